Source: an optimization exercise on an open RTL-to-GDS flow (aim: small area). Production flows keep margins and buffers that such runs may drop.
At most, simulation tests tie the RTL to the original design; equivalence was not proved.
The runs stand in the order in which they began. Some may have run side by side, so a run need not build on the results above it, and the first need not be the original design.
Not every run is shown, and edits may drop behaviour that the tests do not exercise.
The RTL of runs 1 to 19, 21, 23 to 25, 27 to 29, 31, 43 to 47, 49, 51, 52, 63, 64, 67, 71, 72 and 75 was laid out without a check of its function.
The flow treats the clock pin as an ideal source, which a real chip does not have.
No activity file was given, so power comes from the tool's default toggle rates.

**flow/run.sh**
```bash
#!/bin/bash
# synth_recipe.tcl (not shown) runs the flow's synth.tcl, then flattens the netlist and writes it again
# the make line also repeats each setting of config.mk as NAME=value (left out here)
make -C /OpenROAD-flow-scripts/flow DESIGN_CONFIG=/design/flow/config.mk WORK_HOME=/design/flow/orfs CLKGATE_MAP_FILE= SYNTH_SCRIPT=/design/flow/synth_recipe.tcl finish
```
**flow/config.mk**
```make
export PLATFORM = sky130hd
export DESIGN_NAME = xor_encrypt
export DESIGN_NICKNAME = xor_encrypt
export VERILOG_FILES = /design/flow/design.v
export SDC_FILE = /design/flow/constraint.sdc
export NUM_CORES = 4
export LEC_CHECK = 0
export CAP_MARGIN = 20
export CORE_MARGIN = 2
export CORE_UTILIZATION = 40
export SLEW_MARGIN = 20
export SYNTH_HIERARCHICAL = 1
export SYNTH_MINIMUM_KEEP_SIZE = 0
```
**flow/constraint.sdc**
```tcl
create_clock -name core_clock -period 4.0 [get_ports {clk}]
set_input_delay 0.8000 -clock core_clock [delete_from_list [all_inputs] [get_ports {clk}]]
set_output_delay 0.8000 -clock core_clock [all_outputs]
set_load 0.01 [all_outputs]
```
**flow/design.v**
```verilog
module xor_gate(
    input logic [7:0] A,
    input logic [7:0] B,
    output logic [7:0] Y
);
    assign Y = A^B;
endmodule
`timescale 1ns/1ps
module xor_encrypt(
        input logic clk,
        input logic valid_in,
        input logic [7:0] key,
        input logic [255:0] code,
        output logic [255:0] code_out,
        output logic valid_out
);
logic [255:0] d;    
logic [255:0] r;    
logic [7:0] p0;
logic [7:0] p1;
logic [7:0] bs2_3;
logic [7:0] p2;
logic [7:0] p3;
logic [7:0] p4;
logic [7:0] bs5_6;
logic [7:0] p5;
logic [7:0] p6;
logic [7:0] p7;
logic [7:0] bs8_9;
logic [7:0] p8;
logic [7:0] p9;
logic [7:0] p10;
logic [7:0] bs11_12;
logic [7:0] p11;
logic [7:0] p12;
logic [7:0] p13;
logic [7:0] bs14_15;
logic [7:0] p14;
logic [7:0] p15;
logic [7:0] p16;
logic [7:0] bs17_18;
logic [7:0] bs19_20;
logic [7:0] bs21_22;
logic [7:0] bs23_24;
logic [7:0] bs25_26;
logic [7:0] bs27_28;
logic [7:0] bs29_30;
logic [7:0] q17;
logic [7:0] q18;
logic [7:0] q19;
logic [7:0] q20;
logic [7:0] q21;
logic [7:0] q22;
logic [7:0] q23;
logic [7:0] q24;
logic [7:0] q25;
logic [7:0] q26;
logic [7:0] q27;
logic [7:0] q28;
logic [7:0] q29;
logic [7:0] q30;
logic [7:0] q31;
xor_gate u_p0 (.A(key), .B(code[7:0]), .Y(p0));
xor_gate u_p1 (.A(p0), .B(code[15:8]), .Y(p1));
xor_gate u_bs2_3 (.A(code[23:16]), .B(code[31:24]), .Y(bs2_3));
xor_gate u_p2 (.A(p1), .B(code[23:16]), .Y(p2));
xor_gate u_p3 (.A(p1), .B(bs2_3), .Y(p3));
xor_gate u_p4 (.A(p3), .B(code[39:32]), .Y(p4));
xor_gate u_bs5_6 (.A(code[47:40]), .B(code[55:48]), .Y(bs5_6));
xor_gate u_p5 (.A(p4), .B(code[47:40]), .Y(p5));
xor_gate u_p6 (.A(p4), .B(bs5_6), .Y(p6));
xor_gate u_p7 (.A(p6), .B(code[63:56]), .Y(p7));
xor_gate u_bs8_9 (.A(code[71:64]), .B(code[79:72]), .Y(bs8_9));
xor_gate u_p8 (.A(p7), .B(code[71:64]), .Y(p8));
xor_gate u_p9 (.A(p7), .B(bs8_9), .Y(p9));
xor_gate u_p10 (.A(p9), .B(code[87:80]), .Y(p10));
xor_gate u_bs11_12 (.A(code[95:88]), .B(code[103:96]), .Y(bs11_12));
xor_gate u_p11 (.A(p10), .B(code[95:88]), .Y(p11));
xor_gate u_p12 (.A(p10), .B(bs11_12), .Y(p12));
xor_gate u_p13 (.A(p12), .B(code[111:104]), .Y(p13));
xor_gate u_bs14_15 (.A(code[119:112]), .B(code[127:120]), .Y(bs14_15));
xor_gate u_p14 (.A(p13), .B(code[119:112]), .Y(p14));
xor_gate u_p15 (.A(p13), .B(bs14_15), .Y(p15));
xor_gate u_p16 (.A(p15), .B(code[135:128]), .Y(p16));
xor_gate u_bs17_18 (.A(code[143:136]), .B(code[151:144]), .Y(bs17_18));
xor_gate u_bs19_20 (.A(code[159:152]), .B(code[167:160]), .Y(bs19_20));
xor_gate u_bs21_22 (.A(code[175:168]), .B(code[183:176]), .Y(bs21_22));
xor_gate u_bs23_24 (.A(code[191:184]), .B(code[199:192]), .Y(bs23_24));
xor_gate u_bs25_26 (.A(code[207:200]), .B(code[215:208]), .Y(bs25_26));
xor_gate u_bs27_28 (.A(code[223:216]), .B(code[231:224]), .Y(bs27_28));
xor_gate u_bs29_30 (.A(code[239:232]), .B(code[247:240]), .Y(bs29_30));
xor_gate u_q17 (.A(r[135:128]), .B(r[143:136]), .Y(q17));
xor_gate u_q18 (.A(r[135:128]), .B(r[151:144]), .Y(q18));
xor_gate u_q19 (.A(q18), .B(r[159:152]), .Y(q19));
xor_gate u_q20 (.A(q18), .B(r[167:160]), .Y(q20));
xor_gate u_q21 (.A(q20), .B(r[175:168]), .Y(q21));
xor_gate u_q22 (.A(q20), .B(r[183:176]), .Y(q22));
xor_gate u_q23 (.A(q22), .B(r[191:184]), .Y(q23));
xor_gate u_q24 (.A(q22), .B(r[199:192]), .Y(q24));
xor_gate u_q25 (.A(q24), .B(r[207:200]), .Y(q25));
xor_gate u_q26 (.A(q24), .B(r[215:208]), .Y(q26));
xor_gate u_q27 (.A(q26), .B(r[223:216]), .Y(q27));
xor_gate u_q28 (.A(q26), .B(r[231:224]), .Y(q28));
xor_gate u_q29 (.A(q28), .B(r[239:232]), .Y(q29));
xor_gate u_q30 (.A(q28), .B(r[247:240]), .Y(q30));
xor_gate u_q31 (.A(q30), .B(r[255:248]), .Y(q31));
assign d[7:0] = p0;
assign d[15:8] = p1;
assign d[23:16] = p2;
assign d[31:24] = p3;
assign d[39:32] = p4;
assign d[47:40] = p5;
assign d[55:48] = p6;
assign d[63:56] = p7;
assign d[71:64] = p8;
assign d[79:72] = p9;
assign d[87:80] = p10;
assign d[95:88] = p11;
assign d[103:96] = p12;
assign d[111:104] = p13;
assign d[119:112] = p14;
assign d[127:120] = p15;
assign d[135:128] = p16;
assign d[143:136] = code[143:136];
assign d[151:144] = bs17_18;
assign d[159:152] = code[159:152];
assign d[167:160] = bs19_20;
assign d[175:168] = code[175:168];
assign d[183:176] = bs21_22;
assign d[191:184] = code[191:184];
assign d[199:192] = bs23_24;
assign d[207:200] = code[207:200];
assign d[215:208] = bs25_26;
assign d[223:216] = code[223:216];
assign d[231:224] = bs27_28;
assign d[239:232] = code[239:232];
assign d[247:240] = bs29_30;
assign d[255:248] = code[255:248];
always_ff @(posedge clk) begin
    valid_out <= valid_in;
end
always_ff @(posedge clk) begin
    if (valid_in) r <= d;
end
assign code_out[7:0] = r[7:0];
assign code_out[15:8] = r[15:8];
assign code_out[23:16] = r[23:16];
assign code_out[31:24] = r[31:24];
assign code_out[39:32] = r[39:32];
assign code_out[47:40] = r[47:40];
assign code_out[55:48] = r[55:48];
assign code_out[63:56] = r[63:56];
assign code_out[71:64] = r[71:64];
assign code_out[79:72] = r[79:72];
assign code_out[87:80] = r[87:80];
assign code_out[95:88] = r[95:88];
assign code_out[103:96] = r[103:96];
assign code_out[111:104] = r[111:104];
assign code_out[119:112] = r[119:112];
assign code_out[127:120] = r[127:120];
assign code_out[135:128] = r[135:128];
assign code_out[143:136] = q17;
assign code_out[151:144] = q18;
assign code_out[159:152] = q19;
assign code_out[167:160] = q20;
assign code_out[175:168] = q21;
assign code_out[183:176] = q22;
assign code_out[191:184] = q23;
assign code_out[199:192] = q24;
assign code_out[207:200] = q25;
assign code_out[215:208] = q26;
assign code_out[223:216] = q27;
assign code_out[231:224] = q28;
assign code_out[239:232] = q29;
assign code_out[247:240] = q30;
assign code_out[255:248] = q31;
endmodule
```
==> run notes, run 1 <==
DIE AREA between 30,000 and 40,000 um^2; Net Count, Synth ~1,000; Pwr per Cell Area approximately 770 nW/um^2; Syn Area/Cell between 15 and 20 um^2; H-tree depth 1; Synthesis Warnings 7; # IOs 523; WL per Instance 19.3 um; Slew Viols, Final 0; Startpoint Class input pin; RSZ-0062 raised after global routing yes; Synth Cell Area approximately 12,000 um^2; 1st-iter DRT viols between 300 and 400; Final setup viols 0; register area share after synthesis 0.653; total CTS buffers 29; DR vias/cell 4.23; Synth Register Bits ~260; grt total ovfl 0; buffers added on ports ~520; # DRC 0; Cells after Synth around 750; CP required 4.28 ns; Max Clock Freq approximately 0.26 GHz; CTS Root Cell clkbuf_16; vias in the first global route approximately 7,600; Netlist cell types 4; Die Span Y about 180 um; largest net degree at the start of global routing 82; Initial Util 0.409; worst-path maximum fanout 3; area of the core 28,900 um^2; Hold Startpoint valid_in; DP Wirelength around 26,000 um; CTS tree done; outcome complete, no violations; Final ANT Viol Nets 0; vias post-DR approximately 7,400; Syn-to-layout area delta 62.8%; Worst-Margin Slew a little under 0.6 ns; die width 176 um; CP Class in -> reg; Max IR drop VDD roughly 0.35 mV; post-route cell area ~19,000 um^2; layout cell share with drive strength beyond 1 0.201; Sink Count 257; Synth top area share 0.651; Placed Area approximately 17,000 um^2; Worst setup startpoint key[4]; Slew HR 0.605; setup TNS 0 ns; Layout Nets 1,600; row count 62; final worst path period need around 3.9 ns; first-pass GRT wire length approximately 47,000 um; clock-pin slew on the worst setup and hold paths ~0.06 ns; max-cap viol count 0; Initial DRT Pass Iterations 4; clock buffer depth 3; total wire length between 30,000 and 40,000 um; synth top area cells edfxtp_1 (65%), xor2_1 (26%), buf_4 (8.6%), dfxtp_1 (0.17%); LEAKAGE ~0.0076 uW; GPL Wtd Cong 0.834; Crit path arrival time 4.16 ns; initial antenna violation count 3; Tcrit/Tclk final 0.969; worst hold path type in -> reg; total global-route track usage 0.209; final hold violations 0; Critical Path End Type register; post-synth top area cell edfxtp_1
[final timing paths]
kind	depth (start not counted)	slack [ns]	to
min	1	0.63	valid_out
max	15	0.12	r[132]
[critical path, cell delays in order]
cell and delay, ns:
clkdlybuf4s50_1 0.47, xor2_1 0.21, xor2_1 0.24, xor2_1 0.27, xor2_1 0.20, buf_4 0.15, xor2_1 0.20, xor2_1 0.30
xor2_1 0.25, xor2_1 0.19, buf_4 0.16, xor2_2 0.20, xor2_2 0.25, xor2_2 0.18, xor2_1 0.08
[kinds of logic (layout without fill, tap and decap cells)]
logic type             count (synthesis)  in the layout  share of synthesized area
other                                  0              3                          0
XOR/XNOR                             352            352                      0.261
flip-flops                           257            257                      0.653
buffers and inverters                136            747                     0.0864
[layout by cell type, fill, tap and decap left out, types with 7 or more instances in the layout]
| cell type | count |
|---|---|
| xor2_2 | 53 |
| clkinv_1 | 7 |
| clkdlybuf4s50_1 | 492 |
| clkinv_2 | 9 |
| dlygate4sd2_1 | 13 |
| dlymetal6s2s_1 | 14 |
| edfxtp_1 | 256 |
| buf_4 | 170 |
| xor2_1 | 293 |
| clkbuf_16 | 29 |
[sequential cells by signal (all words and copies together) (netlist names)]
name and flops:
r 256, valid_out 1
[Yosys cell counts]
library cell	n
xor2_1	352
buf_4	136
dfxtp_1	1
edfxtp_1	256
[report_power, final]
part	internal, uW	switching [uW]	total (uW)	leakage (uW)
clock	1450	1040	2490	0.000439
sequential	3770	217	3990	0.00251
combinational	4780	3530	8310	0.00462
[modules after synthesis, one instance, submodules excluded]
module       cell area [um^2]  times used  flops+latches  cells
xor_encrypt              8730           1            257    393
xor_gate                 70.1          44              0      8
[layout make-up]
| type | count | area [um^2] |
|---|---|---|
| well taps | 384 | 480 |
| fillers | 2176 | 9630 |
| diodes | 3 | 7.51 |
| repair buffers | 694 | 6560 |
| clock inverters | 18 | 131 |
| multi-input cells | 352 | 3590 |
| flip-flops and latches | 257 | 7710 |
| clock buffers | 35 | 748 |
[metal layers]
layer | part of all wire | GRT usage
met4 | 0.026 | 0.0627
met2 | 0.55 | 0.403
met3 | 0.098 | 0.0755
met1 | 0.33 | 0.209
met5 | 0 | 0
[stage by stage]
stage          power [uW]  setup WS, ns  hold WS [ns]   util  cells
2_1_floorplan        7200        0.0678         0.828      -    745
3_3_place_gp        11300        -0.538          1.21  0.599   1591
3_5_place_dp        11300        -0.623          1.21  0.599   1591
4_1_cts             14600      0.000309         0.639  0.651   1709
5_1_grt             15500        -0.135         0.640  0.666   1741
6_report            14800         0.123         0.626  0.666   1743
[repair_timing]
action | CTS | global route
hold buffers | 0 | 0
setup endpoints to repair | 30 | 41
pin swaps | 47 | 78
resized for setup | 33 | 40
gates cloned | 0 | 0
setup buffers | 65 | 31
==> run 2, diff against run 1 <==
--- a/flow/design.v
+++ b/flow/design.v
@@ -41,2 +41,4 @@
 logic [7:0] bs17_18;
+logic [7:0] p17;
+logic [7:0] p18;
 logic [7:0] bs19_20;
@@ -47,4 +49,2 @@
 logic [7:0] bs29_30;
-logic [7:0] q17;
-logic [7:0] q18;
 logic [7:0] q19;
@@ -85,2 +85,4 @@
 xor_gate u_bs17_18 (.A(code[143:136]), .B(code[151:144]), .Y(bs17_18));
+xor_gate u_p17 (.A(p16), .B(code[143:136]), .Y(p17));
+xor_gate u_p18 (.A(p16), .B(bs17_18), .Y(p18));
 xor_gate u_bs19_20 (.A(code[159:152]), .B(code[167:160]), .Y(bs19_20));
@@ -91,6 +93,4 @@
 xor_gate u_bs29_30 (.A(code[239:232]), .B(code[247:240]), .Y(bs29_30));
-xor_gate u_q17 (.A(r[135:128]), .B(r[143:136]), .Y(q17));
-xor_gate u_q18 (.A(r[135:128]), .B(r[151:144]), .Y(q18));
-xor_gate u_q19 (.A(q18), .B(r[159:152]), .Y(q19));
-xor_gate u_q20 (.A(q18), .B(r[167:160]), .Y(q20));
+xor_gate u_q19 (.A(r[151:144]), .B(r[159:152]), .Y(q19));
+xor_gate u_q20 (.A(r[151:144]), .B(r[167:160]), .Y(q20));
 xor_gate u_q21 (.A(q20), .B(r[175:168]), .Y(q21));
@@ -123,4 +123,4 @@
 assign d[135:128] = p16;
-assign d[143:136] = code[143:136];
-assign d[151:144] = bs17_18;
+assign d[143:136] = p17;
+assign d[151:144] = p18;
 assign d[159:152] = code[159:152];
@@ -161,4 +161,4 @@
 assign code_out[135:128] = r[135:128];
-assign code_out[143:136] = q17;
-assign code_out[151:144] = q18;
+assign code_out[143:136] = r[143:136];
+assign code_out[151:144] = r[151:144];
 assign code_out[159:152] = q19;
==> run notes, run 2 <==
first-pass GRT wire length 45,800 um (-3.2%); Cells after Synth 761 (+2.1%); H-tree depth 1 (unchanged); GPL Wtd Cong 0.805 (-3.5%); Startpoint Class register; ys async rst share 0 (unchanged); post-synthesis xor/xnor area fraction 0.258 (-0.00263); top post-synthesis cells by count xor2_1 (352), edfxtp_1 (256), buf_4 (152); Syn-to-layout area delta 63.0%; outcome complete, no violations; kind of cell adding the most delay to the critical path XOR/XNOR gates; worst hold endpoint r[1]; largest net degree at the start of global routing 81 (-1.2%); total wire length 33,100 um (-1.6%); Layout Nets 1,611 (+0.69%); Synthesis Warnings 7 (unchanged); row count 63 (+1.6%); max-cap viol count 0 (unchanged); CP Depth 9 (-6); die width 177 um (+0.49%); CP Class reg -> out; final hold violations 0 (unchanged); total global-route track usage 0.200 (-0.00909); total CTS buffers 28 (-3.4%); Netlist cell types 4 (unchanged); ys flop type edfxtp_1; vias post-DR 7,427 (+0.81%); CP most frequent cell xor2_2; Reg with most FFs r; Synth Area in Adders 0 (unchanged); Net Count, Synth 1,027 (+1.6%); Critical Path Slowest Stage Cell clkdlybuf4s50_1; DIE AREA 31,200 um^2 (+0.99%); DP Wirelength 25,700 um (-3.0%); hold_buf cts 0 (unchanged); max reg flops 256 (unchanged); Initial DRT Pass Iterations 4 (unchanged); CP required 3.20 ns (-1.08 ns); Synth Cell Area 11,900 um^2 (+1.0%); Slew Viols, Final 0 (unchanged); WL per Instance 18.8 um (-2.6%); Final ANT Viol Nets 0 (unchanged); most frequent cells in the layout clkdlybuf4s50_1 (482), xor2_1 (276), edfxtp_1 (256); Tcrit/Tclk final 0.976 (+0.00733); Post-CTS Setup Bufs 68 (+4.6%); top-count cell post-synth xor2_1; compound-gate portion of the synthesized area 0 (unchanged); 1st-iter DRT viols 292 (-17%); Hold Crit Depth 2 (+1)
-- run 2: layout make-up --
class	instances	area, um^2
Fill cell	2200	10000
Sequential cell	257	7710
Clock inverter	10	68.8
Timing Repair Buffer	706	6650
Tap cell	390	488
Clock buffer	42	825
Multi-Input combinational cell	352	3700
Antenna cell	4	10.0
-- run 2: power breakdown --
part | internal, uW | switching, uW
combinational | 4630 | 3350
sequential | 3890 | 232
clock | 1480 | 1020
-- run 2: per-stage QoR --
stage               instances  setup TNS (ns)  worst slack, ns
floorplan                 761          -0.219          -0.0137
global placement         1594          -18.32           -0.792
detailed placement       1594          -23.02           -0.956
CTS                      1714               0          0.00329
global route             1760          -0.531          -0.0638
finish                   1761               0           0.0940
-- run 2: layer usage --
metal  part of all wire  vias up  wire [um]  global-route usage
met4              0.021        4        702              0.0530
met5            0.00072        -         24                   0
li1                   -     3531          -                   -
met1               0.31     3536      10100               0.184
met3               0.11       39       3660              0.0874
met2               0.56      317      18600               0.394
-- run 2: kinds of logic (layout without fill, tap and decap cells) --
| family | Yosys count | count (layout) |
|---|---|---|
| buf+inv | 152 | 758 |
| xor+xnor | 352 | 352 |
| flops | 257 | 257 |
| other cells | 0 | 4 |
-- run 2: Yosys stat by module (local to each module, per instance) --
module       area (um^2)  times used  flops+latches
xor_encrypt         8850           1            257
xor_gate            70.1          44              0
==> run 3, diff against run 2 <==
==> flow/flow/run.sh (new file) <==
#!/bin/bash
# Own layout flow: the standard flow (standard synthesis unchanged), with the port
# buffers that global placement inserts on every input and output made the smallest
# buffer, sky130_fd_sc_hd__buf_1, instead of the default pick. Everything else is as in
# the standard flow. make's full output goes to flow_make.log in this folder; ORFS
# writes each step's log under orfs/logs/.
set -euo pipefail
export BUFFER_PORTS_ARGS="-buffer_cell sky130_fd_sc_hd__buf_1"
bash standard.sh finish > flow_make.log 2>&1
test -f out/final.def
==> flow/standard.sh (new file) <==
#!/bin/bash
# synth_recipe.tcl (not shown) runs the flow's synth.tcl, then flattens the netlist and writes it again
# the make line also repeats each setting of config.mk as NAME=value (left out here)
make -C /OpenROAD-flow-scripts/flow DESIGN_CONFIG=/design/flow/config.mk WORK_HOME=/design/flow/orfs CLKGATE_MAP_FILE= SYNTH_SCRIPT=/design/flow/synth_recipe.tcl "${@:-finish}"
removed: flow/run.sh
==> run notes, run 3 <==
Slew HR 0.537; hold_buf cts 0 (unchanged); main combinational cell family by area after synthesis XOR/XNOR gates; ys async rst share 0 (unchanged); Gate power share 0.413 (-0.134); top-count cell post-synth xor2_1; switch share 0.367 (+0.0516); total CTS buffers 30 (+7.1%); Slew Viols, Final 0 (unchanged); Initial DRT Pass Iterations 4 (unchanged); Synth Area in Adders 0 (unchanged); row count 63 (unchanged); max reg flops 256 (unchanged); final hold violations 0 (unchanged); largest registers r x256, valid_out x1; DIE AREA 31,200 um^2 (unchanged); Main power group combinational logic; Flop pwr share 0.352 (+0.070); outcome complete, no violations; Netlist cell types 4 (unchanged); GPL Wtd Cong 0.803 (-0.21%); Filler cells 2,654 (+21%); most frequent cells in the layout buf_1 (521), xor2_1 (283), edfxtp_1 (256); Reg with most FFs r; ys flop type edfxtp_1; Syn-to-layout area delta 29.0%; 1st-iter DRT viols 305 (+4.5%); setup TNS 0 ns (unchanged); post-synthesis simple-gate area fraction 0; CTS Root Cell clkbuf_16; post-synthesis xor/xnor area fraction 0.258 (unchanged); clk pwr 2770 uW (+11%); Net Switching 4320 uW (-6.0%); Tcrit/Tclk final 0.941 (-0.0357); post-synth top area cell edfxtp_1; Layout Nets 1,503 (-6.7%); Final ANT Viol Nets 0 (unchanged); largest net degree at the start of global routing 89 (+9.9%); top post-synthesis cells by count xor2_1 (352), edfxtp_1 (256), buf_4 (152); Power Internal 7470 uW (-25%); compound-gate portion of the synthesized area 0 (unchanged); Startpoint Class register; total global-route track usage 0.171 (-0.0298); Cells after Synth 761 (unchanged); total wire length 28,600 um (-14%); worst hold path type in -> reg; vias in the first global route roughly 7,100; Synth Cell Area 11,900 um^2 (unchanged); post-placement cell count 1,574 (-1.3%); die width 177 um (unchanged); Non-Filler Instances 1,652 (-6.2%); LEAKAGE approximately 0.0056 uW; final worst slack 0.237 ns (+0.143 ns); Synth top area share 0.644; leading cell type in the layout, fill and taps excluded buf_1; WL per Instance 17.3 um (-7.9%); CP Class reg -> out; Net Count, Synth 1,027 (unchanged); buffers added on ports roughly 520; Synthesis Warnings 7 (unchanged); H-tree depth 1 (unchanged); first-pass GRT wire length 39,900 um (-13%); vias post-DR 7,013 (-5.6%); CP required 3.20 ns (about the same); DP Wirelength 22,400 um (-13%); clock share of power 0.235 (+0.064); sequential power 4150 uW (about the same); Comb. pwr 4870 uW (-39%); Worst Setup Slack post-DPL -0.728 ns (+0.227 ns); Hold Startpoint code[251]; max-cap viol count 0 (unchanged)
==> run 3: what timing repair did <==
item	CTS	global route
hold endpoints to repair	0	0
buffers inserted	6	15
endpoints found under the setup margin	14	28
pin swaps	10	40
gates cloned	0	0
gates resized for setup	18	46
==> run 3: cells by family after synthesis <==
| family | count (synthesis) |
|---|---|
| xor gates and xnor gates | 352 |
| buffers and inverters | 152 |
| DFF | 257 |
==> run 3: final timing paths <==
kind | slack (ns) | cells after the start | endpoint
setup / recovery | 0.24 | 9 | code_out[254]
hold / removal | 0.43 | 1 | r[251]
==> run 3: per-layer routing <==
metal  part of all wire  GRT usage  up-vias
met4              0.031     0.0623        4
met5            0.00084          0        -
li1                   -          -     3309
met3               0.10     0.0644       57
met2               0.53      0.319      330
met1               0.33      0.171     3313
==> run 3: area by class of cell <==
type / instances / area [um^2] / share of cell area
flip-flops and latches: 257 / 7710 / 0.501
multi-input cells: 352 / 3630 / 0.236
repair buffers: 596 / 2540 / 0.165
clock buffers: 42 / 867 / 0.0563
well taps: 390 / 488 / 0.0317
clock inverters: 14 / 149 / 0.00967
diodes: 1 / 2.50 / 0.000163
==> run 3: critical path: stages (launching register included) <==
cell and delay, ns:
edfxtp_1 0.45, xor2_2 0.27, xor2_2 0.26, xor2_2 0.21, xor2_1 0.24, xor2_1 0.17
buf_4 0.16, xor2_1 0.22, xor2_1 0.26, buf_1 0.18
==> run 4, diff against run 3 <==
--- a/flow/design.v
+++ b/flow/design.v
@@ -41,4 +41,2 @@
 logic [7:0] bs17_18;
-logic [7:0] p17;
-logic [7:0] p18;
 logic [7:0] bs19_20;
@@ -49,2 +47,4 @@
 logic [7:0] bs29_30;
+logic [7:0] q17;
+logic [7:0] q18;
 logic [7:0] q19;
@@ -85,4 +85,2 @@
 xor_gate u_bs17_18 (.A(code[143:136]), .B(code[151:144]), .Y(bs17_18));
-xor_gate u_p17 (.A(p16), .B(code[143:136]), .Y(p17));
-xor_gate u_p18 (.A(p16), .B(bs17_18), .Y(p18));
 xor_gate u_bs19_20 (.A(code[159:152]), .B(code[167:160]), .Y(bs19_20));
@@ -93,4 +91,6 @@
 xor_gate u_bs29_30 (.A(code[239:232]), .B(code[247:240]), .Y(bs29_30));
-xor_gate u_q19 (.A(r[151:144]), .B(r[159:152]), .Y(q19));
-xor_gate u_q20 (.A(r[151:144]), .B(r[167:160]), .Y(q20));
+xor_gate u_q17 (.A(r[135:128]), .B(r[143:136]), .Y(q17));
+xor_gate u_q18 (.A(r[135:128]), .B(r[151:144]), .Y(q18));
+xor_gate u_q19 (.A(q18), .B(r[159:152]), .Y(q19));
+xor_gate u_q20 (.A(q18), .B(r[167:160]), .Y(q20));
 xor_gate u_q21 (.A(q20), .B(r[175:168]), .Y(q21));
@@ -123,4 +123,4 @@
 assign d[135:128] = p16;
-assign d[143:136] = p17;
-assign d[151:144] = p18;
+assign d[143:136] = code[143:136];
+assign d[151:144] = bs17_18;
 assign d[159:152] = code[159:152];
@@ -161,4 +161,4 @@
 assign code_out[135:128] = r[135:128];
-assign code_out[143:136] = r[143:136];
-assign code_out[151:144] = r[151:144];
+assign code_out[143:136] = q17;
+assign code_out[151:144] = q18;
 assign code_out[159:152] = q19;
==> run notes, run 4 <==
top-count cell post-synth xor2_1; CP Class reg -> out; largest net degree at the start of global routing 50 (-44%); Flop pwr share 0.331 (-0.021); Tcrit/Tclk final 0.972 (+0.0310); vias in the first global route 7,158 (+1.5%); clock share of power 0.223 (-0.012); final worst slack 0.113 ns (-0.124 ns); LEAKAGE 0.00566 uW (+1.0%); DP Wirelength 22,700 um (+1.2%); Worst Setup Slack post-DPL -0.209 ns (+0.520 ns); max-cap viol count 0 (unchanged); max reg flops 256 (unchanged); setup TNS 0 ns (unchanged); Main power group combinational logic; total wire length 28,900 um (+1.0%); clock buffer depth 3; GPL Wtd Cong 0.822 (+2.3%); Post-Route M1 WL 10,100 um (+5.6%); Comb. pwr 5410 uW (+11%); ys flop type edfxtp_1; H-tree depth 1 (unchanged); CTS Root Cell clkbuf_16; Syn-to-layout area delta 30.2%; crit-path cells xor2_2 > xor2_2 > xor2_2 > xor2_2 > xor2_2 > xor2_2 > xor2_2 > xor2_1 > buf_1; Startpoint Class register; post-synth top area cell edfxtp_1; WL per Instance 17.4 um (+0.23%); metal2 WL 15,600 um (+2.2%); buffers added on ports 522 (unchanged); outcome complete, no violations; post-placement cell count 1,569 (-0.32%); 1st-iter DRT viols 318 (+4.3%); switch share 0.372 (+0.00501); CP required 3.20 ns (about the same); die width 176 um (-0.49%); met3 GRT Util 0.0595 (-0.00491); vias post-DR 7,071 (+0.83%); Synth Cell Area 11,800 um^2 (-1.0%); Cells after Synth 745 (-2.1%); M2 GR Usage 0.331 (+0.0119); Synthesis Warnings 7 (unchanged); final hold violations 0 (unchanged); total CTS buffers 30 (unchanged); first-pass GRT wire length 40,600 um (+1.6%); Synth top area share 0.651 (+0.00655); Slew HR 0.451 (-0.0862); clk pwr 2700 uW (-3%); largest registers r x256, valid_out x1; total global-route track usage 0.174 (+0.00370); top post-synthesis cells by count xor2_1 (352), edfxtp_1 (256), buf_4 (136); Reg with most FFs r; Net Switching 4510 uW (+4.3%); Slew Viols, Final 0 (unchanged); Non-Filler Instances 1,665 (+0.79%); Max Used Layer met4; Critical Path Slowest Stage Cell edfxtp_1; Layout Nets 1,525 (+1.5%); hold_buf cts 0 (unchanged); critical path's largest stage delay 0.50 ns (+0.05 ns); Filler cells 2,555 (-3.7%); worst hold path type in -> reg; Net Count, Synth 1,011 (-1.6%); gr busiest metal met2; Power Internal 7620 uW (+2.1%); worst-path maximum fanout 3; Gate power share 0.446 (+0.033); row count 62 (-1.6%); sequential power 4010 uW (-3%); leading cell type in the layout, fill and taps excluded buf_1; CP most frequent cell xor2_2
[run 4: changes by cell type after synthesis, sizes merged]
cell | previous run | this run
buf | 152 | 136
[run 4: timing repair]
| item | 4_1_cts | 5_1_grt |
|---|---|---|
| resized for setup | 18 | 9 |
| setup endpoints to repair | 18 | 12 |
| pin swaps | 15 | 30 |
| buffers inserted | 15 | 27 |
| cloned | 0 | 0 |
[run 4: Yosys stat by module, one instance, submodules excluded]
| module | copies in the design | area [um^2] | cells | flip-flops and latches |
|---|---|---|---|---|
| xor_encrypt | 1 | 8730 | 393 | 257 |
| xor_gate | 44 | 70.1 | 8 | 0 |
[run 4: logic make-up after synthesis]
group     count (synthesis)  synth area share
xor+xnor                352             0.261
flops                   257             0.653
buf+inv                 136            0.0864
[run 4: cell type report]
type / count / area [um^2] / share of cell area
Timing Repair Buffer: 618 / 2750 / 0.179
Antenna cell: 1 / 2.50 / 0.000163
Clock inverter: 18 / 180 / 0.0117
Clock buffer: 35 / 791 / 0.0514
Sequential cell: 257 / 7710 / 0.501
Tap cell: 384 / 480 / 0.0312
Multi-Input combinational cell: 352 / 3470 / 0.226
[run 4: worst max-delay path: cells and delay by family, from the launching register on]
kind	cells	cell delay, ns
XOR/XNOR	8	1.89
buffers and inverters	1	0.16
flip-flops	1	0.50
[run 4: worst paths after layout]
path	slack [ns]	start	end	depth (start not counted)
setup / recovery	0.11	r[133]	code_out[253]	9
hold / removal	0.43	code[255]	r[255]	1
==> run 5, diff against run 4 <==
--- a/flow/design.v
+++ b/flow/design.v
@@ -31,5 +31,6 @@
 logic [7:0] p9;
+logic [7:0] bs10_11;
 logic [7:0] p10;
-logic [7:0] bs11_12;
 logic [7:0] p11;
+logic [7:0] bs12_13;
 logic [7:0] p12;
@@ -39,13 +40,14 @@
 logic [7:0] p15;
+logic [7:0] bs16_17;
 logic [7:0] p16;
-logic [7:0] bs17_18;
-logic [7:0] bs19_20;
-logic [7:0] bs21_22;
-logic [7:0] bs23_24;
-logic [7:0] bs25_26;
-logic [7:0] bs27_28;
-logic [7:0] bs29_30;
-logic [7:0] q17;
-logic [7:0] q18;
-logic [7:0] q19;
+logic [7:0] p17;
+logic [7:0] bs18_19;
+logic [7:0] p18;
+logic [7:0] p19;
+logic [7:0] bs20_21;
+logic [7:0] bs22_23;
+logic [7:0] bs24_25;
+logic [7:0] bs26_27;
+logic [7:0] bs28_29;
+logic [7:0] bs30_31;
 logic [7:0] q20;
@@ -75,7 +77,8 @@
 xor_gate u_p9 (.A(p7), .B(bs8_9), .Y(p9));
+xor_gate u_bs10_11 (.A(code[87:80]), .B(code[95:88]), .Y(bs10_11));
 xor_gate u_p10 (.A(p9), .B(code[87:80]), .Y(p10));
-xor_gate u_bs11_12 (.A(code[95:88]), .B(code[103:96]), .Y(bs11_12));
-xor_gate u_p11 (.A(p10), .B(code[95:88]), .Y(p11));
-xor_gate u_p12 (.A(p10), .B(bs11_12), .Y(p12));
-xor_gate u_p13 (.A(p12), .B(code[111:104]), .Y(p13));
+xor_gate u_p11 (.A(p9), .B(bs10_11), .Y(p11));
+xor_gate u_bs12_13 (.A(code[103:96]), .B(code[111:104]), .Y(bs12_13));
+xor_gate u_p12 (.A(p11), .B(code[103:96]), .Y(p12));
+xor_gate u_p13 (.A(p11), .B(bs12_13), .Y(p13));
 xor_gate u_bs14_15 (.A(code[119:112]), .B(code[127:120]), .Y(bs14_15));
@@ -83,25 +86,26 @@
 xor_gate u_p15 (.A(p13), .B(bs14_15), .Y(p15));
+xor_gate u_bs16_17 (.A(code[135:128]), .B(code[143:136]), .Y(bs16_17));
 xor_gate u_p16 (.A(p15), .B(code[135:128]), .Y(p16));
-xor_gate u_bs17_18 (.A(code[143:136]), .B(code[151:144]), .Y(bs17_18));
-xor_gate u_bs19_20 (.A(code[159:152]), .B(code[167:160]), .Y(bs19_20));
-xor_gate u_bs21_22 (.A(code[175:168]), .B(code[183:176]), .Y(bs21_22));
-xor_gate u_bs23_24 (.A(code[191:184]), .B(code[199:192]), .Y(bs23_24));
-xor_gate u_bs25_26 (.A(code[207:200]), .B(code[215:208]), .Y(bs25_26));
-xor_gate u_bs27_28 (.A(code[223:216]), .B(code[231:224]), .Y(bs27_28));
-xor_gate u_bs29_30 (.A(code[239:232]), .B(code[247:240]), .Y(bs29_30));
-xor_gate u_q17 (.A(r[135:128]), .B(r[143:136]), .Y(q17));
-xor_gate u_q18 (.A(r[135:128]), .B(r[151:144]), .Y(q18));
-xor_gate u_q19 (.A(q18), .B(r[159:152]), .Y(q19));
-xor_gate u_q20 (.A(q18), .B(r[167:160]), .Y(q20));
-xor_gate u_q21 (.A(q20), .B(r[175:168]), .Y(q21));
-xor_gate u_q22 (.A(q20), .B(r[183:176]), .Y(q22));
-xor_gate u_q23 (.A(q22), .B(r[191:184]), .Y(q23));
-xor_gate u_q24 (.A(q22), .B(r[199:192]), .Y(q24));
-xor_gate u_q25 (.A(q24), .B(r[207:200]), .Y(q25));
-xor_gate u_q26 (.A(q24), .B(r[215:208]), .Y(q26));
-xor_gate u_q27 (.A(q26), .B(r[223:216]), .Y(q27));
-xor_gate u_q28 (.A(q26), .B(r[231:224]), .Y(q28));
-xor_gate u_q29 (.A(q28), .B(r[239:232]), .Y(q29));
-xor_gate u_q30 (.A(q28), .B(r[247:240]), .Y(q30));
-xor_gate u_q31 (.A(q30), .B(r[255:248]), .Y(q31));
+xor_gate u_p17 (.A(p15), .B(bs16_17), .Y(p17));
+xor_gate u_bs18_19 (.A(code[151:144]), .B(code[159:152]), .Y(bs18_19));
+xor_gate u_p18 (.A(p17), .B(code[151:144]), .Y(p18));
+xor_gate u_p19 (.A(p17), .B(bs18_19), .Y(p19));
+xor_gate u_bs20_21 (.A(code[167:160]), .B(code[175:168]), .Y(bs20_21));
+xor_gate u_bs22_23 (.A(code[183:176]), .B(code[191:184]), .Y(bs22_23));
+xor_gate u_bs24_25 (.A(code[199:192]), .B(code[207:200]), .Y(bs24_25));
+xor_gate u_bs26_27 (.A(code[215:208]), .B(code[223:216]), .Y(bs26_27));
+xor_gate u_bs28_29 (.A(code[231:224]), .B(code[239:232]), .Y(bs28_29));
+xor_gate u_bs30_31 (.A(code[247:240]), .B(code[255:248]), .Y(bs30_31));
+xor_gate u_q20 (.A(r[159:152]), .B(r[167:160]), .Y(q20));
+xor_gate u_q21 (.A(r[159:152]), .B(r[175:168]), .Y(q21));
+xor_gate u_q22 (.A(q21), .B(r[183:176]), .Y(q22));
+xor_gate u_q23 (.A(q21), .B(r[191:184]), .Y(q23));
+xor_gate u_q24 (.A(q23), .B(r[199:192]), .Y(q24));
+xor_gate u_q25 (.A(q23), .B(r[207:200]), .Y(q25));
+xor_gate u_q26 (.A(q25), .B(r[215:208]), .Y(q26));
+xor_gate u_q27 (.A(q25), .B(r[223:216]), .Y(q27));
+xor_gate u_q28 (.A(q27), .B(r[231:224]), .Y(q28));
+xor_gate u_q29 (.A(q27), .B(r[239:232]), .Y(q29));
+xor_gate u_q30 (.A(q29), .B(r[247:240]), .Y(q30));
+xor_gate u_q31 (.A(q29), .B(r[255:248]), .Y(q31));
 assign d[7:0] = p0;
@@ -123,17 +127,17 @@
 assign d[135:128] = p16;
-assign d[143:136] = code[143:136];
-assign d[151:144] = bs17_18;
-assign d[159:152] = code[159:152];
-assign d[167:160] = bs19_20;
-assign d[175:168] = code[175:168];
-assign d[183:176] = bs21_22;
-assign d[191:184] = code[191:184];
-assign d[199:192] = bs23_24;
-assign d[207:200] = code[207:200];
-assign d[215:208] = bs25_26;
-assign d[223:216] = code[223:216];
-assign d[231:224] = bs27_28;
-assign d[239:232] = code[239:232];
-assign d[247:240] = bs29_30;
-assign d[255:248] = code[255:248];
+assign d[143:136] = p17;
+assign d[151:144] = p18;
+assign d[159:152] = p19;
+assign d[167:160] = code[167:160];
+assign d[175:168] = bs20_21;
+assign d[183:176] = code[183:176];
+assign d[191:184] = bs22_23;
+assign d[199:192] = code[199:192];
+assign d[207:200] = bs24_25;
+assign d[215:208] = code[215:208];
+assign d[223:216] = bs26_27;
+assign d[231:224] = code[231:224];
+assign d[239:232] = bs28_29;
+assign d[247:240] = code[247:240];
+assign d[255:248] = bs30_31;
 always_ff @(posedge clk) begin
@@ -161,5 +165,5 @@
 assign code_out[135:128] = r[135:128];
-assign code_out[143:136] = q17;
-assign code_out[151:144] = q18;
-assign code_out[159:152] = q19;
+assign code_out[143:136] = r[143:136];
+assign code_out[151:144] = r[151:144];
+assign code_out[159:152] = r[159:152];
 assign code_out[167:160] = q20;
==> run notes, run 5 <==
outcome complete, no violations; max-cap viol count 0 (unchanged); M2 GR Usage 0.306 (-0.0250); Synthesis Warnings 7 (unchanged); top post-synthesis cells by count xor2_1 (368), edfxtp_1 (256), buf_4 (160); post-placement cell count 1,592 (+1.5%); worst-path maximum fanout 3 (unchanged); Cells after Synth 785 (+5.4%); GPL Wtd Cong 0.812 (-1.2%); vias post-DR 6,972 (-1.4%); largest net degree at the start of global routing 67 (+34%); total CTS buffers 29 (-3.3%); Synth Cell Area 12,100 um^2 (+2.7%); final worst path period need 3.76 ns; first-pass GRT wire length 39,000 um (-4.0%); Power Internal 6960 uW (-8.7%); Synth top area share 0.634 (-0.0172); Worst Setup Slack post-DPL -0.407 ns (-0.199 ns); worst hold path type in -> reg; clk pwr 2400 uW (-11%); CTS Root Cell clkbuf_16; Gate power share 0.400 (-0.046); Tcrit/Tclk final 0.941 (-0.0307); Net Count, Synth 1,051 (+4.0%); Hold Crit Depth 1 (unchanged); Layout Nets 1,499 (-1.7%); final worst slack 0.236 ns (+0.123 ns); leading cell type in the layout, fill and taps excluded buf_1; Flop pwr share 0.383 (+0.052); LEAKAGE 0.00543 uW (-4.1%); WHS roughly 0.5 ns; Slew Viols, Final 0 (unchanged); Startpoint Class register; total global-route track usage 0.163 (-0.0115); Main power group combinational logic; Netlist cell types 4; ys flop type edfxtp_1; Comb. pwr 4400 uW (-19%); Non-Filler Instances 1,642 (-1.4%); clock share of power 0.218 (-0.005); Max Used Layer met5; switch share 0.369 (-0.00307); WL per Instance 17.0 um (-2.4%); clock buffer depth 3 (unchanged); CP Class reg -> out; metal2 WL 14,700 um (-5.8%); DP Wirelength 22,300 um (-1.8%); CP required 3.20 ns (about the same); post-synth top area cell edfxtp_1; initial antenna violation count 3; setup TNS 0 ns (unchanged); buffers added on ports 522 (unchanged); Slew HR 0.527 (+0.0763); 1st-iter DRT viols 249 (-22%); largest registers r x256, valid_out x1; row count 63 (+1.6%); die width 178 um (+1.3%); max reg flops 256 (unchanged); total wire length 27,800 um (-3.8%); vias in the first global route 7,011 (-2.1%); # IOs 523; Reg with most FFs r; Worst-Margin Slew between 0.7 and 0.8 ns; ys async rst share 0; final hold violations 0 (unchanged); Net Switching 4060 uW (-9.9%); H-tree depth 1 (unchanged); sequential power 4220 uW (+5.2%); top-count cell post-synth xor2_1; Syn-to-layout area delta 22.2%; gr busiest metal met2
==> run 5: cell count changes after synthesis <==
cell / before / now
xor2_1: 352 / 368
buf_4: 136 / 160
==> run 5: path summary, 6_finish.rpt <==
path / start / endpoint / slack [ns]
max: r[156] / code_out[252] / 0.24
min: code[164] / r[164] / 0.49
==> run 5: critical path, stage by stage (launching register included) <==
cell	delay [ns]
edfxtp_1	0.48
xor2_2	0.31
xor2_2	0.27
xor2_1	0.40
xor2_2	0.29
xor2_1	0.33
xor2_1	0.19
buf_1	0.17
==> run 5: kinds of logic (layout without fill, tap and decap cells) <==
logic type	after synthesis	after routing	synth area share
xor+xnor	368	368	0.266
other cells	0	1	0
buf+inv	160	626	0.0990
flops	257	257	0.635
==> run 5: layout make-up <==
cell class / count / area (um^2)
diodes: 1 / 2.50
well taps: 390 / 488
multi-input cells: 368 / 3380
fillers: 2706 / 14900
clock inverters: 15 / 103
clock buffers: 34 / 744
flip-flops and latches: 257 / 7710
repair buffers: 577 / 2400
==> run 5: what timing repair did <==
action | 4_1_cts | 5_1_grt
gates resized for setup | 4 | 17
setup endpoints to repair | 4 | 17
setup buffers | 0 | 0
hold buffers | 0 | 0
pin swaps | 0 | 0
==> run 5: Yosys stat by module (local to each module, per instance) <==
module / flip-flops and latches / cell area, um^2 / cells / times used
xor_encrypt: 257 / 8910 / 417 / 1
xor_gate: 0 / 70.1 / 8 / 46
==> run 6, diff against run 5 <==
--- a/flow/design.v
+++ b/flow/design.v
@@ -19,9 +19,10 @@
 logic [7:0] p0;
+logic [7:0] bs1_2;
 logic [7:0] p1;
-logic [7:0] bs2_3;
 logic [7:0] p2;
 logic [7:0] p3;
+logic [7:0] bs4_5;
 logic [7:0] p4;
-logic [7:0] bs5_6;
 logic [7:0] p5;
+logic [7:0] bs6_7;
 logic [7:0] p6;
@@ -43,11 +44,10 @@
 logic [7:0] p17;
-logic [7:0] bs18_19;
 logic [7:0] p18;
-logic [7:0] p19;
-logic [7:0] bs20_21;
-logic [7:0] bs22_23;
-logic [7:0] bs24_25;
-logic [7:0] bs26_27;
-logic [7:0] bs28_29;
-logic [7:0] bs30_31;
+logic [7:0] bs19_20;
+logic [7:0] bs21_22;
+logic [7:0] bs23_24;
+logic [7:0] bs25_26;
+logic [7:0] bs27_28;
+logic [7:0] bs29_30;
+logic [7:0] q19;
 logic [7:0] q20;
@@ -65,11 +65,12 @@
 xor_gate u_p0 (.A(key), .B(code[7:0]), .Y(p0));
+xor_gate u_bs1_2 (.A(code[15:8]), .B(code[23:16]), .Y(bs1_2));
 xor_gate u_p1 (.A(p0), .B(code[15:8]), .Y(p1));
-xor_gate u_bs2_3 (.A(code[23:16]), .B(code[31:24]), .Y(bs2_3));
-xor_gate u_p2 (.A(p1), .B(code[23:16]), .Y(p2));
-xor_gate u_p3 (.A(p1), .B(bs2_3), .Y(p3));
+xor_gate u_p2 (.A(p0), .B(bs1_2), .Y(p2));
+xor_gate u_p3 (.A(p2), .B(code[31:24]), .Y(p3));
+xor_gate u_bs4_5 (.A(code[39:32]), .B(code[47:40]), .Y(bs4_5));
 xor_gate u_p4 (.A(p3), .B(code[39:32]), .Y(p4));
-xor_gate u_bs5_6 (.A(code[47:40]), .B(code[55:48]), .Y(bs5_6));
-xor_gate u_p5 (.A(p4), .B(code[47:40]), .Y(p5));
-xor_gate u_p6 (.A(p4), .B(bs5_6), .Y(p6));
-xor_gate u_p7 (.A(p6), .B(code[63:56]), .Y(p7));
+xor_gate u_p5 (.A(p3), .B(bs4_5), .Y(p5));
+xor_gate u_bs6_7 (.A(code[55:48]), .B(code[63:56]), .Y(bs6_7));
+xor_gate u_p6 (.A(p5), .B(code[55:48]), .Y(p6));
+xor_gate u_p7 (.A(p5), .B(bs6_7), .Y(p7));
 xor_gate u_bs8_9 (.A(code[71:64]), .B(code[79:72]), .Y(bs8_9));
@@ -89,23 +90,22 @@
 xor_gate u_p17 (.A(p15), .B(bs16_17), .Y(p17));
-xor_gate u_bs18_19 (.A(code[151:144]), .B(code[159:152]), .Y(bs18_19));
 xor_gate u_p18 (.A(p17), .B(code[151:144]), .Y(p18));
-xor_gate u_p19 (.A(p17), .B(bs18_19), .Y(p19));
-xor_gate u_bs20_21 (.A(code[167:160]), .B(code[175:168]), .Y(bs20_21));
-xor_gate u_bs22_23 (.A(code[183:176]), .B(code[191:184]), .Y(bs22_23));
-xor_gate u_bs24_25 (.A(code[199:192]), .B(code[207:200]), .Y(bs24_25));
-xor_gate u_bs26_27 (.A(code[215:208]), .B(code[223:216]), .Y(bs26_27));
-xor_gate u_bs28_29 (.A(code[231:224]), .B(code[239:232]), .Y(bs28_29));
-xor_gate u_bs30_31 (.A(code[247:240]), .B(code[255:248]), .Y(bs30_31));
-xor_gate u_q20 (.A(r[159:152]), .B(r[167:160]), .Y(q20));
-xor_gate u_q21 (.A(r[159:152]), .B(r[175:168]), .Y(q21));
-xor_gate u_q22 (.A(q21), .B(r[183:176]), .Y(q22));
-xor_gate u_q23 (.A(q21), .B(r[191:184]), .Y(q23));
-xor_gate u_q24 (.A(q23), .B(r[199:192]), .Y(q24));
-xor_gate u_q25 (.A(q23), .B(r[207:200]), .Y(q25));
-xor_gate u_q26 (.A(q25), .B(r[215:208]), .Y(q26));
-xor_gate u_q27 (.A(q25), .B(r[223:216]), .Y(q27));
-xor_gate u_q28 (.A(q27), .B(r[231:224]), .Y(q28));
-xor_gate u_q29 (.A(q27), .B(r[239:232]), .Y(q29));
-xor_gate u_q30 (.A(q29), .B(r[247:240]), .Y(q30));
-xor_gate u_q31 (.A(q29), .B(r[255:248]), .Y(q31));
+xor_gate u_bs19_20 (.A(code[159:152]), .B(code[167:160]), .Y(bs19_20));
+xor_gate u_bs21_22 (.A(code[175:168]), .B(code[183:176]), .Y(bs21_22));
+xor_gate u_bs23_24 (.A(code[191:184]), .B(code[199:192]), .Y(bs23_24));
+xor_gate u_bs25_26 (.A(code[207:200]), .B(code[215:208]), .Y(bs25_26));
+xor_gate u_bs27_28 (.A(code[223:216]), .B(code[231:224]), .Y(bs27_28));
+xor_gate u_bs29_30 (.A(code[239:232]), .B(code[247:240]), .Y(bs29_30));
+xor_gate u_q19 (.A(r[151:144]), .B(r[159:152]), .Y(q19));
+xor_gate u_q20 (.A(r[151:144]), .B(r[167:160]), .Y(q20));
+xor_gate u_q21 (.A(q20), .B(r[175:168]), .Y(q21));
+xor_gate u_q22 (.A(q20), .B(r[183:176]), .Y(q22));
+xor_gate u_q23 (.A(q22), .B(r[191:184]), .Y(q23));
+xor_gate u_q24 (.A(q22), .B(r[199:192]), .Y(q24));
+xor_gate u_q25 (.A(q24), .B(r[207:200]), .Y(q25));
+xor_gate u_q26 (.A(q24), .B(r[215:208]), .Y(q26));
+xor_gate u_q27 (.A(q26), .B(r[223:216]), .Y(q27));
+xor_gate u_q28 (.A(q26), .B(r[231:224]), .Y(q28));
+xor_gate u_q29 (.A(q28), .B(r[239:232]), .Y(q29));
+xor_gate u_q30 (.A(q28), .B(r[247:240]), .Y(q30));
+xor_gate u_q31 (.A(q30), .B(r[255:248]), .Y(q31));
 assign d[7:0] = p0;
@@ -129,15 +129,15 @@
 assign d[151:144] = p18;
-assign d[159:152] = p19;
-assign d[167:160] = code[167:160];
-assign d[175:168] = bs20_21;
-assign d[183:176] = code[183:176];
-assign d[191:184] = bs22_23;
-assign d[199:192] = code[199:192];
-assign d[207:200] = bs24_25;
-assign d[215:208] = code[215:208];
-assign d[223:216] = bs26_27;
-assign d[231:224] = code[231:224];
-assign d[239:232] = bs28_29;
-assign d[247:240] = code[247:240];
-assign d[255:248] = bs30_31;
+assign d[159:152] = code[159:152];
+assign d[167:160] = bs19_20;
+assign d[175:168] = code[175:168];
+assign d[183:176] = bs21_22;
+assign d[191:184] = code[191:184];
+assign d[199:192] = bs23_24;
+assign d[207:200] = code[207:200];
+assign d[215:208] = bs25_26;
+assign d[223:216] = code[223:216];
+assign d[231:224] = bs27_28;
+assign d[239:232] = code[239:232];
+assign d[247:240] = bs29_30;
+assign d[255:248] = code[255:248];
 always_ff @(posedge clk) begin
@@ -167,3 +167,3 @@
 assign code_out[151:144] = r[151:144];
-assign code_out[159:152] = r[159:152];
+assign code_out[159:152] = q19;
 assign code_out[167:160] = q20;
==> run notes, run 6 <==
Synth Cell Area 12,100 um^2 (-0.50%); WL per Instance 17.5 um (+3.0%); critical path's largest stage delay 0.52 ns (+0.04 ns); total wire length 28,900 um (+3.8%); die width 178 um (-0.24%); M2 GR Usage 0.314 (+0.00759); WHS 0.419 ns (-0.0715 ns); top-count cell post-synth xor2_1; Cells after Synth 777 (-1.0%); vias in the first global route 6,933 (-1.1%); ys async rst share 0 (unchanged); clock share of power 0.223 (+0.005); DP Wirelength 23,000 um (+3.4%); CP Depth 8 (+1); 1st-iter DRT viols 295 (+18%); Comb. pwr 4710 uW (+7.0%); gr busiest metal met2; sequential power 4170 uW (-1%); final hold violations 0 (unchanged); Synth top area share 0.637 (+0.00315); Setup crit end code_out[252]; worst hold endpoint r[252]; clock buffer depth 3 (unchanged); Hold Startpoint code[252]; CP required 3.20 ns (about the same); Worst-Margin Slew 0.792 ns (+0.0825 ns); switch share 0.375 (+0.00658); Critical Path Slowest Stage Cell edfxtp_1; outcome complete, no violations; total global-route track usage 0.169 (+0.00643); Power Internal 7140 uW (+2.7%); Crit path arrival time between 3 and 4 ns; post-synth top area cell edfxtp_1; Max IR drop VDD around 0.39 mV; Gate power share 0.412 (+0.012); Hold Crit Depth 1 (unchanged); initial antenna violation count 0 (-3); row count 63 (unchanged); clk pwr 2550 uW (+6%); leading cell type in the layout, fill and taps excluded buf_1; GPL Wtd Cong 0.809 (-0.38%); LEAKAGE 0.00550 uW (+1.3%); Syn-to-layout area delta 25.1%; Net Switching 4290 uW (+5.6%); worst hold path type in -> reg; Worst setup startpoint r[148]; # DRC 0; Slew HR 0.472 (-0.0550); Buf/Inv on CP 1 (unchanged); Main power group combinational logic; top post-synthesis cells by count xor2_1 (368), edfxtp_1 (256), buf_4 (152); clock-pin slew on the worst setup and hold paths about 0.06 ns; first-pass GRT wire length 39,600 um (+1.6%); crit-path cells xor2_4 > xor2_2 > xor2_2 > xor2_2 > xor2_2 > xor2_1 > xor2_1 > buf_1; final worst slack 0.175 ns (-0.0612 ns); Synthesis Warnings 7 (unchanged); Layout Nets 1,506 (+0.47%); Netlist cell types 4 (unchanged); kind of cell adding the most delay to the critical path XOR/XNOR gates; Slew Viols, Final 0 (unchanged); max-cap viol count 0 (unchanged); Tcrit/Tclk final 0.956 (+0.0153); Net Count, Synth 1,043 (-0.76%); Reg with most FFs r; largest net degree at the start of global routing 57 (-15%); buffers added on ports 522 (unchanged); ys flop type edfxtp_1; CP Class reg -> out; vias post-DR 6,954 (-0.26%); max reg flops 256 (unchanged); total CTS buffers 29 (unchanged)
## run 6: changes by cell type after synthesis
cell / before / now
buf_4: 160 / 152
## run 6: layer usage
metal,share of wire,up-vias
li1,-,3360
met1,0.35,3238
met2,0.53,306
met3,0.094,50
met4,0.031,0
met5,0,-
## run 6: through the flow
stage                     setup TNS, ns  std cells  utilization  total power (uW)  cell area [um^2]
final                                 0       1654        0.508             11400             15100
after global routing            -0.0174       1653        0.508             12100             15100
after CTS                             0       1647        0.502             11400             14900
after detailed placement        -0.0666       1589        0.465              8710             13800
after global placement                0       1589        0.465              8660             13800
after floorplan                       0        777            -              7190             12100
## run 6: kinds of logic (layout without fill, tap and decap cells)
kind of cell | Yosys count | count (layout) | synth area share
other cells | 0 | 1 | 0
flops | 257 | 257 | 0.638
xor+xnor | 368 | 368 | 0.267
buf+inv | 152 | 638 | 0.0945
## run 6: what timing repair did
action                                  in CTS  in global routing
buffers inserted                             4                  6
resized for setup                           21                 17
hold buffers                                 0                  0
pin swaps                                    4                  5
endpoints found under the setup margin      13                  9
## run 6: modules after synthesis, one instance, submodules excluded
module	flip-flops and latches	times used	cells
xor_encrypt	257	1	409
xor_gate	0	46	8
## run 6: cell type report
cell class                 count  area, um^2
clock buffer                  32         737
sequential                   257        7710
timing repair buffer         584        2480
clock inverter                22         178
tap                          390         488
fill                        2684       14600
antenna                        1        2.50
multi-input combinational    368        3510
==> run 7, diff against run 6 <==
==> flow/design.v: back to that of run 5 <==
--- a/flow/config.mk
+++ b/flow/config.mk
@@ -9,3 +9,4 @@
 export CORE_MARGIN = 2
-export CORE_UTILIZATION = 40
+export CORE_UTILIZATION = 60
+export GPL_TIMING_DRIVEN = 0
 export SLEW_MARGIN = 20
==> run notes, run 7 <==
Syn Area/Cell between 15 and 20 um^2; synth top area cells edfxtp_1 (63%), xor2_1 (27%), buf_4 (9.9%), dfxtp_1 (0.17%); Initial Util 0.605; row count 52 (-17%); outcome did not finish; Synth Register Bits roughly 260; Synth Cell Area 12,100 um^2 (+0.50%); Synthesis Warnings 7 (unchanged); Post-synth EDFFs between 200 and 300; Die Span Y between 100 and 150 um; Cells after Synth 785 (+1.0%); ys async rst share 0 (unchanged); ys flop type edfxtp_1; top post-synthesis cells by count xor2_1 (368), edfxtp_1 (256), buf_4 (160); top-count cell post-synth xor2_1; Net Count, Synth 1,051 (+0.77%); die width 146 um (-18%); Log Error [ERROR PPL-0024] Number of IO pins (523) exceeds maximum number of available positions (522). Increase the die perimeter from 584.78um to 711.28um.; Halt Stage I/O pin placement (3_2_place_iop); Synth top area share 0.634 (-0.00315); Netlist cell types 4 (unchanged); post-synth top area cell edfxtp_1; register area share after synthesis 0.635
## run 7: cells by family after synthesis
kind of cell,share of synthesized area
buffers and inverters,0.0990
xor gates and xnor gates,0.266
DFF,0.635
## run 7: modules after synthesis, one instance, submodules excluded
| module | copies in the design | flops+latches | cells inside |
|---|---|---|---|
| xor_encrypt | 1 | 257 | 417 |
| xor_gate | 46 | 0 | 8 |
==> run 8, diff against run 7 <==
--- a/flow/config.mk
+++ b/flow/config.mk
@@ -9,3 +9,3 @@
 export CORE_MARGIN = 2
-export CORE_UTILIZATION = 60
+export CORE_UTILIZATION = 40
 export GPL_TIMING_DRIVEN = 0
==> run notes, run 8 <==
DIE AREA 31,700 um^2; post-route cell area 16,300 um^2; setup TNS 0 ns; top-count cell post-synth xor2_1; crit-path cells xor2_1 > xor2_1 > xor2_2 > xor2_1 > xor2_1 > xor2_1 > buf_1; Synth Cell Area 12,100 um^2 (unchanged); row count 63 (+21%); Crit path arrival time between 3 and 4 ns; Syn Area/Cell 15.5 um^2 (unchanged); area of the core a little under 30,000 um^2; Register Area between 7000 and 8000 um^2; ys flop type edfxtp_1; vias in the first global route between 7,000 and 8,000; final hold violations 0; max reg flops about 260; Synth Register Bits 257 (unchanged); post-synth top area cell edfxtp_1; clock-pin slew on the worst setup and hold paths roughly 0.06 ns; Final setup viols 0; Multi-input gate area roughly 3800 um^2; Filler cells between 2,000 and 3,000; CTS tree done; Layout Nets between 1,500 and 2,000; Synthesis Warnings 7 (unchanged); Critical Path End Type output pin; first-pass GRT wire length roughly 40,000 um; CP required about 3.2 ns; # IOs 523; Max Clock Freq about 0.26 GHz; kind of cell adding the most delay to the critical path XOR/XNOR gates; Post-synth EDFFs 256 (unchanged); ys async rst share 0 (unchanged); grt total ovfl 0; layout cell share with drive strength beyond 1 0.207; Sink Count 257; Initial DRT Pass Iterations 4; Final ANT Viol Nets 0; leading cell type in the layout, fill and taps excluded buf_1; outcome complete, no violations; DR vias/cell between 4 and 5; Worst setup startpoint r[153]; top post-synthesis cells by count xor2_1 (368), edfxtp_1 (256), buf_4 (160); Die Span Y 178 um (+22%); final worst path period need roughly 3.8 ns; Slew Viols, Final 0; Final Power roughly 12,000 uW; Cells after Synth 785 (unchanged); largest registers r x256, valid_out x1; Netlist cell types 4 (unchanged); Placed Area 14,800 um^2; synth top area cells edfxtp_1 (63%), xor2_1 (27%), buf_4 (9.9%), dfxtp_1 (0.17%); Startpoint Class register; vias post-DR between 7,000 and 8,000; LEAKAGE about 0.0061 uW; Layout Utilization 0.548; total wire length 29,100 um; Slew HR 0.491; Initial Util 0.408 (-0.197); DP Wirelength 23,400 um; H-tree depth 1; 1st-iter DRT viols approximately 250; Pwr per Cell Area between 700 and 800 nW/um^2; total CTS buffers 29; die width 178 um (+22%); largest net degree at the start of global routing 35; Net Count, Synth 1,051 (unchanged); GPL Wtd Cong slightly above 0.8; Worst Setup Slack post-DPL -0.974 ns; Synth top area share 0.634 (unchanged); register area share after synthesis 0.635 (unchanged); # DRC 0
run 8: metal layers:
metal | GRT usage | part of all wire | up-vias
li1 | - | - | 3565
met1 | 0.166 | 0.33 | 3449
met2 | 0.323 | 0.54 | 337
met3 | 0.0586 | 0.10 | 51
met4 | 0.0632 | 0.030 | 2
met5 | 0 | 0.00045 | -
run 8: logic make-up after synthesis:
family,Yosys count,share of synthesized area
XOR/XNOR,368,0.266
buffers and inverters,160,0.0990
flip-flops,257,0.635
run 8: cell type report:
cell class / count / area share
repair buffers: 536 / 0.136
plain buffers: 160 / 0.0738
clock inverters: 18 / 0.00846
well taps: 390 / 0.0300
flip-flops and latches: 257 / 0.474
clock buffers: 36 / 0.0462
diodes: 4 / 0.000615
multi-input cells: 368 / 0.232
run 8: repair_timing:
item                       CTS  global route
setup endpoints to repair   24            39
pin swaps                    3             1
gates resized for setup     26            46
buffers inserted             4             1
run 8: modules after synthesis, one instance, submodules excluded:
module,copies in the design,flops+latches,cell area (um^2)
xor_encrypt,1,257,8910
xor_gate,46,0,70.1
run 8: power breakdown:
part	total, uW	leakage [uW]	switching, uW	internal [uW]
sequential	4190	0.00251	236	3950
clock	2500	0.000429	1050	1450
combinational	5080	0.00318	3010	2070
run 8: path summary, 6_finish.rpt:
path | endpoint | slack (ns) | cells after the start
setup / recovery | code_out[241] | 0.18 | 7
hold / removal | r[167] | 0.47 | 1
==> run 9, diff against run 8 <==
--- a/flow/config.mk
+++ b/flow/config.mk
@@ -10,3 +10,3 @@
 export CORE_UTILIZATION = 40
-export GPL_TIMING_DRIVEN = 0
+export CTS_BUF_LIST = sky130_fd_sc_hd__clkbuf_4
 export SLEW_MARGIN = 20
==> run notes, run 9 <==
outcome complete, no violations; max reg flops 256 (unchanged); row count 63 (unchanged); Final Power 11,200 uW (-4.8%); Max Clock Freq 0.262 GHz (+0.32%); Layout Utilization 0.506 (-0.0419); DIE AREA 31,700 um^2 (unchanged); 1st-iter DRT viols 243 (-1.6%); GPL Wtd Cong 0.812 (+0.91%); gr busiest metal met2; Initial DRT Pass Iterations 4 (unchanged); total wire length 28,200 um (-3.1%); Net Count, Synth 1,051 (unchanged); H-tree depth 3 (+2); Synth top area share 0.634 (unchanged); Die Span Y 178 um (unchanged); Setup crit end code_out[252]; GR Util met1 0.152 (-0.0141); Worst setup startpoint r[156]; Pwr per Cell Area 745 nW/um^2 (+3.1%); Multi-input gate area 3440 um^2 (-8.8%); Final ANT Viol Nets 0 (unchanged); post-synth top area cell edfxtp_1; Layout Nets 1,543 (-4.6%); top post-synthesis cells by count xor2_1 (368), edfxtp_1 (256), buf_4 (160); Synth Register Bits 257 (unchanged); leading cell type in the layout, fill and taps excluded buf_1; Placed Area 13,800 um^2 (-6.6%); Post-CTS Setup Bufs 0 (-4); register area share after synthesis 0.635 (unchanged); Netlist cell types 4 (unchanged); DR vias/cell 4.21 (+0.67%); worst hold endpoint r[244]; Slew HR 0.526 (+0.0348); setup TNS 0 ns (unchanged); area of the core 29,700 um^2 (unchanged); worst-path maximum fanout 3; first-pass GRT wire length 39,500 um (-2.1%); total CTS buffers 73 (+150%); Cells after Synth 785 (unchanged); DP Wirelength 22,300 um (-5.0%); # IOs 523 (unchanged); Post-synth EDFFs 256 (unchanged); # DRC 0 (unchanged); Critical Path End Type output pin; vias post-DR 7,260 (-1.9%); Sink Count 257 (unchanged); CTS tree done; largest registers r x256, valid_out x1; CP required 3.20 ns (about the same); clock-pin slew on the worst setup and hold paths 0.06 ns (about the same); final worst path period need 3.81 ns (-0.0121 ns); synth top area cells edfxtp_1 (63%), xor2_1 (27%), buf_4 (9.9%), dfxtp_1 (0.17%); Syn-to-layout area delta 23.9%; Syn Area/Cell 15.5 um^2 (unchanged); die width 178 um (unchanged); met3 GRT Util 0.0878 (+0.0292); Slew Viols, Final 0 (unchanged); Startpoint Class register; Final setup viols 0 (unchanged); Synth Cell Area 12,100 um^2 (unchanged); Synthesis Warnings 7 (unchanged); Crit path arrival time 3.01 ns (about the same); LEAKAGE 0.00560 uW (-8.5%); Filler cells 2,731 (+3.0%); Worst Setup Slack post-DPL -0.407 ns (+0.567 ns); ys flop type edfxtp_1; Register Area 7710 um^2 (unchanged); layout cell share with drive strength beyond 1 0.151 (-0.0555); grt total ovfl 0 (unchanged); ys async rst share 0 (unchanged)
[run 9: repair_timing]
| item | 4_1_cts | 5_1_grt |
|---|---|---|
| resized for setup | 11 | 17 |
| hold buffers | 0 | 0 |
| pin swaps | 0 | 0 |
| gates cloned | 0 | 0 |
| endpoints found under the setup margin | 12 | 17 |
[run 9: kinds of logic after synthesis]
logic type / after synthesis / share of synthesized area
buffers and inverters: 160 / 0.0990
XOR/XNOR: 368 / 0.266
flip-flops: 257 / 0.635
[run 9: modules after synthesis, one instance, submodules excluded]
module,times used,cell area (um^2),flops+latches
xor_encrypt,1,8910,257
xor_gate,46,70.1,0
[run 9: layout make-up]
type,instances,area share
sequential,257,0.513
tap,390,0.0325
clock inverter,17,0.00991
multi-input combinational,368,0.229
timing repair buffer,577,0.160
clock buffer,112,0.0559
antenna,2,0.000333
[run 9: layer usage]
metal	wire length, um	part of all wire
met5	13	0.00046
met1	8990	0.32
met4	980	0.035
met2	14700	0.52
met3	3570	0.13
[run 9: worst max-delay path, stage by stage (launching register included)]
cell,delay (ns)
edfxtp_1,0.48
xor2_2,0.31
xor2_2,0.31
xor2_2,0.30
xor2_2,0.28
xor2_1,0.33
xor2_1,0.19
buf_1,0.17
[run 9: power breakdown]
| group | switching (uW) | leakage, uW | internal (uW) |
|---|---|---|---|
| clock | 1080 | 0.000583 | 1460 |
| combinational | 2790 | 0.00250 | 1640 |
| sequential | 275 | 0.00251 | 3960 |
==> run 10, diff against run 9 <==
--- a/flow/config.mk
+++ b/flow/config.mk
@@ -10,3 +10,4 @@
 export CORE_UTILIZATION = 40
-export CTS_BUF_LIST = sky130_fd_sc_hd__clkbuf_4
+export CTS_BUF_LIST = sky130_fd_sc_hd__clkbuf_8
+export CTS_CLUSTER_SIZE = 20
 export SLEW_MARGIN = 20
==> run notes, run 10 <==
post-synth top area cell edfxtp_1; Netlist cell types 4 (unchanged); Layout Nets 1,516 (-1.7%); kind of cell adding the most delay to the critical path XOR/XNOR gates; Tcrit/Tclk final 0.948; Die Span Y 178 um (unchanged); final worst path period need 3.79 ns (-0.0177 ns); Antenna Cells 2 (unchanged); crit-path cells buf_1 > xor2_1 > xor2_1 > xor2_1 > xor2_1 > xor2_1 > xor2_1 > xor2_1 > xor2_1 > xor2_1 > xor2_2 > xor2_2 > xor2_1; buffer share of cell area 0.163 (+0.00279); register share of the cell area 0.522 (+0.00895); die width 178 um (unchanged); area of the core 29,700 um^2 (unchanged); clk_buf instances 49 (-56%); leading cell type in the layout, fill and taps excluded buf_1; CP required 4.28 ns (+1.08 ns); Synth top area share 0.634 (unchanged); Buf/Inv on CP 1 (unchanged); Cells after Synth 785 (unchanged); Multi-input gate area 3370 um^2 (-1.9%); worst hold endpoint r[164]; vias post-DR 7,020 (-3.3%); DIE AREA 31,700 um^2 (unchanged); outcome complete, no violations; Syn Area/Cell 15.5 um^2 (unchanged); Synthesis Warnings 7 (unchanged); Layout clock area frac 0.0539 (-0.0120); DR vias/cell 4.21 (-0.12%); comb_multi_in 368 (unchanged); Slew Viols, Final 0 (unchanged); Synth Register Bits 257 (unchanged); top cell category flip-flops and latches; Slew HR 0.518 (-0.00743); Non-clk bufs 577 (unchanged); Critical Path End Type register; Sink Count 257 (unchanged); # DRC 0 (unchanged); H-tree depth 2 (-1); metal2 WL 14,900 um (+1.4%); grt total ovfl 0 (unchanged); first-pass GRT wire length 39,200 um (-0.61%); clock-pin slew on the worst setup and hold paths 0.06 ns (about the same); max reg flops 256 (unchanged); Final ANT Viol Nets 0 (unchanged); layout cell share with drive strength beyond 1 0.0995 (-0.0515); Max Used Layer met5; met3 GRT Util 0.0714 (-0.0164); total wire length 28,000 um (-0.59%); Filler cells 2,732 (+0.037%); largest registers r x256, valid_out x1; total CTS buffers 46 (-37%); routed wl met3 3150 um (-12%); Register Area 7710 um^2 (unchanged); LEAKAGE 0.00546 uW (-2.5%); Syn-to-layout area delta 21.8%; Synth Cell Area 12,100 um^2 (unchanged); Tap Cells 390 (unchanged); Net Count, Synth 1,051 (unchanged); register area share after synthesis 0.635 (unchanged); Initial DRT Pass Iterations 4 (unchanged); CP most frequent cell xor2_1; GR Util met1 0.160 (+0.00850); DP Wirelength 22,300 um (unchanged); row count 63 (unchanged); Critical Path Slowest Stage Cell xor2_1; # IOs 523 (unchanged); Post-Route M1 WL 9280 um (+3.2%); synth top area cells edfxtp_1 (63%), xor2_1 (27%), buf_4 (9.9%), dfxtp_1 (0.17%); Pwr per Cell Area 732 nW/um^2 (-1.8%); Placed Area 13,800 um^2 (unchanged); Post-synth EDFFs 256 (unchanged)
==> run 10: logic make-up after synthesis <==
family	synth area share
xor gates and xnor gates	0.266
buffers and inverters	0.0990
DFF	0.635
==> run 10: power by group <==
group | internal [uW] | total, uW | switching, uW
logic | 1620 | 4400 | 2780
clock network | 1170 | 2190 | 1020
registers | 3960 | 4220 | 260
==> run 10: metrics by stage <==
stage | hold WS (ns) | setup TNS [ns] | setup WS [ns] | utilization
floorplan | 0.828 | 0 | 0.0246 | -
global placement | 1.02 | -1.67 | -0.265 | 0.465
detailed placement | 1.03 | -4.43 | -0.407 | 0.465
CTS | 0.438 | 0 | 0.0525 | 0.493
global route | 0.448 | -0.00183 | -0.00183 | 0.497
finish | 0.485 | 0 | 0.206 | 0.497
==> run 10: how the worst max path moves through the flow <==
stage	start	to	slack, ns	depth (start not counted)
after floorplan	code[0]	r[144]	0.02	12
after global placement	code[1]	r[145]	-0.26	13
after detailed placement	code[1]	r[153]	-0.41	13
after CTS	r[157]	code_out[253]	0.05	7
after global routing	r[157]	code_out[245]	-0.002	7
final	code[1]	r[153]	0.21	13
==> run 10: per-module statistics from Yosys, one instance, submodules excluded <==
module	flops+latches	cell area [um^2]	copies in the design	cells inside
xor_gate	0	70.1	46	8
xor_encrypt	257	8910	1	417
==> run 10: timing repair <==
item / CTS / global route
setup endpoints to repair: 4 / 18
gates resized for setup: 4 / 16
hold buffers: 0 / 0
setup buffers: 0 / 0
==> run 11, diff against run 10 <==
--- a/flow/config.mk
+++ b/flow/config.mk
@@ -10,4 +10,3 @@
 export CORE_UTILIZATION = 40
-export CTS_BUF_LIST = sky130_fd_sc_hd__clkbuf_8
-export CTS_CLUSTER_SIZE = 20
+export PLACE_DENSITY = 0.8
 export SLEW_MARGIN = 20
==> run notes, run 11 <==
crit-path cells xor2_2 > xor2_2 > xor2_1 > xor2_1 > xor2_2 > xor2_1 > buf_1; Setup crit end code_out[247]; Resize count post-CTS 1 (-3); area of the core 29,700 um^2 (unchanged); Slew HR 0.500 (-0.0178); Placed Area 13,800 um^2 (-0.34%); LEAKAGE 0.00547 uW (about the same); Initial DRT Pass Iterations 5 (+1); Synth Cell Area 12,100 um^2 (unchanged); Layout Nets 1,490 (-1.7%); setup TNS 0 ns (unchanged); H-tree depth 1 (-1); Synthesis Warnings 7 (unchanged); Post-Route M1 WL 10,300 um (+11%); Die Span Y 178 um (unchanged); DR vias/cell 4.38 (+4.1%); Sink Count 257 (unchanged); CP Depth 7 (-6); leading cell type in the layout, fill and taps excluded buf_1; Initial Util 0.408; post-synth top area cell edfxtp_1; total wire length 28,600 um (+1.9%); total CTS buffers 27 (-41%); Pwr per Cell Area 762 nW/um^2 (+4.1%); Max Used Layer met4; # IOs 523 (unchanged); synth top area cells edfxtp_1 (63%), xor2_1 (27%), buf_4 (9.9%), dfxtp_1 (0.17%); Netlist cell types 4 (unchanged); Slew Viols, Final 0 (unchanged); register area share after synthesis 0.635 (unchanged); metal2 WL 15,000 um (+0.67%); largest registers r x256, valid_out x1; Tcrit/Tclk final 0.955 (+0.00709); first-pass GRT wire length 40,500 um (+3.3%); routed wl met3 2510 um (-20%); die width 178 um (unchanged); Cells after Synth 785 (unchanged); outcome complete, no violations; Critical Path End Type output pin; Net Count, Synth 1,051 (unchanged); Worst setup startpoint r[159]; kind of cell adding the most delay to the critical path XOR/XNOR gates; vias post-DR 7,162 (+2.0%); row count 63 (unchanged); Synth Register Bits 257 (unchanged); DIE AREA 31,700 um^2 (unchanged); WHS 0.485 ns (+0.000721 ns); Post-synth EDFFs 256 (unchanged); DP Wirelength 22,800 um (+2.5%); Final ANT Viol Nets 0 (unchanged); Antenna Cells 0 (-2); Buf/Inv on CP 1 (unchanged); layout cell share with drive strength beyond 1 0.0964 (-0.00314); final worst slack 0.178 ns (-0.0283 ns); grt total ovfl 0 (unchanged); Critical Path Slowest Stage Cell edfxtp_1; final worst path period need 3.82 ns (+0.0283 ns); max reg flops 256 (unchanged); hold_buf cts 0 (unchanged); Syn-to-layout area delta 23.1%; Synth top area share 0.634 (unchanged); total global-route track usage 0.169; Syn Area/Cell 15.5 um^2 (unchanged); clock-pin slew on the worst setup and hold paths 0.06 ns (about the same); CP required 3.20 ns (-1.08 ns); Worst Setup Slack post-DPL -0.537 ns (-0.129 ns); CTS Root Cell clkbuf_16; Post-CTS Setup Bufs 0 (unchanged); WL per Instance around 17 um; Layout Utilization 0.503 (+0.00564); # DRC 0 (unchanged)
## run 11: cell counts after synthesis
Identical to the previous run, type by type.
## run 11: cell type report
type / count / area [um^2]
Fill cell: 2565 / 14800
Tap cell: 390 / 488
Timing Repair Buffer: 570 / 2360
Multi-Input combinational cell: 368 / 3420
Clock inverter: 17 / 245
Clock buffer: 33 / 718
Sequential cell: 257 / 7710
## run 11: kinds of logic after synthesis
logic type,count (synthesis),share of synthesized area
xor gates and xnor gates,368,0.266
DFF,257,0.635
buffers and inverters,160,0.0990
## run 11: how the worst min path moves through the flow
stage,end,depth (start not counted),slack (ns),from
floorplan,valid_out,0,0.83,valid_in
global placement,r[227],1,1.02,code[227]
detailed placement,r[228],1,1.03,code[228]
CTS,r[228],1,0.45,code[228]
global route,r[215],1,0.46,code[215]
finish,r[228],1,0.49,code[228]
## run 11: metal layers
metal,track usage,vias to the layer above
met5,0,-
met4,0.0557,0
met3,0.0450,57
met2,0.309,348
met1,0.189,3415
li1,-,3342
## run 11: where the power goes
part | leakage [uW] | total [uW] | switching, uW | internal, uW
Sequential | 0.00251 | 4230 | 271 | 3960
Combinational | 0.00247 | 4460 | 2840 | 1620
Clock | 0.000479 | 2690 | 1030 | 1670
Total | 0.00547 | 11400 | 4130 | 7240
## run 11: Yosys stat by module, one instance, submodules excluded
module	cell area (um^2)	copies in the design	flip-flops and latches	cells inside
xor_encrypt	8910	1	257	417
xor_gate	70.1	46	0	8
==> run 12, diff against run 11 <==
--- a/flow/config.mk
+++ b/flow/config.mk
@@ -10,3 +10,3 @@
 export CORE_UTILIZATION = 40
-export PLACE_DENSITY = 0.8
+export PLACE_DENSITY = 0.4
 export SLEW_MARGIN = 20
==> run notes, run 12 <==
Synth Register Bits 257 (unchanged); max reg flops 256 (unchanged); Max Used Layer met5; CP required 3.20 ns (about the same); Slew Viols, Final 0 (unchanged); Net Count, Synth 1,051 (unchanged); FFs & Latches 257 (unchanged); Initial DRT Pass Iterations 4 (-1); switch share 0.369 (+0.00558); Syn Area/Cell 15.5 um^2 (unchanged); Synth top area share 0.634 (unchanged); Layout clock area frac 0.0602 (-0.00425); total wire length 30,600 um (+7.1%); kind of cell adding the most delay to the critical path XOR/XNOR gates; Main power group combinational logic; sequential power 4190 uW (-0.9%); Critical Path End Type output pin; Post-CTS Setup Bufs 0 (unchanged); die width 178 um (unchanged); Sink Count 257 (unchanged); Final ANT Viol Nets 0 (unchanged); vias post-DR 7,088 (-1.0%); Multi-input gate area 3320 um^2 (-2.9%); Gate power share 0.403 (+0.011); Comb. pwr 4550 uW (+2%); synth top area cells edfxtp_1 (63%), xor2_1 (27%), buf_4 (9.9%), dfxtp_1 (0.17%); grt total ovfl 0 (unchanged); WHS 0.476 ns (-0.00892 ns); metal2 WL 16,200 um (+8.1%); register share of the cell area 0.518 (+0.00160); gr busiest metal met2; Initial Util 0.408 (unchanged); clk_buf instances 37 (+12%); Cells after Synth 785 (unchanged); main combinational cell family by area after synthesis XOR/XNOR gates; largest registers r x256, valid_out x1; Buf/Inv on CP 1 (unchanged); Netlist cell types 4 (unchanged); register area share after synthesis 0.635 (unchanged); Placed Area 13,900 um^2 (+0.82%); layout cell share with drive strength beyond 1 0.0905 (-0.00584); total global-route track usage 0.184 (+0.0150); Critical Path Slowest Stage Cell edfxtp_1; Die Span Y 178 um (unchanged); Non-clk bufs 584 (+2.5%); Power Internal 7110 uW (-1.8%); clock share of power 0.225 (-0.012); Post-synth EDFFs 256 (unchanged); post-synth top area cell edfxtp_1; Antenna Cells 5 (+5); outcome complete, no violations; Worst setup startpoint r[159]; final worst path period need 3.79 ns (-0.0273 ns); Layout Nets 1,507 (+1.1%); # DRC 0 (unchanged); GR Util met1 0.170 (-0.0198); CP Depth 7 (unchanged); DP Wirelength 24,900 um (+9.3%); Filler cells 2,767 (+7.9%); total CTS buffers 30 (+11%); M2 GR Usage 0.338 (+0.0292); Flop pwr share 0.372 (about the same); WL per Instance 18.5 um (+5.8%); H-tree depth 1 (unchanged); Register Area 7710 um^2 (unchanged); Synth Area in Adders 0 (unchanged); mux share of post-synthesis cell area 0 (unchanged); top cell category flip-flops and latches; Slew HR 0.616 (+0.115); post-synthesis xor/xnor area fraction 0.266 (unchanged); Synthesis Warnings 7 (unchanged)
## run 12: cells by family (layout without fill, tap and decap cells)
group	count (synthesis)	after routing
buffers and inverters	160	634
other	0	5
DFF	257	257
xor gates and xnor gates	368	368
## run 12: how the worst min path moves through the flow
stage                   start         to  slack (ns)  cells after the start
floorplan            valid_in  valid_out        0.83                      0
finish              code[244]     r[244]        0.48                      1
global route        code[240]     r[240]        0.44                      1
CTS                 code[244]     r[244]        0.44                      1
global placement    code[198]     r[198]        1.03                      1
detailed placement  code[244]     r[244]        1.03                      1
## run 12: per-module statistics from Yosys (local to each module, per instance)
module | cell area (um^2) | times used | flops+latches | cells
xor_encrypt | 8910 | 1 | 257 | 417
xor_gate | 70.1 | 46 | 0 | 8
## run 12: metrics by stage
| step | setup WS (ns) | utilization | cells | setup TNS (ns) |
|---|---|---|---|---|
| 6_report | 0.205 | 0.501 | 1654 | 0 |
| 5_1_grt | -0.00772 | 0.501 | 1653 | -0.00772 |
| 4_1_cts | 0.00490 | 0.498 | 1649 | 0 |
| 3_5_place_dp | -0.355 | 0.467 | 1599 | -1.53 |
| 3_3_place_gp | -0.202 | 0.467 | 1599 | -0.439 |
| 2_1_floorplan | 0.0246 | - | 785 | 0 |
## run 12: timing repair
item / 4_1_cts / 5_1_grt
endpoints found under the setup margin: 1 / 15
hold endpoints to repair: 0 / 0
gates resized for setup: 1 / 12
==> run 13, diff against run 12 <==
--- a/flow/config.mk
+++ b/flow/config.mk
@@ -10,3 +10,5 @@
 export CORE_UTILIZATION = 40
-export PLACE_DENSITY = 0.4
+export CTS_BUF_LIST = sky130_fd_sc_hd__clkbuf_16
+export CTS_CLUSTER_DIAMETER = 100
+export CTS_CLUSTER_SIZE = 24
 export SLEW_MARGIN = 20
==> run notes, run 13 <==
total wire length 27,500 um (-10%); final worst slack 0.221 ns (+0.0157 ns); register area share after synthesis 0.635 (unchanged); synth top area cells edfxtp_1 (63%), xor2_1 (27%), buf_4 (9.9%), dfxtp_1 (0.17%); grt total ovfl 0 (unchanged); clock share of power 0.150 (-0.075); # DRC 0 (unchanged); Layout Utilization 0.483 (-0.0179); worst-path maximum fanout 3; Tcrit/Tclk final 0.945; outcome complete, no violations; leading cell type in the layout, fill and taps excluded buf_1; Initial DRT Pass Iterations 4 (unchanged); kind of cell adding the most delay to the critical path XOR/XNOR gates; Worst-Margin Slew ~0.71 ns; die width 178 um (unchanged); Reg with most FFs r; WHS 0.530 ns (+0.0540 ns); clock-pin slew on the worst setup and hold paths around 0.10 ns; Slew HR 0.527 (-0.0885); Critical Path End Type register; CTS Root Cell clkbuf_16; largest registers r x256, valid_out x1; Power Internal 6250 uW (-12%); Critical Path Slowest Stage Cell xor2_1; Synth Register Bits 257 (unchanged); Post-synth EDFFs 256 (unchanged); Buf/Inv on CP 1 (unchanged); layout cell share with drive strength beyond 1 0.0736 (-0.0170); Net Count, Synth 1,051 (unchanged); Layout Nets 1,484 (-1.5%); Flop pwr share 0.416 (+0.044); final worst path period need 3.78 ns (-0.0157 ns); Post-CTS Setup Bufs 0 (unchanged); ys flop type edfxtp_1; post-placement cell count 1,592 (-0.44%); Netlist cell types 4 (unchanged); H-tree depth 1 (unchanged); Final setup viols 0; Slew Viols, Final 0 (unchanged); sequential power 4200 uW (about the same); Main power group combinational logic; Synth top area share 0.634 (unchanged); Final ANT Viol Nets 0 (unchanged); switch share 0.382 (+0.0135); Worst setup startpoint code[1]; Worst Setup Slack post-DPL -0.407 ns (-0.0526 ns); CP required 4.23 ns (+1.03 ns); DP Wirelength 22,300 um (-11%); Filler cells 2,746 (-0.76%); vias post-DR 6,806 (-4.0%); setup TNS 0 ns (unchanged); total CTS buffers 14 (-53%); WL per Instance 17.0 um (-8.1%); Cells after Synth 785 (unchanged); Syn Area/Cell 15.5 um^2 (unchanged); Die Span Y 178 um (unchanged); Crit path arrival time 4.01 ns; Gate power share 0.434 (+0.031); Placed Area 13,800 um^2 (-0.47%); post-synth top area cell edfxtp_1; Sink Count 257 (unchanged); clk pwr ~1500 uW; total global-route track usage 0.160 (-0.0236); Comb. pwr 4390 uW (-4%); first-pass GRT wire length 38,200 um; max reg flops 256 (unchanged); Synthesis Warnings 7 (unchanged); Initial Util 0.408 (unchanged); Hold Startpoint code[226]; Non-Filler Instances 1,614 (-2.4%)
-- run 13: worst paths after layout --
kind     end  slack, ns  depth (start not counted)
max   r[153]       0.22                         13
min   r[226]       0.53                          1
-- run 13: cells by family (layout without fill, tap and decap cells) --
family / Yosys count / after routing / synth area share
xor+xnor: 368 / 368 / 0.266
flops: 257 / 257 / 0.635
buf+inv: 160 / 598 / 0.0990
other cells: 0 / 1 / 0
-- run 13: routing by layer --
metal / wire length (um) / vias up / share of wire / track usage
met3: 2980 / 35 / 0.11 / 0.0614
met5: 13 / - / 0.00047 / 0
met1: 9250 / 3149 / 0.34 / 0.161
li1: - / 3321 / - / -
met2: 14600 / 299 / 0.53 / 0.305
met4: 563 / 2 / 0.021 / 0.0434
-- run 13: final cells by class --
cell class / instances / area [um^2] / share of cell area
sequential: 257 / 7710 / 0.537
multi-input combinational: 368 / 3360 / 0.234
timing repair buffer: 577 / 2400 / 0.167
tap: 390 / 488 / 0.0340
clock buffer: 15 / 375 / 0.0261
clock inverter: 6 / 27.5 / 0.00192
antenna: 1 / 2.50 / 0.000174
-- run 13: timing repair --
action                                  4_1_cts  5_1_grt
gates resized for setup                       2       16
hold buffers                                  0        0
endpoints found under the setup margin        4       17
-- run 13: per-module statistics from Yosys (local to each module, per instance) --
module,cells inside,copies in the design
xor_encrypt,417,1
xor_gate,8,46
==> run 14, diff against run 13 <==
--- a/flow/flow/run.sh
+++ b/flow/flow/run.sh
@@ -8,2 +8,3 @@
 export BUFFER_PORTS_ARGS="-buffer_cell sky130_fd_sc_hd__buf_1"
+export GLOBAL_PLACEMENT_ARGS="-keep_resize_below_overflow 0"
 bash standard.sh finish > flow_make.log 2>&1
--- a/flow/config.mk
+++ b/flow/config.mk
@@ -10,5 +10,2 @@
 export CORE_UTILIZATION = 40
-export CTS_BUF_LIST = sky130_fd_sc_hd__clkbuf_16
-export CTS_CLUSTER_DIAMETER = 100
-export CTS_CLUSTER_SIZE = 24
 export SLEW_MARGIN = 20
==> run notes, run 14 <==
outcome complete, no violations; Synth Register Bits 257 (unchanged); synth top area cells edfxtp_1 (63%), xor2_1 (27%), buf_4 (9.9%), dfxtp_1 (0.17%); Worst Setup Slack post-DPL -0.762 ns (-0.355 ns); routed wl met3 3190 um (+7.3%); Buf/Inv on CP 1 (unchanged); Layout Nets 1,453 (-2.1%); mux share of post-synthesis cell area 0 (unchanged); Final setup viols 0 (unchanged); main combinational cell family by area after synthesis XOR/XNOR gates; Worst-Margin Slew 0.674 ns (-0.0348 ns); GR Util met1 0.158 (-0.00337); metal2 WL 15,000 um (+2.6%); Non-Filler Instances 1,597 (-1.1%); setup TNS 0 ns (unchanged); Max Used Layer met5; Hold Startpoint code[242]; compound-gate portion of the synthesized area 0 (unchanged); Crit path arrival time 4.09 ns (+0.08 ns); Synthesis Warnings 7 (unchanged); Critical Path Slowest Stage Cell xor2_1; Initial Util 0.408 (unchanged); die width 178 um (unchanged); met3 GRT Util 0.0648 (+0.00341); post-synthesis xor/xnor area fraction 0.266 (unchanged); vias post-DR 6,789 (-0.25%); Final ANT Viol Nets 0 (unchanged); register area share after synthesis 0.635 (unchanged); hold_buf cts 0 (unchanged); Reg with most FFs r; Netlist cell types 4 (unchanged); leading cell type in the layout, fill and taps excluded buf_1; grt total ovfl 0 (unchanged); CP required 4.27 ns (+0.04 ns); Slew Viols, Final 0 (unchanged); Synth Area in Adders 0 (unchanged); worst-path maximum fanout 3 (unchanged); total global-route track usage 0.162 (+0.00194); Synth top area share 0.634 (unchanged); CP Depth 13 (unchanged); WHS 0.489 ns (-0.0416 ns); Filler cells 2,642 (-3.8%); Post-Route M1 WL 9000 um (-2.7%); Multi-input gate area 3720 um^2 (+11%); post-synthesis simple-gate area fraction 0 (unchanged); # DRC 0 (unchanged); worst hold endpoint r[242]; LEAKAGE ~0.0053 uW; Cells after Synth 785 (unchanged); post-placement cell count 1,545 (-3.0%); total wire length 27,800 um (+1.4%); final worst path period need 3.82 ns (+0.0389 ns); Register Area 7710 um^2 (unchanged); clock buffer depth 3; Initial DRT Pass Iterations 4 (unchanged); CTS Root Cell clkbuf_16; Placed Area 13,600 um^2 (-1.9%); Slew HR 0.551 (+0.0232); max reg flops 256 (unchanged); kind of cell adding the most delay to the critical path XOR/XNOR gates; Hold Crit Depth 1 (unchanged); Layout Utilization 0.501 (+0.0183); final worst slack 0.182 ns (-0.0389 ns); # IOs 523; Sink Count 257 (unchanged); WL per Instance 17.4 um (+2.5%); total CTS buffers 29 (+15); clock-pin slew on the worst setup and hold paths 0.06 ns (-0.04 ns); H-tree depth 1 (unchanged); M2 GR Usage 0.310 (+0.00517); Net Count, Synth 1,051 (unchanged)
==> run 14: area by class of cell <==
| type | count | share of cell area |
|---|---|---|
| diodes | 2 | 0.000336 |
| clock buffers | 37 | 0.0507 |
| clock inverters | 12 | 0.00546 |
| multi-input cells | 368 | 0.250 |
| flip-flops and latches | 257 | 0.517 |
| well taps | 390 | 0.0327 |
| repair buffers | 531 | 0.144 |
==> run 14: worst max path at each step <==
stage                        start         to  slack [ns]
after detailed placement   code[6]     r[158]       -0.76
after global placement    valid_in  valid_out       -7.71
after global routing       code[6]     r[150]       -0.04
final                      code[1]     r[145]        0.18
after CTS                   key[5]     r[149]       0.007
after floorplan            code[0]     r[144]        0.02
==> run 14: cells by family (layout without fill, tap and decap cells) <==
logic type / after synthesis / in the layout
buffers and inverters: 160 / 580
other: 0 / 2
xor gates and xnor gates: 368 / 368
DFF: 257 / 257
==> run 14: repair_timing <==
item,in CTS,in global routing
setup endpoints to repair,17,37
setup buffers,0,1
cloned,0,0
resized for setup,18,48
pin swaps,0,1
==> run 14: where the power goes <==
group | leakage, uW | total (uW) | switching [uW] | internal (uW)
clock network | 0.000402 | 2390 | 1010 | 1380
logic | 0.00237 | 4220 | 2810 | 1400
registers | 0.00251 | 4220 | 269 | 3950
total | 0.00528 | 10800 | 4090 | 6740
==> run 14: modules after synthesis, one instance, submodules excluded <==
module       cells  times used  area, um^2
xor_encrypt    417           1        8910
xor_gate         8          46        70.1
==> run 15, diff against run 14 <==
--- a/flow/flow/run.sh
+++ b/flow/flow/run.sh
@@ -8,3 +8,3 @@
 export BUFFER_PORTS_ARGS="-buffer_cell sky130_fd_sc_hd__buf_1"
-export GLOBAL_PLACEMENT_ARGS="-keep_resize_below_overflow 0"
+export GLOBAL_PLACEMENT_ARGS="-virtual_cts"
 bash standard.sh finish > flow_make.log 2>&1
==> run notes, run 15 <==
outcome complete, no violations; grt total ovfl 0 (unchanged); Cells after Synth 785 (unchanged); post-synthesis xor/xnor area fraction 0.266 (unchanged); max reg flops 256 (unchanged); Layout Utilization 0.499 (-0.00278); Antenna Cells 0 (-2); critical path's largest stage delay approximately 0.46 ns; main combinational cell family by area after synthesis XOR/XNOR gates; setup TNS 0 ns (unchanged); # IOs 523 (unchanged); Sink Count 257 (unchanged); compound-gate portion of the synthesized area 0 (unchanged); synth top area cells edfxtp_1 (63%), xor2_1 (27%), buf_4 (9.9%), dfxtp_1 (0.17%); CP required 3.20 ns (-1.07 ns); kind of cell adding the most delay to the critical path XOR/XNOR gates; Critical Path Slowest Stage Cell edfxtp_1; # DRC 0 (unchanged); Final setup viols 0 (unchanged); clock buffer depth 3 (unchanged); Netlist cell types 4 (unchanged); Die Span Y about 180 um; mux share of post-synthesis cell area 0 (unchanged); Reg with most FFs r; Initial DRT Pass Iterations 4 (unchanged); final worst slack 0.138 ns (-0.0441 ns); worst hold path type in -> reg; total global-route track usage 0.163 (+0.000467); total CTS buffers 29 (unchanged); LEAKAGE 0.00544 uW (+3.0%); Tcrit/Tclk final 0.965; Initial Util 0.408 (unchanged); hold_buf cts 0 (unchanged); Worst-Margin Slew 0.730 ns (+0.0557 ns); clock-pin slew on the worst setup and hold paths 0.06 ns (about the same); top-count cell post-synth xor2_1; CP Depth 7 (-6); Layout Nets 1,498 (+3.1%); Worst setup startpoint r[153]; total wire length 27,900 um (about the same); CTS Root Cell clkbuf_16; Non-Filler Instances 1,643 (+2.9%); Synth Cell Area 12,100 um^2; Slew Viols, Final 0 (unchanged); Worst Setup Slack post-DPL -0.345 ns (+0.417 ns); Max Clock Freq 0.259 GHz; Slew HR 0.513 (-0.0371); WHS 0.486 ns (-0.00230 ns); leading cell type in the layout, fill and taps excluded buf_1; Buf/Inv on CP 1 (unchanged); Syn-to-layout area delta 22.2%; Placed Area 13,800 um^2 (+2.0%); Setup crit end code_out[241]; Synth Area in Adders 0 (unchanged); Crit path arrival time 3.06 ns (-1.03 ns); post-synthesis simple-gate area fraction 0 (unchanged); register area share after synthesis 0.635 (unchanged); die width 178 um (unchanged); vias post-DR 6,969 (+2.7%); final worst path period need 3.86 ns (+0.0441 ns); first-pass GRT wire length 38,800 um; H-tree depth 1 (unchanged); Synthesis Warnings 7 (unchanged); Final ANT Viol Nets 0 (unchanged); Synth top area share 0.634 (unchanged); worst-path maximum fanout 3 (unchanged); Synth Register Bits 257 (unchanged); WL per Instance 17.0 um (-2.8%); Net Count, Synth 1,051 (unchanged); post-placement cell count 1,589 (+2.8%); final hold violations 0
run 15: cell counts after synthesis:
Identical to the previous run, type by type.
run 15: modules after synthesis, one instance, submodules excluded:
| module | cells inside | cell area [um^2] |
|---|---|---|
| xor_encrypt | 417 | 8910 |
| xor_gate | 8 | 70.1 |
run 15: worst min-delay path by stage:
| stage | end | depth (start not counted) | startpoint |
|---|---|---|---|
| after floorplan | valid_out | 0 | valid_in |
| after global placement | r[208] | 1 | code[208] |
| after detailed placement | r[178] | 1 | code[178] |
| after CTS | r[160] | 1 | code[160] |
| after global routing | r[244] | 1 | code[244] |
| final | r[160] | 1 | code[160] |
run 15: kinds of logic after synthesis:
| kind of cell | Yosys count |
|---|---|
| xor gates and xnor gates | 368 |
| DFF | 257 |
| buffers and inverters | 160 |
run 15: layout make-up:
type | count | area [um^2]
clock inverter | 16 | 125
multi-input combinational | 368 | 3320
clock buffer | 36 | 752
tap | 390 | 488
timing repair buffer | 576 | 2430
sequential | 257 | 7710
fill | 2706 | 14900
run 15: repair_timing:
action                     4_1_cts  5_1_grt
gates resized for setup          1       11
setup endpoints to repair        2       16
setup buffers                    0        2
run 15: power by group:
group	total (uW)	internal (uW)	switching, uW
Clock	2480	1450	1030
Combinational	4440	1640	2790
Sequential	4200	3950	246
Total	11100	7050	4070
run 15: routing by layer:
layer,GRT usage,wire (um)
met5,0,13
met4,0.0546,732
met3,0.0663,3130
met2,0.302,14600
met1,0.163,9380
==> run 16, diff against run 15 <==
--- a/flow/design.v
+++ b/flow/design.v
@@ -19,5 +19,6 @@
 logic [7:0] p0;
+logic [7:0] bs1_2;
 logic [7:0] p1;
-logic [7:0] bs2_3;
 logic [7:0] p2;
+logic [7:0] bs3_4;
 logic [7:0] p3;
@@ -27,19 +28,19 @@
 logic [7:0] p6;
+logic [7:0] bs7_8;
 logic [7:0] p7;
-logic [7:0] bs8_9;
 logic [7:0] p8;
+logic [7:0] bs9_10;
 logic [7:0] p9;
-logic [7:0] bs10_11;
 logic [7:0] p10;
+logic [7:0] bs11_12;
 logic [7:0] p11;
-logic [7:0] bs12_13;
 logic [7:0] p12;
+logic [7:0] bs13_14;
 logic [7:0] p13;
-logic [7:0] bs14_15;
 logic [7:0] p14;
+logic [7:0] bs15_16;
 logic [7:0] p15;
-logic [7:0] bs16_17;
 logic [7:0] p16;
+logic [7:0] bs17_18;
 logic [7:0] p17;
-logic [7:0] bs18_19;
 logic [7:0] p18;
@@ -65,7 +66,8 @@
 xor_gate u_p0 (.A(key), .B(code[7:0]), .Y(p0));
+xor_gate u_bs1_2 (.A(code[15:8]), .B(code[23:16]), .Y(bs1_2));
 xor_gate u_p1 (.A(p0), .B(code[15:8]), .Y(p1));
-xor_gate u_bs2_3 (.A(code[23:16]), .B(code[31:24]), .Y(bs2_3));
-xor_gate u_p2 (.A(p1), .B(code[23:16]), .Y(p2));
-xor_gate u_p3 (.A(p1), .B(bs2_3), .Y(p3));
-xor_gate u_p4 (.A(p3), .B(code[39:32]), .Y(p4));
+xor_gate u_p2 (.A(p0), .B(bs1_2), .Y(p2));
+xor_gate u_bs3_4 (.A(code[31:24]), .B(code[39:32]), .Y(bs3_4));
+xor_gate u_p3 (.A(p2), .B(code[31:24]), .Y(p3));
+xor_gate u_p4 (.A(p2), .B(bs3_4), .Y(p4));
 xor_gate u_bs5_6 (.A(code[47:40]), .B(code[55:48]), .Y(bs5_6));
@@ -73,21 +75,21 @@
 xor_gate u_p6 (.A(p4), .B(bs5_6), .Y(p6));
+xor_gate u_bs7_8 (.A(code[63:56]), .B(code[71:64]), .Y(bs7_8));
 xor_gate u_p7 (.A(p6), .B(code[63:56]), .Y(p7));
-xor_gate u_bs8_9 (.A(code[71:64]), .B(code[79:72]), .Y(bs8_9));
-xor_gate u_p8 (.A(p7), .B(code[71:64]), .Y(p8));
-xor_gate u_p9 (.A(p7), .B(bs8_9), .Y(p9));
-xor_gate u_bs10_11 (.A(code[87:80]), .B(code[95:88]), .Y(bs10_11));
-xor_gate u_p10 (.A(p9), .B(code[87:80]), .Y(p10));
-xor_gate u_p11 (.A(p9), .B(bs10_11), .Y(p11));
-xor_gate u_bs12_13 (.A(code[103:96]), .B(code[111:104]), .Y(bs12_13));
-xor_gate u_p12 (.A(p11), .B(code[103:96]), .Y(p12));
-xor_gate u_p13 (.A(p11), .B(bs12_13), .Y(p13));
-xor_gate u_bs14_15 (.A(code[119:112]), .B(code[127:120]), .Y(bs14_15));
-xor_gate u_p14 (.A(p13), .B(code[119:112]), .Y(p14));
-xor_gate u_p15 (.A(p13), .B(bs14_15), .Y(p15));
-xor_gate u_bs16_17 (.A(code[135:128]), .B(code[143:136]), .Y(bs16_17));
-xor_gate u_p16 (.A(p15), .B(code[135:128]), .Y(p16));
-xor_gate u_p17 (.A(p15), .B(bs16_17), .Y(p17));
-xor_gate u_bs18_19 (.A(code[151:144]), .B(code[159:152]), .Y(bs18_19));
-xor_gate u_p18 (.A(p17), .B(code[151:144]), .Y(p18));
-xor_gate u_p19 (.A(p17), .B(bs18_19), .Y(p19));
+xor_gate u_p8 (.A(p6), .B(bs7_8), .Y(p8));
+xor_gate u_bs9_10 (.A(code[79:72]), .B(code[87:80]), .Y(bs9_10));
+xor_gate u_p9 (.A(p8), .B(code[79:72]), .Y(p9));
+xor_gate u_p10 (.A(p8), .B(bs9_10), .Y(p10));
+xor_gate u_bs11_12 (.A(code[95:88]), .B(code[103:96]), .Y(bs11_12));
+xor_gate u_p11 (.A(p10), .B(code[95:88]), .Y(p11));
+xor_gate u_p12 (.A(p10), .B(bs11_12), .Y(p12));
+xor_gate u_bs13_14 (.A(code[111:104]), .B(code[119:112]), .Y(bs13_14));
+xor_gate u_p13 (.A(p12), .B(code[111:104]), .Y(p13));
+xor_gate u_p14 (.A(p12), .B(bs13_14), .Y(p14));
+xor_gate u_bs15_16 (.A(code[127:120]), .B(code[135:128]), .Y(bs15_16));
+xor_gate u_p15 (.A(p14), .B(code[127:120]), .Y(p15));
+xor_gate u_p16 (.A(p14), .B(bs15_16), .Y(p16));
+xor_gate u_bs17_18 (.A(code[143:136]), .B(code[151:144]), .Y(bs17_18));
+xor_gate u_p17 (.A(p16), .B(code[143:136]), .Y(p17));
+xor_gate u_p18 (.A(p16), .B(bs17_18), .Y(p18));
+xor_gate u_p19 (.A(p18), .B(code[159:152]), .Y(p19));
 xor_gate u_bs20_21 (.A(code[167:160]), .B(code[175:168]), .Y(bs20_21));
--- a/flow/flow/run.sh
+++ b/flow/flow/run.sh
@@ -8,3 +8,2 @@
 export BUFFER_PORTS_ARGS="-buffer_cell sky130_fd_sc_hd__buf_1"
-export GLOBAL_PLACEMENT_ARGS="-virtual_cts"
 bash standard.sh finish > flow_make.log 2>&1
--- a/flow/config.mk
+++ b/flow/config.mk
@@ -10,2 +10,5 @@
 export CORE_UTILIZATION = 40
+export CTS_BUF_LIST = sky130_fd_sc_hd__clkbuf_16
+export CTS_CLUSTER_DIAMETER = 100
+export CTS_CLUSTER_SIZE = 24
 export SLEW_MARGIN = 20
==> run notes, run 16 <==
outcome complete, no violations; Final setup viols 0 (unchanged); ys async rst share 0; Initial DRT Pass Iterations 4 (unchanged); WHS 0.533 ns (+0.0468 ns); synth top area cells edfxtp_1 (63%), xor2_1 (27%), buf_4 (9.8%), dfxtp_1 (0.16%); Net Count, Synth 1,059 (+0.76%); Synthesis Warnings 7 (unchanged); kind of cell adding the most delay to the critical path XOR/XNOR gates; H-tree depth 1 (unchanged); grt total ovfl 0 (unchanged); Synth top area share 0.630 (-0.00364); Sink Count 257 (unchanged); first-pass GRT wire length 40,200 um (+3.6%); worst-path maximum fanout 3 (unchanged); Placed Area 13,900 um^2 (+0.76%); critical path's largest stage delay 0.47 ns (about the same); Netlist cell types 4 (unchanged); post-placement cell count 1,605 (+1.0%); # IOs 523 (unchanged); Layout Utilization 0.482 (-0.0165); Worst Setup Slack post-DPL -0.311 ns (+0.0339 ns); total wire length 28,900 um (+3.6%); Max IR drop VDD about 0.37 mV; Slew Viols, Final 0 (unchanged); Reg with most FFs r; Post-CTS Setup Bufs 0 (unchanged); Die Span Y 179 um (+0.28%); WL per Instance 17.7 um (+4.7%); CP required 3.20 ns (about the same); Slew HR 0.452 (-0.0613); Register Area 7710 um^2 (unchanged); Worst-Margin Slew 0.822 ns (+0.0920 ns); Non-Filler Instances 1,627 (-0.97%); DP Wirelength ~23,000 um; layout cell share with drive strength beyond 1 0.0704; Tcrit/Tclk final 0.947 (-0.0188); vias post-DR 6,974 (+0.072%); worst hold path type in -> reg; final hold violations 0 (unchanged); Worst setup startpoint r[153]; setup TNS 0 ns (unchanged); Net Switching 3930 uW (-3.3%); final worst slack 0.213 ns (+0.0751 ns); Critical Path Slowest Stage Cell edfxtp_1; die width 179 um (+0.28%); Synth Register Bits 257 (unchanged); register area share after synthesis 0.632 (-0.00365); final worst path period need 3.79 ns (-0.0751 ns); Flop pwr share 0.413 (+0.035); Gate power share 0.436 (+0.037); switch share 0.387 (+0.0206); Synth Cell Area 12,200 um^2 (+0.58%); clock-pin slew on the worst setup and hold paths 0.10 ns (+0.04 ns); total global-route track usage 0.168 (+0.00575); area of the core 29,900 um^2; Filler cells 2,811 (+3.9%); CTS Root Cell clkbuf_16; top-count cell post-synth xor2_1; Final ANT Viol Nets 0 (unchanged); Cells after Synth 793 (+1.0%); Layout Nets 1,497 (-0.067%); leading cell type in the layout, fill and taps excluded buf_1; Buf/Inv on CP 1 (unchanged); # DRC 0 (unchanged); Crit path arrival time 2.99 ns (-0.07 ns); Initial Util 0.408 (about the same); Multi-input gate area 3370 um^2 (+1.5%); Hold Startpoint code[226]; total CTS buffers 14 (-52%); Syn-to-layout area delta 18.1%
-- run 16: cell count changes after synthesis, sizes merged --
cell  change
xor2      +8
-- run 16: layout make-up --
type	count	area share
antenna	1	0.000174
clock buffer	15	0.0261
clock inverter	6	0.00182
multi-input combinational	376	0.234
sequential	257	0.535
tap	390	0.0339
timing repair buffer	582	0.169
-- run 16: final timing paths --
path / end / depth (start not counted)
min: r[226] / 1
max: code_out[241] / 7
-- run 16: cells by family after synthesis --
logic type / count (synthesis) / synth area share
XOR/XNOR: 376 / 0.270
flip-flops: 257 / 0.632
buffers and inverters: 160 / 0.0984
-- run 16: what timing repair did --
action,4_1_cts,5_1_grt
resized for setup,0,10
setup endpoints to repair,0,12
hold endpoints to repair,0,0
hold buffers,0,0
-- run 16: power by group through the flow --
stage | clock network, uW | logic, uW | registers [uW]
global route | 1680 | 4920 | 4270
finish | 1530 | 4440 | 4200
floorplan | 0 | 3110 | 4170
detailed placement | 0 | 4480 | 4260
global placement | 0 | 4440 | 4240
CTS | 1590 | 4490 | 4200
-- run 16: layer usage --
layer | GRT usage | up-vias | wire (um)
li1 | - | 3361 | -
met3 | 0.0447 | 27 | 2170
met2 | 0.312 | 255 | 15500
met4 | 0.0379 | 0 | 418
met5 | 0 | - | 0
met1 | 0.193 | 3331 | 10700
-- run 16: modules after synthesis (local to each module, per instance) --
module,flops+latches,times used
xor_encrypt,257,1
xor_gate,0,47
==> run 17, diff against run 16 <==
==> flow/design.v: back to that of run 5 <==
--- a/flow/flow/run.sh
+++ b/flow/flow/run.sh
@@ -8,2 +8,3 @@
 export BUFFER_PORTS_ARGS="-buffer_cell sky130_fd_sc_hd__buf_1"
+export RECOVER_POWER=100
 bash standard.sh finish > flow_make.log 2>&1
==> run notes, run 17 <==
buffers added on ports ~520; layout cell share with drive strength beyond 1 0.0597 (-0.0107); Tcrit/Tclk final 0.940 (-0.00656); die width 178 um (-0.28%); Initial DRT Pass Iterations 5 (+1); worst hold path type in -> reg; total CTS buffers 14 (unchanged); H-tree depth 1 (unchanged); CTS tree done; # DRC 0 (unchanged); Buf/Inv on CP 1 (unchanged); kind of cell adding the most delay to the critical path XOR/XNOR gates; Synth Register Bits 257 (unchanged); clock buffer depth 3; final worst slack 0.239 ns (+0.0262 ns); DP Wirelength 22,300 um (-5.0%); Netlist cell types 4 (unchanged); register area share after synthesis 0.635 (+0.00365); area of the core 29,700 um^2 (-0.53%); Die Span Y 178 um (-0.28%); clock-pin slew on the worst setup and hold paths 0.10 ns (about the same); Worst Setup Slack post-DPL -0.407 ns (-0.0961 ns); Worst-Margin Slew 2.68 ns (+1.86 ns); Placed Area 13,800 um^2 (-0.77%); Critical Path Slowest Stage Cell edfxtp_1; Slew Viols, Final 46 (+46); Initial Util 0.408 (about the same); Cells after Synth 785 (-1.0%); Crit path arrival time 2.96 ns (-0.03 ns); RSZ-0062 raised after global routing no; Syn Area/Cell 15.5 um^2; final hold violations 0 (unchanged); hold_buf cts 0 (unchanged); max-cap viol count 1; # IOs 523 (unchanged); Pwr per Cell Area between 700 and 800 nW/um^2; Layout Utilization 0.480 (-0.00182); total wire length 27,400 um (-5.1%); Net Count, Synth 1,051 (-0.76%); Critical Path End Type output pin; ys async rst share 0 (unchanged); CP required 3.20 ns (about the same); grt total ovfl 0 (unchanged); Layout Nets 1,484 (-0.87%); Synthesis Warnings 7 (unchanged); Resize count post-CTS 2 (+2); Synth Cell Area 12,100 um^2 (-0.57%); Reg with most FFs r; total global-route track usage 0.160 (-0.00815); leading cell type in the layout, fill and taps excluded buf_1; outcome failed layout checks; first-pass GRT wire length 38,200 um (-4.9%); Syn-to-layout area delta 17.7%; top-count cell post-synth xor2_1; Post-CTS Setup Bufs 0 (unchanged); critical path's largest stage delay 0.50 ns (+0.03 ns); Sink Count 257 (unchanged); Slew HR -0.787 (-1.24); synth top area cells edfxtp_1 (63%), xor2_1 (27%), buf_4 (9.9%), dfxtp_1 (0.17%); Final setup viols 0 (unchanged); setup TNS 0 ns (unchanged); final worst path period need 3.76 ns (-0.0262 ns); Synth top area share 0.634 (+0.00364); WL per Instance 17.0 um (-4.3%); Final ANT Viol Nets 0 (unchanged); vias post-DR 6,809 (-2.4%); SO Viols max-capacitance violations, max-slew violations; Max IR drop VDD 0.336 mV (-8.3%); worst-path maximum fanout 3 (unchanged); CTS Root Cell clkbuf_16; Final Power around 10,000 uW
-- run 17: cell types whose count changed after synthesis --
cell    change
xor2_1      -8
-- run 17: path summary, 6_finish.rpt --
kind                   from       endpoint  depth (start not counted)
setup / recovery     r[156]  code_out[252]                          7
hold / removal    code[226]         r[226]                          1
-- run 17: logic make-up (layout without fill, tap and decap cells) --
family	count (synthesis)	in the layout	synth area share
DFF	257	257	0.635
other	0	1	0
buffers and inverters	160	598	0.0990
xor gates and xnor gates	368	368	0.266
-- run 17: layout make-up --
class                      instances  area (um^2)
tap                              390          488
multi-input combinational        368         3360
clock inverter                     6         27.5
clock buffer                      15          375
antenna                            1         2.50
sequential                       257         7710
fill                            2764        15400
timing repair buffer             577         2320
-- run 17: power breakdown --
group          switching (uW)  internal [uW]
combinational            2770           1570
clock                     834            684
sequential                257           3950
total                    3860           6200
-- run 17: layer usage --
metal,global-route usage,routed length (um),part of all wire
met1,0.161,9180,0.34
met2,0.305,14600,0.53
met3,0.0614,2990,0.11
met4,0.0434,571,0.021
met5,0,13,0.00047
-- run 17: per-stage QoR --
step | hold slack, ns | cells
finish | 0.529 | 1614
global route | 0.506 | 1613
CTS | 0.505 | 1613
detailed placement | 1.03 | 1592
global placement | 1.02 | 1592
floorplan | 0.828 | 785
-- run 17: per-module statistics from Yosys (local to each module, per instance) --
module | copies in the design | cells
xor_gate | 46 | 8
xor_encrypt | 1 | 417
==> run 18, diff against run 17 <==
--- a/flow/design.v
+++ b/flow/design.v
@@ -19,5 +19,6 @@
 logic [7:0] p0;
+logic [7:0] bs1_2;
 logic [7:0] p1;
-logic [7:0] bs2_3;
 logic [7:0] p2;
+logic [7:0] bs3_4;
 logic [7:0] p3;
@@ -27,22 +28,24 @@
 logic [7:0] p6;
+logic [7:0] bs7_8;
 logic [7:0] p7;
-logic [7:0] bs8_9;
 logic [7:0] p8;
+logic [7:0] bs9_10;
 logic [7:0] p9;
-logic [7:0] bs10_11;
 logic [7:0] p10;
+logic [7:0] bs11_12;
 logic [7:0] p11;
-logic [7:0] bs12_13;
 logic [7:0] p12;
+logic [7:0] bs13_14;
 logic [7:0] p13;
-logic [7:0] bs14_15;
 logic [7:0] p14;
+logic [7:0] bs15_16;
 logic [7:0] p15;
-logic [7:0] bs16_17;
 logic [7:0] p16;
+logic [7:0] bs17_18;
 logic [7:0] p17;
-logic [7:0] bs18_19;
 logic [7:0] p18;
+logic [7:0] bs19_20;
 logic [7:0] p19;
-logic [7:0] bs20_21;
+logic [7:0] p20;
+logic [7:0] p21;
 logic [7:0] bs22_23;
@@ -52,4 +55,2 @@
 logic [7:0] bs30_31;
-logic [7:0] q20;
-logic [7:0] q21;
 logic [7:0] q22;
@@ -65,7 +66,8 @@
 xor_gate u_p0 (.A(key), .B(code[7:0]), .Y(p0));
+xor_gate u_bs1_2 (.A(code[15:8]), .B(code[23:16]), .Y(bs1_2));
 xor_gate u_p1 (.A(p0), .B(code[15:8]), .Y(p1));
-xor_gate u_bs2_3 (.A(code[23:16]), .B(code[31:24]), .Y(bs2_3));
-xor_gate u_p2 (.A(p1), .B(code[23:16]), .Y(p2));
-xor_gate u_p3 (.A(p1), .B(bs2_3), .Y(p3));
-xor_gate u_p4 (.A(p3), .B(code[39:32]), .Y(p4));
+xor_gate u_p2 (.A(p0), .B(bs1_2), .Y(p2));
+xor_gate u_bs3_4 (.A(code[31:24]), .B(code[39:32]), .Y(bs3_4));
+xor_gate u_p3 (.A(p2), .B(code[31:24]), .Y(p3));
+xor_gate u_p4 (.A(p2), .B(bs3_4), .Y(p4));
 xor_gate u_bs5_6 (.A(code[47:40]), .B(code[55:48]), .Y(bs5_6));
@@ -73,22 +75,24 @@
 xor_gate u_p6 (.A(p4), .B(bs5_6), .Y(p6));
+xor_gate u_bs7_8 (.A(code[63:56]), .B(code[71:64]), .Y(bs7_8));
 xor_gate u_p7 (.A(p6), .B(code[63:56]), .Y(p7));
-xor_gate u_bs8_9 (.A(code[71:64]), .B(code[79:72]), .Y(bs8_9));
-xor_gate u_p8 (.A(p7), .B(code[71:64]), .Y(p8));
-xor_gate u_p9 (.A(p7), .B(bs8_9), .Y(p9));
-xor_gate u_bs10_11 (.A(code[87:80]), .B(code[95:88]), .Y(bs10_11));
-xor_gate u_p10 (.A(p9), .B(code[87:80]), .Y(p10));
-xor_gate u_p11 (.A(p9), .B(bs10_11), .Y(p11));
-xor_gate u_bs12_13 (.A(code[103:96]), .B(code[111:104]), .Y(bs12_13));
-xor_gate u_p12 (.A(p11), .B(code[103:96]), .Y(p12));
-xor_gate u_p13 (.A(p11), .B(bs12_13), .Y(p13));
-xor_gate u_bs14_15 (.A(code[119:112]), .B(code[127:120]), .Y(bs14_15));
-xor_gate u_p14 (.A(p13), .B(code[119:112]), .Y(p14));
-xor_gate u_p15 (.A(p13), .B(bs14_15), .Y(p15));
-xor_gate u_bs16_17 (.A(code[135:128]), .B(code[143:136]), .Y(bs16_17));
-xor_gate u_p16 (.A(p15), .B(code[135:128]), .Y(p16));
-xor_gate u_p17 (.A(p15), .B(bs16_17), .Y(p17));
-xor_gate u_bs18_19 (.A(code[151:144]), .B(code[159:152]), .Y(bs18_19));
-xor_gate u_p18 (.A(p17), .B(code[151:144]), .Y(p18));
-xor_gate u_p19 (.A(p17), .B(bs18_19), .Y(p19));
-xor_gate u_bs20_21 (.A(code[167:160]), .B(code[175:168]), .Y(bs20_21));
+xor_gate u_p8 (.A(p6), .B(bs7_8), .Y(p8));
+xor_gate u_bs9_10 (.A(code[79:72]), .B(code[87:80]), .Y(bs9_10));
+xor_gate u_p9 (.A(p8), .B(code[79:72]), .Y(p9));
+xor_gate u_p10 (.A(p8), .B(bs9_10), .Y(p10));
+xor_gate u_bs11_12 (.A(code[95:88]), .B(code[103:96]), .Y(bs11_12));
+xor_gate u_p11 (.A(p10), .B(code[95:88]), .Y(p11));
+xor_gate u_p12 (.A(p10), .B(bs11_12), .Y(p12));
+xor_gate u_bs13_14 (.A(code[111:104]), .B(code[119:112]), .Y(bs13_14));
+xor_gate u_p13 (.A(p12), .B(code[111:104]), .Y(p13));
+xor_gate u_p14 (.A(p12), .B(bs13_14), .Y(p14));
+xor_gate u_bs15_16 (.A(code[127:120]), .B(code[135:128]), .Y(bs15_16));
+xor_gate u_p15 (.A(p14), .B(code[127:120]), .Y(p15));
+xor_gate u_p16 (.A(p14), .B(bs15_16), .Y(p16));
+xor_gate u_bs17_18 (.A(code[143:136]), .B(code[151:144]), .Y(bs17_18));
+xor_gate u_p17 (.A(p16), .B(code[143:136]), .Y(p17));
+xor_gate u_p18 (.A(p16), .B(bs17_18), .Y(p18));
+xor_gate u_bs19_20 (.A(code[159:152]), .B(code[167:160]), .Y(bs19_20));
+xor_gate u_p19 (.A(p18), .B(code[159:152]), .Y(p19));
+xor_gate u_p20 (.A(p18), .B(bs19_20), .Y(p20));
+xor_gate u_p21 (.A(p20), .B(code[175:168]), .Y(p21));
 xor_gate u_bs22_23 (.A(code[183:176]), .B(code[191:184]), .Y(bs22_23));
@@ -98,6 +102,4 @@
 xor_gate u_bs30_31 (.A(code[247:240]), .B(code[255:248]), .Y(bs30_31));
-xor_gate u_q20 (.A(r[159:152]), .B(r[167:160]), .Y(q20));
-xor_gate u_q21 (.A(r[159:152]), .B(r[175:168]), .Y(q21));
-xor_gate u_q22 (.A(q21), .B(r[183:176]), .Y(q22));
-xor_gate u_q23 (.A(q21), .B(r[191:184]), .Y(q23));
+xor_gate u_q22 (.A(r[175:168]), .B(r[183:176]), .Y(q22));
+xor_gate u_q23 (.A(r[175:168]), .B(r[191:184]), .Y(q23));
 xor_gate u_q24 (.A(q23), .B(r[199:192]), .Y(q24));
@@ -130,4 +132,4 @@
 assign d[159:152] = p19;
-assign d[167:160] = code[167:160];
-assign d[175:168] = bs20_21;
+assign d[167:160] = p20;
+assign d[175:168] = p21;
 assign d[183:176] = code[183:176];
@@ -168,4 +170,4 @@
 assign code_out[159:152] = r[159:152];
-assign code_out[167:160] = q20;
-assign code_out[175:168] = q21;
+assign code_out[167:160] = r[167:160];
+assign code_out[175:168] = r[175:168];
 assign code_out[183:176] = q22;
--- a/flow/flow/run.sh
+++ b/flow/flow/run.sh
@@ -8,3 +8,2 @@
 export BUFFER_PORTS_ARGS="-buffer_cell sky130_fd_sc_hd__buf_1"
-export RECOVER_POWER=100
 bash standard.sh finish > flow_make.log 2>&1
==> run notes, run 18 <==
clock buffer depth 3 (unchanged); Cells after Synth 809 (+3.1%); worst hold path type in -> reg; # IOs 523 (unchanged); Post-Route M1 WL 10,100 um (+9.7%); switch share 0.368 (-0.0162); synth top area cells edfxtp_1 (62%), xor2_1 (27%), buf_4 (11%), dfxtp_1 (0.16%); gr busiest metal met2; Die Span Y 180 um (+0.76%); Synth top area share 0.624 (-0.00978); Gate power share 0.427 (-0.004); grt total ovfl 0 (unchanged); compound-gate portion of the synthesized area 0 (unchanged); Power Internal 6520 uW (+5.2%); DP Wirelength 22,600 um (+1.5%); Worst-Margin Slew 0.638 ns (-2.04 ns); main combinational cell family by area after synthesis XOR/XNOR gates; met3 GRT Util 0.0519 (-0.00952); metal2 WL 14,800 um (+0.87%); CTS Root Cell clkbuf_16; final worst path period need 3.75 ns (-0.0109 ns); # DRC 0 (unchanged); Post-CTS Setup Bufs 0 (unchanged); Sink Count 257 (unchanged); total global-route track usage 0.165 (+0.00531); Synthesis Warnings 7 (unchanged); Syn Area/Cell 15.2 um^2 (-1.4%); clock share of power 0.154 (+0.003); register area share after synthesis 0.626 (-0.00981); final hold violations 0 (unchanged); Layout Nets 1,514 (+2.0%); Initial DRT Pass Iterations 4 (-1); Main power group combinational logic; Reg with most FFs r; Net Count, Synth 1,075 (+2.3%); Max IR drop VDD 0.339 mV (+0.73%); CTS tree done; Synth Register Bits 257 (unchanged); clk pwr 1590 uW (+5%); kind of cell adding the most delay to the critical path XOR/XNOR gates; area of the core 30,400 um^2 (+2.4%); total wire length 28,000 um (+2.1%); H-tree depth 1 (unchanged); Tcrit/Tclk final 0.937 (-0.00272); Resize count post-CTS 0 (-2); Syn-to-layout area delta 19.5%; first-pass GRT wire length 41,100 um (+7.6%); Initial Util 0.405 (-0.00330); Pwr per Cell Area 701 nW/um^2 (-0.56%); RSZ-0062 raised after global routing no; worst-path maximum fanout 3 (unchanged); Critical Path End Type register; Slew Viols, Final 0 (-100%); leading cell type in the layout, fill and taps excluded buf_1; outcome complete, no violations; Slew HR 0.575 (+1.36); Final Power 10,300 uW (+2.5%); Synth Cell Area 12,300 um^2 (+1.6%); ys async rst share 0 (unchanged); WL per Instance 16.9 um (-0.27%); Filler cells 2,840 (+2.7%); buffers added on ports 522 (unchanged); M2 GR Usage 0.305 (about the same); Final ANT Viol Nets 0 (unchanged); die width 180 um (+0.76%); max-cap viol count 0 (-1); Buf/Inv on CP 1 (unchanged); Netlist cell types 4 (unchanged); Crit path arrival time 3.98 ns (+1.02 ns); Critical Path Slowest Stage Cell xor2_1; total CTS buffers 14 (unchanged)
==> run 18: cell types whose count changed after synthesis <==
cell / delta
buf_4: +16
xor2_1: +8
==> run 18: Yosys stat by module, one instance, submodules excluded <==
module       flip-flops and latches  cell area [um^2]
xor_gate                          0              70.1
xor_encrypt                     257              9030
==> run 18: worst paths after layout <==
check                    end  slack (ns)      start  cells after the start
worst min-delay path  r[193]        0.53  code[193]                      1
worst max-delay path  r[175]        0.25    code[7]                     13
==> run 18: area by class of cell <==
type	count	area, um^2	share of cell area
Sequential cell	257	7710	0.524
Multi-Input combinational cell	376	3520	0.239
Timing Repair Buffer	599	2570	0.174
Tap cell	396	495	0.0337
Clock buffer	15	375	0.0255
Clock inverter	6	48.8	0.00332
Antenna cell	3	7.51	0.000510
==> run 18: metrics by stage <==
step | utilization | setup slack [ns] | instance area [um^2] | setup TNS (ns) | instances
after detailed placement | 0.468 | -0.397 | 14200 | -2.81 | 1628
after floorplan | - | -0.0639 | 12500 | -0.0639 | 809
after CTS | 0.482 | 0.115 | 14700 | 0 | 1649
after global routing | 0.484 | 0.0362 | 14700 | 0 | 1652
after global placement | 0.468 | -0.298 | 14200 | -1.63 | 1628
final | 0.484 | 0.250 | 14700 | 0 | 1652
==> run 18: logic make-up (layout without fill, tap and decap cells) <==
kind of cell | count (synthesis) | count (layout)
other cells | 0 | 3
buf+inv | 176 | 620
flops | 257 | 257
xor+xnor | 376 | 376
==> run 19, diff against run 18 <==
--- a/flow/design.v
+++ b/flow/design.v
@@ -47,10 +47,10 @@
 logic [7:0] bs19_20;
-logic [7:0] p19;
-logic [7:0] p20;
-logic [7:0] p21;
-logic [7:0] bs22_23;
-logic [7:0] bs24_25;
-logic [7:0] bs26_27;
-logic [7:0] bs28_29;
-logic [7:0] bs30_31;
+logic [7:0] bs21_22;
+logic [7:0] bs23_24;
+logic [7:0] bs25_26;
+logic [7:0] bs27_28;
+logic [7:0] bs29_30;
+logic [7:0] q19;
+logic [7:0] q20;
+logic [7:0] q21;
 logic [7:0] q22;
@@ -94,20 +94,20 @@
 xor_gate u_bs19_20 (.A(code[159:152]), .B(code[167:160]), .Y(bs19_20));
-xor_gate u_p19 (.A(p18), .B(code[159:152]), .Y(p19));
-xor_gate u_p20 (.A(p18), .B(bs19_20), .Y(p20));
-xor_gate u_p21 (.A(p20), .B(code[175:168]), .Y(p21));
-xor_gate u_bs22_23 (.A(code[183:176]), .B(code[191:184]), .Y(bs22_23));
-xor_gate u_bs24_25 (.A(code[199:192]), .B(code[207:200]), .Y(bs24_25));
-xor_gate u_bs26_27 (.A(code[215:208]), .B(code[223:216]), .Y(bs26_27));
-xor_gate u_bs28_29 (.A(code[231:224]), .B(code[239:232]), .Y(bs28_29));
-xor_gate u_bs30_31 (.A(code[247:240]), .B(code[255:248]), .Y(bs30_31));
-xor_gate u_q22 (.A(r[175:168]), .B(r[183:176]), .Y(q22));
-xor_gate u_q23 (.A(r[175:168]), .B(r[191:184]), .Y(q23));
-xor_gate u_q24 (.A(q23), .B(r[199:192]), .Y(q24));
-xor_gate u_q25 (.A(q23), .B(r[207:200]), .Y(q25));
-xor_gate u_q26 (.A(q25), .B(r[215:208]), .Y(q26));
-xor_gate u_q27 (.A(q25), .B(r[223:216]), .Y(q27));
-xor_gate u_q28 (.A(q27), .B(r[231:224]), .Y(q28));
-xor_gate u_q29 (.A(q27), .B(r[239:232]), .Y(q29));
-xor_gate u_q30 (.A(q29), .B(r[247:240]), .Y(q30));
-xor_gate u_q31 (.A(q29), .B(r[255:248]), .Y(q31));
+xor_gate u_bs21_22 (.A(code[175:168]), .B(code[183:176]), .Y(bs21_22));
+xor_gate u_bs23_24 (.A(code[191:184]), .B(code[199:192]), .Y(bs23_24));
+xor_gate u_bs25_26 (.A(code[207:200]), .B(code[215:208]), .Y(bs25_26));
+xor_gate u_bs27_28 (.A(code[223:216]), .B(code[231:224]), .Y(bs27_28));
+xor_gate u_bs29_30 (.A(code[239:232]), .B(code[247:240]), .Y(bs29_30));
+xor_gate u_q19 (.A(r[151:144]), .B(r[159:152]), .Y(q19));
+xor_gate u_q20 (.A(r[151:144]), .B(r[167:160]), .Y(q20));
+xor_gate u_q21 (.A(q20), .B(r[175:168]), .Y(q21));
+xor_gate u_q22 (.A(q20), .B(r[183:176]), .Y(q22));
+xor_gate u_q23 (.A(q22), .B(r[191:184]), .Y(q23));
+xor_gate u_q24 (.A(q22), .B(r[199:192]), .Y(q24));
+xor_gate u_q25 (.A(q24), .B(r[207:200]), .Y(q25));
+xor_gate u_q26 (.A(q24), .B(r[215:208]), .Y(q26));
+xor_gate u_q27 (.A(q26), .B(r[223:216]), .Y(q27));
+xor_gate u_q28 (.A(q26), .B(r[231:224]), .Y(q28));
+xor_gate u_q29 (.A(q28), .B(r[239:232]), .Y(q29));
+xor_gate u_q30 (.A(q28), .B(r[247:240]), .Y(q30));
+xor_gate u_q31 (.A(q30), .B(r[255:248]), .Y(q31));
 assign d[7:0] = p0;
@@ -131,15 +131,15 @@
 assign d[151:144] = p18;
-assign d[159:152] = p19;
-assign d[167:160] = p20;
-assign d[175:168] = p21;
-assign d[183:176] = code[183:176];
-assign d[191:184] = bs22_23;
-assign d[199:192] = code[199:192];
-assign d[207:200] = bs24_25;
-assign d[215:208] = code[215:208];
-assign d[223:216] = bs26_27;
-assign d[231:224] = code[231:224];
-assign d[239:232] = bs28_29;
-assign d[247:240] = code[247:240];
-assign d[255:248] = bs30_31;
+assign d[159:152] = code[159:152];
+assign d[167:160] = bs19_20;
+assign d[175:168] = code[175:168];
+assign d[183:176] = bs21_22;
+assign d[191:184] = code[191:184];
+assign d[199:192] = bs23_24;
+assign d[207:200] = code[207:200];
+assign d[215:208] = bs25_26;
+assign d[223:216] = code[223:216];
+assign d[231:224] = bs27_28;
+assign d[239:232] = code[239:232];
+assign d[247:240] = bs29_30;
+assign d[255:248] = code[255:248];
 always_ff @(posedge clk) begin
@@ -169,5 +169,5 @@
 assign code_out[151:144] = r[151:144];
-assign code_out[159:152] = r[159:152];
-assign code_out[167:160] = r[167:160];
-assign code_out[175:168] = r[175:168];
+assign code_out[159:152] = q19;
+assign code_out[167:160] = q20;
+assign code_out[175:168] = q21;
 assign code_out[183:176] = q22;
==> run notes, run 19 <==
Layout Utilization 0.486 (+0.00209); outcome complete, no violations; # IOs 523 (unchanged); Resize count post-CTS 14 (+14); ys async rst share 0 (unchanged); Slew HR 0.466 (-0.109); Syn Area/Cell 15.5 um^2 (+1.6%); Cells after Synth 785 (-3.0%); Pwr per Cell Area 702 nW/um^2 (+0.22%); max reg flops between 200 and 300; final worst slack 0.235 ns (-0.0155 ns); CP Class reg -> out; Layout Nets 1,481 (-2.2%); RSZ-0062 raised after global routing no; post-placement cell count 1,588 (-2.5%); # DRC 0 (unchanged); H-tree depth 1 (unchanged); Slew Viols, Final 0 (unchanged); leading cell type in the layout, fill and taps excluded buf_1; setup TNS 0 ns (unchanged); buffers added on ports 522 (unchanged); Final Power 10,200 uW (-1.4%); Hold Crit Depth 1 (unchanged); Non-Filler Instances 1,612 (-2.4%); Initial DRT Pass Iterations 4 (unchanged); 1st-iter DRT viols 315; DP Wirelength 22,800 um (+0.90%); Post-CTS Setup Bufs 0 (unchanged); Crit path arrival time 2.97 ns (-1.01 ns); first-pass GRT wire length 39,100 um (-5.0%); Setup crit end code_out[255]; Synth top area share 0.633 (+0.00926); post-route cell area 14,500 um^2 (-1.7%); Final ANT Viol Nets 0 (unchanged); Sink Count 257 (unchanged); final hold violations 0 (unchanged); worst hold endpoint r[255]; final worst path period need 3.77 ns (+0.0155 ns); Die Span Y 178 um (-0.72%); Net Count, Synth 1,051 (-2.2%); Worst Setup Slack post-DPL -0.0152 ns (+0.382 ns); total CTS buffers 14 (unchanged); Worst setup startpoint r[151]; die width 178 um (-0.72%); Syn-to-layout area delta 19.2%; Max IR drop VDD 0.345 mV (+1.8%); CTS tree done; worst hold path type in -> reg; Synth Cell Area 12,100 um^2 (-1.5%); area of the core 29,800 um^2 (-2.1%); Critical Path End Type output pin; CTS Root Cell clkbuf_16; register area share after synthesis 0.635 (+0.00928); Synthesis Warnings 7 (unchanged); worst-path maximum fanout 3 (unchanged); max-cap viol count 0 (unchanged); Netlist cell types 4 (unchanged); grt total ovfl 0 (unchanged); Synth Register Bits 257 (unchanged); Initial Util 0.407 (+0.00256); Tcrit/Tclk final 0.941 (+0.00388); synth top area cells edfxtp_1 (63%), xor2_1 (27%), buf_4 (9.4%), dfxtp_1 (0.16%); clock buffer depth 3 (unchanged); total global-route track usage 0.164 (-0.00168); hold_buf cts 0; total wire length 28,000 um (+0.20%); Worst-Margin Slew 0.801 ns (+0.163 ns); Reg with most FFs r; Hold Startpoint code[255]; Placed Area 13,800 um^2 (-3.1%); WL per Instance 17.4 um (+2.7%)
-- run 19: cell types whose count changed in the layout (fill, tap and decap cells not counted), sizes merged --
cell      previous run  this run
bufinv               1         0
inv                  4         5
buf                598       565
clkinvlp             0         1
diode                3         1
-- run 19: per-layer routing --
layer	global-route usage	wire length, um
met5	0	0
met4	0.0329	367
met3	0.0458	2480
met2	0.308	15000
met1	0.184	10200
-- run 19: power by group --
group	total (uW)	internal [uW]	leakage, uW	switching (uW)
Clock	1520	683	0.000213	834
Sequential	4150	3890	0.00251	269
Combinational	4500	1630	0.00250	2870
-- run 19: critical path, stage by stage, from the launching register on --
cell and delay, ns:
edfxtp_1 0.48, xor2_2 0.27, xor2_2 0.31, xor2_2 0.29, xor2_2 0.27, xor2_1 0.27, xor2_1 0.26, xor2_1 0.17
buf_1 0.16
-- run 19: per-module statistics from Yosys (local to each module, per instance) --
module | area, um^2 | cells inside
xor_gate | 70.1 | 8
xor_encrypt | 8850 | 409
-- run 19: cell families (layout without fill, tap and decap cells) --
kind of cell              after synthesis  after routing  synth area share
xor gates and xnor gates              376            376             0.271
DFF                                   257            257             0.635
buffers and inverters                 152            588            0.0940
other                                   0              1                 0
-- run 19: cell type report --
type                       count  area, um^2
tap                          390         488
multi-input combinational    376        3540
clock inverter                 7        30.0
timing repair buffer         566        2330
clock buffer                  15         375
antenna                        1        2.50
sequential                   257        7710
fill                        2727       15300
==> run 20, diff against run 19 <==
--- a/flow/design.v
+++ b/flow/design.v
@@ -50,4 +50,5 @@
 logic [7:0] bs25_26;
-logic [7:0] bs27_28;
-logic [7:0] bs29_30;
+logic [7:0] bs25_27;
+logic [7:0] bs28_29;
+logic [7:0] bs30_31;
 logic [7:0] q19;
@@ -97,4 +98,5 @@
 xor_gate u_bs25_26 (.A(code[207:200]), .B(code[215:208]), .Y(bs25_26));
-xor_gate u_bs27_28 (.A(code[223:216]), .B(code[231:224]), .Y(bs27_28));
-xor_gate u_bs29_30 (.A(code[239:232]), .B(code[247:240]), .Y(bs29_30));
+xor_gate u_bs25_27 (.A(bs25_26), .B(code[223:216]), .Y(bs25_27));
+xor_gate u_bs28_29 (.A(code[231:224]), .B(code[239:232]), .Y(bs28_29));
+xor_gate u_bs30_31 (.A(code[247:240]), .B(code[255:248]), .Y(bs30_31));
 xor_gate u_q19 (.A(r[151:144]), .B(r[159:152]), .Y(q19));
@@ -107,7 +109,7 @@
 xor_gate u_q26 (.A(q24), .B(r[215:208]), .Y(q26));
-xor_gate u_q27 (.A(q26), .B(r[223:216]), .Y(q27));
-xor_gate u_q28 (.A(q26), .B(r[231:224]), .Y(q28));
-xor_gate u_q29 (.A(q28), .B(r[239:232]), .Y(q29));
-xor_gate u_q30 (.A(q28), .B(r[247:240]), .Y(q30));
-xor_gate u_q31 (.A(q30), .B(r[255:248]), .Y(q31));
+xor_gate u_q27 (.A(q24), .B(r[223:216]), .Y(q27));
+xor_gate u_q28 (.A(q27), .B(r[231:224]), .Y(q28));
+xor_gate u_q29 (.A(q27), .B(r[239:232]), .Y(q29));
+xor_gate u_q30 (.A(q29), .B(r[247:240]), .Y(q30));
+xor_gate u_q31 (.A(q29), .B(r[255:248]), .Y(q31));
 assign d[7:0] = p0;
@@ -139,7 +141,7 @@
 assign d[215:208] = bs25_26;
-assign d[223:216] = code[223:216];
-assign d[231:224] = bs27_28;
-assign d[239:232] = code[239:232];
-assign d[247:240] = bs29_30;
-assign d[255:248] = code[255:248];
+assign d[223:216] = bs25_27;
+assign d[231:224] = code[231:224];
+assign d[239:232] = bs28_29;
+assign d[247:240] = code[247:240];
+assign d[255:248] = bs30_31;
 always_ff @(posedge clk) begin
--- a/flow/flow/run.sh
+++ b/flow/flow/run.sh
@@ -8,2 +8,3 @@
 export BUFFER_PORTS_ARGS="-buffer_cell sky130_fd_sc_hd__buf_1"
+export PRE_GLOBAL_PLACE_TCL="$PWD/flow/pre_gpl.tcl"
 bash standard.sh finish > flow_make.log 2>&1
==> flow/flow/pre_gpl.tcl (new file) <==
remove_buffers
--- a/flow/config.mk
+++ b/flow/config.mk
@@ -13,2 +13,3 @@
 export CTS_CLUSTER_SIZE = 24
+export GPL_TIMING_DRIVEN = 0
 export SLEW_MARGIN = 20
==> run notes, run 20 <==
Non-Filler Instances 1,585 (-1.7%); total CTS buffers 14 (unchanged); CTS Root Cell clkbuf_16; H-tree depth 1 (unchanged); Filler cells 2,745 (+0.66%); WL per Instance 17.6 um (+1.2%); Worst-Margin Slew 0.471 ns (-0.330 ns); Register Area 7710 um^2 (unchanged); clk_buf instances 15 (unchanged); total wire length 27,900 um (-0.46%); CP Class reg -> out; Critical Path Slowest Stage Cell edfxtp_1; total global-route track usage 0.163 (-0.00101); Die Span Y 179 um (+0.28%); Cells after Synth 793 (+1.0%); GR Util met1 0.176 (-0.00858); Post-Route M1 WL 9850 um (-3.2%); M2 GR Usage 0.308 (-0.000385); Pwr per Cell Area 687 nW/um^2 (-2.3%); Reg with most FFs r; hold_buf cts 0 (unchanged); post-placement cell count 1,562 (-1.6%); grt total ovfl 0 (unchanged); first-pass GRT wire length 38,900 um (-0.51%); worst-path maximum fanout 4 (+1); gr busiest metal met2; CP most frequent cell xor2_1; met3 GRT Util 0.0464 (+0.000615); register share of the cell area 0.536 (+0.00394); final hold violations 0 (unchanged); max-cap viol count 0 (unchanged); Synth Cell Area 12,200 um^2 (+0.58%); Flop pwr share 0.417 (+0.008); register area share after synthesis 0.631 (-0.00364); Syn Area/Cell 15.4 um^2 (-0.44%); # DRC 0 (unchanged); Critical Path End Type output pin; Max IR drop VDD 0.355 mV (+2.8%); buffer share of cell area 0.150 (-0.0110); Initial Util 0.409 (+0.00127); Multi-input gate area 3610 um^2 (+2.0%); leading cell type in the layout, fill and taps excluded buf_1; outcome complete, no violations; area of the core 29,900 um^2 (+0.26%); Power Internal 5940 uW (-4.1%); max reg flops 256 (unchanged); die width 179 um (+0.28%); clock buffer depth 3 (unchanged); Crit path arrival time 2.98 ns (about the same); Netlist cell types 4 (unchanged); Synthesis Warnings 7 (unchanged); final worst path period need 3.78 ns (+0.0181 ns); metal2 WL 15,100 um (+0.31%); Syn-to-layout area delta 17.7%; 1st-iter DRT viols 310 (-1.6%); top cell category flip-flops and latches; Slew HR 0.685 (+0.219); Layout Nets 1,454 (-1.8%); Tap Cells 390 (unchanged); invs w/o clock 0 (unchanged); switch share 0.398 (+0.00686); FFs & Latches 257 (unchanged); Final Power 9860 uW (-3.0%); routed wl met3 2260 um (-8.6%); Post-CTS Setup Bufs 0 (unchanged); crit-path cells xor2_1 > xor2_2 > xor2_2 > xor2_1 > xor2_1 > xor2_1 > buf_1; Tcrit/Tclk final 0.946 (+0.00453); post-route cell area 14,400 um^2 (-0.73%); DP Wirelength 22,900 um (+0.26%); CTS tree done; Layout clock area frac 0.0283 (+0.000294)
run 20: changes by cell type after synthesis, sizes merged:
| cell | before | now |
|---|---|---|
| xor2 | 376 | 384 |
run 20: through the flow:
stage / setup TNS [ns] / utilization / setup slack (ns) / hold WS, ns
6_report: 0 / 0.481 / 0.217 / 0.529
5_1_grt: -0.00834 / 0.481 / -0.00828 / 0.508
4_1_cts: 0 / 0.474 / 0.00130 / 0.498
3_5_place_dp: -9.08 / 0.459 / -0.648 / 1.03
3_3_place_gp: -1905.08 / 0.452 / -7.79 / 1.02
2_1_floorplan: 0 / - / 0.370 / 0.828
run 20: power groups by stage:
stage	registers [uW]	logic, uW	clock network [uW]
after global placement	4210	4120	0
after detailed placement	4180	4170	0
after global routing	4180	4690	1670
after floorplan	4110	3090	0
after CTS	4120	4200	1590
final	4110	4230	1520
run 20: timing repair:
action | 4_1_cts | 5_1_grt
pin swaps | 0 | 0
endpoints found under the setup margin | 6 | 35
resized for setup | 4 | 29
run 20: kinds of logic (layout without fill, tap and decap cells):
group	count (synthesis)	in the layout	synth area share
buffers and inverters	152	554	0.0934
DFF	257	257	0.631
xor gates and xnor gates	384	384	0.275
run 20: Yosys stat by module, one instance, submodules excluded:
module       times used  cells inside
xor_encrypt           1           409
xor_gate             48             8
run 20: path summary, 6_finish.rpt:
check,from,endpoint,slack [ns],depth (start not counted)
worst max-delay path,r[146],code_out[242],0.22,7
worst min-delay path,code[225],r[225],0.53,1
==> run 21, diff against run 20 <==
==> flow/design.v: back to that of run 5 <==
==> run notes, run 21 <==
outcome complete, no violations; worst-path maximum fanout 3 (-1); vias post-DR between 6,000 and 7,000; Non-Filler Instances 1,578 (-0.44%); Worst setup startpoint code[5]; max-cap viol count 0 (unchanged); grt total ovfl 0 (unchanged); Pwr per Cell Area 685 nW/um^2 (-0.18%); Reg with most FFs r; 1st-iter DRT viols 285 (-8.1%); Critical Path Slowest Stage Cell xor2_1; final worst slack 0.215 ns (-0.00163 ns); CP Depth 14 (+7); total CTS buffers 14 (unchanged); routed wl met3 2880 um (+27%); Synthesis Warnings 7 (unchanged); Cells after Synth 785 (-1.0%); Filler cells 2,704 (-1.5%); register share of the cell area 0.527 (-0.00941); hold_buf cts 0 (unchanged); buffer share of cell area 0.154 (+0.00353); top cell category flip-flops and latches; Final Power 10,000 uW (+1.6%); Critical Path End Type register; Crit path arrival time 4.03 ns (+1.05 ns); metal2 WL 14,500 um (-3.7%); clock buffer depth 3 (unchanged); DP Wirelength 21,900 um (-4.0%); Layout Nets 1,449 (-0.34%); WL per Instance 17.0 um (-3.6%); Final setup viols 0; max reg flops 256 (unchanged); first-pass GRT wire length 38,000 um (-2.4%); WHS 0.531 ns (+0.00274 ns); Multi-input gate area 3780 um^2 (+4.7%); final hold violations 0 (unchanged); Initial Util 0.408 (-0.000526); Tap Cells 390 (unchanged); total wire length 26,800 um (-4.1%); Setup crit end r[157]; Tcrit/Tclk final 0.946 (about the same); critical path's largest stage delay 0.31 ns; H-tree depth 1 (unchanged); Syn Area/Cell 15.5 um^2 (+0.36%); crit-path cells buf_1 > xor2_2 > xor2_2 > xor2_1 > xor2_1 > xor2_1 > xor2_2 > xor2_2 > xor2_2 > xor2_2 > xor2_2 > xor2_2 > buf_4 > xor2_1; register area share after synthesis 0.635 (+0.00417); Layout Utilization 0.492 (+0.0112); Syn-to-layout area delta 20.6%; die width 178 um (-0.32%); invs w/o clock 0 (unchanged); Synth Cell Area 12,100 um^2 (-0.66%); Die Span Y 178 um (-0.32%); Layout clock area frac 0.0273 (-0.00101); clk_buf instances 15 (unchanged); Max IR drop VDD 0.337 mV (-5.1%); CTS tree done; CP Class in -> reg; post-placement cell count 1,546 (-1.0%); area of the core 29,700 um^2 (-0.53%); Worst-Margin Slew 0.581 ns (+0.110 ns); leading cell type in the layout, fill and taps excluded buf_1; CTS Root Cell clkbuf_16; Startpoint Class input pin; total global-route track usage 0.159 (-0.00345); Slew HR 0.613 (-0.0722); final worst path period need 3.79 ns (+0.00163 ns); FFs & Latches 257 (unchanged); Netlist cell types 4 (unchanged); # DRC 0 (unchanged); Post-Route M1 WL 8750 um (-11%); CP most frequent cell xor2_2
run 21: cell types whose count changed in the layout (fill, tap and decap cells not counted), sizes merged:
cell,before,now
buf,531,542
clkinv,2,0
diode,0,1
inv,6,5
xor2,384,368
run 21: per-stage QoR:
step | area [um^2] | setup TNS (ns)
after floorplan | 12100 | 0
after global placement | 13400 | -1902.23
after detailed placement | 13600 | -24.97
after CTS | 14300 | -0.0750
after global routing | 14600 | -0.0535
final | 14600 | 0
run 21: power by group:
group,leakage (uW),internal (uW),total [uW],switching [uW]
clock network,0.000211,683,1510,825
logic,0.00244,1480,4340,2850
registers,0.00251,3940,4180,238
total,0.00516,6110,10000,3910
run 21: cell families after synthesis:
family | Yosys count | synth area share
buf+inv | 160 | 0.0990
xor+xnor | 368 | 0.266
flops | 257 | 0.635
run 21: routing by layer:
metal | up-vias | global-route usage
li1 | 3203 | -
met1 | 3192 | 0.162
met2 | 321 | 0.304
met3 | 33 | 0.0556
met4 | 2 | 0.0464
met5 | - | 0
run 21: how the worst min path moves through the flow:
stage / startpoint / to / cells after the start
global route: code[192] / r[192] / 1
global placement: code[244] / r[244] / 1
finish: code[244] / r[244] / 1
detailed placement: code[192] / r[192] / 1
floorplan: valid_in / valid_out / 0
CTS: code[164] / r[164] / 1
run 21: repair_timing:
action                     4_1_cts  5_1_grt
setup endpoints to repair       26       36
pin swaps                        3        6
gates resized for setup         32       42
setup buffers                    4        7
--- run 22: outline of the changes from run 21 ---
flow/design.v: 181 -> 195 lines; modules unchanged: 1
  xor_encrypt: edited, 173 -> 187 lines, shown in part
==> module xor_encrypt, changes in run 22, first 81 of 218 lines <==
@@ -11,12 +11,15 @@
 logic [7:0] p0;
+logic [7:0] bs1_2;
+logic [7:0] bs1_3;
 logic [7:0] p1;
-logic [7:0] bs2_3;
 logic [7:0] p2;
 logic [7:0] p3;
+logic [7:0] bs4_5;
+logic [7:0] bs4_6;
 logic [7:0] p4;
-logic [7:0] bs5_6;
 logic [7:0] p5;
 logic [7:0] p6;
+logic [7:0] bs7_8;
+logic [7:0] bs7_9;
 logic [7:0] p7;
-logic [7:0] bs8_9;
 logic [7:0] p8;
@@ -24,8 +27,9 @@
 logic [7:0] bs10_11;
+logic [7:0] bs10_12;
 logic [7:0] p10;
 logic [7:0] p11;
-logic [7:0] bs12_13;
 logic [7:0] p12;
+logic [7:0] bs13_14;
+logic [7:0] bs13_15;
 logic [7:0] p13;
-logic [7:0] bs14_15;
 logic [7:0] p14;
@@ -33,71 +37,81 @@
 logic [7:0] bs16_17;
+logic [7:0] bs16_18;
 logic [7:0] p16;
 logic [7:0] p17;
-logic [7:0] bs18_19;
 logic [7:0] p18;
+logic [7:0] bs19_20;
+logic [7:0] bs19_21;
 logic [7:0] p19;
-logic [7:0] bs20_21;
+logic [7:0] p20;
+logic [7:0] p21;
 logic [7:0] bs22_23;
-logic [7:0] bs24_25;
-logic [7:0] bs26_27;
+logic [7:0] bs22_24;
+logic [7:0] p22;
+logic [7:0] p23;
+logic [7:0] p24;
+logic [7:0] bs25_26;
+logic [7:0] bs25_27;
+logic [7:0] p25;
+logic [7:0] p26;
+logic [7:0] p27;
 logic [7:0] bs28_29;
-logic [7:0] bs30_31;
-logic [7:0] q20;
-logic [7:0] q21;
-logic [7:0] q22;
-logic [7:0] q23;
-logic [7:0] q24;
-logic [7:0] q25;
-logic [7:0] q26;
-logic [7:0] q27;
-logic [7:0] q28;
-logic [7:0] q29;
-logic [7:0] q30;
-logic [7:0] q31;
+logic [7:0] bs28_30;
+logic [7:0] bs28_31;
+logic [7:0] p28;
+logic [7:0] p29;
+logic [7:0] p30;
+logic [7:0] p31;
 xor_gate u_p0 (.A(key), .B(code[7:0]), .Y(p0));
+xor_gate u_bs1_2 (.A(code[15:8]), .B(code[23:16]), .Y(bs1_2));
+xor_gate u_bs1_3 (.A(bs1_2), .B(code[31:24]), .Y(bs1_3));
 xor_gate u_p1 (.A(p0), .B(code[15:8]), .Y(p1));
-xor_gate u_bs2_3 (.A(code[23:16]), .B(code[31:24]), .Y(bs2_3));
removed: flow/flow/pre_gpl.tcl
--- a/flow/flow/run.sh
+++ b/flow/flow/run.sh
@@ -8,3 +8,2 @@
 export BUFFER_PORTS_ARGS="-buffer_cell sky130_fd_sc_hd__buf_1"
-export PRE_GLOBAL_PLACE_TCL="$PWD/flow/pre_gpl.tcl"
 bash standard.sh finish > flow_make.log 2>&1
--- a/flow/config.mk
+++ b/flow/config.mk
@@ -13,3 +13,2 @@
 export CTS_CLUSTER_SIZE = 24
-export GPL_TIMING_DRIVEN = 0
 export SLEW_MARGIN = 20
==> run notes, run 22 <==
outcome complete, no violations; post-route cell area 15,700 um^2 (+7.5%); Slew HR 0.488 (-0.124); Main power group combinational logic; Comb. pwr 5450 uW (+26%); CP Class in -> reg; Crit path arrival time 3.72 ns (-0.31 ns); first-pass GRT wire length 44,400 um (+17%); Cells after Synth 681 (-13%); 1st-iter DRT viols 358 (+26%); routed wl met3 2580 um (-10%); Flop pwr share 0.422 (+0.005); total global-route track usage 0.198 (+0.0382); invs w/o clock 0 (unchanged); Worst-Margin Slew 0.767 ns (+0.187 ns); vias post-DR 7,161 (+6.1%); clk pwr 1520 uW (about the same); Synth Area in Adders 0 (unchanged); Multi-input gate area 4520 um^2 (+20%); Final setup viols 0 (unchanged); Layout clock area frac 0.0252 (-0.00214); Tap Cells 378 (-3.1%); clock buffer depth 3 (unchanged); switch share 0.362 (-0.0283); Layout Utilization 0.563 (+0.0706); clk_buf instances 15 (unchanged); Resize count post-CTS 0 (-100%); gr busiest metal met2; Post-CTS Setup Bufs 0 (-4); WL per Instance 18.1 um (+6.9%); Startpoint Class input pin; leading cell type in the layout, fill and taps excluded buf_1; Critical Path End Type register; register share of the cell area 0.490 (-0.0367); grt total ovfl 0 (unchanged); sequential power 5100 uW (+22%); total CTS buffers 14 (unchanged); post-synthesis simple-gate area fraction 0 (unchanged); Syn-to-layout area delta 37.6%; Post-Route M1 WL 10,700 um (+22%); Non-Filler Instances 1,685 (+6.8%); max reg flops 256 (unchanged); register area share after synthesis 0.675 (+0.0395); mux share of post-synthesis cell area 0 (unchanged); Net Switching 4370 uW (+12%); CTS tree done; Power Internal 7700 uW (+26%); setup TNS 0 ns (unchanged); die width 173 um (-2.9%); Gate power share 0.452 (+0.019); Syn Area/Cell 16.8 um^2 (+8.5%); Synth Cell Area 11,400 um^2 (-5.9%); final hold violations 0 (unchanged); final worst path period need 3.50 ns (-0.284 ns); clock-pin slew on the worst setup and hold paths roughly 0.090 ns; Netlist cell types 3 (-1); post-synthesis xor/xnor area fraction 0.325 (+0.0595); max-cap viol count 0 (unchanged); M2 GR Usage 0.369 (+0.0647); Filler cells 2,423 (-10%); GR Util met1 0.207 (+0.0454); Tcrit/Tclk final 0.875 (-0.0709); Max IR drop VDD 0.363 mV (+7.6%); area of the core 27,900 um^2 (-6.0%); top cell category flip-flops and latches; CTS Root Cell clkbuf_16; Die Span Y 173 um (-2.9%); # DRC 0 (unchanged); met3 GRT Util 0.0660 (+0.0103); buffer share of cell area 0.166 (+0.0124); Layout Nets 1,566 (+8.1%)
==> run 22: cell count changes in the layout (fill, tap and decap cells not counted), moves of 3 or more <==
cell / previous run / this run
buf_16: 3 / 0
buf_4: 11 / 78
xor2_1: 295 / 328
buf_12: 6 / 3
xor2_2: 72 / 88
xor2_4: 1 / 8
diode_2: 1 / 4
==> run 22: critical path, stage by stage <==
cell    delay [ns]
buf_1         0.20
xor2_4        0.23
xor2_2        0.18
xor2_2        0.23
xor2_2        0.24
xor2_2        0.22
xor2_2        0.23
xor2_2        0.22
xor2_2        0.22
xor2_2        0.27
xor2_2        0.23
xor2_2        0.32
xor2_1        0.12
==> run 22: final timing paths <==
path	startpoint	end	slack, ns	cells past startpoint
worst max-delay path	code[15]	r[239]	0.50	13
worst min-delay path	code[225]	r[225]	0.65	2
==> run 22: stage by stage <==
| stage | hold slack, ns | total power, uW | worst slack (ns) |
|---|---|---|---|
| after floorplan | 0.828 | 8260 | -0.132 |
| after global placement | 1.15 | 10600 | 0.0571 |
| after detailed placement | 1.15 | 10700 | -0.0318 |
| after CTS | 0.630 | 12200 | 0.482 |
| after global routing | 0.647 | 12800 | 0.257 |
| final | 0.654 | 12100 | 0.499 |
==> run 22: Yosys stat by module, one instance, submodules excluded <==
module,cell area (um^2),flops+latches
xor_gate,70.1,0
xor_encrypt,7710,257
==> run 23, diff against run 22 <==
--- a/flow/design.v
+++ b/flow/design.v
@@ -65,6 +65,5 @@
 logic [7:0] bs28_29;
-logic [7:0] bs28_30;
-logic [7:0] bs28_31;
 logic [7:0] p28;
 logic [7:0] p29;
+logic [7:0] bs30_31;
 logic [7:0] p30;
@@ -118,8 +117,7 @@
 xor_gate u_bs28_29 (.A(code[231:224]), .B(code[239:232]), .Y(bs28_29));
-xor_gate u_bs28_30 (.A(bs28_29), .B(code[247:240]), .Y(bs28_30));
-xor_gate u_bs28_31 (.A(bs28_30), .B(code[255:248]), .Y(bs28_31));
 xor_gate u_p28 (.A(p27), .B(code[231:224]), .Y(p28));
 xor_gate u_p29 (.A(p27), .B(bs28_29), .Y(p29));
-xor_gate u_p30 (.A(p27), .B(bs28_30), .Y(p30));
-xor_gate u_p31 (.A(p27), .B(bs28_31), .Y(p31));
+xor_gate u_bs30_31 (.A(code[247:240]), .B(code[255:248]), .Y(bs30_31));
+xor_gate u_p30 (.A(p29), .B(code[247:240]), .Y(p30));
+xor_gate u_p31 (.A(p29), .B(bs30_31), .Y(p31));
 assign d[7:0] = p0;
==> run notes, run 23 <==
outcome complete, no violations; buffers added on ports about 520; CP most frequent cell xor2_2; met3 GRT Util 0.0607 (-0.00531); Flop pwr share 0.414 (-0.008); final hold violations 0 (unchanged); Initial Util 0.407; ys async rst share 0; Netlist cell types 3 (unchanged); total global-route track usage 0.192 (-0.00562); die width 172 um (-0.30%); vias post-DR 7,260 (+1.4%); WL per Instance 17.9 um (-1.2%); area of the core 27,900 um^2 (-0.27%); Syn-to-layout area delta 40.1%; first-pass GRT wire length 42,100 um (-5.2%); final worst slack 0.298 ns (-0.200 ns); Final setup viols 0 (unchanged); synth top area cells edfxtp_1 (68%), xor2_1 (32%), dfxtp_1 (0.18%); CTS Root Cell clkbuf_16; Die Span Y 172 um (-0.30%); Layout Nets 1,582 (+1.0%); max-cap viol count 0 (unchanged); CTS tree done; # DRC 0 (unchanged); Synth Cell Area 11,400 um^2 (-0.61%); Gate power share 0.459 (+0.007); gr busiest metal met2; Tcrit/Tclk final 0.925 (+0.0501); total CTS buffers 14 (unchanged); Buf/Inv on CP 1 (unchanged); Worst-Margin Slew 0.837 ns (+0.0696 ns); WHS 0.673 ns (+0.0182 ns); Crit path arrival time 3.92 ns (+0.20 ns); Critical Path End Type register; max reg flops 256 (unchanged); critical path's largest stage delay 0.31 ns (about the same); Post-CTS Setup Bufs 0 (unchanged); Synth Area in Adders 0 (unchanged); Resize count post-CTS 0 (unchanged); grt total ovfl 0 (unchanged); Worst Setup Slack post-DPL -0.256 ns (-0.224 ns); kind of cell adding the most delay to the critical path XOR/XNOR gates; Critical Path Slowest Stage Cell xor2_1; hold_buf cts 0; Hold Startpoint code[206]; Post-Route M1 WL 10,600 um (about the same); 1st-iter DRT viols 379 (+5.9%); crit-path cells buf_1 > xor2_4 > xor2_2 > xor2_2 > xor2_2 > xor2_2 > xor2_2 > xor2_2 > xor2_2 > xor2_2 > xor2_2 > xor2_2 > xor2_1 > xor2_1; DP Wirelength about 25,000 um; compound-gate portion of the synthesized area 0; Syn Area/Cell 16.9 um^2 (+0.57%); clock-pin slew on the worst setup and hold paths 0.10 ns (about the same); M2 GR Usage 0.355 (-0.0137); mux share of post-synthesis cell area 0 (unchanged); final worst path period need 3.70 ns (+0.200 ns); post-synthesis xor/xnor area fraction 0.321 (-0.00417); post-synthesis simple-gate area fraction 0 (unchanged); register area share after synthesis 0.679 (+0.00417); Net Switching 4410 uW (+0.98%); Startpoint Class input pin; Cells after Synth 673 (-1.2%); worst hold endpoint r[206]; Max IR drop VDD 0.326 mV (-10%); LEAKAGE between 0.005 and 0.006 uW; leading cell type in the layout, fill and taps excluded buf_1; routed wl met3 2740 um (+6.0%); Sink Count 257; DIE AREA 29,700 um^2; CP Class in -> reg; switch share 0.360 (-0.00254)
-- run 23: worst max path at each step --
stage                         from      to  cells after the start
after floorplan           code[16]  r[240]                     13
after global placement    code[15]  r[247]                     14
after detailed placement  code[15]  r[247]                     14
after CTS                 code[15]  r[247]                     14
after global routing      code[23]  r[255]                     14
final                     code[15]  r[247]                     14
-- run 23: logic make-up after synthesis --
family      after synthesis
XOR/XNOR                416
flip-flops              257
-- run 23: through the flow --
step	power, uW	util	area (um^2)	setup TNS (ns)
2_1_floorplan	8280	-	12200	-5.21
3_3_place_gp	10700	0.556	15500	-0.566
4_1_cts	12400	0.571	15900	0
6_report	12300	0.571	15900	0
3_5_place_dp	10800	0.556	15500	-2.02
5_1_grt	13100	0.571	15900	0
-- run 23: layout make-up --
class	instances	area (um^2)
multi-input combinational	416	4480
clock inverter	2	35.0
tap	378	473
fill	2378	12000
sequential	257	7710
timing repair buffer	627	2830
antenna	1	2.50
clock buffer	15	375
-- run 23: power groups by stage --
| stage | clock (uW) | sequential (uW) | combinational [uW] |
|---|---|---|---|
| finish | 1570 | 5080 | 5630 |
| global route | 1700 | 5200 | 6170 |
| CTS | 1630 | 5090 | 5710 |
| detailed placement | 0 | 5150 | 5700 |
| global placement | 0 | 5130 | 5610 |
| floorplan | 0 | 5750 | 2530 |
-- run 23: modules after synthesis (local to each module, per instance) --
module / flip-flops and latches / area, um^2
xor_encrypt: 257 / 7710
xor_gate: 0 / 70.1
==> run 24, diff against run 23 <==
==> flow/design.v (replaced) <==
module xor_gate(
    input logic [7:0] A,
    input logic [7:0] B,
    output logic [7:0] Y
);
    assign Y = A^B;
endmodule
`timescale 1ns/1ps
module xor_encrypt(
        input logic clk,
        input logic valid_in,
        input logic [7:0] key,
        input logic [255:0] code,
        output logic [255:0] code_out,
        output logic valid_out
);
logic [255:0] d;    
logic [255:0] r;    
logic [7:0] p0;
logic [7:0] bs1_2;
logic [7:0] p1;
logic [7:0] p2;
logic [7:0] bs3_4;
logic [7:0] p3;
logic [7:0] p4;
logic [7:0] bs5_6;
logic [7:0] p5;
logic [7:0] p6;
logic [7:0] bs7_8;
logic [7:0] p7;
logic [7:0] p8;
logic [7:0] bs9_10;
logic [7:0] p9;
logic [7:0] p10;
logic [7:0] bs11_12;
logic [7:0] p11;
logic [7:0] p12;
logic [7:0] bs13_14;
logic [7:0] p13;
logic [7:0] p14;
logic [7:0] bs15_16;
logic [7:0] p15;
logic [7:0] p16;
logic [7:0] bs17_18;
logic [7:0] bs17_19;
logic [7:0] p17;
logic [7:0] p18;
logic [7:0] p19;
logic [7:0] bs20_21;
logic [7:0] p20;
logic [7:0] p21;
logic [7:0] bs22_23;
logic [7:0] bs24_25;
logic [7:0] bs26_27;
logic [7:0] bs28_29;
logic [7:0] bs30_31;
logic [7:0] q22;
logic [7:0] q23;
logic [7:0] q24;
logic [7:0] q25;
logic [7:0] q26;
logic [7:0] q27;
logic [7:0] q28;
logic [7:0] q29;
logic [7:0] q30;
logic [7:0] q31;
xor_gate u_p0 (.A(key), .B(code[7:0]), .Y(p0));
xor_gate u_bs1_2 (.A(code[15:8]), .B(code[23:16]), .Y(bs1_2));
xor_gate u_p1 (.A(p0), .B(code[15:8]), .Y(p1));
xor_gate u_p2 (.A(p0), .B(bs1_2), .Y(p2));
xor_gate u_bs3_4 (.A(code[31:24]), .B(code[39:32]), .Y(bs3_4));
xor_gate u_p3 (.A(p2), .B(code[31:24]), .Y(p3));
xor_gate u_p4 (.A(p2), .B(bs3_4), .Y(p4));
xor_gate u_bs5_6 (.A(code[47:40]), .B(code[55:48]), .Y(bs5_6));
xor_gate u_p5 (.A(p4), .B(code[47:40]), .Y(p5));
xor_gate u_p6 (.A(p4), .B(bs5_6), .Y(p6));
xor_gate u_bs7_8 (.A(code[63:56]), .B(code[71:64]), .Y(bs7_8));
xor_gate u_p7 (.A(p6), .B(code[63:56]), .Y(p7));
xor_gate u_p8 (.A(p6), .B(bs7_8), .Y(p8));
xor_gate u_bs9_10 (.A(code[79:72]), .B(code[87:80]), .Y(bs9_10));
xor_gate u_p9 (.A(p8), .B(code[79:72]), .Y(p9));
xor_gate u_p10 (.A(p8), .B(bs9_10), .Y(p10));
xor_gate u_bs11_12 (.A(code[95:88]), .B(code[103:96]), .Y(bs11_12));
xor_gate u_p11 (.A(p10), .B(code[95:88]), .Y(p11));
xor_gate u_p12 (.A(p10), .B(bs11_12), .Y(p12));
xor_gate u_bs13_14 (.A(code[111:104]), .B(code[119:112]), .Y(bs13_14));
xor_gate u_p13 (.A(p12), .B(code[111:104]), .Y(p13));
xor_gate u_p14 (.A(p12), .B(bs13_14), .Y(p14));
xor_gate u_bs15_16 (.A(code[127:120]), .B(code[135:128]), .Y(bs15_16));
xor_gate u_p15 (.A(p14), .B(code[127:120]), .Y(p15));
xor_gate u_p16 (.A(p14), .B(bs15_16), .Y(p16));
xor_gate u_bs17_18 (.A(code[143:136]), .B(code[151:144]), .Y(bs17_18));
xor_gate u_bs17_19 (.A(bs17_18), .B(code[159:152]), .Y(bs17_19));
xor_gate u_p17 (.A(p16), .B(code[143:136]), .Y(p17));
xor_gate u_p18 (.A(p16), .B(bs17_18), .Y(p18));
xor_gate u_p19 (.A(p16), .B(bs17_19), .Y(p19));
xor_gate u_bs20_21 (.A(code[167:160]), .B(code[175:168]), .Y(bs20_21));
xor_gate u_p20 (.A(p19), .B(code[167:160]), .Y(p20));
xor_gate u_p21 (.A(p19), .B(bs20_21), .Y(p21));
xor_gate u_bs22_23 (.A(code[183:176]), .B(code[191:184]), .Y(bs22_23));
xor_gate u_bs24_25 (.A(code[199:192]), .B(code[207:200]), .Y(bs24_25));
xor_gate u_bs26_27 (.A(code[215:208]), .B(code[223:216]), .Y(bs26_27));
xor_gate u_bs28_29 (.A(code[231:224]), .B(code[239:232]), .Y(bs28_29));
xor_gate u_bs30_31 (.A(code[247:240]), .B(code[255:248]), .Y(bs30_31));
xor_gate u_q22 (.A(r[175:168]), .B(r[183:176]), .Y(q22));
xor_gate u_q23 (.A(r[175:168]), .B(r[191:184]), .Y(q23));
xor_gate u_q24 (.A(q23), .B(r[199:192]), .Y(q24));
xor_gate u_q25 (.A(q23), .B(r[207:200]), .Y(q25));
xor_gate u_q26 (.A(q25), .B(r[215:208]), .Y(q26));
xor_gate u_q27 (.A(q25), .B(r[223:216]), .Y(q27));
xor_gate u_q28 (.A(q27), .B(r[231:224]), .Y(q28));
xor_gate u_q29 (.A(q27), .B(r[239:232]), .Y(q29));
xor_gate u_q30 (.A(q29), .B(r[247:240]), .Y(q30));
xor_gate u_q31 (.A(q29), .B(r[255:248]), .Y(q31));
assign d[7:0] = p0;
assign d[15:8] = p1;
assign d[23:16] = p2;
assign d[31:24] = p3;
assign d[39:32] = p4;
assign d[47:40] = p5;
assign d[55:48] = p6;
assign d[63:56] = p7;
assign d[71:64] = p8;
assign d[79:72] = p9;
assign d[87:80] = p10;
assign d[95:88] = p11;
assign d[103:96] = p12;
assign d[111:104] = p13;
assign d[119:112] = p14;
assign d[127:120] = p15;
assign d[135:128] = p16;
assign d[143:136] = p17;
assign d[151:144] = p18;
assign d[159:152] = p19;
assign d[167:160] = p20;
assign d[175:168] = p21;
assign d[183:176] = code[183:176];
assign d[191:184] = bs22_23;
assign d[199:192] = code[199:192];
assign d[207:200] = bs24_25;
assign d[215:208] = code[215:208];
assign d[223:216] = bs26_27;
assign d[231:224] = code[231:224];
assign d[239:232] = bs28_29;
assign d[247:240] = code[247:240];
assign d[255:248] = bs30_31;
always_ff @(posedge clk) begin
    valid_out <= valid_in;
end
always_ff @(posedge clk) begin
    if (valid_in) r <= d;
end
assign code_out[7:0] = r[7:0];
assign code_out[15:8] = r[15:8];
assign code_out[23:16] = r[23:16];
assign code_out[31:24] = r[31:24];
assign code_out[39:32] = r[39:32];
assign code_out[47:40] = r[47:40];
assign code_out[55:48] = r[55:48];
assign code_out[63:56] = r[63:56];
assign code_out[71:64] = r[71:64];
assign code_out[79:72] = r[79:72];
assign code_out[87:80] = r[87:80];
assign code_out[95:88] = r[95:88];
assign code_out[103:96] = r[103:96];
assign code_out[111:104] = r[111:104];
assign code_out[119:112] = r[119:112];
assign code_out[127:120] = r[127:120];
assign code_out[135:128] = r[135:128];
assign code_out[143:136] = r[143:136];
assign code_out[151:144] = r[151:144];
assign code_out[159:152] = r[159:152];
assign code_out[167:160] = r[167:160];
assign code_out[175:168] = r[175:168];
assign code_out[183:176] = q22;
assign code_out[191:184] = q23;
assign code_out[199:192] = q24;
assign code_out[207:200] = q25;
assign code_out[215:208] = q26;
assign code_out[223:216] = q27;
assign code_out[231:224] = q28;
assign code_out[239:232] = q29;
assign code_out[247:240] = q30;
assign code_out[255:248] = q31;
endmodule
--- a/flow/flow/run.sh
+++ b/flow/flow/run.sh
@@ -8,2 +8,3 @@
 export BUFFER_PORTS_ARGS="-buffer_cell sky130_fd_sc_hd__buf_1"
+export PRE_GLOBAL_PLACE_TCL="$PWD/flow/pre_gpl.tcl"
 bash standard.sh finish > flow_make.log 2>&1
==> flow/flow/pre_gpl.tcl (new file) <==
remove_buffers
--- a/flow/config.mk
+++ b/flow/config.mk
@@ -13,2 +13,3 @@
 export CTS_CLUSTER_SIZE = 24
+export GPL_TIMING_DRIVEN = 0
 export SLEW_MARGIN = 20
==> run notes, run 24 <==
outcome complete, no violations; Crit path arrival time 4.00 ns (+0.08 ns); met3 GRT Util 0.0418 (-0.0188); max-cap viol count 0 (unchanged); # IOs approximately 520; first-pass GRT wire length 41,200 um (-2.1%); post-synthesis xor/xnor area fraction 0.271 (-0.0496); ys flop type edfxtp_1; max reg flops 256 (unchanged); M2 GR Usage 0.299 (-0.0561); Tcrit/Tclk final 0.943 (+0.0175); Syn-to-layout area delta 17.9%; register area share after synthesis 0.622 (-0.0570); CTS tree done; Syn Area/Cell 15.2 um^2 (-10%); Critical Path End Type register; Comb. pwr 4190 uW (-26%); die width 180 um (+4.4%); post-synthesis simple-gate area fraction 0 (unchanged); clk pwr 1510 uW (-4%); metal2 WL about 15,000 um; DP Wirelength 22,800 um (-9.0%); final worst path period need 3.77 ns (+0.0700 ns); post-route cell area 14,600 um^2 (-8.1%); final worst slack 0.228 ns (-0.0700 ns); LEAKAGE 0.00515 uW (-11%); total global-route track usage 0.166 (-0.0258); Startpoint Class input pin; vias post-DR 6,828 (-6.0%); setup TNS 0 ns (unchanged); CP Class in -> reg; Post-synth EDFFs roughly 260; worst hold endpoint r[212]; CTS Root Cell clkbuf_16; Net Switching 3890 uW (-12%); clock-pin slew on the worst setup and hold paths 0.10 ns (about the same); Synth Cell Area 12,400 um^2 (+9.2%); WHS 0.539 ns (-0.134 ns); grt total ovfl 0 (unchanged); leading cell type in the layout, fill and taps excluded buf_1; # DRC 0 (unchanged); Post-Route M1 WL 10,700 um (+0.52%); Post-CTS Setup Bufs 0 (unchanged); gr busiest metal met2; ys async rst share 0 (unchanged); buffers added on ports 522 (unchanged); Max IR drop VDD 0.313 mV (-4.1%); Gate power share 0.419 (-0.040); mux share of post-synthesis cell area 0 (unchanged); final hold violations 0 (unchanged); synth top area cells edfxtp_1 (62%), xor2_1 (27%), buf_4 (11%), dfxtp_1 (0.16%); total CTS buffers 14 (unchanged); Die Span Y 180 um (+4.4%); DIE AREA 32,400 um^2 (+9.0%); Layout Utilization 0.479 (-0.0919); switch share 0.388 (+0.0286); Synth Area in Adders 0 (unchanged); Netlist cell types 4 (+1); compound-gate portion of the synthesized area 0 (unchanged); Pwr per Cell Area slightly below 700 nW/um^2; WL per Instance 17.7 um (-1.5%); Placed Area 13,700 um^2 (-12%); Final Power 10,000 uW (-18%); routed wl met3 2010 um (-27%); Final setup viols 0 (unchanged); Cells after Synth 817 (+21%); area of the core 30,500 um^2 (+9.5%); Sink Count 257 (unchanged); Worst Setup Slack post-DPL -1.23 ns (-0.975 ns); 1st-iter DRT viols 307 (-19%); sequential power 4310 uW (-15%)
run 24: layout make-up:
| cell class | instances | area [um^2] |
|---|---|---|
| diodes | 1 | 2.50 |
| multi-input cells | 384 | 3880 |
| clock inverters | 6 | 26.3 |
| flip-flops and latches | 257 | 7710 |
| fillers | 2811 | 15900 |
| well taps | 396 | 495 |
| repair buffers | 530 | 2120 |
| clock buffers | 15 | 375 |
run 24: worst max-delay path, cell delays in order:
cell and delay, ns:
buf_1 0.09, xor2_1 0.32, xor2_1 0.36, xor2_2 0.27, xor2_2 0.25, xor2_2 0.29
xor2_2 0.32, xor2_2 0.29, xor2_2 0.29, xor2_2 0.28, xor2_1 0.32, xor2_1 0.10
run 24: timing repair:
item | 4_1_cts | 5_1_grt
setup endpoints to repair | 30 | 24
gates resized for setup | 36 | 31
cloned | 0 | 0
hold endpoints to repair | 0 | 0
hold buffers | 0 | 0
run 24: worst max path at each step:
stage / startpoint / to / slack (ns) / depth (start not counted)
after floorplan: code[0] / r[160] / 0.02 / 11
after global placement: valid_in / valid_out / -7.73 / 1
after detailed placement: key[6] / r[166] / -1.23 / 12
after CTS: key[4] / r[164] / 0.004 / 12
after global routing: key[4] / r[172] / -0.03 / 12
final: key[2] / r[170] / 0.23 / 12
run 24: kinds of logic (layout without fill, tap and decap cells):
logic type / Yosys count / count (layout)
DFF: 257 / 257
buffers and inverters: 176 / 551
xor gates and xnor gates: 384 / 384
other: 0 / 1
==> run 25, diff against run 24 <==
--- a/flow/design.v
+++ b/flow/design.v
@@ -44,3 +44,2 @@
 logic [7:0] bs17_18;
-logic [7:0] bs17_19;
 logic [7:0] p17;
@@ -49,4 +48,2 @@
 logic [7:0] bs20_21;
-logic [7:0] p20;
-logic [7:0] p21;
 logic [7:0] bs22_23;
@@ -56,2 +53,4 @@
 logic [7:0] bs30_31;
+logic [7:0] q20;
+logic [7:0] q21;
 logic [7:0] q22;
@@ -92,9 +91,6 @@
 xor_gate u_bs17_18 (.A(code[143:136]), .B(code[151:144]), .Y(bs17_18));
-xor_gate u_bs17_19 (.A(bs17_18), .B(code[159:152]), .Y(bs17_19));
 xor_gate u_p17 (.A(p16), .B(code[143:136]), .Y(p17));
 xor_gate u_p18 (.A(p16), .B(bs17_18), .Y(p18));
-xor_gate u_p19 (.A(p16), .B(bs17_19), .Y(p19));
+xor_gate u_p19 (.A(p18), .B(code[159:152]), .Y(p19));
 xor_gate u_bs20_21 (.A(code[167:160]), .B(code[175:168]), .Y(bs20_21));
-xor_gate u_p20 (.A(p19), .B(code[167:160]), .Y(p20));
-xor_gate u_p21 (.A(p19), .B(bs20_21), .Y(p21));
 xor_gate u_bs22_23 (.A(code[183:176]), .B(code[191:184]), .Y(bs22_23));
@@ -104,4 +100,6 @@
 xor_gate u_bs30_31 (.A(code[247:240]), .B(code[255:248]), .Y(bs30_31));
-xor_gate u_q22 (.A(r[175:168]), .B(r[183:176]), .Y(q22));
-xor_gate u_q23 (.A(r[175:168]), .B(r[191:184]), .Y(q23));
+xor_gate u_q20 (.A(r[159:152]), .B(r[167:160]), .Y(q20));
+xor_gate u_q21 (.A(r[159:152]), .B(r[175:168]), .Y(q21));
+xor_gate u_q22 (.A(q21), .B(r[183:176]), .Y(q22));
+xor_gate u_q23 (.A(q21), .B(r[191:184]), .Y(q23));
 xor_gate u_q24 (.A(q23), .B(r[199:192]), .Y(q24));
@@ -134,4 +132,4 @@
 assign d[159:152] = p19;
-assign d[167:160] = p20;
-assign d[175:168] = p21;
+assign d[167:160] = code[167:160];
+assign d[175:168] = bs20_21;
 assign d[183:176] = code[183:176];
@@ -172,4 +170,4 @@
 assign code_out[159:152] = r[159:152];
-assign code_out[167:160] = r[167:160];
-assign code_out[175:168] = r[175:168];
+assign code_out[167:160] = q20;
+assign code_out[175:168] = q21;
 assign code_out[183:176] = q22;
==> run notes, run 25 <==
Tcrit/Tclk final 0.964 (+0.0214); synth top area cells edfxtp_1 (63%), xor2_1 (27%), buf_4 (9.8%), dfxtp_1 (0.16%); Die Span Y 179 um (-0.75%); ys flop type edfxtp_1; outcome complete, no violations; final worst slack 0.143 ns (-0.0856 ns); DP Wirelength 22,900 um (+0.38%); WL per Instance 17.8 um (+1.0%); area of the core 29,900 um^2 (-2.1%); max-cap viol count 0 (unchanged); total CTS buffers 14 (unchanged); Max Clock Freq ~0.26 GHz; buffers added on ports 522 (unchanged); Final setup viols 0 (unchanged); mux share of post-synthesis cell area 0 (unchanged); Synth Cell Area 12,200 um^2 (-1.5%); LEAKAGE 0.00510 uW (-0.90%); compound-gate portion of the synthesized area 0 (unchanged); Filler cells 2,749 (-2.2%); Max IR drop VDD 0.357 mV (+14%); post-synth top area cell edfxtp_1; hold_buf cts 0 (unchanged); Syn Area/Cell 15.4 um^2 (+1.4%); clock-pin slew on the worst setup and hold paths 0.10 ns (about the same); Post-Route M1 WL 9970 um (-6.8%); CTS Root Cell clkbuf_16; # DRC 0 (unchanged); Critical Path End Type register; 1st-iter DRT viols 306 (-0.33%); vias post-DR 6,780 (-0.70%); M2 GR Usage 0.299 (about the same); Initial DRT Pass Iterations 4; post-synthesis xor/xnor area fraction 0.270 (-0.00151); Worst Setup Slack post-DPL -0.751 ns (+0.480 ns); gr busiest metal met2; metal2 WL 15,100 um (+2.8%); leading cell type in the layout, fill and taps excluded buf_1; crit-path cells buf_1 > xor2_1 > xor2_2 > xor2_2 > xor2_2 > xor2_1 > xor2_1 > xor2_1 > xor2_1 > xor2_1 > xor2_1 > xor2_1; kind of cell adding the most delay to the critical path XOR/XNOR gates; Netlist cell types 4 (unchanged); DIE AREA 31,900 um^2 (-1.5%); Synth Area in Adders 0 (unchanged); Crit path arrival time 4.09 ns (+0.09 ns); Post-synth EDFFs 256 (unchanged); final worst path period need 3.86 ns (+0.0856 ns); Layout Utilization 0.482 (+0.00343); layout cell share with drive strength beyond 1 0.0633; DR vias/cell ~4.3; Startpoint Class input pin; Placed Area 13,600 um^2 (-0.51%); final hold violations 0 (unchanged); setup TNS 0 ns (unchanged); post-synthesis simple-gate area fraction 0 (unchanged); CTS tree done; Sink Count 257 (unchanged); first-pass GRT wire length 38,500 um (-6.6%); post-route cell area 14,400 um^2 (-1.4%); CP most frequent cell xor2_1; ys async rst share 0 (unchanged); CP Class in -> reg; Syn-to-layout area delta 18.1%; worst hold path type in -> reg; die width 179 um (-0.75%); total global-route track usage 0.161 (-0.00482); Pwr per Cell Area 686 nW/um^2 (about the same); # IOs 523 (unchanged); routed wl met3 2490 um (+24%); WHS 0.529 ns (-0.00966 ns); register area share after synthesis 0.632 (+0.00969); max reg flops 256 (unchanged); Critical Path Slowest Stage Cell xor2_1
[run 25: final timing paths]
check | start | end | slack, ns | cells past startpoint
max | code[8] | r[152] | 0.14 | 12
min | code[213] | r[213] | 0.53 | 1
[run 25: timing repair]
action / CTS / global route
pin swaps: 0 / 0
gates cloned: 0 / 0
setup buffers: 0 / 0
endpoints found under the setup margin: 7 / 27
gates resized for setup: 11 / 40
[run 25: per-module statistics from Yosys (local to each module, per instance)]
module | copies in the design | cells inside | flops+latches | area, um^2
xor_gate | 47 | 8 | 0 | 70.1
xor_encrypt | 1 | 417 | 257 | 8910
[run 25: power breakdown]
group          switching, uW  internal [uW]  leakage (uW)  total [uW]
Clock                    845            684      0.000216        1530
Sequential               241           3940       0.00251        4180
Combinational           2820           1350       0.00237        4170
[run 25: kinds of logic after synthesis]
group / count (synthesis)
xor gates and xnor gates: 376
buffers and inverters: 160
DFF: 257
[run 25: final cells by class]
type | instances | area, um^2 | area share
clock buffer | 15 | 375 | 0.0260
timing repair buffer | 530 | 2130 | 0.148
antenna | 2 | 5.00 | 0.000347
clock inverter | 6 | 27.5 | 0.00191
tap | 390 | 488 | 0.0339
multi-input combinational | 376 | 3680 | 0.255
sequential | 257 | 7710 | 0.535
==> run 26, diff against run 25 <==
==> flow/design.v: back to that of run 20 <==
--- a/flow/flow/run.sh
+++ b/flow/flow/run.sh
@@ -8,3 +8,2 @@
 export BUFFER_PORTS_ARGS="-buffer_cell sky130_fd_sc_hd__buf_1"
-export PRE_GLOBAL_PLACE_TCL="$PWD/flow/pre_gpl.tcl"
 bash standard.sh finish > flow_make.log 2>&1
--- a/flow/config.mk
+++ b/flow/config.mk
@@ -13,3 +13,2 @@
 export CTS_CLUSTER_SIZE = 24
-export GPL_TIMING_DRIVEN = 0
 export SLEW_MARGIN = 20
removed: flow/flow/pre_gpl.tcl
==> run notes, run 26 <==
Critical Path End Type output pin; row count 63; area of the core 29,900 um^2 (unchanged); Post-synth EDFFs 256 (unchanged); layout cell share with drive strength beyond 1 0.0517 (-0.0116); Worst Setup Slack post-DPL -0.112 ns (+0.639 ns); post-synth top area cell edfxtp_1; total wire length between 20,000 and 30,000 um; final hold violations 0 (unchanged); Synth Cell Area 12,200 um^2 (about the same); leading cell type in the layout, fill and taps excluded buf_1; Antenna Cells 0 (-2); total global-route track usage 0.164 (+0.00284); Startpoint Class register; Netlist cell types 4 (unchanged); CTS tree done; Sink Count 257 (unchanged); LEAKAGE 0.00519 uW (+1.7%); Final setup viols 0 (unchanged); Worst-Margin Slew approximately 0.8 ns; Max IR drop VDD 0.303 mV (-15%); CTS Root Cell clkbuf_16; register area share after synthesis 0.631 (about the same); die width 179 um (about the same); top post-synthesis cells by count xor2_1 (384), edfxtp_1 (256), buf_4 (152); DP Wirelength 23,100 um (+0.66%); final worst slack 0.201 ns (+0.0582 ns); Crit path arrival time 3.00 ns (-1.09 ns); DR vias/cell 4.32 (+0.34%); Placed Area 13,800 um^2 (+1.5%); Pwr per Cell Area 696 nW/um^2 (+1.5%); WHS 0.532 ns (+0.00250 ns); WL per Instance 17.7 um (-0.77%); Syn Area/Cell 15.4 um^2 (about the same); synth top area cells edfxtp_1 (63%), xor2_1 (28%), buf_4 (9.3%), dfxtp_1 (0.16%); crit-path cells xor2_1 > xor2_2 > xor2_2 > xor2_1 > xor2_1 > xor2_1 > buf_1; total CTS buffers 14 (unchanged); final worst path period need 3.80 ns (-0.0582 ns); largest net degree at the start of global routing between 60 and 70; post-route cell area 14,300 um^2 (-0.63%); 1st-iter DRT viols 260 (-15%); ys flop type edfxtp_1; Die Span Y 179 um (about the same); Critical Path Slowest Stage Cell edfxtp_1; initial antenna violation count 0; ys async rst share 0 (unchanged); max reg flops 256 (unchanged); # DRC 0 (unchanged); Initial DRT Pass Iterations 4 (unchanged); CP Class reg -> out; CP most frequent cell xor2_1; Tcrit/Tclk final 0.950 (-0.0146); Max Clock Freq 0.263 GHz (+1.5%); Post-CTS Setup Bufs 0 (unchanged); most frequent cells in the layout buf_1 (521), xor2_1 (372), edfxtp_1 (256); clock-pin slew on the worst setup and hold paths 0.10 ns (about the same); largest registers r x256, valid_out x1; first-pass GRT wire length 39,100 um (+1.7%); Layout Utilization 0.479 (-0.00306); setup TNS 0 ns (unchanged); outcome complete, no violations; max-cap viol count 0 (unchanged); buffers added on ports 522 (unchanged); Syn-to-layout area delta 17.3%; clock buffer depth 3; post-placement cell count ~1,600; # IOs 523 (unchanged); H-tree depth 1; worst hold path type in -> reg; DIE AREA 31,900 um^2 (about the same); vias post-DR 6,941 (+2.4%)
run 26: layout make-up:
type	instances	area, um^2
repair buffers	556	2270
well taps	390	488
fillers	2745	15600
clock inverters	6	27.5
clock buffers	15	375
multi-input cells	384	3450
flip-flops and latches	257	7710
run 26: worst max-delay path, delay by kind of cell, from the launching register on:
kind / cells / cell delay, ns
buffers and inverters: 1 / 0.17
XOR/XNOR: 6 / 1.86
flip-flops: 1 / 0.48
run 26: repair_timing:
item	4_1_cts	5_1_grt
hold buffers	0	0
endpoints found under the setup margin	0	17
gates resized for setup	0	12
run 26: worst paths after layout:
kind | startpoint | to | slack [ns] | cells after the start
worst max-delay path | r[146] | code_out[242] | 0.20 | 7
worst min-delay path | code[156] | r[156] | 0.53 | 1
run 26: cells by family after synthesis:
family,synth area share
xor+xnor,0.275
flops,0.631
buf+inv,0.0934
run 26: where the power goes:
group,leakage [uW],switching [uW],internal (uW)
Sequential,0.00251,248,3890
Clock,0.000216,834,683
Combinational,0.00246,2820,1500
run 26: per-layer routing:
| metal | global-route usage | wire length, um | share of wire | vias up |
|---|---|---|---|---|
| li1 | - | - | - | 3328 |
| met1 | 0.183 | 10300 | 0.36 | 3289 |
| met2 | 0.303 | 14900 | 0.52 | 286 |
| met3 | 0.0456 | 2500 | 0.088 | 38 |
| met4 | 0.0505 | 768 | 0.027 | 0 |
| met5 | 0 | 0 | 0 | - |
==> run 27, diff against run 26 <==
==> flow/design.v (replaced) <==
module xor_gate(
    input logic [7:0] A,
    input logic [7:0] B,
    output logic [7:0] Y
);
    assign Y = A^B;
endmodule
`timescale 1ns/1ps
module xor_encrypt(
        input logic clk,
        input logic valid_in,
        input logic [7:0] key,
        input logic [255:0] code,
        output logic [255:0] code_out,
        output logic valid_out
);
logic [255:0] d;    
logic [255:0] r;    
logic [7:0] p0;
logic [7:0] bs1_2;
logic [7:0] bs1_3;
logic [7:0] p1;
logic [7:0] p2;
logic [7:0] p3;
logic [7:0] bs4_5;
logic [7:0] bs4_6;
logic [7:0] p4;
logic [7:0] p5;
logic [7:0] p6;
logic [7:0] bs7_8;
logic [7:0] p7;
logic [7:0] p8;
logic [7:0] bs9_10;
logic [7:0] bs9_11;
logic [7:0] p9;
logic [7:0] p10;
logic [7:0] p11;
logic [7:0] bs12_13;
logic [7:0] p12;
logic [7:0] p13;
logic [7:0] bs14_15;
logic [7:0] bs14_16;
logic [7:0] p14;
logic [7:0] p15;
logic [7:0] p16;
logic [7:0] bs17_18;
logic [7:0] p17;
logic [7:0] p18;
logic [7:0] bs19_20;
logic [7:0] bs19_21;
logic [7:0] p19;
logic [7:0] p20;
logic [7:0] p21;
logic [7:0] bs22_23;
logic [7:0] p22;
logic [7:0] p23;
logic [7:0] bs24_25;
logic [7:0] bs24_26;
logic [7:0] p24;
logic [7:0] p25;
logic [7:0] p26;
logic [7:0] bs27_28;
logic [7:0] p27;
logic [7:0] p28;
logic [7:0] bs29_30;
logic [7:0] bs29_31;
logic [7:0] p29;
logic [7:0] p30;
logic [7:0] p31;
xor_gate u_p0 (.A(key), .B(code[7:0]), .Y(p0));
xor_gate u_bs1_2 (.A(code[15:8]), .B(code[23:16]), .Y(bs1_2));
xor_gate u_bs1_3 (.A(bs1_2), .B(code[31:24]), .Y(bs1_3));
xor_gate u_p1 (.A(p0), .B(code[15:8]), .Y(p1));
xor_gate u_p2 (.A(p0), .B(bs1_2), .Y(p2));
xor_gate u_p3 (.A(p0), .B(bs1_3), .Y(p3));
xor_gate u_bs4_5 (.A(code[39:32]), .B(code[47:40]), .Y(bs4_5));
xor_gate u_bs4_6 (.A(bs4_5), .B(code[55:48]), .Y(bs4_6));
xor_gate u_p4 (.A(p3), .B(code[39:32]), .Y(p4));
xor_gate u_p5 (.A(p3), .B(bs4_5), .Y(p5));
xor_gate u_p6 (.A(p3), .B(bs4_6), .Y(p6));
xor_gate u_bs7_8 (.A(code[63:56]), .B(code[71:64]), .Y(bs7_8));
xor_gate u_p7 (.A(p6), .B(code[63:56]), .Y(p7));
xor_gate u_p8 (.A(p6), .B(bs7_8), .Y(p8));
xor_gate u_bs9_10 (.A(code[79:72]), .B(code[87:80]), .Y(bs9_10));
xor_gate u_bs9_11 (.A(bs9_10), .B(code[95:88]), .Y(bs9_11));
xor_gate u_p9 (.A(p8), .B(code[79:72]), .Y(p9));
xor_gate u_p10 (.A(p8), .B(bs9_10), .Y(p10));
xor_gate u_p11 (.A(p8), .B(bs9_11), .Y(p11));
xor_gate u_bs12_13 (.A(code[103:96]), .B(code[111:104]), .Y(bs12_13));
xor_gate u_p12 (.A(p11), .B(code[103:96]), .Y(p12));
xor_gate u_p13 (.A(p11), .B(bs12_13), .Y(p13));
xor_gate u_bs14_15 (.A(code[119:112]), .B(code[127:120]), .Y(bs14_15));
xor_gate u_bs14_16 (.A(bs14_15), .B(code[135:128]), .Y(bs14_16));
xor_gate u_p14 (.A(p13), .B(code[119:112]), .Y(p14));
xor_gate u_p15 (.A(p13), .B(bs14_15), .Y(p15));
xor_gate u_p16 (.A(p13), .B(bs14_16), .Y(p16));
xor_gate u_bs17_18 (.A(code[143:136]), .B(code[151:144]), .Y(bs17_18));
xor_gate u_p17 (.A(p16), .B(code[143:136]), .Y(p17));
xor_gate u_p18 (.A(p16), .B(bs17_18), .Y(p18));
xor_gate u_bs19_20 (.A(code[159:152]), .B(code[167:160]), .Y(bs19_20));
xor_gate u_bs19_21 (.A(bs19_20), .B(code[175:168]), .Y(bs19_21));
xor_gate u_p19 (.A(p18), .B(code[159:152]), .Y(p19));
xor_gate u_p20 (.A(p18), .B(bs19_20), .Y(p20));
xor_gate u_p21 (.A(p18), .B(bs19_21), .Y(p21));
xor_gate u_bs22_23 (.A(code[183:176]), .B(code[191:184]), .Y(bs22_23));
xor_gate u_p22 (.A(p21), .B(code[183:176]), .Y(p22));
xor_gate u_p23 (.A(p21), .B(bs22_23), .Y(p23));
xor_gate u_bs24_25 (.A(code[199:192]), .B(code[207:200]), .Y(bs24_25));
xor_gate u_bs24_26 (.A(bs24_25), .B(code[215:208]), .Y(bs24_26));
xor_gate u_p24 (.A(p23), .B(code[199:192]), .Y(p24));
xor_gate u_p25 (.A(p23), .B(bs24_25), .Y(p25));
xor_gate u_p26 (.A(p23), .B(bs24_26), .Y(p26));
xor_gate u_bs27_28 (.A(code[223:216]), .B(code[231:224]), .Y(bs27_28));
xor_gate u_p27 (.A(p26), .B(code[223:216]), .Y(p27));
xor_gate u_p28 (.A(p26), .B(bs27_28), .Y(p28));
xor_gate u_bs29_30 (.A(code[239:232]), .B(code[247:240]), .Y(bs29_30));
xor_gate u_bs29_31 (.A(bs29_30), .B(code[255:248]), .Y(bs29_31));
xor_gate u_p29 (.A(p28), .B(code[239:232]), .Y(p29));
xor_gate u_p30 (.A(p28), .B(bs29_30), .Y(p30));
xor_gate u_p31 (.A(p28), .B(bs29_31), .Y(p31));
assign d[7:0] = p0;
assign d[15:8] = p1;
assign d[23:16] = p2;
assign d[31:24] = p3;
assign d[39:32] = p4;
assign d[47:40] = p5;
assign d[55:48] = p6;
assign d[63:56] = p7;
assign d[71:64] = p8;
assign d[79:72] = p9;
assign d[87:80] = p10;
assign d[95:88] = p11;
assign d[103:96] = p12;
assign d[111:104] = p13;
assign d[119:112] = p14;
assign d[127:120] = p15;
assign d[135:128] = p16;
assign d[143:136] = p17;
assign d[151:144] = p18;
assign d[159:152] = p19;
assign d[167:160] = p20;
assign d[175:168] = p21;
assign d[183:176] = p22;
assign d[191:184] = p23;
assign d[199:192] = p24;
assign d[207:200] = p25;
assign d[215:208] = p26;
assign d[223:216] = p27;
assign d[231:224] = p28;
assign d[239:232] = p29;
assign d[247:240] = p30;
assign d[255:248] = p31;
always_ff @(posedge clk) begin
    valid_out <= valid_in;
end
always_ff @(posedge clk) begin
    if (valid_in) r <= d;
end
assign code_out[7:0] = r[7:0];
assign code_out[15:8] = r[15:8];
assign code_out[23:16] = r[23:16];
assign code_out[31:24] = r[31:24];
assign code_out[39:32] = r[39:32];
assign code_out[47:40] = r[47:40];
assign code_out[55:48] = r[55:48];
assign code_out[63:56] = r[63:56];
assign code_out[71:64] = r[71:64];
assign code_out[79:72] = r[79:72];
assign code_out[87:80] = r[87:80];
assign code_out[95:88] = r[95:88];
assign code_out[103:96] = r[103:96];
assign code_out[111:104] = r[111:104];
assign code_out[119:112] = r[119:112];
assign code_out[127:120] = r[127:120];
assign code_out[135:128] = r[135:128];
assign code_out[143:136] = r[143:136];
assign code_out[151:144] = r[151:144];
assign code_out[159:152] = r[159:152];
assign code_out[167:160] = r[167:160];
assign code_out[175:168] = r[175:168];
assign code_out[183:176] = r[183:176];
assign code_out[191:184] = r[191:184];
assign code_out[199:192] = r[199:192];
assign code_out[207:200] = r[207:200];
assign code_out[215:208] = r[215:208];
assign code_out[223:216] = r[223:216];
assign code_out[231:224] = r[231:224];
assign code_out[239:232] = r[239:232];
assign code_out[247:240] = r[247:240];
assign code_out[255:248] = r[255:248];
endmodule
--- a/flow/flow/run.sh
+++ b/flow/flow/run.sh
@@ -8,2 +8,3 @@
 export BUFFER_PORTS_ARGS="-buffer_cell sky130_fd_sc_hd__buf_1"
+export PRE_GLOBAL_PLACE_TCL="$PWD/flow/pre_gpl.tcl"
 bash standard.sh finish > flow_make.log 2>&1
==> flow/flow/pre_gpl.tcl (new file) <==
remove_buffers
--- a/flow/config.mk
+++ b/flow/config.mk
@@ -13,2 +13,3 @@
 export CTS_CLUSTER_SIZE = 24
+export GPL_TIMING_DRIVEN = 0
 export SLEW_MARGIN = 20
==> run notes, run 27 <==
outcome complete, no violations; Post-Route M1 WL 11,000 um (+6.8%); largest registers r x256, valid_out x1; # IOs 523 (unchanged); Layout Utilization 0.578 (+0.0989); worst hold endpoint r[10]; ys async rst share 0 (unchanged); CTS tree done; post-route cell area 16,100 um^2 (+12%); max-cap viol count 0 (unchanged); total global-route track usage 0.189 (+0.0246); Post-synth EDFFs 256 (unchanged); metal2 WL 15,800 um (+6.1%); Die Span Y 172 um (-3.8%); leading cell type in the layout, fill and taps excluded buf_1; Syn Area/Cell 17.0 um^2 (+10%); synth top area cells edfxtp_1 (68%), xor2_1 (32%), dfxtp_1 (0.18%); Worst-Margin Slew 0.497 ns (-0.318 ns); routed wl met3 2540 um (+1.4%); Placed Area 14,600 um^2 (+5.6%); Pwr per Cell Area 792 nW/um^2 (+14%); Main power group combinational logic; Filler cells 2,411 (-12%); Critical Path End Type register; largest net degree at the start of global routing 35 (-44%); Syn-to-layout area delta 42.4%; Tcrit/Tclk final 0.968 (+0.0183); M2 GR Usage 0.336 (+0.0330); vias post-DR 7,302 (+5.2%); Max Used Layer met5; Crit path arrival time 4.10 ns (+1.10 ns); register area share after synthesis 0.683 (+0.0521); layout cell share with drive strength beyond 1 0.191 (+0.139); post-synth top area cell edfxtp_1; setup TNS 0 ns (unchanged); Sink Count 257 (unchanged); H-tree depth 1 (unchanged); Post-CTS Setup Bufs 69 (+69); buffers added on ports 522 (unchanged); DR vias/cell 4.31 (-0.26%); die width 172 um (-3.8%); clk pwr 1530 uW (about the same); final worst path period need 3.87 ns (+0.0733 ns); Final setup viols 0 (unchanged); Initial DRT Pass Iterations 4 (unchanged); DP Wirelength 24,300 um (+5.4%); Net Switching 4590 uW (+18%); Gate power share 0.479 (+0.046); switch share 0.361 (-0.0304); LEAKAGE 0.00587 uW (+13%); Hold Crit Depth 2 (+1); 1st-iter DRT viols 329 (+27%); post-placement cell count 1,574 (-0.82%); Flop pwr share 0.401 (-0.014); Synth Cell Area 11,300 um^2 (-7.6%); Resize count post-CTS 21 (+21); Max IR drop VDD 0.365 mV (+20%); top post-synthesis cells by count xor2_1 (408), edfxtp_1 (256), dfxtp_1 (1); clock-pin slew on the worst setup and hold paths 0.10 ns (about the same); row count 61 (-3.2%); initial antenna violation count 3 (+3); area of the core 27,800 um^2 (-7.0%); Startpoint Class input pin; GR Util met1 0.208 (+0.0256); total wire length 30,600 um (+7.5%); Netlist cell types 3 (-1); max reg flops 256 (unchanged); Power Internal 8130 uW (+34%); CP most frequent cell xor2_2; # DRC 0 (unchanged); clock buffer depth 3 (unchanged)
-- run 27: cell types whose count changed after synthesis --
| cell | delta |
|---|---|
| buf_4 | -152 |
| xor2_1 | +24 |
-- run 27: Yosys stat by module, one instance, submodules excluded --
module | flip-flops and latches | cells | copies in the design | area, um^2
xor_encrypt | 257 | 257 | 1 | 7710
xor_gate | 0 | 8 | 51 | 70.1
-- run 27: critical path: cells and delay by family --
family,cells,cell delay (ns)
xor+xnor,14,3.19
buf+inv,1,0.12
-- run 27: area by class of cell --
| cell class | instances | area [um^2] | area share |
|---|---|---|---|
| Timing Repair Buffer | 630 | 2930 | 0.182 |
| Clock buffer | 15 | 375 | 0.0234 |
| Antenna cell | 3 | 7.51 | 0.000467 |
| Tap cell | 378 | 473 | 0.0294 |
| Sequential cell | 257 | 7710 | 0.480 |
| Multi-Input combinational cell | 408 | 4550 | 0.283 |
| Clock inverter | 5 | 23.8 | 0.00148 |
-- run 27: how the worst max path moves through the flow --
stage / start / endpoint / slack (ns) / cells past startpoint
after detailed placement: code[11] / r[243] / -1.35 / 15
after global routing: code[18] / r[242] / -0.08 / 15
after CTS: code[12] / r[252] / 0.001 / 16
final: code[18] / r[242] / 0.13 / 15
after floorplan: code[16] / r[232] / -0.51 / 14
after global placement: valid_in / valid_out / -7.90 / 1
-- run 27: logic make-up after synthesis --
logic type	Yosys count	share of synthesized area
XOR/XNOR	408	0.317
flip-flops	257	0.683
==> run 28, diff against run 27 <==
==> flow/design.v: back to that of run 23 <==
==> run notes, run 28 <==
outcome complete, no violations; 1st-iter DRT viols 308 (-6.4%); GR Util met1 0.199 (-0.00970); Max IR drop VDD 0.366 mV (+0.49%); Flop pwr share 0.410 (+0.009); compound-gate portion of the synthesized area 0 (unchanged); Worst-Margin Slew 0.596 ns (+0.0990 ns); Max Used Layer met4; Gate power share 0.467 (-0.012); Hold Crit Depth 2 (unchanged); clock-pin slew on the worst setup and hold paths 0.09 ns (about the same); Initial DRT Pass Iterations 4 (unchanged); Sink Count 257 (unchanged); die width 172 um (+0.30%); Power Internal 7840 uW (-3.7%); Syn Area/Cell 16.9 um^2 (-0.57%); Synth Cell Area 11,400 um^2 (+0.62%); register area share after synthesis 0.679 (-0.00422); Critical Path End Type register; largest registers r x256, valid_out x1; WL per Instance around 18 um; Setup crit end r[249]; ys async rst share 0 (unchanged); leading cell type in the layout, fill and taps excluded buf_1; LEAKAGE 0.00573 uW (-2.4%); # DRC 0 (unchanged); Buf/Inv on CP 1 (unchanged); setup TNS 0 ns (unchanged); Net Switching 4520 uW (-1.5%); initial antenna violation count 1 (-2); post-synthesis xor/xnor area fraction 0.321 (+0.00422); row count 61 (unchanged); Pwr per Cell Area 778 nW/um^2 (-1.8%); # IOs 523 (unchanged); Worst setup startpoint code[9]; Synth Area in Adders 0 (unchanged); total global-route track usage 0.190 (+0.00145); Placed Area 14,800 um^2 (+1.5%); buffers added on ports 522 (unchanged); CP Depth 14 (-1); routed wl met3 2750 um (+8.5%); Tcrit/Tclk final 0.954 (-0.0142); area of the core 27,900 um^2 (+0.28%); Main power group combinational logic; Syn-to-layout area delta 40.0%; clk pwr 1520 uW (about the same); synth top area cells edfxtp_1 (68%), xor2_1 (32%), dfxtp_1 (0.18%); Post-Route M1 WL 10,100 um (-8.3%); post-placement cell count 1,582 (+0.51%); main combinational cell family by area after synthesis XOR/XNOR gates; Netlist cell types 3 (unchanged); Final setup viols 0 (unchanged); M2 GR Usage 0.353 (+0.0169); max reg flops 256 (unchanged); post-synth top area cell edfxtp_1; final worst path period need 3.82 ns (-0.0568 ns); total wire length 30,200 um (-1.3%); gr busiest metal met2; max-cap viol count 0 (unchanged); DP Wirelength 24,300 um (-0.12%); post-route cell area 15,900 um^2 (-1.1%); H-tree depth 1 (unchanged); Crit path arrival time 4.06 ns (-0.04 ns); layout cell share with drive strength beyond 1 0.159 (-0.0318); Startpoint Class input pin; Layout Utilization 0.571 (-0.00769); CTS tree done; Die Span Y 172 um (+0.30%); largest net degree at the start of global routing 35 (unchanged); DR vias/cell 4.30 (-0.20%); mux share of post-synthesis cell area 0 (unchanged)
run 28: cell types whose count changed in the layout (fill, tap and decap cells not counted):
| cell | change |
|---|---|
| buf_1 | +11 |
| buf_2 | -3 |
| buf_4 | -28 |
| buf_6 | -2 |
| clkbuf_2 | -6 |
| clkinv_4 | -1 |
| clkinvlp_4 | +1 |
| diode_2 | -1 |
| xor2_1 | +14 |
| xor2_2 | -10 |
| xor2_4 | +4 |
run 28: cell type report:
cell class	count	area (um^2)
repair buffers	602	2700
clock inverters	5	22.5
clock buffers	15	375
multi-input cells	416	4620
fillers	2342	12000
diodes	2	5.00
well taps	378	473
flip-flops and latches	257	7710
run 28: cells by family (layout without fill, tap and decap cells):
kind of cell | Yosys count | after routing
xor gates and xnor gates | 416 | 416
DFF | 257 | 257
buffers and inverters | 0 | 622
other | 0 | 2
run 28: worst min-delay path by stage:
stage | from | to | slack [ns]
after floorplan | valid_in | valid_out | 0.83
after global placement | code[178] | r[178] | 1.16
after detailed placement | code[134] | r[134] | 1.17
after CTS | code[85] | r[85] | 0.64
after global routing | code[33] | r[33] | 0.66
final | code[109] | r[109] | 0.67
run 28: what timing repair did:
| action | CTS | global route |
|---|---|---|
| gates resized for setup | 12 | 6 |
| endpoints found under the hold margin | 0 | 0 |
| buffers inserted | 36 | 35 |
| pin swaps | 43 | 15 |
| endpoints found under the setup margin | 38 | 21 |
==> run 29, diff against run 28 <==
==> flow/design.v: back to that of run 5 <==
==> flow/flow/pre_gpl.tcl (replaced) <==
set_clock_latency 0.48 [all_clocks]
--- a/flow/config.mk
+++ b/flow/config.mk
@@ -13,3 +13,2 @@
 export CTS_CLUSTER_SIZE = 24
-export GPL_TIMING_DRIVEN = 0
 export SLEW_MARGIN = 20
==> run notes, run 29 <==
multi-input combinational area share 0.232 (-0.0589); invs w/o clock 0 (unchanged); register share of the cell area 0.537 (+0.0519); GR Util met1 0.163 (-0.0359); max reg flops 256 (unchanged); Max IR drop VDD 0.377 mV (+2.9%); Gate power share 0.434 (-0.033); Syn-to-layout area delta 18.3%; Tap Cells 390 (+3.2%); total wire length 27,300 um (-9.5%); comb_multi_in 368 (-12%); Flop pwr share 0.416 (+0.006); DR vias/cell 4.18 (-2.7%); Max Used Layer met4; top cell category flip-flops and latches; # DRC 0 (unchanged); clk pwr 1520 uW (about the same); row count 63 (+3.3%); Syn Area/Cell 15.5 um^2 (-8.4%); Pwr per Cell Area 703 nW/um^2 (-9.6%); # IOs 523 (unchanged); register area share after synthesis 0.635 (-0.0437); area of the core 29,700 um^2 (+6.7%); setup TNS 0 ns (unchanged); CTS tree done; M2 GR Usage 0.300 (-0.0525); clock-pin slew on the worst setup and hold paths 0.09 ns (about the same); Crit path arrival time 3.01 ns (-1.05 ns); initial antenna violation count 2 (+1); Tcrit/Tclk final 0.953 (about the same); Synth Cell Area 12,100 um^2 (+6.9%); buffers added on ports 522 (unchanged); die width 178 um (+3.3%); Post-CTS Setup Bufs 0 (-100%); Post-Route M1 WL 9270 um (-8.2%); gr busiest metal met2; Worst setup startpoint r[156]; WL per Instance 16.9 um (-6.3%); Filler cells 2,731 (+17%); ys flop type edfxtp_1; Register Area 7710 um^2 (unchanged); max-cap viol count 0 (unchanged); layout cell share with drive strength beyond 1 0.0710 (-0.0881); post-synth top area cell edfxtp_1; synth top area cells edfxtp_1 (63%), xor2_1 (27%), buf_4 (9.9%), dfxtp_1 (0.17%); DP Wirelength 22,200 um (-8.5%); largest registers r x256, valid_out x1; Sink Count 257 (unchanged); total global-route track usage 0.159 (-0.0309); Antenna Cells 2 (unchanged); ys async rst share 0 (unchanged); routed wl met3 2890 um (+5.1%); Non-clk bufs 579 (-3.8%); CP Depth 7 (-7); clk_buf instances 15 (unchanged); Layout clock area frac 0.0281 (+0.00311); Power Internal 6250 uW (-20%); Netlist cell types 4 (+1); 1st-iter DRT viols 279 (-9.4%); Multi-input gate area 3320 um^2 (-28%); LEAKAGE 0.00523 uW (-8.7%); buffer share of cell area 0.169 (-0.000415); Final setup viols 0 (unchanged); FFs & Latches 257 (unchanged); Startpoint Class register; Initial DRT Pass Iterations 4 (unchanged); Setup crit end code_out[252]; H-tree depth 1 (unchanged); final worst path period need 3.81 ns (-0.00201 ns); Main power group combinational logic; outcome complete, no violations
## run 29: worst min path at each step
stage / start / to / slack [ns] / cells after the start
after detailed placement: code[160] / r[160] / 1.03 / 1
final: code[164] / r[164] / 0.53 / 1
after floorplan: valid_in / valid_out / 0.83 / 0
after global placement: code[208] / r[208] / 1.02 / 1
after CTS: code[160] / r[160] / 0.50 / 1
after global routing: code[244] / r[244] / 0.51 / 1
## run 29: timing repair
item / CTS / global route
gates resized for setup: 1 / 12
endpoints found under the setup margin: 2 / 13
hold endpoints to repair: 0 / 0
pin swaps: 0 / 0
## run 29: modules after synthesis (local to each module, per instance)
module | cell area (um^2) | copies in the design | cells
xor_encrypt | 8910 | 1 | 417
xor_gate | 70.1 | 46 | 8
## run 29: cell families (layout without fill, tap and decap cells)
kind of cell	count (synthesis)	in the layout	synth area share
xor+xnor	368	368	0.266
flops	257	257	0.635
buf+inv	160	601	0.0990
other cells	0	2	0
## run 29: stage by stage
stage	instance area, um^2	hold WS (ns)	worst slack (ns)	util	total power (uW)
after global placement	13800	1.02	-0.270	0.466	8630
after global routing	14400	0.507	0.00695	0.483	10800
final	14400	0.533	0.186	0.483	10100
after floorplan	12100	0.828	0.0246	-	7280
after detailed placement	13800	1.03	-0.444	0.466	8680
after CTS	14300	0.500	0.0205	0.480	10200
==> run 30, diff against run 29 <==
==> flow/design.v: back to that of run 20 <==
==> run notes, run 30 <==
Initial DRT Pass Iterations 4 (unchanged); Worst setup startpoint r[145]; CP Depth 7 (unchanged); DP Wirelength 23,300 um (+4.8%); Setup crit end code_out[249]; Max Used Layer met4; Tcrit/Tclk final 0.938 (-0.0151); largest registers r x256, valid_out x1; Worst Setup Slack post-DPL -0.0963 ns (+0.348 ns); M2 GR Usage 0.312 (+0.0122); register area share after synthesis 0.631 (-0.00417); post-synth top area cell edfxtp_1; LEAKAGE 0.00520 uW (-0.56%); CTS tree done; WL per Instance 17.9 um (+5.8%); 1st-iter DRT viols 330 (+18%); die width 179 um (+0.32%); Main power group combinational logic; initial antenna violation count 0 (-2); Netlist cell types 4 (unchanged); final worst path period need 3.75 ns (-0.0604 ns); # DRC 0 (unchanged); Resize count post-CTS 1 (unchanged); row count 63 (unchanged); Post-CTS Setup Bufs 0 (unchanged); layout cell share with drive strength beyond 1 0.0557 (-0.0152); Syn Area/Cell 15.4 um^2 (-0.36%); Max IR drop VDD 0.290 mV (-23%); Comb. pwr around 4300 uW; setup TNS 0 ns (unchanged); synth top area cells edfxtp_1 (63%), xor2_1 (28%), buf_4 (9.3%), dfxtp_1 (0.16%); area of the core 29,900 um^2 (+0.53%); Pwr per Cell Area 696 nW/um^2 (-1.1%); Post-Route M1 WL 10,800 um (+17%); buffers added on ports 522 (unchanged); Startpoint Class register; Crit path arrival time 2.95 ns (-0.06 ns); kind of cell adding the most delay to the critical path XOR/XNOR gates; outcome complete, no violations; Power Internal 6080 uW (-2.7%); clk pwr 1520 uW (about the same); total global-route track usage 0.166 (+0.00722); gr busiest metal met2; max-cap viol count 0 (unchanged); Flop pwr share 0.414 (-0.002); H-tree depth 1 (unchanged); max reg flops 256 (unchanged); Syn-to-layout area delta 17.6%; first-pass GRT wire length approximately 40,000 um; top-count cell post-synth xor2_1; Final Power 9990 uW (-1.1%); clock-pin slew on the worst setup and hold paths 0.10 ns (about the same); ys flop type edfxtp_1; total wire length 28,800 um (+5.4%); Die Span Y roughly 180 um; Slew Viols, Final 0; Synth Cell Area 12,200 um^2 (+0.66%); Sink Count 257 (unchanged); Hold Crit Depth 1 (unchanged); final worst slack 0.247 ns (+0.0604 ns); # IOs 523 (unchanged); post-route cell area 14,400 um^2 (about the same); routed wl met3 2070 um (-28%); Final setup viols 0 (unchanged); Gate power share 0.434 (about the same); GR Util met1 0.191 (+0.0285); Placed Area 13,800 um^2 (about the same); DR vias/cell 4.31 (+3.2%); Synthesis Warnings 7; Post-synth EDFFs 256; ys async rst share 0 (unchanged)
## run 30: changes by cell type in the layout (fill, tap and decap cells not counted)
cell	change
xor2_1	+13
diode_2	-1
buf_12	+1
xor2_4	-1
xor2_2	+4
buf_4	-22
clkinv_4	+1
clkinv_2	-2
## run 30: worst min path at each step
stage | start | end | slack (ns)
floorplan | valid_in | valid_out | 0.83
global route | code[241] | r[241] | 0.51
CTS | code[225] | r[225] | 0.51
detailed placement | code[226] | r[226] | 1.03
global placement | code[170] | r[170] | 1.02
finish | code[174] | r[174] | 0.53
## run 30: modules after synthesis, one instance, submodules excluded
module / times used / flops+latches
xor_encrypt: 1 / 257
xor_gate: 48 / 0
## run 30: stage by stage
step                      utilization  hold slack [ns]
after global routing            0.481            0.510
after CTS                       0.477            0.508
final                           0.481            0.531
after floorplan                     -            0.828
after global placement          0.463             1.02
after detailed placement        0.463             1.03
## run 30: cell families (layout without fill, tap and decap cells)
family,count (synthesis),count (layout),share of synthesized area
XOR/XNOR,384,384,0.275
other,0,1,0
flip-flops,257,257,0.631
buffers and inverters,152,579,0.0934
## run 30: area by class of cell
class | count | area (um^2)
fill | 2732 | 15500
sequential | 257 | 7710
multi-input combinational | 384 | 3480
timing repair buffer | 558 | 2280
tap | 390 | 488
clock buffer | 15 | 375
clock inverter | 6 | 27.5
antenna | 1 | 2.50
==> run 31, diff against run 30 <==
==> flow/design.v: back to that of run 16 <==
==> run notes, run 31 <==
Gate power share 0.435 (about the same); Netlist cell types 4 (unchanged); Synth Register Bits approximately 260; clock buffer depth 3; row count 63 (unchanged); Main power group combinational logic; Slew Viols, Final 0 (unchanged); largest registers r x256, valid_out x1; Startpoint Class register; setup TNS 0 ns (unchanged); first-pass GRT wire length 40,300 um (+0.78%); Worst Setup Slack post-DPL -0.394 ns (-0.298 ns); DP Wirelength 23,800 um (+2.3%); Tcrit/Tclk final 0.952 (+0.0136); initial antenna violation count 2 (+2); crit-path cells xor2_1 > xor2_1 > xor2_1 > xor2_1 > xor2_1 > xor2_1 > buf_1; DR vias/cell 4.32 (+0.21%); Syn Area/Cell 15.4 um^2 (about the same); max-cap viol count 0 (unchanged); Comb. pwr 4450 uW (+3%); Synthesis Warnings 7 (unchanged); Die Span Y 179 um (about the same); layout cell share with drive strength beyond 1 0.0729 (+0.0171); area of the core 29,900 um^2 (unchanged); Power Internal 6300 uW (+3.7%); clk pwr 1580 uW (+4%); CTS tree done; Crit path arrival time 3.01 ns (+0.06 ns); clock share of power 0.154; ys async rst share 0 (unchanged); Net Switching around 4000 uW; 1st-iter DRT viols 368 (+12%); Max Clock Freq between 0.2 and 0.3 GHz; # DRC 0 (unchanged); Register Area 7710 um^2 (unchanged); Post-CTS Setup Bufs 0 (unchanged); outcome complete, no violations; kind of cell adding the most delay to the critical path XOR/XNOR gates; CTS Root Cell clkbuf_16; final worst path period need 3.81 ns (+0.0543 ns); Pwr per Cell Area 709 nW/um^2 (+1.9%); top-count cell post-synth xor2_1; vias in the first global route ~7,000; total wire length 29,100 um (+1.1%); leading cell type in the layout, fill and taps excluded buf_1; clock-pin slew on the worst setup and hold paths 0.10 ns (about the same); Resize count post-CTS 0 (-1); Filler cells 2,799 (+2.5%); die width 179 um (about the same); total CTS buffers 14; # IOs 523 (unchanged); H-tree depth 1 (unchanged); post-synth top area cell edfxtp_1; Flop pwr share 0.410 (-0.004); max reg flops 256 (unchanged); total global-route track usage 0.169 (+0.00275); Synth Cell Area 12,200 um^2 (about the same); Max IR drop VDD 0.379 mV (+31%); Initial DRT Pass Iterations 4 (unchanged); synth top area cells edfxtp_1 (63%), xor2_1 (27%), buf_4 (9.8%), dfxtp_1 (0.16%); Syn-to-layout area delta 18.4%; Sink Count 257 (unchanged); ys flop type edfxtp_1; WL per Instance 17.9 um (about the same); Multi-input gate area 3380 um^2 (-2.9%); Final setup viols 0 (unchanged); buffers added on ports 522 (unchanged); register area share after synthesis 0.632 (about the same); Post-synth EDFFs 256 (unchanged); LEAKAGE 0.00527 uW (+1.3%); final worst slack 0.192 ns (-0.0543 ns)
run 31: cell types whose count changed after synthesis, sizes merged:
cell  previous run  this run
buf            152       160
xor2           384       376
run 31: kinds of logic after synthesis:
| logic type | after synthesis | synth area share |
|---|---|---|
| buffers and inverters | 160 | 0.0984 |
| flip-flops | 257 | 0.632 |
| XOR/XNOR | 376 | 0.270 |
run 31: final cells by class:
| class | instances | share of cell area |
|---|---|---|
| Antenna cell | 2 | 0.000347 |
| Clock buffer | 15 | 0.0260 |
| Clock inverter | 3 | 0.00260 |
| Multi-Input combinational cell | 376 | 0.234 |
| Sequential cell | 257 | 0.534 |
| Tap cell | 390 | 0.0338 |
| Timing Repair Buffer | 584 | 0.170 |
run 31: through the flow:
step,total power [uW],util,hold WS [ns],cell area [um^2]
floorplan,7280,-,0.828,12200
global placement,8680,0.467,1.02,13900
detailed placement,8740,0.467,1.03,13900
CTS,10300,0.481,0.507,14400
global route,10900,0.483,0.514,14400
finish,10200,0.483,0.531,14400
run 31: worst paths after layout:
kind,startpoint,endpoint,slack (ns),depth (start not counted)
max,r[154],code_out[250],0.19,7
min,code[211],r[211],0.53,1
run 31: per-layer routing:
metal | GRT usage | vias up | share of wire
met5 | 0 | - | 0
met4 | 0.0400 | 0 | 0.012
met3 | 0.0433 | 19 | 0.081
met2 | 0.313 | 268 | 0.54
met1 | 0.195 | 3383 | 0.37
li1 | - | 3364 | -
==> run 32, diff against run 31 <==
==> flow/design.v: back to that of run 20 <==
--- a/flow/flow/run.sh
+++ b/flow/flow/run.sh
@@ -8,3 +8,3 @@
 export BUFFER_PORTS_ARGS="-buffer_cell sky130_fd_sc_hd__buf_1"
-export PRE_GLOBAL_PLACE_TCL="$PWD/flow/pre_gpl.tcl"
+export POST_GLOBAL_PLACE_TCL="$PWD/flow/post_gpl.tcl"
 bash standard.sh finish > flow_make.log 2>&1
==> flow/flow/post_gpl.tcl (new file) <==
# Drop the buffers that timing-driven global placement added with ideal clocks; the
# repair after clock tree synthesis adds back what the real clock timing needs.
set bufs [get_cells -quiet place*]
if { [llength $bufs] > 0 } { remove_buffers $bufs }
removed: flow/flow/pre_gpl.tcl
==> run notes, run 32 <==
outcome complete, no violations; LEAKAGE 0.00448 uW (-15%); CTS tree done; row count 63 (unchanged); DR vias/cell 4.71 (+8.8%); Sink Count 257 (unchanged); Post-synth EDFFs 256 (unchanged); Synth Cell Area 12,200 um^2 (about the same); Syn-to-layout area delta 2.84%; max-cap viol count 0 (unchanged); Synth Register Bits 257 (unchanged); layout cell share with drive strength beyond 1 0.0937 (+0.0208); max reg flops 256 (unchanged); Slew HR 0.592; CTS Root Cell clkbuf_16; Hold Crit Depth 0 (-1); top-count cell post-synth xor2_1; Hold Startpoint code[170]; Final setup viols 0 (unchanged); Initial DRT Pass Iterations 4 (unchanged); Buf/Inv on CP 0; DP Wirelength 21,200 um (-11%); post-synth top area cell edfxtp_1; total wire length 26,900 um (-7.5%); final worst slack 0.141 ns (-0.0514 ns); WL per Instance 25.6 um (+43%); Syn Area/Cell 15.4 um^2 (about the same); Synthesis Warnings 7 (unchanged); ys async rst share 0 (unchanged); Post-CTS Setup Bufs 0 (unchanged); Tcrit/Tclk final 0.965 (+0.0128); vias in the first global route 5,171 (-26%); Resize count post-CTS 48 (+48); buffers added on ports 522 (unchanged); Max IR drop VDD 0.234 mV (-38%); clock buffer depth 3 (unchanged); worst-path maximum fanout 4; # DRC 0 (unchanged); Antenna Cells 0 (-2); Pwr per Cell Area 729 nW/um^2 (+2.8%); post-route cell area 12,600 um^2 (-13%); initial antenna violation count 0 (-2); synth top area cells edfxtp_1 (63%), xor2_1 (28%), buf_4 (9.3%), dfxtp_1 (0.16%); Placed Area 11,600 um^2 (-17%); Worst Setup Slack post-DPL -0.504 ns (-0.110 ns); Cells after Synth ~800; Final Power 9150 uW (-11%); total CTS buffers 14 (unchanged); area of the core 29,900 um^2 (unchanged); crit-path cells xor2_4 > xor2_4 > xor2_4 > xor2_2 > xor2_2 > xor2_1; Slew Viols, Final 0 (unchanged); Die Span Y 179 um (about the same); leading cell type in the layout, fill and taps excluded xor2_1; largest registers r x256, valid_out x1; final worst path period need 3.86 ns (+0.0514 ns); # IOs 523 (unchanged); clock-pin slew on the worst setup and hold paths 0.10 ns (about the same); post-placement cell count between 1,000 and 1,500; Netlist cell types 4 (unchanged); die width 179 um (about the same); Layout Utilization 0.420 (-0.0631); 1st-iter DRT viols 288 (-22%); Crit path arrival time 3.06 ns (+0.05 ns); first-pass GRT wire length 36,100 um (-10%); Startpoint Class register; setup TNS 0 ns (unchanged); Max Clock Freq 0.259 GHz (-1.3%); worst hold endpoint r[170]; ys flop type edfxtp_1; WHS 0.397 ns (-0.134 ns); register area share after synthesis 0.631 (about the same)
-- run 32: modules after synthesis, one instance, submodules excluded --
module       times used  cells  area [um^2]
xor_encrypt           1    409         8850
xor_gate             48      8         70.1
-- run 32: layer usage --
metal	GRT usage	wire [um]	share of wire
met5	0	0	0
met4	0.0298	304	0.011
met3	0.0566	2810	0.10
met2	0.290	14600	0.54
met1	0.170	9150	0.34
-- run 32: cell type report --
| cell class | count | area (um^2) |
|---|---|---|
| Sequential cell | 257 | 7710 |
| Tap cell | 390 | 488 |
| Clock buffer | 15 | 375 |
| Fill cell | 2690 | 17300 |
| Multi-Input combinational cell | 384 | 3940 |
| Clock inverter | 6 | 50.0 |
-- run 32: worst max path at each step --
stage                        start       endpoint  slack (ns)  cells past startpoint
after CTS                   r[146]  code_out[242]      0.0008                      6
after global routing        r[147]  code_out[251]       -0.02                      6
after floorplan            code[0]         r[136]        0.37                     10
after global placement    code[13]         r[141]        0.03                     12
after detailed placement   code[7]         r[151]       -0.50                     10
final                       r[145]  code_out[249]        0.14                      6
-- run 32: cells by family after synthesis --
group,count (synthesis),share of synthesized area
buffers and inverters,152,0.0934
flip-flops,257,0.631
XOR/XNOR,384,0.275
-- run 32: power by group --
group | internal, uW | total [uW] | leakage, uW | switching (uW)
registers | 3930 | 4700 | 0.00251 | 769
logic | 870 | 2860 | 0.00174 | 1990
clock network | 747 | 1590 | 0.000224 | 844
total | 5550 | 9150 | 0.00448 | 3600
==> run 33, diff against run 32 <==
--- a/flow/flow/post_gpl.tcl
+++ b/flow/flow/post_gpl.tcl
@@ -4 +4,8 @@
 if { [llength $bufs] > 0 } { remove_buffers $bufs }
+# Likewise return the XOR gates it upsized to the smallest size.
+foreach inst [get_cells -quiet *] {
+  set m [get_property $inst ref_name]
+  if { [regexp {^sky130_fd_sc_hd__xor2_[24]$} $m] } {
+    replace_cell $inst sky130_fd_sc_hd__xor2_1
+  }
+}
==> run notes, run 33 <==
DR vias/cell 4.71 (unchanged); gr busiest metal met2; post-synthesis simple-gate area fraction 0 (unchanged); Post-Route M1 WL 9150 um (unchanged); top-count cell post-synth xor2_1; Tcrit/Tclk final 0.965 (unchanged); Initial DRT Pass Iterations 4 (unchanged); post-synth top area cell edfxtp_1; first-pass GRT wire length 36,100 um (unchanged); register area share after synthesis 0.631 (unchanged); WHS 0.397 ns (unchanged); metal2 WL 14,600 um (unchanged); synth top area cells edfxtp_1 (63%), xor2_1 (28%), buf_4 (9.3%), dfxtp_1 (0.16%); M2 GR Usage 0.290 (unchanged); GR Util met1 0.170 (unchanged); Net Count, Synth 1,059; ys flop type edfxtp_1; Syn Area/Cell 15.4 um^2 (unchanged); Syn-to-layout area delta 2.84% (unchanged); post-route cell area 12,600 um^2 (unchanged); ys async rst share 0 (unchanged); Netlist cell types 4 (unchanged); row count 63 (unchanged); Crit path arrival time 3.06 ns (about the same); Post-CTS Setup Bufs 0 (unchanged); Max Used Layer met4; Slew HR 0.592 (unchanged); compound-gate portion of the synthesized area 0 (unchanged); Cells after Synth 793 (unchanged); WL per Instance 25.6 um (unchanged); # DRC 0 (unchanged); 1st-iter DRT viols 288 (unchanged); Final setup viols 0 (unchanged); total CTS buffers 14 (unchanged); Pwr per Cell Area 729 nW/um^2 (unchanged); CTS tree done; Multi-input gate area 3940 um^2 (unchanged); final worst path period need 3.86 ns (unchanged); clock buffer depth 3 (unchanged); Antenna Cells 0 (unchanged); # IOs 523 (unchanged); Die Span Y 179 um (unchanged); area of the core 29,900 um^2 (unchanged); worst-path maximum fanout 4 (unchanged); initial antenna violation count 0 (unchanged); routed wl met3 2810 um (unchanged); Filler cells 2,690 (unchanged); die width 179 um (unchanged); max reg flops 256 (unchanged); Synth Register Bits 257 (unchanged); outcome complete, no violations; DP Wirelength 21,200 um (unchanged); Slew Viols, Final 0 (unchanged); layout cell share with drive strength beyond 1 0.0937 (unchanged); Register Area 7710 um^2 (unchanged); total wire length 26,900 um (unchanged); Resize count post-CTS 48 (unchanged); Max Clock Freq 0.259 GHz (unchanged); setup TNS 0 ns (unchanged); largest registers r x256, valid_out x1; max-cap viol count 0 (unchanged); Sink Count 257 (unchanged); Max IR drop VDD 0.234 mV (unchanged); CTS Root Cell clkbuf_16; mux share of post-synthesis cell area 0 (unchanged); main combinational cell family by area after synthesis XOR/XNOR gates; met3 GRT Util 0.0566 (unchanged); Synth Cell Area 12,200 um^2 (unchanged); Final ANT Viol Nets 0; LEAKAGE 0.00448 uW (unchanged); Post-synth EDFFs 256 (unchanged)
run 33: per-stage QoR:
stage	utilization	setup WS, ns	std cells
floorplan	-	0.370	793
global placement	0.463	0.0337	1587
detailed placement	0.387	-0.504	1031
CTS	0.414	0.000828	1052
global route	0.420	-0.0249	1052
finish	0.420	0.141	1052
run 33: final cells by class:
class / instances / share of cell area
clock buffer: 15 / 0.0299
clock inverter: 6 / 0.00399
sequential: 257 / 0.614
tap: 390 / 0.0389
multi-input combinational: 384 / 0.314
run 33: power by group:
part	switching [uW]	internal [uW]	total [uW]
Sequential	769	3930	4700
Combinational	1990	870	2860
Clock	844	747	1590
run 33: modules after synthesis (local to each module, per instance):
module	times used	area, um^2
xor_encrypt	1	8850
xor_gate	48	70.1
run 33: final timing paths:
| kind | endpoint | startpoint | slack [ns] | cells after the start |
|---|---|---|---|---|
| worst max-delay path | code_out[249] | r[145] | 0.14 | 6 |
| worst min-delay path | r[170] | code[170] | 0.40 | 0 |
run 33: critical path, stage by stage (launching register included):
cell	delay, ns
edfxtp_1	0.56
xor2_4	0.37
xor2_4	0.32
xor2_4	0.33
xor2_2	0.37
xor2_2	0.32
xor2_1	0.29
run 33: cells by family after synthesis:
kind of cell              count (synthesis)
xor gates and xnor gates                384
DFF                                     257
buffers and inverters                   152
==> run 34, diff against run 33 <==
==> flow/flow/post_gpl.tcl (replaced) <==
# Post global placement hook.
# Drop the buffers that timing-driven global placement added (instances named place*),
# reconnecting their loads to the buffer's input net.
proc drop_place_buffers {} {
  set n 0
  foreach inst [get_cells -quiet place*] {
    set ref [get_property $inst ref_name]
    if { ![regexp {^sky130_fd_sc_hd__(buf|clkbuf)_[0-9]+$} $ref] } { continue }
    set name [get_full_name $inst]
    set in_net [get_nets -of_objects [get_pins $name/A]]
    set out_net [get_nets -of_objects [get_pins $name/X]]
    set loads {}
    foreach pin [get_pins -quiet -of_objects $out_net] {
      if { [get_full_name $pin] != "$name/X" } { lappend loads $pin }
    }
    if { [llength [get_ports -quiet -of_objects $out_net]] > 0 } { continue }
    disconnect_pin $in_net [get_pins $name/A]
    disconnect_pin $out_net [get_pins $name/X]
    foreach pin $loads {
      disconnect_pin $out_net $pin
      connect_pin $in_net $pin
    }
    delete_instance $inst
    delete_net $out_net
    incr n
  }
  puts "Dropped $n placement buffers."
}
drop_place_buffers
==> run notes, run 34 <==
multi-input combinational area share 0.250 (-0.0639); Syn-to-layout area delta 16.0%; clock share of power 0.160 (-0.014); Main power group sequential cells; first-pass GRT wire length 38,600 um (+6.9%); Hold Crit Depth 1 (+1); Register Area 7710 um^2 (unchanged); post-placement cell count 1,554 (+51%); die width 179 um (unchanged); max-cap viol count 0 (unchanged); clk pwr 1580 uW (about the same); register share of the cell area 0.544 (-0.0696); CTS tree done; Initial DRT Pass Iterations 4 (unchanged); WHS 0.532 ns (+0.135 ns); area of the core 29,900 um^2 (unchanged); outcome complete, no violations; Slew Viols, Final 0 (unchanged); # IOs 523 (unchanged); Slew HR 0.442 (-0.150); Netlist cell types 4 (unchanged); Comb. pwr 4140 uW (+45%); worst hold endpoint r[188]; post-route cell area 14,200 um^2 (+13%); Tcrit/Tclk final 0.965 (about the same); Crit path arrival time 3.06 ns (about the same); LEAKAGE 0.00505 uW (+13%); Final ANT Viol Nets 0 (unchanged); comb_multi_in 384 (unchanged); Die Span Y 179 um (unchanged); Syn Area/Cell 15.4 um^2 (unchanged); Hold Startpoint code[188]; # DRC 0 (unchanged); top-count cell post-synth xor2_1; ys async rst share 0 (unchanged); row count 63 (unchanged); Filler cells 2,745 (+2.0%); DP Wirelength 22,600 um (+6.4%); total CTS buffers 14 (unchanged); FFs & Latches 257 (unchanged); Gate power share 0.420 (+0.108); switch share 0.394 (+0.000659); Multi-input gate area 3540 um^2 (-10%); clock buffer depth 3 (unchanged); WL per Instance 17.8 um (-30%); Pwr per Cell Area 696 nW/um^2 (-4.4%); Net Switching 3890 uW (+8.0%); Max Clock Freq 0.259 GHz (about the same); Post-synth EDFFs 256 (unchanged); post-synth top area cell edfxtp_1; buffer share of cell area 0.142 (+0.142); worst-path maximum fanout 4 (unchanged); Final setup viols 0 (unchanged); Tap Cells 390 (unchanged); Layout Utilization 0.474 (+0.0537); Sink Count 257 (unchanged); CTS Root Cell clkbuf_16; Synth Register Bits 257 (unchanged); Non-clk bufs 523 (+523); Power Internal 5970 uW (+7.7%); Cells after Synth 793 (unchanged); total wire length 28,000 um (+4.2%); initial antenna violation count 0 (unchanged); max reg flops 256 (unchanged); Antenna Cells 0 (unchanged); Synth Cell Area 12,200 um^2 (unchanged); final worst slack 0.142 ns (+0.000848 ns); setup TNS 0 ns (unchanged); synth top area cells edfxtp_1 (63%), xor2_1 (28%), buf_4 (9.3%), dfxtp_1 (0.16%); Post-CTS Setup Bufs 0 (unchanged); Net Count, Synth 1,059 (unchanged)
## run 34: per-layer routing
metal	up-vias	track usage	wire length, um
met4	0	0.0518	869
met1	3186	0.182	10300
li1	3250	-	-
met5	-	0	0
met3	40	0.0420	2230
met2	284	0.297	14600
## run 34: worst max-delay path, cell delays in order, from the launching register on
cell,delay [ns]
edfxtp_1,0.47
xor2_1,0.31
xor2_1,0.48
xor2_2,0.33
xor2_1,0.30
xor2_1,0.34
xor2_1,0.18
buf_1,0.17
## run 34: worst max-delay path by stage
stage | startpoint | to | slack, ns | depth (start not counted)
after floorplan | code[0] | r[136] | 0.37 | 10
after global placement | code[13] | r[141] | 0.03 | 12
after detailed placement | code[7] | r[151] | -0.62 | 11
after CTS | code[7] | r[151] | 0.02 | 11
after global routing | r[146] | code_out[242] | -0.003 | 7
final | r[146] | code_out[242] | 0.14 | 7
## run 34: per-module statistics from Yosys (local to each module, per instance)
module / cell area, um^2 / copies in the design / cells inside
xor_encrypt: 8850 / 1 / 409
xor_gate: 70.1 / 48 / 8
## run 34: repair_timing
item | CTS | global route
setup endpoints to repair | 4 | 28
pin swaps | 0 | 0
resized for setup | 2 | 21
## run 34: cells by family (layout without fill, tap and decap cells)
logic type | count (synthesis) | count (layout) | share of synthesized area
buffers and inverters | 152 | 544 | 0.0934
XOR/XNOR | 384 | 384 | 0.275
flip-flops | 257 | 257 | 0.631
==> run 35, diff against run 34 <==
--- a/flow/flow/run.sh
+++ b/flow/flow/run.sh
@@ -8,3 +8,2 @@
 export BUFFER_PORTS_ARGS="-buffer_cell sky130_fd_sc_hd__buf_1"
-export POST_GLOBAL_PLACE_TCL="$PWD/flow/post_gpl.tcl"
 bash standard.sh finish > flow_make.log 2>&1
--- a/flow/config.mk
+++ b/flow/config.mk
@@ -10,5 +10,5 @@
 export CORE_UTILIZATION = 40
-export CTS_BUF_LIST = sky130_fd_sc_hd__clkbuf_16
+export CTS_BUF_LIST = sky130_fd_sc_hd__clkbuf_8
 export CTS_CLUSTER_DIAMETER = 100
-export CTS_CLUSTER_SIZE = 24
+export CTS_CLUSTER_SIZE = 16
 export SLEW_MARGIN = 20
removed: flow/flow/post_gpl.tcl
==> run notes, run 35 <==
final hold violations 0; die width 179 um (unchanged); Crit path arrival time 3.02 ns (-0.04 ns); Die Span Y 179 um (unchanged); top-count cell post-synth xor2_1; Synth Cell Area 12,200 um^2 (unchanged); Slew HR 0.450 (+0.00777); total CTS buffers 20 (+6); post-route cell area 14,300 um^2 (+1.0%); Multi-input gate area 3510 um^2 (-0.85%); critical path's largest stage delay 0.48 ns (about the same); Post-synth EDFFs 256 (unchanged); Netlist cell types 4 (unchanged); initial antenna violation count 0 (unchanged); Pwr per Cell Area 688 nW/um^2 (-1.2%); Register Area 7710 um^2 (unchanged); Syn-to-layout area delta 17.2%; Worst Setup Slack post-DPL -0.112 ns; H-tree depth 1; DIE AREA 31,900 um^2; metal2 WL 14,900 um (+2.0%); leading cell type in the layout, fill and taps excluded buf_1; post-placement cell count 1,587 (+2.1%); CTS tree done; # DRC 0 (unchanged); ys async rst share 0 (unchanged); final worst slack 0.179 ns (+0.0374 ns); Placed Area about 14,000 um^2; Post-Route M1 WL 10,600 um (+2.5%); Max Clock Freq 0.262 GHz (+0.98%); Final ANT Viol Nets 0 (unchanged); Cells after Synth 793 (unchanged); Synth Register Bits 257 (unchanged); DP Wirelength 23,100 um (+2.2%); Synth top area share 0.630; area of the core 29,900 um^2 (unchanged); max reg flops 256 (unchanged); Initial DRT Pass Iterations 4 (unchanged); Antenna Cells 0 (unchanged); Startpoint Class register; Buf/Inv on CP 1 (unchanged); LEAKAGE 0.00519 uW (+2.8%); Tcrit/Tclk final 0.955 (-0.00935); routed wl met3 2230 um (about the same); CTS Root Cell clkbuf_8; Filler cells 2,765 (+0.73%); total wire length 28,700 um (+2.3%); Critical Path Slowest Stage Cell edfxtp_1; crit-path cells xor2_1 > xor2_2 > xor2_2 > xor2_1 > xor2_1 > xor2_1 > buf_1; WL per Instance 17.7 um (-0.45%); clock buffer depth 3 (unchanged); row count 63 (unchanged); Syn Area/Cell 15.4 um^2 (unchanged); worst-path maximum fanout 4 (unchanged); max-cap viol count 0 (unchanged); Sink Count 257 (unchanged); Final setup viols 0 (unchanged); Net Count, Synth 1,059 (unchanged); first-pass GRT wire length 39,400 um (+2.1%); synth top area cells edfxtp_1 (63%), xor2_1 (28%), buf_4 (9.3%), dfxtp_1 (0.16%); Layout Utilization 0.479 (+0.00486); buffers added on ports about 520; CP most frequent cell xor2_1; outcome complete, no violations; kind of cell adding the most delay to the critical path XOR/XNOR gates; post-synth top area cell edfxtp_1; Slew Viols, Final 0 (unchanged); # IOs 523 (unchanged); setup TNS 0 ns (unchanged); WHS 0.475 ns (-0.0574 ns); largest net degree at the start of global routing 63
[run 35: cell counts after synthesis]
Identical to the previous run, type by type.
[run 35: Yosys stat by module, one instance, submodules excluded]
module | area [um^2] | cells
xor_encrypt | 8850 | 409
xor_gate | 70.1 | 8
[run 35: timing repair]
action                                  4_1_cts  5_1_grt
endpoints found under the setup margin        6       17
cloned                                        0        0
setup buffers                                 0        0
resized for setup                             3       16
[run 35: power breakdown]
part	switching (uW)	leakage [uW]	internal (uW)
sequential	257	0.00251	3890
clock	861	0.000206	495
combinational	2830	0.00247	1510
[run 35: kinds of logic (layout without fill, tap and decap cells)]
group	count (synthesis)	count (layout)	share of synthesized area
DFF	257	257	0.631
buffers and inverters	152	587	0.0934
xor gates and xnor gates	384	384	0.275
[run 35: worst paths after layout]
path | cells after the start | from | end
setup / recovery | 7 | r[146] | code_out[242]
hold / removal | 1 | code[186] | r[186]
[run 35: layer usage]
metal  GRT usage  up-vias
met5           0        -
met2       0.304      278
met1       0.185     3254
met3      0.0450       41
li1            -     3334
met4      0.0556        0
[run 35: final cells by class]
cell class / instances / share of cell area
Sequential cell: 257 / 0.539
Multi-Input combinational cell: 384 / 0.245
Timing Repair Buffer: 556 / 0.159
Tap cell: 390 / 0.0341
Clock buffer: 21 / 0.0202
Clock inverter: 10 / 0.00350
==> run 36, diff against run 35 <==
--- a/flow/config.mk
+++ b/flow/config.mk
@@ -10,5 +10,5 @@
 export CORE_UTILIZATION = 40
-export CTS_BUF_LIST = sky130_fd_sc_hd__clkbuf_8
-export CTS_CLUSTER_DIAMETER = 100
-export CTS_CLUSTER_SIZE = 16
+export CTS_BUF_LIST = sky130_fd_sc_hd__clkbuf_16
+export CTS_CLUSTER_DIAMETER = 120
+export CTS_CLUSTER_SIZE = 30
 export SLEW_MARGIN = 20
==> run notes, run 36 <==
Netlist cell types 4 (unchanged); Post-synth EDFFs 256 (unchanged); Max Clock Freq 0.264 GHz (+0.73%); clock share of power 0.144 (+0.006); Pwr per Cell Area 692 nW/um^2 (+0.55%); Post-CTS Setup Bufs 0 (unchanged); Net Switching 3890 uW (-1.5%); grt total ovfl 0; Crit path arrival time 2.99 ns (-0.03 ns); Synth top area share 0.630 (unchanged); Worst-Margin Slew between 0.8 and 0.9 ns; outcome complete, no violations; Hold Crit Depth 1 (unchanged); compound-gate portion of the synthesized area 0 (unchanged); initial antenna violation count 0 (unchanged); final worst slack 0.207 ns (+0.0278 ns); Synth Area in Adders 0 (unchanged); Placed Area 13,800 um^2 (unchanged); area of the core 29,900 um^2 (unchanged); Gate power share 0.437 (-0.004); routed wl met3 2290 um (+2.7%); max reg flops 256 (unchanged); post-synth top area cell edfxtp_1; # IOs 523 (unchanged); DIE AREA 31,900 um^2 (unchanged); WL per Instance 17.7 um (-0.33%); top-count cell post-synth xor2_1; final hold violations 0 (unchanged); Syn-to-layout area delta 16.9%; Post-Route M1 WL 10,400 um (-1.6%); Synth Cell Area 12,200 um^2 (unchanged); Final ANT Viol Nets 0 (unchanged); synth top area cells edfxtp_1 (63%), xor2_1 (28%), buf_4 (9.3%), dfxtp_1 (0.16%); leading cell type in the layout, fill and taps excluded buf_1; mux share of post-synthesis cell area 0 (unchanged); Syn Area/Cell 15.4 um^2 (unchanged); Net Count, Synth 1,059 (unchanged); Startpoint Class register; met3 GRT Util 0.0424 (-0.00254); Synth Register Bits 257 (unchanged); first-pass GRT wire length 39,000 um (-1.2%); Cells after Synth 793 (unchanged); clock buffer depth 3 (unchanged); GR Util met1 0.182 (-0.00342); post-synthesis xor/xnor area fraction 0.275 (unchanged); CTS tree done; Hold Startpoint code[168]; ys async rst share 0 (unchanged); Tcrit/Tclk final 0.948 (-0.00694); max-cap viol count 0 (unchanged); M2 GR Usage 0.305 (+0.000965); switch share 0.394 (-0.00734); post-route cell area 14,300 um^2 (-0.23%); Resize count post-CTS 0 (-3); DP Wirelength 23,100 um (unchanged); Final setup viols 0 (unchanged); Slew Viols, Final 0 (unchanged); Layout Utilization 0.478 (-0.00109); Sink Count 257 (unchanged); post-synthesis simple-gate area fraction 0 (unchanged); gr busiest metal met2; main combinational cell family by area after synthesis XOR/XNOR gates; worst-path maximum fanout 4 (unchanged); Worst Setup Slack post-DPL -0.112 ns (unchanged); CTS Root Cell clkbuf_16; Initial DRT Pass Iterations 4 (unchanged); die width 179 um (unchanged); Power Internal 5990 uW (+1.6%); # DRC 0 (unchanged); total CTS buffers 12 (-40%); LEAKAGE 0.00516 uW (-0.52%)
## run 36: cell counts after synthesis
No cell type changed its count.
## run 36: cell type report
class / count / area [um^2]
sequential: 257 / 7710
clock buffer: 13 / 325
multi-input combinational: 384 / 3450
clock inverter: 5 / 31.3
tap: 390 / 488
antenna: 1 / 2.50
fill: 2762 / 15600
timing repair buffer: 556 / 2270
## run 36: power groups by stage
stage,clock [uW],combinational [uW],sequential [uW]
after floorplan,0,3090,4110
after global placement,0,4300,4180
after detailed placement,0,4340,4200
after CTS,1480,4340,4140
after global routing,1560,4750,4200
final,1420,4320,4140
## run 36: worst max path at each step
stage	to	start	cells after the start
after floorplan	r[136]	code[0]	10
after global placement	r[141]	code[13]	12
after detailed placement	r[149]	code[13]	12
after CTS	code_out[241]	r[145]	7
after global routing	code_out[247]	r[151]	7
final	code_out[242]	r[146]	7
## run 36: modules after synthesis, one instance, submodules excluded
module / cells inside / flops+latches
xor_gate: 8 / 0
xor_encrypt: 409 / 257
## run 36: worst max-delay path, stage by stage, from the launching register on
cell	delay [ns]
edfxtp_1	0.48
xor2_1	0.38
xor2_2	0.34
xor2_2	0.33
xor2_1	0.31
xor2_1	0.33
xor2_1	0.18
buf_1	0.17
## run 36: through the flow
step	power, uW	hold WS, ns	cells
final	9880	0.529	1606
after global routing	10500	0.504	1605
after CTS	9970	0.502	1605
after detailed placement	8540	1.03	1587
after global placement	8480	1.02	1587
after floorplan	7200	0.828	793
==> run 37, diff against run 36 <==
--- a/flow/flow/run.sh
+++ b/flow/flow/run.sh
@@ -8,2 +8,3 @@
 export BUFFER_PORTS_ARGS="-buffer_cell sky130_fd_sc_hd__buf_1"
+export POST_GLOBAL_PLACE_TCL="$PWD/flow/post_gpl.tcl"
 bash standard.sh finish > flow_make.log 2>&1
==> flow/flow/post_gpl.tcl (new file) <==
# Post global placement hook.
# Drop the buffers that timing-driven global placement added (instances named place*),
# reconnecting their loads to the buffer's input net.
proc drop_place_buffers {} {
  set n 0
  foreach inst [get_cells -quiet place*] {
    set ref [get_property $inst ref_name]
    if { ![regexp {^sky130_fd_sc_hd__(buf|clkbuf)_[0-9]+$} $ref] } { continue }
    set name [get_full_name $inst]
    set in_net [get_nets -of_objects [get_pins $name/A]]
    set out_net [get_nets -of_objects [get_pins $name/X]]
    set loads {}
    foreach pin [get_pins -quiet -of_objects $out_net] {
      if { [get_full_name $pin] != "$name/X" } { lappend loads $pin }
    }
    if { [llength [get_ports -quiet -of_objects $out_net]] > 0 } { continue }
    disconnect_pin $in_net [get_pins $name/A]
    disconnect_pin $out_net [get_pins $name/X]
    foreach pin $loads {
      disconnect_pin $out_net $pin
      connect_pin $in_net $pin
    }
    delete_instance $inst
    delete_net $out_net
    incr n
  }
  puts "Dropped $n placement buffers."
}
drop_place_buffers
--- a/flow/config.mk
+++ b/flow/config.mk
@@ -10,5 +10,5 @@
 export CORE_UTILIZATION = 40
-export CTS_BUF_LIST = sky130_fd_sc_hd__clkbuf_16
-export CTS_CLUSTER_DIAMETER = 120
-export CTS_CLUSTER_SIZE = 30
+export CTS_BUF_LIST = sky130_fd_sc_hd__clkbuf_8
+export CTS_CLUSTER_DIAMETER = 100
+export CTS_CLUSTER_SIZE = 16
 export SLEW_MARGIN = 20
==> run notes, run 37 <==
synth top area cells edfxtp_1 (63%), xor2_1 (28%), buf_4 (9.3%), dfxtp_1 (0.16%); Syn-to-layout area delta 15.7%; top-count cell post-synth xor2_1; CP required roughly 3.2 ns; Pwr per Cell Area 686 nW/um^2 (-0.89%); outcome complete, no violations; worst-path maximum fanout 4 (unchanged); Hold Crit Depth 1 (unchanged); post-synth top area cell edfxtp_1; # DRC 0 (unchanged); Hold Startpoint code[225]; Crit path arrival time 3.06 ns (+0.07 ns); met3 GRT Util 0.0479 (+0.00551); post-route cell area 14,100 um^2 (-1.0%); final worst slack 0.144 ns (-0.0634 ns); clock-pin slew on the worst setup and hold paths roughly 0.1 ns; M2 GR Usage 0.296 (-0.00933); total CTS buffers 20 (+8); Post-CTS Setup Bufs 0 (unchanged); Tcrit/Tclk final 0.964 (+0.0158); ys async rst share 0 (unchanged); ys flop type edfxtp_1; Buf/Inv on CP 1 (unchanged); main combinational cell family by area after synthesis XOR/XNOR gates; first-pass GRT wire length 39,100 um (+0.37%); gr busiest metal met2; Synth Cell Area 12,200 um^2 (unchanged); Net Count, Synth 1,059 (unchanged); LEAKAGE 0.00504 uW (-2.3%); Critical Path Slowest Stage Cell edfxtp_1; post-synthesis xor/xnor area fraction 0.275 (unchanged); Max Clock Freq 0.259 GHz (-1.6%); max reg flops 256 (unchanged); Syn Area/Cell 15.4 um^2 (unchanged); CTS Root Cell clkbuf_8; WL per Instance 18.0 um (+2.1%); post-synthesis simple-gate area fraction 0 (unchanged); kind of cell adding the most delay to the critical path XOR/XNOR gates; Worst setup startpoint r[146]; Worst-Margin Slew 0.835 ns (+0.0247 ns); DP Wirelength 22,600 um (-2.2%); Synth Register Bits 257 (unchanged); Multi-input gate area 3590 um^2 (+3.9%); Final ANT Viol Nets 0 (unchanged); Startpoint Class register; leading cell type in the layout, fill and taps excluded buf_1; critical path's largest stage delay 0.47 ns (about the same); Sink Count 257 (unchanged); die width 179 um (unchanged); CP most frequent cell xor2_1; Worst Setup Slack post-DPL -0.616 ns (-0.503 ns); routed wl met3 2410 um (+5.2%); initial antenna violation count 0 (unchanged); max-cap viol count 0 (unchanged); CP Depth 7 (unchanged); Synth top area share 0.630 (unchanged); Post-synth EDFFs 256 (unchanged); Cells after Synth 793 (unchanged); Synth Area in Adders 0 (unchanged); CTS tree done; final hold violations 0 (unchanged); Netlist cell types 4 (unchanged); # IOs 523 (unchanged); crit-path cells xor2_1 > xor2_2 > xor2_2 > xor2_1 > xor2_1 > xor2_1 > buf_1; Initial DRT Pass Iterations 4 (unchanged); DIE AREA 31,900 um^2 (unchanged); Slew Viols, Final 0 (unchanged); area of the core 29,900 um^2 (unchanged); Layout Utilization 0.473 (-0.00486); Antenna Cells 0 (-1); grt total ovfl 0 (unchanged)
==> run 37: Yosys stat by module (local to each module, per instance) <==
module,cells inside,flops+latches
xor_gate,8,0
xor_encrypt,409,257
==> run 37: where the power goes <==
group / internal [uW] / total [uW] / switching, uW / leakage (uW)
registers: 3890 / 4160 / 265 / 0.00251
clock network: 494 / 1360 / 870 / 0.000206
logic: 1350 / 4170 / 2820 / 0.00232
total: 5740 / 9690 / 3950 / 0.00504
==> run 37: final cells by class <==
cell class | count | share of cell area
Timing Repair Buffer | 523 | 0.142
Tap cell | 390 | 0.0345
Sequential cell | 257 | 0.545
Multi-Input combinational cell | 384 | 0.254
Clock buffer | 21 | 0.0205
Clock inverter | 10 | 0.00354
==> run 37: timing repair <==
item | in CTS | in global routing
setup endpoints to repair | 10 | 22
resized for setup | 6 | 24
endpoints found under the hold margin | 0 | 0
==> run 37: how the worst max path moves through the flow <==
stage               endpoint  slack, ns
2_1_floorplan         r[136]       0.37
3_3_place_gp          r[141]       0.03
3_5_place_dp          r[151]      -0.62
4_1_cts        code_out[255]      0.003
5_1_grt        code_out[242]      -0.02
6_report       code_out[242]       0.14
==> run 37: metrics by stage <==
step | setup TNS, ns | instances | total power, uW
after floorplan | 0 | 793 | 7200
after global placement | 0 | 1587 | 8480
after detailed placement | -6.68 | 1554 | 8330
after CTS | 0 | 1585 | 9740
after global routing | -0.0302 | 1585 | 10300
final | 0 | 1585 | 9690
==> run 38, diff against run 37 <==
--- a/flow/config.mk
+++ b/flow/config.mk
@@ -10,5 +10,5 @@
 export CORE_UTILIZATION = 40
-export CTS_BUF_LIST = sky130_fd_sc_hd__clkbuf_8
-export CTS_CLUSTER_DIAMETER = 100
-export CTS_CLUSTER_SIZE = 16
+export CTS_BUF_LIST = sky130_fd_sc_hd__clkbuf_16
+export CTS_CLUSTER_DIAMETER = 120
+export CTS_CLUSTER_SIZE = 30
 export SLEW_MARGIN = 20
==> run notes, run 38 <==
outcome complete, no violations; register area share after synthesis 0.631; main combinational cell family by area after synthesis XOR/XNOR gates; most frequent cells in the layout buf_1 (521), xor2_1 (359), edfxtp_1 (256); LEAKAGE 0.00502 uW (-0.48%); Placed Area 13,600 um^2; Buf/Inv on CP 1 (unchanged); worst-path maximum fanout 4 (unchanged); Final ANT Viol Nets 0 (unchanged); CTS Root Cell clkbuf_16; area of the core 29,900 um^2 (unchanged); DP Wirelength 22,600 um (unchanged); initial antenna violation count 0 (unchanged); CP required 3.20 ns (about the same); Max Clock Freq 0.259 GHz (about the same); post-route cell area 14,100 um^2 (-0.14%); CP Depth 7 (unchanged); post-synthesis xor/xnor area fraction 0.275 (unchanged); Post-synth EDFFs 256 (unchanged); Initial DRT Pass Iterations 4 (unchanged); total global-route track usage 0.161; Sink Count 257 (unchanged); post-synthesis simple-gate area fraction 0 (unchanged); CTS tree done; Netlist cell types 4 (unchanged); Synth Area in Adders 0 (unchanged); leading cell type in the layout, fill and taps excluded buf_1; post-synth top area cell edfxtp_1; Synth Cell Area 12,200 um^2 (unchanged); Cells after Synth 793 (unchanged); Syn Area/Cell 15.4 um^2 (unchanged); max-cap viol count 0 (unchanged); crit-path cells xor2_1 > xor2_1 > xor2_2 > xor2_1 > xor2_1 > xor2_1 > buf_1; Hold Startpoint code[225]; Setup crit end code_out[242]; WL per Instance 17.8 um (-1.2%); ys flop type edfxtp_1; Hold Crit Depth 1 (unchanged); setup TNS 0 ns (unchanged); Syn-to-layout area delta 15.6%; total CTS buffers 12 (-40%); Worst Setup Slack post-DPL -0.616 ns (unchanged); Worst-Margin Slew 0.843 ns (+0.00821 ns); kind of cell adding the most delay to the critical path XOR/XNOR gates; DIE AREA 31,900 um^2 (unchanged); clock-pin slew on the worst setup and hold paths 0.12 ns (+0.02 ns); die width 179 um (unchanged); CP most frequent cell xor2_1; # DRC 0 (unchanged); max reg flops 256 (unchanged); final hold violations 0 (unchanged); Layout Utilization 0.472 (-0.000670); synth top area cells edfxtp_1 (63%), xor2_1 (28%), buf_4 (9.3%), dfxtp_1 (0.16%); top-count cell post-synth xor2_1; grt total ovfl 0 (unchanged); Worst setup startpoint r[146]; Slew Viols, Final 0 (unchanged); critical path's largest stage delay 0.48 ns (about the same); Tcrit/Tclk final 0.964 (about the same); Critical Path Slowest Stage Cell edfxtp_1; Net Count, Synth 1,059 (unchanged); Crit path arrival time 3.06 ns (about the same); post-placement cell count 1,554 (unchanged); Final Power 9710 uW (+0.21%); first-pass GRT wire length 38,500 um (-1.6%); final worst slack 0.144 ns (+0.000420 ns); Pwr per Cell Area 688 nW/um^2 (+0.35%); Non-Filler Instances 1,572 (-0.82%); Synthesis Warnings 7; # IOs 523 (unchanged); Startpoint Class register
==> run 38: area by class of cell <==
| class | instances | area, um^2 |
|---|---|---|
| Multi-Input combinational cell | 384 | 3550 |
| Clock inverter | 5 | 31.3 |
| Timing Repair Buffer | 523 | 2010 |
| Clock buffer | 13 | 325 |
| Sequential cell | 257 | 7710 |
| Tap cell | 390 | 488 |
| Fill cell | 2754 | 15800 |
==> run 38: Yosys stat by module (local to each module, per instance) <==
module,flip-flops and latches,times used,cells inside,area (um^2)
xor_encrypt,257,1,409,8850
xor_gate,0,48,8,70.1
==> run 38: layer usage <==
| layer | share of wire | vias to the layer above | track usage |
|---|---|---|---|
| met5 | 0 | - | 0 |
| met4 | 0.026 | 0 | 0.0444 |
| met3 | 0.081 | 33 | 0.0435 |
| met2 | 0.52 | 276 | 0.298 |
| met1 | 0.37 | 3194 | 0.181 |
| li1 | - | 3244 | - |
==> run 38: kinds of logic after synthesis <==
| group | count (synthesis) |
|---|---|
| DFF | 257 |
| buffers and inverters | 152 |
| xor gates and xnor gates | 384 |
==> run 38: power by group <==
part	switching, uW	internal, uW	total (uW)
Clock	819	601	1420
Sequential	251	3890	4140
Combinational	2810	1340	4150
Total	3880	5830	9710
==> run 38: repair_timing <==
| action | 4_1_cts | 5_1_grt |
|---|---|---|
| buffers inserted | 0 | 0 |
| endpoints found under the setup margin | 4 | 28 |
| gates resized for setup | 2 | 23 |
==> run 39, diff against run 38 <==
--- a/flow/flow/run.sh
+++ b/flow/flow/run.sh
@@ -9,2 +9,3 @@
 export POST_GLOBAL_PLACE_TCL="$PWD/flow/post_gpl.tcl"
+export POST_GLOBAL_ROUTE_TCL="$PWD/flow/post_grt.tcl"
 bash standard.sh finish > flow_make.log 2>&1
==> flow/flow/post_grt.tcl (new file) <==
# Post global route hook: the timing repairs before this point size gates up against
# estimates made with less accurate parasitics. Return each upsized XOR gate to
# sky130_fd_sc_hd__xor2_1 where the worst setup slack, with global-route parasitics,
# stays at least 0.06 ns, then reroute the changed nets and rewrite the route guides.
proc recover_xor_area { margin est } {
  estimate_parasitics $est
  set cands {}
  foreach inst [get_cells -quiet *] {
    set ref [get_property $inst ref_name]
    if { [regexp {^sky130_fd_sc_hd__xor2_[248]$} $ref] } {
      lappend cands [list [get_full_name $inst] $ref]
    }
  }
  set n 0
  foreach c $cands {
    lassign $c name ref
    set inst [get_cells $name]
    replace_cell $inst sky130_fd_sc_hd__xor2_1
    estimate_parasitics $est
    set ws [expr {[sta::worst_slack_cmd max] * 1e9}]
    if { $ws < $margin } {
      replace_cell $inst $ref
      estimate_parasitics $est
    } else {
      incr n
    }
  }
  puts "Recovered $n of [llength $cands] upsized XOR gates;\
    worst slack [expr {[sta::worst_slack_cmd max] * 1e9}] ns"
}

global_route -start_incremental
recover_xor_area 0.06 -global_routing
global_route -end_incremental
estimate_parasitics -global_routing
report_worst_slack -max
report_check_types -max_slew -max_capacitance -violators
write_guides $::env(RESULTS_DIR)/route.guide
--- a/flow/config.mk
+++ b/flow/config.mk
@@ -10,5 +10,5 @@
 export CORE_UTILIZATION = 40
-export CTS_BUF_LIST = sky130_fd_sc_hd__clkbuf_16
-export CTS_CLUSTER_DIAMETER = 120
-export CTS_CLUSTER_SIZE = 30
+export CTS_BUF_LIST = sky130_fd_sc_hd__clkbuf_8
+export CTS_CLUSTER_DIAMETER = 100
+export CTS_CLUSTER_SIZE = 16
 export SLEW_MARGIN = 20
==> run notes, run 39 <==
Syn-to-layout area delta 15.7%; LEAKAGE 0.00504 uW (+0.49%); register area share after synthesis 0.631 (unchanged); Critical Path Slowest Stage Cell edfxtp_1; Synth top area share 0.630; Comb. pwr 4170 uW (about the same); Filler cells 2,758 (+0.15%); DP Wirelength 22,600 um (unchanged); CP most frequent cell xor2_1; leading cell type in the layout, fill and taps excluded buf_1; Post-CTS Setup Bufs 0 (unchanged); Syn Area/Cell 15.4 um^2 (unchanged); Register Area 7710 um^2 (unchanged); Hold Crit Depth 1 (unchanged); Netlist cell types 4 (unchanged); most frequent cells in the layout buf_1 (521), xor2_1 (354), edfxtp_1 (256); Cells after Synth 793 (unchanged); first-pass GRT wire length 39,100 um (+1.6%); Net Count, Synth 1,059 (unchanged); setup TNS 0 ns (unchanged); DIE AREA 31,900 um^2 (unchanged); Slew Viols, Final 0 (unchanged); CP Depth 7 (unchanged); outcome complete, no violations; final worst path period need 3.86 ns; Worst Setup Slack post-DPL -0.616 ns (unchanged); total global-route track usage 0.165 (+0.00357); crit-path cells xor2_1 > xor2_2 > xor2_2 > xor2_1 > xor2_1 > xor2_1 > buf_1; Max Clock Freq 0.259 GHz (about the same); Synth Cell Area 12,200 um^2 (unchanged); Multi-input gate area 3590 um^2 (+1.1%); post-synth top area cell edfxtp_1; Final Power 9690 uW (-0.21%); final worst slack 0.144 ns (-0.000420 ns); initial antenna violation count 0 (unchanged); Flop pwr share 0.429 (+0.003); WL per Instance 18.0 um (+1.3%); WHS 0.471 ns; Tcrit/Tclk final 0.964 (about the same); critical path's largest stage delay 0.47 ns (about the same); Gate power share 0.430 (+0.003); Worst-Margin Slew 0.835 ns (-0.00821 ns); top-count cell post-synth xor2_1; die width 179 um (unchanged); # DRC 0 (unchanged); vias in the first global route around 7,000; total CTS buffers 20 (+8); Pwr per Cell Area 686 nW/um^2 (-0.35%); Synthesis Warnings 7 (unchanged); final hold violations 0 (unchanged); Net Switching 3950 uW (+1.9%); worst-path maximum fanout 4 (unchanged); sequential power 4160 uW (about the same); CP required 3.20 ns (about the same); area of the core 29,900 um^2 (unchanged); clock-pin slew on the worst setup and hold paths 0.10 ns (-0.02 ns); CTS tree done; DR vias/cell 4.28; Buf/Inv on CP 1 (unchanged); Main power group combinational logic; max-cap viol count 0 (unchanged); # IOs 523 (unchanged); ys flop type edfxtp_1; Startpoint Class register; kind of cell adding the most delay to the critical path XOR/XNOR gates; Final ANT Viol Nets 0 (unchanged); switch share 0.408 (+0.00858); Post-synth EDFFs 256 (unchanged); synth top area cells edfxtp_1 (63%), xor2_1 (28%), buf_4 (9.3%), dfxtp_1 (0.16%); Sink Count 257 (unchanged); grt total ovfl 0 (unchanged)
## run 39: cell counts after synthesis
No cell type changed its count.
## run 39: cell type report
type	count	area share
Sequential cell	257	0.545
Timing Repair Buffer	523	0.142
Clock inverter	10	0.00354
Multi-Input combinational cell	384	0.254
Clock buffer	21	0.0205
Tap cell	390	0.0345
## run 39: worst paths after layout
check,start,end,slack [ns]
worst max-delay path,r[146],code_out[242],0.14
worst min-delay path,code[225],r[225],0.47
## run 39: through the flow
stage / instance area, um^2 / utilization / instances
2_1_floorplan: 12200 / - / 793
3_3_place_gp: 13800 / 0.463 / 1587
3_5_place_dp: 13600 / 0.454 / 1554
4_1_cts: 14000 / 0.467 / 1585
6_report: 14100 / 0.473 / 1585
## run 39: modules after synthesis, one instance, submodules excluded
| module | cells | flip-flops and latches |
|---|---|---|
| xor_gate | 8 | 0 |
| xor_encrypt | 409 | 257 |
## run 39: kinds of logic (layout without fill, tap and decap cells)
family / count (synthesis) / count (layout) / share of synthesized area
XOR/XNOR: 384 / 384 / 0.275
flip-flops: 257 / 257 / 0.631
buffers and inverters: 152 / 554 / 0.0934
## run 39: metal layers
metal / track usage / up-vias / routed length [um]
met5: 0 / - / 0
met4: 0.0688 / 0 / 1220
met3: 0.0479 / 56 / 2410
met2: 0.296 / 295 / 14700
met1: 0.181 / 3182 / 10300
li1: - / 3255 / -
==> run 40, diff against run 39 <==
--- a/flow/config.mk
+++ b/flow/config.mk
@@ -10,5 +10,5 @@
 export CORE_UTILIZATION = 40
-export CTS_BUF_LIST = sky130_fd_sc_hd__clkbuf_8
-export CTS_CLUSTER_DIAMETER = 100
-export CTS_CLUSTER_SIZE = 16
+export CTS_BUF_LIST = sky130_fd_sc_hd__clkbuf_16
+export CTS_CLUSTER_DIAMETER = 120
+export CTS_CLUSTER_SIZE = 30
 export SLEW_MARGIN = 20
==> run notes, run 40 <==
grt total ovfl 0 (unchanged); Net Count, Synth 1,059 (unchanged); CTS tree done; Startpoint Class register; Filler cells 2,754 (-0.15%); leading cell type in the layout, fill and taps excluded buf_1; area of the core 29,900 um^2 (unchanged); most frequent cells in the layout buf_1 (521), xor2_1 (359), edfxtp_1 (256); Flop pwr share 0.426 (-0.003); crit-path cells xor2_1 > xor2_1 > xor2_2 > xor2_1 > xor2_1 > xor2_1 > buf_1; ys flop type edfxtp_1; critical path's largest stage delay 0.48 ns (about the same); Sink Count 257 (unchanged); # IOs 523 (unchanged); Synth Cell Area 12,200 um^2 (unchanged); Buf/Inv on CP 1 (unchanged); Post-synth EDFFs 256 (unchanged); post-synth top area cell edfxtp_1; Critical Path Slowest Stage Cell edfxtp_1; Final ANT Viol Nets 0 (unchanged); kind of cell adding the most delay to the critical path XOR/XNOR gates; Cells after Synth 793 (unchanged); total CTS buffers 12 (-40%); Final setup viols 0; CP required 3.20 ns (about the same); Antenna Cells 0; final hold violations 0 (unchanged); Multi-input gate area 3550 um^2 (-1.0%); Max Used Layer met4; Syn Area/Cell 15.4 um^2 (unchanged); switch share 0.399 (-0.00858); CP most frequent cell xor2_1; LEAKAGE 0.00502 uW (-0.48%); vias in the first global route 6,703 (-2.0%); top-count cell post-synth xor2_1; max-cap viol count 0 (unchanged); clock-pin slew on the worst setup and hold paths 0.12 ns (+0.02 ns); initial antenna violation count 0 (unchanged); Worst Setup Slack post-DPL -0.616 ns (unchanged); Initial DRT Pass Iterations 4; total global-route track usage 0.161 (-0.00357); Synthesis Warnings 7 (unchanged); Resize count post-CTS 2; Net Switching 3880 uW (-1.9%); outcome complete, no violations; synth top area cells edfxtp_1 (63%), xor2_1 (28%), buf_4 (9.3%), dfxtp_1 (0.16%); Syn-to-layout area delta 15.6%; metal2 WL 14,700 um (about the same); Max Clock Freq 0.259 GHz (about the same); Slew Viols, Final 0 (unchanged); final worst slack 0.144 ns (+0.000420 ns); Worst-Margin Slew 0.843 ns (+0.00821 ns); top post-synthesis cells by count xor2_1 (384), edfxtp_1 (256), buf_4 (152); Pwr per Cell Area 688 nW/um^2 (+0.35%); DP Wirelength 22,600 um (unchanged); WL per Instance 17.8 um (-1.2%); WHS 0.521 ns (+0.0504 ns); routed wl met3 2250 um (-6.4%); Gate power share 0.427 (-0.003); total wire length approximately 28,000 um; # DRC 0 (unchanged); Post-Route M1 WL 10,300 um (+0.59%); die width 179 um (unchanged); Power Internal ~5800 uW; Synth top area share 0.630 (unchanged); Tcrit/Tclk final 0.964 (about the same); Post-CTS Setup Bufs 0 (unchanged); register area share after synthesis 0.631 (unchanged); DIE AREA 31,900 um^2 (unchanged); Netlist cell types 4 (unchanged); worst-path maximum fanout 4 (unchanged)
==> run 40: cell counts after synthesis <==
Identical to the previous run, type by type.
==> run 40: path summary, 6_finish.rpt <==
path | cells after the start | end | start
min | 1 | r[225] | code[225]
max | 7 | code_out[242] | r[146]
==> run 40: cell families after synthesis <==
family / synth area share
XOR/XNOR: 0.275
flip-flops: 0.631
buffers and inverters: 0.0934
==> run 40: final cells by class <==
type / instances / area share
tap: 390 / 0.0346
clock inverter: 5 / 0.00222
multi-input combinational: 384 / 0.252
timing repair buffer: 523 / 0.142
sequential: 257 / 0.546
clock buffer: 13 / 0.0231
==> run 40: per-layer routing <==
metal  track usage  vias up
li1              -     3244
met4        0.0444        0
met2         0.298      276
met3        0.0435       33
met1         0.181     3194
met5             0        -
==> run 40: per-stage QoR <==
stage | power (uW) | cells | TNS, ns | instance area (um^2) | util
2_1_floorplan | 7200 | 793 | 0 | 12200 | -
4_1_cts | 9770 | 1572 | 0 | 13900 | 0.467
6_report | 9710 | 1572 | 0 | 14100 | 0.472
3_5_place_dp | 8330 | 1554 | -6.68 | 13600 | 0.454
3_3_place_gp | 8480 | 1587 | 0 | 13800 | 0.463
==> run 40: power by group through the flow <==
stage	logic, uW	registers, uW	clock network (uW)
finish	4150	4140	1420
detailed placement	4130	4200	0
global placement	4300	4180	0
floorplan	3090	4110	0
CTS	4140	4150	1480
==> run 41, diff against run 40 <==
--- a/flow/flow/post_grt.tcl
+++ b/flow/flow/post_grt.tcl
@@ -3,5 +3,8 @@
 # sky130_fd_sc_hd__xor2_1 where the worst setup slack, with global-route parasitics,
-# stays at least 0.06 ns, then reroute the changed nets and rewrite the route guides.
+# stays at least the smaller of its value before and the margin given, then reroute the
+# changed nets and rewrite the route guides.
 proc recover_xor_area { margin est } {
   estimate_parasitics $est
+  set base [expr {[sta::worst_slack_cmd max] * 1e9}]
+  if { $base < $margin } { set margin [expr {$base - 0.001}] }
   set cands {}
@@ -32,3 +35,3 @@
 global_route -start_incremental
-recover_xor_area 0.06 -global_routing
+recover_xor_area 0.03 -global_routing
 global_route -end_incremental
==> run notes, run 41 <==
Worst-Margin Slew 0.843 ns (unchanged); # DRC 0 (unchanged); Filler cells 2,754 (unchanged); sequential power 4140 uW (about the same); switch share 0.399 (unchanged); Antenna Cells 0 (unchanged); Hold Startpoint code[225]; grt total ovfl 0 (unchanged); post-placement cell count 1,554 (unchanged); most frequent cells in the layout buf_1 (521), xor2_1 (359), edfxtp_1 (256); DP Wirelength 22,600 um (unchanged); Pwr per Cell Area 688 nW/um^2 (unchanged); Netlist cell types 4 (unchanged); Synth Cell Area 12,200 um^2 (unchanged); Main power group combinational logic; Gate power share 0.427 (about the same); Non-Filler Instances 1,572 (unchanged); Initial DRT Pass Iterations 4 (unchanged); leading cell type in the layout, fill and taps excluded buf_1; register area share after synthesis 0.631 (unchanged); # IOs 523 (unchanged); area of the core 29,900 um^2 (unchanged); top-count cell post-synth xor2_1; outcome complete, no violations; Post-synth EDFFs 256 (unchanged); clk pwr 1420 uW (about the same); ys flop type edfxtp_1; setup TNS 0 ns (unchanged); Max Clock Freq 0.259 GHz (unchanged); Sink Count 257 (unchanged); Comb. pwr 4150 uW (about the same); Syn Area/Cell 15.4 um^2 (unchanged); Flop pwr share 0.426 (about the same); Post-CTS Setup Bufs 0 (unchanged); total global-route track usage 0.161 (unchanged); Power Internal 5830 uW (unchanged); Layout Utilization 0.472 (unchanged); Final setup viols 0 (unchanged); vias in the first global route 6,703 (unchanged); worst-path maximum fanout 4 (unchanged); Startpoint Class register; gr busiest metal met2; Slew Viols, Final 0 (unchanged); post-synth top area cell edfxtp_1; met3 GRT Util 0.0435 (unchanged); post-route cell area 14,100 um^2 (unchanged); Synthesis Warnings 7 (unchanged); Final Power 9710 uW (unchanged); clock-pin slew on the worst setup and hold paths 0.12 ns (about the same); top post-synthesis cells by count xor2_1 (384), edfxtp_1 (256), buf_4 (152); Worst setup startpoint r[146]; synth top area cells edfxtp_1 (63%), xor2_1 (28%), buf_4 (9.3%), dfxtp_1 (0.16%); total wire length 28,000 um (unchanged); Multi-input gate area 3550 um^2 (unchanged); final worst slack 0.144 ns (unchanged); Resize count post-CTS 2 (unchanged); WL per Instance 17.8 um (unchanged); Synth top area share 0.630 (unchanged); die width 179 um (unchanged); LEAKAGE 0.00502 uW (unchanged); row count 63; Cells after Synth 793 (unchanged); DIE AREA 31,900 um^2 (unchanged); GR Util met1 0.181 (unchanged); CTS tree done; max-cap viol count 0 (unchanged); Syn-to-layout area delta 15.6% (unchanged); Net Count, Synth 1,059 (unchanged); M2 GR Usage 0.298 (unchanged); Tcrit/Tclk final 0.964 (unchanged); Final ANT Viol Nets 0 (unchanged)
[run 41: worst max-delay path, cell delays in order (launching register included)]
cell and delay, ns:
edfxtp_1 0.48, xor2_1 0.31, xor2_1 0.47, xor2_2 0.33
xor2_1 0.30, xor2_1 0.33, xor2_1 0.18, buf_1 0.17
[run 41: Yosys stat by module (local to each module, per instance)]
| module | flip-flops and latches | times used |
|---|---|---|
| xor_encrypt | 257 | 1 |
| xor_gate | 0 | 48 |
[run 41: cell families (layout without fill, tap and decap cells)]
kind of cell | Yosys count | count (layout) | share of synthesized area
xor+xnor | 384 | 384 | 0.275
flops | 257 | 257 | 0.631
buf+inv | 152 | 541 | 0.0934
[run 41: worst min path at each step]
stage	end	slack [ns]	depth (start not counted)
after floorplan	valid_out	0.83	0
after global placement	r[170]	1.02	1
after detailed placement	r[170]	1.03	1
after CTS	r[205]	0.50	1
final	r[225]	0.52	1
[run 41: layout make-up]
type,count,share of cell area
repair buffers,523,0.142
flip-flops and latches,257,0.546
clock inverters,5,0.00222
well taps,390,0.0346
clock buffers,13,0.0231
multi-input cells,384,0.252
[run 41: per-layer routing]
metal | part of all wire | routed length, um | up-vias
met5 | 0 | 0 | -
met4 | 0.026 | 724 | 0
met3 | 0.081 | 2250 | 33
met2 | 0.52 | 14700 | 276
met1 | 0.37 | 10300 | 3194
li1 | - | - | 3244
==> run 42, diff against run 41 <==
--- a/flow/config.mk
+++ b/flow/config.mk
@@ -10,5 +10,5 @@
 export CORE_UTILIZATION = 40
-export CTS_BUF_LIST = sky130_fd_sc_hd__clkbuf_16
-export CTS_CLUSTER_DIAMETER = 120
-export CTS_CLUSTER_SIZE = 30
+export CTS_BUF_LIST = sky130_fd_sc_hd__clkbuf_8
+export CTS_CLUSTER_DIAMETER = 100
+export CTS_CLUSTER_SIZE = 16
 export SLEW_MARGIN = 20
==> run notes, run 42 <==
outcome complete, no violations; most frequent cells in the layout buf_1 (521), xor2_1 (357), edfxtp_1 (256); DIE AREA 31,900 um^2 (unchanged); Initial DRT Pass Iterations 4 (unchanged); register area share after synthesis 0.631 (unchanged); Main power group combinational logic; setup TNS 0 ns (unchanged); critical path's largest stage delay 0.47 ns (about the same); top post-synthesis cells by count xor2_1 (384), edfxtp_1 (256), buf_4 (152); post-placement cell count 1,554 (unchanged); Net Count, Synth 1,059 (unchanged); post-synthesis xor/xnor area fraction 0.275 (unchanged); grt total ovfl 0 (unchanged); Cells after Synth 793 (unchanged); Startpoint Class register; main combinational cell family by area after synthesis XOR/XNOR gates; Comb. pwr 4160 uW (about the same); WL per Instance 18.0 um (+1.2%); leading cell type in the layout, fill and taps excluded buf_1; ys flop type edfxtp_1; CP most frequent cell xor2_1; Tcrit/Tclk final 0.964 (about the same); Synth Cell Area 12,200 um^2 (unchanged); Sink Count 257 (unchanged); top-count cell post-synth xor2_1; Slew Viols, Final 0 (unchanged); Post-synth EDFFs 256 (unchanged); crit-path cells xor2_1 > xor2_2 > xor2_2 > xor2_1 > xor2_1 > xor2_1 > buf_1; Final Power 9680 uW (-0.33%); row count 63 (unchanged); synth top area cells edfxtp_1 (63%), xor2_1 (28%), buf_4 (9.3%), dfxtp_1 (0.16%); Final setup viols 0 (unchanged); clock-pin slew on the worst setup and hold paths 0.11 ns (about the same); # IOs 523 (unchanged); die width 179 um (unchanged); mux share of post-synthesis cell area 0 (unchanged); Non-Filler Instances 1,585 (+0.83%); switch share 0.408 (+0.00841); vias in the first global route 6,842 (+2.1%); Gate power share 0.430 (+0.003); Post-CTS Setup Bufs 0 (unchanged); Flop pwr share 0.429 (+0.003); Synthesis Warnings 7 (unchanged); Critical Path Slowest Stage Cell edfxtp_1; area of the core 29,900 um^2 (unchanged); CTS tree done; Syn Area/Cell 15.4 um^2 (unchanged); post-synthesis simple-gate area fraction 0 (unchanged); Synth top area share 0.630 (unchanged); clk pwr 1360 uW (-4%); Resize count post-CTS 6 (+4); Antenna Cells 0 (unchanged); Power Internal 5730 uW (-1.7%); Worst-Margin Slew 0.797 ns (-0.0464 ns); total wire length 28,500 um (+2.0%); DP Wirelength 22,600 um (unchanged); max-cap viol count 0 (unchanged); Netlist cell types 4 (unchanged); Final ANT Viol Nets 0 (unchanged); Synth Area in Adders 0 (unchanged); LEAKAGE 0.00504 uW (+0.41%); Max Clock Freq 0.259 GHz (about the same); Buf/Inv on CP 1 (unchanged); Filler cells 2,762 (+0.29%); Layout Utilization 0.472 (about the same); Pwr per Cell Area 686 nW/um^2 (-0.31%); total global-route track usage 0.165 (+0.00357); Critical Path End Type output pin; Syn-to-layout area delta 15.5% (about the same); # DRC 0 (unchanged); compound-gate portion of the synthesized area 0 (unchanged)
==> run 42: cell families after synthesis <==
kind of cell           after synthesis
XOR/XNOR                           384
flip-flops                         257
buffers and inverters              152
==> run 42: per-layer routing <==
| metal | track usage | vias to the layer above | routed length, um |
|---|---|---|---|
| met1 | 0.181 | 3181 | 10300 |
| met5 | 0 | - | 0 |
| met4 | 0.0688 | 0 | 1210 |
| met3 | 0.0479 | 55 | 2410 |
| li1 | - | 3261 | - |
| met2 | 0.296 | 295 | 14700 |
==> run 42: layout make-up <==
type                            instances  area (um^2)  area share
Clock buffer                           21          289      0.0205
Clock inverter                         10         50.0     0.00355
Multi-Input combinational cell        384         3570       0.253
Sequential cell                       257         7710       0.546
Tap cell                              390          488      0.0346
Timing Repair Buffer                  523         2010       0.142
==> run 42: per-module statistics from Yosys (local to each module, per instance) <==
module,cells inside,times used
xor_gate,8,48
xor_encrypt,409,1
==> run 42: metrics by stage <==
| step | setup WS [ns] | cell area (um^2) |
|---|---|---|
| final | 0.145 | 14100 |
| after CTS | 0.00337 | 14000 |
| after detailed placement | -0.616 | 13600 |
| after global placement | 0.0337 | 13800 |
| after floorplan | 0.370 | 12200 |
==> run 42: path summary, 6_finish.rpt <==
kind / from / end / slack [ns] / cells past startpoint
max: r[146] / code_out[250] / 0.15 / 7
min: code[185] / r[185] / 0.47 / 1
==> run 43, diff against run 42 <==
--- a/flow/design.v
+++ b/flow/design.v
@@ -50,5 +50,4 @@
 logic [7:0] bs25_26;
-logic [7:0] bs25_27;
-logic [7:0] bs28_29;
-logic [7:0] bs30_31;
+logic [7:0] bs27_28;
+logic [7:0] bs29_30;
 logic [7:0] q19;
@@ -98,5 +97,4 @@
 xor_gate u_bs25_26 (.A(code[207:200]), .B(code[215:208]), .Y(bs25_26));
-xor_gate u_bs25_27 (.A(bs25_26), .B(code[223:216]), .Y(bs25_27));
-xor_gate u_bs28_29 (.A(code[231:224]), .B(code[239:232]), .Y(bs28_29));
-xor_gate u_bs30_31 (.A(code[247:240]), .B(code[255:248]), .Y(bs30_31));
+xor_gate u_bs27_28 (.A(code[223:216]), .B(code[231:224]), .Y(bs27_28));
+xor_gate u_bs29_30 (.A(code[239:232]), .B(code[247:240]), .Y(bs29_30));
 xor_gate u_q19 (.A(r[151:144]), .B(r[159:152]), .Y(q19));
@@ -109,7 +107,7 @@
 xor_gate u_q26 (.A(q24), .B(r[215:208]), .Y(q26));
-xor_gate u_q27 (.A(q24), .B(r[223:216]), .Y(q27));
-xor_gate u_q28 (.A(q27), .B(r[231:224]), .Y(q28));
-xor_gate u_q29 (.A(q27), .B(r[239:232]), .Y(q29));
-xor_gate u_q30 (.A(q29), .B(r[247:240]), .Y(q30));
-xor_gate u_q31 (.A(q29), .B(r[255:248]), .Y(q31));
+xor_gate u_q27 (.A(q26), .B(r[223:216]), .Y(q27));
+xor_gate u_q28 (.A(q26), .B(r[231:224]), .Y(q28));
+xor_gate u_q29 (.A(q28), .B(r[239:232]), .Y(q29));
+xor_gate u_q30 (.A(q28), .B(r[247:240]), .Y(q30));
+xor_gate u_q31 (.A(q30), .B(r[255:248]), .Y(q31));
 assign d[7:0] = p0;
@@ -141,7 +139,7 @@
 assign d[215:208] = bs25_26;
-assign d[223:216] = bs25_27;
-assign d[231:224] = code[231:224];
-assign d[239:232] = bs28_29;
-assign d[247:240] = code[247:240];
-assign d[255:248] = bs30_31;
+assign d[223:216] = code[223:216];
+assign d[231:224] = bs27_28;
+assign d[239:232] = code[239:232];
+assign d[247:240] = bs29_30;
+assign d[255:248] = code[255:248];
 always_ff @(posedge clk) begin
--- a/flow/flow/run.sh
+++ b/flow/flow/run.sh
@@ -9,3 +9,2 @@
 export POST_GLOBAL_PLACE_TCL="$PWD/flow/post_gpl.tcl"
-export POST_GLOBAL_ROUTE_TCL="$PWD/flow/post_grt.tcl"
 bash standard.sh finish > flow_make.log 2>&1
--- a/flow/config.mk
+++ b/flow/config.mk
@@ -10,5 +10,5 @@
 export CORE_UTILIZATION = 40
-export CTS_BUF_LIST = sky130_fd_sc_hd__clkbuf_8
-export CTS_CLUSTER_DIAMETER = 100
-export CTS_CLUSTER_SIZE = 16
+export CTS_BUF_LIST = sky130_fd_sc_hd__clkbuf_16
+export CTS_CLUSTER_DIAMETER = 120
+export CTS_CLUSTER_SIZE = 30
 export SLEW_MARGIN = 20
removed: flow/flow/post_grt.tcl
==> run notes, run 43 <==
M2 GR Usage 0.298 (+0.00211); leading cell type in the layout, fill and taps excluded buf_1; kind of cell adding the most delay to the critical path XOR/XNOR gates; Post-Route M1 WL 10,200 um (-0.92%); metal2 WL 14,600 um (-0.68%); Initial DRT Pass Iterations 4 (unchanged); outcome complete, no violations; Startpoint Class register; largest net degree at the start of global routing around 150; Pwr per Cell Area 693 nW/um^2 (+0.98%); max-cap viol count 0 (unchanged); # DRC 0 (unchanged); top post-synthesis cells by count xor2_1 (376), edfxtp_1 (256), buf_4 (152); register area share after synthesis 0.635 (+0.00364); Final ANT Viol Nets 0 (unchanged); Syn-to-layout area delta 17.7%; CP most frequent cell xor2_2; routed wl met3 2270 um (-6.1%); Cells after Synth 785 (-1.0%); Synth top area share 0.633 (+0.00363); clock-pin slew on the worst setup and hold paths 0.11 ns (about the same); Max Clock Freq 0.265 GHz (+2.1%); die width 178 um (-0.28%); Critical Path Slowest Stage Cell edfxtp_1; met3 GRT Util 0.0418 (-0.00615); final hold violations 0; crit-path cells xor2_2 > xor2_2 > xor2_2 > xor2_2 > xor2_2 > xor2_1 > xor2_1 > buf_1; Post-CTS Setup Bufs 0 (unchanged); Resize count post-CTS 19 (+13); top-count cell post-synth xor2_1; Synth Cell Area 12,100 um^2 (-0.57%); WL per Instance 17.5 um (-2.9%); row count 63 (unchanged); DP Wirelength 22,000 um (-2.4%); Layout Utilization 0.479 (+0.00721); Filler cells 2,769 (+0.25%); GR Util met1 0.188 (+0.00716); Max Used Layer met4; Worst-Margin Slew 0.882 ns (+0.0849 ns); Multi-input gate area 3680 um^2 (+3.3%); Critical Path End Type output pin; H-tree depth 1; Register Area 7710 um^2 (unchanged); setup TNS 0 ns (unchanged); Net Count, Synth 1,051 (-0.76%); Syn Area/Cell 15.5 um^2 (+0.44%); Placed Area 13,500 um^2 (-0.52%); Sink Count 257 (unchanged); critical path's largest stage delay 0.49 ns (+0.02 ns); Initial Util 0.407; total wire length 27,500 um (-3.7%); Buf/Inv on CP 1 (unchanged); # IOs 523 (unchanged); ys flop type edfxtp_1; synth top area cells edfxtp_1 (63%), xor2_1 (27%), buf_4 (9.4%), dfxtp_1 (0.16%); total global-route track usage 0.162 (-0.00227); Post-synth EDFFs 256 (unchanged); gr busiest metal met2; Final setup viols 0 (unchanged); grt total ovfl 0 (unchanged); Slew Viols, Final 0 (unchanged); Synthesis Warnings 7 (unchanged); most frequent cells in the layout buf_1 (521), xor2_1 (324), edfxtp_1 (256); LEAKAGE 0.00505 uW (+0.16%); Tcrit/Tclk final 0.944 (-0.0197); area of the core 29,800 um^2 (-0.26%); CTS tree done; Netlist cell types 4 (unchanged); post-route cell area 14,300 um^2 (+1.3%); DIE AREA 31,800 um^2 (-0.56%); vias in the first global route 6,695 (-2.1%)
run 43: cell types whose count changed in the layout (fill, tap and decap cells not counted), sizes merged:
| cell | previous run | this run |
|---|---|---|
| inv | 10 | 5 |
| xor2 | 384 | 376 |
| clkbuf | 22 | 14 |
| diode | 0 | 2 |
| buf | 522 | 527 |
| clkinv | 0 | 1 |
run 43: cell type report:
type	instances	area share
repair buffers	528	0.143
well taps	390	0.0342
clock inverters	6	0.00219
multi-input cells	376	0.258
clock buffers	13	0.0228
flip-flops and latches	257	0.539
diodes	2	0.000350
run 43: worst paths after layout:
path	slack, ns	from	depth (start not counted)	endpoint
worst max-delay path	0.22	r[151]	8	code_out[255]
worst min-delay path	0.48	code[253]	1	r[253]
run 43: cells by family after synthesis:
kind of cell / synth area share
XOR/XNOR: 0.271
flip-flops: 0.635
buffers and inverters: 0.0940
run 43: through the flow:
| step | power [uW] | setup slack (ns) | hold slack [ns] | std cells |
|---|---|---|---|---|
| final | 9900 | 0.224 | 0.478 | 1572 |
| after global routing | 10600 | -0.0165 | 0.461 | 1571 |
| after CTS | 9850 | 0.0140 | 0.440 | 1565 |
| after detailed placement | 8320 | -0.511 | 0.970 | 1546 |
| after global placement | 8590 | 0.0652 | 0.972 | 1588 |
| after floorplan | 7200 | 0.234 | 0.828 | 785 |
run 43: power by group:
part	internal [uW]	switching, uW
Combinational	1450	2860
Sequential	3890	272
Clock	603	828
Total	5940	3960
==> run 44, diff against run 43 <==
==> flow/design.v: back to that of run 16 <==
==> run notes, run 44 <==
# IOs 523 (unchanged); Critical Path End Type register; Buf/Inv on CP 1 (unchanged); kind of cell adding the most delay to the critical path XOR/XNOR gates; main combinational cell family by area after synthesis XOR/XNOR gates; Synth Cell Area 12,200 um^2 (+0.49%); Synthesis Warnings 7 (unchanged); total wire length 28,300 um (+3.2%); post-synthesis xor/xnor area fraction 0.270 (-0.00134); Synth Area in Adders 0 (unchanged); synth top area cells edfxtp_1 (63%), xor2_1 (27%), buf_4 (9.8%), dfxtp_1 (0.16%); DP Wirelength 22,400 um (+1.8%); post-synthesis simple-gate area fraction 0 (unchanged); Tcrit/Tclk final 0.952 (+0.00811); Non-Filler Instances 1,563 (-0.57%); post-route cell area 14,300 um^2 (-0.23%); CTS tree done; critical path's largest stage delay 0.37 ns (-0.12 ns); DIE AREA 31,900 um^2 (+0.48%); top-count cell post-synth xor2_1; Net Count, Synth 1,059 (+0.76%); Sink Count 257 (unchanged); LEAKAGE 0.00501 uW (-0.71%); most frequent cells in the layout buf_1 (521), xor2_1 (326), edfxtp_1 (256); Resize count post-CTS 11 (-8); Cells after Synth 793 (+1.0%); # DRC 0 (unchanged); max-cap viol count 0 (unchanged); vias in the first global route 6,693 (-0.030%); Layout Utilization 0.477 (-0.00235); clock-pin slew on the worst setup and hold paths 0.12 ns (about the same); largest net degree at the start of global routing 159 (+4.6%); Post-CTS Setup Bufs 0 (unchanged); crit-path cells buf_1 > xor2_1 > xor2_2 > xor2_2 > xor2_2 > xor2_2 > xor2_2 > xor2_2 > xor2_1 > xor2_1 > xor2_1 > xor2_1; Final ANT Viol Nets 0 (unchanged); Initial Util 0.408 (+0.000935); Startpoint Class input pin; Multi-input gate area 3680 um^2 (-0.10%); setup TNS 0 ns (unchanged); row count 63 (unchanged); Syn-to-layout area delta 16.8%; outcome complete, no violations; ys flop type edfxtp_1; Max Clock Freq 0.263 GHz (-0.85%); Slew Viols, Final 0 (unchanged); Filler cells 2,774 (+0.18%); Critical Path Slowest Stage Cell xor2_1; post-placement cell count 1,546 (unchanged); Netlist cell types 4 (unchanged)
[run 44: path summary, 6_finish.rpt]
| kind | start | endpoint | slack, ns | cells after the start |
|---|---|---|---|---|
| min | code[226] | r[226] | 0.53 | 1 |
| max | key[7] | r[159] | 0.19 | 12 |
[run 44: modules after synthesis (local to each module, per instance)]
module,cells inside,times used
xor_gate,8,47
xor_encrypt,417,1
[run 44: metrics by stage]
stage | hold WS, ns | setup WS [ns]
floorplan | 0.828 | 0.169
global placement | 1.02 | -0.181
detailed placement | 1.03 | -0.644
CTS | 0.499 | 0.00551
global route | 0.501 | -0.0449
finish | 0.529 | 0.191
[run 44: layout make-up]
class                      instances  share of cell area
antenna                            1            0.000176
sequential                       257               0.541
tap                              390              0.0342
multi-input combinational        376               0.258
timing repair buffer             523               0.141
clock buffer                      13              0.0228
clock inverter                     3             0.00298
[run 44: per-layer routing]
layer  routed length [um]  track usage  part of all wire  vias up
met1                10300        0.189              0.36     3284
li1                     -            -                 -     3196
met5                    0            0                 0        -
met4                  493       0.0356             0.017        0
met3                 2210       0.0466             0.078       25
met2                15300        0.304              0.54      255
[run 44: logic make-up after synthesis]
kind of cell	Yosys count
flops	257
buf+inv	160
xor+xnor	376
[run 44: power breakdown]
part / total (uW) / switching (uW) / internal, uW
registers: 4200 / 260 / 3940
logic: 4180 / 2820 / 1360
clock network: 1490 / 832 / 661
total: 9870 / 3910 / 5960
==> run 45, diff against run 44 <==
==> flow/design.v (replaced) <==
module xor_gate(
    input logic [7:0] A,
    input logic [7:0] B,
    output logic [7:0] Y
);
    assign Y = A^B;
endmodule
`timescale 1ns/1ps
module xor_encrypt(
        input logic clk,
        input logic valid_in,
        input logic [7:0] key,
        input logic [255:0] code,
        output logic [255:0] code_out,
        output logic valid_out
);
logic [255:0] d;    
logic [255:0] r;    
logic [7:0] p0;
logic [7:0] bs1_2;
logic [7:0] p1;
logic [7:0] p2;
logic [7:0] p3;
logic [7:0] bs4_5;
logic [7:0] p4;
logic [7:0] p5;
logic [7:0] bs6_7;
logic [7:0] p6;
logic [7:0] p7;
logic [7:0] bs8_9;
logic [7:0] p8;
logic [7:0] p9;
logic [7:0] bs10_11;
logic [7:0] p10;
logic [7:0] p11;
logic [7:0] bs12_13;
logic [7:0] p12;
logic [7:0] p13;
logic [7:0] bs14_15;
logic [7:0] p14;
logic [7:0] p15;
logic [7:0] bs16_17;
logic [7:0] p16;
logic [7:0] p17;
logic [7:0] bs18_19;
logic [7:0] p18;
logic [7:0] p19;
logic [7:0] p20;
logic [7:0] bs21_22;
logic [7:0] bs23_24;
logic [7:0] bs25_26;
logic [7:0] bs27_28;
logic [7:0] bs29_30;
logic [7:0] q21;
logic [7:0] q22;
logic [7:0] q23;
logic [7:0] q24;
logic [7:0] q25;
logic [7:0] q26;
logic [7:0] q27;
logic [7:0] q28;
logic [7:0] q29;
logic [7:0] q30;
logic [7:0] q31;
xor_gate u_p0 (.A(key), .B(code[7:0]), .Y(p0));
xor_gate u_bs1_2 (.A(code[15:8]), .B(code[23:16]), .Y(bs1_2));
xor_gate u_p1 (.A(p0), .B(code[15:8]), .Y(p1));
xor_gate u_p2 (.A(p0), .B(bs1_2), .Y(p2));
xor_gate u_p3 (.A(p2), .B(code[31:24]), .Y(p3));
xor_gate u_bs4_5 (.A(code[39:32]), .B(code[47:40]), .Y(bs4_5));
xor_gate u_p4 (.A(p3), .B(code[39:32]), .Y(p4));
xor_gate u_p5 (.A(p3), .B(bs4_5), .Y(p5));
xor_gate u_bs6_7 (.A(code[55:48]), .B(code[63:56]), .Y(bs6_7));
xor_gate u_p6 (.A(p5), .B(code[55:48]), .Y(p6));
xor_gate u_p7 (.A(p5), .B(bs6_7), .Y(p7));
xor_gate u_bs8_9 (.A(code[71:64]), .B(code[79:72]), .Y(bs8_9));
xor_gate u_p8 (.A(p7), .B(code[71:64]), .Y(p8));
xor_gate u_p9 (.A(p7), .B(bs8_9), .Y(p9));
xor_gate u_bs10_11 (.A(code[87:80]), .B(code[95:88]), .Y(bs10_11));
xor_gate u_p10 (.A(p9), .B(code[87:80]), .Y(p10));
xor_gate u_p11 (.A(p9), .B(bs10_11), .Y(p11));
xor_gate u_bs12_13 (.A(code[103:96]), .B(code[111:104]), .Y(bs12_13));
xor_gate u_p12 (.A(p11), .B(code[103:96]), .Y(p12));
xor_gate u_p13 (.A(p11), .B(bs12_13), .Y(p13));
xor_gate u_bs14_15 (.A(code[119:112]), .B(code[127:120]), .Y(bs14_15));
xor_gate u_p14 (.A(p13), .B(code[119:112]), .Y(p14));
xor_gate u_p15 (.A(p13), .B(bs14_15), .Y(p15));
xor_gate u_bs16_17 (.A(code[135:128]), .B(code[143:136]), .Y(bs16_17));
xor_gate u_p16 (.A(p15), .B(code[135:128]), .Y(p16));
xor_gate u_p17 (.A(p15), .B(bs16_17), .Y(p17));
xor_gate u_bs18_19 (.A(code[151:144]), .B(code[159:152]), .Y(bs18_19));
xor_gate u_p18 (.A(p17), .B(code[151:144]), .Y(p18));
xor_gate u_p19 (.A(p17), .B(bs18_19), .Y(p19));
xor_gate u_p20 (.A(p19), .B(code[167:160]), .Y(p20));
xor_gate u_bs21_22 (.A(code[175:168]), .B(code[183:176]), .Y(bs21_22));
xor_gate u_bs23_24 (.A(code[191:184]), .B(code[199:192]), .Y(bs23_24));
xor_gate u_bs25_26 (.A(code[207:200]), .B(code[215:208]), .Y(bs25_26));
xor_gate u_bs27_28 (.A(code[223:216]), .B(code[231:224]), .Y(bs27_28));
xor_gate u_bs29_30 (.A(code[239:232]), .B(code[247:240]), .Y(bs29_30));
xor_gate u_q21 (.A(r[167:160]), .B(r[175:168]), .Y(q21));
xor_gate u_q22 (.A(r[167:160]), .B(r[183:176]), .Y(q22));
xor_gate u_q23 (.A(q22), .B(r[191:184]), .Y(q23));
xor_gate u_q24 (.A(q22), .B(r[199:192]), .Y(q24));
xor_gate u_q25 (.A(q24), .B(r[207:200]), .Y(q25));
xor_gate u_q26 (.A(q24), .B(r[215:208]), .Y(q26));
xor_gate u_q27 (.A(q26), .B(r[223:216]), .Y(q27));
xor_gate u_q28 (.A(q26), .B(r[231:224]), .Y(q28));
xor_gate u_q29 (.A(q28), .B(r[239:232]), .Y(q29));
xor_gate u_q30 (.A(q28), .B(r[247:240]), .Y(q30));
xor_gate u_q31 (.A(q30), .B(r[255:248]), .Y(q31));
assign d[7:0] = p0;
assign d[15:8] = p1;
assign d[23:16] = p2;
assign d[31:24] = p3;
assign d[39:32] = p4;
assign d[47:40] = p5;
assign d[55:48] = p6;
assign d[63:56] = p7;
assign d[71:64] = p8;
assign d[79:72] = p9;
assign d[87:80] = p10;
assign d[95:88] = p11;
assign d[103:96] = p12;
assign d[111:104] = p13;
assign d[119:112] = p14;
assign d[127:120] = p15;
assign d[135:128] = p16;
assign d[143:136] = p17;
assign d[151:144] = p18;
assign d[159:152] = p19;
assign d[167:160] = p20;
assign d[175:168] = code[175:168];
assign d[183:176] = bs21_22;
assign d[191:184] = code[191:184];
assign d[199:192] = bs23_24;
assign d[207:200] = code[207:200];
assign d[215:208] = bs25_26;
assign d[223:216] = code[223:216];
assign d[231:224] = bs27_28;
assign d[239:232] = code[239:232];
assign d[247:240] = bs29_30;
assign d[255:248] = code[255:248];
always_ff @(posedge clk) begin
    valid_out <= valid_in;
end
always_ff @(posedge clk) begin
    if (valid_in) r <= d;
end
assign code_out[7:0] = r[7:0];
assign code_out[15:8] = r[15:8];
assign code_out[23:16] = r[23:16];
assign code_out[31:24] = r[31:24];
assign code_out[39:32] = r[39:32];
assign code_out[47:40] = r[47:40];
assign code_out[55:48] = r[55:48];
assign code_out[63:56] = r[63:56];
assign code_out[71:64] = r[71:64];
assign code_out[79:72] = r[79:72];
assign code_out[87:80] = r[87:80];
assign code_out[95:88] = r[95:88];
assign code_out[103:96] = r[103:96];
assign code_out[111:104] = r[111:104];
assign code_out[119:112] = r[119:112];
assign code_out[127:120] = r[127:120];
assign code_out[135:128] = r[135:128];
assign code_out[143:136] = r[143:136];
assign code_out[151:144] = r[151:144];
assign code_out[159:152] = r[159:152];
assign code_out[167:160] = r[167:160];
assign code_out[175:168] = q21;
assign code_out[183:176] = q22;
assign code_out[191:184] = q23;
assign code_out[199:192] = q24;
assign code_out[207:200] = q25;
assign code_out[215:208] = q26;
assign code_out[223:216] = q27;
assign code_out[231:224] = q28;
assign code_out[239:232] = q29;
assign code_out[247:240] = q30;
assign code_out[255:248] = q31;
endmodule
==> run notes, run 45 <==
Synthesis Warnings 7 (unchanged); Flop pwr share 0.432 (+0.006); max-cap viol count 0 (unchanged); top-count cell post-synth xor2_1; clock share of power 0.146 (-0.005); worst hold path type in -> reg; row count 63 (unchanged); setup TNS 0 ns (unchanged); Syn-to-layout area delta 17.5%; WHS 0.471 ns (-0.0572 ns); final worst path period need between 3 and 4 ns; Tcrit/Tclk final 0.950 (-0.00177); Synth Cell Area 12,200 um^2 (about the same); clock-pin slew on the worst setup and hold paths 0.12 ns (about the same); Worst-Margin Slew 0.860 ns; Layout Nets about 1,400; 1st-iter DRT viols ~400; Power Internal 6000 uW (+0.67%); most frequent cells in the layout buf_1 (521), xor2_1 (300), edfxtp_1 (256); largest net degree at the start of global routing 156 (-1.9%); Net Count, Synth 1,059 (unchanged); switch share 0.390 (-0.00577); Post-synth EDFFs 256; synth top area cells edfxtp_1 (63%), xor2_1 (26%), buf_4 (10%), dfxtp_1 (0.16%); total CTS buffers 12; Synth Area in Adders 0 (unchanged); post-synthesis xor/xnor area fraction 0.264 (-0.00553); Critical Path End Type register; final worst slack 0.198 ns (+0.00708 ns); Gate power share 0.422 (about the same); CTS tree done; DIE AREA 31,900 um^2 (about the same); # IOs 523 (unchanged); ys async rst share 0; Synth top area share 0.631; LEAKAGE 0.00503 uW (+0.30%); CTS Root Cell clkbuf_16; Slew Viols, Final 0 (unchanged); Non-Filler Instances 1,562 (-0.064%); crit-path cells buf_1 > xor2_2 > xor2_1 > xor2_2 > xor2_2 > xor2_2 > xor2_2 > xor2_2 > xor2_2 > xor2_2 > xor2_2 > xor2_1 > xor2_1; Cells after Synth 793 (unchanged); post-route cell area 14,300 um^2 (+0.53%); Sink Count 257 (unchanged); # DRC 0 (unchanged); post-placement cell count 1,538 (-0.52%); vias in the first global route 6,530 (-2.4%); post-synthesis simple-gate area fraction 0 (unchanged); Reg with most FFs r; Net Switching 3840 uW (-1.7%); buffers added on ports around 520; total global-route track usage 0.164; Max Clock Freq 0.263 GHz (+0.19%); Layout Utilization 0.481 (+0.00378); DP Wirelength 22,600 um (+0.80%); Pwr per Cell Area just under 700 nW/um^2; Final ANT Viol Nets 0 (unchanged); Initial DRT Pass Iterations 4; total wire length 28,100 um (-0.91%); Worst Setup Slack post-DPL -1.17 ns (-0.528 ns); main combinational cell family by area after synthesis XOR/XNOR gates; Resize count post-CTS 25 (+14); Startpoint Class input pin; final hold violations 0; critical path's largest stage delay 0.32 ns (-0.05 ns); Netlist cell types 4 (unchanged); Critical Path Slowest Stage Cell xor2_2; mux share of post-synthesis cell area 0; Initial Util 0.409 (+0.000745); Post-CTS Setup Bufs 3 (+3); ys flop type edfxtp_1; outcome complete, no violations
## run 45: cell types whose count changed in the layout (fill, tap and decap cells not counted), sizes merged
| cell | before | now |
|---|---|---|
| buf | 522 | 526 |
| bufinv | 1 | 0 |
| inv | 1 | 4 |
| diode | 1 | 2 |
| xor2 | 376 | 368 |
## run 45: metal layers
| layer | vias up | global-route usage | wire [um] |
|---|---|---|---|
| met1 | 3214 | 0.194 | 10400 |
| li1 | 3174 | - | - |
| met5 | - | 0 | 0 |
| met3 | 20 | 0.0445 | 2310 |
| met2 | 269 | 0.295 | 14900 |
| met4 | 0 | 0.0366 | 475 |
## run 45: critical path, delay by kind of cell
kind                   cells  cell delay, ns
XOR/XNOR                  12            3.11
buffers and inverters      1            0.12
## run 45: power groups by stage
stage / combinational [uW] / sequential (uW) / clock, uW
after floorplan: 3140 / 4240 / 0
after global placement: 4420 / 4320 / 0
after detailed placement: 3970 / 4330 / 0
after CTS: 4100 / 4270 / 1500
after global routing: 4600 / 4330 / 1560
final: 4150 / 4260 / 1440
## run 45: cell type report
cell class	count	area, um^2
multi-input cells	368	3730
well taps	390	488
fillers	2717	15500
clock buffers	13	325
repair buffers	527	2040
clock inverters	5	31.3
flip-flops and latches	257	7710
diodes	2	5.00
## run 45: final timing paths
| kind | cells after the start | from | to |
|---|---|---|---|
| setup / recovery | 13 | key[2] | r[162] |
| hold / removal | 1 | code[255] | r[255] |
==> run 46, diff against run 45 <==
--- a/flow/design.v
+++ b/flow/design.v
@@ -22,19 +22,20 @@
 logic [7:0] p2;
+logic [7:0] bs3_4;
 logic [7:0] p3;
-logic [7:0] bs4_5;
 logic [7:0] p4;
+logic [7:0] bs5_6;
 logic [7:0] p5;
-logic [7:0] bs6_7;
 logic [7:0] p6;
+logic [7:0] bs7_8;
 logic [7:0] p7;
-logic [7:0] bs8_9;
 logic [7:0] p8;
+logic [7:0] bs9_10;
 logic [7:0] p9;
-logic [7:0] bs10_11;
 logic [7:0] p10;
+logic [7:0] bs11_12;
 logic [7:0] p11;
-logic [7:0] bs12_13;
 logic [7:0] p12;
+logic [7:0] bs13_14;
+logic [7:0] bs13_15;
 logic [7:0] p13;
-logic [7:0] bs14_15;
 logic [7:0] p14;
@@ -42,8 +43,7 @@
 logic [7:0] bs16_17;
+logic [7:0] bs16_18;
 logic [7:0] p16;
 logic [7:0] p17;
-logic [7:0] bs18_19;
 logic [7:0] p18;
-logic [7:0] p19;
-logic [7:0] p20;
+logic [7:0] bs19_20;
 logic [7:0] bs21_22;
@@ -53,2 +53,5 @@
 logic [7:0] bs29_30;
+logic [7:0] bs29_31;
+logic [7:0] q19;
+logic [7:0] q20;
 logic [7:0] q21;
@@ -68,28 +71,28 @@
 xor_gate u_p2 (.A(p0), .B(bs1_2), .Y(p2));
+xor_gate u_bs3_4 (.A(code[31:24]), .B(code[39:32]), .Y(bs3_4));
 xor_gate u_p3 (.A(p2), .B(code[31:24]), .Y(p3));
-xor_gate u_bs4_5 (.A(code[39:32]), .B(code[47:40]), .Y(bs4_5));
-xor_gate u_p4 (.A(p3), .B(code[39:32]), .Y(p4));
-xor_gate u_p5 (.A(p3), .B(bs4_5), .Y(p5));
-xor_gate u_bs6_7 (.A(code[55:48]), .B(code[63:56]), .Y(bs6_7));
-xor_gate u_p6 (.A(p5), .B(code[55:48]), .Y(p6));
-xor_gate u_p7 (.A(p5), .B(bs6_7), .Y(p7));
-xor_gate u_bs8_9 (.A(code[71:64]), .B(code[79:72]), .Y(bs8_9));
-xor_gate u_p8 (.A(p7), .B(code[71:64]), .Y(p8));
-xor_gate u_p9 (.A(p7), .B(bs8_9), .Y(p9));
-xor_gate u_bs10_11 (.A(code[87:80]), .B(code[95:88]), .Y(bs10_11));
-xor_gate u_p10 (.A(p9), .B(code[87:80]), .Y(p10));
-xor_gate u_p11 (.A(p9), .B(bs10_11), .Y(p11));
-xor_gate u_bs12_13 (.A(code[103:96]), .B(code[111:104]), .Y(bs12_13));
-xor_gate u_p12 (.A(p11), .B(code[103:96]), .Y(p12));
-xor_gate u_p13 (.A(p11), .B(bs12_13), .Y(p13));
-xor_gate u_bs14_15 (.A(code[119:112]), .B(code[127:120]), .Y(bs14_15));
-xor_gate u_p14 (.A(p13), .B(code[119:112]), .Y(p14));
-xor_gate u_p15 (.A(p13), .B(bs14_15), .Y(p15));
+xor_gate u_p4 (.A(p2), .B(bs3_4), .Y(p4));
+xor_gate u_bs5_6 (.A(code[47:40]), .B(code[55:48]), .Y(bs5_6));
+xor_gate u_p5 (.A(p4), .B(code[47:40]), .Y(p5));
+xor_gate u_p6 (.A(p4), .B(bs5_6), .Y(p6));
+xor_gate u_bs7_8 (.A(code[63:56]), .B(code[71:64]), .Y(bs7_8));
+xor_gate u_p7 (.A(p6), .B(code[63:56]), .Y(p7));
+xor_gate u_p8 (.A(p6), .B(bs7_8), .Y(p8));
+xor_gate u_bs9_10 (.A(code[79:72]), .B(code[87:80]), .Y(bs9_10));
+xor_gate u_p9 (.A(p8), .B(code[79:72]), .Y(p9));
+xor_gate u_p10 (.A(p8), .B(bs9_10), .Y(p10));
+xor_gate u_bs11_12 (.A(code[95:88]), .B(code[103:96]), .Y(bs11_12));
+xor_gate u_p11 (.A(p10), .B(code[95:88]), .Y(p11));
+xor_gate u_p12 (.A(p10), .B(bs11_12), .Y(p12));
+xor_gate u_bs13_14 (.A(code[111:104]), .B(code[119:112]), .Y(bs13_14));
+xor_gate u_bs13_15 (.A(bs13_14), .B(code[127:120]), .Y(bs13_15));
+xor_gate u_p13 (.A(p12), .B(code[111:104]), .Y(p13));
+xor_gate u_p14 (.A(p12), .B(bs13_14), .Y(p14));
+xor_gate u_p15 (.A(p12), .B(bs13_15), .Y(p15));
 xor_gate u_bs16_17 (.A(code[135:128]), .B(code[143:136]), .Y(bs16_17));
+xor_gate u_bs16_18 (.A(bs16_17), .B(code[151:144]), .Y(bs16_18));
 xor_gate u_p16 (.A(p15), .B(code[135:128]), .Y(p16));
 xor_gate u_p17 (.A(p15), .B(bs16_17), .Y(p17));
-xor_gate u_bs18_19 (.A(code[151:144]), .B(code[159:152]), .Y(bs18_19));
-xor_gate u_p18 (.A(p17), .B(code[151:144]), .Y(p18));
-xor_gate u_p19 (.A(p17), .B(bs18_19), .Y(p19));
-xor_gate u_p20 (.A(p19), .B(code[167:160]), .Y(p20));
+xor_gate u_p18 (.A(p15), .B(bs16_18), .Y(p18));
+xor_gate u_bs19_20 (.A(code[159:152]), .B(code[167:160]), .Y(bs19_20));
 xor_gate u_bs21_22 (.A(code[175:168]), .B(code[183:176]), .Y(bs21_22));
@@ -99,4 +102,7 @@
 xor_gate u_bs29_30 (.A(code[239:232]), .B(code[247:240]), .Y(bs29_30));
-xor_gate u_q21 (.A(r[167:160]), .B(r[175:168]), .Y(q21));
-xor_gate u_q22 (.A(r[167:160]), .B(r[183:176]), .Y(q22));
+xor_gate u_bs29_31 (.A(bs29_30), .B(code[255:248]), .Y(bs29_31));
+xor_gate u_q19 (.A(r[151:144]), .B(r[159:152]), .Y(q19));
+xor_gate u_q20 (.A(r[151:144]), .B(r[167:160]), .Y(q20));
+xor_gate u_q21 (.A(q20), .B(r[175:168]), .Y(q21));
+xor_gate u_q22 (.A(q20), .B(r[183:176]), .Y(q22));
 xor_gate u_q23 (.A(q22), .B(r[191:184]), .Y(q23));
@@ -109,3 +115,3 @@
 xor_gate u_q30 (.A(q28), .B(r[247:240]), .Y(q30));
-xor_gate u_q31 (.A(q30), .B(r[255:248]), .Y(q31));
+xor_gate u_q31 (.A(q28), .B(r[255:248]), .Y(q31));
 assign d[7:0] = p0;
@@ -129,4 +135,4 @@
 assign d[151:144] = p18;
-assign d[159:152] = p19;
-assign d[167:160] = p20;
+assign d[159:152] = code[159:152];
+assign d[167:160] = bs19_20;
 assign d[175:168] = code[175:168];
@@ -141,3 +147,3 @@
 assign d[247:240] = bs29_30;
-assign d[255:248] = code[255:248];
+assign d[255:248] = bs29_31;
 always_ff @(posedge clk) begin
@@ -167,4 +173,4 @@
 assign code_out[151:144] = r[151:144];
-assign code_out[159:152] = r[159:152];
-assign code_out[167:160] = r[167:160];
+assign code_out[159:152] = q19;
+assign code_out[167:160] = q20;
 assign code_out[175:168] = q21;
==> run notes, run 46 <==
row count 64 (+1.6%); Reg with most FFs r; clock-pin slew on the worst setup and hold paths 0.11 ns (about the same); crit-path cells xor2_2 > xor2_2 > xor2_1 > xor2_1 > xor2_2 > xor2_1 > buf_1; worst-path maximum fanout 4; # DRC 0 (unchanged); Crit path arrival time approximately 3.0 ns; CTS tree done; Synth Register Bits between 200 and 300; Worst setup startpoint r[148]; total CTS buffers 12 (unchanged); largest net degree at the start of global routing 137 (-12%); Max Clock Freq 0.265 GHz (+0.55%); Initial DRT Pass Iterations 5 (+1); Syn-to-layout area delta 15.4%; Resize count post-CTS 6 (-76%); most frequent cells in the layout buf_1 (521), xor2_1 (369), edfxtp_1 (256); Sink Count 257 (unchanged); top-count cell post-synth xor2_1; Netlist cell types 4 (unchanged); Pwr per Cell Area 688 nW/um^2 (+0.15%); max-cap viol count 0 (unchanged); LEAKAGE 0.00504 uW (+0.27%); Final ANT Viol Nets 0 (unchanged); post-placement cell count 1,568 (+2.0%); Layout Nets 1,452 (+1.4%); Worst Setup Slack post-DPL -0.266 ns (+0.905 ns); CTS Root Cell clkbuf_16; total wire length 28,100 um (about the same); CP Class reg -> out; final hold violations 0 (unchanged); ys flop type edfxtp_1; Layout Utilization 0.466 (-0.0153); buffers added on ports 522 (unchanged); vias in the first global route 6,705 (+2.7%); Slew Viols, Final 0 (unchanged); outcome complete, no violations; Buf/Inv on CP 1 (unchanged); synth top area cells edfxtp_1 (63%), xor2_1 (28%), buf_4 (9.3%), dfxtp_1 (0.16%); Initial Util 0.404 (-0.00555); Tcrit/Tclk final 0.945 (-0.00524); Post-synth EDFFs 256 (unchanged); # IOs 523 (unchanged); Post-CTS Setup Bufs 0 (-3); Synth Cell Area 12,300 um^2 (+0.74%); WHS 0.527 ns (+0.0552 ns); total global-route track usage 0.159 (-0.00446); initial antenna violation count 0; final worst path period need 3.78 ns (-0.0210 ns); DIE AREA 32,100 um^2 (+0.72%); kind of cell adding the most delay to the critical path XOR/XNOR gates; post-route cell area 14,200 um^2 (-1.1%); Non-Filler Instances 1,585 (+1.5%); Net Count, Synth 1,067 (+0.76%); setup TNS 0 ns (unchanged); critical path's largest stage delay 0.52 ns (+0.20 ns); 1st-iter DRT viols 274 (-31%); Startpoint Class register; Setup crit end code_out[252]; DP Wirelength 22,600 um (-0.12%); leading cell type in the layout, fill and taps excluded buf_1; Synth top area share 0.626 (-0.00463); Worst-Margin Slew 0.755 ns (-0.106 ns); ys async rst share 0 (unchanged); Synthesis Warnings 7 (unchanged); Cells after Synth 801 (+1.0%); final worst slack 0.219 ns (+0.0210 ns); Critical Path End Type output pin; worst hold path type in -> reg; Critical Path Slowest Stage Cell edfxtp_1; CP Depth 7 (-6)
==> run 46: cells by family (layout without fill, tap and decap cells) <==
group | after synthesis | in the layout | share of synthesized area
buffers and inverters | 152 | 539 | 0.0929
XOR/XNOR | 392 | 392 | 0.280
flip-flops | 257 | 257 | 0.628
other | 0 | 1 | 0
==> run 46: Yosys stat by module, one instance, submodules excluded <==
module       times used  cells
xor_encrypt           1    409
xor_gate             49      8
==> run 46: layer usage <==
metal  global-route usage  wire, um
met1                0.187     10600
met2                0.291     15000
met3               0.0384      1940
met4               0.0393       584
met5                    0         0
==> run 46: area by class of cell <==
cell class / count / area [um^2]
diodes: 1 / 2.50
clock buffers: 13 / 325
clock inverters: 3 / 23.8
fillers: 2850 / 16300
multi-input cells: 392 / 3610
flip-flops and latches: 257 / 7710
well taps: 396 / 495
repair buffers: 523 / 2010
==> run 46: worst min-delay path by stage <==
stage,end,startpoint,depth (start not counted),slack [ns]
floorplan,valid_out,valid_in,0,0.83
global placement,r[218],code[218],1,1.02
detailed placement,r[217],code[217],1,1.03
CTS,r[217],code[217],1,0.51
global route,r[221],code[221],1,0.50
finish,r[156],code[156],1,0.53
==> run 46: power breakdown <==
group          switching, uW  leakage, uW  internal (uW)
sequential               273      0.00251           3890
combinational           2820      0.00235           1360
clock                    813     0.000178            598
==> run 47, diff against run 46 <==
--- a/flow/design.v
+++ b/flow/design.v
@@ -48,11 +48,11 @@
 logic [7:0] bs19_20;
-logic [7:0] bs21_22;
-logic [7:0] bs23_24;
-logic [7:0] bs25_26;
-logic [7:0] bs27_28;
-logic [7:0] bs29_30;
-logic [7:0] bs29_31;
-logic [7:0] q19;
-logic [7:0] q20;
-logic [7:0] q21;
+logic [7:0] bs19_21;
+logic [7:0] p19;
+logic [7:0] p20;
+logic [7:0] p21;
+logic [7:0] bs22_23;
+logic [7:0] bs24_25;
+logic [7:0] bs26_27;
+logic [7:0] bs28_29;
+logic [7:0] bs30_31;
 logic [7:0] q22;
@@ -97,21 +97,21 @@
 xor_gate u_bs19_20 (.A(code[159:152]), .B(code[167:160]), .Y(bs19_20));
-xor_gate u_bs21_22 (.A(code[175:168]), .B(code[183:176]), .Y(bs21_22));
-xor_gate u_bs23_24 (.A(code[191:184]), .B(code[199:192]), .Y(bs23_24));
-xor_gate u_bs25_26 (.A(code[207:200]), .B(code[215:208]), .Y(bs25_26));
-xor_gate u_bs27_28 (.A(code[223:216]), .B(code[231:224]), .Y(bs27_28));
-xor_gate u_bs29_30 (.A(code[239:232]), .B(code[247:240]), .Y(bs29_30));
-xor_gate u_bs29_31 (.A(bs29_30), .B(code[255:248]), .Y(bs29_31));
-xor_gate u_q19 (.A(r[151:144]), .B(r[159:152]), .Y(q19));
-xor_gate u_q20 (.A(r[151:144]), .B(r[167:160]), .Y(q20));
-xor_gate u_q21 (.A(q20), .B(r[175:168]), .Y(q21));
-xor_gate u_q22 (.A(q20), .B(r[183:176]), .Y(q22));
-xor_gate u_q23 (.A(q22), .B(r[191:184]), .Y(q23));
-xor_gate u_q24 (.A(q22), .B(r[199:192]), .Y(q24));
-xor_gate u_q25 (.A(q24), .B(r[207:200]), .Y(q25));
-xor_gate u_q26 (.A(q24), .B(r[215:208]), .Y(q26));
-xor_gate u_q27 (.A(q26), .B(r[223:216]), .Y(q27));
-xor_gate u_q28 (.A(q26), .B(r[231:224]), .Y(q28));
-xor_gate u_q29 (.A(q28), .B(r[239:232]), .Y(q29));
-xor_gate u_q30 (.A(q28), .B(r[247:240]), .Y(q30));
-xor_gate u_q31 (.A(q28), .B(r[255:248]), .Y(q31));
+xor_gate u_bs19_21 (.A(bs19_20), .B(code[175:168]), .Y(bs19_21));
+xor_gate u_p19 (.A(p18), .B(code[159:152]), .Y(p19));
+xor_gate u_p20 (.A(p18), .B(bs19_20), .Y(p20));
+xor_gate u_p21 (.A(p18), .B(bs19_21), .Y(p21));
+xor_gate u_bs22_23 (.A(code[183:176]), .B(code[191:184]), .Y(bs22_23));
+xor_gate u_bs24_25 (.A(code[199:192]), .B(code[207:200]), .Y(bs24_25));
+xor_gate u_bs26_27 (.A(code[215:208]), .B(code[223:216]), .Y(bs26_27));
+xor_gate u_bs28_29 (.A(code[231:224]), .B(code[239:232]), .Y(bs28_29));
+xor_gate u_bs30_31 (.A(code[247:240]), .B(code[255:248]), .Y(bs30_31));
+xor_gate u_q22 (.A(r[175:168]), .B(r[183:176]), .Y(q22));
+xor_gate u_q23 (.A(r[175:168]), .B(r[191:184]), .Y(q23));
+xor_gate u_q24 (.A(q23), .B(r[199:192]), .Y(q24));
+xor_gate u_q25 (.A(q23), .B(r[207:200]), .Y(q25));
+xor_gate u_q26 (.A(q25), .B(r[215:208]), .Y(q26));
+xor_gate u_q27 (.A(q25), .B(r[223:216]), .Y(q27));
+xor_gate u_q28 (.A(q27), .B(r[231:224]), .Y(q28));
+xor_gate u_q29 (.A(q27), .B(r[239:232]), .Y(q29));
+xor_gate u_q30 (.A(q29), .B(r[247:240]), .Y(q30));
+xor_gate u_q31 (.A(q29), .B(r[255:248]), .Y(q31));
 assign d[7:0] = p0;
@@ -135,15 +135,15 @@
 assign d[151:144] = p18;
-assign d[159:152] = code[159:152];
-assign d[167:160] = bs19_20;
-assign d[175:168] = code[175:168];
-assign d[183:176] = bs21_22;
-assign d[191:184] = code[191:184];
-assign d[199:192] = bs23_24;
-assign d[207:200] = code[207:200];
-assign d[215:208] = bs25_26;
-assign d[223:216] = code[223:216];
-assign d[231:224] = bs27_28;
-assign d[239:232] = code[239:232];
-assign d[247:240] = bs29_30;
-assign d[255:248] = bs29_31;
+assign d[159:152] = p19;
+assign d[167:160] = p20;
+assign d[175:168] = p21;
+assign d[183:176] = code[183:176];
+assign d[191:184] = bs22_23;
+assign d[199:192] = code[199:192];
+assign d[207:200] = bs24_25;
+assign d[215:208] = code[215:208];
+assign d[223:216] = bs26_27;
+assign d[231:224] = code[231:224];
+assign d[239:232] = bs28_29;
+assign d[247:240] = code[247:240];
+assign d[255:248] = bs30_31;
 always_ff @(posedge clk) begin
@@ -173,5 +173,5 @@
 assign code_out[151:144] = r[151:144];
-assign code_out[159:152] = q19;
-assign code_out[167:160] = q20;
-assign code_out[175:168] = q21;
+assign code_out[159:152] = r[159:152];
+assign code_out[167:160] = r[167:160];
+assign code_out[175:168] = r[175:168];
 assign code_out[183:176] = q22;
==> run notes, run 47 <==
Initial Util 0.406 (+0.00271); Syn-to-layout area delta 14.0%; Hold Startpoint code[224]; top-count cell post-synth xor2_1; Cells after Synth 825 (+3.0%); # IOs 523 (unchanged); Final ANT Viol Nets 0 (unchanged); final worst slack 0.195 ns (-0.0243 ns); crit-path cells buf_1 > xor2_1 > xor2_1 > xor2_1 > xor2_1 > xor2_1 > xor2_2 > xor2_2 > xor2_2 > xor2_1 > xor2_1; Hold Crit Depth 1 (unchanged); post-synthesis xor/xnor area fraction 0.276 (-0.00404); final hold violations 0 (unchanged); Synth Register Bits 257 (unchanged); Reg with most FFs r; synth top area cells edfxtp_1 (62%), xor2_1 (28%), buf_4 (11%), dfxtp_1 (0.16%); Non-Filler Instances 1,587 (+0.13%); clock share of power 0.147 (+0.002); ys async rst share 0 (unchanged); Pwr per Cell Area 691 nW/um^2 (+0.37%); Gate power share 0.412 (-0.016); Initial DRT Pass Iterations 6 (+1); post-synthesis simple-gate area fraction 0 (unchanged); largest net degree at the start of global routing 140 (+2.2%); Crit path arrival time 4.04 ns (+1.06 ns); main combinational cell family by area after synthesis XOR/XNOR gates; Antenna Cells 0 (-1); Layout Utilization 0.463 (-0.00238); DP Wirelength 22,500 um (-0.36%); Startpoint Class input pin; sequential power 4330 uW (+4%); Post-synth EDFFs 256 (unchanged); worst hold endpoint r[224]; Resize count post-CTS 6 (unchanged); Synth Cell Area 12,500 um^2 (+1.5%); Critical Path End Type register; 1st-iter DRT viols 312 (+14%); Critical Path Slowest Stage Cell xor2_1; initial antenna violation count 0 (unchanged); clk pwr 1440 uW (about the same); outcome complete, no violations; Netlist cell types 4 (unchanged); Worst setup startpoint code[3]; total wire length 28,100 um (+0.19%); row count 64 (unchanged); Net Switching 3830 uW (-1.9%); ys flop type edfxtp_1; max-cap viol count 0 (unchanged); CTS Root Cell clkbuf_16; Max Clock Freq 0.263 GHz (-0.64%); Sink Count 257 (unchanged); worst hold path type in -> reg; mux share of post-synthesis cell area 0 (unchanged); LEAKAGE 0.00506 uW (+0.39%); most frequent cells in the layout buf_1 (521), xor2_1 (366), edfxtp_1 (256); worst-path maximum fanout 4 (unchanged); Worst Setup Slack post-DPL -0.781 ns (-0.515 ns); Buf/Inv on CP 1 (unchanged); Slew Viols, Final 0 (unchanged); Flop pwr share 0.441 (+0.014); total CTS buffers 12 (unchanged); Synth top area share 0.617 (-0.00905); Net Count, Synth 1,091 (+2.2%); post-placement cell count 1,568 (unchanged); CTS tree done; Tcrit/Tclk final 0.951 (+0.00608); Synthesis Warnings 7 (unchanged); Comb. pwr 4040 uW (-3%); leading cell type in the layout, fill and taps excluded buf_1; switch share 0.390 (-0.0102); critical path's largest stage delay 0.42 ns (-0.10 ns); DIE AREA 32,600 um^2 (+1.4%)
run 47: cell types whose count changed in the layout (fill, tap and decap cells not counted), sizes merged:
cell | before | now
inv | 2 | 5
diode | 1 | 0
run 47: kinds of logic (layout without fill, tap and decap cells):
family,Yosys count,count (layout)
XOR/XNOR,392,392
flip-flops,257,257
buffers and inverters,176,542
run 47: cell type report:
type / instances / area [um^2]
clock inverters: 6 / 31.3
multi-input cells: 392 / 3640
repair buffers: 523 / 2010
clock buffers: 13 / 325
flip-flops and latches: 257 / 7710
fillers: 2898 / 16500
well taps: 396 / 495
run 47: per-stage QoR:
stage	TNS [ns]	hold slack [ns]	area (um^2)	total power [uW]
global route	-0.0585	0.506	14200	10400
global placement	-0.0864	1.03	13900	8640
finish	0	0.520	14200	9810
CTS	0	0.494	14000	9860
detailed placement	-19.43	1.03	13600	8380
floorplan	0	0.828	12500	7500
run 47: worst max path at each step:
| stage | endpoint | slack (ns) | cells past startpoint |
|---|---|---|---|
| final | r[163] | 0.20 | 11 |
| after global routing | r[172] | -0.02 | 11 |
| after CTS | r[166] | 0.01 | 11 |
| after detailed placement | r[172] | -0.78 | 11 |
| after global placement | r[175] | -0.03 | 11 |
| after floorplan | r[152] | 0.17 | 10 |
run 47: metal layers:
layer	up-vias	share of wire	global-route usage
met5	-	0	0
met4	0	0.016	0.0365
met3	23	0.071	0.0437
met2	275	0.53	0.301
met1	3294	0.38	0.187
li1	3273	-	-
==> run 48, diff against run 47 <==
==> flow/design.v: back to that of run 20 <==
==> flow/flow/run.sh (replaced) <==
#!/bin/bash
# Own layout flow: the standard flow (standard synthesis unchanged) with two changes:
#  - the buffers that global placement puts on every input and output port are the
#    smallest buffer, sky130_fd_sc_hd__buf_1, instead of the default pick;
#  - post_gpl.tcl drops the buffers that timing-driven global placement adds while the
#    clock is still ideal; the repairs after clock tree synthesis add what the real
#    clock timing needs.
# make's full output goes to flow_make.log in this folder; ORFS writes each step's log
# under orfs/logs/.
set -euo pipefail
export BUFFER_PORTS_ARGS="-buffer_cell sky130_fd_sc_hd__buf_1"
export POST_GLOBAL_PLACE_TCL="$PWD/flow/post_gpl.tcl"
bash standard.sh finish > flow_make.log 2>&1
test -f out/final.def
==> run notes, run 48 <==
outcome complete, no violations; Max Clock Freq 0.259 GHz (-1.3%); compound-gate portion of the synthesized area 0; Netlist cell types 4 (unchanged); ys async rst share 0 (unchanged); largest net degree at the start of global routing 148 (+5.7%); DIE AREA 31,900 um^2 (-2.0%); Max IR drop VDD about 0.33 mV; Reg with most FFs r; Filler cells 2,754 (-5.0%); leading cell type in the layout, fill and taps excluded buf_1; final worst slack 0.144 ns (-0.0510 ns); CTS Root Cell clkbuf_16; LEAKAGE 0.00502 uW (-0.80%); Resize count post-CTS 2 (-4); Placed Area 13,600 um^2 (-0.57%); worst-path maximum fanout 4 (unchanged); # IOs 523 (unchanged); post-synthesis xor/xnor area fraction 0.275 (about the same); setup TNS 0 ns (unchanged); final hold violations 0 (unchanged); initial antenna violation count 0 (unchanged); Post-synth EDFFs 256 (unchanged); Synth Register Bits 257 (unchanged); worst hold path type in -> reg; Net Count, Synth 1,059 (-2.9%); Worst Setup Slack post-DPL -0.616 ns (+0.165 ns); Cells after Synth 793 (-3.9%); Synth Cell Area 12,200 um^2 (-2.0%); max-cap viol count 0 (unchanged); layout cell share with drive strength beyond 1 0.0347; die width 179 um; Tcrit/Tclk final 0.964 (+0.0128); Syn-to-layout area delta 15.6%; Final Power 9710 uW (-1.1%); ys flop type edfxtp_1; Register Area 7710 um^2 (unchanged); Crit path arrival time 3.06 ns (-0.98 ns); total CTS buffers 12 (unchanged); Final setup viols 0; Synthesis Warnings 7 (unchanged); post-synthesis simple-gate area fraction 0 (unchanged); Pwr per Cell Area 688 nW/um^2 (-0.38%); Slew Viols, Final 0 (unchanged); WL per Instance between 15 and 20 um; H-tree depth 1; synth top area cells edfxtp_1 (63%), xor2_1 (28%), buf_4 (9.3%), dfxtp_1 (0.16%); 1st-iter DRT viols 362 (+16%); DP Wirelength 22,600 um (+0.28%); Antenna Cells 0 (unchanged); most frequent cells in the layout buf_1 (521), xor2_1 (359), edfxtp_1 (256); register area share after synthesis 0.631; mux share of post-synthesis cell area 0 (unchanged); Hold Crit Depth 1 (unchanged); row count 63 (-1.6%); largest registers r x256, valid_out x1; top-count cell post-synth xor2_1; main combinational cell family by area after synthesis XOR/XNOR gates; Synth top area share 0.630 (+0.0126); worst hold endpoint r[225]; Startpoint Class register; post-route cell area 14,100 um^2 (-0.68%); Final ANT Viol Nets 0 (unchanged); Critical Path End Type output pin; Hold Startpoint code[225]; Initial DRT Pass Iterations 4 (-2); Sink Count 257 (unchanged); Initial Util 0.409 (+0.00243); Multi-input gate area 3550 um^2 (-2.4%); total wire length 28,000 um (-0.46%); CTS tree done
## run 48: changes by cell type after synthesis
cell,change
buf_4,-24
xor2_1,-8
## run 48: how the worst max path moves through the flow
stage               startpoint            end  slack (ns)  cells after the start
floorplan              code[0]         r[136]        0.37                     10
detailed placement     code[7]         r[151]       -0.62                     11
global placement      code[13]         r[141]        0.03                     12
CTS                    code[7]         r[151]        0.03                     11
global route            r[146]  code_out[242]      -0.001                      7
finish                  r[146]  code_out[242]        0.14                      7
## run 48: cell type report
class / instances / share of cell area
multi-input combinational: 384 / 0.252
clock inverter: 5 / 0.00222
tap: 390 / 0.0346
timing repair buffer: 523 / 0.142
clock buffer: 13 / 0.0231
sequential: 257 / 0.546
## run 48: through the flow
stage,hold WS (ns),cells,util
final,0.521,1572,0.472
after global routing,0.511,1572,0.472
after CTS,0.504,1572,0.467
after detailed placement,1.03,1554,0.454
after global placement,1.02,1587,0.463
after floorplan,0.828,793,-
## run 48: critical path: stages (launching register included)
cell and delay [ns]:
edfxtp_1 0.48, xor2_1 0.31, xor2_1 0.47, xor2_2 0.33
xor2_1 0.30, xor2_1 0.33, xor2_1 0.18, buf_1 0.17
## run 48: routing by layer
layer / routed length, um / track usage
met4: 724 / 0.0444
met3: 2250 / 0.0435
met2: 14700 / 0.298
met5: 0 / 0
met1: 10300 / 0.181
## run 48: report_power, final
group,switching [uW],internal (uW)
logic,2810,1340
registers,251,3890
clock network,819,601
total,3880,5830
==> run 49, diff against run 48 <==
==> flow/design.v: back to that of run 23 <==
==> run notes, run 49 <==
outcome complete, no violations; Synth top area share 0.677 (+0.0477); Crit path arrival time 4.12 ns (+1.06 ns); largest registers r x256, valid_out x1; total CTS buffers 12 (unchanged); top-count cell post-synth xor2_1; 1st-iter DRT viols 356 (-1.7%); Register Area 7710 um^2 (unchanged); CTS tree done; final worst slack 0.110 ns (-0.0343 ns); Final Power 12,100 uW (+24%); Final ANT Viol Nets 0 (unchanged); DIE AREA 29,700 um^2 (-6.9%); worst-path maximum fanout 4 (unchanged); final hold violations 0 (unchanged); post-synth top area cell edfxtp_1; max-cap viol count 0 (unchanged); Reg with most FFs r; leading cell type in the layout, fill and taps excluded buf_1; Layout Utilization 0.563 (+0.0905); register area share after synthesis 0.679 (+0.0479); critical path's largest stage delay 0.31 ns (-0.17 ns); crit-path cells buf_1 > xor2_4 > xor2_2 > xor2_2 > xor2_2 > xor2_2 > xor2_2 > xor2_2 > xor2_2 > xor2_2 > xor2_2 > xor2_2 > xor2_2 > xor2_1; post-route cell area 15,700 um^2 (+11%); Cells after Synth 673 (-15%); Final setup viols 0 (unchanged); Synth Cell Area 11,400 um^2 (-7.0%); Hold Crit Depth 2 (+1); Post-synth EDFFs 256 (unchanged); row count 61 (-3.2%); WL per Instance 18.0 um (+1.3%); Hold Startpoint code[85]; layout cell share with drive strength beyond 1 0.140 (+0.106); die width 172 um (-3.5%); most frequent cells in the layout buf_1 (519), xor2_1 (312), edfxtp_1 (256); largest net degree at the start of global routing 134 (-9.5%); CTS Root Cell clkbuf_16; Slew Viols, Final 0 (unchanged); Startpoint Class input pin; # IOs 523 (unchanged); H-tree depth 1 (unchanged); Tcrit/Tclk final 0.973 (+0.00858); initial antenna violation count 2 (+2); Netlist cell types 3 (-1); final worst path period need 3.89 ns; Placed Area 14,700 um^2 (+8.2%); Sink Count 257 (unchanged); ys async rst share 0 (unchanged); Initial DRT Pass Iterations 5 (+1); Worst Setup Slack post-DPL -1.19 ns (-0.577 ns); synth top area cells edfxtp_1 (68%), xor2_1 (32%), dfxtp_1 (0.18%); Max IR drop VDD 0.320 mV (-3.3%); Critical Path Slowest Stage Cell xor2_2; Filler cells 2,361 (-14%); DP Wirelength 23,600 um (+4.4%); metal2 WL 16,300 um (+11%); Die Span Y 172 um; Post-Route M1 WL 10,100 um (-1.8%); Initial Util 0.407 (-0.00131); WHS 0.666 ns (+0.145 ns); Max Used Layer met4; Post-CTS Setup Bufs 31; Resize count post-CTS 20 (+18); Non-Filler Instances 1,647 (+4.8%); ys flop type edfxtp_1; worst hold endpoint r[85]; CP most frequent cell xor2_2; routed wl met3 2640 um (+17%); setup TNS 0 ns (unchanged); Critical Path End Type register; Net Count, Synth 939 (-11%)
-- run 49: cell count changes after synthesis --
| cell | delta |
|---|---|
| buf_4 | -152 |
| xor2_1 | +32 |
-- run 49: layout make-up --
cell class / instances / share of cell area
sequential: 257 / 0.492
multi-input combinational: 416 / 0.301
timing repair buffer: 579 / 0.155
tap: 378 / 0.0302
clock buffer: 13 / 0.0207
clock inverter: 2 / 0.00128
antenna: 2 / 0.000319
-- run 49: report_power, final --
group          leakage, uW  switching [uW]  internal (uW)  total, uW
clock             0.000172             810            597       1410
sequential         0.00251             297           4790       5090
combinational      0.00288            3370           2220       5590
total              0.00556            4480           7610      12100
-- run 49: routing by layer --
metal	vias to the layer above	track usage
li1	3395	-
met3	28	0.0600
met1	3393	0.197
met5	-	0
met2	287	0.353
met4	0	0.0453
-- run 49: worst max-delay path, delay by kind of cell --
kind | cells | cell delay, ns
buf+inv | 1 | 0.19
xor+xnor | 13 | 3.13
-- run 49: how the worst max path moves through the flow --
stage / startpoint / to / cells past startpoint / slack (ns)
2_1_floorplan: code[16] / r[240] / 13 / -0.32
6_report: code[21] / r[253] / 14 / 0.11
4_1_cts: code[9] / r[249] / 14 / 0.01
5_1_grt: code[21] / r[245] / 14 / -0.003
3_5_place_dp: code[15] / r[247] / 14 / -1.19
3_3_place_gp: code[15] / r[247] / 14 / -0.13
-- run 49: logic make-up after synthesis --
logic type,share of synthesized area
xor gates and xnor gates,0.321
DFF,0.679
==> run 50, diff against run 49 <==
--- a/flow/design.v
+++ b/flow/design.v
@@ -65,5 +65,6 @@
 logic [7:0] bs28_29;
+logic [7:0] bs28_30;
+logic [7:0] bs28_31;
 logic [7:0] p28;
 logic [7:0] p29;
-logic [7:0] bs30_31;
 logic [7:0] p30;
@@ -117,7 +118,8 @@
 xor_gate u_bs28_29 (.A(code[231:224]), .B(code[239:232]), .Y(bs28_29));
+xor_gate u_bs28_30 (.A(bs28_29), .B(code[247:240]), .Y(bs28_30));
+xor_gate u_bs28_31 (.A(bs28_30), .B(code[255:248]), .Y(bs28_31));
 xor_gate u_p28 (.A(p27), .B(code[231:224]), .Y(p28));
 xor_gate u_p29 (.A(p27), .B(bs28_29), .Y(p29));
-xor_gate u_bs30_31 (.A(code[247:240]), .B(code[255:248]), .Y(bs30_31));
-xor_gate u_p30 (.A(p29), .B(code[247:240]), .Y(p30));
-xor_gate u_p31 (.A(p29), .B(bs30_31), .Y(p31));
+xor_gate u_p30 (.A(p27), .B(bs28_30), .Y(p30));
+xor_gate u_p31 (.A(p27), .B(bs28_31), .Y(p31));
 assign d[7:0] = p0;
==> run notes, run 50 <==
outcome complete, no violations; worst-path maximum fanout 5 (+1); gr busiest metal met2; mux share of post-synthesis cell area 0 (unchanged); largest net degree at the start of global routing 146 (+9.0%); Synth top area share 0.673 (-0.00415); Slew Viols, Final 0 (unchanged); most frequent cells in the layout buf_1 (520), xor2_1 (328), edfxtp_1 (256); DIE AREA 29,900 um^2 (+0.60%); Final Power 12,000 uW (-0.40%); Cells after Synth 681 (+1.2%); post-synthesis simple-gate area fraction 0 (unchanged); Final setup viols 0 (unchanged); Startpoint Class input pin; Crit path arrival time 4.11 ns (about the same); WHS 0.653 ns (-0.0131 ns); Hold Crit Depth 2 (unchanged); Syn-to-layout area delta 37.2%; met3 GRT Util 0.0602 (+0.000278); Post-CTS Setup Bufs 20 (-35%); ys async rst share 0 (unchanged); WL per Instance 18.4 um (+2.2%); Initial Util 0.409 (+0.00140); Tcrit/Tclk final 0.969 (-0.00346); final hold violations 0 (unchanged); 1st-iter DRT viols 396 (+11%); CTS Root Cell clkbuf_16; synth top area cells edfxtp_1 (67%), xor2_1 (33%), dfxtp_1 (0.18%); leading cell type in the layout, fill and taps excluded buf_1; Layout Utilization 0.561 (-0.00190); M2 GR Usage 0.363 (+0.00946); metal2 WL 16,400 um (+0.62%); ys flop type edfxtp_1; Synth Register Bits 257; Synth Area in Adders 0 (unchanged); Netlist cell types 3 (unchanged); layout cell share with drive strength beyond 1 0.121 (-0.0191); Synth Cell Area 11,400 um^2 (+0.62%); die width 173 um (+0.30%); routed wl met3 2420 um (-8.2%); Hold Startpoint code[225]; Buf/Inv on CP 2 (+1); worst hold endpoint r[225]; CP most frequent cell xor2_2; Critical Path Slowest Stage Cell xor2_2; total CTS buffers 12 (unchanged); row count 61 (unchanged); Max Used Layer met4; setup TNS 0 ns (unchanged); post-synth top area cell edfxtp_1; final worst path period need 3.88 ns (-0.0138 ns); Critical Path End Type register; Reg with most FFs r; Max IR drop VDD 0.359 mV (+12%); critical path's largest stage delay 0.31 ns (about the same); Net Count, Synth 947 (+0.85%); Non-Filler Instances 1,643 (-0.24%); initial antenna violation count 4 (+2); largest registers r x256, valid_out x1; DP Wirelength 24,200 um (+2.7%); Sink Count 257 (unchanged); Initial DRT Pass Iterations 4 (-1); Die Span Y 173 um (+0.30%); compound-gate portion of the synthesized area 0 (unchanged); kind of cell adding the most delay to the critical path XOR/XNOR gates; register area share after synthesis 0.675 (-0.00417); post-synthesis xor/xnor area fraction 0.325 (+0.00417); crit-path cells buf_1 > xor2_4 > xor2_2 > xor2_2 > xor2_2 > xor2_2 > xor2_2 > xor2_2 > xor2_2 > xor2_2 > xor2_2 > xor2_2 > buf_4 > xor2_1; GR Util met1 0.209 (+0.0121); H-tree depth 1 (unchanged); # IOs 523 (unchanged)
run 50: modules after synthesis, one instance, submodules excluded:
module,flip-flops and latches,times used
xor_gate,0,53
xor_encrypt,257,1
run 50: power by group:
| part | switching, uW | internal (uW) | leakage, uW |
|---|---|---|---|
| Combinational | 3350 | 2170 | 0.00284 |
| Sequential | 311 | 4790 | 0.00251 |
| Clock | 818 | 599 | 0.000178 |
run 50: cells by family (layout without fill, tap and decap cells):
group | after synthesis | count (layout)
flip-flops | 257 | 257
buffers and inverters | 0 | 579
other | 0 | 5
XOR/XNOR | 424 | 424
run 50: stage by stage:
| stage | area (um^2) | setup WS, ns |
|---|---|---|
| after CTS | 15400 | 0.00611 |
| final | 15700 | 0.124 |
| after global routing | 15700 | -0.0291 |
| after detailed placement | 14700 | -0.959 |
| after floorplan | 12200 | -0.132 |
| after global placement | 15300 | 0.0571 |
run 50: how the worst max path moves through the flow:
stage                        start  cells past startpoint     end  slack [ns]
after floorplan           code[16]                     12  r[224]       -0.13
after global placement    code[10]                     13  r[234]        0.06
after detailed placement  code[15]                     13  r[239]       -0.96
after CTS                 code[15]                     13  r[239]       0.006
after global routing      code[13]                     14  r[253]       -0.03
final                     code[13]                     14  r[253]        0.12
run 50: cell type report:
cell class                 instances  area [um^2]
antenna                            5         12.5
clock buffer                      13          325
clock inverter                     3         23.8
fill                            2397        12300
multi-input combinational        424         4820
sequential                       257         7710
tap                              378          473
timing repair buffer             563         2310
==> run 51, diff against run 50 <==
==> flow/design.v (replaced) <==
module xor_gate(
    input logic [7:0] A,
    input logic [7:0] B,
    output logic [7:0] Y
);
    assign Y = A^B;
endmodule
`timescale 1ns/1ps
module xor_encrypt(
        input logic clk,
        input logic valid_in,
        input logic [7:0] key,
        input logic [255:0] code,
        output logic [255:0] code_out,
        output logic valid_out
);
logic [255:0] d;    
logic [255:0] r;    
logic [7:0] p0;
logic [7:0] bs1_2;
logic [7:0] p1;
logic [7:0] p2;
logic [7:0] bs3_4;
logic [7:0] p3;
logic [7:0] p4;
logic [7:0] bs5_6;
logic [7:0] p5;
logic [7:0] p6;
logic [7:0] bs7_8;
logic [7:0] p7;
logic [7:0] p8;
logic [7:0] bs9_10;
logic [7:0] p9;
logic [7:0] p10;
logic [7:0] bs11_12;
logic [7:0] p11;
logic [7:0] p12;
logic [7:0] bs13_14;
logic [7:0] p13;
logic [7:0] p14;
logic [7:0] bs15_16;
logic [7:0] p15;
logic [7:0] p16;
logic [7:0] bs17_18;
logic [7:0] bs17_19;
logic [7:0] p17;
logic [7:0] p18;
logic [7:0] p19;
logic [7:0] bs20_21;
logic [7:0] bs22_23;
logic [7:0] bs24_25;
logic [7:0] bs26_27;
logic [7:0] bs28_29;
logic [7:0] bs30_31;
logic [7:0] q20;
logic [7:0] q21;
logic [7:0] q22;
logic [7:0] q23;
logic [7:0] q24;
logic [7:0] q25;
logic [7:0] q26;
logic [7:0] q27;
logic [7:0] q28;
logic [7:0] q29;
logic [7:0] q30;
logic [7:0] q31;
xor_gate u_p0 (.A(key), .B(code[7:0]), .Y(p0));
xor_gate u_bs1_2 (.A(code[15:8]), .B(code[23:16]), .Y(bs1_2));
xor_gate u_p1 (.A(p0), .B(code[15:8]), .Y(p1));
xor_gate u_p2 (.A(p0), .B(bs1_2), .Y(p2));
xor_gate u_bs3_4 (.A(code[31:24]), .B(code[39:32]), .Y(bs3_4));
xor_gate u_p3 (.A(p2), .B(code[31:24]), .Y(p3));
xor_gate u_p4 (.A(p2), .B(bs3_4), .Y(p4));
xor_gate u_bs5_6 (.A(code[47:40]), .B(code[55:48]), .Y(bs5_6));
xor_gate u_p5 (.A(p4), .B(code[47:40]), .Y(p5));
xor_gate u_p6 (.A(p4), .B(bs5_6), .Y(p6));
xor_gate u_bs7_8 (.A(code[63:56]), .B(code[71:64]), .Y(bs7_8));
xor_gate u_p7 (.A(p6), .B(code[63:56]), .Y(p7));
xor_gate u_p8 (.A(p6), .B(bs7_8), .Y(p8));
xor_gate u_bs9_10 (.A(code[79:72]), .B(code[87:80]), .Y(bs9_10));
xor_gate u_p9 (.A(p8), .B(code[79:72]), .Y(p9));
xor_gate u_p10 (.A(p8), .B(bs9_10), .Y(p10));
xor_gate u_bs11_12 (.A(code[95:88]), .B(code[103:96]), .Y(bs11_12));
xor_gate u_p11 (.A(p10), .B(code[95:88]), .Y(p11));
xor_gate u_p12 (.A(p10), .B(bs11_12), .Y(p12));
xor_gate u_bs13_14 (.A(code[111:104]), .B(code[119:112]), .Y(bs13_14));
xor_gate u_p13 (.A(p12), .B(code[111:104]), .Y(p13));
xor_gate u_p14 (.A(p12), .B(bs13_14), .Y(p14));
xor_gate u_bs15_16 (.A(code[127:120]), .B(code[135:128]), .Y(bs15_16));
xor_gate u_p15 (.A(p14), .B(code[127:120]), .Y(p15));
xor_gate u_p16 (.A(p14), .B(bs15_16), .Y(p16));
xor_gate u_bs17_18 (.A(code[143:136]), .B(code[151:144]), .Y(bs17_18));
xor_gate u_bs17_19 (.A(bs17_18), .B(code[159:152]), .Y(bs17_19));
xor_gate u_p17 (.A(p16), .B(code[143:136]), .Y(p17));
xor_gate u_p18 (.A(p16), .B(bs17_18), .Y(p18));
xor_gate u_p19 (.A(p16), .B(bs17_19), .Y(p19));
xor_gate u_bs20_21 (.A(code[167:160]), .B(code[175:168]), .Y(bs20_21));
xor_gate u_bs22_23 (.A(code[183:176]), .B(code[191:184]), .Y(bs22_23));
xor_gate u_bs24_25 (.A(code[199:192]), .B(code[207:200]), .Y(bs24_25));
xor_gate u_bs26_27 (.A(code[215:208]), .B(code[223:216]), .Y(bs26_27));
xor_gate u_bs28_29 (.A(code[231:224]), .B(code[239:232]), .Y(bs28_29));
xor_gate u_bs30_31 (.A(code[247:240]), .B(code[255:248]), .Y(bs30_31));
xor_gate u_q20 (.A(r[159:152]), .B(r[167:160]), .Y(q20));
xor_gate u_q21 (.A(r[159:152]), .B(r[175:168]), .Y(q21));
xor_gate u_q22 (.A(q21), .B(r[183:176]), .Y(q22));
xor_gate u_q23 (.A(q21), .B(r[191:184]), .Y(q23));
xor_gate u_q24 (.A(q23), .B(r[199:192]), .Y(q24));
xor_gate u_q25 (.A(q23), .B(r[207:200]), .Y(q25));
xor_gate u_q26 (.A(q25), .B(r[215:208]), .Y(q26));
xor_gate u_q27 (.A(q25), .B(r[223:216]), .Y(q27));
xor_gate u_q28 (.A(q27), .B(r[231:224]), .Y(q28));
xor_gate u_q29 (.A(q27), .B(r[239:232]), .Y(q29));
xor_gate u_q30 (.A(q29), .B(r[247:240]), .Y(q30));
xor_gate u_q31 (.A(q29), .B(r[255:248]), .Y(q31));
assign d[7:0] = p0;
assign d[15:8] = p1;
assign d[23:16] = p2;
assign d[31:24] = p3;
assign d[39:32] = p4;
assign d[47:40] = p5;
assign d[55:48] = p6;
assign d[63:56] = p7;
assign d[71:64] = p8;
assign d[79:72] = p9;
assign d[87:80] = p10;
assign d[95:88] = p11;
assign d[103:96] = p12;
assign d[111:104] = p13;
assign d[119:112] = p14;
assign d[127:120] = p15;
assign d[135:128] = p16;
assign d[143:136] = p17;
assign d[151:144] = p18;
assign d[159:152] = p19;
assign d[167:160] = code[167:160];
assign d[175:168] = bs20_21;
assign d[183:176] = code[183:176];
assign d[191:184] = bs22_23;
assign d[199:192] = code[199:192];
assign d[207:200] = bs24_25;
assign d[215:208] = code[215:208];
assign d[223:216] = bs26_27;
assign d[231:224] = code[231:224];
assign d[239:232] = bs28_29;
assign d[247:240] = code[247:240];
assign d[255:248] = bs30_31;
always_ff @(posedge clk) begin
    valid_out <= valid_in;
end
always_ff @(posedge clk) begin
    if (valid_in) r <= d;
end
assign code_out[7:0] = r[7:0];
assign code_out[15:8] = r[15:8];
assign code_out[23:16] = r[23:16];
assign code_out[31:24] = r[31:24];
assign code_out[39:32] = r[39:32];
assign code_out[47:40] = r[47:40];
assign code_out[55:48] = r[55:48];
assign code_out[63:56] = r[63:56];
assign code_out[71:64] = r[71:64];
assign code_out[79:72] = r[79:72];
assign code_out[87:80] = r[87:80];
assign code_out[95:88] = r[95:88];
assign code_out[103:96] = r[103:96];
assign code_out[111:104] = r[111:104];
assign code_out[119:112] = r[119:112];
assign code_out[127:120] = r[127:120];
assign code_out[135:128] = r[135:128];
assign code_out[143:136] = r[143:136];
assign code_out[151:144] = r[151:144];
assign code_out[159:152] = r[159:152];
assign code_out[167:160] = q20;
assign code_out[175:168] = q21;
assign code_out[183:176] = q22;
assign code_out[191:184] = q23;
assign code_out[199:192] = q24;
assign code_out[207:200] = q25;
assign code_out[215:208] = q26;
assign code_out[223:216] = q27;
assign code_out[231:224] = q28;
assign code_out[239:232] = q29;
assign code_out[247:240] = q30;
assign code_out[255:248] = q31;
endmodule
==> run notes, run 51 <==
Crit path arrival time 4.01 ns (-0.10 ns); most frequent cells in the layout buf_1 (521), xor2_1 (354), edfxtp_1 (256); largest registers r x256, valid_out x1; Main power group sequential cells; WHS 0.525 ns (-0.128 ns); 1st-iter DRT viols 358 (-9.6%); Net Count, Synth 1,067 (+13%); Flop pwr share 0.431 (+0.007); Final setup viols 0 (unchanged); Syn-to-layout area delta 15.3%; Comb. pwr 4140 uW (-25%); M2 GR Usage 0.286 (-0.0769); clock share of power 0.145 (+0.027); worst-path maximum fanout 4 (-1); total CTS buffers 12 (unchanged); Max Used Layer met4; clk pwr 1420 uW (about the same); Worst Setup Slack post-DPL -0.512 ns (+0.446 ns); die width 179 um (+3.6%); final worst path period need 3.77 ns (-0.103 ns); CP required 4.24 ns; Gate power share 0.424 (-0.035); outcome complete, no violations; Cells after Synth 801 (+18%); Filler cells 2,829 (+18%); synth top area cells edfxtp_1 (63%), xor2_1 (27%), buf_4 (9.8%), dfxtp_1 (0.16%); Synth Register Bits 257 (unchanged); Reg with most FFs r; H-tree depth 1 (unchanged); max-cap viol count 0; ys async rst share 0 (unchanged); # IOs 523 (unchanged); Power Internal 5880 uW (-22%); sequential power 4200 uW (-18%); met3 GRT Util 0.0426 (-0.0176); Antenna Cells 0 (-5); WL per Instance 17.6 um (-4.3%); final worst slack 0.227 ns (+0.103 ns); Final Power 9760 uW (-19%); Synth top area share 0.626 (-0.0467); DIE AREA 32,100 um^2 (+7.3%); largest net degree at the start of global routing 136 (-6.8%); final hold violations 0 (unchanged); Initial Util 0.403 (-0.00556); routed wl met3 2220 um (-8.3%); total global-route track usage 0.158; post-synth top area cell edfxtp_1; leading cell type in the layout, fill and taps excluded buf_1; Placed Area 13,600 um^2 (-7.7%); Post-CTS Setup Bufs 0 (-100%); grt total ovfl 0; layout cell share with drive strength beyond 1 0.0398 (-0.0816); register area share after synthesis 0.628 (-0.0468); Synth Cell Area 12,300 um^2 (+7.4%); Net Switching 3870 uW (-13%); # DRC 0; GR Util met1 0.182 (-0.0271); CTS Root Cell clkbuf_16; Layout Utilization 0.465 (-0.0961); Max IR drop VDD 0.280 mV (-22%); Netlist cell types 4 (+1); switch share 0.397 (+0.0253); Startpoint Class input pin; post-route cell area 14,100 um^2 (-9.7%); Initial DRT Pass Iterations 4 (unchanged); metal2 WL 14,400 um (-12%); Sink Count 257 (unchanged); Die Span Y 179 um (+3.6%); ys flop type edfxtp_1; row count 64 (+4.9%); DP Wirelength 22,200 um (-8.2%)
## run 51: cell count changes in the layout (fill, tap and decap cells not counted), moves of 5 or more
| cell | delta |
|---|---|
| buf_4 | -40 |
| diode_2 | -5 |
| xor2_1 | +26 |
| xor2_2 | -32 |
| xor2_4 | -34 |
## run 51: kinds of logic (layout without fill, tap and decap cells)
group,after synthesis,in the layout,synth area share
buf+inv,160,539,0.0979
flops,257,257,0.628
xor+xnor,384,384,0.274
## run 51: final timing paths
kind / end / slack (ns) / from / cells after the start
setup / recovery: r[145] / 0.23 / key[1] / 11
hold / removal: r[230] / 0.53 / code[230] / 1
## run 51: cell type report
type	count	area [um^2]	area share
Clock buffer	13	325	0.0230
Clock inverter	3	20.0	0.00142
Multi-Input combinational cell	384	3590	0.254
Sequential cell	257	7710	0.545
Tap cell	396	495	0.0350
Timing Repair Buffer	523	2010	0.142
## run 51: per-module statistics from Yosys (local to each module, per instance)
module | flops+latches | cells
xor_encrypt | 257 | 417
xor_gate | 0 | 8
## run 51: critical path: stages
cell    delay [ns]
buf_1         0.09
xor2_1        0.27
xor2_1        0.31
xor2_1        0.33
xor2_1        0.31
xor2_1        0.31
xor2_1        0.44
xor2_2        0.33
xor2_2        0.30
xor2_1        0.40
xor2_1        0.12
## run 51: stage by stage
stage               instances  TNS (ns)
finish                   1576         0
global route             1576  -0.00151
CTS                      1576         0
detailed placement       1560    -11.24
global placement         1601         0
floorplan                 801         0
==> run 52, diff against run 51 <==
--- a/flow/design.v
+++ b/flow/design.v
@@ -44,7 +44,9 @@
 logic [7:0] bs17_18;
-logic [7:0] bs17_19;
 logic [7:0] p17;
 logic [7:0] p18;
+logic [7:0] bs19_20;
+logic [7:0] bs19_21;
 logic [7:0] p19;
-logic [7:0] bs20_21;
+logic [7:0] p20;
+logic [7:0] p21;
 logic [7:0] bs22_23;
@@ -54,4 +56,2 @@
 logic [7:0] bs30_31;
-logic [7:0] q20;
-logic [7:0] q21;
 logic [7:0] q22;
@@ -92,7 +92,9 @@
 xor_gate u_bs17_18 (.A(code[143:136]), .B(code[151:144]), .Y(bs17_18));
-xor_gate u_bs17_19 (.A(bs17_18), .B(code[159:152]), .Y(bs17_19));
 xor_gate u_p17 (.A(p16), .B(code[143:136]), .Y(p17));
 xor_gate u_p18 (.A(p16), .B(bs17_18), .Y(p18));
-xor_gate u_p19 (.A(p16), .B(bs17_19), .Y(p19));
-xor_gate u_bs20_21 (.A(code[167:160]), .B(code[175:168]), .Y(bs20_21));
+xor_gate u_bs19_20 (.A(code[159:152]), .B(code[167:160]), .Y(bs19_20));
+xor_gate u_bs19_21 (.A(bs19_20), .B(code[175:168]), .Y(bs19_21));
+xor_gate u_p19 (.A(p18), .B(code[159:152]), .Y(p19));
+xor_gate u_p20 (.A(p18), .B(bs19_20), .Y(p20));
+xor_gate u_p21 (.A(p18), .B(bs19_21), .Y(p21));
 xor_gate u_bs22_23 (.A(code[183:176]), .B(code[191:184]), .Y(bs22_23));
@@ -102,6 +104,4 @@
 xor_gate u_bs30_31 (.A(code[247:240]), .B(code[255:248]), .Y(bs30_31));
-xor_gate u_q20 (.A(r[159:152]), .B(r[167:160]), .Y(q20));
-xor_gate u_q21 (.A(r[159:152]), .B(r[175:168]), .Y(q21));
-xor_gate u_q22 (.A(q21), .B(r[183:176]), .Y(q22));
-xor_gate u_q23 (.A(q21), .B(r[191:184]), .Y(q23));
+xor_gate u_q22 (.A(r[175:168]), .B(r[183:176]), .Y(q22));
+xor_gate u_q23 (.A(r[175:168]), .B(r[191:184]), .Y(q23));
 xor_gate u_q24 (.A(q23), .B(r[199:192]), .Y(q24));
@@ -134,4 +134,4 @@
 assign d[159:152] = p19;
-assign d[167:160] = code[167:160];
-assign d[175:168] = bs20_21;
+assign d[167:160] = p20;
+assign d[175:168] = p21;
 assign d[183:176] = code[183:176];
@@ -172,4 +172,4 @@
 assign code_out[159:152] = r[159:152];
-assign code_out[167:160] = q20;
-assign code_out[175:168] = q21;
+assign code_out[167:160] = r[167:160];
+assign code_out[175:168] = r[175:168];
 assign code_out[183:176] = q22;
==> run notes, run 52 <==
outcome complete, no violations; met3 GRT Util 0.0497 (+0.00710); largest registers r x256, valid_out x1; WHS 0.523 ns (-0.00231 ns); final hold violations 0 (unchanged); Net Switching 3840 uW (-1.0%); Sink Count 257 (unchanged); Initial Util 0.406 (+0.00288); Hold Startpoint code[182]; Gate power share 0.416 (-0.008); max-cap viol count 0 (unchanged); Critical Path Slowest Stage Cell xor2_1; Startpoint Class input pin; final worst path period need 3.76 ns (-0.0159 ns); WL per Instance 17.4 um (-1.4%); Max Used Layer met4; die width 180 um (+0.48%); Net Count, Synth 1,083 (+1.5%); CP required 4.23 ns (about the same); Flop pwr share 0.440 (+0.009); Final setup viols 0 (unchanged); synth top area cells edfxtp_1 (62%), xor2_1 (27%), buf_4 (11%), dfxtp_1 (0.16%); Crit path arrival time 3.99 ns (-0.02 ns); Power Internal 6020 uW (+2.4%); Synth Register Bits 257 (unchanged); Max IR drop VDD 0.264 mV (-5.7%); DIE AREA 32,400 um^2 (+0.96%); DP Wirelength 22,000 um (-0.91%); Worst Setup Slack post-DPL -0.898 ns (-0.386 ns); total CTS buffers 12 (unchanged); Buf/Inv on CP 1 (unchanged); M2 GR Usage 0.297 (+0.0119); total global-route track usage 0.160 (+0.00200); final worst slack 0.243 ns (+0.0159 ns); Antenna Cells 0 (unchanged); clock share of power 0.144 (about the same); Layout Utilization 0.472 (+0.00702); Hold Crit Depth 1 (unchanged); register area share after synthesis 0.622 (-0.00609); Non-Filler Instances 1,577 (+0.063%); Placed Area 13,600 um^2 (unchanged); Cells after Synth 817 (+2.0%); Reg with most FFs r; Syn-to-layout area delta 16.2%; Initial DRT Pass Iterations 5 (+1); worst hold endpoint r[182]; routed wl met3 2600 um (+17%); 1st-iter DRT viols 294 (-18%); row count 64 (unchanged); GR Util met1 0.172 (-0.0101); metal2 WL 14,500 um (+0.26%); Filler cells 2,807 (-0.78%); # DRC 0 (unchanged); post-route cell area 14,400 um^2 (+1.8%); Die Span Y 180 um (+0.48%); switch share 0.389 (-0.00799); most frequent cells in the layout buf_1 (521), xor2_1 (321), edfxtp_1 (256); area of the core between 30,000 and 40,000 um^2; crit-path cells buf_1 > xor2_1 > xor2_2 > xor2_2 > xor2_2 > xor2_2 > xor2_2 > xor2_2 > xor2_2 > xor2_2 > xor2_2 > xor2_1; ys flop type edfxtp_1; Multi-input gate area 3840 um^2 (+6.9%); Register Area 7710 um^2 (unchanged); post-synth top area cell edfxtp_1; layout cell share with drive strength beyond 1 0.0677 (+0.0279); leading cell type in the layout, fill and taps excluded buf_1; # IOs 523 (unchanged); Synth Cell Area 12,400 um^2 (+0.98%); setup TNS 0 ns (unchanged); Synth top area share 0.620 (-0.00607); CTS Root Cell clkbuf_16; kind of cell adding the most delay to the critical path XOR/XNOR gates
[run 52: cell types whose count changed in the layout (fill, tap and decap cells not counted), sizes merged]
| cell | before | now |
|---|---|---|
| inv | 2 | 3 |
[run 52: cells by family after synthesis]
family                    share of synthesized area
buffers and inverters                         0.107
xor gates and xnor gates                      0.271
DFF                                           0.622
[run 52: worst max-delay path by stage]
stage,startpoint,to,slack [ns],depth (start not counted)
floorplan,code[0],r[152],0.02,11
global placement,code[10],r[170],-0.25,13
detailed placement,code[1],r[169],-0.90,12
CTS,code[7],r[159],0.002,12
global route,key[5],r[173],-0.0002,12
finish,code[1],r[169],0.24,12
[run 52: Yosys stat by module, one instance, submodules excluded]
module | copies in the design | flops+latches
xor_encrypt | 1 | 257
xor_gate | 48 | 0
[run 52: power by group through the flow]
stage	registers, uW	clock network (uW)	logic, uW
3_5_place_dp	4410	0	3940
2_1_floorplan	4310	0	3170
6_report	4340	1420	4100
3_3_place_gp	4390	0	4350
4_1_cts	4350	1490	4060
5_1_grt	4420	1560	4470
[run 52: layout make-up]
type / instances / area share
sequential: 257 / 0.535
multi-input combinational: 384 / 0.266
timing repair buffer: 523 / 0.139
tap: 396 / 0.0344
clock buffer: 13 / 0.0226
clock inverter: 4 / 0.00165
[run 52: timing repair]
item / CTS / global route
setup endpoints to repair: 31 / 34
setup buffers: 0 / 0
resized for setup: 27 / 36
==> run 53, diff against run 52 <==
==> flow/design.v: back to that of run 20 <==
--- a/flow/config.mk
+++ b/flow/config.mk
@@ -13,2 +13,3 @@
 export CTS_CLUSTER_SIZE = 30
+export GPL_ROUTABILITY_DRIVEN = 0
 export SLEW_MARGIN = 20
==> run notes, run 53 <==
DIE AREA 31,900 um^2 (-1.4%); register area share after synthesis 0.631 (+0.00918); Startpoint Class register; CTS tree done; Setup crit end code_out[242]; Sink Count 257 (unchanged); Hold Startpoint code[225]; total CTS buffers 12 (unchanged); Synth Register Bits 257 (unchanged); Register Area 7710 um^2 (unchanged); post-route cell area 14,100 um^2 (-2.0%); Critical Path Slowest Stage Cell edfxtp_1; post-synth top area cell edfxtp_1; Final setup viols 0 (unchanged); leading cell type in the layout, fill and taps excluded buf_1; Layout Utilization 0.472 (about the same); synth top area cells edfxtp_1 (63%), xor2_1 (28%), buf_4 (9.3%), dfxtp_1 (0.16%); Synth top area share 0.630 (+0.00915); layout cell share with drive strength beyond 1 0.0347 (-0.0331); # IOs 523 (unchanged); Post-CTS Setup Bufs 0 (unchanged); final hold violations 0 (unchanged); max-cap viol count 0 (unchanged); critical path's largest stage delay approximately 0.48 ns; Reg with most FFs r; CP required 3.20 ns (-1.03 ns); Initial DRT Pass Iterations 4 (-1); WHS 0.521 ns (-0.00211 ns); Die Span Y 179 um (-0.71%); Antenna Cells 0 (unchanged); largest registers r x256, valid_out x1; worst hold path type in -> reg; Worst setup startpoint r[146]; # DRC 0 (unchanged); CTS Root Cell clkbuf_16; Filler cells 2,754 (-1.9%); largest net degree at the start of global routing 148; post-synthesis simple-gate area fraction 0 (unchanged); first-pass GRT wire length just under 40,000 um; DR vias/cell 4.29; Initial Util 0.409 (+0.00259); 1st-iter DRT viols 362 (+23%); WL per Instance 17.8 um (+2.4%); area of the core 29,900 um^2 (-2.1%); ys flop type edfxtp_1; final worst slack 0.144 ns (-0.0985 ns); Layout Nets 1,444; Net Count, Synth 1,059 (-2.2%); Worst Setup Slack post-DPL -0.616 ns (+0.282 ns); Worst-Margin Slew 0.843 ns; Crit path arrival time 3.06 ns (-0.93 ns); final worst path period need 3.86 ns (+0.0985 ns); Resize count post-CTS 2 (-93%); Synth Cell Area 12,200 um^2 (-1.5%); Synth Area in Adders 0 (unchanged); Max IR drop VDD 0.331 mV (+25%); Multi-input gate area 3550 um^2 (-7.4%); die width 179 um (-0.71%); compound-gate portion of the synthesized area 0 (unchanged); main combinational cell family by area after synthesis XOR/XNOR gates; outcome complete, no violations; crit-path cells xor2_1 > xor2_1 > xor2_2 > xor2_1 > xor2_1 > xor2_1 > buf_1; Final ANT Viol Nets 0; Cells after Synth 793 (-2.9%); setup TNS 0 ns (unchanged); total global-route track usage 0.161 (+0.000761); mux share of post-synthesis cell area 0 (unchanged); Non-Filler Instances 1,572 (-0.32%); Syn-to-layout area delta 15.6%; Placed Area 13,600 um^2 (about the same); most frequent cells in the layout buf_1 (521), xor2_1 (359), edfxtp_1 (256)
## run 53: cell types whose count changed after synthesis, sizes merged
cell	previous run	this run
buf	176	152
## run 53: Yosys stat by module (local to each module, per instance)
module       cell area, um^2  times used
xor_gate                70.1          48
xor_encrypt             8850           1
## run 53: cell type report
cell class	count	area share
flip-flops and latches	257	0.546
multi-input cells	384	0.252
clock inverters	5	0.00222
well taps	390	0.0346
repair buffers	523	0.142
clock buffers	13	0.0231
## run 53: report_power, final
group          leakage [uW]  internal (uW)  switching [uW]
Combinational       0.00232           1340            2810
Sequential          0.00251           3890             251
Clock              0.000188            601             819
## run 53: worst min-delay path by stage
stage	to	cells after the start
final	r[225]	1
after global routing	r[242]	1
after CTS	r[205]	1
after detailed placement	r[170]	1
after global placement	r[170]	1
after floorplan	valid_out	0
## run 53: per-layer routing
layer  global-route usage  up-vias  wire length (um)
li1                     -     3244                 -
met3               0.0435       33              2250
met2                0.298      276             14700
met5                    0        -                 0
met1                0.181     3194             10300
met4               0.0444        0               724
## run 53: logic make-up after synthesis
kind of cell / Yosys count
xor+xnor: 384
buf+inv: 152
flops: 257
## run 53: critical path: cells and delay by family, from the launching register on
family	cells	cell delay, ns
buffers and inverters	1	0.17
DFF	1	0.48
xor gates and xnor gates	6	1.92
==> run 54, diff against run 53 <==
--- a/flow/config.mk
+++ b/flow/config.mk
@@ -8,2 +8,4 @@
 export CAP_MARGIN = 20
+export CELL_PAD_IN_SITES_DETAIL_PLACEMENT = 0
+export CELL_PAD_IN_SITES_GLOBAL_PLACEMENT = 0
 export CORE_MARGIN = 2
@@ -13,3 +15,2 @@
 export CTS_CLUSTER_SIZE = 30
-export GPL_ROUTABILITY_DRIVEN = 0
 export SLEW_MARGIN = 20
==> run notes, run 54 <==
outcome complete, no violations; CP required 3.20 ns (about the same); Initial DRT Pass Iterations 4 (unchanged); Antenna Cells 0 (unchanged); Worst-Margin Slew 0.843 ns (unchanged); GR Util met1 0.181 (unchanged); Power Internal 5830 uW (unchanged); most frequent cells in the layout buf_1 (521), xor2_1 (359), edfxtp_1 (256); M2 GR Usage 0.298 (unchanged); leading cell type in the layout, fill and taps excluded buf_1; Sink Count 257 (unchanged); clk pwr 1420 uW (about the same); worst hold path type in -> reg; ys flop type edfxtp_1; Crit path arrival time 3.06 ns (about the same); Reg with most FFs r; Synth Register Bits 257 (unchanged); switch share 0.399 (unchanged); 1st-iter DRT viols 362 (unchanged); Resize count post-CTS 2 (unchanged); total wire length between 20,000 and 30,000 um; DR vias/cell 4.29 (unchanged); final hold violations 0 (unchanged); total global-route track usage 0.161 (unchanged); Synthesis Warnings 7; Layout Nets 1,444 (unchanged); Pwr per Cell Area around 700 nW/um^2; clock share of power 0.146 (about the same); sequential power 4140 uW (about the same); met3 GRT Util 0.0435 (unchanged); kind of cell adding the most delay to the critical path XOR/XNOR gates; Hold Crit Depth 1 (unchanged); gr busiest metal met2; Comb. pwr 4150 uW (about the same); Non-Filler Instances 1,572 (unchanged); CTS Root Cell clkbuf_16; worst hold endpoint r[225]; CP Class reg -> out; max-cap viol count 0 (unchanged); Main power group combinational logic; critical path's largest stage delay 0.48 ns (about the same); Die Span Y 179 um (unchanged); total CTS buffers 12 (unchanged); Final ANT Viol Nets 0 (unchanged); Net Count, Synth 1,059 (unchanged); Post-CTS Setup Bufs 0 (unchanged); clock buffer depth 3; CP Depth 7 (unchanged); # DRC 0 (unchanged); Synth top area share 0.630 (unchanged); DIE AREA 31,900 um^2 (unchanged); top post-synthesis cells by count xor2_1 (384), edfxtp_1 (256), buf_4 (152); Cells after Synth 793 (unchanged); first-pass GRT wire length 38,500 um (unchanged); Max Clock Freq 0.259 GHz; area of the core 29,900 um^2 (unchanged); # IOs 523 (unchanged); Gate power share 0.427 (about the same); die width 179 um (unchanged); synth top area cells edfxtp_1 (63%), xor2_1 (28%), buf_4 (9.3%), dfxtp_1 (0.16%); Net Switching 3880 uW (unchanged); Flop pwr share 0.426 (about the same); Initial Util 0.409 (unchanged); Critical Path Slowest Stage Cell edfxtp_1; final worst path period need 3.86 ns (unchanged); CTS tree done; register area share after synthesis 0.631 (unchanged); WL per Instance 17.8 um (unchanged); crit-path cells xor2_1 > xor2_1 > xor2_2 > xor2_1 > xor2_1 > xor2_1 > buf_1; largest net degree at the start of global routing 148 (unchanged); Max IR drop VDD 0.331 mV (unchanged)
-- run 54: metrics by stage --
step	area, um^2	TNS [ns]	hold slack, ns	util	setup WS [ns]
after floorplan	12200	0	0.828	-	0.370
after global placement	13800	0	1.02	0.463	0.0337
after detailed placement	13600	-6.68	1.03	0.454	-0.616
after CTS	13900	0	0.504	0.467	0.0266
after global routing	14100	-0.00142	0.511	0.472	-0.00142
final	14100	0	0.521	0.472	0.144
-- run 54: area by class of cell --
type | count | area [um^2]
fill | 2754 | 15800
sequential | 257 | 7710
multi-input combinational | 384 | 3550
timing repair buffer | 523 | 2010
tap | 390 | 488
clock buffer | 13 | 325
clock inverter | 5 | 31.3
-- run 54: how the worst max path moves through the flow --
stage               startpoint             to  slack, ns
floorplan              code[0]         r[136]       0.37
global placement      code[13]         r[141]       0.03
detailed placement     code[7]         r[151]      -0.62
CTS                    code[7]         r[151]       0.03
global route            r[146]  code_out[242]     -0.001
finish                  r[146]  code_out[242]       0.14
-- run 54: layer usage --
metal,part of all wire,up-vias
met4,0.026,0
met2,0.52,276
met5,0,-
li1,-,3244
met1,0.37,3194
met3,0.081,33
-- run 54: logic make-up after synthesis --
group,after synthesis,synth area share
flip-flops,257,0.631
buffers and inverters,152,0.0934
XOR/XNOR,384,0.275
-- run 54: Yosys stat by module, one instance, submodules excluded --
module	flops+latches	cells	cell area (um^2)
xor_encrypt	257	409	8850
xor_gate	0	8	70.1
==> run 55, diff against run 54 <==
--- a/flow/config.mk
+++ b/flow/config.mk
@@ -8,4 +8,2 @@
 export CAP_MARGIN = 20
-export CELL_PAD_IN_SITES_DETAIL_PLACEMENT = 0
-export CELL_PAD_IN_SITES_GLOBAL_PLACEMENT = 0
 export CORE_MARGIN = 2
@@ -15,2 +13,3 @@
 export CTS_CLUSTER_SIZE = 30
+export PLACE_DENSITY = 0.7
 export SLEW_MARGIN = 20
==> run notes, run 55 <==
Pwr per Cell Area 691 nW/um^2 (+0.37%); Layout Utilization 0.476 (+0.00335); DIE AREA 31,900 um^2 (unchanged); Cells after Synth 793 (unchanged); Initial Util 0.409 (unchanged); met3 GRT Util 0.0348 (-0.00869); M2 GR Usage 0.305 (+0.00724); outcome complete, no violations; die width 179 um (unchanged); Synthesis Warnings 7 (unchanged); leading cell type in the layout, fill and taps excluded buf_1; synth top area cells edfxtp_1 (63%), xor2_1 (28%), buf_4 (9.3%), dfxtp_1 (0.16%); Max Clock Freq 0.265 GHz (+2.2%); Hold Crit Depth 1 (unchanged); Multi-input gate area 3650 um^2 (+2.7%); crit-path cells buf_1 > xor2_1 > xor2_1 > xor2_2 > xor2_1 > xor2_2 > xor2_2 > xor2_2 > xor2_2 > xor2_1 > xor2_1; Resize count post-CTS 9 (+7); Initial DRT Pass Iterations 5 (+1); top post-synthesis cells by count xor2_1 (384), edfxtp_1 (256), buf_4 (152); Net Count, Synth 1,059 (unchanged); Worst Setup Slack post-DPL -0.778 ns (-0.163 ns); Post-Route M1 WL 10,400 um (+0.86%); first-pass GRT wire length 38,800 um (+0.79%); Synth top area share 0.630 (unchanged); Reg with most FFs r; final hold violations 0 (unchanged); Synth Register Bits 257 (unchanged); Sink Count 257 (unchanged); final worst slack 0.226 ns (+0.0820 ns); Layout Nets 1,444 (unchanged); CTS Root Cell clkbuf_16; CP required 4.24 ns (+1.04 ns); worst hold endpoint r[191]; CP Class in -> reg; ys flop type edfxtp_1; largest net degree at the start of global routing 149 (+0.68%); Crit path arrival time 4.01 ns (+0.95 ns); Max Used Layer met4; Post-CTS Setup Bufs 0 (unchanged); total global-route track usage 0.162 (+0.00116); clock buffer depth 3 (unchanged); gr busiest metal met2; max-cap viol count 0 (unchanged); Max IR drop VDD 0.366 mV (+11%); Die Span Y 179 um (unchanged); WL per Instance 17.8 um (+0.25%); Register Area 7710 um^2 (unchanged); # DRC 0 (unchanged); # IOs 523 (unchanged)
==> run 55: stage by stage <==
step,hold slack (ns),std cells,area [um^2],TNS [ns]
6_report,0.527,1573,14200,0
5_1_grt,0.498,1573,14200,-0.0279
4_1_cts,0.496,1572,14000,0
3_5_place_dp,1.03,1554,13600,-9.32
2_1_floorplan,0.828,793,12200,0
3_3_place_gp,1.02,1593,13900,-0.0450
==> run 55: modules after synthesis (local to each module, per instance) <==
module,copies in the design,flops+latches
xor_encrypt,1,257
xor_gate,48,0
==> run 55: worst max-delay path by stage <==
stage / to / slack, ns / depth (start not counted)
3_3_place_gp: r[141] / -0.02 / 11
4_1_cts: r[136] / 0.01 / 11
3_5_place_dp: r[136] / -0.78 / 11
6_report: r[136] / 0.23 / 11
5_1_grt: code_out[251] / -0.01 / 7
2_1_floorplan: r[136] / 0.37 / 10
==> run 55: final cells by class <==
class | count | area share
tap | 390 | 0.0343
multi-input combinational | 384 | 0.257
timing repair buffer | 523 | 0.141
antenna | 1 | 0.000176
clock buffer | 13 | 0.0229
sequential | 257 | 0.542
clock inverter | 5 | 0.00220
==> run 55: cells by family (layout without fill, tap and decap cells) <==
family	after synthesis	after routing	synth area share
other	0	1	0
buffers and inverters	152	541	0.0934
flip-flops	257	257	0.631
XOR/XNOR	384	384	0.275
==> run 55: power by group <==
part | internal (uW) | switching [uW]
Clock | 601 | 822
Sequential | 3890 | 277
Combinational | 1370 | 2850
==> run 56, diff against run 55 <==
--- a/flow/config.mk
+++ b/flow/config.mk
@@ -13,3 +13,3 @@
 export CTS_CLUSTER_SIZE = 30
-export PLACE_DENSITY = 0.7
+export PLACE_DENSITY = 0.5
 export SLEW_MARGIN = 20
==> run notes, run 56 <==
post-synthesis simple-gate area fraction 0 (unchanged); Synth top area share 0.630 (unchanged); clock buffer depth 3 (unchanged); max reg flops about 260; setup TNS 0 ns (unchanged); Non-Filler Instances 1,576 (+0.19%); leading cell type in the layout, fill and taps excluded buf_1; CTS Root Cell clkbuf_16; Register Area 7710 um^2 (unchanged); die width 179 um (unchanged); compound-gate portion of the synthesized area 0 (unchanged); DIE AREA 31,900 um^2 (unchanged); Sink Count 257 (unchanged); Synth Register Bits 257 (unchanged); Cells after Synth 793 (unchanged); total global-route track usage 0.168 (+0.00589); Multi-input gate area 3520 um^2 (-3.5%); layout cell share with drive strength beyond 1 0.0330; worst-path maximum fanout 4; CP required 3.20 ns (-1.04 ns); final worst slack 0.215 ns (-0.0115 ns); main combinational cell family by area after synthesis XOR/XNOR gates; Pwr per Cell Area 689 nW/um^2 (-0.24%); Max IR drop VDD 0.357 mV (-2.4%); Slew Viols, Final 0; outcome complete, no violations; final worst path period need about 3.8 ns; Post-synth EDFFs 256; Max Used Layer met5; ys flop type edfxtp_1; grt total ovfl 0; # IOs 523 (unchanged); buffers added on ports around 520; max-cap viol count 0 (unchanged); Max Clock Freq 0.264 GHz (-0.30%); vias post-DR between 6,000 and 7,000; Layout Utilization 0.472 (-0.00398); vias in the first global route ~6,600; gr busiest metal met2; Net Count, Synth 1,059 (unchanged); CP Class reg -> out; Post-Route M1 WL 9640 um (-7.4%); final hold violations 0 (unchanged); Initial DRT Pass Iterations 4 (-1); Worst Setup Slack post-DPL -0.559 ns (+0.219 ns); Die Span Y 179 um (unchanged); Initial Util 0.409 (unchanged); Crit path arrival time 2.99 ns (-1.02 ns); Placed Area 13,600 um^2 (unchanged); synth top area cells edfxtp_1 (63%), xor2_1 (28%), buf_4 (9.3%), dfxtp_1 (0.16%); Slew HR 0.400; row count 63; Synth Area in Adders 0 (unchanged); mux share of post-synthesis cell area 0 (unchanged); Synthesis Warnings 7 (unchanged); WHS 0.516 ns (-0.0111 ns); # DRC 0 (unchanged); top post-synthesis cells by count xor2_1 (384), edfxtp_1 (256), buf_4 (152); post-synthesis xor/xnor area fraction 0.275 (unchanged); Filler cells around 2,900; post-route cell area 14,100 um^2 (-0.84%); Worst-Margin Slew around 0.90 ns; WL per Instance 18.5 um (+3.4%); first-pass GRT wire length 39,100 um (+0.91%); largest net degree at the start of global routing 136 (-8.7%); post-placement cell count 1,554 (unchanged); H-tree depth 1; M2 GR Usage 0.320 (+0.0153); Layout Nets 1,445 (+0.069%); Reg with most FFs r; met3 GRT Util 0.0602 (+0.0254)
[run 56: cells by family (layout without fill, tap and decap cells)]
logic type,Yosys count,after routing
xor gates and xnor gates,384,384
buffers and inverters,152,542
DFF,257,257
other,0,3
[run 56: timing repair]
item / 4_1_cts / 5_1_grt
resized for setup: 4 / 17
setup buffers: 0 / 1
setup endpoints to repair: 6 / 23
pin swaps: 0 / 1
[run 56: worst paths after layout]
kind | startpoint | endpoint | cells past startpoint
max | r[145] | code_out[249] | 7
min | code[189] | r[189] | 1
[run 56: Yosys stat by module (local to each module, per instance)]
| module | area [um^2] | flip-flops and latches |
|---|---|---|
| xor_encrypt | 8850 | 257 |
| xor_gate | 70.1 | 0 |
[run 56: where the power goes]
group	switching (uW)	internal (uW)	leakage [uW]
sequential	238	3890	0.00251
combinational	2810	1340	0.00232
clock	833	602	0.000186
[run 56: area by class of cell]
| cell class | count | area share |
|---|---|---|
| clock inverter | 5 | 0.00195 |
| clock buffer | 13 | 0.0231 |
| tap | 390 | 0.0346 |
| sequential | 257 | 0.547 |
| antenna | 3 | 0.000533 |
| multi-input combinational | 384 | 0.250 |
| timing repair buffer | 524 | 0.143 |
[run 56: critical path, stage by stage, from the launching register on]
cell      delay [ns]
edfxtp_1        0.51
xor2_2          0.27
xor2_1          0.36
xor2_2          0.34
xor2_1          0.36
xor2_1          0.32
xor2_1          0.17
buf_1           0.17
==> run 57, diff against run 56 <==
--- a/flow/config.mk
+++ b/flow/config.mk
@@ -11,4 +11,4 @@
 export CTS_BUF_LIST = sky130_fd_sc_hd__clkbuf_16
-export CTS_CLUSTER_DIAMETER = 120
-export CTS_CLUSTER_SIZE = 30
+export CTS_CLUSTER_DIAMETER = 100
+export CTS_CLUSTER_SIZE = 24
 export PLACE_DENSITY = 0.5
==> run notes, run 57 <==
Synthesis Warnings 7 (unchanged); final worst path period need 3.77 ns (-0.0137 ns); DIE AREA 31,900 um^2 (unchanged); row count 63 (unchanged); synth top area cells edfxtp_1 (63%), xor2_1 (28%), buf_4 (9.3%), dfxtp_1 (0.16%); Worst setup startpoint r[146]; Pwr per Cell Area 693 nW/um^2 (+0.64%); Slew HR 0.500 (+0.0999); Net Switching 3890 uW (+0.31%); CTS Root Cell clkbuf_16; LEAKAGE about 0.005 uW; vias in the first global route 6,585 (+0.21%); Power Internal 5910 uW (+1.4%); Initial Util 0.409 (unchanged); setup TNS 0 ns (unchanged); H-tree depth 1 (unchanged); buffers added on ports 522 (unchanged); critical path's largest stage delay 0.46 ns (-0.05 ns); Hold Startpoint code[205]; clock share of power 0.156 (+0.008); Critical Path Slowest Stage Cell edfxtp_1; worst-path maximum fanout 4 (unchanged); Placed Area 13,600 um^2 (unchanged); Synth top area share 0.630 (unchanged); total global-route track usage 0.168 (+0.000215); # DRC 0 (unchanged); Die Span Y 179 um (unchanged); leading cell type in the layout, fill and taps excluded buf_1; Synth Register Bits 257 (unchanged); Main power group combinational logic; Initial DRT Pass Iterations 4 (unchanged); sequential power 4130 uW (about the same); first-pass GRT wire length 39,300 um (+0.39%); layout cell share with drive strength beyond 1 0.0337 (+0.000731); Max IR drop VDD 0.248 mV (-31%); Gate power share 0.423 (-0.004); Startpoint Class register; Reg with most FFs r; ys flop type edfxtp_1; Setup crit end code_out[242]; Cells after Synth 793 (unchanged); post-synthesis xor/xnor area fraction 0.275 (unchanged); # IOs 523 (unchanged); post-synthesis simple-gate area fraction 0 (unchanged); Filler cells 2,885 (-0.035%); grt total ovfl 0 (unchanged); Multi-input gate area 3520 um^2 (unchanged); Flop pwr share 0.421 (-0.004); Slew Viols, Final 0 (unchanged); Synth Area in Adders 0 (unchanged); Worst-Margin Slew 0.750 ns (-0.150 ns); Register Area 7710 um^2 (unchanged); Hold Crit Depth 1 (unchanged); crit-path cells xor2_1 > xor2_1 > xor2_2 > xor2_1 > xor2_1 > xor2_1 > buf_1; Net Count, Synth 1,059 (unchanged); largest net degree at the start of global routing 136 (unchanged); mux share of post-synthesis cell area 0 (unchanged); Post-synth EDFFs 256 (unchanged); CP required 3.20 ns (about the same); max reg flops 256 (unchanged); vias post-DR 6,786 (+0.33%); outcome complete, no violations; Layout Nets 1,447 (+0.14%); switch share 0.397 (-0.00265); top post-synthesis cells by count xor2_1 (384), edfxtp_1 (256), buf_4 (152); CP Class reg -> out; worst hold endpoint r[205]; max-cap viol count 0 (unchanged); Max Clock Freq 0.265 GHz (+0.36%); main combinational cell family by area after synthesis XOR/XNOR gates; Crit path arrival time 2.97 ns (-0.02 ns)
==> run 57: changes by cell type in the layout (fill, tap and decap cells not counted), sizes merged <==
cell	before	now
clkbuf	14	16
clkinv	1	3
diode	3	2
==> run 57: worst max-delay path: cells and delay by family (launching register included) <==
kind	cells	cell delay [ns]
XOR/XNOR	6	1.87
buffers and inverters	1	0.16
flip-flops	1	0.46
==> run 57: layout make-up <==
type,count,area share
clock inverter,7,0.00195
tap,390,0.0345
timing repair buffer,524,0.143
clock buffer,15,0.0265
antenna,2,0.000354
sequential,257,0.545
multi-input combinational,384,0.249
==> run 57: what timing repair did <==
action	CTS	global route
pin swaps	0	1
setup buffers	0	1
setup endpoints to repair	5	23
resized for setup	4	17
==> run 57: stage by stage <==
step | cells | hold slack [ns] | power [uW] | setup WS, ns | util
final | 1579 | 0.529 | 9800 | 0.228 | 0.473
after global routing | 1578 | 0.510 | 10500 | 0.00859 | 0.473
after CTS | 1576 | 0.502 | 9930 | 0.00186 | 0.469
after detailed placement | 1554 | 1.03 | 8360 | -0.559 | 0.454
after global placement | 1590 | 1.02 | 8550 | 0.0844 | 0.463
after floorplan | 793 | 0.828 | 7200 | 0.370 | -
==> run 57: layer usage <==
layer / GRT usage / part of all wire / vias up
li1: - / - / 3263
met1: 0.168 / 0.33 / 3181
met2: 0.323 / 0.54 / 306
met3: 0.0626 / 0.10 / 34
met4: 0.0474 / 0.023 / 2
met5: 0 / 0.00045 / -
==> run 58, diff against run 57 <==
==> flow/design.v (replaced) <==
module xor_gate(
    input logic [7:0] A,
    input logic [7:0] B,
    output logic [7:0] Y
);
    assign Y = A^B;
endmodule
`timescale 1ns/1ps
module xor_encrypt(
        input logic clk,
        input logic valid_in,
        input logic [7:0] key,
        input logic [255:0] code,
        output logic [255:0] code_out,
        output logic valid_out
);
logic [255:0] d;    
logic [7:0] n0;
logic [7:0] n1;
logic [7:0] n2;
logic [7:0] n3;
logic [7:0] n4;
logic [7:0] n5;
logic [7:0] n6;
logic [7:0] n7;
logic [7:0] n8;
logic [7:0] n9;
logic [7:0] n10;
logic [7:0] n11;
logic [7:0] n12;
logic [7:0] n13;
logic [7:0] n14;
logic [7:0] n15;
logic [7:0] n16;
logic [7:0] n17;
logic [7:0] n18;
logic [7:0] n19;
logic [7:0] n20;
logic [7:0] n21;
logic [7:0] n22;
logic [7:0] n23;
logic [7:0] n24;
logic [7:0] n25;
logic [7:0] n26;
logic [7:0] n27;
logic [7:0] n28;
logic [7:0] n29;
logic [7:0] n30;
logic [7:0] n31;
logic [7:0] n32;
logic [7:0] n33;
logic [7:0] n34;
logic [7:0] n35;
logic [7:0] n36;
logic [7:0] n37;
logic [7:0] n38;
logic [7:0] n39;
logic [7:0] n40;
logic [7:0] n41;
logic [7:0] n42;
logic [7:0] n43;
logic [7:0] n44;
logic [7:0] n45;
logic [7:0] n46;
logic [7:0] n47;
logic [7:0] n48;
logic [7:0] n49;
logic [7:0] n50;
logic [7:0] n51;
logic [7:0] n52;
logic [7:0] n53;
logic [7:0] n54;
logic [7:0] n55;
logic [7:0] n56;
logic [7:0] n57;
xor_gate u_n0 (.A(key), .B(code[7:0]), .Y(n0));
xor_gate u_n1 (.A(code[15:8]), .B(code[23:16]), .Y(n1));
xor_gate u_n2 (.A(code[31:24]), .B(code[39:32]), .Y(n2));
xor_gate u_n3 (.A(code[47:40]), .B(code[55:48]), .Y(n3));
xor_gate u_n4 (.A(code[63:56]), .B(code[71:64]), .Y(n4));
xor_gate u_n5 (.A(code[79:72]), .B(code[87:80]), .Y(n5));
xor_gate u_n6 (.A(code[95:88]), .B(code[103:96]), .Y(n6));
xor_gate u_n7 (.A(code[111:104]), .B(code[119:112]), .Y(n7));
xor_gate u_n8 (.A(code[127:120]), .B(code[135:128]), .Y(n8));
xor_gate u_n9 (.A(code[143:136]), .B(code[151:144]), .Y(n9));
xor_gate u_n10 (.A(code[159:152]), .B(code[167:160]), .Y(n10));
xor_gate u_n11 (.A(code[175:168]), .B(code[183:176]), .Y(n11));
xor_gate u_n12 (.A(code[191:184]), .B(code[199:192]), .Y(n12));
xor_gate u_n13 (.A(code[207:200]), .B(code[215:208]), .Y(n13));
xor_gate u_n14 (.A(code[223:216]), .B(code[231:224]), .Y(n14));
xor_gate u_n15 (.A(code[239:232]), .B(code[247:240]), .Y(n15));
xor_gate u_n16 (.A(n0), .B(n1), .Y(n16));
xor_gate u_n17 (.A(n2), .B(n3), .Y(n17));
xor_gate u_n18 (.A(n4), .B(n5), .Y(n18));
xor_gate u_n19 (.A(n6), .B(n7), .Y(n19));
xor_gate u_n20 (.A(n8), .B(n9), .Y(n20));
xor_gate u_n21 (.A(n10), .B(n11), .Y(n21));
xor_gate u_n22 (.A(n12), .B(n13), .Y(n22));
xor_gate u_n23 (.A(n14), .B(n15), .Y(n23));
xor_gate u_n24 (.A(n16), .B(n17), .Y(n24));
xor_gate u_n25 (.A(n18), .B(n19), .Y(n25));
xor_gate u_n26 (.A(n20), .B(n21), .Y(n26));
xor_gate u_n27 (.A(n22), .B(n23), .Y(n27));
xor_gate u_n28 (.A(n24), .B(n25), .Y(n28));
xor_gate u_n29 (.A(n26), .B(n27), .Y(n29));
xor_gate u_n30 (.A(n28), .B(n29), .Y(n30));
xor_gate u_n31 (.A(n28), .B(n26), .Y(n31));
xor_gate u_n32 (.A(n24), .B(n18), .Y(n32));
xor_gate u_n33 (.A(n28), .B(n20), .Y(n33));
xor_gate u_n34 (.A(n31), .B(n22), .Y(n34));
xor_gate u_n35 (.A(n16), .B(n2), .Y(n35));
xor_gate u_n36 (.A(n24), .B(n4), .Y(n36));
xor_gate u_n37 (.A(n32), .B(n6), .Y(n37));
xor_gate u_n38 (.A(n28), .B(n8), .Y(n38));
xor_gate u_n39 (.A(n33), .B(n10), .Y(n39));
xor_gate u_n40 (.A(n31), .B(n12), .Y(n40));
xor_gate u_n41 (.A(n34), .B(n14), .Y(n41));
xor_gate u_n42 (.A(n0), .B(code[15:8]), .Y(n42));
xor_gate u_n43 (.A(n16), .B(code[31:24]), .Y(n43));
xor_gate u_n44 (.A(n35), .B(code[47:40]), .Y(n44));
xor_gate u_n45 (.A(n24), .B(code[63:56]), .Y(n45));
xor_gate u_n46 (.A(n36), .B(code[79:72]), .Y(n46));
xor_gate u_n47 (.A(n32), .B(code[95:88]), .Y(n47));
xor_gate u_n48 (.A(n37), .B(code[111:104]), .Y(n48));
xor_gate u_n49 (.A(n28), .B(code[127:120]), .Y(n49));
xor_gate u_n50 (.A(n38), .B(code[143:136]), .Y(n50));
xor_gate u_n51 (.A(n33), .B(code[159:152]), .Y(n51));
xor_gate u_n52 (.A(n39), .B(code[175:168]), .Y(n52));
xor_gate u_n53 (.A(n31), .B(code[191:184]), .Y(n53));
xor_gate u_n54 (.A(n40), .B(code[207:200]), .Y(n54));
xor_gate u_n55 (.A(n34), .B(code[223:216]), .Y(n55));
xor_gate u_n56 (.A(n41), .B(code[239:232]), .Y(n56));
xor_gate u_n57 (.A(n30), .B(code[255:248]), .Y(n57));
assign d[7:0] = n0;
assign d[15:8] = n42;
assign d[23:16] = n16;
assign d[31:24] = n43;
assign d[39:32] = n35;
assign d[47:40] = n44;
assign d[55:48] = n24;
assign d[63:56] = n45;
assign d[71:64] = n36;
assign d[79:72] = n46;
assign d[87:80] = n32;
assign d[95:88] = n47;
assign d[103:96] = n37;
assign d[111:104] = n48;
assign d[119:112] = n28;
assign d[127:120] = n49;
assign d[135:128] = n38;
assign d[143:136] = n50;
assign d[151:144] = n33;
assign d[159:152] = n51;
assign d[167:160] = n39;
assign d[175:168] = n52;
assign d[183:176] = n31;
assign d[191:184] = n53;
assign d[199:192] = n40;
assign d[207:200] = n54;
assign d[215:208] = n34;
assign d[223:216] = n55;
assign d[231:224] = n41;
assign d[239:232] = n56;
assign d[247:240] = n30;
assign d[255:248] = n57;
always_ff @(posedge clk) begin
    valid_out <= valid_in;
end
always_ff @(posedge clk) begin
    if (valid_in) code_out <= d;
end
endmodule
--- a/flow/config.mk
+++ b/flow/config.mk
@@ -11,5 +11,4 @@
 export CTS_BUF_LIST = sky130_fd_sc_hd__clkbuf_16
-export CTS_CLUSTER_DIAMETER = 100
-export CTS_CLUSTER_SIZE = 24
-export PLACE_DENSITY = 0.5
+export CTS_CLUSTER_DIAMETER = 120
+export CTS_CLUSTER_SIZE = 30
 export SLEW_MARGIN = 20
==> run notes, run 58 <==
Synth top area share 0.653 (+0.0236); CP Class in -> reg; row count 62 (-1.6%); Synth Area in Adders 0 (unchanged); Initial Util 0.408 (-0.000853); mux share of post-synthesis cell area 0 (unchanged); post-synthesis xor/xnor area fraction 0.345 (+0.0698); leading cell type in the layout, fill and taps excluded buf_1; first-pass GRT wire length 42,600 um (+8.4%); Non-Filler Instances 1,646 (+4.2%); Antenna Cells 0 (-2); layout cell share with drive strength beyond 1 0.0135 (-0.0202); largest registers code_out x256, valid_out x1; Buf/Inv on CP 1 (unchanged); Post-CTS Setup Bufs 0 (unchanged); Initial DRT Pass Iterations 4 (unchanged); DIE AREA 30,800 um^2 (-3.5%); Slew HR 0.495 (-0.00569); Critical Path Slowest Stage Cell xor2_1; Layout Nets 1,524 (+5.3%); crit-path cells buf_1 > xor2_1 > xor2_1 > xor2_1 > xor2_1 > xor2_1 > xor2_1 > xor2_1 > xor2_1; top post-synthesis cells by count xor2_1 (464), edfxtp_1 (256), dfxtp_1 (1); Hold Crit Depth 2 (+1); Synth Cell Area approximately 12,000 um^2; Worst-Margin Slew 0.756 ns (+0.00597 ns); vias in the first global route 7,310 (+11%); outcome complete, no violations; Max Clock Freq 0.276 GHz (+4.2%); buffers added on ports 522 (unchanged); Resize count post-CTS 0 (-4); Max IR drop VDD 0.331 mV (+33%); Slew Viols, Final 0 (unchanged); Startpoint Class input pin; clock buffer depth 3; final worst path period need 3.62 ns (-0.153 ns); max reg flops 256 (unchanged); Reg with most FFs code_out; Tcrit/Tclk final 0.905; Die Span Y 176 um (-1.8%); Crit path arrival time 3.85 ns (+0.88 ns); synth top area cells edfxtp_1 (65%), xor2_1 (35%), dfxtp_1 (0.17%); H-tree depth 1 (unchanged); Post-synth EDFFs 256 (unchanged); vias post-DR 7,300 (+7.6%); CP Depth 9 (+2); max-cap viol count 0 (unchanged); Pwr per Cell Area 751 nW/um^2 (+8.3%); WHS 0.610 ns (+0.0815 ns); DP Wirelength 24,200 um; Net Count, Synth 987 (-6.8%); post-synthesis simple-gate area fraction 0 (unchanged); CP most frequent cell xor2_1; Synth Register Bits 257 (unchanged); total global-route track usage 0.182 (+0.0141); largest net degree at the start of global routing 130 (-4.4%); critical path's largest stage delay 0.57 ns (+0.11 ns); ys flop type edfxtp_1; kind of cell adding the most delay to the critical path XOR/XNOR gates; Synthesis Warnings 7 (unchanged); CP required 4.23 ns (+1.03 ns); Sink Count 257; worst-path maximum fanout 6 (+2); # IOs 523 (unchanged); CTS Root Cell clkbuf_16; Filler cells 2,637 (-8.6%); # DRC 0 (unchanged); post-placement cell count 1,628 (+4.8%); LEAKAGE 0.00534 uW (+5.8%); grt total ovfl 0 (unchanged); clock-pin slew on the worst setup and hold paths approximately 0.12 ns; main combinational cell family by area after synthesis XOR/XNOR gates
run 58: through the flow:
stage	TNS [ns]	setup slack, ns	utilization	instance area (um^2)	total power [uW]
final	0	0.382	0.507	14600	11000
after global placement	0	0.490	0.501	14500	9780
after floorplan	0	0.547	-	11800	7960
after detailed placement	-1.05	-0.164	0.494	14300	9630
after global routing	0	0.0340	0.507	14600	11700
after CTS	0	0.344	0.507	14600	11100
run 58: final cells by class:
class / instances / area, um^2 / area share
Clock inverter: 5 / 52.6 / 0.00359
Sequential cell: 257 / 7710 / 0.527
Timing Repair Buffer: 523 / 2010 / 0.137
Multi-Input combinational cell: 464 / 4060 / 0.278
Clock buffer: 13 / 325 / 0.0222
Tap cell: 384 / 480 / 0.0328
run 58: path summary, 6_finish.rpt:
kind	slack [ns]	from	to
worst max-delay path	0.38	key[6]	code_out[238]
worst min-delay path	0.61	code[251]	code_out[251]
run 58: where the power goes:
part	total [uW]	switching, uW	internal, uW	leakage, uW
logic	4410	2970	1440	0.00263
registers	5090	299	4790	0.00251
clock network	1490	829	666	0.000196
run 58: metal layers:
layer,wire length (um),global-route usage,part of all wire
met5,0,0,0
met4,642,0.0444,0.021
met3,2090,0.0385,0.070
met2,15600,0.337,0.52
met1,11600,0.216,0.39
run 58: modules after synthesis, one instance, submodules excluded:
module | area (um^2) | cells | times used
xor_encrypt | 7710 | 257 | 1
xor_gate | 70.1 | 8 | 58
==> run 59, diff against run 58 <==
==> flow/design.v: back to that of run 20 <==
--- a/flow/flow/run.sh
+++ b/flow/flow/run.sh
@@ -12,2 +12,3 @@
 export POST_GLOBAL_PLACE_TCL="$PWD/flow/post_gpl.tcl"
+export SETUP_MOVE_SEQUENCE="unbuffer,swap,buffer,sizeup"
 bash standard.sh finish > flow_make.log 2>&1
==> run notes, run 59 <==
Placed Area 13,600 um^2 (-4.9%); Net Switching 3870 uW (-5.6%); Antenna Cells 0 (unchanged); multi-input combinational area share 0.238 (-0.0394); Max Clock Freq 0.264 GHz (-4.6%); clock-pin slew on the worst setup and hold paths 0.12 ns (about the same); max-cap viol count 0 (unchanged); # DRC 0 (unchanged); # IOs 523 (unchanged); outcome complete, no violations; post-synthesis simple-gate area fraction 0 (unchanged); Flop pwr share 0.418 (-0.045); max reg flops 256 (unchanged); Resize count post-CTS 0 (unchanged); first-pass GRT wire length 38,600 um (-9.5%); Worst Setup Slack post-DPL -0.616 ns (-0.451 ns); Synth Register Bits 257 (unchanged); top post-synthesis cells by count xor2_1 (384), edfxtp_1 (256), buf_4 (152); LEAKAGE 0.00511 uW (-4.2%); Net Count, Synth 1,059 (+7.3%); setup TNS 0 ns (unchanged); Final Power 9890 uW (-10%); Synth Area in Adders 0 (unchanged); Slew HR 0.447 (-0.0476); Synthesis Warnings 7 (unchanged); post-synthesis xor/xnor area fraction 0.275 (-0.0698); post-placement cell count 1,554 (-4.5%); mux share of post-synthesis cell area 0 (unchanged); Post-synth EDFFs 256 (unchanged); DIE AREA 31,900 um^2 (+3.7%); layout cell share with drive strength beyond 1 0.0348 (+0.0213); switch share 0.391 (+0.0186); top cell category flip-flops and latches; total global-route track usage 0.161 (-0.0211); Non-Filler Instances 1,598 (-2.9%); CTS tree done; Layout clock area frac 0.0253 (-0.000557); Initial Util 0.409 (+0.000853); CP Class reg -> out; main combinational cell family by area after synthesis XOR/XNOR gates; buffers added on ports 522 (unchanged); Tcrit/Tclk final 0.948 (+0.0431); WHS 0.533 ns (-0.0772 ns); row count 63 (+1.6%); Sink Count 257 (unchanged); FFs & Latches 257 (unchanged); synth top area cells edfxtp_1 (63%), xor2_1 (28%), buf_4 (9.3%), dfxtp_1 (0.16%); Layout Nets 1,470 (-3.5%); comb_multi_in 384 (-17%); post-route cell area 14,100 um^2 (-3.5%); register share of the cell area 0.546 (+0.0194); clock buffer depth 3 (unchanged); H-tree depth 1 (unchanged); Pwr per Cell Area 700 nW/um^2 (-6.8%); Register Area 7710 um^2 (unchanged); largest registers r x256, valid_out x1; DP Wirelength 22,600 um (-6.7%); Filler cells 2,767 (+4.9%); vias in the first global route 6,727 (-8.0%); Hold Startpoint code[188]; invs w/o clock 0 (unchanged); Startpoint Class register; Reg with most FFs r; largest net degree at the start of global routing 148 (+14%); Slew Viols, Final 0 (unchanged); leading cell type in the layout, fill and taps excluded buf_1; buffer share of cell area 0.156 (+0.0189); Non-clk bufs 549 (+5.0%); Crit path arrival time 2.99 ns (-0.86 ns); Die Span Y 179 um (+1.8%); CTS Root Cell clkbuf_16
==> run 59: cell count changes after synthesis <==
cell,change
buf_4,+152
xor2_1,-80
==> run 59: final timing paths <==
check | endpoint | slack (ns) | cells past startpoint
min | r[188] | 0.53 | 1
max | code_out[242] | 0.21 | 7
==> run 59: logic make-up (layout without fill, tap and decap cells) <==
group	after synthesis	after routing
flip-flops	257	257
XOR/XNOR	384	384
buffers and inverters	152	567
==> run 59: worst max-delay path, cell delays in order, from the launching register on <==
cell      delay (ns)
edfxtp_1        0.48
xor2_1          0.31
xor2_1          0.40
xor2_1          0.34
xor2_1          0.32
xor2_1          0.33
xor2_1          0.18
buf_1           0.17
==> run 59: power groups by stage <==
stage	registers, uW	clock network, uW	logic (uW)
finish	4130	1410	4340
global route	4200	1570	4770
CTS	4150	1480	4170
detailed placement	4200	0	4130
global placement	4180	0	4300
floorplan	4110	0	3090
==> run 59: what timing repair did <==
item / 4_1_cts / 5_1_grt
endpoints found under the setup margin: 4 / 28
pin swaps: 2 / 14
setup buffers: 4 / 22
==> run 59: metal layers <==
metal  GRT usage  vias to the layer above  share of wire
li1            -                     3321              -
met1       0.181                     3204           0.37
met2       0.299                      270           0.53
met3      0.0435                       33          0.080
met4      0.0444                        0          0.026
met5           0                        -              0
==> run 59: per-module statistics from Yosys (local to each module, per instance) <==
module | cells inside | cell area (um^2) | times used
xor_encrypt | 409 | 8850 | 1
xor_gate | 8 | 70.1 | 48
==> run 60, diff against run 59 <==
--- a/flow/flow/run.sh
+++ b/flow/flow/run.sh
@@ -13,2 +13,4 @@
 export SETUP_MOVE_SEQUENCE="unbuffer,swap,buffer,sizeup"
+export PRE_CTS_TCL="$PWD/flow/small_bufs.tcl"
+export PRE_GLOBAL_ROUTE_TCL="$PWD/flow/small_bufs.tcl"
 bash standard.sh finish > flow_make.log 2>&1
==> flow/flow/small_bufs.tcl (new file) <==
# Timing repairs after clock tree synthesis: buffer with the small buffers only.
set_dont_use [get_lib_cells {sky130_fd_sc_hd__buf_4 sky130_fd_sc_hd__buf_6 sky130_fd_sc_hd__buf_8 sky130_fd_sc_hd__buf_12 sky130_fd_sc_hd__buf_16 sky130_fd_sc_hd__xor2_4}]
==> run notes, run 60 <==
Slew HR 0.441 (-0.00575); Layout Utilization 0.475; LEAKAGE 0.00514 uW (+0.57%); max-cap viol count 0 (unchanged); synth top area cells edfxtp_1 (63%), xor2_1 (28%), buf_4 (9.3%), dfxtp_1 (0.16%); buffers added on ports 522 (unchanged); Synth Register Bits 257 (unchanged); largest registers r x256, valid_out x1; Slew Viols, Final 0 (unchanged); Synthesis Warnings 7 (unchanged); Max Clock Freq 0.265 GHz (+0.29%); Crit path arrival time 2.98 ns (about the same); post-synth top area cell edfxtp_1; Post-CTS Setup Bufs 2 (-2); setup TNS 0 ns (unchanged); post-synthesis simple-gate area fraction 0 (unchanged); Max Used Layer met4; mux share of post-synthesis cell area 0 (unchanged); Startpoint Class register; Power Internal ~6000 uW; clock-pin slew on the worst setup and hold paths 0.11 ns (about the same); Syn-to-layout area delta 16.2%; CTS tree done; # IOs 523 (unchanged); kind of cell adding the most delay to the critical path XOR/XNOR gates; Layout Nets 1,469 (-0.068%); Die Span Y 179 um (unchanged); Filler cells 2,756 (-0.40%); metal2 WL 14,900 um (+0.77%); GR Util met1 0.181 (unchanged); top post-synthesis cells by count xor2_1 (384), edfxtp_1 (256), buf_4 (152); Net Switching 3890 uW (+0.51%); outcome complete, no violations; Synth Area in Adders 0 (unchanged); CP Class reg -> out; Pwr per Cell Area 695 nW/um^2 (-0.80%); post-synthesis xor/xnor area fraction 0.275 (unchanged); first-pass GRT wire length 38,500 um (about the same); CP most frequent cell xor2_1; Reg with most FFs r; Post-synth EDFFs 256 (unchanged); top-count cell post-synth xor2_1; gr busiest metal met2; Worst Setup Slack post-DPL -0.616 ns (unchanged); WHS 0.533 ns (+0.000171 ns); total global-route track usage 0.161 (about the same); main combinational cell family by area after synthesis XOR/XNOR gates; critical path's largest stage delay 0.51 ns (+0.03 ns); crit-path cells xor2_1 > xor2_1 > xor2_1 > xor2_1 > xor2_1 > xor2_1 > buf_1; Post-Route M1 WL 10,300 um (-0.55%); Non-Filler Instances 1,597 (-0.063%); Sink Count 257 (unchanged); Flop pwr share 0.419 (about the same); # DRC 0 (unchanged); post-placement cell count 1,554 (unchanged); DP Wirelength 22,600 um (unchanged); max reg flops 256 (unchanged); row count 63 (unchanged); largest net degree at the start of global routing 148 (unchanged); Critical Path Slowest Stage Cell edfxtp_1; Buf/Inv on CP 1 (unchanged); Initial Util 0.409 (unchanged); switch share 0.394 (+0.00302); vias in the first global route 6,722 (-0.074%); leading cell type in the layout, fill and taps excluded buf_1; routed wl met3 2310 um (+3.1%); Tcrit/Tclk final 0.945 (-0.00272); Net Count, Synth 1,059 (unchanged); Resize count post-CTS 0 (unchanged); layout cell share with drive strength beyond 1 0.0191 (-0.0157); DIE AREA 31,900 um^2 (unchanged)
[run 60: cell type report]
class | instances | area [um^2] | area share
multi-input combinational | 384 | 3420 | 0.241
clock inverter | 5 | 31.3 | 0.00220
sequential | 257 | 7710 | 0.543
clock buffer | 13 | 325 | 0.0229
tap | 390 | 488 | 0.0344
timing repair buffer | 548 | 2230 | 0.157
[run 60: final timing paths]
| kind | from | end | slack, ns | cells past startpoint |
|---|---|---|---|---|
| worst max-delay path | r[147] | code_out[251] | 0.22 | 7 |
| worst min-delay path | code[225] | r[225] | 0.53 | 1 |
[run 60: per-module statistics from Yosys, one instance, submodules excluded]
module / cells / area [um^2] / flops+latches / times used
xor_encrypt: 409 / 8850 / 257 / 1
xor_gate: 8 / 70.1 / 0 / 48
[run 60: power groups by stage]
stage | registers, uW | clock network (uW) | logic (uW)
floorplan | 4110 | 0 | 3090
global placement | 4180 | 0 | 4300
detailed placement | 4200 | 0 | 4130
CTS | 4150 | 1480 | 4150
global route | 4200 | 1570 | 4730
finish | 4130 | 1420 | 4310
[run 60: stage by stage]
| stage | cell area (um^2) | total power, uW |
|---|---|---|
| 2_1_floorplan | 12200 | 7200 |
| 3_3_place_gp | 13800 | 8480 |
| 3_5_place_dp | 13600 | 8330 |
| 4_1_cts | 13900 | 9780 |
| 5_1_grt | 14200 | 10500 |
| 6_report | 14200 | 9860 |
==> run 61, diff against run 60 <==
==> flow/flow/small_bufs.tcl (replaced) <==
# Timing repairs after clock tree synthesis: buffer with the small buffers only.
set_dont_use [get_lib_cells {sky130_fd_sc_hd__buf_4 sky130_fd_sc_hd__buf_6 sky130_fd_sc_hd__buf_8 sky130_fd_sc_hd__buf_12 sky130_fd_sc_hd__buf_16 sky130_fd_sc_hd__xor2_4 sky130_fd_sc_hd__dlygate* sky130_fd_sc_hd__dlymetal* sky130_fd_sc_hd__clkdlybuf* sky130_fd_sc_hd__bufbuf* sky130_fd_sc_hd__clkbuf_4 sky130_fd_sc_hd__clkbuf_8}]
==> run notes, run 61 <==
largest registers r x256, valid_out x1; crit-path cells xor2_1 > xor2_1 > xor2_1 > xor2_1 > xor2_1 > xor2_1 > buf_1; 1st-iter DRT viols between 300 and 400; Multi-input gate area 3360 um^2 (-1.5%); sequential power 4130 uW (about the same); CP required approximately 3.2 ns; Net Switching 3870 uW (-0.52%); Non-Filler Instances 1,600 (+0.19%); DIE AREA 31,900 um^2 (unchanged); Pwr per Cell Area 696 nW/um^2 (+0.22%); Flop pwr share 0.422 (+0.003); layout cell share with drive strength beyond 1 0.0322 (+0.0132); Startpoint Class register; Net Count, Synth 1,059 (unchanged); Power Internal 5920 uW (-0.90%); synth top area cells edfxtp_1 (63%), xor2_1 (28%), buf_4 (9.3%), dfxtp_1 (0.16%); # DRC 0 (unchanged); CP most frequent cell xor2_1; WHS 0.532 ns (-0.00101 ns); ys async rst share 0; Initial Util 0.409 (unchanged); Slew Viols, Final 0 (unchanged); register area share after synthesis 0.631; vias in the first global route 6,724 (+0.030%); Worst Setup Slack post-DPL -0.616 ns (unchanged); post-placement cell count 1,554 (unchanged); Tcrit/Tclk final 0.944 (about the same); CTS tree done; Synth Register Bits 257 (unchanged); CP Class reg -> out; WL per Instance between 15 and 20 um; first-pass GRT wire length 38,500 um (about the same); Layout Nets 1,472 (+0.20%); Syn-to-layout area delta 15.1%; LEAKAGE 0.00508 uW (-1.1%); leading cell type in the layout, fill and taps excluded buf_1; DP Wirelength 22,600 um (unchanged); post-route cell area 14,100 um^2 (-0.97%); Max Clock Freq 0.265 GHz (about the same); top post-synthesis cells by count xor2_1 (384), edfxtp_1 (256), buf_4 (152); Critical Path Slowest Stage Cell edfxtp_1; total global-route track usage 0.161 (about the same); Sink Count 257 (unchanged); clock-pin slew on the worst setup and hold paths 0.12 ns (about the same); Die Span Y 179 um (unchanged); largest net degree at the start of global routing 148 (unchanged); Register Area 7710 um^2 (unchanged); outcome complete, no violations; Resize count post-CTS 0 (unchanged); max reg flops 256 (unchanged); Layout Utilization 0.471 (-0.00461); post-synth top area cell edfxtp_1; Main power group combinational logic; vias post-DR 6,834; critical path's largest stage delay 0.51 ns (about the same); Post-synth EDFFs 256 (unchanged); Final Power 9790 uW (-0.75%); Crit path arrival time 2.98 ns (about the same); Filler cells 2,766 (+0.36%); Netlist cell types 4; setup TNS 0 ns (unchanged); Comb. pwr 4240 uW (-2%); row count 63 (unchanged); Placed Area 13,600 um^2 (unchanged); max-cap viol count 0 (unchanged); Slew HR 0.439 (-0.00259); # IOs 523 (unchanged); kind of cell adding the most delay to the critical path XOR/XNOR gates; Buf/Inv on CP 1 (unchanged); clk pwr 1420 uW (about the same); Synthesis Warnings 7 (unchanged)
[run 61: changes by cell type in the layout (fill, tap and decap cells not counted)]
cell,previous run,this run
buf_1,521,526
buf_2,0,23
dlygate4sd1_1,25,0
xor2_1,377,384
xor2_2,7,0
[run 61: kinds of logic (layout without fill, tap and decap cells)]
family | Yosys count | in the layout | synth area share
xor+xnor | 384 | 384 | 0.275
flops | 257 | 257 | 0.631
buf+inv | 152 | 569 | 0.0934
[run 61: final cells by class]
type	count	area share
timing repair buffer	551	0.152
multi-input combinational	384	0.239
sequential	257	0.548
tap	390	0.0347
clock inverter	5	0.00223
clock buffer	13	0.0231
[run 61: path summary, 6_finish.rpt]
| path | to | depth (start not counted) | from | slack [ns] |
|---|---|---|---|---|
| worst min-delay path | r[225] | 1 | code[225] | 0.53 |
| worst max-delay path | code_out[251] | 7 | r[147] | 0.22 |
[run 61: per-module statistics from Yosys, one instance, submodules excluded]
module / copies in the design / flops+latches / cells inside / cell area, um^2
xor_encrypt: 1 / 257 / 409 / 8850
xor_gate: 48 / 0 / 8 / 70.1
[run 61: repair_timing]
item                                    CTS  global route
pin swaps                                 2            18
buffers inserted                          3            25
endpoints found under the setup margin    4            28
hold endpoints to repair                  0             0
[run 61: layer usage]
metal  track usage  wire [um]  vias up
li1              -          -     3326
met1         0.181      10400     3205
met4        0.0444        724        0
met2         0.299      14800      270
met3        0.0435       2250       33
met5             0          0        -
==> run 62, diff against run 61 <==
==> flow/flow/small_bufs.tcl (replaced) <==
# Timing repairs after clock tree synthesis: buffer with the small buffers only.
set_dont_use [get_lib_cells {sky130_fd_sc_hd__buf_2 sky130_fd_sc_hd__buf_4 sky130_fd_sc_hd__buf_6 sky130_fd_sc_hd__buf_8 sky130_fd_sc_hd__buf_12 sky130_fd_sc_hd__buf_16 sky130_fd_sc_hd__xor2_4 sky130_fd_sc_hd__dlygate* sky130_fd_sc_hd__dlymetal* sky130_fd_sc_hd__clkdlybuf* sky130_fd_sc_hd__bufbuf* sky130_fd_sc_hd__clkbuf_4 sky130_fd_sc_hd__clkbuf_8}]
==> run notes, run 62 <==
LEAKAGE 0.00502 uW (-1.1%); Non-clk bufs 547 (-0.73%); Die Span Y 179 um (unchanged); Initial Util 0.409 (unchanged); Slew HR 0.441 (+0.00215); top cell category flip-flops and latches; FFs & Latches 257 (unchanged); Net Count, Synth 1,059 (unchanged); ys async rst share 0 (unchanged); Sink Count 257 (unchanged); Netlist cell types 4 (unchanged); critical path's largest stage delay 0.48 ns (-0.03 ns); Post-CTS Setup Bufs 2 (-1); buffers added on ports approximately 520; Register Area 7710 um^2 (unchanged); largest registers r x256, valid_out x1; Tap Cells 390 (unchanged); # DRC 0 (unchanged); Buf/Inv on CP 1 (unchanged); Non-Filler Instances 1,596 (-0.25%); layout cell share with drive strength beyond 1 0.0199 (-0.0123); Max Clock Freq 0.264 GHz (-0.18%); CP Class reg -> out; Critical Path Slowest Stage Cell edfxtp_1; Final setup viols 0; # IOs 523 (unchanged); first-pass GRT wire length 38,500 um (about the same); WL per Instance 17.6 um (+0.15%); DR vias/cell ~4.3; row count 63 (unchanged); top post-synthesis cells by count xor2_1 (384), edfxtp_1 (256), buf_4 (152); multi-input combinational area share 0.243 (+0.00399); DP Wirelength 22,600 um (unchanged); Resize count post-CTS 0 (unchanged); Filler cells 2,768 (+0.072%); Layout Utilization 0.471 (+0.000545); Synthesis Warnings 7 (unchanged); Startpoint Class register; vias in the first global route 6,718 (-0.089%); vias post-DR 6,815 (-0.28%); post-placement cell count 1,554 (unchanged); leading cell type in the layout, fill and taps excluded buf_1; clock-pin slew on the worst setup and hold paths 0.12 ns (about the same); clk_buf instances 13 (unchanged); Layout clock area frac 0.0253 (-0.0000294); buffer share of cell area 0.149 (-0.00329); Tcrit/Tclk final 0.946 (+0.00170); post-synth top area cell edfxtp_1; Slew Viols, Final 0 (unchanged); Pwr per Cell Area 694 nW/um^2 (-0.39%); synth top area cells edfxtp_1 (63%), xor2_1 (28%), buf_4 (9.3%), dfxtp_1 (0.16%); Layout Nets 1,468 (-0.27%); register area share after synthesis 0.631 (unchanged); max-cap viol count 0 (unchanged); Synth Register Bits 257 (unchanged); crit-path cells xor2_1 > xor2_1 > xor2_1 > xor2_1 > xor2_1 > xor2_1 > buf_1; max reg flops 256 (unchanged); CP required 3.20 ns (about the same); CP most frequent cell xor2_1; register share of the cell area 0.548 (-0.000635); Net Switching 3880 uW (+0.40%); Flop pwr share 0.424 (+0.002); largest net degree at the start of global routing 148 (unchanged); comb_multi_in 384 (unchanged); 1st-iter DRT viols 349 (-2.0%); Multi-input gate area 3420 um^2 (+1.8%); kind of cell adding the most delay to the critical path XOR/XNOR gates; Crit path arrival time 2.98 ns (about the same); outcome complete, no violations; invs w/o clock 0 (unchanged); total global-route track usage 0.161 (about the same)
-- run 62: logic make-up (layout without fill, tap and decap cells) --
logic type | after synthesis | count (layout) | share of synthesized area
buffers and inverters | 152 | 565 | 0.0934
xor gates and xnor gates | 384 | 384 | 0.275
DFF | 257 | 257 | 0.631
-- run 62: path summary, 6_finish.rpt --
path | endpoint | startpoint | cells past startpoint | slack (ns)
setup / recovery | code_out[242] | r[146] | 7 | 0.22
hold / removal | r[188] | code[188] | 1 | 0.53
-- run 62: power by group through the flow --
stage / Sequential [uW] / Combinational [uW] / Clock (uW)
floorplan: 4110 / 3090 / 0
global placement: 4180 / 4300 / 0
detailed placement: 4200 / 4130 / 0
CTS: 4150 / 4140 / 1480
global route: 4200 / 4630 / 1570
finish: 4130 / 4210 / 1420
-- run 62: per-stage QoR --
step                area [um^2]  total power (uW)  setup slack (ns)  TNS, ns
floorplan                 12200              7200             0.370        0
global placement          13800              8480            0.0337        0
detailed placement        13600              8330            -0.616    -6.68
CTS                       13900              9770           0.00863        0
global route              14100             10400          0.000282        0
finish                    14100              9760             0.215        0
-- run 62: per-module statistics from Yosys (local to each module, per instance) --
module,cells,area [um^2],times used,flip-flops and latches
xor_encrypt,409,8850,1,257
xor_gate,8,70.1,48,0
-- run 62: layer usage --
layer  GRT usage  part of all wire
met3      0.0435             0.081
met1       0.181              0.37
met2       0.299              0.53
met4      0.0444             0.026
met5           0                 0
==> run 63, diff against run 62 <==
==> flow/design.v: back to that of run 5 <==
==> flow/flow/small_bufs.tcl (replaced) <==
# Timing repairs after clock tree synthesis: buffer with the small buffers only.
set_dont_use [get_lib_cells {sky130_fd_sc_hd__buf_4 sky130_fd_sc_hd__buf_6 sky130_fd_sc_hd__buf_8 sky130_fd_sc_hd__buf_12 sky130_fd_sc_hd__buf_16 sky130_fd_sc_hd__xor2_4 sky130_fd_sc_hd__dlygate* sky130_fd_sc_hd__dlymetal* sky130_fd_sc_hd__clkdlybuf* sky130_fd_sc_hd__bufbuf* sky130_fd_sc_hd__clkbuf_4 sky130_fd_sc_hd__clkbuf_8}]
==> run notes, run 63 <==
Net Count, Synth 1,051 (-0.76%); DP Wirelength 21,600 um (-4.5%); first-pass GRT wire length 38,100 um (-1.2%); vias in the first global route 6,692 (-0.39%); Buf/Inv on CP 1 (unchanged); ys async rst share 0 (unchanged); final worst path period need roughly 3.8 ns; metal2 WL 14,400 um (-2.4%); kind of cell adding the most delay to the critical path XOR/XNOR gates; register area share after synthesis 0.635 (+0.00417); buffers added on ports 522 (unchanged); Post-Route M1 WL 9410 um (-9.0%); synth top area cells edfxtp_1 (63%), xor2_1 (27%), buf_4 (9.9%), dfxtp_1 (0.17%); routed wl met3 2870 um (+26%); # DRC 0 (unchanged); Final setup viols 0 (unchanged); Net Switching 3860 uW (-0.71%); largest net degree at the start of global routing 132 (-11%); Critical Path Slowest Stage Cell xor2_1; Max Clock Freq 0.265 GHz (+0.26%); met3 GRT Util 0.0563 (+0.0128); max reg flops 256 (unchanged); setup TNS 0 ns (unchanged); Final ANT Viol Nets 0; outcome complete, no violations; post-synth top area cell edfxtp_1; critical path's largest stage delay 0.31 ns (-0.17 ns); Max Used Layer met5; Main power group combinational logic; Netlist cell types 4 (unchanged); 1st-iter DRT viols 371 (+6.3%); top post-synthesis cells by count xor2_1 (368), edfxtp_1 (256), buf_4 (160); Tcrit/Tclk final 0.944 (-0.00244); Die Span Y 178 um (-0.32%); largest registers r x256, valid_out x1; leading cell type in the layout, fill and taps excluded buf_1; Initial Util 0.408 (-0.000526); WL per Instance 16.8 um (-4.9%); M2 GR Usage 0.296 (-0.00256); Synthesis Warnings 7 (unchanged); LEAKAGE 0.00522 uW (+3.8%); Startpoint Class input pin; initial antenna violation count 2; Crit path arrival time 4.01 ns (+1.03 ns); GR Util met1 0.168 (-0.0134); CP Class in -> reg; # IOs 523 (unchanged); clock-pin slew on the worst setup and hold paths 0.11 ns (about the same); crit-path cells buf_1 > xor2_1 > xor2_1 > xor2_1 > xor2_1 > xor2_1 > xor2_1 > xor2_1 > xor2_1 > xor2_1 > xor2_1 > xor2_1 > xor2_1; Synth Register Bits 257 (unchanged); Synth top area share 0.634; Sink Count 257 (unchanged); row count 63 (unchanged); clk pwr 1420 uW (about the same); Pwr per Cell Area 705 nW/um^2 (+1.6%); CP required 4.24 ns (+1.04 ns); Layout Nets 1,506 (+2.6%); max-cap viol count 0 (unchanged); Layout Utilization 0.477 (+0.00629); total global-route track usage 0.159 (-0.00178); Slew HR 0.526 (+0.0857); Syn-to-layout area delta 16.9%; sequential power 4190 uW (+1%); Comb. pwr 4390 uW (+4%); layout cell share with drive strength beyond 1 0.0772 (+0.0573); CP most frequent cell xor2_1; vias post-DR 7,027 (+3.1%); gr busiest metal met2; Slew Viols, Final 0 (unchanged); DR vias/cell 4.30 (+0.65%); Flop pwr share 0.419 (-0.005)
run 63: area by class of cell:
| type | instances | area (um^2) |
|---|---|---|
| clock inverter | 5 | 27.5 |
| clock buffer | 13 | 325 |
| fill | 2775 | 15500 |
| antenna | 1 | 2.50 |
| multi-input combinational | 368 | 3240 |
| timing repair buffer | 601 | 2400 |
| tap | 390 | 488 |
| sequential | 257 | 7710 |
run 63: per-stage QoR:
step                      hold WS (ns)  setup WS, ns  instances  area, um^2  total power [uW]
final                            0.526         0.225       1635       14200             10000
after CTS                        0.490        0.0133       1574       13900              9860
after detailed placement          1.03        -0.852       1538       13400              8300
after floorplan                  0.828        0.0246        785       12100              7280
after global placement            1.02        -0.265       1592       13800              8620
after global routing             0.497       -0.0655       1634       14200             10700
run 63: modules after synthesis, one instance, submodules excluded:
module / area (um^2) / flip-flops and latches / cells
xor_encrypt: 8910 / 257 / 417
xor_gate: 70.1 / 0 / 8
run 63: what timing repair did:
action / in CTS / in global routing
buffers inserted: 18 / 60
resized for setup: 0 / 2
setup endpoints to repair: 24 / 40
pin swaps: 16 / 59
run 63: kinds of logic (layout without fill, tap and decap cells):
logic type	Yosys count	after routing	synth area share
DFF	257	257	0.635
buffers and inverters	160	619	0.0990
xor gates and xnor gates	368	368	0.266
other	0	1	0
run 63: path summary, 6_finish.rpt:
kind | start | endpoint | cells after the start
max | code[1] | r[153] | 13
min | code[178] | r[178] | 1
==> run 64, diff against run 63 <==
==> flow/design.v: back to that of run 16 <==
==> run notes, run 64 <==
outcome complete, no violations; Register Area 7710 um^2 (unchanged); M2 GR Usage 0.303 (+0.00690); Netlist cell types 4 (unchanged); metal2 WL 15,100 um (+4.7%); WL per Instance 17.7 um (+5.7%); main combinational cell family by area after synthesis XOR/XNOR gates; setup TNS 0 ns (unchanged); Final ANT Viol Nets 0 (unchanged); CP required 4.23 ns (about the same); vias in the first global route 6,690 (-0.030%); Die Span Y 179 um (+0.28%); Layout Nets 1,485 (-1.4%); Worst-Margin Slew roughly 0.86 ns; worst hold endpoint r[193]; 1st-iter DRT viols 413 (+11%); Synth top area share 0.630 (-0.00364); mux share of post-synthesis cell area 0 (unchanged); layout cell share with drive strength beyond 1 0.0549 (-0.0223); synth top area cells edfxtp_1 (63%), xor2_1 (27%), buf_4 (9.8%), dfxtp_1 (0.16%); row count 63 (unchanged); GR Util met1 0.190 (+0.0220); initial antenna violation count 2 (unchanged); final worst path period need 3.80 ns (+0.0248 ns); Hold Crit Depth 1 (unchanged); post-synthesis simple-gate area fraction 0 (unchanged); Slew HR 0.428 (-0.0982); post-synthesis xor/xnor area fraction 0.270 (+0.00422); Post-Route M1 WL 10,700 um (+14%); Filler cells 2,799 (+0.86%); post-synth top area cell edfxtp_1; ys async rst share 0 (unchanged); Initial Util 0.408 (about the same); Max Used Layer met4; # DRC 0 (unchanged); Final setup viols 0 (unchanged); largest net degree at the start of global routing 159 (+20%); Non-Filler Instances 1,613 (-1.3%); Hold Startpoint code[193]; leading cell type in the layout, fill and taps excluded buf_1; total CTS buffers 12; max-cap viol count 0 (unchanged); Tcrit/Tclk final 0.950 (+0.00619); post-placement cell count 1,546 (+0.52%); Slew Viols, Final 0 (unchanged); met3 GRT Util 0.0466 (-0.00962); Synth Register Bits 257 (unchanged); Worst setup startpoint code[7]; CP Class in -> reg; clock-pin slew on the worst setup and hold paths 0.12 ns (about the same); routed wl met3 2180 um (-24%); DP Wirelength 22,400 um (+4.0%); first-pass GRT wire length 39,300 um (+3.3%); compound-gate portion of the synthesized area 0 (unchanged); buffers added on ports 522 (unchanged); Net Switching 3880 uW (+0.74%); Synth Area in Adders 0 (unchanged); gr busiest metal met2; register area share after synthesis 0.632 (-0.00365); total global-route track usage 0.165 (+0.00541); vias post-DR 6,961 (-0.94%); Pwr per Cell Area 706 nW/um^2 (+0.15%); # IOs 523 (unchanged); max reg flops 256 (unchanged); Syn-to-layout area delta 15.8%; Synthesis Warnings 7 (unchanged); top post-synthesis cells by count xor2_1 (376), edfxtp_1 (256), buf_4 (160); largest registers r x256, valid_out x1; CTS tree done; Startpoint Class input pin; Sink Count 257 (unchanged)
## run 64: critical path: stages
cell    delay [ns]
buf_1         0.08
xor2_1        0.27
xor2_1        0.33
xor2_1        0.33
xor2_1        0.24
xor2_1        0.31
xor2_1        0.32
xor2_1        0.29
xor2_1        0.34
xor2_1        0.34
xor2_1        0.28
xor2_1        0.10
## run 64: layout make-up
cell class | count | area share
flip-flops and latches | 257 | 0.546
multi-input cells | 376 | 0.234
repair buffers | 572 | 0.159
well taps | 390 | 0.0345
clock buffers | 13 | 0.0230
clock inverters | 3 | 0.00301
diodes | 2 | 0.000354
## run 64: timing repair
action	4_1_cts	5_1_grt
hold buffers	0	0
endpoints found under the setup margin	9	29
resized for setup	0	2
gates cloned	0	0
buffers inserted	7	42
pin swaps	6	33
## run 64: per-stage QoR
step                setup slack (ns)  power, uW   util  hold WS [ns]  cell area [um^2]
finish                         0.200       9970  0.473         0.529             14100
global route                 -0.0194      10600  0.473         0.501             14100
CTS                           0.0304       9870  0.465         0.499             13900
floorplan                      0.169       7280      -         0.828             12200
global placement              -0.181       8690  0.466          1.02             13900
detailed placement            -0.644       8340  0.452          1.03             13500
## run 64: power groups by stage
stage	Combinational [uW]	Sequential [uW]	Clock, uW
finish	4290	4190	1490
global route	4760	4260	1630
CTS	4130	4200	1540
detailed placement	4080	4260	0
global placement	4440	4240	0
floorplan	3110	4170	0
==> run 65, diff against run 64 <==
==> flow/design.v: back to that of run 20 <==
--- a/flow/flow/run.sh
+++ b/flow/flow/run.sh
@@ -1,3 +1,3 @@
 #!/bin/bash
-# Own layout flow: the standard flow (standard synthesis unchanged) with two changes:
+# Own layout flow: the standard flow (standard synthesis unchanged) with these changes:
 #  - the buffers that global placement puts on every input and output port are the
@@ -6,3 +6,5 @@
 #    clock is still ideal; the repairs after clock tree synthesis add what the real
-#    clock timing needs.
+#    clock timing needs;
+#  - those repairs try buffering before sizing gates up, and small_bufs.tcl keeps them
+#    to the small buffers (no large or delay buffers, no xor2_4).
 # make's full output goes to flow_make.log in this folder; ORFS writes each step's log
==> run notes, run 65 <==
outcome complete, no violations; kind of cell adding the most delay to the critical path XOR/XNOR gates; layout cell share with drive strength beyond 1 0.0322 (-0.0226); crit-path cells xor2_1 > xor2_1 > xor2_1 > xor2_1 > xor2_1 > xor2_1 > buf_1; hold_buf cts 0 (unchanged); Slew HR 0.439 (+0.0103); Final ANT Viol Nets 0 (unchanged); Layout Utilization 0.471 (-0.00239); post-route cell area 14,100 um^2 (-0.51%); register area share after synthesis 0.631 (about the same); # DRC 0 (unchanged); main combinational cell family by area after synthesis XOR/XNOR gates; Resize count post-CTS 0 (unchanged); Synth top area share 0.630 (about the same); post-synth top area cell edfxtp_1; leading cell type in the layout, fill and taps excluded buf_1; vias in the first global route 6,724 (+0.51%); CTS tree done; Placed Area 13,600 um^2 (+0.52%); largest registers r x256, valid_out x1; Sink Count 257 (unchanged); clock-pin slew on the worst setup and hold paths 0.12 ns (about the same); max reg flops 256 (unchanged); CP Class reg -> out; Synth Register Bits 257 (unchanged); Syn-to-layout area delta 15.1%; final worst slack 0.222 ns (+0.0218 ns); WHS 0.532 ns (+0.00360 ns); first-pass GRT wire length 38,500 um (-2.0%); buffers added on ports 522 (unchanged); Netlist cell types 4 (unchanged); Die Span Y 179 um (about the same); post-placement cell count 1,554 (+0.52%); Final setup viols 0 (unchanged); Non-Filler Instances 1,600 (-0.81%); setup TNS 0 ns (unchanged); total CTS buffers 12 (unchanged); Synthesis Warnings 7 (unchanged); total global-route track usage 0.161 (-0.00358); Startpoint Class register; row count 63 (unchanged); vias post-DR 6,834 (-1.8%); WL per Instance 17.6 um (-0.63%); post-synthesis simple-gate area fraction 0 (unchanged); Worst-Margin Slew 0.842 ns (-0.0154 ns); CP most frequent cell xor2_1; 1st-iter DRT viols 356 (-14%); Antenna Cells 0 (-2); DP Wirelength 22,600 um (+0.60%); Initial Util 0.409 (about the same); top post-synthesis cells by count xor2_1 (384), edfxtp_1 (256), buf_4 (152); synth top area cells edfxtp_1 (63%), xor2_1 (28%), buf_4 (9.3%), dfxtp_1 (0.16%); Critical Path Slowest Stage Cell edfxtp_1; compound-gate portion of the synthesized area 0 (unchanged); mux share of post-synthesis cell area 0 (unchanged); Buf/Inv on CP 1 (unchanged); # IOs 523 (unchanged); worst-path maximum fanout 4; Layout Nets 1,472 (-0.88%); max-cap viol count 0 (unchanged); Pwr per Cell Area 696 nW/um^2 (-1.3%); largest net degree at the start of global routing 148 (-6.9%); post-synthesis xor/xnor area fraction 0.275 (+0.00552); Slew Viols, Final 0 (unchanged); Final Power 9790 uW (-1.8%); critical path's largest stage delay 0.51 ns (+0.17 ns); ys async rst share 0 (unchanged); CP required 3.20 ns (-1.03 ns); Tcrit/Tclk final 0.944 (-0.00544); Worst Setup Slack post-DPL -0.616 ns (+0.0280 ns); Crit path arrival time 2.98 ns
## run 65: changes by cell type after synthesis
cell / delta
xor2_1: +8
buf_4: -8
## run 65: final timing paths
check	cells past startpoint	slack, ns	end	startpoint
hold / removal	1	0.53	r[225]	code[225]
setup / recovery	7	0.22	code_out[251]	r[147]
## run 65: repair_timing
action / CTS / global route
hold endpoints to repair: 0 / 0
buffers inserted: 3 / 25
pin swaps: 2 / 18
setup endpoints to repair: 4 / 28
cloned: 0 / 0
## run 65: final cells by class
cell class / count / area (um^2)
clock buffer: 13 / 325
clock inverter: 5 / 31.3
fill: 2766 / 15800
multi-input combinational: 384 / 3360
sequential: 257 / 7710
tap: 390 / 488
timing repair buffer: 551 / 2140
## run 65: per-module statistics from Yosys, one instance, submodules excluded
| module | cells inside | copies in the design |
|---|---|---|
| xor_encrypt | 409 | 1 |
| xor_gate | 8 | 48 |
## run 65: layer usage
layer	wire length [um]	vias to the layer above	GRT usage
met5	0	-	0
met4	724	0	0.0444
met3	2250	33	0.0435
met2	14800	270	0.299
met1	10400	3205	0.181
li1	-	3326	-
## run 65: report_power, final
| part | switching (uW) | internal [uW] |
|---|---|---|
| clock network | 817 | 601 |
| registers | 244 | 3890 |
| logic | 2810 | 1430 |
==> run 66, diff against run 65 <==
==> flow/design.v: back to that of run 22 <==
==> run notes, run 66 <==
crit-path cells buf_1 > xor2_4 > xor2_2 > xor2_2 > xor2_2 > xor2_2 > xor2_2 > xor2_2 > xor2_2 > xor2_2 > xor2_2 > xor2_2 > xor2_1; top post-synthesis cells by count xor2_1 (424), edfxtp_1 (256), dfxtp_1 (1); Initial Util 0.409 (about the same); Slew Viols, Final 0 (unchanged); Die Span Y 173 um (-3.2%); clock-pin slew on the worst setup and hold paths 0.11 ns (about the same); Layout Nets 1,536 (+4.3%); Buf/Inv on CP 1 (unchanged); Syn-to-layout area delta 34.2%; largest registers r x256, valid_out x1; Final ANT Viol Nets 0 (unchanged); largest net degree at the start of global routing 146 (-1.4%); Final setup viols 0 (unchanged); Startpoint Class input pin; post-synth top area cell edfxtp_1; Filler cells 2,448 (-11%); Tcrit/Tclk final 0.959 (+0.0147); clk_buf instances 13 (unchanged); setup TNS 0 ns (unchanged); Tap Cells 378 (-3.1%); Non-clk bufs 575 (+4.4%); vias in the first global route 7,278 (+8.2%); Synthesis Warnings 7 (unchanged); max-cap viol count 0 (unchanged); # IOs 523 (unchanged); CP required 4.23 ns (+1.03 ns); outcome complete, no violations; comb_multi_in 424 (+10%); Layout Utilization 0.549 (+0.0782); Layout clock area frac 0.0228 (-0.00260); hold_buf cts 0 (unchanged); compound-gate portion of the synthesized area 0 (unchanged); main combinational cell family by area after synthesis XOR/XNOR gates; 1st-iter DRT viols 445 (+25%); DP Wirelength 24,200 um (+7.2%); WL per Instance 18.3 um (+3.8%); Final Power 11,600 uW (+19%); ys async rst share 0 (unchanged); total global-route track usage 0.194 (+0.0329); buffer share of cell area 0.148 (-0.00473); total CTS buffers 12 (unchanged); post-placement cell count 1,582 (+1.8%); Placed Area 14,700 um^2 (+8.4%); initial antenna violation count 4; Synth top area share 0.673 (+0.0436); Netlist cell types 3 (-1); synth top area cells edfxtp_1 (67%), xor2_1 (33%), dfxtp_1 (0.18%); Worst Setup Slack post-DPL -0.959 ns (-0.343 ns); layout cell share with drive strength beyond 1 0.126 (+0.0936); top cell category flip-flops and latches; post-synthesis xor/xnor area fraction 0.325 (+0.0497); WHS 0.648 ns (+0.116 ns); Critical Path Slowest Stage Cell xor2_2; final worst slack 0.163 ns (-0.0588 ns); Synth Register Bits 257 (unchanged); critical path's largest stage delay 0.33 ns (-0.18 ns); leading cell type in the layout, fill and taps excluded buf_1; register area share after synthesis 0.675 (+0.0437); mux share of post-synthesis cell area 0 (unchanged); row count 61 (-3.2%); invs w/o clock 0 (unchanged); vias post-DR 7,187 (+5.2%); Crit path arrival time 4.07 ns (+1.09 ns); Slew HR 0.489 (+0.0504); CP Class in -> reg; kind of cell adding the most delay to the critical path XOR/XNOR gates; # DRC 0 (unchanged); buffers added on ports 522 (unchanged); Resize count post-CTS 0 (unchanged); Sink Count 257 (unchanged); Worst-Margin Slew 0.766 ns (-0.0756 ns)
run 66: changes by cell type in the layout (fill, tap and decap cells not counted), sizes merged:
cell,delta
buf,+24
xor2,+40
diode,+5
inv,-2
run 66: per-module statistics from Yosys, one instance, submodules excluded:
| module | cells inside | flip-flops and latches |
|---|---|---|
| xor_encrypt | 257 | 257 |
| xor_gate | 8 | 0 |
run 66: report_power, final:
group          leakage [uW]  internal [uW]  total (uW)  switching [uW]
clock              0.000178            599        1420             819
sequential          0.00251           4790        5100             309
combinational       0.00279           1890        5100            3220
run 66: worst paths after layout:
path	from	to	slack [ns]	cells past startpoint
worst min-delay path	code[225]	r[225]	0.65	2
worst max-delay path	code[11]	r[243]	0.16	13
run 66: per-layer routing:
| layer | global-route usage | wire length [um] | vias to the layer above |
|---|---|---|---|
| met2 | 0.359 | 16200 | 287 |
| met5 | 0 | 0 | - |
| met3 | 0.0602 | 2450 | 41 |
| met1 | 0.209 | 10700 | 3452 |
| met4 | 0.0664 | 936 | 0 |
| li1 | - | - | 3407 |
run 66: cell families (layout without fill, tap and decap cells):
group / Yosys count / count (layout)
xor gates and xnor gates: 424 / 424
buffers and inverters: 0 / 591
DFF: 257 / 257
other: 0 / 5
run 66: what timing repair did:
action                                  in CTS  in global routing
endpoints found under the setup margin      43                 37
pin swaps                                   38                 20
buffers inserted                            24                 28
==> run 67, diff against run 66 <==
==> flow/design.v: back to that of run 51 <==
==> run notes, run 67 <==
outcome complete, no violations; WHS 0.525 ns (-0.123 ns); Tcrit/Tclk final 0.958 (about the same); Final ANT Viol Nets 0 (unchanged); most frequent cells in the layout buf_1 (526), xor2_1 (384), edfxtp_1 (256); Gate power share 0.432 (-0.007); critical path's largest stage delay 0.40 ns (+0.07 ns); CP Class in -> reg; Flop pwr share 0.424 (-0.015); Critical Path Slowest Stage Cell xor2_1; M2 GR Usage 0.286 (-0.0729); GR Util met1 0.182 (-0.0274); routed wl met3 2240 um (-8.5%); total global-route track usage 0.158 (-0.0358); Layout Nets 1,478 (-3.8%); hold_buf cts 0 (unchanged); Initial Util 0.403 (-0.00556); total wire length 27,900 um; Layout Utilization 0.463 (-0.0859); worst-path maximum fanout 3; Synth Register Bits 257 (unchanged); vias post-DR 6,908 (-3.9%); Worst Setup Slack post-DPL -0.512 ns (+0.446 ns); buffers added on ports 522 (unchanged); row count 64 (+4.9%); 1st-iter DRT viols 348 (-22%); # DRC 0 (unchanged); Post-Route M1 WL 10,400 um (-2.4%); setup TNS 0 ns (unchanged); vias in the first global route 6,637 (-8.8%); leading cell type in the layout, fill and taps excluded buf_1; gr busiest metal met2; Worst-Margin Slew 0.718 ns (-0.0485 ns); met3 GRT Util 0.0426 (-0.0176); Placed Area 13,600 um^2 (-7.7%); largest registers r x256, valid_out x1; register area share after synthesis 0.628 (-0.0468); layout cell share with drive strength beyond 1 0.0379 (-0.0879); Synthesis Warnings 7 (unchanged); Final setup viols 0 (unchanged); post-synth top area cell edfxtp_1; DP Wirelength 22,200 um (-8.2%); Sink Count 257 (unchanged); # IOs 523 (unchanged); Buf/Inv on CP 2 (+1); Slew HR 0.521 (+0.0323); Filler cells 2,843 (+16%); total CTS buffers 12 (unchanged); largest net degree at the start of global routing 136 (-6.8%); Synth top area share 0.626 (-0.0467); Slew Viols, Final 0 (unchanged); synth top area cells edfxtp_1 (63%), xor2_1 (27%), buf_4 (9.8%), dfxtp_1 (0.16%); final worst slack 0.167 ns (+0.00366 ns); CP required 4.25 ns (+0.02 ns); Netlist cell types 4 (+1); Max Used Layer met4; crit-path cells buf_1 > xor2_1 > xor2_1 > xor2_1 > xor2_1 > xor2_1 > xor2_1 > xor2_1 > xor2_1 > xor2_1 > buf_2 > xor2_1; initial antenna violation count 0 (-4); Syn-to-layout area delta 14.8%; max-cap viol count 0 (unchanged); metal2 WL 14,400 um (-11%); Die Span Y 179 um (+3.6%); top post-synthesis cells by count xor2_1 (384), edfxtp_1 (256), buf_4 (160); clock-pin slew on the worst setup and hold paths 0.11 ns (about the same); Startpoint Class input pin; Crit path arrival time 4.09 ns (+0.02 ns); switch share 0.392 (+0.0183); Register Area ~7700 um^2; WL per Instance 17.4 um (-5.1%); clock share of power 0.144 (+0.022); Net Switching 3870 uW (-11%)
[run 67: cell count changes after synthesis, sizes merged]
cell  previous run  this run
xor2           424       384
buf              0       160
[run 67: worst paths after layout]
check / start / to / depth (start not counted)
max: key[6] / r[158] / 12
min: code[230] / r[230] / 1
[run 67: timing repair]
| item | in CTS | in global routing |
|---|---|---|
| pin swaps | 3 | 20 |
| endpoints found under the setup margin | 6 | 40 |
| gates resized for setup | 0 | 0 |
| setup buffers | 4 | 30 |
| gates cloned | 0 | 0 |
[run 67: cell families after synthesis]
kind of cell	synth area share
flip-flops	0.628
XOR/XNOR	0.274
buffers and inverters	0.0979
[run 67: cell type report]
type,count,share of cell area
repair buffers,557,0.154
multi-input cells,384,0.239
clock inverters,3,0.00142
clock buffers,13,0.0231
well taps,396,0.0352
flip-flops and latches,257,0.547
[run 67: metrics by stage]
step	total power, uW	cells
2_1_floorplan	7290	801
3_3_place_gp	8540	1601
3_5_place_dp	8350	1560
4_1_cts	9810	1580
5_1_grt	10600	1610
6_report	9870	1610
[run 67: power groups by stage]
stage	Sequential [uW]	Clock (uW)	Combinational, uW
finish	4190	1420	4260
global route	4270	1560	4730
CTS	4200	1490	4120
detailed placement	4260	0	4080
global placement	4240	0	4300
floorplan	4170	0	3120
[run 67: modules after synthesis, one instance, submodules excluded]
module       cells inside  times used  cell area [um^2]  flops+latches
xor_encrypt           417           1              8910            257
xor_gate                8          48              70.1              0
==> run 68, diff against run 67 <==
==> flow/design.v: back to that of run 20 <==
--- a/flow/config.mk
+++ b/flow/config.mk
@@ -10,5 +10,5 @@
 export CORE_UTILIZATION = 40
-export CTS_BUF_LIST = sky130_fd_sc_hd__clkbuf_16
-export CTS_CLUSTER_DIAMETER = 120
-export CTS_CLUSTER_SIZE = 30
+export CTS_BUF_LIST = sky130_fd_sc_hd__clkbuf_8 sky130_fd_sc_hd__clkbuf_16
+export CTS_CLUSTER_DIAMETER = 100
+export CTS_CLUSTER_SIZE = 20
 export SLEW_MARGIN = 20
==> run notes, run 68 <==
Max Used Layer met4; total global-route track usage 0.163 (+0.00476); grt total ovfl 0; 1st-iter DRT viols 330 (-5.2%); synth top area cells edfxtp_1 (63%), xor2_1 (28%), buf_4 (9.3%), dfxtp_1 (0.16%); row count 63 (-1.6%); clk pwr 1610 uW (+13%); WL per Instance 17.7 um (+2.0%); Layout Nets 1,477 (-0.068%); Comb. pwr 4240 uW (about the same); Worst-Margin Slew 0.836 ns (+0.118 ns); Critical Path Slowest Stage Cell edfxtp_1; Post-CTS Setup Bufs 3 (-1); initial antenna violation count 0 (unchanged); Slew HR 0.443 (-0.0786); total wire length 28,400 um (+1.7%); Initial Util 0.409 (+0.00547); Final Power 9990 uW (+1.2%); Sink Count 257 (unchanged); hold_buf cts 0 (unchanged); Flop pwr share 0.414 (-0.010); vias post-DR 6,887 (-0.30%); Synth Register Bits 257 (unchanged); sequential power 4140 uW (-1%); critical path's largest stage delay 0.47 ns (+0.07 ns); max-cap viol count 0 (unchanged); Final ANT Viol Nets 0 (unchanged); main combinational cell family by area after synthesis XOR/XNOR gates; crit-path cells xor2_1 > xor2_1 > xor2_1 > xor2_1 > xor2_1 > xor2_1 > buf_1; final worst slack 0.235 ns (+0.0675 ns); Syn-to-layout area delta 15.9%; outcome complete, no violations; vias in the first global route 6,792 (+2.3%); mux share of post-synthesis cell area 0 (unchanged); Synth top area share 0.630 (+0.00308); setup TNS 0 ns (unchanged); compound-gate portion of the synthesized area 0 (unchanged); post-synthesis xor/xnor area fraction 0.275 (+0.00135); Placed Area 13,600 um^2 (about the same); Crit path arrival time 2.97 ns (-1.12 ns); post-synthesis simple-gate area fraction 0 (unchanged); Hold Crit Depth 1 (unchanged); Tcrit/Tclk final 0.941 (-0.0169); CP required 3.20 ns (-1.05 ns); Resize count post-CTS 0 (unchanged); top post-synthesis cells by count xor2_1 (384), edfxtp_1 (256), buf_4 (152); Worst Setup Slack post-DPL -0.616 ns (-0.104 ns); Net Switching 3900 uW (+0.74%); switch share 0.390 (-0.00169); clock share of power 0.162 (+0.018); Final setup viols 0 (unchanged); Gate power share 0.424 (-0.008); leading cell type in the layout, fill and taps excluded buf_1; Post-Route M1 WL 10,400 um (-0.60%); register area share after synthesis 0.631 (+0.00309); most frequent cells in the layout buf_1 (526), xor2_1 (384), edfxtp_1 (256); metal2 WL 14,900 um (+3.2%); Synthesis Warnings 7 (unchanged); # DRC 0 (unchanged); DP Wirelength 22,600 um (+1.7%); Startpoint Class register; clock-pin slew on the worst setup and hold paths 0.08 ns (-0.03 ns); routed wl met3 2440 um (+8.6%); # IOs 523 (unchanged); largest net degree at the start of global routing 148 (+8.8%); layout cell share with drive strength beyond 1 0.0362 (-0.00171); worst-path maximum fanout 3 (unchanged); buffers added on ports 522 (unchanged); total CTS buffers 16 (+4); Netlist cell types 4 (unchanged); Main power group combinational logic
run 68: final timing paths:
kind / start / to / slack, ns
worst min-delay path: code[170] / r[170] / 0.53
worst max-delay path: r[146] / code_out[242] / 0.23
run 68: critical path: cells and delay by family (launching register included):
family | cells | cell delay, ns
xor gates and xnor gates | 6 | 1.84
buffers and inverters | 1 | 0.17
DFF | 1 | 0.47
run 68: Yosys stat by module, one instance, submodules excluded:
module / flip-flops and latches / cells inside
xor_encrypt: 257 / 409
xor_gate: 0 / 8
run 68: logic make-up after synthesis:
kind of cell,Yosys count
xor gates and xnor gates,384
DFF,257
buffers and inverters,152
run 68: metrics by stage:
| stage | instances | util | hold WS (ns) |
|---|---|---|---|
| after global placement | 1587 | 0.463 | 1.02 |
| after global routing | 1606 | 0.474 | 0.496 |
| after CTS | 1580 | 0.470 | 0.494 |
| after floorplan | 793 | - | 0.828 |
| final | 1606 | 0.474 | 0.533 |
| after detailed placement | 1554 | 0.454 | 1.03 |
run 68: layer usage:
layer  global-route usage  vias to the layer above
met5                    0                        -
met3               0.0450                       39
met2                0.301                      293
met4               0.0501                        0
li1                     -                     3333
met1                0.182                     3222
run 68: area by class of cell:
cell class	instances	area, um^2
multi-input cells	384	3360
repair buffers	552	2150
flip-flops and latches	257	7710
well taps	390	488
clock inverters	6	23.8
fillers	2769	15700
clock buffers	17	425
==> run 69, diff against run 68 <==
--- a/flow/config.mk
+++ b/flow/config.mk
@@ -10,5 +10,5 @@
 export CORE_UTILIZATION = 40
-export CTS_BUF_LIST = sky130_fd_sc_hd__clkbuf_8 sky130_fd_sc_hd__clkbuf_16
+export CTS_BUF_LIST = sky130_fd_sc_hd__clkbuf_8
 export CTS_CLUSTER_DIAMETER = 100
-export CTS_CLUSTER_SIZE = 20
+export CTS_CLUSTER_SIZE = 16
 export SLEW_MARGIN = 20
==> run notes, run 69 <==
crit-path cells xor2_1 > xor2_1 > xor2_1 > xor2_1 > xor2_1 > xor2_1 > buf_1; Hold Startpoint code[185]; 1st-iter DRT viols 369 (+12%); Critical Path Slowest Stage Cell edfxtp_1; Placed Area 13,600 um^2 (unchanged); Syn-to-layout area delta 15.0%; Resize count post-CTS 0 (unchanged); hold_buf cts 0 (unchanged); metal2 WL 14,700 um (-1.1%); Max Used Layer met4; largest registers r x256, valid_out x1; # IOs 523 (unchanged); top post-synthesis cells by count xor2_1 (384), edfxtp_1 (256), buf_4 (152); Slew HR 0.458 (+0.0151); most frequent cells in the layout buf_1 (526), xor2_1 (384), edfxtp_1 (256); total CTS buffers 20 (+4); grt total ovfl 0 (unchanged); Buf/Inv on CP 1 (unchanged); Worst-Margin Slew 0.813 ns (-0.0226 ns); Synth top area share 0.630 (unchanged); critical path's largest stage delay 0.47 ns (about the same); final hold violations 0; Die Span Y roughly 180 um; max-cap viol count 0 (unchanged); largest net degree at the start of global routing 148 (unchanged); CP required 3.20 ns (about the same); Final Power 9750 uW (-2.4%); Synth Register Bits 257 (unchanged); initial antenna violation count 0 (unchanged); register area share after synthesis 0.631 (unchanged); routed wl met3 2380 um (-2.1%); Initial DRT Pass Iterations 4; Final ANT Viol Nets 0 (unchanged); WHS 0.469 ns (-0.0633 ns); Post-CTS Setup Bufs 6 (+3); Worst setup startpoint r[146]; total global-route track usage 0.165 (+0.00204); total wire length 28,800 um (+1.2%); buffers added on ports 522 (unchanged); post-placement cell count 1,554 (unchanged); synth top area cells edfxtp_1 (63%), xor2_1 (28%), buf_4 (9.3%), dfxtp_1 (0.16%); max reg flops between 200 and 300; Synthesis Warnings 7 (unchanged); Final setup viols 0 (unchanged); Sink Count 257 (unchanged); # DRC 0 (unchanged); setup TNS 0 ns (unchanged); leading cell type in the layout, fill and taps excluded buf_1; row count 63 (unchanged); Netlist cell types 4 (unchanged); Post-Route M1 WL 10,400 um (+0.69%); Tcrit/Tclk final 0.941 (about the same); vias in the first global route 6,880 (+1.3%); outcome complete, no violations; CP Class reg -> out; WL per Instance 17.8 um (+0.74%); Layout Nets 1,481 (+0.27%); Non-Filler Instances 1,614 (+0.50%); final worst path period need 3.76 ns; Initial Util 0.409 (unchanged); clock-pin slew on the worst setup and hold paths 0.11 ns (+0.03 ns); post-route cell area between 10,000 and 15,000 um^2; worst-path maximum fanout 3 (unchanged); DP Wirelength 22,600 um (unchanged); Net Count, Synth between 1,000 and 1,500; vias post-DR 6,928 (+0.60%); Startpoint Class register; Crit path arrival time 2.96 ns (about the same); worst hold path type in -> reg; layout cell share with drive strength beyond 1 0.0392 (+0.00303); kind of cell adding the most delay to the critical path XOR/XNOR gates
-- run 69: area by class of cell --
class	instances	area, um^2
clock buffer	21	289
clock inverter	10	50.0
fill	2778	15800
multi-input combinational	384	3360
sequential	257	7710
tap	390	488
timing repair buffer	552	2150
-- run 69: path summary, 6_finish.rpt --
path | endpoint | slack (ns) | depth (start not counted)
worst max-delay path | code_out[242] | 0.24 | 7
worst min-delay path | r[185] | 0.47 | 1
-- run 69: report_power, final --
part | switching [uW] | internal, uW | total (uW) | leakage (uW)
sequential | 245 | 3890 | 4140 | 0.00251
clock | 869 | 494 | 1360 | 0.000206
combinational | 2820 | 1440 | 4260 | 0.00238
total | 3930 | 5820 | 9750 | 0.00510
-- run 69: routing by layer --
layer / track usage / vias to the layer above
li1: - / 3347
met1: 0.181 / 3230
met2: 0.297 / 296
met3: 0.0479 / 55
met4: 0.0688 / 0
met5: 0 / -
-- run 69: cell families after synthesis --
| kind of cell | Yosys count | share of synthesized area |
|---|---|---|
| xor gates and xnor gates | 384 | 0.275 |
| buffers and inverters | 152 | 0.0934 |
| DFF | 257 | 0.631 |
-- run 69: per-stage QoR --
stage,utilization,worst slack (ns)
after detailed placement,0.454,-0.616
after global placement,0.463,0.0337
after CTS,0.466,0.00337
after floorplan,-,0.370
final,0.470,0.236
after global routing,0.470,0.00539
==> run 70, diff against run 69 <==
==> flow/design.v: back to that of run 58 <==
==> run notes, run 70 <==
Post-CTS Setup Bufs 0 (-6); # DRC 0 (unchanged); grt total ovfl 0 (unchanged); routed wl met3 2300 um (-3.7%); final worst path period need 3.59 ns (-0.174 ns); Multi-input gate area 4060 um^2 (+21%); Net Switching 4130 uW (+5.0%); final hold violations 0 (unchanged); initial antenna violation count 1 (+1); Tcrit/Tclk final 0.897 (-0.0436); Synth Register Bits 257 (unchanged); Final setup viols 0 (unchanged); Slew HR 0.489 (+0.0311); Startpoint Class input pin; CP required 4.29 ns (+1.09 ns); Max Used Layer met4; clock share of power 0.125 (-0.015); Layout Nets 1,532 (+3.4%); setup TNS 0 ns (unchanged); CP Class in -> reg; leading cell type in the layout, fill and taps excluded buf_1; Net Count, Synth 987 (-6.8%); outcome complete, no violations; Initial Util 0.408 (-0.000853); largest registers code_out x256, valid_out x1; Crit path arrival time 3.88 ns (+0.92 ns); Netlist cell types 3 (-1); worst hold path type in -> reg; CP Depth 9 (+2); DP Wirelength 24,200 um (+7.1%); synth top area cells edfxtp_1 (65%), xor2_1 (35%), dfxtp_1 (0.17%); Final ANT Viol Nets 0 (unchanged); M2 GR Usage 0.332 (+0.0351); Post-Route M1 WL 11,600 um (+11%); worst-path maximum fanout 6 (+3); Filler cells 2,661 (-4.2%); WHS 0.574 ns (+0.105 ns); Gate power share 0.406 (-0.030); Buf/Inv on CP 1 (unchanged); Hold Crit Depth 2 (+1); Register Area 7710 um^2 (unchanged); WL per Instance 18.2 um (+2.2%); Synthesis Warnings 7 (unchanged); row count 62 (-1.6%); switch share 0.380 (-0.0229); 1st-iter DRT viols 362 (-1.9%); Die Span Y 176 um (-1.8%); vias in the first global route 7,345 (+6.8%); Power Internal 6730 uW (+16%); Worst Setup Slack post-DPL -0.164 ns (+0.451 ns); top post-synthesis cells by count xor2_1 (464), edfxtp_1 (256), dfxtp_1 (1); buffers added on ports 522 (unchanged); final worst slack 0.410 ns (+0.174 ns); met3 GRT Util 0.0437 (-0.00420); max reg flops 256 (unchanged); most frequent cells in the layout buf_1 (521), xor2_1 (464), edfxtp_1 (256); Worst-Margin Slew 0.764 ns (-0.0492 ns); layout cell share with drive strength beyond 1 0.0188 (-0.0204); total wire length 30,200 um (+5.0%); crit-path cells buf_1 > xor2_1 > xor2_1 > xor2_1 > xor2_1 > xor2_1 > xor2_1 > xor2_1 > xor2_1; metal2 WL 15,500 um (+4.9%); Synth top area share 0.653 (+0.0236); largest net degree at the start of global routing 130 (-12%); Syn-to-layout area delta 24.0%; critical path's largest stage delay 0.59 ns (+0.12 ns); Layout Utilization 0.506 (+0.0357); kind of cell adding the most delay to the critical path XOR/XNOR gates; hold_buf cts 0 (unchanged); total CTS buffers 20 (unchanged); Sink Count 257 (unchanged); vias post-DR 7,342 (+6.0%)
## run 70: cells by family (layout without fill, tap and decap cells)
kind of cell           count (synthesis)  in the layout  synth area share
buffers and inverters                  0            553                 0
flip-flops                           257            257             0.655
XOR/XNOR                             464            464             0.345
other                                  0              1                 0
## run 70: stage by stage
step                      area, um^2  power (uW)
final                          14600       10900
after global routing           14600       11600
after CTS                      14600       11000
after detailed placement       14300        9630
after global placement         14500        9780
after floorplan                11800        7960
## run 70: worst paths after layout
path | from | slack, ns | endpoint
worst max-delay path | key[6] | 0.41 | code_out[238]
worst min-delay path | code[250] | 0.57 | code_out[250]
## run 70: layout make-up
type | instances | share of cell area
clock inverter | 9 | 0.00317
timing repair buffer | 523 | 0.138
sequential | 257 | 0.528
multi-input combinational | 464 | 0.278
antenna | 1 | 0.000171
clock buffer | 21 | 0.0198
tap | 384 | 0.0329
## run 70: per-module statistics from Yosys (local to each module, per instance)
module       flip-flops and latches  copies in the design
xor_encrypt                     257                     1
xor_gate                          0                    58
## run 70: power groups by stage
| stage | logic, uW | clock network [uW] | registers (uW) |
|---|---|---|---|
| after detailed placement | 4470 | 0 | 5160 |
| final | 4410 | 1360 | 5090 |
| after global placement | 4640 | 0 | 5140 |
| after CTS | 4490 | 1410 | 5100 |
| after global routing | 4860 | 1500 | 5200 |
| after floorplan | 2210 | 0 | 5750 |
==> run 71, diff against run 70 <==
==> flow/design.v (replaced) <==
module xor_gate(
    input logic [7:0] A,
    input logic [7:0] B,
    output logic [7:0] Y
);
    assign Y = A^B;
endmodule
`timescale 1ns/1ps
module xor_encrypt(
        input logic clk,
        input logic valid_in,
        input logic [7:0] key,
        input logic [255:0] code,
        output logic [255:0] code_out,
        output logic valid_out
);
logic [255:0] d;    
logic [255:0] r;    
logic [7:0] p0;
logic [7:0] bs1_2;
logic [7:0] p1;
logic [7:0] p2;
logic [7:0] bs3_4;
logic [7:0] p3;
logic [7:0] p4;
logic [7:0] bs5_6;
logic [7:0] p5;
logic [7:0] p6;
logic [7:0] bs7_8;
logic [7:0] p7;
logic [7:0] p8;
logic [7:0] bs9_10;
logic [7:0] p9;
logic [7:0] p10;
logic [7:0] bs11_12;
logic [7:0] p11;
logic [7:0] p12;
logic [7:0] bs13_14;
logic [7:0] p13;
logic [7:0] p14;
logic [7:0] bs15_16;
logic [7:0] p15;
logic [7:0] p16;
logic [7:0] bs17_18;
logic [7:0] p17;
logic [7:0] p18;
logic [7:0] bs19_20;
logic [7:0] bs19_21;
logic [7:0] bs22_23;
logic [7:0] bs24_25;
logic [7:0] bs26_27;
logic [7:0] bs28_29;
logic [7:0] bs30_31;
logic [7:0] q19;
logic [7:0] q20;
logic [7:0] q21;
logic [7:0] q22;
logic [7:0] q23;
logic [7:0] q24;
logic [7:0] q25;
logic [7:0] q26;
logic [7:0] q27;
logic [7:0] q28;
logic [7:0] q29;
logic [7:0] q30;
logic [7:0] q31;
xor_gate u_p0 (.A(key), .B(code[7:0]), .Y(p0));
xor_gate u_bs1_2 (.A(code[15:8]), .B(code[23:16]), .Y(bs1_2));
xor_gate u_p1 (.A(p0), .B(code[15:8]), .Y(p1));
xor_gate u_p2 (.A(p0), .B(bs1_2), .Y(p2));
xor_gate u_bs3_4 (.A(code[31:24]), .B(code[39:32]), .Y(bs3_4));
xor_gate u_p3 (.A(p2), .B(code[31:24]), .Y(p3));
xor_gate u_p4 (.A(p2), .B(bs3_4), .Y(p4));
xor_gate u_bs5_6 (.A(code[47:40]), .B(code[55:48]), .Y(bs5_6));
xor_gate u_p5 (.A(p4), .B(code[47:40]), .Y(p5));
xor_gate u_p6 (.A(p4), .B(bs5_6), .Y(p6));
xor_gate u_bs7_8 (.A(code[63:56]), .B(code[71:64]), .Y(bs7_8));
xor_gate u_p7 (.A(p6), .B(code[63:56]), .Y(p7));
xor_gate u_p8 (.A(p6), .B(bs7_8), .Y(p8));
xor_gate u_bs9_10 (.A(code[79:72]), .B(code[87:80]), .Y(bs9_10));
xor_gate u_p9 (.A(p8), .B(code[79:72]), .Y(p9));
xor_gate u_p10 (.A(p8), .B(bs9_10), .Y(p10));
xor_gate u_bs11_12 (.A(code[95:88]), .B(code[103:96]), .Y(bs11_12));
xor_gate u_p11 (.A(p10), .B(code[95:88]), .Y(p11));
xor_gate u_p12 (.A(p10), .B(bs11_12), .Y(p12));
xor_gate u_bs13_14 (.A(code[111:104]), .B(code[119:112]), .Y(bs13_14));
xor_gate u_p13 (.A(p12), .B(code[111:104]), .Y(p13));
xor_gate u_p14 (.A(p12), .B(bs13_14), .Y(p14));
xor_gate u_bs15_16 (.A(code[127:120]), .B(code[135:128]), .Y(bs15_16));
xor_gate u_p15 (.A(p14), .B(code[127:120]), .Y(p15));
xor_gate u_p16 (.A(p14), .B(bs15_16), .Y(p16));
xor_gate u_bs17_18 (.A(code[143:136]), .B(code[151:144]), .Y(bs17_18));
xor_gate u_p17 (.A(p16), .B(code[143:136]), .Y(p17));
xor_gate u_p18 (.A(p16), .B(bs17_18), .Y(p18));
xor_gate u_bs19_20 (.A(code[159:152]), .B(code[167:160]), .Y(bs19_20));
xor_gate u_bs19_21 (.A(bs19_20), .B(code[175:168]), .Y(bs19_21));
xor_gate u_bs22_23 (.A(code[183:176]), .B(code[191:184]), .Y(bs22_23));
xor_gate u_bs24_25 (.A(code[199:192]), .B(code[207:200]), .Y(bs24_25));
xor_gate u_bs26_27 (.A(code[215:208]), .B(code[223:216]), .Y(bs26_27));
xor_gate u_bs28_29 (.A(code[231:224]), .B(code[239:232]), .Y(bs28_29));
xor_gate u_bs30_31 (.A(code[247:240]), .B(code[255:248]), .Y(bs30_31));
xor_gate u_q19 (.A(r[151:144]), .B(r[159:152]), .Y(q19));
xor_gate u_q20 (.A(r[151:144]), .B(r[167:160]), .Y(q20));
xor_gate u_q21 (.A(r[151:144]), .B(r[175:168]), .Y(q21));
xor_gate u_q22 (.A(q21), .B(r[183:176]), .Y(q22));
xor_gate u_q23 (.A(q21), .B(r[191:184]), .Y(q23));
xor_gate u_q24 (.A(q23), .B(r[199:192]), .Y(q24));
xor_gate u_q25 (.A(q23), .B(r[207:200]), .Y(q25));
xor_gate u_q26 (.A(q25), .B(r[215:208]), .Y(q26));
xor_gate u_q27 (.A(q25), .B(r[223:216]), .Y(q27));
xor_gate u_q28 (.A(q27), .B(r[231:224]), .Y(q28));
xor_gate u_q29 (.A(q27), .B(r[239:232]), .Y(q29));
xor_gate u_q30 (.A(q29), .B(r[247:240]), .Y(q30));
xor_gate u_q31 (.A(q29), .B(r[255:248]), .Y(q31));
assign d[7:0] = p0;
assign d[15:8] = p1;
assign d[23:16] = p2;
assign d[31:24] = p3;
assign d[39:32] = p4;
assign d[47:40] = p5;
assign d[55:48] = p6;
assign d[63:56] = p7;
assign d[71:64] = p8;
assign d[79:72] = p9;
assign d[87:80] = p10;
assign d[95:88] = p11;
assign d[103:96] = p12;
assign d[111:104] = p13;
assign d[119:112] = p14;
assign d[127:120] = p15;
assign d[135:128] = p16;
assign d[143:136] = p17;
assign d[151:144] = p18;
assign d[159:152] = code[159:152];
assign d[167:160] = bs19_20;
assign d[175:168] = bs19_21;
assign d[183:176] = code[183:176];
assign d[191:184] = bs22_23;
assign d[199:192] = code[199:192];
assign d[207:200] = bs24_25;
assign d[215:208] = code[215:208];
assign d[223:216] = bs26_27;
assign d[231:224] = code[231:224];
assign d[239:232] = bs28_29;
assign d[247:240] = code[247:240];
assign d[255:248] = bs30_31;
always_ff @(posedge clk) begin
    valid_out <= valid_in;
end
always_ff @(posedge clk) begin
    if (valid_in) r <= d;
end
assign code_out[7:0] = r[7:0];
assign code_out[15:8] = r[15:8];
assign code_out[23:16] = r[23:16];
assign code_out[31:24] = r[31:24];
assign code_out[39:32] = r[39:32];
assign code_out[47:40] = r[47:40];
assign code_out[55:48] = r[55:48];
assign code_out[63:56] = r[63:56];
assign code_out[71:64] = r[71:64];
assign code_out[79:72] = r[79:72];
assign code_out[87:80] = r[87:80];
assign code_out[95:88] = r[95:88];
assign code_out[103:96] = r[103:96];
assign code_out[111:104] = r[111:104];
assign code_out[119:112] = r[119:112];
assign code_out[127:120] = r[127:120];
assign code_out[135:128] = r[135:128];
assign code_out[143:136] = r[143:136];
assign code_out[151:144] = r[151:144];
assign code_out[159:152] = q19;
assign code_out[167:160] = q20;
assign code_out[175:168] = q21;
assign code_out[183:176] = q22;
assign code_out[191:184] = q23;
assign code_out[199:192] = q24;
assign code_out[207:200] = q25;
assign code_out[215:208] = q26;
assign code_out[223:216] = q27;
assign code_out[231:224] = q28;
assign code_out[239:232] = q29;
assign code_out[247:240] = q30;
assign code_out[255:248] = q31;
endmodule
==> run notes, run 71 <==
register share of the cell area 0.546 (+0.0184); setup TNS 0 ns (unchanged); Net Count, Synth 1,059 (+7.3%); buffer share of cell area 0.155 (+0.0169); leading cell type in the layout, fill and taps excluded buf_1; Synth Register Bits 257 (unchanged); row count 63 (+1.6%); synth top area cells edfxtp_1 (63%), xor2_1 (28%), buf_4 (9.3%), dfxtp_1 (0.16%); grt total ovfl 0 (unchanged); outcome complete, no violations; CP required 3.20 ns (-1.09 ns); Synth top area share 0.630 (-0.0236); Final setup viols 0 (unchanged); Synthesis Warnings 7 (unchanged); WL per Instance 17.4 um (-4.3%); max reg flops 256 (unchanged); most frequent cells in the layout buf_1 (524), xor2_1 (381), edfxtp_1 (256); top post-synthesis cells by count xor2_1 (384), edfxtp_1 (256), buf_4 (152); worst hold path type in -> reg; comb_multi_in 384 (-17%); critical path's largest stage delay 0.55 ns (-0.04 ns); CP most frequent cell xor2_1; crit-path cells xor2_2 > xor2_1 > xor2_1 > xor2_1 > xor2_1 > buf_2 > xor2_1 > buf_1; Antenna Cells 2 (+1); Post-Route M1 WL 10,100 um (-13%); Sink Count 257 (unchanged); total wire length 28,200 um (-6.5%); routed wl met3 2610 um (+14%); hold_buf cts 0 (unchanged); Startpoint Class register; ys async rst share 0; Layout Nets 1,487 (-2.9%); Initial Util 0.409 (+0.000853); Register Area 7710 um^2 (unchanged); Filler cells 2,810 (+5.6%); Non-clk bufs 558 (+6.7%); clk_buf instances 22 (+4.8%); metal2 WL 14,800 um (-4.1%); final worst path period need 3.77 ns (+0.176 ns); largest net degree at the start of global routing 139 (+6.9%); top cell category flip-flops and latches; initial antenna violation count 1 (unchanged); kind of cell adding the most delay to the critical path XOR/XNOR gates; Worst-Margin Slew 0.855 ns (+0.0908 ns); Post-synth EDFFs 256; largest registers r x256, valid_out x1; vias in the first global route 6,771 (-7.8%); # DRC 0 (unchanged); final hold violations 0 (unchanged); met3 GRT Util 0.0486 (+0.00484); Layout clock area frac 0.0242 (+0.00124); Crit path arrival time 2.97 ns (-0.91 ns); worst-path maximum fanout 4 (-2); Die Span Y 179 um (+1.8%); Buf/Inv on CP 2 (+1); top-count cell post-synth xor2_1; Syn-to-layout area delta 15.5%; Tcrit/Tclk final 0.941 (+0.0440); multi-input combinational area share 0.240 (-0.0384); Layout Utilization 0.472 (-0.0336); M2 GR Usage 0.302 (-0.0302); Netlist cell types 4 (+1); Max Used Layer met4; CP Class reg -> out; Final ANT Viol Nets 0 (unchanged); layout cell share with drive strength beyond 1 0.0489 (+0.0300); buffers added on ports 522 (unchanged); 1st-iter DRT viols 260 (-28%); Multi-input gate area 3390 um^2 (-17%); FFs & Latches 257 (unchanged); Tap Cells 390 (+1.6%)
-- run 71: changes by cell type after synthesis --
cell | previous run | this run
buf_4 | 0 | 152
xor2_1 | 464 | 384
-- run 71: stage by stage --
stage	power (uW)	setup WS, ns	hold slack (ns)	instance area [um^2]	instances
3_5_place_dp	8310	-0.442	1.03	13600	1554
5_1_grt	10500	-0.0178	0.436	14100	1618
2_1_floorplan	7180	0.370	0.828	12200	793
4_1_cts	9730	0.0111	0.430	13900	1589
6_report	9780	0.235	0.483	14100	1620
3_3_place_gp	8440	0.0569	1.02	13800	1583
-- run 71: power by group --
| group | total [uW] | leakage [uW] | internal (uW) | switching (uW) |
|---|---|---|---|---|
| logic | 4260 | 0.00242 | 1470 | 2790 |
| registers | 4150 | 0.00251 | 3890 | 262 |
| clock network | 1370 | 0.000197 | 509 | 858 |
-- run 71: what timing repair did --
| item | in CTS | in global routing |
|---|---|---|
| pin swaps | 4 | 28 |
| setup endpoints to repair | 5 | 24 |
| resized for setup | 0 | 3 |
| setup buffers | 6 | 29 |
-- run 71: path summary, 6_finish.rpt --
path,end,cells past startpoint,startpoint
setup / recovery,code_out[243],8,r[147]
hold / removal,r[211],1,code[211]
-- run 71: logic make-up after synthesis --
family / after synthesis / synth area share
xor+xnor: 384 / 0.275
flops: 257 / 0.631
buf+inv: 152 / 0.0934
==> run 72, diff against run 71 <==
--- a/flow/design.v
+++ b/flow/design.v
@@ -47,8 +47,8 @@
 logic [7:0] bs19_20;
-logic [7:0] bs19_21;
-logic [7:0] bs22_23;
-logic [7:0] bs24_25;
-logic [7:0] bs26_27;
-logic [7:0] bs28_29;
-logic [7:0] bs30_31;
+logic [7:0] bs21_22;
+logic [7:0] bs23_24;
+logic [7:0] bs25_26;
+logic [7:0] bs27_28;
+logic [7:0] bs29_30;
+logic [7:0] bs29_31;
 logic [7:0] q19;
@@ -95,21 +95,21 @@
 xor_gate u_bs19_20 (.A(code[159:152]), .B(code[167:160]), .Y(bs19_20));
-xor_gate u_bs19_21 (.A(bs19_20), .B(code[175:168]), .Y(bs19_21));
-xor_gate u_bs22_23 (.A(code[183:176]), .B(code[191:184]), .Y(bs22_23));
-xor_gate u_bs24_25 (.A(code[199:192]), .B(code[207:200]), .Y(bs24_25));
-xor_gate u_bs26_27 (.A(code[215:208]), .B(code[223:216]), .Y(bs26_27));
-xor_gate u_bs28_29 (.A(code[231:224]), .B(code[239:232]), .Y(bs28_29));
-xor_gate u_bs30_31 (.A(code[247:240]), .B(code[255:248]), .Y(bs30_31));
+xor_gate u_bs21_22 (.A(code[175:168]), .B(code[183:176]), .Y(bs21_22));
+xor_gate u_bs23_24 (.A(code[191:184]), .B(code[199:192]), .Y(bs23_24));
+xor_gate u_bs25_26 (.A(code[207:200]), .B(code[215:208]), .Y(bs25_26));
+xor_gate u_bs27_28 (.A(code[223:216]), .B(code[231:224]), .Y(bs27_28));
+xor_gate u_bs29_30 (.A(code[239:232]), .B(code[247:240]), .Y(bs29_30));
+xor_gate u_bs29_31 (.A(bs29_30), .B(code[255:248]), .Y(bs29_31));
 xor_gate u_q19 (.A(r[151:144]), .B(r[159:152]), .Y(q19));
 xor_gate u_q20 (.A(r[151:144]), .B(r[167:160]), .Y(q20));
-xor_gate u_q21 (.A(r[151:144]), .B(r[175:168]), .Y(q21));
-xor_gate u_q22 (.A(q21), .B(r[183:176]), .Y(q22));
-xor_gate u_q23 (.A(q21), .B(r[191:184]), .Y(q23));
-xor_gate u_q24 (.A(q23), .B(r[199:192]), .Y(q24));
-xor_gate u_q25 (.A(q23), .B(r[207:200]), .Y(q25));
-xor_gate u_q26 (.A(q25), .B(r[215:208]), .Y(q26));
-xor_gate u_q27 (.A(q25), .B(r[223:216]), .Y(q27));
-xor_gate u_q28 (.A(q27), .B(r[231:224]), .Y(q28));
-xor_gate u_q29 (.A(q27), .B(r[239:232]), .Y(q29));
-xor_gate u_q30 (.A(q29), .B(r[247:240]), .Y(q30));
-xor_gate u_q31 (.A(q29), .B(r[255:248]), .Y(q31));
+xor_gate u_q21 (.A(q20), .B(r[175:168]), .Y(q21));
+xor_gate u_q22 (.A(q20), .B(r[183:176]), .Y(q22));
+xor_gate u_q23 (.A(q22), .B(r[191:184]), .Y(q23));
+xor_gate u_q24 (.A(q22), .B(r[199:192]), .Y(q24));
+xor_gate u_q25 (.A(q24), .B(r[207:200]), .Y(q25));
+xor_gate u_q26 (.A(q24), .B(r[215:208]), .Y(q26));
+xor_gate u_q27 (.A(q26), .B(r[223:216]), .Y(q27));
+xor_gate u_q28 (.A(q26), .B(r[231:224]), .Y(q28));
+xor_gate u_q29 (.A(q28), .B(r[239:232]), .Y(q29));
+xor_gate u_q30 (.A(q28), .B(r[247:240]), .Y(q30));
+xor_gate u_q31 (.A(q28), .B(r[255:248]), .Y(q31));
 assign d[7:0] = p0;
@@ -135,13 +135,13 @@
 assign d[167:160] = bs19_20;
-assign d[175:168] = bs19_21;
-assign d[183:176] = code[183:176];
-assign d[191:184] = bs22_23;
-assign d[199:192] = code[199:192];
-assign d[207:200] = bs24_25;
-assign d[215:208] = code[215:208];
-assign d[223:216] = bs26_27;
-assign d[231:224] = code[231:224];
-assign d[239:232] = bs28_29;
-assign d[247:240] = code[247:240];
-assign d[255:248] = bs30_31;
+assign d[175:168] = code[175:168];
+assign d[183:176] = bs21_22;
+assign d[191:184] = code[191:184];
+assign d[199:192] = bs23_24;
+assign d[207:200] = code[207:200];
+assign d[215:208] = bs25_26;
+assign d[223:216] = code[223:216];
+assign d[231:224] = bs27_28;
+assign d[239:232] = code[239:232];
+assign d[247:240] = bs29_30;
+assign d[255:248] = bs29_31;
 always_ff @(posedge clk) begin
==> run notes, run 72 <==
Initial Util 0.409 (unchanged); Syn-to-layout area delta 15.5% (about the same); WL per Instance 17.9 um (+2.6%); Final Power 9840 uW (+0.63%); largest net degree at the start of global routing 136 (-2.2%); vias in the first global route 6,970 (+2.9%); clock share of power 0.137 (-0.003); critical path's largest stage delay 0.50 ns (-0.05 ns); Worst Setup Slack post-DPL -0.405 ns (+0.0362 ns); Placed Area 13,600 um^2 (unchanged); Worst-Margin Slew 0.781 ns (-0.0741 ns); post-route cell area 14,100 um^2 (about the same); Buf/Inv on CP 2 (unchanged); Final setup viols 0 (unchanged); Final ANT Viol Nets 0 (unchanged); top-count cell post-synth xor2_1; Synthesis Warnings 7 (unchanged); 1st-iter DRT viols 280 (+7.7%); Netlist cell types 4 (unchanged); Post-synth EDFFs 256 (unchanged); ys async rst share 0 (unchanged); most frequent cells in the layout buf_1 (527), xor2_1 (378), edfxtp_1 (256); Flop pwr share 0.420 (-0.005); final worst slack 0.258 ns (+0.0233 ns); Crit path arrival time 2.94 ns (-0.03 ns); initial antenna violation count 0 (-1); Power Internal 5870 uW (+0.10%); CP required 3.20 ns (about the same); switch share 0.403 (+0.00313); # DRC 0 (unchanged); worst-path maximum fanout 4 (unchanged); total wire length 28,900 um (+2.4%); post-placement cell count 1,554 (unchanged); Net Count, Synth 1,059 (unchanged); layout cell share with drive strength beyond 1 0.0465 (-0.00237); Synth Register Bits 257 (unchanged); Slew HR 0.480; final worst path period need 3.74 ns (-0.0233 ns); row count 63 (unchanged); Sink Count 257 (unchanged); CP most frequent cell xor2_1; largest registers r x256, valid_out x1; top post-synthesis cells by count xor2_1 (384), edfxtp_1 (256), buf_4 (152); worst hold path type in -> reg; max reg flops 256 (unchanged); Layout Utilization 0.472 (about the same); Net Switching 3960 uW (+1.4%); Layout Nets 1,485 (-0.13%); crit-path cells xor2_1 > xor2_1 > xor2_1 > xor2_1 > xor2_1 > buf_2 > xor2_1 > buf_1; setup TNS 0 ns (unchanged); post-synth top area cell edfxtp_1; Tcrit/Tclk final 0.936 (-0.00582); Synth top area share 0.630 (unchanged); CP Class reg -> out; leading cell type in the layout, fill and taps excluded buf_1; Critical Path Slowest Stage Cell edfxtp_1; # IOs 523; final hold violations 0 (unchanged); kind of cell adding the most delay to the critical path XOR/XNOR gates; Gate power share 0.442 (+0.006); total global-route track usage 0.168; Non-Filler Instances 1,616 (-0.25%); Cells after Synth 793; synth top area cells edfxtp_1 (63%), xor2_1 (28%), buf_4 (9.3%), dfxtp_1 (0.16%); buffers added on ports 522 (unchanged); grt total ovfl 0 (unchanged); Die Span Y 179 um (unchanged); Startpoint Class register; WHS 0.476 ns (-0.00703 ns); Antenna Cells 0 (-2); outcome complete, no violations
run 72: final cells by class:
cell class	instances	area (um^2)
clock buffers	21	289
repair buffers	556	2170
flip-flops and latches	257	7710
fillers	2787	15800
well taps	390	488
clock inverters	8	42.5
multi-input cells	384	3410
run 72: per-module statistics from Yosys (local to each module, per instance):
module,flip-flops and latches,cell area (um^2),cells inside,copies in the design
xor_encrypt,257,8850,409,1
xor_gate,0,70.1,8,48
run 72: layer usage:
| metal | vias up | wire, um | track usage |
|---|---|---|---|
| met4 | 0 | 522 | 0.0410 |
| li1 | 3347 | - | - |
| met1 | 3348 | 10400 | 0.186 |
| met3 | 33 | 2600 | 0.0528 |
| met2 | 275 | 15400 | 0.311 |
| met5 | - | 0 | 0 |
run 72: worst paths after layout:
path	from	end	slack (ns)	cells past startpoint
max	r[150]	code_out[238]	0.26	8
min	code[217]	r[217]	0.48	1
run 72: cells by family after synthesis:
group,count (synthesis),share of synthesized area
xor+xnor,384,0.275
buf+inv,152,0.0934
flops,257,0.631
run 72: what timing repair did:
action                                  CTS  global route
resized for setup                         0             6
pin swaps                                 6            21
setup buffers                             8            25
endpoints found under the setup margin   15            31
hold buffers                              0             0
run 72: power groups by stage:
stage                     clock network [uW]  registers [uW]  logic (uW)
after floorplan                            0            4110        3100
after global placement                     0            4190        4300
after detailed placement                   0            4200        4160
after CTS                               1410            4140        4230
after global routing                    1510            4200        4830
final                                   1350            4140        4350
==> run 73, diff against run 72 <==
--- a/flow/design.v
+++ b/flow/design.v
@@ -50,5 +50,5 @@
 logic [7:0] bs25_26;
-logic [7:0] bs27_28;
-logic [7:0] bs29_30;
-logic [7:0] bs29_31;
+logic [7:0] bs25_27;
+logic [7:0] bs28_29;
+logic [7:0] bs30_31;
 logic [7:0] q19;
@@ -98,5 +98,5 @@
 xor_gate u_bs25_26 (.A(code[207:200]), .B(code[215:208]), .Y(bs25_26));
-xor_gate u_bs27_28 (.A(code[223:216]), .B(code[231:224]), .Y(bs27_28));
-xor_gate u_bs29_30 (.A(code[239:232]), .B(code[247:240]), .Y(bs29_30));
-xor_gate u_bs29_31 (.A(bs29_30), .B(code[255:248]), .Y(bs29_31));
+xor_gate u_bs25_27 (.A(bs25_26), .B(code[223:216]), .Y(bs25_27));
+xor_gate u_bs28_29 (.A(code[231:224]), .B(code[239:232]), .Y(bs28_29));
+xor_gate u_bs30_31 (.A(code[247:240]), .B(code[255:248]), .Y(bs30_31));
 xor_gate u_q19 (.A(r[151:144]), .B(r[159:152]), .Y(q19));
@@ -109,7 +109,7 @@
 xor_gate u_q26 (.A(q24), .B(r[215:208]), .Y(q26));
-xor_gate u_q27 (.A(q26), .B(r[223:216]), .Y(q27));
-xor_gate u_q28 (.A(q26), .B(r[231:224]), .Y(q28));
-xor_gate u_q29 (.A(q28), .B(r[239:232]), .Y(q29));
-xor_gate u_q30 (.A(q28), .B(r[247:240]), .Y(q30));
-xor_gate u_q31 (.A(q28), .B(r[255:248]), .Y(q31));
+xor_gate u_q27 (.A(q24), .B(r[223:216]), .Y(q27));
+xor_gate u_q28 (.A(q27), .B(r[231:224]), .Y(q28));
+xor_gate u_q29 (.A(q27), .B(r[239:232]), .Y(q29));
+xor_gate u_q30 (.A(q29), .B(r[247:240]), .Y(q30));
+xor_gate u_q31 (.A(q29), .B(r[255:248]), .Y(q31));
 assign d[7:0] = p0;
@@ -141,7 +141,7 @@
 assign d[215:208] = bs25_26;
-assign d[223:216] = code[223:216];
-assign d[231:224] = bs27_28;
-assign d[239:232] = code[239:232];
-assign d[247:240] = bs29_30;
-assign d[255:248] = bs29_31;
+assign d[223:216] = bs25_27;
+assign d[231:224] = code[231:224];
+assign d[239:232] = bs28_29;
+assign d[247:240] = code[247:240];
+assign d[255:248] = bs30_31;
 always_ff @(posedge clk) begin
--- a/flow/config.mk
+++ b/flow/config.mk
@@ -8,4 +8,5 @@
 export CAP_MARGIN = 20
+export CORE_ASPECT_RATIO = 0.3
 export CORE_MARGIN = 2
-export CORE_UTILIZATION = 40
+export CORE_UTILIZATION = 50
 export CTS_BUF_LIST = sky130_fd_sc_hd__clkbuf_8
==> run notes, run 73 <==
outcome complete, no violations; Final ANT Viol Nets 0 (unchanged); Sink Count 257 (unchanged); total global-route track usage 0.170 (+0.00208); largest registers r x256, valid_out x1; post-placement cell count 1,494 (-3.9%); largest net degree at the start of global routing 147 (+8.1%); Tcrit/Tclk final 0.938 (+0.00286); Net Count, Synth 1,059 (unchanged); final worst path period need 3.75 ns (+0.0114 ns); FFs & Latches 257 (unchanged); clock share of power 0.142 (+0.005); Non-Filler Instances 1,550 (-4.1%); Netlist cell types 4 (unchanged); synth top area cells edfxtp_1 (63%), xor2_1 (28%), buf_4 (9.3%), dfxtp_1 (0.16%); switch share 0.395 (-0.00815); WHS 0.466 ns (-0.00996 ns); hold_buf cts 0 (unchanged); # DRC 0 (unchanged); top post-synthesis cells by count xor2_1 (384), edfxtp_1 (256), buf_4 (152); Cells after Synth 793 (unchanged); post-synth top area cell edfxtp_1; Antenna Cells 2 (+2); Multi-input gate area 3370 um^2 (-1.1%); worst hold path type in -> reg; Flop pwr share 0.428 (+0.008); Gate power share 0.431 (-0.011); Slew HR 0.374 (-0.106); Layout Nets 1,477 (-0.54%); final hold violations 0 (unchanged); Resize count post-CTS 0 (unchanged); Placed Area 13,500 um^2 (-0.55%); most frequent cells in the layout buf_1 (523), xor2_1 (383), edfxtp_1 (256); row count 31 (-51%); CP required 3.20 ns (about the same); initial antenna violation count 1 (+1); Register Area 7710 um^2 (unchanged); Net Switching 3790 uW (-4.5%); multi-input combinational area share 0.241 (about the same); Power Internal 5800 uW (-1.2%); Layout Utilization 0.581 (+0.109); WL per Instance 15.8 um (-12%); Worst-Margin Slew 0.939 ns (+0.158 ns); Startpoint Class register; # IOs 523 (unchanged); Layout clock area frac 0.0238 (+0.000240); ys async rst share 0 (unchanged); Die Span Y 89.6 um (-50%); invs w/o clock 0 (unchanged); Final setup viols 0 (unchanged); Synth top area share 0.630 (unchanged); worst-path maximum fanout 4 (unchanged); Non-clk bufs 548 (-1.4%); grt total ovfl 0 (unchanged); post-route cell area 14,000 um^2 (-1.0%); Hold Crit Depth 1 (unchanged); Synth Register Bits 257 (unchanged); comb_multi_in 384 (unchanged); buffer share of cell area 0.153 (-0.000941); final worst slack 0.246 ns (-0.0114 ns); buffers added on ports 522 (unchanged); leading cell type in the layout, fill and taps excluded buf_1; total wire length 24,400 um (-15%); layout cell share with drive strength beyond 1 0.0394 (-0.00708); Tap Cells 330 (-15%); register share of the cell area 0.552 (+0.00558); 1st-iter DRT viols 276 (-1.4%); Crit path arrival time 2.95 ns (about the same); Post-CTS Setup Bufs 4 (-4); max reg flops 256 (unchanged); first-pass GRT wire length 33,500 um
==> run 73: kinds of logic (layout without fill, tap and decap cells) <==
| kind of cell | after synthesis | in the layout | share of synthesized area |
|---|---|---|---|
| xor+xnor | 384 | 384 | 0.275 |
| other cells | 0 | 2 | 0 |
| buf+inv | 152 | 577 | 0.0934 |
| flops | 257 | 257 | 0.631 |
==> run 73: final timing paths <==
check / slack [ns] / end / from
min: 0.47 / r[228] / code[228]
max: 0.25 / code_out[245] / r[149]
==> run 73: modules after synthesis (local to each module, per instance) <==
module	cell area (um^2)	flip-flops and latches
xor_gate	70.1	0
xor_encrypt	8850	257
==> run 73: critical path, stage by stage (launching register included) <==
cell and delay (ns):
edfxtp_1 0.48, xor2_1 0.28, xor2_1 0.33, xor2_1 0.18, buf_2 0.17, xor2_1 0.29, xor2_1 0.32, xor2_1 0.19
buf_1 0.17
==> run 73: power by group through the flow <==
stage | sequential [uW] | combinational (uW) | clock (uW)
after global routing | 4170 | 4580 | 1510
after CTS | 4110 | 4060 | 1420
after detailed placement | 4170 | 4010 | 0
after floorplan | 4110 | 3090 | 0
final | 4100 | 4130 | 1360
after global placement | 4150 | 4100 | 0
==> run 73: metal layers <==
metal	share of wire	wire (um)	vias up	track usage
met5	0	0	-	0
met4	0.023	572	0	0.0492
met3	0.058	1410	41	0.0492
met2	0.55	13400	159	0.327
met1	0.37	9110	3200	0.188
li1	-	-	3339	-
==> run 74, diff against run 73 <==
--- a/flow/config.mk
+++ b/flow/config.mk
@@ -8,5 +8,5 @@
 export CAP_MARGIN = 20
-export CORE_ASPECT_RATIO = 0.3
+export CORE_ASPECT_RATIO = 0.25
 export CORE_MARGIN = 2
-export CORE_UTILIZATION = 50
+export CORE_UTILIZATION = 40
 export CTS_BUF_LIST = sky130_fd_sc_hd__clkbuf_8
==> run notes, run 74 <==
total wire length 24,700 um (+1.1%); Placed Area 13,600 um^2 (+0.76%); outcome complete, no violations; post-route cell area 14,100 um^2 (+0.74%); largest registers r x256, valid_out x1; most frequent cells in the layout buf_1 (522), xor2_1 (384), edfxtp_1 (256); Startpoint Class register; switch share 0.397 (+0.00175); post-placement cell count 1,576 (+5.5%); Post-Route M1 WL 8160 um (-10%); register area share after synthesis 0.631; Layout Nets 1,478 (+0.068%); Net Switching 3820 uW (+0.89%); row count 31 (unchanged); Crit path arrival time 2.96 ns (about the same); sequential power 4100 uW (about the same); WL per Instance 15.1 um (-4.1%); DP Wirelength 19,100 um; Comb. pwr 4160 uW (about the same); Netlist cell types 4 (unchanged); final hold violations 0 (unchanged); Synth Cell Area 12,200 um^2; ys async rst share 0 (unchanged); clk pwr 1370 uW (about the same); WHS 0.463 ns (-0.00309 ns); synth top area cells edfxtp_1 (63%), xor2_1 (28%), buf_4 (9.3%), dfxtp_1 (0.16%); top post-synthesis cells by count xor2_1 (384), edfxtp_1 (256), buf_4 (152); Synth Register Bits 257 (unchanged); CP required 3.20 ns (about the same); Die Span Y 91.4 um (+2.0%); Worst-Margin Slew 0.729 ns (-0.210 ns); clock share of power 0.142 (about the same); Power Internal 5810 uW (+0.15%); layout cell share with drive strength beyond 1 0.0401 (+0.000722); Flop pwr share 0.426 (-0.002); Non-Filler Instances 1,633 (+5.4%); metal2 WL 15,400 um (+16%); Synth top area share 0.630 (unchanged); # IOs 523 (unchanged); Net Count, Synth 1,059 (unchanged); worst hold path type in -> reg; leading cell type in the layout, fill and taps excluded buf_1; Cells after Synth 793 (unchanged); Main power group combinational logic; routed wl met3 665 um (-53%); Slew HR 0.514 (+0.140); max reg flops 256 (unchanged); Worst setup startpoint r[148]; 1st-iter DRT viols 256 (-7.2%); Final ANT Viol Nets 0 (unchanged); final worst slack 0.236 ns (-0.0103 ns); grt total ovfl 0 (unchanged); Max Used Layer met4; first-pass GRT wire length 36,400 um (+8.6%); Antenna Cells 0 (-2); Synthesis Warnings 7; vias post-DR around 6,700; worst-path maximum fanout 3 (-1); largest net degree at the start of global routing 135 (-8.2%); Gate power share 0.432 (about the same); buffers added on ports 522 (unchanged); # DRC 0 (unchanged); total global-route track usage 0.146 (-0.0239); final worst path period need 3.76 ns (+0.0103 ns); post-synth top area cell edfxtp_1; Sink Count 257 (unchanged); Final setup viols 0 (unchanged); Layout Utilization 0.478 (-0.104); initial antenna violation count 0 (-1); Tcrit/Tclk final 0.941 (+0.00257); Hold Startpoint code[244]
run 74: critical path: stages (launching register included):
cell and delay [ns]:
edfxtp_1 0.48, xor2_1 0.32, xor2_1 0.36, xor2_1 0.29, xor2_1 0.32, xor2_1 0.31
xor2_1 0.17, buf_1 0.16
run 74: per-layer routing:
| layer | vias to the layer above | track usage |
|---|---|---|
| met5 | - | 0 |
| met4 | 0 | 0.0319 |
| met3 | 37 | 0.0302 |
| met2 | 80 | 0.319 |
| met1 | 3207 | 0.138 |
| li1 | 3337 | - |
run 74: logic make-up after synthesis:
logic type	Yosys count	share of synthesized area
xor+xnor	384	0.275
flops	257	0.631
buf+inv	152	0.0934
run 74: final cells by class:
| class | instances | area, um^2 |
|---|---|---|
| Tap cell | 412 | 515 |
| Clock buffer | 21 | 289 |
| Timing Repair Buffer | 549 | 2140 |
| Clock inverter | 10 | 50.0 |
| Multi-Input combinational cell | 384 | 3360 |
| Sequential cell | 257 | 7710 |
| Fill cell | 2742 | 15400 |
run 74: path summary, 6_finish.rpt:
kind / endpoint / slack (ns) / depth (start not counted)
max: code_out[244] / 0.24 / 7
min: r[244] / 0.46 / 1
run 74: timing repair:
action / in CTS / in global routing
gates resized for setup: 0 / 0
pin swaps: 3 / 13
buffers inserted: 3 / 23
cloned: 0 / 0
hold endpoints to repair: 0 / 0
endpoints found under the setup margin: 5 / 20
==> run 75, diff against run 74 <==
==> flow/design.v: back to that of run 1 <==
==> flow/run.sh (new file) <==
#!/bin/bash
# synth_recipe.tcl (not shown) runs the flow's synth.tcl, then flattens the netlist and writes it again
# the make line also repeats each setting of config.mk as NAME=value (left out here)
make -C /OpenROAD-flow-scripts/flow DESIGN_CONFIG=/design/flow/config.mk WORK_HOME=/design/flow/orfs CLKGATE_MAP_FILE= SYNTH_SCRIPT=/design/flow/synth_recipe.tcl finish
--- a/flow/config.mk
+++ b/flow/config.mk
@@ -8,3 +8,2 @@
 export CAP_MARGIN = 20
-export CORE_ASPECT_RATIO = 0.25
 export CORE_MARGIN = 2
removed: flow/flow/run.sh
removed: flow/flow/post_gpl.tcl
removed: flow/flow/small_bufs.tcl
removed: flow/standard.sh
==> run notes, run 75 <==
outcome complete, no violations; post-route cell area 18,600 um^2 (+32%); row count 62 (+100%); Synthesis Warnings 7 (unchanged); Final ANT Viol Nets 0 (unchanged); worst hold endpoint valid_out; top-count cell post-synth xor2_1; Reg with most FFs r; final worst path period need 3.85 ns (+0.0827 ns); worst-path maximum fanout 2 (-1); Startpoint Class register; crit-path cells xor2_2 > xor2_2 > xor2_2 > xor2_2 > xor2_2 > xor2_2 > buf_4 > clkdlybuf4s50_1; largest net degree at the start of global routing 82 (-39%); Synth top area share 0.651 (+0.0213); total wire length 33,500 um (+35%); Net Count, Synth 1,011 (-4.5%); Critical Path Slowest Stage Cell clkdlybuf4s50_1; CP Depth 8 (+1); Setup crit end code_out[226]; buffers added on ports 522 (unchanged); Hold Crit Depth 1 (unchanged); layout cell share with drive strength beyond 1 0.194 (+0.154); GR Util met1 0.207 (+0.0694); largest registers r x256, valid_out x1; GPL Wtd Cong between 0.8 and 0.9; Netlist cell types 4 (unchanged); Final setup viols 0 (unchanged); # IOs 523 (unchanged); Sink Count 257 (unchanged); most frequent cells in the layout clkdlybuf4s50_1 (492), xor2_1 (294), edfxtp_1 (256); Synth Cell Area 11,800 um^2 (-3.3%); vias post-DR 7,302 (+9.6%); top post-synthesis cells by count xor2_1 (352), edfxtp_1 (256), buf_4 (136); CP most frequent cell xor2_2; register area share after synthesis 0.653 (+0.0214); Resize count post-CTS 42 (+42); Cells after Synth 745 (-6.1%); setup TNS 0 ns; final worst slack 0.153 ns (-0.0827 ns); Tcrit/Tclk final 0.962 (+0.0207); total global-route track usage 0.209 (+0.0625); post-placement cell count 1,591 (+0.95%); Synth Register Bits 257 (unchanged); gr busiest metal met2; Buf/Inv on CP 2 (+1); Worst setup startpoint r[130]; final hold violations 0 (unchanged); synth top area cells edfxtp_1 (65%), xor2_1 (26%), buf_4 (8.6%), dfxtp_1 (0.17%); Layout Utilization 0.645 (+0.168); leading cell type in the layout, fill and taps excluded clkdlybuf4s50_1; initial antenna violation count 4 (+4); Power Internal 9010 uW (+55%); critical path's largest stage delay 0.53 ns (+0.05 ns); max reg flops 256 (unchanged); Die Span Y 176 um (+92%); CP required 3.20 ns (about the same); Crit path arrival time 3.05 ns (+0.09 ns); Post-CTS Setup Bufs 68 (+65); # DRC 0 (unchanged); Worst-Margin Slew 0.593 ns (-0.136 ns); Layout Nets 1,590 (+7.6%); Initial Util 0.409; grt total ovfl 0 (unchanged); kind of cell adding the most delay to the critical path XOR/XNOR gates; first-pass GRT wire length 47,100 um (+29%); switch share 0.339 (-0.0579); clock share of power 0.100 (-0.042); 1st-iter DRT viols 274 (+7.0%); Hold Startpoint valid_in; Net Switching 4610 uW (+21%); post-synth top area cell edfxtp_1
[run 75: cell types whose count changed after synthesis, sizes merged]
cell  previous run  this run
buf            152       136
xor2           384       352
[run 75: per-module statistics from Yosys (local to each module, per instance)]
module,cells inside,copies in the design,area [um^2]
xor_gate,8,44,70.1
xor_encrypt,393,1,8730
[run 75: stage by stage]
step,hold WS [ns],total power (uW)
final,0.622,13600
after floorplan,0.828,7200
after global routing,0.606,14300
after global placement,1.21,11300
after detailed placement,1.21,11300
after CTS,0.606,13500
[run 75: layout make-up]
class / count / area, um^2
clock inverter: 8 / 42.5
fill: 2258 / 10200
sequential: 257 / 7710
antenna: 3 / 7.51
tap: 384 / 480
clock buffer: 21 / 289
timing repair buffer: 693 / 6510
multi-input combinational: 352 / 3590
[run 75: per-layer routing]
layer / wire (um) / up-vias
li1: - / 3489
met1: 11100 / 3466
met2: 18300 / 300
met3: 3310 / 45
met4: 791 / 2
met5: 13 / -
[run 75: power by group through the flow]
stage | sequential, uW | combinational (uW) | clock, uW
finish | 3980 | 8280 | 1360
global route | 4040 | 8800 | 1500
CTS | 3980 | 8050 | 1430
detailed placement | 4030 | 7260 | 0
global placement | 4020 | 7240 | 0
floorplan | 3980 | 3220 | 0
[run 75: cell families (layout without fill, tap and decap cells)]
family                    count (synthesis)  after routing  synth area share
xor gates and xnor gates                352            352             0.261
buffers and inverters                   136            722            0.0864
DFF                                     257            257             0.653
other                                     0              3                 0
==> run 76, diff against run 75 <==
==> flow/design.v: back to that of run 20 <==
==> run notes, run 76 <==
post-synth top area cell edfxtp_1; Cells after Synth 793 (+6.4%); total global-route track usage 0.198 (-0.0106); largest net degree at the start of global routing 76 (-7.3%); sequential power 4130 uW (+4%); top-count cell post-synth xor2_1; layout cell share with drive strength beyond 1 0.120 (-0.0735); metal2 WL 18,200 um (-0.26%); Tcrit/Tclk final 0.958 (-0.00348); CP required 3.20 ns (about the same); Critical Path Slowest Stage Cell clkdlybuf4s50_1; Final Power 12,600 uW (-7.8%); Net Count, Synth 1,059 (+4.7%); buffers added on ports 522 (unchanged); Sink Count 257 (unchanged); Layout Utilization 0.608 (-0.0372); Setup crit end code_out[250]; Net Switching 4210 uW (-8.7%); gr busiest metal met2; Synth top area share 0.630 (-0.0213); final worst path period need 3.83 ns (-0.0139 ns); Main power group combinational logic; crit-path cells xor2_2 > xor2_2 > xor2_2 > xor2_2 > xor2_2 > xor2_1 > clkdlybuf4s50_1; Final ANT Viol Nets 0 (unchanged); critical path's largest stage delay 0.56 ns (+0.03 ns); Filler cells 2,404 (+6.5%); switch share 0.335 (-0.00331); Final setup viols 0 (unchanged); clock share of power 0.109 (+0.009); grt total ovfl 0 (unchanged); setup TNS 0 ns (unchanged); Max Used Layer met5; LEAKAGE 0.00692 uW; final hold violations 0 (unchanged); worst-path maximum fanout 3 (+1); largest registers r x256, valid_out x1; # IOs 523 (unchanged); Startpoint Class register; CP Depth 7 (-1); first-pass GRT wire length 45,500 um (-3.4%); Worst setup startpoint r[146]; Worst-Margin Slew 0.622 ns (+0.0286 ns); top post-synthesis cells by count xor2_1 (384), edfxtp_1 (256), buf_4 (152); Register Area 7710 um^2 (unchanged); most frequent cells in the layout clkdlybuf4s50_1 (521), xor2_1 (347), edfxtp_1 (256); Synthesis Warnings 7 (unchanged); initial antenna violation count 3 (-1); Layout Nets 1,546 (-2.8%); synth top area cells edfxtp_1 (63%), xor2_1 (28%), buf_4 (9.3%), dfxtp_1 (0.16%); # DRC 0 (unchanged); Power Internal 8350 uW (-7.3%); GR Util met1 0.210 (+0.00313); max reg flops 256 (unchanged); vias post-DR 7,181 (-1.7%); CP most frequent cell xor2_2; kind of cell adding the most delay to the critical path XOR/XNOR gates; Synth Cell Area 12,200 um^2 (+3.4%); routed wl met3 2710 um (-18%); Netlist cell types 4 (unchanged); Initial Util 0.409 (-0.000534); row count 63 (+1.6%); Reg with most FFs r; outcome complete, no violations; total CTS buffers 20; Die Span Y 179 um (+1.6%); register area share after synthesis 0.631 (-0.0214); Synth Register Bits 257 (unchanged); Buf/Inv on CP 1 (-1); Crit path arrival time 3.03 ns (-0.02 ns); Multi-input gate area 3660 um^2 (+2.2%); post-route cell area 18,200 um^2 (-2.4%)
-- run 76: kinds of logic after synthesis --
| logic type | count (synthesis) | share of synthesized area |
|---|---|---|
| xor+xnor | 384 | 0.275 |
| flops | 257 | 0.631 |
| buf+inv | 152 | 0.0934 |
-- run 76: area by class of cell --
type	count	area share
diodes	2	0.000275
clock inverters	9	0.00255
repair buffers	617	0.329
well taps	390	0.0269
clock buffers	21	0.0159
flip-flops and latches	257	0.424
multi-input cells	384	0.202
-- run 76: stage by stage --
step                      instances  hold WS (ns)  setup slack [ns]
after floorplan                 793         0.828             0.370
after global placement         1624          1.32            -0.184
after detailed placement       1624          1.33            -0.240
after CTS                      1659         0.713           0.00421
after global routing           1680         0.728           -0.0495
final                          1680         0.732             0.167
-- run 76: timing repair --
action,4_1_cts,5_1_grt
gates resized for setup,29,10
cloned,0,0
setup buffers,5,19
hold buffers,0,0
pin swaps,3,17
setup endpoints to repair,25,16
-- run 76: worst min-delay path by stage --
stage | from | to | slack, ns | cells past startpoint
2_1_floorplan | valid_in | valid_out | 0.83 | 0
3_3_place_gp | valid_in | r[0] | 1.32 | 1
3_5_place_dp | valid_in | r[0] | 1.33 | 1
4_1_cts | valid_in | r[0] | 0.71 | 1
5_1_grt | valid_in | r[8] | 0.73 | 1
6_report | valid_in | r[8] | 0.73 | 1
==> run 77, diff against run 76 <==
==> flow/design.v: back to that of run 58 <==
==> run notes, run 77 <==
post-synth top area cell edfxtp_1; setup TNS 0 ns (unchanged); Layout Nets 1,566 (+1.3%); largest net degree at the start of global routing 80 (+5.3%); Netlist cell types 3 (-1); Resize count post-CTS 0 (-100%); Filler cells 2,299 (-4.4%); Multi-input gate area 4060 um^2 (+11%); final worst path period need 3.24 ns (-0.592 ns); H-tree depth 1; Synthesis Warnings 7 (unchanged); # IOs 523 (unchanged); Power Internal 8470 uW (+1.5%); Die Span Y 176 um (-1.8%); final hold violations 0 (unchanged); Hold Crit Depth 1 (unchanged); worst hold endpoint code_out[141]; Sink Count 257 (unchanged); WHS 0.733 ns (+0.00132 ns); total global-route track usage 0.219 (+0.0208); CP required 4.29 ns (+1.09 ns); total CTS buffers 20 (unchanged); Buf/Inv on CP 1 (unchanged); Synth Register Bits 257 (unchanged); top post-synthesis cells by count xor2_1 (464), edfxtp_1 (256), dfxtp_1 (1); Worst-Margin Slew 0.639 ns (+0.0169 ns); largest registers code_out x256, valid_out x1; Non-Filler Instances 1,694 (+0.83%); outcome complete, no violations; Tcrit/Tclk final 0.810 (-0.148); Register Area 7710 um^2 (unchanged); LEAKAGE 0.00692 uW (about the same); Post-CTS Setup Bufs 0 (-5); max reg flops 256 (unchanged); crit-path cells clkdlybuf4s50_1 > xor2_1 > xor2_1 > xor2_1 > xor2_1 > xor2_1 > xor2_1 > xor2_1 > xor2_1; critical path's largest stage delay 0.49 ns (-0.07 ns); CP most frequent cell xor2_1; kind of cell adding the most delay to the critical path XOR/XNOR gates; Initial Util 0.408 (-0.000853); grt total ovfl 0 (unchanged); Synth Cell Area 11,800 um^2 (-3.6%); top-count cell post-synth xor2_1; final worst slack 0.760 ns (+0.592 ns); Layout Utilization 0.628 (+0.0194); Crit path arrival time 3.53 ns (+0.50 ns); Hold Startpoint valid_in; most frequent cells in the layout clkdlybuf4s50_1 (521), xor2_1 (464), edfxtp_1 (256); Net Switching 4300 uW (+2.1%); initial antenna violation count 4 (+1); Worst setup startpoint key[3]; layout cell share with drive strength beyond 1 0.0444 (-0.0760); row count 62 (-1.6%); worst-path maximum fanout 4 (+1); Critical Path Slowest Stage Cell clkdlybuf4s50_1; vias post-DR 7,438 (+3.6%); switch share 0.337 (+0.00129); buffers added on ports 522 (unchanged); Reg with most FFs code_out; Startpoint Class input pin; Cells after Synth 721 (-9.1%); Synth top area share 0.653 (+0.0236); Final ANT Viol Nets 0 (unchanged); Final setup viols 0 (unchanged); post-placement cell count 1,662 (+2.3%); Worst Setup Slack post-DPL 0.176 ns (+0.416 ns); Final Power 12,800 uW (+1.7%); hold_buf cts 0 (unchanged); clock share of power 0.106 (-0.003); Net Count, Synth 987 (-6.8%); post-route cell area 18,100 um^2 (-0.32%); synth top area cells edfxtp_1 (65%), xor2_1 (35%), dfxtp_1 (0.17%)
[run 77: changes by cell type after synthesis]
cell / before / now
buf_4: 152 / 0
xor2_1: 384 / 464
[run 77: power by group through the flow]
stage,logic [uW],registers (uW),clock network [uW]
6_report,6350,5070,1350
5_1_grt,6830,5190,1490
4_1_cts,6430,5090,1420
3_5_place_dp,6400,5150,0
3_3_place_gp,6350,5120,0
2_1_floorplan,2210,5750,0
[run 77: final cells by class]
type                    count  area share
flip-flops and latches    257       0.426
repair buffers            557       0.305
multi-input cells         464       0.224
well taps                 384      0.0265
clock buffers              21      0.0160
clock inverters             8     0.00235
diodes                      3    0.000415
[run 77: worst max-delay path by stage]
| stage | end | cells after the start |
|---|---|---|
| 4_1_cts | code_out[235] | 9 |
| 2_1_floorplan | code_out[232] | 8 |
| 6_report | code_out[235] | 9 |
| 5_1_grt | code_out[235] | 9 |
| 3_5_place_dp | code_out[171] | 9 |
| 3_3_place_gp | code_out[235] | 9 |
[run 77: per-layer routing]
metal,global-route usage,routed length (um),vias up
li1,-,-,3609
met1,0.232,12000,3435
met2,0.392,17800,320
met3,0.0781,3260,72
met4,0.0930,1550,2
met5,0,13,-
[run 77: Yosys stat by module (local to each module, per instance)]
module	flip-flops and latches	cells	area, um^2
xor_encrypt	257	257	7710
xor_gate	0	8	70.1
[run 77: cells by family after synthesis]
logic type	synth area share
xor+xnor	0.345
flops	0.655
==> run 78, diff against run 77 <==
==> flow/design.v (replaced) <==
module xor_gate(
    input logic [7:0] A,
    input logic [7:0] B,
    output logic [7:0] Y
);
    assign Y = A^B;
endmodule
`timescale 1ns/1ps
module xor_encrypt(
        input logic clk,
        input logic valid_in,
        input logic [7:0] key,
        input logic [255:0] code,
        output logic [255:0] code_out,
        output logic valid_out
);
logic [255:0] d;    
logic [255:0] r;    
logic [7:0] p0;
logic [7:0] bs1_2;
logic [7:0] p1;
logic [7:0] p2;
logic [7:0] bs3_4;
logic [7:0] p3;
logic [7:0] p4;
logic [7:0] bs5_6;
logic [7:0] p5;
logic [7:0] p6;
logic [7:0] bs7_8;
logic [7:0] p7;
logic [7:0] p8;
logic [7:0] bs9_10;
logic [7:0] bs9_11;
logic [7:0] p9;
logic [7:0] p10;
logic [7:0] p11;
logic [7:0] bs12_13;
logic [7:0] bs12_14;
logic [7:0] p12;
logic [7:0] p13;
logic [7:0] p14;
logic [7:0] bs15_16;
logic [7:0] bs15_17;
logic [7:0] p15;
logic [7:0] p16;
logic [7:0] p17;
logic [7:0] bs18_19;
logic [7:0] bs18_20;
logic [7:0] p18;
logic [7:0] p19;
logic [7:0] p20;
logic [7:0] bs21_22;
logic [7:0] bs23_24;
logic [7:0] bs25_26;
logic [7:0] bs27_28;
logic [7:0] bs27_29;
logic [7:0] bs30_31;
logic [7:0] q21;
logic [7:0] q22;
logic [7:0] q23;
logic [7:0] q24;
logic [7:0] q25;
logic [7:0] q26;
logic [7:0] q27;
logic [7:0] q28;
logic [7:0] q29;
logic [7:0] q30;
logic [7:0] q31;
xor_gate u_p0 (.A(key), .B(code[7:0]), .Y(p0));
xor_gate u_bs1_2 (.A(code[15:8]), .B(code[23:16]), .Y(bs1_2));
xor_gate u_p1 (.A(p0), .B(code[15:8]), .Y(p1));
xor_gate u_p2 (.A(p0), .B(bs1_2), .Y(p2));
xor_gate u_bs3_4 (.A(code[31:24]), .B(code[39:32]), .Y(bs3_4));
xor_gate u_p3 (.A(p2), .B(code[31:24]), .Y(p3));
xor_gate u_p4 (.A(p2), .B(bs3_4), .Y(p4));
xor_gate u_bs5_6 (.A(code[47:40]), .B(code[55:48]), .Y(bs5_6));
xor_gate u_p5 (.A(p4), .B(code[47:40]), .Y(p5));
xor_gate u_p6 (.A(p4), .B(bs5_6), .Y(p6));
xor_gate u_bs7_8 (.A(code[63:56]), .B(code[71:64]), .Y(bs7_8));
xor_gate u_p7 (.A(p6), .B(code[63:56]), .Y(p7));
xor_gate u_p8 (.A(p6), .B(bs7_8), .Y(p8));
xor_gate u_bs9_10 (.A(code[79:72]), .B(code[87:80]), .Y(bs9_10));
xor_gate u_bs9_11 (.A(bs9_10), .B(code[95:88]), .Y(bs9_11));
xor_gate u_p9 (.A(p8), .B(code[79:72]), .Y(p9));
xor_gate u_p10 (.A(p8), .B(bs9_10), .Y(p10));
xor_gate u_p11 (.A(p8), .B(bs9_11), .Y(p11));
xor_gate u_bs12_13 (.A(code[103:96]), .B(code[111:104]), .Y(bs12_13));
xor_gate u_bs12_14 (.A(bs12_13), .B(code[119:112]), .Y(bs12_14));
xor_gate u_p12 (.A(p11), .B(code[103:96]), .Y(p12));
xor_gate u_p13 (.A(p11), .B(bs12_13), .Y(p13));
xor_gate u_p14 (.A(p11), .B(bs12_14), .Y(p14));
xor_gate u_bs15_16 (.A(code[127:120]), .B(code[135:128]), .Y(bs15_16));
xor_gate u_bs15_17 (.A(bs15_16), .B(code[143:136]), .Y(bs15_17));
xor_gate u_p15 (.A(p14), .B(code[127:120]), .Y(p15));
xor_gate u_p16 (.A(p14), .B(bs15_16), .Y(p16));
xor_gate u_p17 (.A(p14), .B(bs15_17), .Y(p17));
xor_gate u_bs18_19 (.A(code[151:144]), .B(code[159:152]), .Y(bs18_19));
xor_gate u_bs18_20 (.A(bs18_19), .B(code[167:160]), .Y(bs18_20));
xor_gate u_p18 (.A(p17), .B(code[151:144]), .Y(p18));
xor_gate u_p19 (.A(p17), .B(bs18_19), .Y(p19));
xor_gate u_p20 (.A(p17), .B(bs18_20), .Y(p20));
xor_gate u_bs21_22 (.A(code[175:168]), .B(code[183:176]), .Y(bs21_22));
xor_gate u_bs23_24 (.A(code[191:184]), .B(code[199:192]), .Y(bs23_24));
xor_gate u_bs25_26 (.A(code[207:200]), .B(code[215:208]), .Y(bs25_26));
xor_gate u_bs27_28 (.A(code[223:216]), .B(code[231:224]), .Y(bs27_28));
xor_gate u_bs27_29 (.A(bs27_28), .B(code[239:232]), .Y(bs27_29));
xor_gate u_bs30_31 (.A(code[247:240]), .B(code[255:248]), .Y(bs30_31));
xor_gate u_q21 (.A(r[167:160]), .B(r[175:168]), .Y(q21));
xor_gate u_q22 (.A(r[167:160]), .B(r[183:176]), .Y(q22));
xor_gate u_q23 (.A(q22), .B(r[191:184]), .Y(q23));
xor_gate u_q24 (.A(q22), .B(r[199:192]), .Y(q24));
xor_gate u_q25 (.A(q24), .B(r[207:200]), .Y(q25));
xor_gate u_q26 (.A(q24), .B(r[215:208]), .Y(q26));
xor_gate u_q27 (.A(q26), .B(r[223:216]), .Y(q27));
xor_gate u_q28 (.A(q26), .B(r[231:224]), .Y(q28));
xor_gate u_q29 (.A(q26), .B(r[239:232]), .Y(q29));
xor_gate u_q30 (.A(q29), .B(r[247:240]), .Y(q30));
xor_gate u_q31 (.A(q29), .B(r[255:248]), .Y(q31));
assign d[7:0] = p0;
assign d[15:8] = p1;
assign d[23:16] = p2;
assign d[31:24] = p3;
assign d[39:32] = p4;
assign d[47:40] = p5;
assign d[55:48] = p6;
assign d[63:56] = p7;
assign d[71:64] = p8;
assign d[79:72] = p9;
assign d[87:80] = p10;
assign d[95:88] = p11;
assign d[103:96] = p12;
assign d[111:104] = p13;
assign d[119:112] = p14;
assign d[127:120] = p15;
assign d[135:128] = p16;
assign d[143:136] = p17;
assign d[151:144] = p18;
assign d[159:152] = p19;
assign d[167:160] = p20;
assign d[175:168] = code[175:168];
assign d[183:176] = bs21_22;
assign d[191:184] = code[191:184];
assign d[199:192] = bs23_24;
assign d[207:200] = code[207:200];
assign d[215:208] = bs25_26;
assign d[223:216] = code[223:216];
assign d[231:224] = bs27_28;
assign d[239:232] = bs27_29;
assign d[247:240] = code[247:240];
assign d[255:248] = bs30_31;
always_ff @(posedge clk) begin
    valid_out <= valid_in;
end
always_ff @(posedge clk) begin
    if (valid_in) r <= d;
end
assign code_out[7:0] = r[7:0];
assign code_out[15:8] = r[15:8];
assign code_out[23:16] = r[23:16];
assign code_out[31:24] = r[31:24];
assign code_out[39:32] = r[39:32];
assign code_out[47:40] = r[47:40];
assign code_out[55:48] = r[55:48];
assign code_out[63:56] = r[63:56];
assign code_out[71:64] = r[71:64];
assign code_out[79:72] = r[79:72];
assign code_out[87:80] = r[87:80];
assign code_out[95:88] = r[95:88];
assign code_out[103:96] = r[103:96];
assign code_out[111:104] = r[111:104];
assign code_out[119:112] = r[119:112];
assign code_out[127:120] = r[127:120];
assign code_out[135:128] = r[135:128];
assign code_out[143:136] = r[143:136];
assign code_out[151:144] = r[151:144];
assign code_out[159:152] = r[159:152];
assign code_out[167:160] = r[167:160];
assign code_out[175:168] = q21;
assign code_out[183:176] = q22;
assign code_out[191:184] = q23;
assign code_out[199:192] = q24;
assign code_out[207:200] = q25;
assign code_out[215:208] = q26;
assign code_out[223:216] = q27;
assign code_out[231:224] = q28;
assign code_out[239:232] = q29;
assign code_out[247:240] = q30;
assign code_out[255:248] = q31;
endmodule
==> run notes, run 78 <==
outcome complete, no violations; Register Area 7710 um^2 (unchanged); setup TNS 0 ns (unchanged); Buf/Inv on CP 1 (unchanged); invs w/o clock 0 (unchanged); critical path's largest stage delay 0.55 ns (+0.06 ns); top-count cell post-synth xor2_1; buffer share of cell area 0.314 (+0.00912); comb_multi_in 400 (-14%); Synth Register Bits 257 (unchanged); Synthesis Warnings 7 (unchanged); Filler cells 2,519 (+9.6%); CP required 3.20 ns (-1.09 ns); crit-path cells xor2_1 > xor2_2 > xor2_2 > xor2_1 > xor2_1 > clkdlybuf4s50_1; max reg flops 256 (unchanged); register share of the cell area 0.433 (+0.00724); Max IR drop VDD around 0.23 mV; Antenna Cells 5 (+2); Die Span Y 181 um (+2.9%); post-synth top area cell edfxtp_1; Final setup viols 0 (unchanged); Critical Path Slowest Stage Cell clkdlybuf4s50_1; largest net degree at the start of global routing 81 (+1.3%); Netlist cell types 4 (+1); Tcrit/Tclk final 0.946 (+0.136); CP most frequent cell xor2_1; Worst-Margin Slew 0.711 ns (+0.0725 ns); Final Power 11,900 uW (-7.2%); most frequent cells in the layout clkdlybuf4s50_1 (521), xor2_1 (377), edfxtp_1 (256); vias post-DR 7,052 (-5.2%); Reg with most FFs r; # IOs 523 (unchanged); final worst path period need 3.78 ns (+0.542 ns); worst-path maximum fanout 4 (unchanged); grt total ovfl 0 (unchanged); Cells after Synth 825 (+14%); Final ANT Viol Nets 0 (unchanged); Multi-input gate area 3680 um^2 (-9.5%); initial antenna violation count 5 (+1); post-placement cell count 1,621 (-2.5%); H-tree depth 1 (unchanged); Non-Filler Instances 1,655 (-2.3%); layout cell share with drive strength beyond 1 0.0734 (+0.0290); Non-clk bufs 568 (+2.0%); final hold violations 0 (unchanged); Tap Cells 396 (+3.1%); Initial Util 0.407 (-0.00125); largest registers r x256, valid_out x1; total CTS buffers 20 (unchanged); FFs & Latches 257 (unchanged); buffers added on ports 522 (unchanged); ys async rst share 0; synth top area cells edfxtp_1 (62%), xor2_1 (28%), buf_4 (10%), dfxtp_1 (0.16%); Layout Nets 1,513 (-3.4%); LEAKAGE 0.00672 uW (-2.9%); top cell category flip-flops and latches; Layout clock area frac 0.0183 (+0.0000303); Startpoint Class register; WHS 0.678 ns (-0.0551 ns); Hold Startpoint valid_in; Post-CTS Setup Bufs 0 (unchanged); total global-route track usage 0.191 (-0.0279); row count 64 (+3.2%); Synth Cell Area 12,500 um^2 (+6.0%); Layout Utilization 0.581 (-0.0469); Synth top area share 0.616 (-0.0367); clk_buf instances 20 (-4.8%); Worst setup startpoint r[162]; DR vias/cell around 4.3; Crit path arrival time 2.98 ns (-0.55 ns); top post-synthesis cells by count xor2_1 (400), edfxtp_1 (256), buf_4 (168)
## run 78: cell count changes after synthesis, sizes merged
cell | before | now
buf | 0 | 168
xor2 | 464 | 400
## run 78: cells by family after synthesis
logic type                share of synthesized area
xor gates and xnor gates                      0.281
buffers and inverters                         0.101
DFF                                           0.618
## run 78: path summary, 6_finish.rpt
path / to / depth (start not counted) / slack (ns)
setup / recovery: code_out[250] / 6 / 0.22
hold / removal: r[31] / 1 / 0.68
## run 78: where the power goes
group	switching (uW)	leakage, uW	internal [uW]	total, uW
sequential	261	0.00251	4010	4280
combinational	2860	0.00401	3390	6240
clock	860	0.000193	477	1340
total	3980	0.00672	7880	11900
## run 78: repair_timing
item	CTS	global route
setup endpoints to repair	9	20
gates resized for setup	5	18
hold buffers	0	0
## run 78: metal layers
layer  vias to the layer above  GRT usage  routed length (um)
met3                        44     0.0645                2790
met1                      3317      0.201               11300
met2                       282      0.358               17500
li1                       3409          -                   -
met5                         -          0                   0
met4                         0     0.0568                 793
## run 78: Yosys stat by module (local to each module, per instance)
module	flip-flops and latches	area [um^2]	cells inside	times used
xor_gate	0	70.1	8	50
xor_encrypt	257	8970	425	1
## run 78: per-stage QoR
step           cell area, um^2  setup slack, ns
2_1_floorplan            12500            0.379
3_3_place_gp             17300         -0.00221
3_5_place_dp             17300          -0.0864
4_1_cts                  17700          0.00348
5_1_grt                  17800          -0.0143
6_report                 17800            0.218
==> run 79, diff against run 78 <==
==> flow/design.v: back to that of run 20 <==
==> flow/flow/run.sh (new file) <==
#!/bin/bash
# Own layout flow: the standard flow (standard synthesis unchanged) with these changes:
#  - the buffers that global placement puts on every input and output port are the
#    smallest buffer, sky130_fd_sc_hd__buf_1, instead of the default pick;
#  - post_gpl.tcl drops the buffers that timing-driven global placement adds while the
#    clock is still ideal; the repairs after clock tree synthesis add what the real
#    clock timing needs;
#  - those repairs try buffering before sizing gates up, and small_bufs.tcl keeps them
#    to the small buffers (no large or delay buffers, no xor2_4).
# make's full output goes to flow_make.log in this folder; ORFS writes each step's log
# under orfs/logs/.
set -euo pipefail
export BUFFER_PORTS_ARGS="-buffer_cell sky130_fd_sc_hd__buf_1"
export POST_GLOBAL_PLACE_TCL="$PWD/flow/post_gpl.tcl"
export SETUP_MOVE_SEQUENCE="unbuffer,swap,buffer,sizeup"
export PRE_CTS_TCL="$PWD/flow/small_bufs.tcl"
export PRE_GLOBAL_ROUTE_TCL="$PWD/flow/small_bufs.tcl"
bash standard.sh finish > flow_make.log 2>&1
test -f out/final.def
==> flow/flow/post_gpl.tcl (new file) <==
# Post global placement hook.
# Drop the buffers that timing-driven global placement added (instances named place*),
# reconnecting their loads to the buffer's input net.
proc drop_place_buffers {} {
  set n 0
  foreach inst [get_cells -quiet place*] {
    set ref [get_property $inst ref_name]
    if { ![regexp {^sky130_fd_sc_hd__(buf|clkbuf)_[0-9]+$} $ref] } { continue }
    set name [get_full_name $inst]
    set in_net [get_nets -of_objects [get_pins $name/A]]
    set out_net [get_nets -of_objects [get_pins $name/X]]
    set loads {}
    foreach pin [get_pins -quiet -of_objects $out_net] {
      if { [get_full_name $pin] != "$name/X" } { lappend loads $pin }
    }
    if { [llength [get_ports -quiet -of_objects $out_net]] > 0 } { continue }
    disconnect_pin $in_net [get_pins $name/A]
    disconnect_pin $out_net [get_pins $name/X]
    foreach pin $loads {
      disconnect_pin $out_net $pin
      connect_pin $in_net $pin
    }
    delete_instance $inst
    delete_net $out_net
    incr n
  }
  puts "Dropped $n placement buffers."
}
drop_place_buffers
==> flow/flow/small_bufs.tcl (new file) <==
# Timing repairs after clock tree synthesis: buffer with the small buffers only.
set_dont_use [get_lib_cells {sky130_fd_sc_hd__buf_4 sky130_fd_sc_hd__buf_6 sky130_fd_sc_hd__buf_8 sky130_fd_sc_hd__buf_12 sky130_fd_sc_hd__buf_16 sky130_fd_sc_hd__xor2_4 sky130_fd_sc_hd__dlygate* sky130_fd_sc_hd__dlymetal* sky130_fd_sc_hd__clkdlybuf* sky130_fd_sc_hd__bufbuf* sky130_fd_sc_hd__clkbuf_4 sky130_fd_sc_hd__clkbuf_8}]
==> flow/standard.sh (new file) <==
#!/bin/bash
# synth_recipe.tcl (not shown) runs the flow's synth.tcl, then flattens the netlist and writes it again
# the make line also repeats each setting of config.mk as NAME=value (left out here)
make -C /OpenROAD-flow-scripts/flow DESIGN_CONFIG=/design/flow/config.mk WORK_HOME=/design/flow/orfs CLKGATE_MAP_FILE= SYNTH_SCRIPT=/design/flow/synth_recipe.tcl "${@:-finish}"
--- a/flow/config.mk
+++ b/flow/config.mk
@@ -13,2 +13,3 @@
 export CTS_CLUSTER_SIZE = 16
+export SETUP_SLACK_MARGIN = -0.06
 export SLEW_MARGIN = 20
removed: flow/run.sh
==> run notes, run 79 <==
Max IR drop VDD 0.409 mV (+76%); Reg with most FFs r; final worst slack 0.152 ns (-0.0659 ns); Flop pwr share 0.426 (+0.065); Die Span Y 179 um (-1.0%); Netlist cell types 4 (unchanged); Hold Startpoint code[185]; post-route cell area 14,000 um^2 (-21%); Power Internal 5790 uW (-27%); clk pwr 1360 uW (about the same); LEAKAGE 0.00508 uW (-24%); top-count cell post-synth xor2_1; Critical Path Slowest Stage Cell edfxtp_1; Synth Register Bits 257 (unchanged); Layout Nets 1,473 (-2.6%); Gate power share 0.433 (-0.094); Synthesis Warnings 7 (unchanged); DR vias/cell 4.27 (+0.27%); Resize count post-CTS 0 (-5); Buf/Inv on CP 1 (unchanged); DIE AREA approximately 32,000 um^2; Placed Area 13,600 um^2 (-22%); total CTS buffers 20 (unchanged); Net Switching 3920 uW (-1.5%); Final ANT Viol Nets 0 (unchanged); Worst Setup Slack post-DPL -0.616 ns (-0.529 ns); total global-route track usage 0.165 (-0.0264); hold_buf cts 0 (unchanged); Synth Cell Area 12,200 um^2 (-2.1%); worst hold endpoint r[185]; # IOs 523 (unchanged); critical path's largest stage delay 0.47 ns (-0.08 ns); outcome complete, no violations; largest registers r x256, valid_out x1; max reg flops 256 (unchanged); worst-path maximum fanout 3 (-1); Filler cells 2,768 (+9.9%); row count 63 (-1.6%); Initial Util 0.409 (+0.00210); Cells after Synth 793 (-3.9%); Main power group combinational logic; buffers added on ports 522 (unchanged); Hold Crit Depth 1 (unchanged); post-synth top area cell edfxtp_1; initial antenna violation count 0 (-5); final hold violations 0 (unchanged); Crit path arrival time 3.05 ns (+0.07 ns); switch share 0.404 (+0.0682); Startpoint Class register; clock share of power 0.141 (+0.028); Pwr per Cell Area around 690 nW/um^2; Final Power 9710 uW (-18%); ys async rst share 0 (unchanged); synth top area cells edfxtp_1 (63%), xor2_1 (28%), buf_4 (9.3%), dfxtp_1 (0.16%); Critical Path End Type output pin; Post-CTS Setup Bufs 1 (+1); CP required 3.20 ns (about the same); Final setup viols 0 (unchanged); crit-path cells xor2_1 > xor2_1 > xor2_1 > xor2_1 > xor2_1 > xor2_1 > buf_1; WHS 0.469 ns (-0.209 ns); area of the core 29,900 um^2; Layout Utilization 0.469 (-0.111); top post-synthesis cells by count xor2_1 (384), edfxtp_1 (256), buf_4 (152); final worst path period need 3.85 ns (+0.0659 ns); most frequent cells in the layout buf_1 (525), xor2_1 (383), edfxtp_1 (256); Tcrit/Tclk final 0.962 (+0.0165); largest net degree at the start of global routing 148 (+83%); Comb. pwr 4210 uW (-33%); sequential power 4140 uW (-3%); Synth top area share 0.630 (+0.0131); CP most frequent cell xor2_1
run 79: how the worst max path moves through the flow:
stage | end | from | cells past startpoint | slack (ns)
final | code_out[242] | r[146] | 7 | 0.15
after floorplan | r[136] | code[0] | 10 | 0.37
after CTS | code_out[243] | r[147] | 7 | -0.06
after global routing | code_out[247] | r[151] | 8 | -0.06
after global placement | r[141] | code[13] | 12 | 0.03
after detailed placement | r[151] | code[7] | 11 | -0.62
run 79: layer usage:
metal	part of all wire	track usage
met1	0.36	0.181
met2	0.51	0.296
met3	0.087	0.0479
met4	0.042	0.0688
met5	0	0
run 79: cell type report:
class	instances	area [um^2]	share of cell area
clock inverters	10	50.0	0.00357
well taps	390	488	0.0348
flip-flops and latches	257	7710	0.550
diodes	1	2.50	0.000179
multi-input cells	384	3370	0.240
repair buffers	544	2110	0.150
clock buffers	21	289	0.0206
run 79: cell families after synthesis:
family                    count (synthesis)  share of synthesized area
xor gates and xnor gates                384                      0.275
DFF                                     257                      0.631
buffers and inverters                   152                     0.0934
run 79: stage by stage:
stage | TNS [ns] | std cells
floorplan | 0 | 793
global placement | 0 | 1587
detailed placement | -6.68 | 1554
CTS | -0.419 | 1586
global route | -0.319 | 1606
finish | 0 | 1607
run 79: per-module statistics from Yosys (local to each module, per instance):
module	copies in the design	cell area, um^2	cells inside
xor_encrypt	1	8850	409
xor_gate	48	70.1	8

re-timing with driven ports:
The flow's constraints put no driver on any port. The routed layouts listed below were extracted and timed again, unchanged, in two steps. Step 1 (the two cells are an assumption about what drives the block):
set clk [get_ports {clk}]
set_driving_cell -lib_cell sky130_fd_sc_hd__clkbuf_16 $clk
set_driving_cell -lib_cell sky130_fd_sc_hd__buf_2 [delete_from_list [all_inputs] $clk]
Step 2, shift: input delay + t, output delay - t, t = (earliest + latest rising clock arrival at the registers) / 2. This alone moves slack from input paths to output paths. Three values: ideal ports, drivers, drivers and shift; two values: the first two.
run	shift t [ns]	setup slack, ns	worst register clock-pin slew, ns	max-slew violations	capacitance violations
run 1	0.575	0.123 / 0.074 / -0.426	0.06 / 0.06	0 / 0	0 / 0
run 2	0.573	0.094 / 0.045 / -0.444	0.06 / 0.06	0 / 0	0 / 0
run 3	0.583	0.237 / 0.188 / -0.315	0.06 / 0.06	0 / 0	0 / 0
run 4	0.584	0.113 / 0.065 / -0.256	0.06 / 0.06	0 / 0	0 / 0
run 5	0.571	0.236 / 0.188 / -0.292	0.06 / 0.06	0 / 0	0 / 0
run 6	0.588	0.175 / 0.126 / -0.015	0.07 / 0.07	0 / 0	0 / 0
run 8	0.585	0.177 / 0.130 / -0.369	0.06 / 0.06	0 / 0	0 / 0
run 9	0.673	0.189 / 0.147 / -0.428	0.07 / 0.07	0 / 0	0 / 0
run 10	0.573	0.206 / 0.176 / -0.345	0.06 / 0.06	0 / 0	0 / 0
run 11	0.575	0.178 / 0.130 / -0.324	0.06 / 0.06	0 / 0	0 / 0
run 12	0.589	0.205 / 0.156 / -0.175	0.06 / 0.06	0 / 0	0 / 0
run 13	0.527	0.221 / 0.198 / -0.280	0.10 / 0.10	0 / 0	0 / 0
run 14	0.574	0.182 / 0.190 / -0.369	0.06 / 0.06	0 / 0	0 / 0
run 15	0.574	0.138 / 0.090 / -0.242	0.06 / 0.06	0 / 0	0 / 0
run 16	0.530	0.213 / 0.164 / -0.283	0.10 / 0.10	0 / 0	0 / 0
run 17	0.528	0.239 / 0.191 / -0.249	0.10 / 0.10	46 / 46	1 / 1
run 18	0.530	0.250 / 0.263 / -0.267	0.10 / 0.10	0 / 0	0 / 0
run 19	0.534	0.235 / 0.185 / -0.019	0.10 / 0.10	0 / 0	0 / 0
run 20	0.526	0.217 / 0.170 / -0.281	0.10 / 0.10	0 / 0	0 / 0
run 21	0.529	0.215 / 0.197 / -0.321	0.10 / 0.10	0 / 0	0 / 0
run 22	0.536	0.499 / 0.525 / -0.011	0.10 / 0.10	0 / 0	0 / 0
run 23	0.522	0.298 / 0.292 / -0.231	0.10 / 0.10	0 / 0	0 / 0
run 24	0.529	0.228 / 0.248 / -0.281	0.10 / 0.10	0 / 0	0 / 0
run 25	0.532	0.143 / 0.170 / -0.362	0.10 / 0.10	0 / 0	0 / 0
run 26	0.528	0.201 / 0.152 / -0.013	0.10 / 0.10	0 / 0	0 / 0
run 27	0.533	0.128 / 0.135 / -0.398	0.10 / 0.10	0 / 0	0 / 0
run 28	0.530	0.184 / 0.182 / -0.348	0.10 / 0.10	0 / 0	0 / 0
run 29	0.529	0.186 / 0.138 / -0.215	0.10 / 0.10	0 / 0	0 / 0
run 30	0.528	0.247 / 0.198 / -0.027	0.10 / 0.10	0 / 0	0 / 0
run 31	0.532	0.192 / 0.142 / -0.170	0.10 / 0.10	0 / 0	0 / 0
run 32	0.530	0.141 / -1.021 / -1.551	0.10 / 0.10	0 / 258	0 / 1
run 33	0.530	0.141 / -1.021 / -1.551	0.10 / 0.10	0 / 258	0 / 1
run 34	0.528	0.142 / 0.095 / -0.270	0.10 / 0.10	0 / 0	0 / 0
run 35	0.567	0.179 / 0.136 / -0.024	0.11 / 0.11	0 / 0	0 / 0
run 36	0.524	0.207 / 0.159 / -0.002	0.12 / 0.12	0 / 0	0 / 0
run 37	0.579	0.144 / 0.102 / -0.264	0.11 / 0.11	0 / 0	0 / 0
run 38	0.524	0.144 / 0.097 / -0.233	0.12 / 0.12	0 / 0	0 / 0
run 39	0.579	0.144 / 0.102 / -0.264	0.11 / 0.11	0 / 0	0 / 0
run 40	0.524	0.144 / 0.097 / -0.233	0.12 / 0.12	0 / 0	0 / 0
run 41	0.524	0.144 / 0.097 / -0.233	0.12 / 0.12	0 / 0	0 / 0
run 42	0.579	0.145 / 0.103 / -0.364	0.11 / 0.11	0 / 0	0 / 0
run 43	0.526	0.224 / 0.176 / -0.233	0.12 / 0.12	0 / 0	0 / 0
run 44	0.531	0.191 / 0.193 / -0.315	0.12 / 0.12	0 / 0	0 / 0
run 45	0.525	0.198 / 0.217 / -0.302	0.12 / 0.12	0 / 0	0 / 0
run 46	0.524	0.219 / 0.173 / -0.238	0.12 / 0.12	0 / 0	0 / 0
run 47	0.526	0.195 / 0.210 / -0.305	0.12 / 0.12	0 / 0	0 / 0
run 48	0.524	0.144 / 0.097 / -0.233	0.12 / 0.12	0 / 0	0 / 0
run 49	0.528	0.110 / 0.134 / -0.394	0.11 / 0.11	0 / 0	0 / 0
run 50	0.528	0.124 / 0.125 / -0.403	0.12 / 0.12	0 / 0	0 / 0
run 51	0.530	0.227 / 0.197 / -0.279	0.12 / 0.12	0 / 0	0 / 0
run 52	0.528	0.243 / 0.265 / -0.264	0.12 / 0.12	0 / 0	0 / 0
run 53	0.524	0.144 / 0.097 / -0.233	0.12 / 0.12	0 / 0	0 / 0
run 54	0.524	0.144 / 0.097 / -0.233	0.12 / 0.12	0 / 0	0 / 0
run 55	0.525	0.226 / 0.189 / -0.273	0.12 / 0.12	0 / 0	0 / 0
run 56	0.528	0.215 / 0.165 / -0.247	0.12 / 0.12	0 / 0	0 / 0
run 57	0.531	0.228 / 0.179 / -0.205	0.10 / 0.10	0 / 0	0 / 0
run 58	0.526	0.382 / 0.403 / -0.123	0.12 / 0.12	0 / 0	0 / 0
run 59	0.520	0.209 / 0.162 / -0.227	0.12 / 0.12	0 / 0	0 / 0
run 60	0.519	0.220 / 0.173 / -0.235	0.12 / 0.12	0 / 0	0 / 0
run 61	0.520	0.222 / 0.175 / -0.233	0.12 / 0.12	0 / 0	0 / 0
run 62	0.520	0.215 / 0.168 / -0.223	0.12 / 0.12	0 / 0	0 / 0
run 63	0.528	0.225 / 0.209 / -0.276	0.12 / 0.12	0 / 0	0 / 0
run 64	0.529	0.200 / 0.220 / -0.304	0.12 / 0.12	0 / 0	0 / 0
run 65	0.520	0.222 / 0.175 / -0.233	0.12 / 0.12	0 / 0	0 / 0
run 66	0.529	0.163 / 0.191 / -0.338	0.12 / 0.12	0 / 0	0 / 0
run 67	0.532	0.167 / 0.186 / -0.346	0.12 / 0.12	0 / 0	0 / 0
run 68	0.530	0.235 / 0.188 / -0.241	0.09 / 0.09	0 / 0	0 / 0
run 69	0.579	0.236 / 0.194 / -0.264	0.11 / 0.11	0 / 0	0 / 0
run 70	0.569	0.410 / 0.427 / -0.142	0.11 / 0.11	0 / 0	0 / 0
run 71	0.570	0.235 / 0.190 / -0.284	0.12 / 0.12	0 / 0	0 / 0
run 72	0.572	0.258 / 0.215 / -0.281	0.11 / 0.11	0 / 0	0 / 0
run 73	0.579	0.246 / 0.198 / -0.257	0.11 / 0.11	0 / 0	0 / 0
run 74	0.576	0.236 / 0.193 / -0.238	0.11 / 0.11	0 / 0	0 / 0
run 75	0.576	0.153 / 0.107 / -0.341	0.11 / 0.11	0 / 0	0 / 0
run 76	0.576	0.167 / 0.121 / -0.141	0.11 / 0.11	0 / 0	0 / 0
run 77	0.573	0.760 / 0.777 / 0.204	0.11 / 0.11	0 / 0	0 / 0
run 78	0.581	0.218 / 0.173 / -0.013	0.11 / 0.11	0 / 0	0 / 0
run 79	0.579	0.152 / 0.110 / -0.359	0.11 / 0.11	0 / 0	0 / 0
With drivers on, slew violations rise in run 32 and run 33. The drivers bring new capacitance violations in run 32 and run 33.
